Source: an optimization exercise on an open RTL-to-GDS flow (aim: small area and a short achievable clock period). Production flows keep margins and buffers that such runs may drop.
RTL that was checked went through simulation tests only; none was proved equivalent to the original.
The runs stand in the order in which they began. Some may have run side by side, so a run need not build on the results above it, and the first need not be the original design.
The series may have gaps, and a smaller design here may also do less where the tests do not look.
For runs 2, 3, 5, 7, 8, 10, 17 to 19, 22, 23, 28, 31, 36 and 41 to 44, only the layout was checked, not whether the RTL still works.

## flow/design.v

```verilog
module DCT(clk,rst_n,ena,done,
			data_in0,data_in1,data_in2,data_in3,data_in4,data_in5,data_in6,data_in7,
			data_out0,data_out1,data_out2,data_out3,data_out4,data_out5,data_out6,data_out7);
parameter DATA_IN_WIDTH = 8;
parameter DATA_IN_SIGNED_WIDTH = DATA_IN_WIDTH + 1'b1;
parameter FACTOR_WIDTH = 4;
parameter FACTOR_SIGNED_WIDTH = FACTOR_WIDTH + 1'b1;
parameter TEMP_MULTIPLY_SIGNED_WIDTH = 17;  
parameter TEMP_ADDER_SIGNED_WIDTH = 18;
parameter DATA_OUT_SIGNED_WIDTH = 19;
input clk,rst_n,ena;
input signed [DATA_IN_SIGNED_WIDTH - 1:0] data_in0,data_in1,data_in2,data_in3,data_in4,data_in5,data_in6,data_in7;
output signed [DATA_OUT_SIGNED_WIDTH - 1:0] data_out0,data_out1,data_out2,data_out3,data_out4,data_out5,data_out6,data_out7;
output done;
reg signed [DATA_OUT_SIGNED_WIDTH - 1:0] data_out0,data_out1,data_out2,data_out3,data_out4,data_out5,data_out6,data_out7;
reg signed [DATA_OUT_SIGNED_WIDTH - 1:0] data_out_reg0,data_out_reg1,data_out_reg2,data_out_reg3,
			 data_out_reg4,data_out_reg5,data_out_reg6,data_out_reg7;
reg done;
reg done_pre;
reg signed [DATA_IN_SIGNED_WIDTH :0] M0,M1,M2,M3,P0,P1,P2,P3;
reg signed [DATA_IN_SIGNED_WIDTH :0] M0_reg1,M1_reg1,M2_reg1,M3_reg1,P0_reg1,P1_reg1,P2_reg1,P3_reg1;
reg signed [DATA_IN_SIGNED_WIDTH :0] M0_reg2,M1_reg2,M2_reg2,M3_reg2,P0_reg2,P1_reg2,P2_reg2,P3_reg2;
reg signed [DATA_IN_SIGNED_WIDTH + 1:0] M03,M12,P03,P12;
reg signed [DATA_IN_SIGNED_WIDTH + 1:0] M03_reg1,M12_reg1,P03_reg1,P12_reg1;
reg signed [DATA_IN_SIGNED_WIDTH + 2:0] M4,P4;
reg signed [TEMP_MULTIPLY_SIGNED_WIDTH - 1:0] tempMultiply[21:0];
reg signed [TEMP_ADDER_SIGNED_WIDTH - 1:0] tempAdder[11:0];
reg pipe0;
reg pipe1;
reg pipe2;
reg pipe3;
reg pipe4;
localparam signed [FACTOR_SIGNED_WIDTH - 1:0]	C1 = 4'd15,
				C2 = 4'd14,
				C3 = 4'd13,
				C4 = 4'd11,
				C5 = 4'd9,
				C6 = 4'd6,
				C7 = 4'd3;
  always@(posedge clk or negedge rst_n)
    begin
	   if(!rst_n)
		  begin
			 pipe0 <= 0;
		    M0 <= 10'b0;
			 M1 <= 10'b0;
			 M2 <= 10'b0;
			 M3 <= 10'b0;
			 P0 <= 10'b0;
			 P1 <= 10'b0;
			 P2 <= 10'b0;
			 P3 <= 10'b0;
			 M0_reg1 <= 10'b0;
			 M1_reg1 <= 10'b0;
			 M2_reg1 <= 10'b0;
			 M3_reg1 <= 10'b0;
			 P0_reg1 <= 10'b0;
			 P1_reg1 <= 10'b0;
			 P2_reg1 <= 10'b0;
			 P3_reg1 <= 10'b0;
			 M0_reg2 <= 10'b0;
			 M1_reg2 <= 10'b0;
			 M2_reg2 <= 10'b0;
			 M3_reg2 <= 10'b0;
			 P0_reg2 <= 10'b0;
			 P1_reg2 <= 10'b0;
			 P2_reg2 <= 10'b0;
			 P3_reg2 <= 10'b0;
		  end
		else
		  begin
		    pipe0 <= ena;
		    if(pipe1)
			   begin
				M0 <= M0_reg2;
				M1 <= M1_reg2;
				M2 <= M2_reg2;
				M3 <= M3_reg2;
				P0 <= P0_reg2;
				P1 <= P1_reg2;
				P2 <= P2_reg2;
				P3 <= P3_reg2;
				end
		    if(pipe0)
			   begin
				M0_reg2 <= M0_reg1;
				M1_reg2 <= M1_reg1;
				M2_reg2 <= M2_reg1;
				M3_reg2 <= M3_reg1;
				P0_reg2 <= P0_reg1;
				P1_reg2 <= P1_reg1;
				P2_reg2 <= P2_reg1;
				P3_reg2 <= P3_reg1;
				end
		    if(ena)
			   begin
				M0_reg1 <= data_in0 - data_in7;
				M1_reg1 <= data_in1 - data_in6;
				M2_reg1 <= data_in2 - data_in5;
				M3_reg1 <= data_in3 - data_in4;
				P0_reg1 <= data_in0 + data_in7;
				P1_reg1 <= data_in1 + data_in6;
				P2_reg1 <= data_in2 + data_in5;
				P3_reg1 <= data_in3 + data_in4;
				end
		  end
	 end
  always@(posedge clk or negedge rst_n)
    begin
	   if(!rst_n)
		  begin
		    M03 <= 11'b0;
			 M12 <= 11'b0;
			 P03 <= 11'b0;
			 P12 <= 11'b0;
			 pipe1 <= 0;
			 M03_reg1 <= 11'b0;
			 M12_reg1 <= 11'b0;
			 P03_reg1 <= 11'b0;
			 P12_reg1 <= 11'b0;
		  end
		else
		  begin
		    pipe1 <= pipe0;
		    if(pipe1)
			   begin
				M03 <= M03_reg1;
				M12 <= M12_reg1;
				P03 <= P03_reg1;
				P12 <= P12_reg1;
				end
		    if(pipe0)
			   begin
				M03_reg1 <= P0_reg1 - P3_reg1;
				M12_reg1 <= P1_reg1 - P2_reg1;
				P03_reg1 <= P0_reg1 + P3_reg1;
				P12_reg1 <= P1_reg1 + P2_reg1;
				end
		  end
	 end
  always@(posedge clk or negedge rst_n)
    begin
	   if(!rst_n)
		  begin
		    M4 <= 12'b0;
			 P4 <= 12'b0;
			 pipe2 <= 0;
		  end
		else
		  begin
		    pipe2 <= pipe1;
		    if(pipe1)
			   begin
				  M4 <= P03_reg1 - P12_reg1;
				  P4 <= P03_reg1 + P12_reg1;
				end
		  end
	 end
always@(posedge clk or negedge rst_n)
  begin
    if(!rst_n)
	   begin
		 tempMultiply[0]  <= 18'b0;
		 tempMultiply[1]  <= 18'b0;
		 tempMultiply[2]  <= 18'b0;
		 tempMultiply[3]  <= 18'b0;
		 tempMultiply[4]  <= 18'b0;
		 tempMultiply[5]  <= 18'b0;
		 tempMultiply[6]  <= 18'b0;
		 tempMultiply[7]  <= 18'b0;
		 tempMultiply[8]  <= 18'b0;
		 tempMultiply[9]  <= 18'b0;
		 tempMultiply[10]  <= 18'b0;
		 tempMultiply[11]  <= 18'b0;
		 tempMultiply[12]  <= 18'b0;
		 tempMultiply[13]  <= 18'b0;
		 tempMultiply[14]  <= 18'b0;
		 tempMultiply[15]  <= 18'b0;
		 tempMultiply[16]  <= 18'b0;
		 tempMultiply[17]  <= 18'b0;
		 tempMultiply[18]  <= 18'b0;
		 tempMultiply[19]  <= 18'b0;
		 tempMultiply[20]  <= 18'b0;
		 tempMultiply[21]  <= 18'b0;
		 pipe3 <= 0;
      end
    else
		begin
		 pipe3 <= pipe2;
		 if(pipe2)
		   begin
			 tempMultiply[0]  <= P4*C4;
			 tempMultiply[1]  <= M0*C1;
			 tempMultiply[2]  <= M1*C3;
			 tempMultiply[3]  <= M2*C5;
			 tempMultiply[4]  <= M3*C7;
			 tempMultiply[5]  <= M03*C2;
			 tempMultiply[6]  <= M12*C6;
			 tempMultiply[7]  <= M0*C3;
			 tempMultiply[8]  <= M1*C7;
			 tempMultiply[9]  <= M2*C1;
			 tempMultiply[10]  <= M3*C5;
			 tempMultiply[11]  <= M4*C4;
			 tempMultiply[12]  <= M0*C5;
			 tempMultiply[13]  <= M1*C1;
			 tempMultiply[14]  <= M2*C7;
			 tempMultiply[15]  <= M3*C3;
			 tempMultiply[16]  <= M03*C6;
			 tempMultiply[17]  <= M12*C2;
			 tempMultiply[18]  <= M0*C7;
			 tempMultiply[19]  <= M1*C5;
			 tempMultiply[20]  <= M2*C3;
			 tempMultiply[21]  <= M3*C1;
			end
	  end		  
  end
always@(posedge clk or negedge rst_n)
  begin
    if(!rst_n)
	   begin
			tempAdder[0]  <= 17'b0;
			tempAdder[1]  <= 17'b0;
			tempAdder[2]  <= 17'b0;
			tempAdder[3]  <= 17'b0;
			tempAdder[4]  <= 17'b0;
			tempAdder[5]  <= 17'b0;
			tempAdder[6]  <= 17'b0;
			tempAdder[7]  <= 17'b0;
			tempAdder[8]  <= 17'b0;
			tempAdder[9]  <= 17'b0;
			tempAdder[10]  <= 17'b0;
			tempAdder[11]  <= 17'b0;
			pipe4 <= 0;
      end
    else
		begin
		 pipe4 <= pipe3;
		 if(pipe3)
		   begin
				tempAdder[0]  <= tempMultiply[0];
				tempAdder[1]  <= tempMultiply[1] + tempMultiply[2];
				tempAdder[2]  <= tempMultiply[3] + tempMultiply[4];
				tempAdder[3]  <= tempMultiply[5] + tempMultiply[6];
				tempAdder[4]  <= tempMultiply[7] - tempMultiply[8];
				tempAdder[5]  <= tempMultiply[9] + tempMultiply[10];
				tempAdder[6]  <= tempMultiply[11];
				tempAdder[7]  <= tempMultiply[12] - tempMultiply[13];
				tempAdder[8]  <= tempMultiply[14] + tempMultiply[15];
				tempAdder[9]  <= tempMultiply[16] - tempMultiply[17];
				tempAdder[10]  <= tempMultiply[18] - tempMultiply[19];
				tempAdder[11]  <= tempMultiply[20] - tempMultiply[21];
			end
	  end		  
  end
always@(posedge clk or negedge rst_n)
  begin
    if(!rst_n)
	   begin
			 data_out_reg0 <= 18'b0;
			 data_out_reg1 <= 18'b0;
			 data_out_reg2 <= 18'b0;
			 data_out_reg3 <= 18'b0;
			 data_out_reg4 <= 18'b0;
			 data_out_reg5 <= 18'b0;
			 data_out_reg6 <= 18'b0;
			 data_out_reg7 <= 18'b0;
			 done_pre <= 0;
      end
    else
		begin
		 done_pre <= pipe4;
		 if(pipe4)
		   begin
			 data_out_reg0  <= tempAdder[0];
			 data_out_reg1  <= tempAdder[1] + tempAdder[2];
			 data_out_reg2  <= tempAdder[3];
			 data_out_reg3  <= tempAdder[4] - tempAdder[5];
			 data_out_reg4  <= tempAdder[6];
			 data_out_reg5  <= tempAdder[7] + tempAdder[8];
			 data_out_reg6  <= tempAdder[9];
			 data_out_reg7  <= tempAdder[10] + tempAdder[11];
			end
	  end		  
  end
always@(posedge clk or negedge rst_n)
  begin
    if(!rst_n)
	   begin
		  data_out0 <= 18'b0;
		  data_out1 <= 18'b0;
		  data_out2 <= 18'b0;
		  data_out3 <= 18'b0;
		  data_out4 <= 18'b0;
		  data_out5 <= 18'b0;
		  data_out6 <= 18'b0;
		  data_out7 <= 18'b0;
		  done <= 0;
      end
    else
	  begin
	    done <= done_pre;
	    if(done_pre)
		   begin
			 data_out0 <= data_out_reg0;
			 data_out1 <= data_out_reg1;
			 data_out2 <= data_out_reg2;
			 data_out3 <= data_out_reg3;
			 data_out4 <= data_out_reg4;
			 data_out5 <= data_out_reg5;
			 data_out6 <= data_out_reg6;
			 data_out7 <= data_out_reg7;
			end
	  end		  
  end
endmodule 
```

## flow/run.sh

```bash
#!/bin/bash
# synth_recipe.tcl (not shown) runs the flow's synth.tcl, then flattens the netlist and writes it again
# the make line also repeats each setting of config.mk as NAME=value (left out here)
make -C /OpenROAD-flow-scripts/flow DESIGN_CONFIG=/design/flow/config.mk WORK_HOME=/design/flow/orfs CLKGATE_MAP_FILE= SYNTH_SCRIPT=/design/flow/synth_recipe.tcl finish
```

## flow/config.mk

```make
export PLATFORM = sky130hd
export DESIGN_NAME = DCT
export DESIGN_NICKNAME = DCT
export VERILOG_FILES = /design/flow/design.v
export SDC_FILE = /design/flow/constraint.sdc
export NUM_CORES = 4
export LEC_CHECK = 0
export CAP_MARGIN = 20
export CORE_MARGIN = 2
export CORE_UTILIZATION = 40
export SLEW_MARGIN = 20
```

## flow/constraint.sdc

```tcl
create_clock -name core_clock -period 4.5 [get_ports {clk}]
set_input_delay 0.9000 -clock core_clock [delete_from_list [all_inputs] [get_ports {clk}]]
set_output_delay 0.9000 -clock core_clock [all_outputs]
set_load 0.01 [all_outputs]
```

==> impl.org, run 1 <==
** Logic synthesis
- Top_reg_cell synth :: sky130_fd_sc_hd__dfrtp_1
- For this run, the register share of the synthesized area comes to 0.3796.
- For this run, the number of Yosys warnings is 3.
- In this run, synthesis inferred 0 flip-flops with an integrated enable.
- Fraction of synthesis flops using an asynchronous set or reset pin :: 1.000
- After synthesis, the netlist uses 77 different library cells.
- Leading post-synthesis cells by cell area :: sky130_fd_sc_hd__dfrtp_1 (38%), sky130_fd_sc_hd__ha_1 (13%), sky130_fd_sc_hd__mux2_2 (9.6%)
- The share of synthesized area in the top cell type comes to 0.3796.
- Library cell occupying the most area in the post-synthesis netlist :: sky130_fd_sc_hd__dfrtp_1
- Syn Std Cell Area :: 67,840 µm²
- Number of instances in the synthesized netlist :: about 6,600
- In this run the mean area of a mapped cell was between 10 and 15 µm².
- In this run, synthesis produced a sequential element count of 1,029.

** Route
- The first routing iteration left between 3,000 and 4,000 violations.
- In the routed design, unresolved DRC markers number 0.
- After detailed routing, the total wire length is between 150 and 200 mm.
- Remaining number of nets flagged by the antenna check after routing :: 0
- The final route contains ~50,000 vias.
- DR WL/cell :: ~20 µm
- Avg Vias per Cell :: 5.308
- DRT Pass-1 Iters :: 5

** Clocking
- The H-tree was split into 3 levels.
- In this run the clock root is driven by a sky130_fd_sc_hd__clkbuf_16.
- Buffers inserted to repair hold after CTS numbered 0.
- TritonCTS created between 100 and 150 clock buffers.
- CTS tree :: done
- After clock tree synthesis, the setup repair step added 0 buffers.
- CTS Buffer Depth :: 3
- The clock drives just over 1,000 sinks.
- Clock transition at the register clock pins on the worst setup and hold paths after CTS :: around 0.060 ns
- Post-CTS repair changed the size of 0 cells.
- The later pin in the worst-skew pair is clocked with a latency of a little under 0.8 ns.

** Floorplan
- Height of the chip :: a little over 400 µm
- In this run the horizontal extent of the chip is between 400 and 500 µm.
- The initial utilization of the core area, before any placement, comes to 0.4016.
- The floorplan step defined a die boundary enclosing 172,900 µm².
- Placeable Area :: around 170,000 µm²
- In this run the core area contains roughly 150 standard-cell rows.
- ~230 I/O pins were placed.

** Global route
- Overall fraction of global-route tracks in use :: 0.2127
- Maximum number of pins on one net before global-route repair :: 154
- Overall overflow remaining after global route :: 0
- The via count of the first global-routing pass is ~48,000.
- Global-route wire length before repair :: between 200 and 300 mm
- The initial antenna violation count came to 18.

** Critical path
- Endpoint kind of the worst setup timing path :: flop
- Endpoint required time on the critical path :: approximately 5.1 ns
- Arrival time worst endpoint :: about 4.7 ns
- Crit path kind :: flop to flop
- In this run the worst path has a maximum fanout of 6.
- STA classifies the critical path startpoint as a flop.

** STA
- Fin Setup TNS :: 0 ns
- Fraction of the cycle the final worst path needs :: 0.9004
- Final Setup Violations :: 0
- Fin Hold WS :: roughly 0.26 ns
- The count of final hold-check violations is 0.
- Number of slew-limit violations in the final report :: 0
- Crit path time final :: between 4 and 5 ns
- Highest achievable clock rate :: ~250 MHz
- At the pin with the least slew margin, the transition time is around 1.1 ns.
- Final worst clock skew :: ~0.07 ns
- Slew HR :: 0.2490
- RSZ-0062 raised after global routing :: no

** Final layout
- After filler insertion, the fill cell instance count of the layout stands at 15,877.
- After the last flow step, the layout net total stands at 7,812.
- Once layout is complete, the cells apart from fillers number between 9,000 and 10,000.
- Ratio of cells with drive above 1 in the final layout :: 0.1324
- Signed area change from the synthesized netlist to the final layout :: 13.51%

** Placement
- The count of buffers added on input and output ports is 225.
- Once detailed placement completed, the half-perimeter wirelength came to about 150 mm.
- Placed insts :: 8,940
- RePlAce Congestion :: between 0.8 and 0.9

** Outcome
- Status :: complete, no violations

** Worst hold path
- The min-delay analysis places its worst path in the category input pin to async pin.

** Job
- Across the run, the number of max-cap violations was 0.
==> layout make-up <==
class	count	area, µm²	area share
antenna	7	17.52	0.0002275
sequential	1029	25770	0.3347
inverter	696	2614	0.03394
tap	2218	2775	0.03604
clock buffer	155	3279	0.04259
timing repair buffer	290	2918	0.03789
clock inverter	63	952.2	0.01236
multi-input combinational	4707	38680	0.5023
==> layer usage <==
metal,global-route usage,part of all wire,wire length [µm]
met5,0,0.000071,13
met4,0.04647,0.022,4011
met3,0.02223,0.041,7497
met2,0.3327,0.44,81490
met1,0.3164,0.49,90790
==> metrics by stage <==
stage,worst slack (ns),instance area (µm²),util
after detailed placement,0.4957,72760,0.4308
after global placement,0.5301,72750,0.4307
after global routing,0.1579,76990,0.4558
final,0.4484,77010,0.4559
after CTS,0.4194,76990,0.4558
after floorplan,0.7475,67840,-
==> logic make-up (layout without fill, tap and decap cells) <==
kind of cell / count (synthesis) / in the layout / share of synthesized area
buf+inv: 899 / 1204 / 0.05052
flops: 1029 / 1029 / 0.3796
xor+xnor: 439 / 439 / 0.05708
fa+ha+maj: 897 / 897 / 0.1859
mux: 624 / 624 / 0.1028
simple gates: 1340 / 1340 / 0.09358
other cells: 1 / 9 / 0.00005528
compound gates: 1405 / 1405 / 0.1305
==> Yosys cell counts (all sizes together), types with 46 or more instances <==
| cell | number |
|---|---|
| xor2 | 99 |
| ha | 712 |
| o31ai | 84 |
| or3 | 46 |
| a31oi | 78 |
| o21a | 104 |
| nor2 | 407 |
| o21ai | 374 |
| nand3 | 59 |
| xnor2 | 338 |
| mux2 | 578 |
| clkbuf | 163 |
| fa | 185 |
| a211oi | 57 |
| nand2b | 69 |
| nor2b | 109 |
| mux2i | 46 |
| dfrtp | 1029 |
| nand2 | 359 |
| a21oi | 370 |
| nor3 | 137 |
| a21o | 96 |
| inv | 692 |
==> layout by cell type, fill, tap and decap left out, drive strengths merged, types with 13 or more instances in the layout <==
cell type and n:
clkinv 37, a21o 96, a2111oi 18, nand3 59, a211oi 57, bufinv 18
xor2 99, nor3 137, clkbuf 155, o211ai 24, and3 27, a31o 29
nor2b 109, a21oi 370, or2 13, o21ai 374, nor3b 15, nand3b 25
nand4 18, a31oi 78, inv 696, xnor2 338, nand2 359, nor2 407
mux2 578, o31ai 84, dfrtp 1029, mux2i 46, fa 185, nand2b 69
buf 67, clkdlybuf4s50 223, ha 712, o21bai 35, o21a 104, or3 46
o2bb2ai 13
==> worst paths after layout <==
check,to,start,slack (ns),cells after the start
max reg2reg,tempMultiply[13][13],M1[1],0.45,14
max in group asynchronous,pipe0,rst_n,3.17,2
min in group core_clock,M3_reg1[1],M3_reg1[1],0.48,2
min,data_out0[1],rst_n,0.26,1
min reg2reg,M3_reg1[1],M3_reg1[1],0.48,2
max,tempMultiply[13][13],M1[1],0.45,14
==> flip-flops by register name, indices dropped and copies added (netlist names), 12 cells and up <==
name	count
data_out_reg7	18
data_out1	19
data_out_reg6	16
data_out0	17
data_out_reg0	17
data_out6	16
data_out7	18
data_out_reg3	18
data_out5	18
data_out_reg1	19
data_out4	16
M4	12
tempMultiply	299
tempAdder	202
data_out3	18
data_out_reg5	18
data_out_reg2	17
data_out_reg4	16
data_out2	17
==> critical path, cell delays in order, from the launching register on <==
cell	delay (ns)
sky130_fd_sc_hd__dfrtp_1	0.44
sky130_fd_sc_hd__ha_1	0.39
sky130_fd_sc_hd__xor2_1	0.22
sky130_fd_sc_hd__ha_1	0.29
sky130_fd_sc_hd__inv_1	0.05
sky130_fd_sc_hd__fa_1	0.51
sky130_fd_sc_hd__inv_1	0.05
sky130_fd_sc_hd__ha_1	0.34
sky130_fd_sc_hd__a21oi_1	0.19
sky130_fd_sc_hd__a21o_1	0.18
sky130_fd_sc_hd__a31oi_1	0.11
sky130_fd_sc_hd__or4_1	0.42
sky130_fd_sc_hd__a31oi_1	0.19
sky130_fd_sc_hd__xnor3_1	0.23
sky130_fd_sc_hd__mux2_2	0.26
Power of run 1 is not shown: the default activity estimate is doubtful for this run.
==> run 2: too many edits to list; what changed since run 1 <==
flow/design.v: 315 -> 1264 lines; modules unchanged: 0
  DCT: edited, 315 -> 1264 lines, shown in part
==> module DCT, changes in run 2, first 28 of 1577 lines <==
@@ -1,315 +1,1264 @@
 module DCT(clk,rst_n,ena,done,
-			data_in0,data_in1,data_in2,data_in3,data_in4,data_in5,data_in6,data_in7,
-			data_out0,data_out1,data_out2,data_out3,data_out4,data_out5,data_out6,data_out7);
-parameter DATA_IN_WIDTH = 8;
-parameter DATA_IN_SIGNED_WIDTH = DATA_IN_WIDTH + 1'b1;
-parameter FACTOR_WIDTH = 4;
-parameter FACTOR_SIGNED_WIDTH = FACTOR_WIDTH + 1'b1;
-parameter TEMP_MULTIPLY_SIGNED_WIDTH = 17;  
-parameter TEMP_ADDER_SIGNED_WIDTH = 18;
-parameter DATA_OUT_SIGNED_WIDTH = 19;
+  data_in0,data_in1,data_in2,data_in3,data_in4,data_in5,data_in6,data_in7,
+  data_out0,data_out1,data_out2,data_out3,data_out4,data_out5,data_out6,data_out7);
 input clk,rst_n,ena;
-input signed [DATA_IN_SIGNED_WIDTH - 1:0] data_in0,data_in1,data_in2,data_in3,data_in4,data_in5,data_in6,data_in7;
-output signed [DATA_OUT_SIGNED_WIDTH - 1:0] data_out0,data_out1,data_out2,data_out3,data_out4,data_out5,data_out6,data_out7;
+input signed [8:0] data_in0,data_in1,data_in2,data_in3,data_in4,data_in5,data_in6,data_in7;
+output signed [18:0] data_out0,data_out1,data_out2,data_out3,data_out4,data_out5,data_out6,data_out7;
 output done;
-reg signed [DATA_OUT_SIGNED_WIDTH - 1:0] data_out0,data_out1,data_out2,data_out3,data_out4,data_out5,data_out6,data_out7;
-reg signed [DATA_OUT_SIGNED_WIDTH - 1:0] data_out_reg0,data_out_reg1,data_out_reg2,data_out_reg3,
-			 data_out_reg4,data_out_reg5,data_out_reg6,data_out_reg7;
-reg done;
-reg done_pre;
-reg signed [DATA_IN_SIGNED_WIDTH :0] M0,M1,M2,M3,P0,P1,P2,P3;
-reg signed [DATA_IN_SIGNED_WIDTH :0] M0_reg1,M1_reg1,M2_reg1,M3_reg1,P0_reg1,P1_reg1,P2_reg1,P3_reg1;
-reg signed [DATA_IN_SIGNED_WIDTH :0] M0_reg2,M1_reg2,M2_reg2,M3_reg2,P0_reg2,P1_reg2,P2_reg2,P3_reg2;
-reg signed [DATA_IN_SIGNED_WIDTH + 1:0] M03,M12,P03,P12;
==> run 2 against run 1 <==
Still clean on timing, DRC and antenna; worst hold slack better by 0.044 ns; global-route usage is 3.7 points lower; count of clock-buffer cells in the layout is 67 lower; final area is 52% lower; final cell count is 54% lower; fmax is 11% higher; critical path type unchanged.
==> impl.org, run 2 <==
** Final layout
- Ratio of cells with drive above 1 in the final layout :: 0.03961
- Utilization of the core after routing :: 0.4768
- Most common cell after layout, fill and taps aside :: sky130_fd_sc_hd__inv_1
- The area growth from synthesis to layout is 18.09%.
- Area of all placed cells without fillers :: 36,880 µm²
- # diodes :: 0
- The top cell types in the final layout, fill and taps aside, are sky130_fd_sc_hd__inv_1 (580), sky130_fd_sc_hd__dfxtp_1 (577), sky130_fd_sc_hd__fa_1 (331), sky130_fd_sc_hd__ha_1 (312), sky130_fd_sc_hd__clkdlybuf4s50_1 (225).
- Registers take about 12,000 µm².
- The final layout contains slightly below 4,000 nets.
- Layout filler cell count :: about 7,200
- Final instance count without filler cells :: 4,221
- Summing all multi-input logic gate instances after layout gives ~17,000 µm².

** Clocking
- After clock tree synthesis, the clock-pin slew on the worst setup and hold paths is about 0.060 ns.
- Number of CTS-inserted buffers :: 68
- CTS tree :: done
- Worst skew pair latency :: 0.63 ns
- Post-CTS setup-driven buffer insertion count :: 0
- Clock Sinks :: 582
- Maximum level of the CTS H-tree :: 3
- After clock tree synthesis, the repair step resized 0 gates.
- Hold-fix buffers at CTS :: 0
- Root Driver :: sky130_fd_sc_hd__clkbuf_16
- No sink is reached through more buffers than the 3 on the longest clock path.

** Global route
- The via count of the first global-routing pass was between 20,000 and 25,000.
- Overall overflow remaining after global route :: 0
- Maximum number of pins on one net before global-route repair :: 15
- Initial antenna violation count :: 5
- The first global-routing pass estimated roughly 110 mm of wire.
- Overall fraction of global-route tracks in use :: 0.1755

** Route
- DRT Pass-1 Iters :: 5
- Starting DRC count in detailed routing :: 1,001
- For this block, the routed nets add up to roughly 69 mm of wire.
- The count of nets left with antenna violations once routing finished came out at 0.
- Final routed DRC violation total :: 0
- DR WL/cell :: 16.39 µm
- Via count :: 19,349
- Avg Vias per Cell :: 4.584

** Critical path
- Endpoint kind of the worst setup timing path :: flop
- Data on the critical path arrives at its endpoint at about 4.2 ns.
- STA classifies the critical path startpoint as a flop.
- Of all nets on the critical path, the largest fanout is 8.
- Crit path kind :: flop to flop
- Endpoint required time on the critical path :: roughly 5.0 ns

** Logic synthesis
- Fraction of the yosys area taken by sequential cells :: 0.3739
- Synthesis produced a netlist whose cell count is ~2,900.
- Dominant cell by count in the synthesized netlist :: sky130_fd_sc_hd__inv_1
- By area the synthesized netlist is led by sky130_fd_sc_hd__dfxtp_1 (37%), sky130_fd_sc_hd__fa_1 (21%), sky130_fd_sc_hd__ha_1 (13%).
- The synthesized design contains 0 enable-type register cells.
- For this run, asynchronously set or reset flops after synthesis account for 0.008591.
- The largest total area in the synthesized netlist belongs to sky130_fd_sc_hd__dfxtp_1.
- The cell area that synthesis handed to floorplanning was between 30,000 and 40,000 µm².
- By count the netlist is led by sky130_fd_sc_hd__inv_1 (580), sky130_fd_sc_hd__dfxtp_1 (577), sky130_fd_sc_hd__fa_1 (331).
- Number of library cell types mapped by synthesis :: 67
- Top_reg_cell synth :: sky130_fd_sc_hd__dfxtp_1
- Yosys synthesis warning count :: 1
- Of the post-synthesis cell area, the dominant cell type holds 0.3699.
- Average footprint of a synthesized cell :: 10.81 µm²
- After synthesis the netlist holds a flip-flop and latch count of between 500 and 600.

** STA
- Crit path time final :: ~3.7 ns
- On the final layout, the worst hold slack is around 0.3 ns.
- RSZ-0062 raised after global routing :: no
- Fin Setup TNS :: 0 ns
- Slew HR :: 0.4031
- The count of final hold-check violations came to 0.
- Once routing completed, OpenROAD measured the worst setup slack at between 0.8 and 0.9 ns.
- Highest achievable clock rate :: around 270 MHz
- Dividing the final minimum period by the clock period gives 0.8114.
- The number of slew-limit violations in the final report is 0.
- On the final layout, the worst clock skew is around 0.029 ns.
- Least-Margin Pin Slew :: roughly 0.87 ns
- Setup violations remaining at the end of the flow were counted as 0.

** Placement
- Count of input and output buffers :: 225
- Placed insts :: roughly 4,100
- After detailed placement, the total cell area comes to about 34,000 µm².
- Detailed placement finished with a half-perimeter wire length of ~56 mm.
- OpenSTA, run right after detailed placement, puts the worst setup slack at ~0.87 ns.
- RePlAce Congestion :: ~0.87

** Floorplan
- The die is 283.4 µm tall.
- The die is ~280 µm wide.
- Full die area :: approximately 80,000 µm²
- Number of placement rows :: a little over 100
- Starting density of the core :: 0.4038
- The core region is between 70,000 and 80,000 µm².
- For this design the top-level I/O count stands at about 230.

** Worst hold path
- The path class of the tightest hold or removal check is flop to flop.

** Job
- # Max-Cap Violations :: 0

** Outcome
- The flow ran to the end and the layout has no timing, DRC or antenna violations.
run 2: logic make-up (layout without fill, tap and decap cells):
group	Yosys count	in the layout	synth area share
simple gates	370	370	0.05806
flops	582	582	0.3739
mux	6	6	0.001923
fa+ha+maj	643	643	0.3372
buf+inv	639	930	0.08050
xor+xnor	191	191	0.05357
compound gates	457	457	0.09468
other cells	1	2	0.0001201
run 2: path summary, 6_finish.rpt:
kind                       endpoint  cells past startpoint  slack, ns  startpoint
max reg2reg                  rs[10]                     13       0.85      rp3[1]
max in group asynchronous    vld[4]                      1       3.80       rst_n
min reg2reg                rm2_c[3]                      0       0.30      rm2[3]
min                        rm2_c[3]                      0       0.30      rm2[3]
max                          rs[10]                     13       0.85      rp3[1]
min in group asynchronous    vld[0]                      1       0.51       rst_n
run 2: final cells by class:
| cell class | count | share of cell area |
|---|---|---|
| Clock inverter | 31 | 0.01242 |
| Inverter | 581 | 0.05914 |
| Multi-Input combinational cell | 1669 | 0.4621 |
| Sequential cell | 582 | 0.3166 |
| Timing Repair Buffer | 230 | 0.06209 |
| Clock buffer | 88 | 0.05232 |
| Tap cell | 1040 | 0.03529 |
run 2: critical path: stages (launching register included):
cell,delay (ns)
sky130_fd_sc_hd__dfxtp_1,0.43
sky130_fd_sc_hd__inv_1,0.07
sky130_fd_sc_hd__ha_1,0.28
sky130_fd_sc_hd__nor2b_1,0.04
sky130_fd_sc_hd__o21a_1,0.18
sky130_fd_sc_hd__o31ai_1,0.37
sky130_fd_sc_hd__a21oi_1,0.20
sky130_fd_sc_hd__xnor2_1,0.28
sky130_fd_sc_hd__ha_1,0.37
sky130_fd_sc_hd__nand2_1,0.10
sky130_fd_sc_hd__a211oi_1,0.05
sky130_fd_sc_hd__a2111oi_0,0.80
sky130_fd_sc_hd__a21oi_1,0.17
sky130_fd_sc_hd__xor2_1,0.18
run 2: per-layer routing:
layer | track usage | vias up | part of all wire
li1 | - | 9598 | -
met4 | 0.05939 | 0 | 0.026
met3 | 0.02942 | 100 | 0.047
met1 | 0.2474 | 9240 | 0.49
met2 | 0.2735 | 411 | 0.44
met5 | 0 | - | 0
Power of run 2 is not shown: the default activity estimate is doubtful for this run.
==> run 3: too many edits to list; what changed since run 2 <==
flow/design.v: 1264 -> 1248 lines; modules unchanged: 0
  DCT: edited, 1264 -> 1248 lines, shown in part
==> module DCT, changes in run 3, first 33 of 1276 lines <==
@@ -5,11 +5,11 @@
 input signed [8:0] data_in0,data_in1,data_in2,data_in3,data_in4,data_in5,data_in6,data_in7;
 output signed [18:0] data_out0,data_out1,data_out2,data_out3,data_out4,data_out5,data_out6,data_out7;
 output done;
-reg [4:0] vld;
+reg [3:0] vld;
 always @(posedge clk or negedge rst_n)
   if (!rst_n) vld <= 0;
-  else vld <= {vld[3:0], ena};
-assign done = vld[4];
+  else vld <= {vld[2:0], ena};
+assign done = vld[3];
 reg [8:0] x0, x1, x2, x3, x4, x5, x6, x7;
 wire signed [9:0] p0 = $signed({x0[8], x0[7], x0[6], x0[5], x0[4], x0[3], x0[2], x0[1], x0[0]}) + $signed({x7[8], x7[7], x7[6], x7[5], x7[4], x7[3], x7[2], x7[1], x7[0]});
 wire signed [9:0] p1 = $signed({x1[8], x1[7], x1[6], x1[5], x1[4], x1[3], x1[2], x1[1], x1[0]}) + $signed({x6[8], x6[7], x6[6], x6[5], x6[4], x6[3], x6[2], x6[1], x6[0]});
@@ -33,194 +33,186 @@
 wire signed [10:0] m12 = $signed({rp1[9], rp1[8], rp1[7], rp1[6], rp1[5], rp1[4], rp1[3], rp1[2], rp1[1], rp1[0]}) - $signed({rp2[9], rp2[8], rp2[7], rp2[6], rp2[5], rp2[4], rp2[3], rp2[2], rp2[1], rp2[0]});
 wire signed [11:0] s = $signed({p03[10], p03[9], p03[8], p03[7], p03[6], p03[5], p03[4], p03[3], p03[2], p03[1], p03[0]}) + $signed({p12[10], p12[9], p12[8], p12[7], p12[6], p12[5], p12[4], p12[3], p12[2], p12[1], p12[0]});
 wire signed [11:0] d = $signed({p03[10], p03[9], p03[8], p03[7], p03[6], p03[5], p03[4], p03[3], p03[2], p03[1], p03[0]}) - $signed({p12[10], p12[9], p12[8], p12[7], p12[6], p12[5], p12[4], p12[3], p12[2], p12[1], p12[0]});
-reg [11:0] rs;
-reg [11:0] rd;
-reg [10:0] rm03_c;
-reg [10:0] rm12_c;
-reg [9:0] rm0_c;
-reg [9:0] rm1_c;
-reg [9:0] rm2_c;
-reg [9:0] rm3_c;
 wire s1, c2;
-assign s1 = rs[0] ^ rs[2];
-assign c2 = rs[0] & rs[2];
+assign s1 = s[0] ^ s[2];
+assign c2 = s[0] & s[2];
 wire s3, c4;
==> run 3 against run 2 <==
Critical path depth is 2 higher; utilization is 0.28 points lower; count of clock-buffer cells in the layout is 17 lower; highest routed layer unchanged.
==> impl.org, run 3 <==
** Logic synthesis
- The fraction of the mapped netlist area in compound gates was 0.09306.
- In the synthesized netlist the dominant register cell turns out to be sky130_fd_sc_hd__dfxtp_1.
- Library cell occupying the most area in the post-synthesis netlist :: sky130_fd_sc_hd__dfxtp_1
- Yosys synthesis warning count :: 1
- Average footprint of a synthesized cell :: 10.53 µm²
- Ranked by instance count, the synthesized netlist is headed by sky130_fd_sc_hd__inv_1 (617), sky130_fd_sc_hd__dfxtp_1 (492), sky130_fd_sc_hd__fa_1 (327).
- Number of instances in the synthesized netlist :: about 2,800
- The share of the Yosys chip area taken by registers is 0.3404.
- Of the total synthesized cell area, the portion taken by full adders, half adders and majority gates is 0.3600.
- FF+latch count, synth :: 496
- Post-synth EDFFs :: 0
- Simple-gate portion of the synthesized area :: 0.05911
- Fraction of synthesis flops using an asynchronous set or reset pin :: 0.008065

** Worst hold path
- The worst hold path was traced through 0 stages.
- The path with the worst hold slack has its endpoint at vld[3].
- Path type of the worst min-delay path :: flop to flop

** Route
- Met3 WL post-DR :: approximately 2.7 mm
- Dividing the detail-routed via count by the number of cells gives between 4 and 5.
- Final routed DRC violation total :: 0
- Routed met2 length :: around 36 mm
- The routed layout has between 15,000 and 20,000 vias.
- Final wirelength :: slightly below 70 mm
- Highest metal layer with signal wires :: met4
- DR WL/cell :: 17.12 µm

** Job
- Max-cap violations in this run came to 0.

** STA
- Crit path time final :: approximately 4.2 ns
- Timing would allow up to 239.3 MHz.
- Number of slew-limit violations in the final report :: 0
- Fin Setup TNS :: 0 ns
- Least-Margin Pin Slew :: 0.8084 ns
- The count of final hold-check violations was 0.
- Fraction of the cycle the final worst path needs :: 0.9286
- Slew HR :: 0.4586
- Setup violations remaining at the end of the flow were counted as 0.

** Floorplan
- Tap cell count :: between 900 and 1,000
- The die is ~270 µm tall.
- Number of placement rows :: 99
- Width of the die :: 274.3 µm

** Critical path
- Arrival time worst endpoint :: 4.67 ns
- Length in cells of the worst reg-to-reg path :: 15
- Along the worst path, the maximum fanout reaches 7.
- Critical register-to-register path endpoint :: ryb4[11]
- By startpoint and endpoint, the worst setup path is classified as flop to flop.
- Kind of start point of the critical path :: flop
- STA puts the critical path data required time at about 5.0 ns.
- In this run the register-to-register setup slack is between 0.3 and 0.4 ns.
- Startpoint of the worst register-to-register path :: rp2[1]

** Global route
- The initial antenna violation count was 1.
- In the global route stage, overall resource usage came out at 0.1880.
- Global Route met3 Usage :: 0.02724
- Met1 GRT Util :: 0.2239

** Final layout
- Signed area change from the synthesized netlist to the final layout :: 17.90%
- Multi-input logic gates represent a cell area share of 0.4833.
- Total number of sequential cells :: 496
- Summing all multi-input logic gate instances after layout gives roughly 17,000 µm².
- CLK BUF :: just over 70
- Footprint of the flip-flops and latches :: between 9000 and 10,000 µm²
- Of the cells placed in the final design, the portion with a size suffix greater than 1 is 0.04241.
- Leaving out fill and tap cells, the most frequent cell in the layout is sky130_fd_sc_hd__inv_1.
- Registers represent a cell area share of 0.2887.
- The fraction of final cell area spent on clock buffers and inverters in this run is 0.05740.

** Clocking
- The later pin in the worst-skew pair is clocked with a latency of between 0.6 and 0.7 ns.
- Once the clock tree was built, the resizer swapped 0 gates to a different size.
- Clock transition at the register clock pins on the worst setup and hold paths after CTS :: roughly 0.06 ns
- Clock Sinks :: 496
- The cell sitting at the root of the clock tree is a sky130_fd_sc_hd__clkbuf_16.
- Maximum level of the CTS H-tree :: 2

** Placement
- Summed over all nets, the half-perimeter wirelength after detailed placement is about 57 mm.
- RePlAce Congestion :: slightly below 0.9
- Port buffering added ~230 buffers.

** Outcome
- Status :: complete, no violations
[run 3: changes by cell type in the layout (fill, tap and decap cells not counted), sizes merged, moves of 9 or more]
cell,before,now
dfxtp,577,492
inv,586,621
nor2,134,101
nand2,51,72
clkbuf,88,71
xor2,62,49
a211oi,19,9
buf,5,14
o21bai,22,31
[run 3: worst max-delay path by stage]
stage | start | endpoint | slack, ns | depth (start not counted)
after floorplan | rm0[0] | ryb4[11] | 0.73 | 11
after global placement | rp2[1] | ryb4[10] | 0.40 | 16
after CTS | rp3[1] | ryb4[11] | 0.31 | 15
after global routing | rp2[1] | ryb4[10] | 0.02 | 16
final | rp2[1] | ryb4[11] | 0.32 | 15
after detailed placement | rp3[1] | ryb4[11] | 0.34 | 15
[run 3: per-stage QoR]
| stage | setup slack [ns] | util | hold slack, ns | area [µm²] | instances |
|---|---|---|---|---|---|
| 2_1_floorplan | 0.7340 | - | 0.3312 | 29230 | 2777 |
| 3_3_place_gp | 0.4004 | 0.4467 | 0.3391 | 32480 | 3923 |
| 3_5_place_dp | 0.3440 | 0.4467 | 0.3411 | 32480 | 3923 |
| 4_1_cts | 0.3112 | 0.4739 | 0.3546 | 34460 | 4024 |
| 5_1_grt | 0.02027 | 0.4739 | 0.3638 | 34460 | 4024 |
| 6_report | 0.3211 | 0.4740 | 0.3489 | 34460 | 4025 |
[run 3: cells by family after synthesis]
logic type / Yosys count
AOI/OAI and AO/OA: 427
adders and majority gates: 645
buffers and inverters: 670
xor gates and xnor gates: 186
DFF: 496
other: 1
muxes: 4
and+or+nand+nor: 347
[run 3: worst max-delay path: stages (launching register included)]
cell and delay [ns]:
sky130_fd_sc_hd__dfxtp_1 0.38, sky130_fd_sc_hd__inv_1 0.10, sky130_fd_sc_hd__ha_1 0.29, sky130_fd_sc_hd__nand2b_1 0.14, sky130_fd_sc_hd__a21oi_1 0.20, sky130_fd_sc_hd__o21bai_1 0.09, sky130_fd_sc_hd__a21oi_1 0.21, sky130_fd_sc_hd__nor2_1 0.07
sky130_fd_sc_hd__xor2_1 0.16, sky130_fd_sc_hd__ha_1 0.42, sky130_fd_sc_hd__or4_1 0.60, sky130_fd_sc_hd__a311oi_2 0.31, sky130_fd_sc_hd__nor2_1 0.12, sky130_fd_sc_hd__xnor2_2 0.31, sky130_fd_sc_hd__inv_1 0.14, sky130_fd_sc_hd__fa_1 0.49
Power of run 3 is left out: the tool's default activity adds up to more than one toggle a clock period on the data nets, which glitch-free logic cannot reach.
--- run 4: outline of the changes from run 3 ---
flow/design.v: 1248 -> 1292 lines; modules unchanged: 0
  DCT: edited, 1248 -> 1292 lines, shown in part
==> module DCT as of run 4, first 29 of 1292 lines <==
module DCT(clk,rst_n,ena,done,
  data_in0,data_in1,data_in2,data_in3,data_in4,data_in5,data_in6,data_in7,
  data_out0,data_out1,data_out2,data_out3,data_out4,data_out5,data_out6,data_out7);
input clk,rst_n,ena;
input signed [8:0] data_in0,data_in1,data_in2,data_in3,data_in4,data_in5,data_in6,data_in7;
output signed [18:0] data_out0,data_out1,data_out2,data_out3,data_out4,data_out5,data_out6,data_out7;
output done;
reg [4:0] vld;
always @(posedge clk or negedge rst_n)
  if (!rst_n) vld <= 0;
  else vld <= {vld[3:0], ena};
assign done = vld[4];
reg [8:0] x0, x1, x2, x3, x4, x5, x6, x7;
wire signed [8:0] p0_a = {x0[8], x0[7], x0[6], x0[5], x0[4], x0[3], x0[2], x0[1], x0[0]};
wire signed [8:0] p0_b = {x7[8], x7[7], x7[6], x7[5], x7[4], x7[3], x7[2], x7[1], x7[0]};
wire signed [9:0] p0 = p0_a + p0_b;
wire signed [8:0] p1_a = {x1[8], x1[7], x1[6], x1[5], x1[4], x1[3], x1[2], x1[1], x1[0]};
wire signed [8:0] p1_b = {x6[8], x6[7], x6[6], x6[5], x6[4], x6[3], x6[2], x6[1], x6[0]};
wire signed [9:0] p1 = p1_a + p1_b;
wire signed [8:0] p2_a = {x2[8], x2[7], x2[6], x2[5], x2[4], x2[3], x2[2], x2[1], x2[0]};
wire signed [8:0] p2_b = {x5[8], x5[7], x5[6], x5[5], x5[4], x5[3], x5[2], x5[1], x5[0]};
wire signed [9:0] p2 = p2_a + p2_b;
wire signed [8:0] p3_a = {x3[8], x3[7], x3[6], x3[5], x3[4], x3[3], x3[2], x3[1], x3[0]};
wire signed [8:0] p3_b = {x4[8], x4[7], x4[6], x4[5], x4[4], x4[3], x4[2], x4[1], x4[0]};
wire signed [9:0] p3 = p3_a + p3_b;
wire signed [8:0] m0_a = {x0[8], x0[7], x0[6], x0[5], x0[4], x0[3], x0[2], x0[1], x0[0]};
wire signed [8:0] m0_b = {x7[8], x7[7], x7[6], x7[5], x7[4], x7[3], x7[2], x7[1], x7[0]};
wire signed [9:0] m0 = m0_a - m0_b;
wire signed [8:0] m1_a = {x1[8], x1[7], x1[6], x1[5], x1[4], x1[3], x1[2], x1[1], x1[0]};
==> run 4 against run 3 <==
Worst hold slack got worse by 0.024 ns; count of clock-buffer cells in the layout rose by 15; critical path depth decreased by 2; still clean on timing, DRC and antenna; synthesized area rose by 7.1%; die area rose by 7.0%; critical endpoint is now rc_d[10]; sequential cell count increased by 86; critical path type unchanged; via count rose by 3.1%; global-route usage down 1.1 points; sequential share of layout area increased by 2.9 points; setup slack better by 0.83 ns; final area increased by 6.8%; first-iteration DRC count rose by 47%.
==> impl.org, run 4 <==
** Floorplan
- Full die area :: approximately 81,000 µm²
- Number of placement rows :: between 100 and 150
- Placeable Area :: slightly below 80,000 µm²
- Starting density of the core :: 0.4043

** Route
- Via count :: between 15,000 and 20,000
- Starting DRC count in detailed routing :: ~1,200
- The highest layer touched by signal routing is met4.
- In the routed design, unresolved DRC markers number 0.
- DR WL/cell :: between 15 and 20 µm
- Routed met2 length :: 30.91 mm
- Remaining number of nets flagged by the antenna check after routing :: 0
- Avg Vias per Cell :: about 4.6

** STA
- For the pin with the worst max-slew slack, the measured transition is roughly 0.82 ns.
- Crit path time final :: roughly 3.4 ns
- RSZ-0062 raised after global routing :: no
- For this run, the top clock speed supported by timing is roughly 300 MHz.
- Between clock sinks in the finished design, the worst skew comes to between 0.015 and 0.02 ns.
- Slew HR :: 0.4548
- Number of slew-limit violations in the final report :: 0
- Setup violations remaining at the end of the flow were counted as 0.
- Fin Setup TNS :: 0 ns

** Clocking
- Post-CTS setup-driven buffer insertion count :: 0
- Hold-fix buffers at CTS :: 0
- Maximum level of the CTS H-tree :: 3
- Root Driver :: sky130_fd_sc_hd__clkbuf_16
- Clock transition at the register clock pins on the worst setup and hold paths after CTS :: around 0.06 ns
- Cells resized by post-CTS repair :: 0
- Number of CTS-inserted buffers :: just under 70
- At the later pin of the worst-skew pair, clock insertion delay measures 0.62 ns.

** Logic synthesis
- Commonest cells post-synth :: sky130_fd_sc_hd__inv_1 (591), sky130_fd_sc_hd__dfxtp_1 (577), sky130_fd_sc_hd__fa_1 (331)
- Number of library cell types mapped by synthesis :: 77
- Leading post-synthesis cells by cell area :: sky130_fd_sc_hd__dfxtp_1 (37%), sky130_fd_sc_hd__fa_1 (21%), sky130_fd_sc_hd__ha_1 (12%)
- Simple-gate portion of the synthesized area :: 0.05301
- For this run, asynchronously set or reset flops after synthesis account for 0.008591.
- sky130_fd_sc_hd__inv_1 is the most common cell in the netlist.
- Counting flops with a built-in enable in the synthesized netlist gives 0.
- Synthesis inferred a little under 600 register bits.
- Dividing the synthesized area by the synthesized cell count gives about 11 µm².
- The cell area that synthesis handed to floorplanning was between 30,000 and 40,000 µm².
- In the synthesized netlist, the number of instances is ~2,900.
- Fraction of synthesized cell area in xor and xnor cells :: 0.05062
- Area fraction of the dominant cell type after synthesis :: 0.3688
- For this run, the register share of the synthesized area comes to 0.3728.
- Top_reg_cell synth :: sky130_fd_sc_hd__dfxtp_1
- Multiplexer share of the synthesized area :: 0.002277
- Library cell occupying the most area in the post-synthesis netlist :: sky130_fd_sc_hd__dfxtp_1

** Global route
- met2 is the most crowded layer.
- Number of global-route vias before repair :: 20,080
- For this run, global-route usage on met3 was measured as 0.02645.
- Maximum number of pins on one net before global-route repair :: 15
- Met2 layer usage reported by global route :: 0.2729
- Initial antenna violation count :: 3
- In the global route stage, met1 resource usage came out at 0.2586.

** Worst hold path
- Origin of the worst min-delay path :: ra_m0[9]
- For hold timing, the worst endpoint is rc_m0[9].
- Path type of the worst min-delay path :: flop to flop
- Along the worst hold path, the cell count comes to 0.

** Final layout
- Total Nets Final :: 3,845
- Footprint of the multi-input gates :: 17,040 µm²
- Utilization of the core after routing :: 0.4749
- The sequential cells in the finished layout cover a total of between 10,000 and 15,000 µm².
- Most common cell after layout, fill and taps aside :: sky130_fd_sc_hd__inv_1
- The library cells used most frequently in the layout, excluding fill and tap cells, are sky130_fd_sc_hd__inv_1 (591), sky130_fd_sc_hd__dfxtp_1 (577), sky130_fd_sc_hd__fa_1 (331), sky130_fd_sc_hd__ha_1 (312), sky130_fd_sc_hd__clkdlybuf4s50_1 (225).

** Critical path
- The setup check on the worst reg-to-reg path leaves a slack of ~1.1 ns.
- The number of cells on the worst reg-to-reg path is 13.
- At the worst endpoint, the required time is a little over 5 ns.

** Job
- # Max-Cap Violations :: 0

** Outcome
- Status :: complete, no violations

** Placement
- Count of input and output buffers :: approximately 230
- DPL Wire Length :: between 50 and 60 mm
- RePlAce Congestion :: ~0.9
-- run 4: cell types whose count changed in the layout (fill, tap and decap cells not counted), moves of 12 or more --
cell	delta
sky130_fd_sc_hd__nand2_1	-34
sky130_fd_sc_hd__o21ai_1	-35
sky130_fd_sc_hd__nor2_1	+21
sky130_fd_sc_hd__o21ai_0	+26
sky130_fd_sc_hd__a21o_1	+22
sky130_fd_sc_hd__o21a_1	+12
sky130_fd_sc_hd__inv_1	-26
sky130_fd_sc_hd__a211oi_1	+15
sky130_fd_sc_hd__dfxtp_1	+85
-- run 4: how the worst max path moves through the flow --
stage	endpoint	slack [ns]	startpoint	cells after the start
floorplan	rya7[8]	1.26	rc_m0[7]	9
global placement	ryb7[10]	1.25	rc_m0[9]	9
detailed placement	rc_s[10]	1.19	ra_p3[1]	14
CTS	rc_s[10]	1.17	ra_p2[1]	13
global route	rc_s[10]	0.85	ra_p2[1]	13
finish	rc_d[10]	1.15	ra_m1[0]	13
-- run 4: area by class of cell --
type / instances / share of cell area
antenna: 1 / 0.00006802
clock buffer: 86 / 0.05026
clock inverter: 36 / 0.01064
inverter: 591 / 0.06030
multi-input combinational: 1651 / 0.4632
sequential: 582 / 0.3174
tap: 1040 / 0.03537
timing repair buffer: 233 / 0.06285
-- run 4: through the flow --
stage	setup slack (ns)	instances	hold slack [ns]	instance area (µm²)
final	1.148	4220	0.3253	36790
after global routing	0.8452	4219	0.3346	36790
after CTS	1.172	4219	0.3271	36790
after detailed placement	1.189	4097	0.3121	34550
after global placement	1.246	4097	0.3114	34550
after floorplan	1.259	2896	0.3096	31320
-- run 4: worst max-delay path, cell delays in order, from the launching register on --
cell                       delay, ns
sky130_fd_sc_hd__dfxtp_1        0.32
sky130_fd_sc_hd__ha_1           0.22
sky130_fd_sc_hd__fa_1           0.41
sky130_fd_sc_hd__nand2b_1       0.09
sky130_fd_sc_hd__a21oi_1        0.08
sky130_fd_sc_hd__o21ai_0        0.24
sky130_fd_sc_hd__nand3_1        0.13
sky130_fd_sc_hd__xnor2_1        0.32
sky130_fd_sc_hd__ha_1           0.39
sky130_fd_sc_hd__or2_2          0.33
sky130_fd_sc_hd__o31ai_1        0.33
sky130_fd_sc_hd__a21oi_1        0.12
sky130_fd_sc_hd__o21bai_1       0.16
sky130_fd_sc_hd__xnor2_1        0.14
Power of run 4 is not shown: the default activity estimate is doubtful for this run.
## Run 5: large edit since run 4, in outline
flow/design.v: 1292 -> 1189 lines; modules unchanged: 0
  DCT: edited, 1292 -> 1172 lines, not shown
  dct_fa: new, 6 lines
  dct_ha: new, 6 lines
  dct_not: new, 5 lines
==> module dct_fa as of run 5 <==
module dct_fa(a, b, c, s, co);
input a, b, c;
output s, co;
assign s = a ^ b ^ c;
assign co = (a & b) | (a & c) | (b & c);
endmodule
==> module dct_ha as of run 5 <==
module dct_ha(a, b, s, co);
input a, b;
output s, co;
assign s = a ^ b;
assign co = a & b;
endmodule
==> module dct_not as of run 5 <==
module dct_not(a, y);
input a;
output y;
assign y = ~a;
endmodule
--- a/flow/config.mk
+++ b/flow/config.mk
@@ -9,3 +9,5 @@
 export CORE_MARGIN = 2
 export CORE_UTILIZATION = 40
 export SLEW_MARGIN = 20
+export SYNTH_HIERARCHICAL = 1
+export SYNTH_MINIMUM_KEEP_SIZE = 0
==> run 5 against run 4 <==
Worst hold slack worse by 0.0032 ns; routed wire length is 0.37% higher; first-iteration DRC count is 24% lower; global-route usage is 0.53 points higher; via count is 2.1% lower; final area is 2.3% lower; clock skew is 0.0032 ns higher; die area is 2.6% lower; largest cell class unchanged.
==> impl.org, run 5 <==
** Clocking
- Worst skew pair latency :: between 0.6 and 0.7 ns
- In this run, post-CTS hold repair placed 0 buffers.
- Cells resized by post-CTS repair :: 0
- CTS Buffer Depth :: 3
- Once the clock tree was built, the setup fixing pass inserted 0 buffers.
- TritonCTS built the clock tree.
- Maximum level of the CTS H-tree :: 3
- The tree is rooted in a sky130_fd_sc_hd__clkbuf_16.
- The clock drives 590 sinks.
- Clock transition at the register clock pins on the worst setup and hold paths after CTS :: ~0.06 ns
- Number of CTS-inserted buffers :: 68

** Placement
- DPL Wire Length :: between 50 and 60 mm
- Port buffering added between 200 and 250 buffers.
- RePlAce Congestion :: between 0.8 and 0.9

** Route
- Dividing the detail-routed wire length by the instance count gives around 18 µm.
- Across all layers, the routed design uses about 19,000 vias.
- DRT Pass-1 Iters :: 7
- Starting DRC count in detailed routing :: just over 900
- Final wirelength :: between 60 and 70 mm
- For this run, design rule violations remaining after detail routing come to 0.
- Avg Vias per Cell :: ~4.9
- The count of nets left with antenna violations once routing finished came out at 0.

** Critical path
- Of all nets on the critical path, the largest fanout is 4.
- For this run, the slowest stage of the critical path takes ~0.45 ns.
- On the critical path, the stage with the largest delay is an instance of sky130_fd_sc_hd__a2111oi_0.
- Traced cell by cell, the critical path runs through ha_1 > fa_1 > a21oi_1 > o21a_1 > o31ai_1 > nor2_1 > xor2_1 > ha_1 > o21ai_0 > nand2b_1 > a21oi_1 > a21oi_1 > a2111oi_0 > a21o_1.
- The worst setup path is launched from a flop.
- Crit path kind :: flop to flop
- Endpoint kind of the worst setup timing path :: flop
- Arrival time worst endpoint :: approximately 4.0 ns
- Endpoint required time on the critical path :: 5.04 ns
- Most prevalent standard cell on the critical path :: sky130_fd_sc_hd__a21oi_1

** STA
- Static timing analysis puts the maximum clock frequency at 288.3 MHz.
- Final Setup Violations :: 0
- Least-Margin Pin Slew :: approximately 0.98 ns
- Final worst clock skew :: around 0.02 ns
- The number of slew-limit violations in the final report was 0.
- Headroom to the max-slew limit came out at 0.3464.
- Fin Setup TNS :: 0 ns
- Fraction of the cycle the final worst path needs :: 0.7709
- For the finished layout, the period the worst path requires is roughly 3.5 ns.
- Final Hold Vio Count :: 0
- Setup repair after global routing left no endpoint under its margin.
- Fin Hold WS :: ~0.32 ns

** Logic synthesis
- Yosys instantiated no cell more often than sky130_fd_sc_hd__dfxtp_1.
- Top_reg_cell synth :: sky130_fd_sc_hd__dfxtp_1
- Of the post-synthesis cell area, the dominant cell type holds 0.3840.
- Yosys mapped a number of flops with a built-in enable equal to 0.
- The synthesized design contains 590 register bits.
- Commonest cells post-synth :: sky130_fd_sc_hd__dfxtp_1 (585), sky130_fd_sc_hd__inv_1 (360), sky130_fd_sc_hd__fa_1 (332)
- Average footprint of a synthesized cell :: about 11 µm²
- Leading post-synthesis cells by cell area :: sky130_fd_sc_hd__dfxtp_1 (38%), sky130_fd_sc_hd__fa_1 (22%), sky130_fd_sc_hd__ha_1 (13%)
- Number of instances in the synthesized netlist :: between 2,000 and 3,000
- Fraction of synthesis flops using an asynchronous set or reset pin :: 0.008475
- Number of library cell types mapped by synthesis :: between 70 and 80
- Summing every instance area after synthesis gives 30,500 µm².
- Of the synthesized area, sequential elements account for 0.3881.
- The biggest area contributor in the post-synthesis netlist is sky130_fd_sc_hd__dfxtp_1.
- For this run, the number of Yosys warnings is 7.

** Floorplan
- Starting density of the core :: 0.4029
- After floorplanning, the core was sized to cover 75,700 µm².
- Height of the chip :: roughly 280 µm
- Number of placement rows :: 101
- The floorplan step defined a die boundary enclosing 78,460 µm².
- In this run the count of I/O pins placed on the die edge is 228.
- The die is 280.1 µm wide.

** Global route
- Global-route wire length before repair :: 110.9 mm
- Entering global routing, the biggest net connects 15 pins.
- Overall overflow remaining after global route :: 0
- Initial antenna violation count :: 0
- Number of global-route vias before repair :: between 20,000 and 25,000
- Overall fraction of global-route tracks in use :: 0.1825

** Final layout
- The top cell types in the final layout, fill and taps aside, are sky130_fd_sc_hd__dfxtp_1 (585), sky130_fd_sc_hd__inv_1 (360), sky130_fd_sc_hd__fa_1 (332), sky130_fd_sc_hd__ha_1 (315), sky130_fd_sc_hd__clkdlybuf4s50_1 (225).
- Most common cell after layout, fill and taps aside :: sky130_fd_sc_hd__dfxtp_1
- From synthesis to final layout, the design area changed by 17.89%.
- In the final layout, the share of cells above drive strength 1 is 0.04357.
- # diodes :: 0
- Total Nets Final :: about 3,600

** Job
- The tool flagged a number of max-cap violations equal to 0.

** Outcome
- The run finished with no timing, DRC or antenna violations.

** Worst hold path
- The tightest min-delay check is of the flop to flop type.
[run 5: kinds of logic after synthesis]
group / share of synthesized area
buffers and inverters: 0.05461
adder cells (fa/ha/maj): 0.3472
AND/OR/NAND/NOR: 0.05888
XOR/XNOR: 0.05198
multiplexers: 0.0009847
flip-flops: 0.3881
other: 0.0001230
AO/OA/AOI/OAI: 0.09810
[run 5: path summary, 6_finish.rpt]
path / from / end / slack [ns] / cells past startpoint
worst max-delay path: ra_m0[0] / rc_s[11] / 1.03 / 14
worst min-delay path: ra_m2[2] / rc_m2[2] / 0.32 / 0
worst max register to register: ra_m0[0] / rc_s[11] / 1.03 / 14
worst min register to register: ra_m2[2] / rc_m2[2] / 0.32 / 0
max in group asynchronous: rst_n / vld[2] / 3.80 / 1
min in group asynchronous: rst_n / vld[3] / 0.52 / 1
[run 5: critical path, delay by kind of cell (launching register included)]
kind,cells,cell delay [ns]
xor+xnor,1,0.40
flops,1,0.33
simple gates,2,0.24
fa+ha+maj,3,1.01
compound gates,8,1.42
[run 5: final cells by class]
class	count	area, µm²
clock buffer	88	1889
timing repair buffer	228	2275
sequential	590	11840
tap	978	1224
inverter	361	1355
multi-input combinational	1662	17000
clock inverter	32	370.4
fill	6757	39740
[run 5: per-stage QoR]
stage	utilization	setup WS, ns	instances	area (µm²)
after detailed placement	0.4450	1.110	3819	33690
after floorplan	-	1.494	2665	30500
after global placement	0.4450	1.190	3819	33690
final	0.4750	1.031	3939	35950
after CTS	0.4749	1.060	3939	35950
after global routing	0.4750	0.7654	3939	35950
[run 5: layer usage]
| layer | track usage | part of all wire | up-vias |
|---|---|---|---|
| li1 | - | - | 9227 |
| met1 | 0.2573 | 0.48 | 9403 |
| met2 | 0.2867 | 0.45 | 412 |
| met3 | 0.02889 | 0.045 | 97 |
| met4 | 0.05923 | 0.024 | 0 |
| met5 | 0 | 0 | - |
[run 5: per-module statistics from Yosys (local to each module, per instance)]
module | times used | cell area [µm²]
dct_not | 128 | 3.754
dct_ha | 66 | 12.51
DCT | 1 | 22980
dct_fa | 310 | 20.02
Power of run 5 is not shown: the default activity estimate is doubtful for this run.
==> run 6: too many edits to list; what changed since run 5 <==
flow/design.v: 1189 -> 3366 lines; modules unchanged: 3
  DCT: edited, 1172 -> 3349 lines, shown in part
==> module DCT as of run 6, first 51 of 3349 lines <==
module DCT(clk,rst_n,ena,done,
  data_in0,data_in1,data_in2,data_in3,data_in4,data_in5,data_in6,data_in7,
  data_out0,data_out1,data_out2,data_out3,data_out4,data_out5,data_out6,data_out7);
input clk,rst_n,ena;
input signed [8:0] data_in0,data_in1,data_in2,data_in3,data_in4,data_in5,data_in6,data_in7;
output signed [18:0] data_out0,data_out1,data_out2,data_out3,data_out4,data_out5,data_out6,data_out7;
output done;
reg [4:0] vld;
always @(posedge clk or negedge rst_n)
  if (!rst_n) vld <= 0;
  else vld <= {vld[3:0], ena};
assign done = vld[4];
reg [8:0] x0, x1, x2, x3, x4, x5, x6, x7;
wire s1, c2;
dct_ha us1 (.a(x0[0]), .b(x7[0]), .s(s1), .co(c2));
wire s3, c4;
dct_ha us3 (.a(x0[1]), .b(x7[1]), .s(s3), .co(c4));
wire s5, c6;
dct_ha us5 (.a(x0[2]), .b(x7[2]), .s(s5), .co(c6));
wire s7, c8;
dct_ha us7 (.a(x0[3]), .b(x7[3]), .s(s7), .co(c8));
wire s9, c10;
dct_ha us9 (.a(x0[4]), .b(x7[4]), .s(s9), .co(c10));
wire s11, c12;
dct_ha us11 (.a(x0[5]), .b(x7[5]), .s(s11), .co(c12));
wire s13, c14;
dct_ha us13 (.a(x0[6]), .b(x7[6]), .s(s13), .co(c14));
wire s15, c16;
dct_ha us15 (.a(x0[7]), .b(x7[7]), .s(s15), .co(c16));
wire s17, c18;
dct_ha us17 (.a(x0[8]), .b(x7[8]), .s(s17), .co(c18));
wire s19, c20;
dct_ha us19 (.a(x0[8]), .b(x7[8]), .s(s19), .co(c20));
wire p0_q21 = s3 & c2;
wire p0_q22 = c4 | (s3 & c2);
wire p0_q23 = s3 & s1;
wire p0_q24 = s7 & c6;
wire p0_q25 = c8 | (s7 & c6);
wire p0_q26 = s7 & s5;
wire p0_q27 = s11 & c10;
wire p0_q28 = c12 | (s11 & c10);
wire p0_q29 = s11 & s9;
wire p0_q30 = s15 & c14;
wire p0_q31 = c16 | (s15 & c14);
wire p0_q32 = s15 & s13;
wire p0_q33 = s19 & c18;
wire p0_q34 = c20 | (s19 & c18);
wire p0_q35 = s19 & s17;
wire p0_q36 = p0_q26 & p0_q22;
wire p0_q37 = p0_q25 | (p0_q26 & p0_q22);
wire p0_q38 = p0_q26 & p0_q23;
==> run 6 against run 5 <==
Sequential share of layout area is 1.8 points higher; register-to-register slack worse by 0.07 ns; worst hold slack lost 0.0018 ns; critical endpoint is now rc_d[11]; via count decreased by 15%; clock skew increased by 0.0043 ns; fmax is 2.0% lower.
==> impl.org, run 6 <==
** Route
- In the routed layout, each cell is associated on average with a via count of ~4.6.
- In the final routed layout, each cell accounts on average for approximately 17 µm.
- For this run, design rule violations remaining after detail routing come to 0.
- Final wirelength :: 59.74 mm
- In this run the remaining antenna-violating nets after routing total 0.
- Via count :: ~16,000
- Starting DRC count in detailed routing :: 653
- DRT Pass-1 Iters :: 4

** Critical path
- Kind of start point of the critical path :: flop
- For this design, the slowest cell found on the critical path is sky130_fd_sc_hd__ha_1.
- Most prevalent standard cell on the critical path :: sky130_fd_sc_hd__ha_1
- Arrival time worst endpoint :: 4.06 ns
- The critical path goes through ha_1 > ha_1 > or2_2 > ha_1 > nor2_1 > xnor2_1 > inv_1 > ha_1 > a21oi_1 > nand2_1 > a31oi_1 > o21ai_1 > a31o_1 > ha_1 > nor2_1 > xnor2_1.
- Endpoint required time on the critical path :: 5.02 ns
- Endpoint kind of the worst setup timing path :: flop
- Crit path kind :: flop to flop
- Cell family contributing the most delay on the critical path :: adder cells
- For this run, the slowest stage of the critical path takes between 0.3 and 0.4 ns.
- Max Fanout on Critical Path :: 3
- Total buffers and inverters traversed by the critical path :: 1

** STA
- Static timing analysis puts the maximum clock frequency at approximately 280 MHz.
- Of the available clock period, the critical path in the final layout requires 0.7863.
- Final Setup Violations :: 0
- RSZ-0062 raised after global routing :: no
- At the pin with the least slew margin, the transition time is between 0.8 and 0.9 ns.
- Slew HR :: 0.4264
- Number of slew-limit violations in the final report :: 0
- Final Hold Vio Count :: 0
- Between clock sinks in the finished design, the worst skew comes to about 0.024 ns.
- Fin Setup TNS :: 0 ns
- Counting I/O delays and the setup requirement, the final critical path takes approximately 3.5 ns.

** Logic synthesis
- In the post-synthesis netlist, the cell with the most instances is sky130_fd_sc_hd__dfxtp_1.
- Number of instances in the synthesized netlist :: between 2,000 and 2,500
- Commonest cells post-synth :: sky130_fd_sc_hd__dfxtp_1 (593), sky130_fd_sc_hd__ha_1 (462), sky130_fd_sc_hd__fa_1 (310)
- FF+latch count, synth :: approximately 600
- Number of library cell types mapped by synthesis :: 39
- Post-synth EDFFs :: 0
- The biggest area contributor in the post-synthesis netlist is sky130_fd_sc_hd__dfxtp_1.
- Yosys printed 7 warnings.
- Of the synthesized area, sequential elements account for 0.4102.
- By area the synthesized netlist is led by sky130_fd_sc_hd__dfxtp_1 (41%), sky130_fd_sc_hd__fa_1 (21%), sky130_fd_sc_hd__ha_1 (20%).
- Counting flops with an async set or reset pin after synthesis yields a share of 0.008361.
- Top_reg_cell synth :: sky130_fd_sc_hd__dfxtp_1
- Averaged over all synthesized cells, the footprint is about 12 µm².
- The synthesized netlist occupies a cell area of 29,250 µm².
- Of the post-synthesis cell area, the dominant cell type holds 0.4059.

** Clocking
- Maximum level of the CTS H-tree :: 3
- Post-CTS setup-driven buffer insertion count :: 0
- Counting every sink on the clock net gives approximately 600.
- CTS Buffer Depth :: 3
- Root Driver :: sky130_fd_sc_hd__clkbuf_16
- The number of gates resized after CTS was 0.
- Clock-pin slew was measured on the worst setup and hold paths at 0.06 ns.
- CTS tree :: done
- TritonCTS created 70 clock buffers.
- Hold-fix buffers at CTS :: 0
- Clock latency on the worst-skew pair, taken at its later pin, is approximately 0.6 ns.

** Final layout
- Footprint of the flip-flops and latches :: 12,000 µm²
- Footprint of the multi-input gates :: roughly 16,000 µm²
- Most common cell after layout, fill and taps aside :: sky130_fd_sc_hd__dfxtp_1
- Ratio of cells with drive above 1 in the final layout :: 0.06229
- Relative to the synthesized area, the layout overhead comes to 18.27%.
- The filler cells instantiated in the layout total 6,371.
- Total Nets Final :: ~3,400
- Commonest non-fill, non-tap cells in the layout :: sky130_fd_sc_hd__dfxtp_1 (593), sky130_fd_sc_hd__ha_1 (462), sky130_fd_sc_hd__fa_1 (310), sky130_fd_sc_hd__inv_1 (276), sky130_fd_sc_hd__clkdlybuf4s50_1 (225)

** Global route
- Global-route wire length before repair :: between 90 and 100 mm
- Maximum number of pins on one net before global-route repair :: 15
- Number of global-route vias before repair :: ~18,000
- The initial antenna violation count is 3.
- Overall fraction of global-route tracks in use :: 0.1677
- For this run the aggregate overflow at the end of global routing stands at 0.

** Placement
- The HPWL after detailed placement is about 48 mm.
- Routability-driven placement finished with a final weighted congestion of approximately 0.8.
- Count of input and output buffers :: about 230

** Worst hold path
- Path type of the worst min-delay path :: flop to flop

** Floorplan
- Placeable Area :: 72,710 µm²
- Starting density of the core :: 0.4023
- Number of placement rows :: between 90 and 100
- Width of the die :: around 270 µm
- Full die area :: roughly 75,000 µm²
- roughly 230 I/O pins were placed.
- Height of the chip :: between 200 and 300 µm

** Outcome
- Status :: complete, no violations

** Job
- # Max-Cap Violations :: 0
-- run 6: cell families (layout without fill, tap and decap cells) --
logic type                 count (synthesis)  count (layout)  synth area share
AOI/OAI and AO/OA                        204             204           0.04419
buffers and inverters                    360             629           0.05698
muxes                                      5               5          0.001882
other                                      1               3         0.0001282
adders and majority gates                772             772            0.4098
DFF                                      598             598            0.4102
xor gates and xnor gates                 109             109           0.03264
and+or+nand+nor                          298             298           0.04419
-- run 6: through the flow --
step                      utilization  hold WS (ns)  worst slack [ns]  cell area (µm²)  cells
final                          0.4757        0.3203            0.9617            34590   3577
after global routing           0.4757        0.3320            0.6564            34590   3576
after CTS                      0.4757        0.3242            0.9426            34590   3576
after floorplan                     -        0.3096             1.458            29250   2348
after global placement         0.4415        0.3143             1.035            32100   3452
after detailed placement       0.4415        0.3132            0.9947            32100   3452
-- run 6: per-module statistics from Yosys, one instance, submodules excluded --
module / flops+latches / cell area [µm²] / copies in the design / cells inside
DCT: 598 / 17950 / 1 / 1450
dct_fa: 0 / 20.02 / 310 / 1
dct_ha: 0 / 12.51 / 330 / 1
dct_not: 0 / 3.754 / 257 / 1
-- run 6: worst paths after layout --
check | start | to | slack [ns] | cells after the start
min in group asynchronous | rst_n | vld[4] | 0.51 | 1
max in group asynchronous | rst_n | vld[0] | 3.80 | 1
hold reg to reg | ra_m2[4] | rc_m2[4] | 0.32 | 0
hold / removal | ra_m2[4] | rc_m2[4] | 0.32 | 0
setup / recovery | ra_p1[1] | rc_d[11] | 0.96 | 16
setup reg to reg | ra_p1[1] | rc_d[11] | 0.96 | 16
-- run 6: layout make-up --
class	count	share of cell area
inverter	276	0.02995
clock buffer	96	0.05936
antenna	1	0.00007234
sequential	598	0.3468
timing repair buffer	229	0.06597
multi-input combinational	1390	0.4506
tap	959	0.03469
clock inverter	28	0.01251
-- run 6: layer usage --
layer | global-route usage | share of wire
met1 | 0.2290 | 0.48
met5 | 0 | 0
met4 | 0.04763 | 0.020
met2 | 0.2721 | 0.46
met3 | 0.03083 | 0.045
Power of run 6 is not shown: the default activity estimate is doubtful for this run.
## Run 7: large edit since run 6, in outline
flow/design.v: 3366 -> 3432 lines; modules unchanged: 3
  DCT: edited, 3349 -> 3415 lines, shown in part
==> module DCT, changes in run 7, first 45 of 4446 lines <==
@@ -5,12 +5,13 @@
 input signed [8:0] data_in0,data_in1,data_in2,data_in3,data_in4,data_in5,data_in6,data_in7;
 output signed [18:0] data_out0,data_out1,data_out2,data_out3,data_out4,data_out5,data_out6,data_out7;
 output done;
-reg [4:0] vld;
+reg [2:0] vld;
 always @(posedge clk or negedge rst_n)
   if (!rst_n) vld <= 0;
-  else vld <= {vld[3:0], ena};
-assign done = vld[4];
-reg [8:0] x0, x1, x2, x3, x4, x5, x6, x7;
+  else vld <= {vld[1:0], ena};
+assign done = vld[2];
+wire [8:0] x0 = data_in0, x1 = data_in1, x2 = data_in2, x3 = data_in3;
+wire [8:0] x4 = data_in4, x5 = data_in5, x6 = data_in6, x7 = data_in7;
 wire s1, c2;
 dct_ha us1 (.a(x0[0]), .b(x7[0]), .s(s1), .co(c2));
 wire s3, c4;
@@ -1013,2271 +1014,2346 @@
 wire m12_q936 = s876 ^ m12_q906;
 wire m12_q937 = s879 ^ m12_q924;
 wire m12_q938 = s881 ^ m12_q912;
-wire s939, c940;
-dct_ha us939 (.a(s609), .b(s686), .s(s939), .co(c940));
-wire s941, c942;
-dct_ha us941 (.a(p03_q676), .b(p12_q753), .s(s941), .co(c942));
-wire s943, c944;
-dct_ha us943 (.a(p03_q677), .b(p12_q754), .s(s943), .co(c944));
-wire s945, c946;
-dct_ha us945 (.a(p03_q678), .b(p12_q755), .s(s945), .co(c946));
+wire n939;
+dct_not un939 (.a(ra_m1[1]), .y(n939));
+wire s940, c941;
+dct_fa us940 (.a(ra_m0[3]), .b(ra_m1[0]), .c(n939), .s(s940), .co(c941));
+wire s942, c943;
+dct_fa us942 (.a(ra_m0[0]), .b(ra_m0[4]), .c(n939), .s(s942), .co(c943));
+wire s944, c945;
+dct_fa us944 (.a(ra_m1[2]), .b(ra_m1[4]), .c(ra_m2[1]), .s(s944), .co(c945));
+wire n946;
+dct_not un946 (.a(ra_m0[5]), .y(n946));
 wire s947, c948;
-dct_ha us947 (.a(p03_q679), .b(p12_q756), .s(s947), .co(c948));
+dct_fa us947 (.a(n946), .b(ra_m0[1]), .c(ra_m1[2]), .s(s947), .co(c948));
 wire s949, c950;
-dct_ha us949 (.a(p03_q680), .b(p12_q757), .s(s949), .co(c950));
==> run 7 against run 6 <==
Still clean; synthesized area fell by 7.9%; worst hold slack better by 0.026 ns; utilization shrank 0.20 points; via count shrank 3.3%; sequential cell count is 154 lower; first-iteration DRC count fell by 7.4%; final cell count fell by 6.2%; final area down 8.3%; critical path depth decreased by 4; critical path type unchanged; highest routed layer is now met5.
==> impl.org, run 7 <==
** Outcome
- The flow ran to the end and the layout has no timing, DRC or antenna violations.

** Logic synthesis
- Number of library cell types mapped by synthesis :: approximately 40
- Multiplexer share of the synthesized area :: 0.002044
- The share of the Yosys chip area taken by registers is 0.3306.
- Area fraction of the dominant cell type after synthesis :: 0.3278
- Fraction of synthesized cell area in xor and xnor cells :: 0.03252
- Yosys attributes the largest share of cell area to sky130_fd_sc_hd__dfxtp_1 (33%), sky130_fd_sc_hd__fa_1 (28%), sky130_fd_sc_hd__ha_1 (21%).
- Simple-gate portion of the synthesized area :: 0.04586
- Top_reg_cell synth :: sky130_fd_sc_hd__dfxtp_1
- Average footprint of a synthesized cell :: around 12 µm²
- Number of instances in the synthesized netlist :: 2,217
- By instance count, the leading cell after synthesis is sky130_fd_sc_hd__ha_1.
- The synthesized design contains 0 enable-type register cells.
- The fraction of the mapped netlist area in compound gates came to 0.04386.

** Placement
- DPL Wire Length :: 47.34 mm
- Count of input and output buffers :: approximately 230
- RePlAce Congestion :: between 0.8 and 0.9

** Route
- Avg Vias per Cell :: between 4 and 5
- For this run, design rule violations remaining after detail routing come to 0.
- DR WL/cell :: ~17 µm
- The count of nets left with antenna violations once routing finished came out at 0.
- Final wirelength :: 57.45 mm
- DRT Pass-1 Iters :: 4
- Across all layers, the routed design uses ~16,000 vias.
- The detailed router finished its first iteration with 605 violations.

** Clocking
- TritonCTS created 51 clock buffers.
- In this run, post-CTS hold repair placed 0 buffers.
- TritonCTS built the clock tree.
- Clock Sinks :: between 400 and 500
- Cells resized by post-CTS repair :: 0
- After clock tree synthesis, the clock-pin slew on the worst setup and hold paths is approximately 0.060 ns.
- Post-CTS timing repair inserted 0 buffers for setup.
- Maximum level of the CTS H-tree :: 2
- Root Driver :: sky130_fd_sc_hd__clkbuf_16
- Counting along the longest clock path gives a buffer depth of 3.

** Critical path
- Data arrives at the worst endpoint at 4.49 ns.
- Endpoint kind of the worst setup timing path :: flop
- Kind of start point of the critical path :: flop
- In this run the critical register-to-register path is captured at ryb4[10].
- Setup slack on the worst reg-to-reg path comes out at around 0.49 ns.
- Worst setup endpoint :: ryb4[10]
- The critical path is of the flop to flop type.
- Crit. path cell count :: 12
- For the worst setup path, the data required time is between 4 and 5 ns.

** Final layout
- The library cell used most frequently in the layout, excluding fill and tap cells, is sky130_fd_sc_hd__ha_1.
- Commonest non-fill, non-tap cells in the layout :: sky130_fd_sc_hd__ha_1 (446), sky130_fd_sc_hd__dfxtp_1 (441), sky130_fd_sc_hd__fa_1 (370), sky130_fd_sc_hd__inv_1 (310), sky130_fd_sc_hd__clkdlybuf4s50_1 (225)
- Relative to the synthesized area, the layout overhead comes to 17.73%.
- Area of all placed cells without fillers :: 31,710 µm²
- Total Nets Final :: roughly 3,300
- Once layout is complete, the utilization of the core stands at 0.4738.

** Global route
- Across every metal layer, demand over resource in global routing totals 0.1736.
- Entering global routing, the biggest net connects 15 pins.
- Number of global-route vias before repair :: 17,649
- The first global-routing pass estimated 93.80 mm of wire.
- Initial antenna violation count :: 13

** Floorplan
- 228 I/O pins were placed.
- Full die area :: between 60,000 and 70,000 µm²
- Placeable Area :: 66,920 µm²
- Starting density of the core :: 0.4024
- Height of the chip :: between 200 and 300 µm

** STA
- Number of slew-limit violations in the final report :: 0
- For this run, the top clock speed supported by timing is 249.2 MHz.
- For the pin with the worst max-slew slack, the measured transition is between 1 and 1.5 ns.
- The worst path needs about 4.0 ns of the cycle, external delays included.
- Clock skew on the completed layout was measured at between 0.015 and 0.02 ns.
- Of the available clock period, the critical path in the final layout requires 0.8916.
- Setup total negative slack on the finished layout was measured at 0 ns.
- Measured against its own limit, the worst slew margin works out to 0.2960.
- Final Setup Violations :: 0
- RSZ-0062 raised after global routing :: no

** Worst hold path
- The path class of the tightest hold or removal check is flop to flop.
[run 7: layout make-up]
cell class | count | area, µm²
Antenna cell | 6 | 15.01
Sequential cell | 444 | 8904
Inverter | 310 | 1164
Timing Repair Buffer | 235 | 2327
Tap cell | 873 | 1092
Clock inverter | 22 | 366.6
Multi-Input combinational cell | 1394 | 16350
Fill cell | 5916 | 35210
Clock buffer | 73 | 1489
[run 7: worst register-to-register path, cell delays in order, from the launching register on]
cell and delay, ns:
sky130_fd_sc_hd__dfxtp_1 0.32, sky130_fd_sc_hd__ha_1 0.29, sky130_fd_sc_hd__ha_1 0.19, sky130_fd_sc_hd__o211ai_1 0.17, sky130_fd_sc_hd__nand2_1 0.15, sky130_fd_sc_hd__a21oi_1 0.36, sky130_fd_sc_hd__inv_1 0.09, sky130_fd_sc_hd__ha_1 0.18
sky130_fd_sc_hd__nor2_1 0.13, sky130_fd_sc_hd__xnor2_1 0.47, sky130_fd_sc_hd__fa_1 0.59, sky130_fd_sc_hd__fa_1 0.55, sky130_fd_sc_hd__fa_1 0.42
[run 7: worst min-delay path by stage]
stage,startpoint,endpoint,cells past startpoint
2_1_floorplan,vld[0],vld[1],0
6_report,vld[1],vld[2],0
3_3_place_gp,vld[0],vld[1],0
3_5_place_dp,vld[1],vld[2],0
5_1_grt,vld[0],vld[1],0
4_1_cts,vld[1],vld[2],0
[run 7: cell families (layout without fill, tap and decap cells)]
group | Yosys count | after routing
flip-flops | 444 | 444
other | 1 | 8
adder cells (fa/ha/maj) | 816 | 816
multiplexers | 5 | 5
AO/OA/AOI/OAI | 188 | 188
XOR/XNOR | 100 | 100
buffers and inverters | 380 | 640
AND/OR/NAND/NOR | 283 | 283
[run 7: Yosys stat by module (local to each module, per instance)]
module	copies in the design	cell area [µm²]	cells
dct_ha	324	12.51	1
dct_fa	370	20.02	1
DCT	1	14360	1228
dct_not	295	3.754	1
[run 7: metrics by stage]
stage / hold WS, ns / instances / worst slack (ns)
global route: 0.3691 / 3352 / 0.2086
detailed placement: 0.3365 / 3256 / 0.4739
CTS: 0.3501 / 3351 / 0.4866
finish: 0.3467 / 3357 / 0.4879
global placement: 0.3380 / 3256 / 0.5506
floorplan: 0.3312 / 2218 / 0.9998
[run 7: routing by layer]
layer  up-vias  part of all wire  GRT usage
met3        93             0.059    0.04378
met2       290              0.47     0.2823
met4        16             0.022    0.04232
met5         -            0.0017          0
met1      7807              0.45     0.2319
li1       7531                 -          -
Power of run 7 is left out: the tool's default activity adds up to more than one toggle a clock period on the data nets, which glitch-free logic cannot reach.
==> inputs of run 8 (changes only) <==
--- a/flow/design.v
+++ b/flow/design.v
@@ -5,11 +5,11 @@
 input signed [8:0] data_in0,data_in1,data_in2,data_in3,data_in4,data_in5,data_in6,data_in7;
 output signed [18:0] data_out0,data_out1,data_out2,data_out3,data_out4,data_out5,data_out6,data_out7;
 output done;
-reg [2:0] vld;
+reg [1:0] vld;
 always @(posedge clk or negedge rst_n)
   if (!rst_n) vld <= 0;
-  else vld <= {vld[1:0], ena};
-assign done = vld[2];
+  else vld <= {vld[0:0], ena};
+assign done = vld[1];
 wire [8:0] x0 = data_in0, x1 = data_in1, x2 = data_in2, x3 = data_in3;
 wire [8:0] x4 = data_in4, x5 = data_in5, x6 = data_in6, x7 = data_in7;
 wire s1, c2;
@@ -3354,14 +3354,6 @@
 wire y6_q3021 = s2940 ^ y6_q2978;
 wire y6_q3022 = s2942 ^ y6_q3005;
 wire y6_q3023 = ~rya6[14] ^ y6_q2987;
-reg [15:0] ry0;
-reg [15:0] ry1;
-reg [14:0] ry2;
-reg [15:0] ry3;
-reg [15:0] ry4;
-reg [15:0] ry5;
-reg [14:0] ry6;
-reg [15:0] ry7;
 always @(posedge clk) begin
   ra_p0 <= {p0_q71, p0_q70, p0_q69, p0_q68, p0_q67, p0_q66, p0_q65, p0_q64, p0_q63, s1};
   ra_p1 <= {p1_q142, p1_q141, p1_q140, p1_q139, p1_q138, p1_q137, p1_q136, p1_q135, p1_q134, s72};
@@ -3387,30 +3379,22 @@
   ryb2 <= {m03_q849, c1945, s1944, s1942, s1939, s1937, s1935, s1933, s1931, s1929, s1926, s1923, s1921, s852};
   rya6 <= {c2015, s2014, s2011, c2007, c2004, c2002, c2000, c1998, c1996, c1994, c1992, c1990, c1988, m12_q929, s764};
   ryb6 <= {c2012, c2010, s2009, s2006, s2003, s2001, s1999, s1997, s1995, s1993, s1991, s1989, s1987, s852};
-  ry0 <= {y0_q2647, y0_q2662, y0_q2661, y0_q2660, y0_q2659, y0_q2658, y0_q2657, y0_q2656, y0_q2655, y0_q2654, y0_q2653, y0_q2652, y0_q2651, y0_q2650, y0_q2649, s2539};
-  ry1 <= {y1_q2124, y1_q2139, y1_q2138, y1_q2137, y1_q2136, y1_q2135, y1_q2134, y1_q2133, y1_q2132, y1_q2131, y1_q2130, y1_q2129, y1_q2128, y1_q2127, y1_q2126, s2016};
-  ry2 <= {y2_q2881, y2_q2913, y2_q2912, y2_q2911, y2_q2910, y2_q2909, y2_q2908, y2_q2907, y2_q2906, y2_q2905, y2_q2904, y2_q2903, y2_q2902, y2_q2901, s2808};
-  ry3 <= {y3_q2278, y3_q2277, y3_q2276, y3_q2275, y3_q2274, y3_q2273, y3_q2272, y3_q2271, y3_q2270, y3_q2269, y3_q2268, y3_q2267, y3_q2266, y3_q2265, y3_q2264, s2140};
-  ry4 <= {y4_q2805, y4_q2804, y4_q2803, y4_q2802, y4_q2801, y4_q2800, y4_q2799, y4_q2798, y4_q2797, y4_q2796, y4_q2795, y4_q2794, y4_q2793, y4_q2792, y4_q2791, s2665};
-  ry5 <= {y5_q2403, y5_q2402, y5_q2401, y5_q2400, y5_q2399, y5_q2398, y5_q2397, y5_q2396, y5_q2395, y5_q2394, y5_q2393, y5_q2392, y5_q2391, y5_q2390, y5_q2389, s2279};
-  ry6 <= {y6_q3023, y6_q3022, y6_q3021, y6_q3020, y6_q3019, y6_q3018, y6_q3017, y6_q3016, y6_q3015, y6_q3014, y6_q3013, y6_q3012, y6_q3011, y6_q3010, s2916};
-  ry7 <= {y7_q2538, y7_q2537, y7_q2536, y7_q2535, y7_q2534, y7_q2533, y7_q2532, y7_q2531, y7_q2530, y7_q2529, y7_q2528, y7_q2527, y7_q2526, y7_q2525, y7_q2524, s2404};
 end
-wire [15:0] yo0 = {~ry0[15], ry0[14], ry0[13], ry0[12], ry0[11], ry0[10], ry0[9], ry0[8], ry0[7], ry0[6], ry0[5], ry0[4], ry0[3], ry0[2], ry0[1], ry0[0]};
+wire [15:0] yo0 = {~y0_q2647, y0_q2662, y0_q2661, y0_q2660, y0_q2659, y0_q2658, y0_q2657, y0_q2656, y0_q2655, y0_q2654, y0_q2653, y0_q2652, y0_q2651, y0_q2650, y0_q2649, s2539};
 assign data_out0 = {{3{yo0[15]}}, yo0};
-wire [15:0] yo1 = {~ry1[15], ry1[14], ry1[13], ry1[12], ry1[11], ry1[10], ry1[9], ry1[8], ry1[7], ry1[6], ry1[5], ry1[4], ry1[3], ry1[2], ry1[1], ry1[0]};
+wire [15:0] yo1 = {~y1_q2124, y1_q2139, y1_q2138, y1_q2137, y1_q2136, y1_q2135, y1_q2134, y1_q2133, y1_q2132, y1_q2131, y1_q2130, y1_q2129, y1_q2128, y1_q2127, y1_q2126, s2016};
 assign data_out1 = {{3{yo1[15]}}, yo1};
-wire [15:0] yo2 = {~ry2[14], ry2[13], ry2[12], ry2[11], ry2[10], ry2[9], ry2[8], ry2[7], ry2[6], ry2[5], ry2[4], ry2[3], ry2[2], ry2[1], ry2[0], 1'b0};
+wire [15:0] yo2 = {~y2_q2881, y2_q2913, y2_q2912, y2_q2911, y2_q2910, y2_q2909, y2_q2908, y2_q2907, y2_q2906, y2_q2905, y2_q2904, y2_q2903, y2_q2902, y2_q2901, s2808, 1'b0};
 assign data_out2 = {{3{yo2[15]}}, yo2};
-wire [15:0] yo3 = {ry3[15], ry3[14], ry3[13], ry3[12], ry3[11], ry3[10], ry3[9], ry3[8], ry3[7], ry3[6], ry3[5], ry3[4], ry3[3], ry3[2], ry3[1], ry3[0]};
+wire [15:0] yo3 = {y3_q2278, y3_q2277, y3_q2276, y3_q2275, y3_q2274, y3_q2273, y3_q2272, y3_q2271, y3_q2270, y3_q2269, y3_q2268, y3_q2267, y3_q2266, y3_q2265, y3_q2264, s2140};
 assign data_out3 = {{3{yo3[15]}}, yo3};
-wire [15:0] yo4 = {ry4[15], ry4[14], ry4[13], ry4[12], ry4[11], ry4[10], ry4[9], ry4[8], ry4[7], ry4[6], ry4[5], ry4[4], ry4[3], ry4[2], ry4[1], ry4[0]};
+wire [15:0] yo4 = {y4_q2805, y4_q2804, y4_q2803, y4_q2802, y4_q2801, y4_q2800, y4_q2799, y4_q2798, y4_q2797, y4_q2796, y4_q2795, y4_q2794, y4_q2793, y4_q2792, y4_q2791, s2665};
 assign data_out4 = {{3{yo4[15]}}, yo4};
-wire [15:0] yo5 = {ry5[15], ry5[14], ry5[13], ry5[12], ry5[11], ry5[10], ry5[9], ry5[8], ry5[7], ry5[6], ry5[5], ry5[4], ry5[3], ry5[2], ry5[1], ry5[0]};
+wire [15:0] yo5 = {y5_q2403, y5_q2402, y5_q2401, y5_q2400, y5_q2399, y5_q2398, y5_q2397, y5_q2396, y5_q2395, y5_q2394, y5_q2393, y5_q2392, y5_q2391, y5_q2390, y5_q2389, s2279};
 assign data_out5 = {{3{yo5[15]}}, yo5};
-wire [15:0] yo6 = {ry6[14], ry6[13], ry6[12], ry6[11], ry6[10], ry6[9], ry6[8], ry6[7], ry6[6], ry6[5], ry6[4], ry6[3], ry6[2], ry6[1], ry6[0], 1'b0};
+wire [15:0] yo6 = {y6_q3023, y6_q3022, y6_q3021, y6_q3020, y6_q3019, y6_q3018, y6_q3017, y6_q3016, y6_q3015, y6_q3014, y6_q3013, y6_q3012, y6_q3011, y6_q3010, s2916, 1'b0};
 assign data_out6 = {{3{yo6[15]}}, yo6};
-wire [15:0] yo7 = {ry7[15], ry7[14], ry7[13], ry7[12], ry7[11], ry7[10], ry7[9], ry7[8], ry7[7], ry7[6], ry7[5], ry7[4], ry7[3], ry7[2], ry7[1], ry7[0]};
+wire [15:0] yo7 = {y7_q2538, y7_q2537, y7_q2536, y7_q2535, y7_q2534, y7_q2533, y7_q2532, y7_q2531, y7_q2530, y7_q2529, y7_q2528, y7_q2527, y7_q2526, y7_q2525, y7_q2524, s2404};
 assign data_out7 = {{3{yo7[15]}}, yo7};
 endmodule
 module dct_fa(a, b, c, s, co);
==> run 8 against run 7 <==
Final cell count down 5.5%; critical path depth down 1; worst hold slack better by 0.013 ns; setup slack worse by 0.30 ns; synthesized cell count down 2.3%; sequential cell count down 127; fmax down 7.0%; sequential share of layout area down 5.9 points; global-route usage up 0.92 points; final area down 9.4%; largest cell class unchanged.
==> impl.org, run 8 <==
** Outcome
- Status :: complete, no violations

** Logic synthesis
- The synthesized design contains 0 enable-type register cells.
- Leading post-synthesis cells by cell area :: sky130_fd_sc_hd__fa_1 (30%), sky130_fd_sc_hd__dfxtp_1 (25%), sky130_fd_sc_hd__ha_1 (22%)
- Yosys synthesis warning count :: 7
- Number of library cell types mapped by synthesis :: 38
- Of the post-synthesis cell area, the dominant cell type holds 0.2968.
- Number of instances in the synthesized netlist :: around 2,200
- Syn Std Cell Area :: roughly 25,000 µm²
- Top_reg_cell synth :: sky130_fd_sc_hd__dfxtp_1
- The most common cell in the synthesized netlist is sky130_fd_sc_hd__ha_1.
- By count the netlist is led by sky130_fd_sc_hd__ha_1 (446), sky130_fd_sc_hd__fa_1 (370), sky130_fd_sc_hd__dfxtp_1 (315).
- For this run, the register share of the synthesized area comes to 0.2547.
- In this run the mean area of a mapped cell was 11.52 µm².
- The largest total area in the synthesized netlist belongs to sky130_fd_sc_hd__fa_1.
- In this run, synthesis produced a sequential element count of between 300 and 400.
- In the synthesized netlist the async set-or-reset flop fraction comes to 0.006309.

** Placement
- RePlAce Congestion :: 0.8202
- OpenSTA, run right after detailed placement, puts the worst setup slack at around 0.27 ns.
- During placement, the flow inserted port buffers numbering 225.
- DPL Wire Length :: between 40 and 50 mm

** Route
- Dividing the detail-routed via count by the number of cells gives approximately 4.7.
- In the final routed layout, each cell accounts on average for ~18 µm.
- For this run, the detailed router's first-pass iteration total came to 5.
- For this block, the via count after detailed routing is 14,923.
- In the routed design, unresolved DRC markers number 0.
- After the first detailed-routing iteration, the DRC count stood at 561.
- For this block, the routed nets add up to around 56 mm of wire.
- Remaining number of nets flagged by the antenna check after routing :: 0

** Critical path
- The most numerous cell type found on the critical path is sky130_fd_sc_hd__ha_1.
- Kind of start point of the critical path :: flop
- STA puts the critical path data required time at approximately 3.6 ns.
- For the worst setup path, the data arrival time is between 3 and 4 ns.
- The signal on the critical path passes through ha_1 > ha_1 > o211ai_1 > a21oi_2 > o31ai_2 > o211ai_1 > buf_4 > ha_1 > nor2_1 > xnor2_1 > clkdlybuf4s50_1.
- The critical path contains buffers and inverters numbering 2 combined.
- Crit path kind :: flop to primary output
- STA classifies the critical path endpoint as a primary output.
- The cell family contributing the most delay on the critical path is compound AO/OA/AOI/OAI gates.
- The largest individual stage delay along the critical path comes from the cell sky130_fd_sc_hd__clkdlybuf4s50_1.
- In this run the worst path has a maximum fanout of 2.
- In this design, the stage delay of the slowest critical-path cell is around 0.57 ns.

** Final layout
- Ratio of cells with drive above 1 in the final layout :: 0.05913
- Signed area change from the synthesized netlist to the final layout :: 15.07%
- Leaving out fill and tap cells, the most frequent cell in the layout is sky130_fd_sc_hd__ha_1.
- The library cells used most frequently in the layout, excluding fill and tap cells, are sky130_fd_sc_hd__ha_1 (446), sky130_fd_sc_hd__fa_1 (370), sky130_fd_sc_hd__dfxtp_1 (315), sky130_fd_sc_hd__inv_1 (307), sky130_fd_sc_hd__clkdlybuf4s50_1 (204).
- The final layout contains 3,195 nets.
- Layout filler cell count :: between 5,000 and 6,000

** Clocking
- Clock tree synthesis selected as its root buffer the cell sky130_fd_sc_hd__clkbuf_16.
- For this design, the CTS-stage hold fixing added 0 buffers.
- TritonCTS built the clock tree.
- Maximum level of the CTS H-tree :: 2
- After clock tree synthesis, the clock-pin slew on the worst setup and hold paths is roughly 0.060 ns.
- The clock passes through at most 3 buffers.
- Number of CTS-inserted buffers :: 40
- Clock Sinks :: ~320
- Worst skew pair latency :: 0.57 ns

** Floorplan
- Height of the chip :: approximately 250 µm
- The core region is around 62,000 µm².
- # IOs :: ~230
- For this configuration, the core starts out at a cell density of 0.4043.
- Width of the die :: around 250 µm
- Full die area :: roughly 64,000 µm²
- Number of placement rows :: 91

** STA
- Final Hold Vio Count :: 0
- Final worst clock skew :: roughly 0.021 ns
- Crit path time final :: ~4.3 ns
- The number of slew-limit violations in the final report is 0.
- RSZ-0062 raised after global routing :: yes
- In the finished design, the share of the clock period the worst path needs comes to 0.9590.
- Highest achievable clock rate :: 231.7 MHz
- Final setup margin :: around 0.18 ns
- For the pin with the worst max-slew slack, the measured transition is 1.073 ns.
- Setup violations remaining at the end of the flow were counted as 0.
- Slew HR :: 0.2792

** Global route
- Entering global routing, the biggest net connects 13 pins.
- The via count of the first global-routing pass was 16,659.
- Global routing finished with a remaining overflow of 0.
- Initial antenna violation count :: 6
- Overall fraction of global-route tracks in use :: 0.1828
- Global-route wire length before repair :: between 80 and 90 mm

** Worst hold path
- Path type of the worst min-delay path :: flop to flop

** Job
- Across the run, the number of max-cap violations was 0.
run 8: changes by cell type after synthesis, sizes merged, moves of 2 or more:
cell	delta
dfxtp	-126
buf	+79
inv	-3
nand2	+2
nand2b	+2
nor2	+2
o21a	-2
or2	-2
run 8: repair_timing:
action	CTS	global route
endpoints found under the setup margin	24	19
resized for setup	28	12
pin swaps	8	8
buffers inserted	4	1
run 8: modules after synthesis, one instance, submodules excluded:
module | cells inside | flops+latches
DCT | 1177 | 317
dct_fa | 1 | 0
dct_ha | 1 | 0
dct_not | 1 | 0
run 8: logic make-up (layout without fill, tap and decap cells):
family	Yosys count	in the layout	share of synthesized area
AO/OA/AOI/OAI	186	186	0.04668
flip-flops	317	317	0.2547
multiplexers	5	5	0.002206
adder cells (fa/ha/maj)	816	816	0.5205
other	1	4	0.0001503
AND/OR/NAND/NOR	285	285	0.04964
XOR/XNOR	100	100	0.03510
buffers and inverters	456	623	0.09101
run 8: per-stage QoR:
stage | cells | instance area [µm²] | utilization | setup TNS (ns) | hold WS (ns)
global placement | 3094 | 27240 | 0.4414 | 0 | 0.3444
global route | 3173 | 28710 | 0.4653 | -0.1287 | 0.3621
CTS | 3170 | 28660 | 0.4643 | 0 | 0.3606
floorplan | 2167 | 24960 | - | 0 | 0.3312
finish | 3173 | 28710 | 0.4653 | 0 | 0.3593
detailed placement | 3094 | 27240 | 0.4414 | 0 | 0.3380
run 8: area by class of cell:
class	count	area (µm²)	share of cell area
Clock inverter	16	216.5	0.007539
Timing Repair Buffer	244	2387	0.08314
Sequential cell	317	6356	0.2214
Tap cell	837	1047	0.03647
Antenna cell	2	5.005	0.0001743
Clock buffer	56	1121	0.03905
Inverter	307	1152	0.04013
Multi-Input combinational cell	1394	16430	0.5721
run 8: path summary, 6_finish.rpt:
path | startpoint | endpoint | slack [ns] | depth (start not counted)
min reg2reg | vld[0] | vld[1] | 0.36 | 0
min in group asynchronous | rst_n | vld[1] | 0.49 | 1
max in group asynchronous | rst_n | vld[0] | 3.90 | 1
max reg2reg | ra_p0[1] | ryb0[10] | 0.50 | 14
min | vld[0] | vld[1] | 0.36 | 0
max | rya0[1] | data_out0[13] | 0.18 | 11
run 8: per-layer routing:
metal	track usage	share of wire	vias up
li1	-	-	7106
met4	0.04454	0.021	4
met2	0.2988	0.47	303
met1	0.2497	0.46	7427
met5	0	0.00043	-
met3	0.03564	0.054	83
Power of run 8 is left out for the same reason.
==> inputs of run 9 (changes only) <==
==> flow/design.v: back to that of run 6 <==
--- a/flow/config.mk
+++ b/flow/config.mk
@@ -8,6 +8,7 @@
 export CAP_MARGIN = 20
 export CORE_MARGIN = 2
 export CORE_UTILIZATION = 40
+export SETUP_SLACK_MARGIN = 1.0
 export SLEW_MARGIN = 20
 export SYNTH_HIERARCHICAL = 1
 export SYNTH_MINIMUM_KEEP_SIZE = 0
==> run 9 against run 8 <==
Sequential share of layout area up 12 points; routed wire length up 7.7%; fmax up 30%; clock skew up 0.0032 ns; final area up 21%; count of clock-buffer cells in the layout up 40; setup slack better by 1.0 ns; first-iteration DRC count up 16%; synthesized cell count up 8.4%; utilization up 1.2 points; largest cell class unchanged.
==> impl.org, run 9 <==
** Route
- Starting DRC count in detailed routing :: ~650
- DRT Pass-1 Iters :: 4
- DR WL/cell :: between 15 and 20 µm
- Via count :: between 15,000 and 20,000
- In this run the remaining antenna-violating nets after routing total 0.
- Wires add up to roughly 60 mm.
- Final routed DRC violation total :: 0
- Avg Vias per Cell :: 4.544

** Placement
- RePlAce Congestion :: ~0.8
- DPL Wire Length :: approximately 48 mm
- Count of input and output buffers :: roughly 230

** Critical path
- Measured in cells, the most critical reg-to-reg path has a length of 16.
- Together, buffers and inverters on the worst path number 1.
- Register-to-register path setup slack :: approximately 1.2 ns
- Endpoint required time on the critical path :: between 5 and 6 ns
- The critical path is of the flop to flop type.
- Along the worst path, the maximum fanout reaches 3.
- Cell family contributing the most delay on the critical path :: adder cells
- Cells along the critical path :: ha_1 > ha_1 > o211ai_1 > nand2_2 > ha_1 > nor2_2 > xnor2_2 > inv_1 > ha_4 > a21o_1 > a31oi_2 > o21ai_1 > a31o_1 > ha_1 > nor2_1 > xnor2_1
- STA classifies the critical path endpoint as a flop.
- The slowest stage of the critical path belongs to the cell sky130_fd_sc_hd__dfxtp_1.
- In this run the worst setup path begins at ra_p1[1].
- Arrival time worst endpoint :: ~3.8 ns
- Delay contributed by the slowest stage of the critical path :: 0.32 ns
- Counting stages on the worst path, the most repeated cell is sky130_fd_sc_hd__ha_1.
- The worst setup path is launched from a flop.
- The startpoint identified for the worst register-to-register timing path is ra_p1[1].
- The worst register-to-register path ends at rc_d[11].

** Worst hold path
- The worst hold path was traced through 0 stages.
- Worst hold path endpoint :: rc_m2[4]
- The path class of the tightest hold or removal check is flop to flop.
- The worst hold path begins at ra_m2[4].

** Global route
- Entering global routing, the biggest net connects 15 pins.
- Overall overflow remaining after global route :: 0
- The via count of the first global-routing pass is 18,151.
- Overall fraction of global-route tracks in use :: 0.1677
- Initial antenna violation count :: 3
- Global-route wire length before repair :: between 90 and 100 mm

** Floorplan
- Full die area :: between 70,000 and 80,000 µm²
- From left edge to right edge, the die measures 274.4 µm.
- For this design the top-level I/O count stands at roughly 230.
- In this run the standard cell core region covers 72,710 µm².
- Height of the chip :: between 200 and 300 µm
- The floorplan has 99 rows.
- Starting density of the core :: 0.4023

** Final layout
- In the layout the commonest cells are sky130_fd_sc_hd__dfxtp_1 (593), sky130_fd_sc_hd__ha_1 (459), sky130_fd_sc_hd__fa_1 (310), sky130_fd_sc_hd__inv_1 (275), sky130_fd_sc_hd__clkdlybuf4s50_1 (225).
- Leaving out fill and tap cells, the most frequent cell in the layout is sky130_fd_sc_hd__dfxtp_1.
- Ratio of cells with drive above 1 in the final layout :: 0.06914
- Signed area change from the synthesized netlist to the final layout :: 18.73%
- Total Nets Final :: 3,413

** STA
- Number of slew-limit violations in the final report :: 0
- The count of final hold-check violations came to 0.
- At the pin with the least slew margin, the transition time is a little under 0.9 ns.
- Fraction of the cycle the final worst path needs :: 0.7358
- Derived from the worst setup path, the maximum achievable clock frequency is 302.0 MHz.
- Between clock sinks in the finished design, the worst skew comes to 0.02426 ns.
- Slew HR :: 0.4148
- RSZ-0062 raised after global routing :: no
- Crit path time final :: 3.311 ns
- Setup violations remaining at the end of the flow were counted as 0.
- Setup total negative slack on the finished layout was measured at 0 ns.

** Logic synthesis
- Average footprint of a synthesized cell :: around 12 µm²
- Of the synthesized area, sequential elements account for 0.4102.
- During synthesis, Yosys emitted a total of 7 warnings.
- Counting flops with a built-in enable in the synthesized netlist gives 0.
- Number of instances in the synthesized netlist :: roughly 2,300
- The mapped netlist covers 29,250 µm².
- Ranked by total cell area, the synthesized netlist is headed by sky130_fd_sc_hd__dfxtp_1 (41%), sky130_fd_sc_hd__fa_1 (21%), sky130_fd_sc_hd__ha_1 (20%).
- For this run, asynchronously set or reset flops after synthesis account for 0.008361.
- sky130_fd_sc_hd__dfxtp_1 takes more of the synthesized area than any other cell.
- Dominant cell by count in the synthesized netlist :: sky130_fd_sc_hd__dfxtp_1
- Top_reg_cell synth :: sky130_fd_sc_hd__dfxtp_1
- Area fraction of the dominant cell type after synthesis :: 0.4059
- Number of library cell types mapped by synthesis :: 39
- The commonest cells after synthesis are sky130_fd_sc_hd__dfxtp_1 (593), sky130_fd_sc_hd__ha_1 (462), sky130_fd_sc_hd__fa_1 (310).
- FF+latch count, synth :: ~600

** Clocking
- CTS Buffer Depth :: 3
- CTS tree :: done
- Clock latency on the worst-skew pair, taken at its later pin, is approximately 0.60 ns.
- After clock tree synthesis, the clock-pin slew on the worst setup and hold paths is ~0.06 ns.
- Number of CTS-inserted buffers :: 70
- The cell sitting at the root of the clock tree is a sky130_fd_sc_hd__clkbuf_16.
- For this design, the sink count on the clock tree is 598.
- The clock tree synthesis step divided the H-tree into 3 levels.

** Job
- # Max-Cap Violations :: 0

** Outcome
- The run finished with no timing, DRC or antenna violations.
-- run 9: changes by cell type after synthesis, sizes merged, moves of 6 or more --
| cell | previous run | this run |
|---|---|---|
| buf | 149 | 84 |
| ha | 446 | 462 |
| fa | 370 | 310 |
| xnor2 | 96 | 106 |
| inv | 307 | 276 |
| nor2 | 119 | 125 |
| dfxtp | 315 | 593 |
-- run 9: how the worst max path moves through the flow --
stage	end	slack, ns	cells after the start
6_report	rc_d[11]	1.19	16
2_1_floorplan	rc_d[11]	1.46	16
3_3_place_gp	rc_d[11]	1.03	16
4_1_cts	rc_d[11]	1.01	16
3_5_place_dp	rc_d[11]	0.99	16
5_1_grt	rc_d[11]	0.99	16
-- run 9: layout make-up --
cell class / count / area [µm²]
fillers: 6367 / 37990
multi-input cells: 1390 / 15720
flip-flops and latches: 598 / 12000
repair buffers: 230 / 2290
clock buffers: 96 / 2053
well taps: 959 / 1200
inverters: 276 / 1036
clock inverters: 28 / 432.9
diodes: 1 / 2.502
-- run 9: cell families after synthesis --
| logic type | after synthesis | share of synthesized area |
|---|---|---|
| and+or+nand+nor | 298 | 0.04419 |
| buffers and inverters | 360 | 0.05698 |
| xor gates and xnor gates | 109 | 0.03264 |
| AOI/OAI and AO/OA | 204 | 0.04419 |
| muxes | 5 | 0.001882 |
| adders and majority gates | 772 | 0.4098 |
| DFF | 598 | 0.4102 |
| other | 1 | 0.0001282 |
-- run 9: modules after synthesis (local to each module, per instance) --
module | cells | flops+latches
dct_fa | 1 | 0
dct_not | 1 | 0
DCT | 1450 | 598
dct_ha | 1 | 0
-- run 9: repair_timing --
action,in CTS,in global routing
pin swaps,0,5
hold buffers,0,0
setup buffers,0,1
gates resized for setup,2,17
setup endpoints to repair,1,5
-- run 9: per-stage QoR --
stage	utilization	hold slack (ns)	area (µm²)	setup WS [ns]	instances
final	0.4776	0.3206	34730	1.189	3578
after global routing	0.4776	0.3320	34720	0.9859	3577
after CTS	0.4759	0.3242	34600	1.009	3576
after detailed placement	0.4415	0.3132	32100	0.9947	3452
after global placement	0.4415	0.3143	32100	1.035	3452
after floorplan	-	0.3096	29250	1.458	2348
-- run 9: routing by layer --
layer  GRT usage  vias up  routed length [µm]
met5           0        -                   0
met4     0.04763        0                1191
met3     0.03083       83                2841
met2      0.2721      274               27410
met1      0.2291     7917               28480
li1            -     7985                   -
Power of run 9 is not shown: the default activity estimate is doubtful for this run.
==> inputs of run 10 (changes only) <==
==> flow/design.v: back to that of run 8 <==
==> run 10 against run 9 <==
Setup slack lost 0.83 ns; utilization is 2.9 points higher; routed wire length down 3.1%; count of clock-buffer cells in the layout is 36 lower; sequential share of layout area down 14 points; critical endpoint is now data_out7[18]; still clean on timing, DRC and antenna; via count is 5.6% lower; sequential cell count fell by 281; clock skew rose by 0.0045 ns; synthesized cell count decreased by 7.7%; non-clock buffer count grew 101; final area shrank 9.9%.
==> impl.org, run 10 <==
** Logic synthesis
- Of the post-synthesis cell area, the part taken by muxes is 0.002206.
- FF+latch count, synth :: roughly 320
- Largest family of logic cells by synthesized area :: adder cells
- Of the synthesized area, sequential elements account for 0.2547.
- Area fraction of the dominant cell type after synthesis :: 0.2968
- Of the total synthesized cell area, the portion taken by XOR and XNOR cells is 0.03510.
- The cell area that synthesis handed to floorplanning was 24,950 µm².
- The synthesized design contains 0 enable-type register cells.
- Summed over all instances, the cell type with the most area after synthesis is sky130_fd_sc_hd__fa_1.
- The fraction of the mapped netlist area in compound gates was 0.04668.
- In this run the mean area of a mapped cell was ~12 µm².
- Leading post-synthesis cells by cell area :: sky130_fd_sc_hd__fa_1 (30%), sky130_fd_sc_hd__dfxtp_1 (25%), sky130_fd_sc_hd__ha_1 (22%)
- Number of instances in the synthesized netlist :: 2,166
- Of all flip-flops after synthesis, the portion carrying an async set or reset was 0.006309.
- Simple-gate portion of the synthesized area :: 0.04964

** STA
- In the final timing run, aggregate negative setup slack is 0 ns.
- Setup violations remaining at the end of the flow were counted as 0.
- Final Hold Vio Count :: 0
- Slew HR :: 0.4133
- Timing would allow up to between 200 and 250 MHz.
- The number of slew-limit violations in the final report came to 0.
- Crit path time final :: 4.137 ns
- Across all setup checks in the final design, the least slack found is ~0.36 ns.
- Dividing the final minimum period by the clock period gives 0.9194.

** Critical path
- STA puts the critical path data arrival time at between 3 and 4 ns.
- Cells along the critical path :: ha_4 > ha_4 > o211ai_1 > a21oi_2 > o31ai_2 > o211ai_1 > o31a_1 > ha_2 > nor2_2 > xor2_1 > buf_4 > buf_6
- The critical path crosses 12 cells after its start point.
- The most critical setup path has its endpoint at data_out7[18].
- Kind of start point of the critical path :: flop
- Across all register-to-register paths, the minimum setup slack is 1.07 ns.
- Critical path origin :: rya7[1]
- In this run the critical register-to-register path is captured at ryb0[10].
- STA puts the critical path data required time at around 3.6 ns.
- The number of buffers and inverters on the critical path is 2.
- Endpoint kind of the worst setup timing path :: primary output
- On the worst path, the slowest cell contributes a delay of 0.32 ns.
- On the critical path, the stage with the largest delay is an instance of sky130_fd_sc_hd__dfxtp_2.

** Floorplan
- The die is approximately 250 µm tall.
- Pin placement for this block handled around 230 I/O pins.
- Number of placement rows :: 91

** Route
- DRT Pass-1 Iters :: 5
- Avg Vias per Cell :: approximately 4.7
- The final layout contains routed wiring with a total length of a little under 60 mm.
- After detailed routing, the number of remaining DRC violations is 0.
- Via count :: ~15,000
- Remaining number of nets flagged by the antenna check after routing :: 0

** Outcome
- Status :: complete, no violations

** Placement
- Worst setup slack before clock tree synthesis :: between 0.2 and 0.25 ns
- Port buffering added about 230 buffers.
- In this run the cell area measured after placement is 27,230 µm².
- RePlAce Congestion :: 0.8440
- DPL Wire Length :: 45.70 mm

** Clocking
- Number of CTS-inserted buffers :: 39
- TritonCTS built the clock tree.
- The clock tree synthesis step divided the H-tree into 2 levels.
- Gates resized during post-CTS repair numbered slightly below 700.
- Clock transition at the register clock pins on the worst setup and hold paths after CTS :: about 0.06 ns
- In this run the deepest clock path goes through 3 buffers.
- The clock reaches the later pin of the worst-skew pair after approximately 0.57 ns.

** Final layout
- Final instance count without filler cells :: approximately 3,300
- Area of all placed cells without fillers :: 31,280 µm²
- In the final layout, the share of cells above drive strength 1 is 0.2365.
- Signed area change from the synthesized netlist to the final layout :: 25.34%
- Fill cells in the final layout number between 5,000 and 6,000.

** Worst hold path
- The path with the worst hold slack has its endpoint at vld[1].
- Path type of the worst min-delay path :: flop to flop
- The worst hold path passes through 0 cells.

** Global route
- The total overflow left after global routing is 0.
- The first global-routing pass estimated roughly 92 mm of wire.
- Maximum number of pins on one net before global-route repair :: 12
- Initial antenna violation count :: 4
-- run 10: changes by cell type in the layout (fill, tap and decap cells not counted), moves of 58 or more --
cell | previous run | this run
sky130_fd_sc_hd__ha_4 | 3 | 66
sky130_fd_sc_hd__buf_6 | 0 | 90
sky130_fd_sc_hd__ha_1 | 459 | 370
sky130_fd_sc_hd__fa_1 | 310 | 368
sky130_fd_sc_hd__dfxtp_1 | 593 | 294
sky130_fd_sc_hd__clkdlybuf4s50_1 | 225 | 100
sky130_fd_sc_hd__buf_4 | 5 | 71
-- run 10: kinds of logic after synthesis --
| group | count (synthesis) |
|---|---|
| AND/OR/NAND/NOR | 285 |
| other | 1 |
| buffers and inverters | 456 |
| adder cells (fa/ha/maj) | 816 |
| XOR/XNOR | 100 |
| flip-flops | 317 |
| multiplexers | 5 |
| AO/OA/AOI/OAI | 186 |
-- run 10: Yosys stat by module (local to each module, per instance) --
module   times used  cells  flip-flops and latches  area, µm²
DCT               1   1177                     317      12380
dct_fa          370      1                       0      20.02
dct_ha          324      1                       0      12.51
dct_not         295      1                       0      3.754
-- run 10: per-layer routing --
layer	vias to the layer above	wire, µm	part of all wire	global-route usage
met2	297	27230	0.47	0.3058
met5	-	23	0.00040	0
met1	7678	26910	0.46	0.2586
met3	79	2583	0.045	0.03257
li1	7289	-	-	-
met4	4	1288	0.022	0.04571
-- run 10: worst reg2reg max path, stage by stage, from the launching register on --
cell and delay, ns:
sky130_fd_sc_hd__dfxtp_2 0.34, sky130_fd_sc_hd__ha_4 0.24, sky130_fd_sc_hd__ha_4 0.15, sky130_fd_sc_hd__o211ai_1 0.19, sky130_fd_sc_hd__nand2_2 0.18, sky130_fd_sc_hd__a21oi_4 0.22, sky130_fd_sc_hd__inv_2 0.07, sky130_fd_sc_hd__ha_4 0.16
sky130_fd_sc_hd__nor2_4 0.14, sky130_fd_sc_hd__xnor2_4 0.13, sky130_fd_sc_hd__buf_6 0.15, sky130_fd_sc_hd__fa_2 0.38, sky130_fd_sc_hd__fa_1 0.57, sky130_fd_sc_hd__fa_1 0.41
-- run 10: cell type report --
type                    count  area [µm²]  share of cell area
diodes                      1       2.502          0.00008001
clock inverters            10       140.1            0.004481
inverters                 307        1155             0.03692
multi-input cells        1394       18350              0.5867
flip-flops and latches    317        6387              0.2042
clock buffers              60        1176             0.03760
well taps                 837        1047             0.03348
repair buffers            331        3018             0.09649
Power of run 10 is not shown: default switching activity piles up to over one toggle a cycle in this logic, so the estimate is an artifact.
==> inputs of run 11 (changes only) <==
==> flow/design.v: back to that of run 6 <==
--- a/flow/config.mk
+++ b/flow/config.mk
@@ -8,7 +8,8 @@
 export CAP_MARGIN = 20
 export CORE_MARGIN = 2
 export CORE_UTILIZATION = 40
-export SETUP_SLACK_MARGIN = 1.0
+export CTS_BUF_LIST = sky130_fd_sc_hd__clkbuf_8
+export SETUP_SLACK_MARGIN = 1.5
 export SLEW_MARGIN = 20
 export SYNTH_HIERARCHICAL = 1
 export SYNTH_MINIMUM_KEEP_SIZE = 0
==> run 11 against run 10 <==
Final area up 11%; routed wire length up 6.1%; utilization down 2.7 points; synthesized area up 17%; critical path type is now flop to flop; clock skew up 0.0076 ns; sequential cell count up 281.
==> impl.org, run 11 <==
** Route
- The detailed router finished its first iteration with 533 violations.
- The first detailed-routing pass ran for 5 iterations.
- Final routed DRC violation total :: 0
- Dividing the detail-routed via count by the number of cells gives ~4.6.
- The routed design has approximately 62 mm of wire.
- Via count :: about 17,000
- Dividing the detail-routed wire length by the instance count gives about 17 µm.
- Remaining number of nets flagged by the antenna check after routing :: 0

** Clocking
- Maximum level of the CTS H-tree :: 3
- Number of CTS-inserted buffers :: around 100
- Clock latency on the worst-skew pair, taken at its later pin, is around 0.72 ns.
- After clock tree synthesis, the clock-pin slew on the worst setup and hold paths is 0.07 ns.
- CTS tree :: done
- In this run the clock root is driven by a sky130_fd_sc_hd__clkbuf_8.
- Cells resized by post-CTS repair :: 99
- CTS saw roughly 600 sinks.

** Critical path
- For this design, the slowest cell found on the critical path is sky130_fd_sc_hd__dfxtp_2.
- The critical path goes through ha_4 > ha_4 > o211ai_1 > nand2_2 > buf_6 > ha_4 > nor2_4 > xnor2_4 > inv_2 > ha_4 > a21o_1 > a31oi_4 > o21ai_2 > a31o_1 > ha_2 > nor2_2 > xnor2_1.
- Along the worst path, the maximum fanout reaches 3.
- Delay contributed by the slowest stage of the critical path :: between 0.3 and 0.4 ns
- The critical path contains buffers and inverters numbering 2 combined.
- Crit path kind :: flop to flop
- STA classifies the critical path endpoint as a flop.
- Cell family contributing the most delay on the critical path :: adder cells
- Endpoint required time on the critical path :: about 5.2 ns
- Arrival time worst endpoint :: 3.76 ns

** STA
- Slew HR :: 0.5259
- Setup violations remaining at the end of the flow were counted as 0.
- For the finished layout, the period the worst path requires is 3.114 ns.
- Least-Margin Pin Slew :: approximately 0.71 ns
- For this run, the top clock speed supported by timing is 321.1 MHz.
- Of the available clock period, the critical path in the final layout requires 0.6921.
- Final worst clock skew :: 0.03637 ns
- Number of slew-limit violations in the final report :: 0
- Fin Setup TNS :: 0 ns
- Final setup margin :: 1.386 ns

** Global route
- Entering global routing, the biggest net connects 15 pins.
- Global-route wire length before repair :: 99.23 mm
- Overall overflow remaining after global route :: 0
- Overall fraction of global-route tracks in use :: 0.1720
- The via count of the first global-routing pass was approximately 19,000.

** Logic synthesis
- Dominant cell by count in the synthesized netlist :: sky130_fd_sc_hd__dfxtp_1
- Sorting the synthesized cells by area gives the leading types as sky130_fd_sc_hd__dfxtp_1 (41%), sky130_fd_sc_hd__fa_1 (21%), sky130_fd_sc_hd__ha_1 (20%).
- Library cell occupying the most area in the post-synthesis netlist :: sky130_fd_sc_hd__dfxtp_1
- FF+latch count, synth :: roughly 600
- The share of synthesized area in the top cell type comes to 0.4059.
- Of the total synthesized cell area, the portion taken by full adders, half adders and majority gates is 0.4098.
- Multiplexer share of the synthesized area :: 0.001882
- In the synthesized netlist the async set-or-reset flop fraction comes to 0.008361.
- Fraction of synthesized cell area in xor and xnor cells :: 0.03264
- Yosys mapped the design onto 39 distinct sky130hd cell types.
- Sorting the synthesized cells by how often they occur yields sky130_fd_sc_hd__dfxtp_1 (593), sky130_fd_sc_hd__ha_1 (462), sky130_fd_sc_hd__fa_1 (310).
- Compound-cell area share of the yosys netlist :: 0.04419
- The synthesized netlist occupies a cell area of a little under 30,000 µm².
- Post-synth EDFFs :: 0

** Floorplan
- Measured along the x axis, the die boundary spans between 200 and 300 µm.
- Placeable Area :: roughly 73,000 µm²
- The die is ~270 µm tall.
- Number of placement rows :: a little under 100
- 228 I/O pins were placed.
- Starting density of the core :: 0.4023

** Final layout
- Most common cell after layout, fill and taps aside :: sky130_fd_sc_hd__dfxtp_1
- Of the cells placed in the final design, the portion with a size suffix greater than 1 is 0.1186.
- Signed area change from the synthesized netlist to the final layout :: 19.20%
- Total Nets Final :: 3,463
- Commonest non-fill, non-tap cells in the layout :: sky130_fd_sc_hd__dfxtp_1 (553), sky130_fd_sc_hd__ha_1 (439), sky130_fd_sc_hd__fa_1 (310), sky130_fd_sc_hd__inv_1 (308), sky130_fd_sc_hd__clkdlybuf4s50_1 (225)

** Placement
- Placed insts :: roughly 3,400
- Count of input and output buffers :: about 230
- DPL Wire Length :: between 40 and 50 mm

** Outcome
- Status :: complete, no violations

** Worst hold path
- Path type of the worst min-delay path :: flop to flop
==> run 11: cell types whose count changed after synthesis, moves of 6 or more <==
cell,delta
sky130_fd_sc_hd__buf_4,-65
sky130_fd_sc_hd__fa_1,-60
sky130_fd_sc_hd__ha_1,+16
sky130_fd_sc_hd__nor2_1,+6
sky130_fd_sc_hd__inv_1,-31
sky130_fd_sc_hd__xnor2_1,+10
sky130_fd_sc_hd__dfxtp_1,+278
==> run 11: layer usage <==
metal / vias up / GRT usage / part of all wire
met5: - / 0 / 0
met4: 0 / 0.05149 / 0.024
met3: 100 / 0.03380 / 0.040
met2: 314 / 0.2764 / 0.46
met1: 8145 / 0.2346 / 0.48
li1: 8120 / - / -
==> run 11: area by class of cell <==
type | count | area [µm²]
Tap cell | 959 | 1200
Fill cell | 6422 | 37850
Multi-Input combinational cell | 1390 | 16040
Sequential cell | 598 | 12060
Clock buffer | 125 | 1720
Clock inverter | 60 | 339.1
Timing Repair Buffer | 249 | 2444
Inverter | 276 | 1047
Antenna cell | 4 | 10.01
==> run 11: worst paths after layout <==
path | from | end | slack (ns) | cells past startpoint
max | ra_p1[1] | rc_d[11] | 1.39 | 17
min reg2reg | ra_m0[4] | rc_m0[4] | 0.31 | 0
min in group asynchronous | rst_n | vld[4] | 0.40 | 1
min | ra_m0[4] | rc_m0[4] | 0.31 | 0
max in group asynchronous | rst_n | vld[1] | 3.91 | 1
max reg2reg | ra_p1[1] | rc_d[11] | 1.39 | 17
==> run 11: per-module statistics from Yosys, one instance, submodules excluded <==
module / cells inside / area (µm²) / flip-flops and latches
DCT: 1450 / 17950 / 598
dct_fa: 1 / 20.02 / 0
dct_ha: 1 / 12.51 / 0
dct_not: 1 / 3.754 / 0
==> run 11: logic make-up (layout without fill, tap and decap cells) <==
kind of cell / count (synthesis) / in the layout
muxes: 5 / 5
buffers and inverters: 360 / 710
AOI/OAI and AO/OA: 204 / 204
xor gates and xnor gates: 109 / 109
and+or+nand+nor: 298 / 298
DFF: 598 / 598
other: 1 / 6
adders and majority gates: 772 / 772
==> run 11: through the flow <==
| stage | hold WS (ns) | util |
|---|---|---|
| 6_report | 0.3127 | 0.4795 |
| 5_1_grt | 0.3266 | 0.4794 |
| 4_1_cts | 0.3184 | 0.4761 |
| 3_5_place_dp | 0.3128 | 0.4411 |
| 3_3_place_gp | 0.3154 | 0.4411 |
| 2_1_floorplan | 0.3095 | - |
Power of run 11 is not shown: the default activity estimate is doubtful for this run.
==> inputs of run 12 (changes only) <==
--- a/flow/config.mk
+++ b/flow/config.mk
@@ -8,8 +8,7 @@
 export CAP_MARGIN = 20
 export CORE_MARGIN = 2
 export CORE_UTILIZATION = 40
-export CTS_BUF_LIST = sky130_fd_sc_hd__clkbuf_8
-export SETUP_SLACK_MARGIN = 1.5
+export SETUP_SLACK_MARGIN = 2.0
 export SLEW_MARGIN = 20
 export SYNTH_HIERARCHICAL = 1
 export SYNTH_MINIMUM_KEEP_SIZE = 0
==> run 12 against run 11 <==
Final cell count is 0.76% higher; count of clock-buffer cells in the layout is 35 lower; routed wire length is 6.7% higher; worst hold slack worse by 0.0011 ns; synthesized cell count stayed put; critical path type unchanged; critical endpoint unchanged.
==> impl.org, run 12 <==
** Placement
- Summed over all nets, the half-perimeter wirelength after detailed placement is about 50 mm.
- Worst setup slack before clock tree synthesis :: 1.381 ns
- Routability-driven placement finished with a final weighted congestion of around 0.86.
- The count of buffers added on input and output ports is about 230.

** Worst hold path
- Path type of the worst min-delay path :: flop to flop
- Worst Hold Depth :: 0

** Logic synthesis
- sky130_fd_sc_hd__dfxtp_1 is the most common cell in the netlist.
- The share of synthesized area in the top cell type comes to 0.4059.
- The synthesized netlist occupies a cell area of just under 30,000 µm².
- Post-synth EDFFs :: 0
- Number of instances in the synthesized netlist :: ~2,300
- Sorting the synthesized cells by area gives the leading types as sky130_fd_sc_hd__dfxtp_1 (41%), sky130_fd_sc_hd__fa_1 (21%), sky130_fd_sc_hd__ha_1 (20%).
- Library cell occupying the most area in the post-synthesis netlist :: sky130_fd_sc_hd__dfxtp_1
- Number of library cell types mapped by synthesis :: 39
- Top_reg_cell synth :: sky130_fd_sc_hd__dfxtp_1
- For this run, asynchronously set or reset flops after synthesis account for 0.008361.
- Fraction of the yosys area taken by sequential cells :: 0.4102
- Commonest cells post-synth :: sky130_fd_sc_hd__dfxtp_1 (593), sky130_fd_sc_hd__ha_1 (462), sky130_fd_sc_hd__fa_1 (310)
- A synthesized cell averages 12.46 µm².
- Yosys synthesis warning count :: 7
- FF+latch count, synth :: roughly 600

** Clocking
- TritonCTS built the clock tree.
- Clock latency on the worst-skew pair, taken at its later pin, is ~0.62 ns.
- CTS Buffer Depth :: 3
- Root Driver :: sky130_fd_sc_hd__clkbuf_16
- The tree built by TritonCTS fans out to 598 sinks.
- Maximum level of the CTS H-tree :: 3
- Hold-fix buffers at CTS :: 0
- Clock transition at the register clock pins on the worst setup and hold paths after CTS :: roughly 0.060 ns
- Number of CTS-inserted buffers :: 68

** Critical path
- Data on the critical path arrives at its endpoint at 3.51 ns.
- Crit path kind :: flop to flop
- The worst setup path is captured at a flop.
- The slowest stage of the critical path belongs to the cell sky130_fd_sc_hd__dfxtp_2.
- Endpoint required time on the critical path :: approximately 5 ns
- For this run, the slowest stage of the critical path takes between 0.3 and 0.4 ns.
- Of all nets on the critical path, the largest fanout is 3.
- By instance count, the cell type seen most on the critical path is sky130_fd_sc_hd__ha_4.
- Length in cells of the worst reg-to-reg path :: 16
- Kind of start point of the critical path :: flop
- The critical path goes through ha_4 > ha_4 > o211ai_1 > nand2_2 > ha_4 > nor2_4 > xnor2_4 > inv_2 > ha_4 > a21o_1 > a31oi_4 > o21ai_2 > a31o_1 > ha_4 > nor2_2 > xnor2_1.
- Register-to-register path setup slack :: ~1.5 ns

** Final layout
- Once layout is complete, the utilization of the core stands at 0.5081.
- The top cell types in the final layout, fill and taps aside, are sky130_fd_sc_hd__dfxtp_1 (542), sky130_fd_sc_hd__ha_1 (410), sky130_fd_sc_hd__inv_1 (234), sky130_fd_sc_hd__clkdlybuf4s50_1 (211), sky130_fd_sc_hd__fa_1 (196).
- Total Nets Final :: between 3,000 and 4,000
- Of the cells placed in the final design, the portion with a size suffix greater than 1 is 0.2191.
- Most common cell after layout, fill and taps aside :: sky130_fd_sc_hd__dfxtp_1
- Relative to the synthesized area, the layout overhead comes to 26.31%.

** STA
- Final Hold Vio Count :: 0
- The worst path meets setup with ~1.5 ns of slack.
- Setup repair after global routing could not meet its margin everywhere.
- In the finished design, the share of the clock period the worst path needs comes to 0.6631.
- Final Setup Violations :: 0
- Number of slew-limit violations in the final report :: 0
- Slew HR :: 0.6579
- Least-Margin Pin Slew :: approximately 0.5 ns
- Fin Setup TNS :: 0 ns
- Final worst clock skew :: 0.04146 ns
- Static timing analysis puts the maximum clock frequency at approximately 340 MHz.
- Counting I/O delays and the setup requirement, the final critical path takes slightly below 3 ns.

** Global route
- Entering global routing, the biggest net connects 15 pins.
- The initial antenna violation count is 1.
- Overall overflow remaining after global route :: 0
- Global Route met3 Usage :: 0.03196
- The via count of the first global-routing pass was ~18,000.
- For met2 alone, demand over resource in global routing was 0.3157.
- Most Used Layer, Global Route :: met2
- The first global-routing pass estimated 102.1 mm of wire.
- In the global route stage, met1 resource usage came out at 0.2239.
- Across every metal layer, demand over resource in global routing totals 0.1810.

** Job
- Across the run, the number of max-cap violations was 0.

** Outcome
- Status :: complete, no violations

** Route
- Avg Vias per Cell :: 4.609
- After detailed routing, the total wire length is ~66 mm.
- DR WL/cell :: approximately 18 µm
- DRT Pass-1 Iters :: 4
- Via count :: around 17,000
- Final routed DRC violation total :: 0
- Starting DRC count in detailed routing :: about 510
- Remaining number of nets flagged by the antenna check after routing :: 0

** Floorplan
- In this run the core area contains a little under 100 standard-cell rows.
- For this configuration, the core starts out at a cell density of 0.4023.
- The die is approximately 270 µm tall.
- Full die area :: 75,300 µm²
- After floorplanning, the core was sized to cover approximately 73,000 µm².
- # IOs :: ~230
- Width of the die :: about 270 µm
==> run 12: through the flow <==
| stage | instance area [µm²] | std cells | hold slack, ns |
|---|---|---|---|
| 6_report | 36940 | 3689 | 0.3116 |
| 5_1_grt | 36940 | 3688 | 0.3198 |
| 4_1_cts | 36190 | 3655 | 0.3075 |
| 3_5_place_dp | 32560 | 3448 | 0.3118 |
| 3_3_place_gp | 32560 | 3448 | 0.3115 |
| 2_1_floorplan | 29730 | 2348 | 0.3089 |
==> run 12: repair_timing <==
action	in CTS	in global routing
setup buffers	85	33
pin swaps	102	111
gates resized for setup	183	120
endpoints found under the setup margin	102	110
cloned	0	0
==> run 12: routing by layer <==
metal | vias up | routed length (µm) | part of all wire
li1 | 8220 | - | -
met1 | 8336 | 27580 | 0.42
met2 | 324 | 32630 | 0.50
met3 | 124 | 3347 | 0.051
met4 | 0 | 2129 | 0.032
met5 | - | 0 | 0
==> run 12: final timing paths <==
path                          start  endpoint
min in group asynchronous     rst_n    vld[4]
hold reg to reg            ra_m2[0]  rc_m2[0]
setup / recovery           ra_p2[1]  rc_d[11]
hold / removal             ra_m2[0]  rc_m2[0]
setup reg to reg           ra_p2[1]  rc_d[11]
max in group asynchronous     rst_n    vld[0]
==> run 12: final cells by class <==
| class | instances | area, µm² |
|---|---|---|
| clock buffer | 90 | 1928 |
| clock inverter | 32 | 337.8 |
| inverter | 276 | 1075 |
| timing repair buffer | 343 | 3403 |
| fill | 6216 | 35770 |
| multi-input combinational | 1390 | 16840 |
| sequential | 598 | 12160 |
| antenna | 1 | 2.502 |
| tap | 959 | 1200 |
==> run 12: Yosys stat by module, one instance, submodules excluded <==
module,cells,flops+latches
dct_fa,1,0
dct_not,1,0
DCT,1450,598
dct_ha,1,0
==> run 12: logic make-up after synthesis <==
kind of cell,after synthesis,share of synthesized area
XOR/XNOR,109,0.03264
multiplexers,5,0.001882
AO/OA/AOI/OAI,204,0.04419
other,1,0.0001282
adder cells (fa/ha/maj),772,0.4098
flip-flops,598,0.4102
buffers and inverters,360,0.05698
AND/OR/NAND/NOR,298,0.04419
==> run 12: critical path: cells and delay by family, from the launching register on <==
| family | cells | cell delay (ns) |
|---|---|---|
| AO/OA/AOI/OAI | 5 | 0.88 |
| XOR/XNOR | 2 | 0.27 |
| adder cells (fa/ha/maj) | 5 | 0.97 |
| buffers and inverters | 1 | 0.06 |
| flip-flops | 1 | 0.33 |
| AND/OR/NAND/NOR | 3 | 0.36 |
Power of run 12 is not shown: the default activity estimate is doubtful for this run.
--- run 13: outline of the changes from run 12 ---
flow/design.v: 3366 -> 3354 lines; modules unchanged: 3
  DCT: edited, 3349 -> 3337 lines, shown in part
==> module DCT, changes in run 13, first 42 of 6421 lines <==
@@ -5,3279 +5,3277 @@
 input signed [8:0] data_in0,data_in1,data_in2,data_in3,data_in4,data_in5,data_in6,data_in7;
 output signed [18:0] data_out0,data_out1,data_out2,data_out3,data_out4,data_out5,data_out6,data_out7;
 output done;
-reg [4:0] vld;
+reg [2:0] vld;
 always @(posedge clk or negedge rst_n)
   if (!rst_n) vld <= 0;
-  else vld <= {vld[3:0], ena};
-assign done = vld[4];
-reg [8:0] x0, x1, x2, x3, x4, x5, x6, x7;
+  else vld <= {vld[1:0], ena};
+assign done = vld[2];
+wire [8:0] x0 = data_in0, x1 = data_in1, x2 = data_in2, x3 = data_in3;
+wire [8:0] x4 = data_in4, x5 = data_in5, x6 = data_in6, x7 = data_in7;
 wire s1, c2;
 dct_ha us1 (.a(x0[0]), .b(x7[0]), .s(s1), .co(c2));
 wire s3, c4;
-dct_ha us3 (.a(x0[1]), .b(x7[1]), .s(s3), .co(c4));
+dct_fa us3 (.a(x0[1]), .b(x7[1]), .c(x3[1]), .s(s3), .co(c4));
 wire s5, c6;
-dct_ha us5 (.a(x0[2]), .b(x7[2]), .s(s5), .co(c6));
+dct_fa us5 (.a(x0[2]), .b(x7[2]), .c(x3[2]), .s(s5), .co(c6));
 wire s7, c8;
-dct_ha us7 (.a(x0[3]), .b(x7[3]), .s(s7), .co(c8));
+dct_fa us7 (.a(x0[3]), .b(x7[3]), .c(x3[3]), .s(s7), .co(c8));
 wire s9, c10;
-dct_ha us9 (.a(x0[4]), .b(x7[4]), .s(s9), .co(c10));
+dct_fa us9 (.a(x0[4]), .b(x7[4]), .c(x3[4]), .s(s9), .co(c10));
 wire s11, c12;
-dct_ha us11 (.a(x0[5]), .b(x7[5]), .s(s11), .co(c12));
+dct_fa us11 (.a(x0[5]), .b(x7[5]), .c(x3[5]), .s(s11), .co(c12));
 wire s13, c14;
-dct_ha us13 (.a(x0[6]), .b(x7[6]), .s(s13), .co(c14));
+dct_fa us13 (.a(x0[6]), .b(x7[6]), .c(x3[6]), .s(s13), .co(c14));
 wire s15, c16;
-dct_ha us15 (.a(x0[7]), .b(x7[7]), .s(s15), .co(c16));
+dct_fa us15 (.a(x0[7]), .b(x7[7]), .c(x3[7]), .s(s15), .co(c16));
 wire s17, c18;
-dct_ha us17 (.a(x0[8]), .b(x7[8]), .s(s17), .co(c18));
+dct_fa us17 (.a(x0[8]), .b(x7[8]), .c(x3[8]), .s(s17), .co(c18));
 wire s19, c20;
--- a/flow/config.mk
+++ b/flow/config.mk
@@ -8,7 +8,7 @@
 export CAP_MARGIN = 20
 export CORE_MARGIN = 2
 export CORE_UTILIZATION = 40
-export SETUP_SLACK_MARGIN = 2.0
+export SETUP_SLACK_MARGIN = 1.0
 export SLEW_MARGIN = 20
 export SYNTH_HIERARCHICAL = 1
 export SYNTH_MINIMUM_KEEP_SIZE = 0
==> run 13 against run 12 <==
Non-clock buffer count shrank 107; fmax shrank 13%; setup slack lost 0.46 ns; largest cell class unchanged; register-to-register slack lost 0.34 ns; clock skew shrank 0.029 ns; highest routed layer is now met5; final cell count shrank 11%; critical path depth shrank 2; synthesized area shrank 6.5%; worst hold slack gained 0.035 ns.
==> impl.org, run 13 <==
** Logic synthesis
- Dominant cell by count in the synthesized netlist :: sky130_fd_sc_hd__dfxtp_1
- The synthesized design spends more area on one cell type than any other, namely sky130_fd_sc_hd__dfxtp_1.
- By count the netlist is led by sky130_fd_sc_hd__dfxtp_1 (446), sky130_fd_sc_hd__fa_1 (434), sky130_fd_sc_hd__ha_1 (406).
- The share of the Yosys chip area taken by registers is 0.3291.
- FF+latch count, synth :: approximately 450
- In this run, synthesis inferred 0 flip-flops with an integrated enable.
- During synthesis, Yosys emitted a total of 7 warnings.
- In this run the mean area of a mapped cell was approximately 13 µm².
- Of the post-synthesis cell area, the dominant cell type holds 0.3263.
- Number of instances in the synthesized netlist :: 2,173
- Leading post-synthesis cells by cell area :: sky130_fd_sc_hd__dfxtp_1 (33%), sky130_fd_sc_hd__fa_1 (32%), sky130_fd_sc_hd__ha_1 (19%)
- Syn Std Cell Area :: 27,360 µm²
- Of all flip-flops after synthesis, the portion carrying an async set or reset was 0.006682.
- In this run, distinct cell masters in the synthesized netlist total 39.
- Top_reg_cell synth :: sky130_fd_sc_hd__dfxtp_1

** Global route
- Overall overflow remaining after global route :: 0
- Overall fraction of global-route tracks in use :: 0.1764
- The initial antenna violation count is 9.
- Entering global routing, the biggest net connects 14 pins.
- The via count of the first global-routing pass came to 17,373.
- Global-route wire length before repair :: between 90 and 100 mm

** Route
- DRT Pass-1 Iters :: 5
- After detailed routing, the number of vias per cell comes to 4.627.
- Final routed DRC violation total :: 0
- Starting DRC count in detailed routing :: 590
- DR WL/cell :: between 15 and 20 µm
- Via count :: around 15,000
- The final layout contains routed wiring with a total length of between 50 and 60 mm.
- Once detail routing completed, the nets flagged for antenna violations numbered 0.

** STA
- The tightest hold path in the finished design has a slack of between 0.3 and 0.4 ns.
- Final Setup Violations :: 0
- Final setup margin :: about 1.1 ns
- The worst path in the final design needs a cycle of 3.440 ns, including I/O delays and setup.
- Measured against its own limit, the worst slew margin works out to 0.4298.
- Least-Margin Pin Slew :: ~0.85 ns
- Based on the critical path, the design can be clocked at up to around 290 MHz.
- Final Hold Vio Count :: 0
- The clock arrives with approximately 0.012 ns of skew.
- RSZ-0062 raised after global routing :: yes
- Number of slew-limit violations in the final report :: 0
- Dividing the final minimum period by the clock period gives 0.7645.
- In the final timing run, aggregate negative setup slack is 0 ns.

** Final layout
- Leaving out fill and tap cells, the most frequent cells in the layout are sky130_fd_sc_hd__dfxtp_1 (445), sky130_fd_sc_hd__fa_1 (433), sky130_fd_sc_hd__ha_1 (403), sky130_fd_sc_hd__inv_1 (335), sky130_fd_sc_hd__clkdlybuf4s50_1 (204).
- Final instance count without filler cells :: ~3,300
- Signed area change from the synthesized netlist to the final layout :: 16.80%
- Ratio of cells with drive above 1 in the final layout :: 0.05289
- Total Nets Final :: 3,306
- Most common cell after layout, fill and taps aside :: sky130_fd_sc_hd__dfxtp_1

** Worst hold path
- Path type of the worst min-delay path :: flop to flop
- Origin of the worst min-delay path :: vld[0]
- Worst Hold Depth :: 0

** Clocking
- CTS tree :: done
- Worst skew pair latency :: roughly 0.59 ns
- Clock Sinks :: 449
- TritonCTS created 49 clock buffers.
- Root Driver :: sky130_fd_sc_hd__clkbuf_16
- Clock transition at the register clock pins on the worst setup and hold paths after CTS :: roughly 0.06 ns
- CTS built an H-tree with a depth of 2.
- The number of hold buffers added after CTS was 0.
- CTS Buffer Depth :: 3

** Critical path
- Data on the critical path is required at its endpoint by about 5.0 ns.
- Slowest library cell on the worst path :: sky130_fd_sc_hd__clkdlybuf4s50_1
- Endpoint kind of the worst setup timing path :: flop
- In this run the worst path has a maximum fanout of 3.
- The critical path contains buffers and inverters numbering 4 combined.
- In this run the critical register-to-register path is launched from ra_m0[9].
- Most prevalent standard cell on the critical path :: sky130_fd_sc_hd__inv_1
- The critical path runs through a total of 14 cells.
- In this run the worst setup path terminates at ra_m12[9].
- Tracing the worst setup path back leads to its startpoint at data_in6[3].
- On the critical path the largest part of the delay comes from adder cells.
- Critical register-to-register path endpoint :: ryb7[10]
- Register-to-register path setup slack :: approximately 1.2 ns
- On the worst path, the slowest cell contributes a delay of around 0.58 ns.
- Counting cells, the worst reg-to-reg path comes to 7.
- Kind of start point of the critical path :: input pin
- The signal on the critical path passes through clkdlybuf4s50_1 > ha_4 > inv_1 > fa_1 > fa_1 > inv_1 > ha_2 > a21oi_2 > inv_1 > a31oi_4 > o21ai_1 > ha_1 > nor2_1 > xnor2_1.
- Crit path kind :: input pin to flop
- At the worst endpoint, the arrival time is 3.96 ns.

** Placement
- RePlAce Congestion :: 0.8399
- Input and output buffers added on the ports amount to 225.
- Placed insts :: 3,209
- The wire-length estimate of the detail-placed layout is ~48 mm.
- Prior to clock tree synthesis, the placed netlist has a worst setup slack of 0.1421 ns.

** Floorplan
- Starting density of the core :: 0.4060
- # IOs :: 228
- Height of the chip :: 265.5 µm
- Placeable Area :: approximately 67,000 µm²
- Width of the die :: 265.5 µm
- The floorplan step defined a die boundary enclosing about 70,000 µm².
- Number of placement rows :: 95

** Job
- Max-cap violations in this run came to 0.

** Outcome
- Status :: complete, no violations
[run 13: cells by family (layout without fill, tap and decap cells)]
kind of cell	Yosys count	count (layout)	share of synthesized area
adders and majority gates	840	840	0.5032
other	1	5	0.0001371
muxes	3	3	0.001280
buffers and inverters	406	652	0.06530
AOI/OAI and AO/OA	169	169	0.03892
DFF	449	449	0.3291
and+or+nand+nor	221	221	0.03521
xor gates and xnor gates	84	84	0.02689
[run 13: final cells by class]
type / instances / area [µm²]
fillers: 5951 / 35440
diodes: 3 / 7.507
multi-input cells: 1319 / 16650
repair buffers: 236 / 2342
clock inverters: 13 / 176.4
flip-flops and latches: 449 / 9005
inverters: 336 / 1261
clock buffers: 67 / 1424
well taps: 873 / 1092
[run 13: repair_timing]
action / CTS / global route
pin swaps: 6 / 8
setup buffers: 4 / 0
endpoints found under the setup margin: 17 / 14
resized for setup: 20 / 18
[run 13: Yosys stat by module (local to each module, per instance)]
| module | cell area [µm²] | cells | flops+latches |
|---|---|---|---|
| dct_not | 3.754 | 1 | 0 |
| dct_ha | 12.51 | 1 | 0 |
| dct_fa | 20.02 | 1 | 0 |
| DCT | 13670 | 1116 | 449 |
[run 13: worst min path at each step]
stage,endpoint,slack [ns]
after floorplan,vld[1],0.33
after global placement,vld[1],0.34
after detailed placement,vld[1],0.34
after CTS,vld[1],0.35
after global routing,vld[1],0.36
final,vld[1],0.35
[run 13: per-stage QoR]
step	utilization	area, µm²
after floorplan	-	27370
after global placement	0.4486	30240
after detailed placement	0.4486	30240
after CTS	0.4733	31900
after global routing	0.4741	31950
final	0.4742	31960
[run 13: per-layer routing]
metal	track usage	vias to the layer above	part of all wire
met3	0.04740	94	0.060
met5	0	-	0.0011
met4	0.04535	10	0.023
met2	0.2892	271	0.47
li1	-	7264	-
met1	0.2315	7613	0.45
Power of run 13 is not shown: the default activity estimate is doubtful for this run.
==> inputs of run 14 (changes only) <==
==> flow/design.v: back to that of run 6 <==
==> flow/flow/run.sh (new file) <==
#!/bin/bash
# The standard layout, with plain buf_1 cells as the input/output port buffers
# (the standard flow picks a larger delay-buffer cell for them).
set -euo pipefail
export BUFFER_PORTS_ARGS="-buffer_cell sky130_fd_sc_hd__buf_1"
bash standard.sh > standard.log 2>&1
==> flow/standard.sh (new file) <==
#!/bin/bash
# synth_recipe.tcl (not shown) runs the flow's synth.tcl, then flattens the netlist and writes it again
# the make line also repeats each setting of config.mk as NAME=value (left out here)
make -C /OpenROAD-flow-scripts/flow DESIGN_CONFIG=/design/flow/config.mk WORK_HOME=/design/flow/orfs CLKGATE_MAP_FILE= SYNTH_SCRIPT=/design/flow/synth_recipe.tcl "${@:-finish}"
--- a/flow/config.mk
+++ b/flow/config.mk
@@ -8,7 +8,7 @@
 export CAP_MARGIN = 20
 export CORE_MARGIN = 2
 export CORE_UTILIZATION = 40
-export SETUP_SLACK_MARGIN = 1.0
+export SETUP_SLACK_MARGIN = 1.5
 export SLEW_MARGIN = 20
 export SYNTH_HIERARCHICAL = 1
 export SYNTH_MINIMUM_KEEP_SIZE = 0
removed: flow/run.sh
==> run 14 against run 13 <==
First-iteration DRC count fell by 0.68%; sequential cell count rose by 149; final cell count up 9.2%; fmax rose by 13%; clock skew increased by 0.0044 ns; critical path depth rose by 2; critical endpoint is now rc_d[11].
==> impl.org, run 14 <==
** Critical path
- The worst setup path is launched from a flop.
- Cells along the critical path :: ha_4 > ha_2 > o211ai_1 > nand2_1 > ha_2 > nor2_4 > xnor2_4 > inv_2 > ha_4 > a21o_1 > a31oi_4 > o21ai_2 > a31o_1 > ha_1 > nor2_2 > xnor2_1
- Register-to-register path setup slack :: 1.45 ns
- The kind of cell with the highest combined delay along the critical path is adder cells.
- Slowest library cell on the worst path :: sky130_fd_sc_hd__dfxtp_2
- Arrival time worst endpoint :: between 3 and 4 ns
- Crit path kind :: flop to flop
- Delay contributed by the slowest stage of the critical path :: about 0.34 ns
- The worst setup path is captured at a flop.
- Max Fanout on Critical Path :: 3
- Total buffers and inverters traversed by the critical path :: 1
- Endpoint required time on the critical path :: 5.03 ns

** Route
- Via count :: between 15,000 and 20,000
- After detailed routing, the met2 layer carries 27.63 mm of wire.
- DR WL/cell :: about 17 µm
- The count of nets left with antenna violations once routing finished came out at 0.
- Highest metal layer with signal wires :: met4
- After detailed routing, the wire length on met1 is between 20 and 30 mm.
- Wire segments on met3 add up to ~2.6 mm in the final route.
- Dividing the detail-routed via count by the number of cells gives around 4.6.
- For this run, design rule violations remaining after detail routing come to 0.
- Summed over all layers, the routed wires come to around 60 mm.
- The first routing iteration left ~590 violations.
- The first TritonRoute pass finished after 6 iterations.

** Logic synthesis
- The cell area that synthesis handed to floorplanning was 29,250 µm².
- Fraction of synthesized cell area in xor and xnor cells :: 0.03264
- Average footprint of a synthesized cell :: 12.46 µm²
- Yosys mapped the design onto 39 distinct sky130hd cell types.
- Dominant cell by count in the synthesized netlist :: sky130_fd_sc_hd__dfxtp_1
- Compound-cell area share of the yosys netlist :: 0.04419
- Fraction of synthesis flops using an asynchronous set or reset pin :: 0.008361
- Counting flops with a built-in enable in the synthesized netlist gives 0.
- Of the post-synthesis cell area, the dominant cell type holds 0.4059.
- Counting instances in the post-synthesis netlist gives the leading cell types as sky130_fd_sc_hd__dfxtp_1 (593), sky130_fd_sc_hd__ha_1 (462), sky130_fd_sc_hd__fa_1 (310).
- Simple-gate portion of the synthesized area :: 0.04419
- Largest family of logic cells by synthesized area :: adder cells
- Synthesis handed over a netlist of roughly 2,300 instances.
- Sorting the synthesized cells by area gives the leading types as sky130_fd_sc_hd__dfxtp_1 (41%), sky130_fd_sc_hd__fa_1 (21%), sky130_fd_sc_hd__ha_1 (20%).
- Top_reg_cell synth :: sky130_fd_sc_hd__dfxtp_1
- Post-Synth Adder-Cell Area :: 0.4098
- Summed over all instances, the cell type with the most area after synthesis is sky130_fd_sc_hd__dfxtp_1.
- During synthesis, Yosys emitted a total of 7 warnings.
- FF+latch count, synth :: between 500 and 600
- Fraction of the yosys area taken by sequential cells :: 0.4102
- The portion of synthesized area spent on multiplexers is 0.001882.

** Global route
- The total overflow left after global routing is 0.
- Maximum number of pins on one net before global-route repair :: 15
- For this run, the total global-route usage over all layers was measured as 0.1696.
- Number of global-route vias before repair :: ~18,000
- The first global-routing pass estimated roughly 98 mm of wire.
- Initial antenna violation count :: 6

** STA
- Fin Setup TNS :: 0 ns
- The worst pin sits at a relative slew slack of 0.5925.
- At the pin with the least slew margin, the transition time is approximately 0.61 ns.
- Final Setup Violations :: 0
- The worst path in the final design needs a cycle of 3.053 ns, including I/O delays and setup.
- On the final layout, the worst clock skew is around 0.016 ns.
- Fraction of the cycle the final worst path needs :: 0.6784
- Fin Hold WS :: about 0.12 ns
- RSZ-0062 raised after global routing :: yes
- Final Hold Vio Count :: 0
- Based on the critical path, the design can be clocked at up to approximately 330 MHz.
- The number of slew-limit violations in the final report was 0.

** Floorplan
- In this run the horizontal extent of the chip is approximately 270 µm.
- Starting density of the core :: 0.4023
- Number of placement rows :: roughly 100
- The region available for standard cell placement spans just over 70,000 µm².
- Height of the chip :: ~270 µm
- Full die area :: 75,300 µm²
- roughly 230 I/O pins were placed.

** Job
- # Max-Cap Violations :: 0

** Final layout
- Leaving out fill and tap cells, the most frequent cell in the layout is sky130_fd_sc_hd__dfxtp_1.
- Commonest non-fill, non-tap cells in the layout :: sky130_fd_sc_hd__dfxtp_1 (553), sky130_fd_sc_hd__ha_1 (447), sky130_fd_sc_hd__fa_1 (310), sky130_fd_sc_hd__inv_1 (269), sky130_fd_sc_hd__buf_1 (225)
- The final layout contains 3,437 nets.
- Signed area change from the synthesized netlist to the final layout :: 15.79%
- # diodes :: 0
- Ratio of cells with drive above 1 in the final layout :: 0.1060

** Clocking
- Clock transition at the register clock pins on the worst setup and hold paths after CTS :: approximately 0.06 ns
- The clock passes through at most 3 buffers.
- CTS tree :: done
- Clock latency on the worst-skew pair, taken at its later pin, is between 0.6 and 0.7 ns.
- Maximum level of the CTS H-tree :: 3
- Root Driver :: sky130_fd_sc_hd__clkbuf_16
- Number of CTS-inserted buffers :: 70
- The clock net in this run drives a total of 598 sinks.

** Outcome
- Status :: complete, no violations

** Worst hold path
- The path class of the tightest hold or removal check is input pin to async pin.

** Placement
- Routability-driven placement finished with a final weighted congestion of about 0.84.
- Buffers placed on the I/O ports in this run total approximately 230.
- DPL Wire Length :: 47.40 mm
run 14: cell count changes after synthesis, sizes merged, moves of 26 or more:
| cell | before | now |
|---|---|---|
| fa | 434 | 310 |
| inv | 336 | 276 |
| dfxtp | 446 | 593 |
| nor2 | 94 | 125 |
| xnor2 | 80 | 106 |
| ha | 406 | 462 |
run 14: final timing paths:
kind | cells past startpoint | to | from
worst max-delay path | 16 | rc_d[11] | ra_p1[1]
worst min-delay path | 1 | vld[3] | rst_n
worst max register to register | 16 | rc_d[11] | ra_p1[1]
worst min register to register | 0 | rc_m3[9] | ra_m3[9]
max in group asynchronous | 1 | vld[1] | rst_n
min in group core_clock | 0 | rc_m3[9] | ra_m3[9]
run 14: final cells by class:
cell class / count / area [µm²]
sequential: 598 / 12060
fill: 6569 / 38840
inverter: 276 / 1055
multi-input combinational: 1390 / 15930
clock buffer: 92 / 1998
tap: 959 / 1200
timing repair buffer: 254 / 1066
clock inverter: 31 / 558.0
run 14: repair_timing:
item | in CTS | in global routing
hold buffers | 0 | 0
gates resized for setup | 87 | 25
setup endpoints to repair | 59 | 23
setup buffers | 14 | 13
pin swaps | 30 | 11
run 14: per-module statistics from Yosys (local to each module, per instance):
module | copies in the design | cell area (µm²) | cells | flip-flops and latches
DCT | 1 | 17950 | 1450 | 598
dct_fa | 310 | 20.02 | 1 | 0
dct_ha | 330 | 12.51 | 1 | 0
dct_not | 257 | 3.754 | 1 | 0
run 14: metrics by stage:
step,instance area [µm²],worst slack [ns],cells,utilization
after global placement,30680,1.043,3450,0.4220
after floorplan,29250,1.458,2348,-
final,33870,1.447,3600,0.4658
after global routing,33870,1.292,3600,0.4658
after detailed placement,30680,1.090,3450,0.4220
after CTS,33670,1.455,3587,0.4630
run 14: metal layers:
layer | vias up | track usage
li1 | 8037 | -
met1 | 8112 | 0.2353
met2 | 304 | 0.2680
met3 | 99 | 0.03380
met4 | 0 | 0.05020
met5 | - | 0
run 14: cells by family after synthesis:
| group | count (synthesis) |
|---|---|
| AND/OR/NAND/NOR | 298 |
| multiplexers | 5 |
| XOR/XNOR | 109 |
| flip-flops | 598 |
| buffers and inverters | 360 |
| AO/OA/AOI/OAI | 204 |
| other | 1 |
| adder cells (fa/ha/maj) | 772 |
Power of run 14 is not shown: the default activity estimate is doubtful for this run.
==> inputs of run 15 (changes only) <==
==> flow/design.v: back to that of run 13 <==
--- a/flow/config.mk
+++ b/flow/config.mk
@@ -8,7 +8,7 @@
 export CAP_MARGIN = 20
 export CORE_MARGIN = 2
 export CORE_UTILIZATION = 40
-export SETUP_SLACK_MARGIN = 1.5
+export SETUP_SLACK_MARGIN = 2.0
 export SLEW_MARGIN = 20
 export SYNTH_HIERARCHICAL = 1
 export SYNTH_MINIMUM_KEEP_SIZE = 0
==> run 15 against run 14 <==
Non-clock buffer count rose by 102; clock skew rose by 0.0033 ns; synthesized cell count fell by 7.4%; worst hold slack got worse by 0.020 ns; synthesized area fell by 6.5%; via count fell by 3.7%; final cell count fell by 4.6%; count of clock-buffer cells in the layout fell by 19; critical path depth fell by 3; first-iteration DRC count rose by 3.2%; fmax rose by 0.95%; critical endpoint is now ra_p12[5]; highest routed layer is now met5.
==> impl.org, run 15 <==
** Logic synthesis
- Of the total synthesized cell area, the portion taken by XOR and XNOR cells is 0.02689.
- FF+latch count, synth :: between 400 and 500
- Commonest cells post-synth :: sky130_fd_sc_hd__dfxtp_1 (446), sky130_fd_sc_hd__fa_1 (434), sky130_fd_sc_hd__ha_1 (406)
- Averaged over all synthesized cells, the footprint is 12.59 µm².
- Of the post-synthesis cell area, the part taken by muxes is 0.001280.
- For this run, the number of Yosys warnings is 7.
- Compound-cell area share of the yosys netlist :: 0.03892
- sky130_fd_sc_hd__dfxtp_1 is the most common cell in the netlist.
- Top_reg_cell synth :: sky130_fd_sc_hd__dfxtp_1
- The largest total area in the synthesized netlist belongs to sky130_fd_sc_hd__dfxtp_1.
- Simple-gate portion of the synthesized area :: 0.03521
- Area fraction of the dominant cell type after synthesis :: 0.3263
- Yosys mapped the design onto 39 distinct sky130hd cell types.
- Synthesis produced 2,173 cells.
- Fraction of the yosys area taken by sequential cells :: 0.3291

** Floorplan
- Width of the die :: between 200 and 300 µm
- From bottom edge to top edge, the die measures 265.5 µm.
- Full die area :: a little over 70,000 µm²
- The total area inside the core boundary comes to just under 70,000 µm².
- Number of placement rows :: 95

** Final layout
- Leaving out fill and tap cells, the most frequent cells in the layout are sky130_fd_sc_hd__dfxtp_1 (400), sky130_fd_sc_hd__ha_1 (336), sky130_fd_sc_hd__fa_1 (327), sky130_fd_sc_hd__inv_1 (286), sky130_fd_sc_hd__buf_1 (199).
- Leaving out fill and tap cells, the most frequent cell in the layout is sky130_fd_sc_hd__dfxtp_1.
- Of the cells placed in the final design, the portion with a size suffix greater than 1 is 0.2388.
- Signed area change from the synthesized netlist to the final layout :: 23.00%
- Layout filler cell count :: approximately 5,700

** STA
- Final setup margin :: ~1.5 ns
- Fin Setup TNS :: 0 ns
- Final Hold Vio Count :: 0
- Slew HR :: 0.5527
- The worst path needs around 3 ns of the cycle, external delays included.
- Final Setup Violations :: 0
- Final worst clock skew :: between 0.015 and 0.02 ns
- Least-Margin Pin Slew :: 0.6701 ns
- RSZ-0062 raised after global routing :: yes

** Route
- In this run the remaining antenna-violating nets after routing total 0.
- Final routed DRC violation total :: 0
- Wires add up to 62.46 mm.
- For this run, the detailed router's first-pass iteration total came to 7.
- DR WL/cell :: around 18 µm
- Wire length on met1 :: ~26 mm
- Met3 WL post-DR :: just under 4 mm
- For this block, the initial DRC count from the detailed router was around 610.
- Highest metal layer with signal wires :: met5

** Clocking
- Number of CTS-inserted buffers :: 51
- The number of hold buffers added after CTS was 0.
- The longest clock path from root to sink contains 3 buffers.
- The H-tree was split into 2 levels.
- Clock transition at the register clock pins on the worst setup and hold paths after CTS :: 0.06 ns
- Clock latency on the worst-skew pair, taken at its later pin, is 0.59 ns.

** Placement
- RePlAce Congestion :: approximately 0.84

** Global route
- Most Used Layer, Global Route :: met2
- Maximum number of pins on one net before global-route repair :: 14
- Met1 GRT Util :: 0.2326
- Initial antenna violation count :: 20
- The first global-routing pass estimated 98.19 mm of wire.

** Critical path
- On the critical path, the stage with the largest delay is an instance of sky130_fd_sc_hd__fa_1.
- Crit path kind :: input pin to flop
- Length in cells of the worst reg-to-reg path :: 7
- Of all nets on the critical path, the largest fanout is 3.
- The critical path crosses 13 cells after its start point.
- Together, buffers and inverters on the worst path number 4.
- Traced cell by cell, the critical path runs through buf_8 > fa_1 > fa_1 > ha_1 > ha_2 > o211ai_1 > nand2_2 > buf_4 > buf_6 > buf_6 > ha_4 > nor2_4 > xnor2_2.
- Arrival time worst endpoint :: between 3 and 4 ns
- Kind of start point of the critical path :: input pin
- Cell family contributing the most delay on the critical path :: adder cells
- Endpoint required time on the critical path :: about 5.0 ns
- Delay contributed by the slowest stage of the critical path :: between 0.5 and 0.6 ns
- STA classifies the critical path endpoint as a flop.

** Worst hold path
- The worst hold path belongs to the class input pin to async pin.

** Job
- # Max-Cap Violations :: 0

** Outcome
- The flow ran to the end and the layout has no timing, DRC or antenna violations.
==> run 15: cell count changes after synthesis, moves of 9 or more <==
| cell | delta |
|---|---|
| sky130_fd_sc_hd__dfxtp_1 | -147 |
| sky130_fd_sc_hd__fa_1 | +124 |
| sky130_fd_sc_hd__inv_1 | +60 |
| sky130_fd_sc_hd__ha_1 | -56 |
| sky130_fd_sc_hd__nor2_1 | -31 |
| sky130_fd_sc_hd__xnor2_1 | -26 |
| sky130_fd_sc_hd__nand2_1 | -25 |
| sky130_fd_sc_hd__a21oi_1 | -17 |
| sky130_fd_sc_hd__buf_4 | -14 |
| sky130_fd_sc_hd__o211ai_1 | -9 |
==> run 15: layout make-up <==
type | instances | area [µm²] | area share
Antenna cell | 7 | 17.52 | 0.0005205
Clock buffer | 73 | 1483 | 0.04406
Clock inverter | 21 | 297.8 | 0.008849
Inverter | 336 | 1368 | 0.04064
Multi-Input combinational cell | 1319 | 18050 | 0.5364
Sequential cell | 449 | 9151 | 0.2719
Tap cell | 873 | 1092 | 0.03246
Timing Repair Buffer | 356 | 2193 | 0.06517
==> run 15: worst paths after layout <==
kind,from,end,slack [ns]
max,data_in1[1],ra_p12[5],1.48
min,rst_n,vld[2],0.10
max reg2reg,ra_m0[6],rya7[8],1.64
min reg2reg,vld[0],vld[1],0.36
max in group asynchronous,rst_n,vld[0],4.24
min in group core_clock,vld[0],vld[1],0.36
==> run 15: through the flow <==
step | hold WS [ns] | instances | util
after floorplan | 0.3312 | 2174 | -
after global placement | 0.3432 | 3202 | 0.4377
after detailed placement | 0.3402 | 3202 | 0.4377
after CTS | 0.07097 | 3384 | 0.4871
after global routing | 0.08720 | 3431 | 0.4992
final | 0.1047 | 3434 | 0.4993
==> run 15: kinds of logic (layout without fill, tap and decap cells) <==
group                      count (synthesis)  in the layout
buffers and inverters                    406            786
muxes                                      3              3
DFF                                      449            449
and+or+nand+nor                          221            221
AOI/OAI and AO/OA                        169            169
adders and majority gates                840            840
xor gates and xnor gates                  84             84
other                                      1              9
==> run 15: Yosys stat by module (local to each module, per instance) <==
| module | area (µm²) | flops+latches | copies in the design |
|---|---|---|---|
| dct_ha | 12.51 | 0 | 304 |
| DCT | 13670 | 449 | 1 |
| dct_fa | 20.02 | 0 | 434 |
| dct_not | 3.754 | 0 | 319 |
==> run 15: what timing repair did <==
action,CTS,global route
setup endpoints to repair,115,112
buffers inserted,88,43
resized for setup,242,128
pin swaps,130,114
Power of run 15 is not shown: the default activity estimate is doubtful for this run.
==> inputs of run 16 (changes only) <==
--- a/flow/config.mk
+++ b/flow/config.mk
@@ -8,7 +8,7 @@
 export CAP_MARGIN = 20
 export CORE_MARGIN = 2
 export CORE_UTILIZATION = 40
-export SETUP_SLACK_MARGIN = 2.0
+export SETUP_SLACK_MARGIN = 1.5
 export SLEW_MARGIN = 20
 export SYNTH_HIERARCHICAL = 1
 export SYNTH_MINIMUM_KEEP_SIZE = 0
==> run 16 against run 15 <==
Still clean; routed wire length shrank 3.7%; clock skew is essentially flat; sequential cell count is the same; sequential share of layout area grew 1.9 points; critical path type unchanged; critical endpoint is now ra_p12[9].
==> impl.org, run 16 <==
** Worst hold path
- Path type of the worst min-delay path :: input pin to async pin

** Critical path
- Cells along the critical path :: buf_8 > fa_1 > fa_1 > ha_4 > ha_4 > o211ai_1 > nand2_2 > a31oi_4 > o21ai_2 > ha_2 > nor2_2 > xnor2_1
- The worst setup path is of the input pin to flop kind.
- Kind of start point of the critical path :: input pin
- Arrival time worst endpoint :: between 3 and 4 ns
- Endpoint required time on the critical path :: approximately 5.0 ns
- The largest single stage delay on the critical path is between 0.5 and 0.6 ns.
- Startpoint of the worst register-to-register path :: ra_m2[4]
- Max Fanout on Critical Path :: 4
- Among all stages on the critical path, the largest delay is contributed by sky130_fd_sc_hd__fa_1.
- Among cell families on the critical path, the largest total delay comes from adder cells.
- The worst setup path is captured at a flop.
- The most critical setup path has its startpoint at data_in1[1].
- The number of buffers and inverters on the critical path is 1.

** Logic synthesis
- Averaged over all synthesized cells, the footprint is approximately 13 µm².
- Of all flip-flops after synthesis, the portion carrying an async set or reset was 0.006682.
- Leading post-synthesis cells by cell area :: sky130_fd_sc_hd__dfxtp_1 (33%), sky130_fd_sc_hd__fa_1 (32%), sky130_fd_sc_hd__ha_1 (19%)
- Library cell occupying the most area in the post-synthesis netlist :: sky130_fd_sc_hd__dfxtp_1
- Commonest cells post-synth :: sky130_fd_sc_hd__dfxtp_1 (446), sky130_fd_sc_hd__fa_1 (434), sky130_fd_sc_hd__ha_1 (406)
- The synthesized design contains 0 enable-type register cells.
- Summing every instance area after synthesis gives about 27,000 µm².
- The synthesized netlist contains 39 unique library cells.
- Dominant cell by count in the synthesized netlist :: sky130_fd_sc_hd__dfxtp_1
- Fraction of the yosys area taken by sequential cells :: 0.3291
- During synthesis, Yosys emitted a total of 7 warnings.
- The cell count after synthesis came out at ~2,200.
- Area fraction of the dominant cell type after synthesis :: 0.3263
- Among all flip-flop cells after synthesis, the most frequent one is sky130_fd_sc_hd__dfxtp_1.
- FF+latch count, synth :: between 400 and 500

** Clocking
- Worst skew pair latency :: ~0.60 ns
- Clock transition at the register clock pins on the worst setup and hold paths after CTS :: approximately 0.06 ns
- Counting every sink on the clock net gives around 450.
- Hold-fix buffers at CTS :: 0
- Maximum level of the CTS H-tree :: 2
- CTS Buffer Depth :: 3
- Clock tree synthesis inserted a total of 50 buffers.
- TritonCTS built the clock tree.
- The root buffer cell chosen for the clock tree is sky130_fd_sc_hd__clkbuf_16.

** Route
- The first detailed-routing pass took 5 iterations.
- Starting DRC count in detailed routing :: between 500 and 600
- After detailed routing, the number of remaining DRC violations is 0.
- Routed met2 length :: 28.89 mm
- Met3 WL post-DR :: ~3.3 mm
- For this block, wires on met1 add up to between 20 and 30 mm.
- Final wirelength :: approximately 60 mm
- Highest metal layer with signal wires :: met5
- After detailed routing, the number of vias per cell comes to 4.663.
- In this run the remaining antenna-violating nets after routing total 0.
- Via count :: between 15,000 and 20,000
- After detailed routing, the average wire length per cell comes to 18.11 µm.

** STA
- Final worst clock skew :: about 0.02 ns
- Highest achievable clock rate :: 332.1 MHz
- At the pin with the least slew margin, the transition time is 0.7278 ns.
- The worst path needs approximately 3.0 ns of the cycle, external delays included.
- Setup repair after global routing could not meet its margin everywhere.
- The number of slew-limit violations in the final report is 0.
- Final Hold Vio Count :: 0
- Setup violations remaining at the end of the flow were counted as 0.
- In this run the tightest slew margin relative to its limit is 0.5142.
- Fin Setup TNS :: 0 ns
- Of the available clock period, the critical path in the final layout requires 0.6691.

** Placement
- RePlAce Congestion :: ~0.83
- Buffers placed on the I/O ports in this run total roughly 230.
- Once detailed placement completed, the half-perimeter wirelength came to between 40 and 50 mm.

** Global route
- Initial antenna violation count :: 21
- The via count of the first global-routing pass is approximately 17,000.
- Across every metal layer, demand over resource in global routing totals 0.1782.
- Maximum number of pins on one net before global-route repair :: 14
- Overall overflow remaining after global route :: 0
- The first global-routing pass estimated about 96 mm of wire.

** Job
- # Max-Cap Violations :: 0

** Final layout
- Registers take 9059 µm².
- Footprint of the multi-input gates :: 16,950 µm²
- Total Nets Final :: 3,320
- The filler cells instantiated in the layout total 6,015.
- Commonest non-fill, non-tap cells in the layout :: sky130_fd_sc_hd__fa_1 (434), sky130_fd_sc_hd__dfxtp_1 (414), sky130_fd_sc_hd__ha_1 (382), sky130_fd_sc_hd__inv_1 (326), sky130_fd_sc_hd__buf_1 (207)
- In the final layout, the share of cells above drive strength 1 is 0.09984.
- Relative to the synthesized area, the layout overhead comes to 13.85%.
- Most common cell after layout, fill and taps aside :: sky130_fd_sc_hd__fa_1

** Floorplan
- The initial utilization of the core area, before any placement, comes to 0.4060.
- Placeable Area :: 67,400 µm²
- Width of the die :: 265.5 µm
- Number of placement rows :: between 90 and 100
- Height of the chip :: between 200 and 300 µm
- Full die area :: 70,510 µm²
- # IOs :: 228

** Outcome
- Status :: complete, no violations
## run 16: logic make-up (layout without fill, tap and decap cells)
family                     after synthesis  after routing  share of synthesized area
adders and majority gates              840            840                     0.5032
DFF                                    449            449                     0.3291
buffers and inverters                  406            676                    0.06530
and+or+nand+nor                        221            221                    0.03521
AOI/OAI and AO/OA                      169            169                    0.03892
xor gates and xnor gates                84             84                    0.02689
muxes                                    3              3                   0.001280
other                                    1              8                  0.0001371
## run 16: final cells by class
| class | instances | share of cell area |
|---|---|---|
| clock buffers | 75 | 0.04703 |
| diodes | 6 | 0.0004820 |
| well taps | 873 | 0.03506 |
| inverters | 336 | 0.04093 |
| flip-flops and latches | 449 | 0.2908 |
| repair buffers | 249 | 0.03498 |
| multi-input cells | 1319 | 0.5442 |
| clock inverters | 16 | 0.006467 |
## run 16: final timing paths
path / to / cells past startpoint / slack (ns)
hold reg to reg: vld[1] / 0 / 0.36
max in group asynchronous: vld[1] / 1 / 4.24
setup reg to reg: rya3[8] / 4 / 1.53
min in group core_clock: vld[1] / 0 / 0.36
setup / recovery: ra_p12[9] / 12 / 1.49
hold / removal: vld[0] / 1 / 0.10
## run 16: routing by layer
layer,up-vias,global-route usage
li1,7318,-
met5,-,0
met1,7790,0.2278
met4,24,0.05466
met3,108,0.04703
met2,256,0.2955
## run 16: repair_timing
action / in CTS / in global routing
buffers inserted: 5 / 15
setup endpoints to repair: 71 / 29
resized for setup: 70 / 45
pin swaps: 30 / 35
## run 16: stage by stage
step / utilization / cells / area (µm²) / setup slack (ns) / hold WS [ns]
2_1_floorplan: - / 2174 / 27530 / 1.127 / 0.3312
3_3_place_gp: 0.4298 / 3206 / 28970 / 0.6214 / 0.3405
3_5_place_dp: 0.4298 / 3206 / 28970 / 0.5482 / 0.3490
4_1_cts: 0.4578 / 3302 / 30850 / 1.420 / 0.06155
5_1_grt: 0.4621 / 3320 / 31140 / 1.387 / 0.09571
6_report: 0.4622 / 3323 / 31150 / 1.489 / 0.1032
## run 16: Yosys stat by module (local to each module, per instance)
| module | times used | area (µm²) |
|---|---|---|
| DCT | 1 | 13670 |
| dct_fa | 434 | 20.02 |
| dct_ha | 304 | 12.51 |
| dct_not | 319 | 3.754 |
Power of run 16 is not shown: the default activity estimate is doubtful for this run.
--- run 17: outline of the changes from run 16 ---
flow/design.v: 3354 -> 3137 lines; modules unchanged: 3
  DCT: edited, 3337 -> 3120 lines, shown in part
==> module DCT, changes in run 17, first 43 of 6088 lines <==
@@ -13,7 +13,7 @@
 wire [8:0] x0 = data_in0, x1 = data_in1, x2 = data_in2, x3 = data_in3;
 wire [8:0] x4 = data_in4, x5 = data_in5, x6 = data_in6, x7 = data_in7;
 wire s1, c2;
-dct_ha us1 (.a(x0[0]), .b(x7[0]), .s(s1), .co(c2));
+dct_fa us1 (.a(x0[0]), .b(x7[0]), .c(x3[0]), .s(s1), .co(c2));
 wire s3, c4;
 dct_fa us3 (.a(x0[1]), .b(x7[1]), .c(x3[1]), .s(s3), .co(c4));
 wire s5, c6;
@@ -31,951 +31,841 @@
 wire s17, c18;
 dct_fa us17 (.a(x0[8]), .b(x7[8]), .c(x3[8]), .s(s17), .co(c18));
 wire s19, c20;
-dct_ha us19 (.a(x3[0]), .b(x4[0]), .s(s19), .co(c20));
+dct_fa us19 (.a(x4[1]), .b(c2), .c(s3), .s(s19), .co(c20));
 wire s21, c22;
-dct_fa us21 (.a(x4[1]), .b(c2), .c(s3), .s(s21), .co(c22));
+dct_fa us21 (.a(x4[2]), .b(c4), .c(s5), .s(s21), .co(c22));
 wire s23, c24;
-dct_fa us23 (.a(x4[2]), .b(c4), .c(s5), .s(s23), .co(c24));
+dct_fa us23 (.a(x4[3]), .b(c6), .c(s7), .s(s23), .co(c24));
 wire s25, c26;
-dct_fa us25 (.a(x4[3]), .b(c6), .c(s7), .s(s25), .co(c26));
+dct_fa us25 (.a(x4[4]), .b(c8), .c(s9), .s(s25), .co(c26));
 wire s27, c28;
-dct_fa us27 (.a(x4[4]), .b(c8), .c(s9), .s(s27), .co(c28));
+dct_fa us27 (.a(x4[5]), .b(c10), .c(s11), .s(s27), .co(c28));
 wire s29, c30;
-dct_fa us29 (.a(x4[5]), .b(c10), .c(s11), .s(s29), .co(c30));
+dct_fa us29 (.a(x4[6]), .b(c12), .c(s13), .s(s29), .co(c30));
 wire s31, c32;
-dct_fa us31 (.a(x4[6]), .b(c12), .c(s13), .s(s31), .co(c32));
-wire s33, c34;
-dct_fa us33 (.a(x4[7]), .b(c14), .c(s15), .s(s33), .co(c34));
-wire n35;
-dct_not un35 (.a(c16), .y(n35));
+dct_fa us31 (.a(x4[7]), .b(c14), .c(s15), .s(s31), .co(c32));
+wire n33;
+dct_not un33 (.a(c16), .y(n33));
+wire s34, c35;
+dct_fa us34 (.a(x4[8]), .b(s17), .c(n33), .s(s34), .co(c35));
 wire s36, c37;
-dct_fa us36 (.a(x4[8]), .b(s17), .c(n35), .s(s36), .co(c37));
==> run 17 against run 16 <==
Still clean on timing, DRC and antenna; synthesized area fell by 3.2%; sequential cell count fell by 11; routed wire length fell by 7.0%; critical path depth fell by 1; fmax fell by 2.5%; non-clock buffer count fell by 13; global-route usage fell by 0.50 points; register-to-register slack improved by 0.09 ns; final area fell by 5.6%; via count fell by 7.1%; highest routed layer unchanged.
==> impl.org, run 17 <==
** Logic synthesis
- Library cell occupying the most area in the post-synthesis netlist :: sky130_fd_sc_hd__dfxtp_1
- Top_reg_cell synth :: sky130_fd_sc_hd__dfxtp_1
- The cell area that synthesis handed to floorplanning was ~26,000 µm².
- The most common cell in the synthesized netlist is sky130_fd_sc_hd__dfxtp_1.
- Commonest cells post-synth :: sky130_fd_sc_hd__dfxtp_1 (435), sky130_fd_sc_hd__fa_1 (420), sky130_fd_sc_hd__ha_1 (345)
- Leading post-synthesis cells by cell area :: sky130_fd_sc_hd__dfxtp_1 (33%), sky130_fd_sc_hd__fa_1 (32%), sky130_fd_sc_hd__ha_1 (16%)
- Area fraction of the dominant cell type after synthesis :: 0.3290
- Number of library cell types mapped by synthesis :: 42
- Synthesis produced a netlist whose cell count is between 2,000 and 2,500.
- Average footprint of a synthesized cell :: approximately 13 µm²
- Fraction of synthesis flops using an asynchronous set or reset pin :: 0.006849
- Post-synth EDFFs :: 0
- Of the synthesized area, sequential elements account for 0.3318.
- FF+latch count, synth :: 438
- Yosys synthesis warning count :: 7

** Placement
- Placed insts :: 3,065
- Count of input and output buffers :: ~230
- At the placement stage, the worst setup path has a slack of a little under 0.7 ns.
- DPL Wire Length :: around 46 mm
- RePlAce Congestion :: between 0.8 and 0.9

** Critical path
- Max Fanout on Critical Path :: 3
- The cell family contributing the most delay on the critical path is adder cells.
- Slowest library cell on the worst path :: sky130_fd_sc_hd__fa_1
- STA classifies the critical path startpoint as an input pin.
- Most prevalent standard cell on the critical path :: sky130_fd_sc_hd__a21o_1
- Arrival time worst endpoint :: 3.61 ns
- Delay contributed by the slowest stage of the critical path :: around 0.56 ns
- Total buffers and inverters traversed by the critical path :: 1
- STA puts the critical path data required time at 5.02 ns.
- The critical path goes through buf_8 > fa_1 > fa_1 > ha_1 > a21o_1 > a21o_1 > a21o_1 > o41a_1 > ha_2 > nor2_2 > xnor2_1.
- STA classifies the critical path endpoint as a flop.
- Crit path kind :: input pin to flop

** Global route
- In the global route stage, overall resource usage came out at 0.1732.
- Initial antenna violation count :: 8
- Overall overflow remaining after global route :: 0
- Number of global-route vias before repair :: 16,228
- Entering global routing, the biggest net connects 15 pins.
- The first global-routing pass estimated a little under 90 mm of wire.

** Floorplan
- The floorplan step set the die width to ~260 µm.
- After floorplanning, the core was divided into 94 placement rows.
- For this design the top-level I/O count stands at 228.
- Full die area :: around 68,000 µm²
- Height of the chip :: ~260 µm
- For this configuration, the core starts out at a cell density of 0.4034.
- Placeable Area :: approximately 66,000 µm²

** Final layout
- Signed area change from the synthesized netlist to the final layout :: 11.03%
- Final instance count without filler cells :: 3,173
- The library cell used most frequently in the layout, excluding fill and tap cells, is sky130_fd_sc_hd__fa_1.
- Total Nets Final :: 3,103
- Layout filler cell count :: roughly 6,100
- Ratio of cells with drive above 1 in the final layout :: 0.08507
- Measured on the finished design, the core utilization comes to 0.4479.
- Commonest non-fill, non-tap cells in the layout :: sky130_fd_sc_hd__fa_1 (420), sky130_fd_sc_hd__dfxtp_1 (401), sky130_fd_sc_hd__inv_1 (342), sky130_fd_sc_hd__ha_1 (336), sky130_fd_sc_hd__buf_1 (213)

** Clocking
- Number of CTS-inserted buffers :: slightly above 50
- The later pin in the worst-skew pair is clocked with a latency of approximately 0.61 ns.
- Hold-fix buffers at CTS :: 0
- Clock transition at the register clock pins on the worst setup and hold paths after CTS :: 0.06 ns
- CTS Buffer Depth :: 3
- CTS built an H-tree with a depth of 2.
- CTS saw between 400 and 500 sinks.
- Root Driver :: sky130_fd_sc_hd__clkbuf_16
- TritonCTS built the clock tree.

** Job
- The tool flagged a number of max-cap violations equal to 0.

** STA
- RSZ-0062 raised after global routing :: yes
- The number of slew-limit violations in the final report was 0.
- Final Hold Vio Count :: 0
- The worst path meets setup with between 1 and 1.5 ns of slack.
- The clock arrives with around 0.032 ns of skew.
- Slew HR :: 0.4975
- Fin Setup TNS :: 0 ns
- Fraction of the cycle the final worst path needs :: 0.6864
- Highest achievable clock rate :: between 300 and 400 MHz
- Setup violations remaining at the end of the flow were counted as 0.
- Least-Margin Pin Slew :: about 0.75 ns
- After layout, the minimum clock period comes to 3.089 ns.

** Route
- Final routed DRC violation total :: 0
- DR WL/cell :: 17.64 µm
- Before antenna repair, the detailed router went through 5 iterations.
- Via count :: between 10,000 and 15,000
- Starting DRC count in detailed routing :: 638
- Wires add up to between 50 and 60 mm.
- Remaining number of nets flagged by the antenna check after routing :: 0
- Using the TritonRoute via totals, the vias-per-cell ratio works out to 4.539.

** Outcome
- The flow ran to the end and the layout has no timing, DRC or antenna violations.

** Worst hold path
- Path type of the worst min-delay path :: input pin to async pin
## run 17: cell types whose count changed after synthesis, moves of 14 or more
cell                      before  now
sky130_fd_sc_hd__fa_1        434  420
sky130_fd_sc_hd__a21o_1       13   36
sky130_fd_sc_hd__nand2_1      72   40
sky130_fd_sc_hd__buf_4        70  140
sky130_fd_sc_hd__ha_1        406  345
sky130_fd_sc_hd__o21ai_0      22    8
sky130_fd_sc_hd__a21oi_1      62   37
## run 17: path summary, 6_finish.rpt
kind | start | endpoint | slack, ns | cells after the start
worst max-delay path | data_in2[2] | ra_p12[9] | 1.41 | 11
worst min-delay path | rst_n | vld[2] | 0.11 | 1
worst max register to register | ra_m1[1] | ryb1[3] | 1.62 | 6
worst min register to register | rya4[0] | ry4[0] | 0.32 | 0
max in group asynchronous | rst_n | vld[0] | 4.24 | 1
min in group core_clock | rya4[0] | ry4[0] | 0.32 | 0
## run 17: per-stage QoR
stage	instance area, µm²	hold WS [ns]
after floorplan	26490	0.3096
after global placement	27380	0.3152
after detailed placement	27380	0.3143
after CTS	29230	0.08020
after global routing	29390	0.08998
final	29390	0.1077
## run 17: per-module statistics from Yosys (local to each module, per instance)
module	flip-flops and latches	cells	copies in the design	cell area [µm²]
DCT	438	1124	1	13770
dct_fa	0	1	420	20.02
dct_ha	0	1	246	12.51
dct_not	0	1	323	3.754
## run 17: cell families (layout without fill, tap and decap cells)
logic type | after synthesis | after routing | share of synthesized area
buffers and inverters | 483 | 673 | 0.08834
and+or+nand+nor | 199 | 199 | 0.03408
other | 1 | 7 | 0.0001417
DFF | 438 | 438 | 0.3318
xor gates and xnor gates | 79 | 79 | 0.02614
adders and majority gates | 765 | 765 | 0.4807
AOI/OAI and AO/OA | 148 | 148 | 0.03885
## run 17: area by class of cell
cell class                 count  area (µm²)  share of cell area
timing repair buffer         236       958.4             0.03261
tap                          864        1081             0.03678
clock inverter                24       320.3             0.01090
multi-input combinational   1193       15470              0.5262
sequential                   438        8826              0.3003
antenna                        5       12.51           0.0004257
clock buffer                  70        1438             0.04891
inverter                     343        1291             0.04393
## run 17: what timing repair did
item                       4_1_cts  5_1_grt
setup endpoints to repair       45       27
hold endpoints to repair         0        0
pin swaps                        6       11
resized for setup               41       32
buffers inserted                 3        6
## run 17: per-layer routing
layer,part of all wire,vias up,track usage
met5,0.00079,-,0
li1,-,6834,-
met3,0.055,81,0.03852
met1,0.46,7204,0.2359
met4,0.020,8,0.04167
met2,0.47,276,0.2816
Power of run 17 is not shown: the default activity estimate is doubtful for this run.
==> inputs of run 18 (changes only) <==
--- a/flow/config.mk
+++ b/flow/config.mk
@@ -5,6 +5,7 @@
 export SDC_FILE = /design/flow/constraint.sdc
 export NUM_CORES = 4
 export LEC_CHECK = 0
+export ABC_CLOCK_PERIOD_IN_PS = 2500
 export CAP_MARGIN = 20
 export CORE_MARGIN = 2
 export CORE_UTILIZATION = 40
==> run 18 against run 17 <==
Clock skew stayed put; critical endpoint unchanged; synthesized area stayed put; largest cell class unchanged; critical path type unchanged; worst hold slack stayed put; fmax stayed put; via count stayed put; global-route usage stayed put; still clean on timing, DRC and antenna.
==> impl.org, run 18 <==
** Clocking
- Worst skew pair latency :: between 0.6 and 0.7 ns
- The cell sitting at the root of the clock tree is a sky130_fd_sc_hd__clkbuf_16.
- For this design, the CTS-stage hold fixing added 0 buffers.
- The H-tree was split into 2 levels.
- TritonCTS built the clock tree.
- In this run, CTS created clock tree buffers numbering 51.
- Clock transition at the register clock pins on the worst setup and hold paths after CTS :: 0.06 ns
- Clock Sinks :: approximately 440
- CTS Buffer Depth :: 3

** Placement
- Including well taps, the total number of placed cells is 3,065.
- Worst setup slack before clock tree synthesis :: around 0.7 ns
- After detailed placement, the total cell area comes to ~27,000 µm².
- Input and output buffers added on the ports amount to ~230.
- At the end of routability-driven placement, the weighted congestion stood at between 0.8 and 0.9.
- DPL Wire Length :: about 46 mm

** Final layout
- Layout filler cell count :: 6,050
- Total Nets Final :: 3,103
- Leaving out fill and tap cells, the most frequent cells in the layout are sky130_fd_sc_hd__fa_1 (420), sky130_fd_sc_hd__dfxtp_1 (401), sky130_fd_sc_hd__inv_1 (342), sky130_fd_sc_hd__ha_1 (336), sky130_fd_sc_hd__buf_1 (213).
- Most common cell after layout, fill and taps aside :: sky130_fd_sc_hd__fa_1
- Summing all multi-input logic gate instances after layout gives about 15,000 µm².
- Summing all flip-flop and latch instances after layout gives around 8800 µm².
- In the final layout, the share of cells above drive strength 1 is 0.08507.
- Signed area change from the synthesized netlist to the final layout :: 11.03%
- Excluding fillers, the count of instances in the completed layout stands at 3,173.
- With fillers left out, the area of the finished cells amounts to between 20,000 and 30,000 µm².

** Logic synthesis
- FF+latch count, synth :: around 440
- Counting instances in the post-synthesis netlist gives the leading cell types as sky130_fd_sc_hd__dfxtp_1 (435), sky130_fd_sc_hd__fa_1 (420), sky130_fd_sc_hd__ha_1 (345).
- The synthesized design contains 0 enable-type register cells.
- Yosys attributes the largest share of cell area to sky130_fd_sc_hd__dfxtp_1 (33%), sky130_fd_sc_hd__fa_1 (32%), sky130_fd_sc_hd__ha_1 (16%).
- The cell count after synthesis came out at between 2,000 and 2,500.
- Fraction of the yosys area taken by sequential cells :: 0.3318
- After synthesis, the mean cell area works out to about 13 µm².
- Area fraction of the dominant cell type after synthesis :: 0.3290
- sky130_fd_sc_hd__dfxtp_1 is the most common cell in the netlist.
- In the synthesized netlist the async set-or-reset flop fraction comes to 0.006849.
- The cell area that synthesis handed to floorplanning was approximately 26,000 µm².
- The Yosys step of the flow raised 7 warnings.
- Top_reg_cell synth :: sky130_fd_sc_hd__dfxtp_1
- Summed over all instances, the cell type with the most area after synthesis is sky130_fd_sc_hd__dfxtp_1.
- Number of library cell types mapped by synthesis :: 42

** STA
- For the final routed database, the setup TNS stands at 0 ns.
- The worst pin sits at a relative slew slack of 0.4975.
- Final Hold Vio Count :: 0
- Crit path time final :: about 3.1 ns
- Fraction of the cycle the final worst path needs :: 0.6864
- The clock arrives with approximately 0.032 ns of skew.
- Least-Margin Pin Slew :: 0.7527 ns
- Final Setup Violations :: 0
- Number of slew-limit violations in the final report :: 0
- Derived from the worst setup path, the maximum achievable clock frequency is about 320 MHz.
- Once routing completed, OpenROAD measured the worst setup slack at approximately 1.4 ns.
- Setup repair after global routing could not meet its margin everywhere.

** Floorplan
- The floorplan step defined a die boundary enclosing slightly below 70,000 µm².
- During I/O placement, the number of pins put on the boundary was 228.
- Starting density of the core :: 0.4034
- In this run the standard cell core region covers between 60,000 and 70,000 µm².
- Number of placement rows :: 94
- Height of the chip :: about 260 µm
- The die is roughly 260 µm wide.

** Outcome
- Status :: complete, no violations

** Global route
- Initial antenna violation count :: 8
- Entering global routing, the biggest net connects 15 pins.
- The first global-routing pass estimated slightly below 90 mm of wire.
- Across every metal layer, demand over resource in global routing totals 0.1732.
- Number of global-route vias before repair :: 16,228
- Overall overflow remaining after global route :: 0

** Route
- Before antenna repair, the detailed router went through 5 iterations.
- Final routed DRC violation total :: 0
- Avg Vias per Cell :: roughly 4.5
- Final wirelength :: 55.96 mm
- In the final routed layout, each cell accounts on average for between 15 and 20 µm.
- In this run the remaining antenna-violating nets after routing total 0.
- Detailed routing inserted a total of 14,403 vias.
- Starting DRC count in detailed routing :: around 640

** Critical path
- Max Fanout on Critical Path :: 3
- Cell family contributing the most delay on the critical path :: adder cells
- STA puts the critical path data arrival time at 3.61 ns.
- The number of buffers and inverters on the critical path is 1.
- Kind of start point of the critical path :: input pin
- Traced cell by cell, the critical path runs through buf_8 > fa_1 > fa_1 > ha_1 > a21o_1 > a21o_1 > a21o_1 > o41a_1 > ha_2 > nor2_2 > xnor2_1.
- The worst setup path is captured at a flop.
- The critical path runs through a total of 11 cells.
- The number of cells on the worst reg-to-reg path is 6.
- By startpoint and endpoint, the worst setup path is classified as input pin to flop.
- Delay contributed by the slowest stage of the critical path :: about 0.56 ns
- The slowest stage of the critical path belongs to the cell sky130_fd_sc_hd__fa_1.
- Counting stages on the worst path, the most repeated cell is sky130_fd_sc_hd__a21o_1.
- At the worst endpoint, the required time is about 5.0 ns.

** Worst hold path
- In this run the worst hold path is classified as input pin to async pin.

** Job
- # Max-Cap Violations :: 0
## run 18: cell counts in the layout (fill, tap and decap cells not counted)
Identical to the previous run, type by type.
## run 18: final cells by class
class / instances / share of cell area
multi-input combinational: 1193 / 0.5262
timing repair buffer: 236 / 0.03261
clock buffer: 70 / 0.04891
tap: 864 / 0.03678
antenna: 5 / 0.0004257
sequential: 438 / 0.3003
inverter: 343 / 0.04393
clock inverter: 24 / 0.01090
## run 18: metrics by stage
stage          hold WS (ns)  utilization
2_1_floorplan        0.3096            -
3_3_place_gp         0.3152       0.4173
3_5_place_dp         0.3143       0.4173
4_1_cts             0.08020       0.4454
5_1_grt             0.08998       0.4478
6_report             0.1077       0.4479
## run 18: worst paths after layout
| kind | to | from | slack, ns |
|---|---|---|---|
| worst min register to register | ry4[0] | rya4[0] | 0.32 |
| worst max-delay path | ra_p12[9] | data_in2[2] | 1.41 |
| worst min-delay path | vld[2] | rst_n | 0.11 |
| max in group asynchronous | vld[0] | rst_n | 4.24 |
| min in group core_clock | ry4[0] | rya4[0] | 0.32 |
| worst max register to register | ryb1[3] | ra_m1[1] | 1.62 |
## run 18: logic make-up (layout without fill, tap and decap cells)
kind of cell	Yosys count	after routing	share of synthesized area
compound gates	148	148	0.03885
fa+ha+maj	765	765	0.4807
other cells	1	7	0.0001417
buf+inv	483	673	0.08834
simple gates	199	199	0.03408
flops	438	438	0.3318
xor+xnor	79	79	0.02614
## run 18: timing repair
| action | CTS | global route |
|---|---|---|
| buffers inserted | 3 | 6 |
| gates resized for setup | 41 | 32 |
| pin swaps | 6 | 11 |
| setup endpoints to repair | 45 | 27 |
| cloned | 0 | 0 |
## run 18: per-module statistics from Yosys (local to each module, per instance)
module | times used | flip-flops and latches | cells
dct_not | 323 | 0 | 1
dct_ha | 246 | 0 | 1
dct_fa | 420 | 0 | 1
DCT | 1 | 438 | 1124
## run 18: metal layers
layer  track usage  part of all wire
met1        0.2359              0.46
met2        0.2816              0.47
met5             0           0.00079
met3       0.03852             0.055
met4       0.04167             0.020
Power of run 18 is not shown: the default activity estimate is doubtful for this run.
## Run 19: large edit since run 18, in outline
flow/design.v: 3137 -> 3678 lines; modules unchanged: 3
  DCT: edited, 3120 -> 3651 lines, shown in part
  dct_ao: new, 5 lines
  dct_and: new, 5 lines
==> module DCT as of run 19, first 43 of 3651 lines <==
module DCT(clk,rst_n,ena,done,
  data_in0,data_in1,data_in2,data_in3,data_in4,data_in5,data_in6,data_in7,
  data_out0,data_out1,data_out2,data_out3,data_out4,data_out5,data_out6,data_out7);
input clk,rst_n,ena;
input signed [8:0] data_in0,data_in1,data_in2,data_in3,data_in4,data_in5,data_in6,data_in7;
output signed [18:0] data_out0,data_out1,data_out2,data_out3,data_out4,data_out5,data_out6,data_out7;
output done;
reg [2:0] vld;
always @(posedge clk or negedge rst_n)
  if (!rst_n) vld <= 0;
  else vld <= {vld[1:0], ena};
assign done = vld[2];
wire [8:0] x0 = data_in0, x1 = data_in1, x2 = data_in2, x3 = data_in3;
wire [8:0] x4 = data_in4, x5 = data_in5, x6 = data_in6, x7 = data_in7;
wire s1, c2;
dct_fa us1 (.a(x0[0]), .b(x7[0]), .c(x3[0]), .s(s1), .co(c2));
wire s3, c4;
dct_fa us3 (.a(x0[1]), .b(x7[1]), .c(x3[1]), .s(s3), .co(c4));
wire s5, c6;
dct_fa us5 (.a(x0[2]), .b(x7[2]), .c(x3[2]), .s(s5), .co(c6));
wire s7, c8;
dct_fa us7 (.a(x0[3]), .b(x7[3]), .c(x3[3]), .s(s7), .co(c8));
wire s9, c10;
dct_fa us9 (.a(x0[4]), .b(x7[4]), .c(x3[4]), .s(s9), .co(c10));
wire s11, c12;
dct_fa us11 (.a(x0[5]), .b(x7[5]), .c(x3[5]), .s(s11), .co(c12));
wire s13, c14;
dct_fa us13 (.a(x0[6]), .b(x7[6]), .c(x3[6]), .s(s13), .co(c14));
wire s15, c16;
dct_fa us15 (.a(x0[7]), .b(x7[7]), .c(x3[7]), .s(s15), .co(c16));
wire s17, c18;
dct_fa us17 (.a(x0[8]), .b(x7[8]), .c(x3[8]), .s(s17), .co(c18));
wire s19, c20;
dct_fa us19 (.a(x4[1]), .b(c2), .c(s3), .s(s19), .co(c20));
wire s21, c22;
dct_fa us21 (.a(x4[2]), .b(c4), .c(s5), .s(s21), .co(c22));
wire s23, c24;
dct_fa us23 (.a(x4[3]), .b(c6), .c(s7), .s(s23), .co(c24));
wire s25, c26;
dct_fa us25 (.a(x4[4]), .b(c8), .c(s9), .s(s25), .co(c26));
wire s27, c28;
dct_fa us27 (.a(x4[5]), .b(c10), .c(s11), .s(s27), .co(c28));
wire s29, c30;
==> module dct_ao as of run 19 <==
module dct_ao(a, b, c, y);
input a, b, c;
output y;
assign y = a | (b & c);
endmodule
==> module dct_and as of run 19 <==
module dct_and(a, b, y);
input a, b;
output y;
assign y = a & b;
endmodule
--- a/flow/config.mk
+++ b/flow/config.mk
@@ -5,7 +5,6 @@
 export SDC_FILE = /design/flow/constraint.sdc
 export NUM_CORES = 4
 export LEC_CHECK = 0
-export ABC_CLOCK_PERIOD_IN_PS = 2500
 export CAP_MARGIN = 20
 export CORE_MARGIN = 2
 export CORE_UTILIZATION = 40
==> run 19 against run 18 <==
Still clean; critical path depth decreased by 2; clock skew is 0.022 ns lower; worst hold slack got worse by 0.0049 ns; synthesized cell count grew 5.2%; sequential cell count unchanged; first-iteration DRC count is 9.1% lower; critical path type unchanged.
==> impl.org, run 19 <==
** Critical path
- The critical path is of the input pin to flop type.
- For the worst setup path, the data arrival time is roughly 3.4 ns.
- The worst register-to-register path has a depth of 4.
- The worst setup path is captured at a flop.
- Critical path origin :: data_in6[3]
- Max Fanout on Critical Path :: 5
- At the worst endpoint, the required time is between 4 and 5 ns.
- The worst setup path is launched from an input pin.
- In this run the critical register-to-register path is captured at ryb1[6].
- Register-to-register path setup slack :: about 1.6 ns
- The worst register-to-register path begins at ra_m0[2].

** Worst hold path
- Path type of the worst min-delay path :: input pin to async pin

** STA
- The clock arrives with just over 0.01 ns of skew.
- RSZ-0062 raised after global routing :: no
- Of the available clock period, the critical path in the final layout requires 0.6485.
- Number of slew-limit violations in the final report :: 0
- Fin Setup TNS :: 0 ns
- Setup violations remaining at the end of the flow were counted as 0.
- At the pin with the least slew margin, the transition time is about 0.74 ns.
- The worst pin sits at a relative slew slack of 0.5035.
- Highest achievable clock rate :: around 340 MHz
- The count of final hold-check violations was 0.
- Crit path time final :: 2.918 ns

** Global route
- Overall overflow remaining after global route :: 0
- Global-route wire length before repair :: 91.07 mm
- Across every metal layer, demand over resource in global routing totals 0.1675.
- Initial antenna violation count :: 14
- The via count of the first global-routing pass was about 17,000.
- Entering global routing, the biggest net connects 14 pins.

** Route
- In the routed design, unresolved DRC markers number 0.
- Starting DRC count in detailed routing :: 580
- In the routed layout, each cell is associated on average with a via count of 4.580.
- The pre-antenna-repair detailed-routing pass consisted of 4 iterations.
- DR WL/cell :: roughly 17 µm
- Via count :: around 15,000
- Final wirelength :: roughly 56 mm
- Remaining number of nets flagged by the antenna check after routing :: 0

** Logic synthesis
- Of the total synthesized cell area, the portion taken by XOR and XNOR cells is 0.05680.
- Average footprint of a synthesized cell :: 12.35 µm²
- The most used flip-flop cell after synthesis is sky130_fd_sc_hd__dfxtp_1.
- Commonest cells post-synth :: sky130_fd_sc_hd__dfxtp_1 (435), sky130_fd_sc_hd__fa_1 (420), sky130_fd_sc_hd__inv_1 (336)
- Dominant cell by count in the synthesized netlist :: sky130_fd_sc_hd__dfxtp_1
- Multiplexer share of the synthesized area :: 0
- For this run, the number of Yosys warnings is 7.
- In the synthesized netlist the async set-or-reset flop fraction comes to 0.006849.
- Area fraction of the dominant cell type after synthesis :: 0.3173
- After synthesis the cells add up to between 20,000 and 30,000 µm².
- Largest family of logic cells by synthesized area :: adder cells
- After synthesis, the netlist uses 12 different library cells.
- For this run, the register share of the synthesized area comes to 0.3200.
- FF+latch count, synth :: around 440
- Of the total synthesized cell area, the portion taken by full adders, half adders and majority gates is 0.4185.
- Leading post-synthesis cells by cell area :: sky130_fd_sc_hd__dfxtp_1 (32%), sky130_fd_sc_hd__fa_1 (31%), sky130_fd_sc_hd__ha_1 (11%)
- Of the total synthesized cell area, the portion taken by AND, OR, NAND and NOR gates is 0.03547.
- The fraction of the mapped netlist area in compound gates is 0.08480.
- Synthesis produced a netlist whose cell count is roughly 2,200.
- Post-synth EDFFs :: 0
- Library cell occupying the most area in the post-synthesis netlist :: sky130_fd_sc_hd__dfxtp_1

** Clocking
- Clock-pin slew was measured on the worst setup and hold paths at roughly 0.060 ns.
- Clock Sinks :: 438
- Number of CTS-inserted buffers :: between 50 and 60
- The clock passes through at most 3 buffers.
- CTS tree :: done
- The H-tree was split into 2 levels.
- The clock reaches the later pin of the worst-skew pair after around 0.6 ns.
- Root Driver :: sky130_fd_sc_hd__clkbuf_16

** Final layout
- In the final design database the tool counted between 3,000 and 4,000 nets.
- Commonest non-fill, non-tap cells in the layout :: sky130_fd_sc_hd__fa_1 (420), sky130_fd_sc_hd__dfxtp_1 (405), sky130_fd_sc_hd__inv_1 (331), sky130_fd_sc_hd__a21o_1 (309), sky130_fd_sc_hd__ha_1 (236)
- Ratio of cells with drive above 1 in the final layout :: 0.05983
- Signed area change from the synthesized netlist to the final layout :: 10.26%
- Leaving out fill and tap cells, the most frequent cell in the layout is sky130_fd_sc_hd__fa_1.

** Floorplan
- Height of the chip :: roughly 270 µm
- The initialized floorplan defines 96 standard-cell rows.
- The floorplan step defined a core boundary enclosing 68,230 µm².
- The floorplan step defined a die boundary enclosing 70,720 µm².
- Measured along the x axis, the die boundary spans approximately 270 µm.
- For this design the top-level I/O count stands at between 200 and 250.
- For this configuration, the core starts out at a cell density of 0.4023.

** Placement
- DPL Wire Length :: roughly 47 mm
- Routability-driven placement finished with a final weighted congestion of 0.8167.
- Buffers placed on the I/O ports in this run total around 230.

** Outcome
- The run finished with no timing, DRC or antenna violations.

** Job
- Across the run, the number of max-cap violations was 0.
## run 19: final cells by class
cell class	count	area [µm²]
fill	6297	37970
multi-input combinational	1310	16480
sequential	438	8823
clock buffer	69	1445
inverter	336	1265
tap	882	1104
timing repair buffer	233	914.6
clock inverter	21	219.0
antenna	4	10.01
## run 19: timing repair
| item | in CTS | in global routing |
|---|---|---|
| hold buffers | 0 | 0 |
| pin swaps | 0 | 0 |
| setup endpoints to repair | 30 | 21 |
| buffers inserted | 0 | 2 |
| resized for setup | 20 | 19 |
| cloned | 0 | 0 |
## run 19: cells by family (layout without fill, tap and decap cells)
kind of cell,Yosys count,after routing
compound gates,310,310
flops,438,438
xor+xnor,178,178
other cells,1,6
fa+ha+maj,666,666
simple gates,154,154
buf+inv,476,659
## run 19: layer usage
metal | vias to the layer above | part of all wire | GRT usage
li1 | 7122 | - | -
met1 | 7610 | 0.45 | 0.2260
met2 | 245 | 0.48 | 0.2722
met3 | 85 | 0.054 | 0.03965
met4 | 20 | 0.021 | 0.04115
met5 | - | 0.0023 | 0
## run 19: critical path, cell delays in order
cell,delay [ns]
sky130_fd_sc_hd__buf_1,0.24
sky130_fd_sc_hd__fa_1,0.49
sky130_fd_sc_hd__fa_1,0.55
sky130_fd_sc_hd__ha_4,0.22
sky130_fd_sc_hd__and2_1,0.15
sky130_fd_sc_hd__a21o_1,0.26
sky130_fd_sc_hd__a21o_1,0.24
sky130_fd_sc_hd__a21o_1,0.18
sky130_fd_sc_hd__xor2_1,0.16
## run 19: how the worst max path moves through the flow
| stage | slack [ns] | to | depth (start not counted) |
|---|---|---|---|
| 2_1_floorplan | 1.33 | ra_m03[9] | 11 |
| 3_3_place_gp | 0.96 | ra_m03[9] | 12 |
| 3_5_place_dp | 0.91 | ra_m03[9] | 10 |
| 4_1_cts | 1.51 | ryb3[8] | 7 |
| 5_1_grt | 1.51 | ryb1[6] | 4 |
| 6_report | 1.58 | ra_p12[9] | 9 |
## run 19: through the flow
step	std cells	utilization	instance area, µm²	hold WS, ns	setup WS (ns)
2_1_floorplan	2224	-	27570	0.3096	1.328
3_3_place_gp	3197	0.4180	28520	0.3154	0.9603
3_5_place_dp	3197	0.4180	28520	0.3143	0.9050
4_1_cts	3287	0.4427	30210	0.06467	1.508
5_1_grt	3292	0.4435	30260	0.08853	1.508
6_report	3293	0.4435	30260	0.1028	1.582
Power of run 19 is not shown: the default activity estimate is doubtful for this run.
## Run 20: large edit since run 19, in outline
flow/design.v: 3678 -> 3446 lines; modules unchanged: 5
  DCT: edited, 3651 -> 3419 lines, shown in part
==> module DCT, changes in run 20, first 40 of 6399 lines <==
@@ -93,96 +93,92 @@
 wire p03_p66;
 dct_and up03_p66 (.a(s55), .b(s51), .y(p03_p66));
 wire p03_g67;
-dct_ao up03_g67 (.a(c39), .b(s38), .c(p03_p57), .y(p03_g67));
+dct_ao up03_g67 (.a(p03_g59), .b(p03_p60), .c(p03_p57), .y(p03_g67));
 wire p03_p68;
-dct_and up03_p68 (.a(s38), .b(p03_p58), .y(p03_p68));
+dct_and up03_p68 (.a(p03_p60), .b(p03_p58), .y(p03_p68));
 wire p03_g69;
-dct_ao up03_g69 (.a(p03_g59), .b(p03_p60), .c(p03_p57), .y(p03_g69));
+dct_ao up03_g69 (.a(p03_g63), .b(p03_p64), .c(p03_g61), .y(p03_g69));
 wire p03_p70;
-dct_and up03_p70 (.a(p03_p60), .b(p03_p58), .y(p03_p70));
+dct_and up03_p70 (.a(p03_p64), .b(p03_p62), .y(p03_p70));
 wire p03_g71;
-dct_ao up03_g71 (.a(c47), .b(s46), .c(p03_g61), .y(p03_g71));
+dct_ao up03_g71 (.a(p03_g69), .b(p03_p70), .c(p03_g67), .y(p03_g71));
 wire p03_p72;
-dct_and up03_p72 (.a(s46), .b(p03_p62), .y(p03_p72));
+dct_and up03_p72 (.a(p03_p70), .b(p03_p68), .y(p03_p72));
 wire p03_g73;
-dct_ao up03_g73 (.a(p03_g63), .b(p03_p64), .c(p03_g61), .y(p03_g73));
+dct_ao up03_g73 (.a(p03_g61), .b(p03_p62), .c(p03_g67), .y(p03_g73));
 wire p03_p74;
-dct_and up03_p74 (.a(p03_p64), .b(p03_p62), .y(p03_p74));
+dct_and up03_p74 (.a(p03_p62), .b(p03_p68), .y(p03_p74));
 wire p03_g75;
-dct_ao up03_g75 (.a(c43), .b(s42), .c(p03_g69), .y(p03_g75));
+dct_ao up03_g75 (.a(p03_g65), .b(p03_p66), .c(p03_g71), .y(p03_g75));
 wire p03_p76;
-dct_and up03_p76 (.a(s42), .b(p03_p70), .y(p03_p76));
+dct_and up03_p76 (.a(p03_p66), .b(p03_p72), .y(p03_p76));
 wire p03_g77;
-dct_ao up03_g77 (.a(p03_g61), .b(p03_p62), .c(p03_g69), .y(p03_g77));
+dct_ao up03_g77 (.a(c39), .b(s38), .c(p03_p57), .y(p03_g77));
 wire p03_p78;
-dct_and up03_p78 (.a(p03_p62), .b(p03_p70), .y(p03_p78));
+dct_and up03_p78 (.a(s38), .b(p03_p58), .y(p03_p78));
 wire p03_g79;
--- a/flow/config.mk
+++ b/flow/config.mk
@@ -8,7 +8,7 @@
 export CAP_MARGIN = 20
 export CORE_MARGIN = 2
 export CORE_UTILIZATION = 40
-export SETUP_SLACK_MARGIN = 1.5
+export SETUP_SLACK_MARGIN = 2.0
 export SLEW_MARGIN = 20
 export SYNTH_HIERARCHICAL = 1
 export SYNTH_MINIMUM_KEEP_SIZE = 0
==> run 20 against run 19 <==
Critical path depth grew 3; synthesized cell count shrank 4.0%; critical path type unchanged; count of clock-buffer cells in the layout grew 1; highest routed layer unchanged; largest cell class unchanged; first-iteration DRC count shrank 29%; final cell count is essentially flat; register-to-register slack gained 0.21 ns; synthesized area shrank 2.3%; setup slack gained 0.096 ns; fmax grew 3.4%; utilization grew 3.2 points.
==> impl.org, run 20 <==
** Logic synthesis
- Dominant cell by count in the synthesized netlist :: sky130_fd_sc_hd__dfxtp_1
- The Yosys step of the flow raised 7 warnings.
- In this run, synthesis produced a sequential element count of between 400 and 500.
- Number of library cell types mapped by synthesis :: 12
- Fraction of synthesis flops using an asynchronous set or reset pin :: 0.006849
- Of the post-synthesis cell area, the dominant cell type holds 0.3246.
- Leading post-synthesis cells by cell area :: sky130_fd_sc_hd__dfxtp_1 (32%), sky130_fd_sc_hd__fa_1 (31%), sky130_fd_sc_hd__ha_1 (11%)
- The synthesized design spends more area on one cell type than any other, namely sky130_fd_sc_hd__dfxtp_1.
- Of the total synthesized cell area, the portion taken by AND, OR, NAND and NOR gates is 0.02579.
- Measured against the total synthesized area, the mux share comes to 0.
- Commonest cells post-synth :: sky130_fd_sc_hd__dfxtp_1 (435), sky130_fd_sc_hd__fa_1 (420), sky130_fd_sc_hd__inv_1 (336)
- The cell area that synthesis handed to floorplanning was 26,830 µm².
- Of the total synthesized cell area, the portion taken by full adders, half adders and majority gates is 0.4282.
- For this run, the leading register cell type out of synthesis is sky130_fd_sc_hd__dfxtp_1.
- Compound-cell area share of the yosys netlist :: 0.07416
- Post-synth EDFFs :: 0
- Number of instances in the synthesized netlist :: roughly 2,100
- Average footprint of a synthesized cell :: around 13 µm²

** Route
- After detailed routing, the wire length on met1 is 25.09 mm.
- In the detailed route, the total length drawn on met2 is between 20 and 30 mm.
- After detailed routing, the number of remaining DRC violations is 0.
- Via count :: around 15,000
- DRT Pass-1 Iters :: 4
- Remaining number of nets flagged by the antenna check after routing :: 0
- The final layout contains routed wiring with a total length of about 57 mm.
- In the final routed layout, each cell accounts on average for around 17 µm.
- Highest metal layer with signal wires :: met5

** Placement
- Count of input and output buffers :: around 230
- Placed insts :: between 3,000 and 4,000
- Routability-driven placement finished with a final weighted congestion of 0.8564.
- After legalization and detailed placement, the total HPWL measured roughly 45 mm.

** STA
- In this run the tightest slew margin relative to its limit is 0.5759.
- Final Hold Vio Count :: 0
- Fraction of the cycle the final worst path needs :: 0.6272
- Crit path time final :: 2.822 ns
- For this run, the top clock speed supported by timing is 354.3 MHz.
- Setup repair after global routing could not meet its margin everywhere.

** Global route
- The via count of the first global-routing pass is about 17,000.
- Global routing finished with a remaining overflow of 0.
- The first global-routing pass estimated approximately 91 mm of wire.
- Maximum number of pins on one net before global-route repair :: 14

** Outcome
- The run finished with no timing, DRC or antenna violations.

** Clocking
- In this run the number of H-tree levels came out at 2.
- Hold repair after CTS inserted 0 buffers.
- Root Driver :: sky130_fd_sc_hd__clkbuf_16
- Clock transition at the register clock pins on the worst setup and hold paths after CTS :: 0.06 ns
- The clock passes through at most 3 buffers.
- Worst skew pair latency :: between 0.5 and 0.6 ns
- The clock net in this run drives a total of approximately 440 sinks.
- TritonCTS built the clock tree.

** Final layout
- Total Nets Final :: between 3,000 and 4,000
- Most common cell after layout, fill and taps aside :: sky130_fd_sc_hd__dfxtp_1
- Signed area change from the synthesized netlist to the final layout :: 17.17%
- In the final layout, the share of cells above drive strength 1 is 0.1720.

** Floorplan
- Starting density of the core :: 0.4058
- The floorplan step set the die width to between 200 and 300 µm.
- Placeable Area :: 66,100 µm²
- 228 I/O pins were placed.
- The floorplan step defined a die boundary enclosing ~70,000 µm².
- The floorplan has 94 rows.

** Critical path
- For this run, the slowest stage of the critical path takes approximately 0.55 ns.
- Endpoint required time on the critical path :: 4.97 ns
- The worst setup path is launched from an input pin.
- Slowest library cell on the worst path :: sky130_fd_sc_hd__fa_1
- The signal on the critical path passes through buf_8 > inv_8 > fa_1 > inv_2 > fa_1 > inv_2 > ha_4 > and2_4 > a21o_4 > a21o_1 > a21o_1 > xor2_1.
- Max Fanout on Critical Path :: 3
- The critical path contains buffers and inverters numbering 4 combined.
- The cell family contributing the most delay on the critical path is adder cells.
- The critical path is of the input pin to flop type.

** Job
- # Max-Cap Violations :: 0

** Worst hold path
- Path type of the worst min-delay path :: input pin to async pin
## run 20: cell types whose count changed after synthesis
cell                     change
sky130_fd_sc_hd__and2_1     -45
sky130_fd_sc_hd__a21o_1     -45
## run 20: cell type report
cell class / count / area [µm²]
flip-flops and latches: 438 / 8934
well taps: 864 / 1081
repair buffers: 345 / 2115
multi-input cells: 1220 / 16280
inverters: 336 / 1306
diodes: 2 / 5.005
clock buffers: 70 / 1459
clock inverters: 21 / 254.0
fillers: 5905 / 34670
## run 20: logic make-up (layout without fill, tap and decap cells)
group                      count (synthesis)  in the layout
other                                      1              4
xor gates and xnor gates                 178            178
AOI/OAI and AO/OA                        265            265
adders and majority gates                666            666
buffers and inverters                    476            772
and+or+nand+nor                          109            109
DFF                                      438            438
## run 20: worst reg2reg max path: cells and delay by family (launching register included)
| kind | cells | cell delay [ns] |
|---|---|---|
| adder cells (fa/ha/maj) | 4 | 1.76 |
| flip-flops | 1 | 0.43 |
| buffers and inverters | 2 | 0.38 |
## run 20: Yosys stat by module, one instance, submodules excluded
module | times used | flops+latches | cell area, µm²
dct_not | 324 | 0 | 3.754
DCT | 1 | 438 | 11480
dct_ao | 265 | 0 | 7.507
dct_and | 105 | 0 | 6.256
dct_fa | 420 | 0 | 20.02
dct_ha | 246 | 0 | 12.51
## run 20: routing by layer
layer	GRT usage	vias up
met2	0.2849	262
met1	0.2213	7442
met4	0.04402	24
met5	0	-
met3	0.04404	99
li1	-	7029
## run 20: what timing repair did
item | in CTS | in global routing
setup buffers | 90 | 30
pin swaps | 93 | 69
setup endpoints to repair | 92 | 76
cloned | 0 | 0
resized for setup | 153 | 72
## run 20: worst paths after layout
path / endpoint / from / slack [ns] / depth (start not counted)
min in group core_clock: ry1[0] / rya1[0] / 0.33 / 0
min: vld[2] / rst_n / 0.10 / 1
min reg2reg: ry1[0] / rya1[0] / 0.33 / 0
max reg2reg: ryb5[6] / ra_m0[3] / 1.81 / 6
max: ra_m12[9] / data_in2[2] / 1.68 / 12
max in group asynchronous: vld[1] / rst_n / 4.23 / 1
## run 20: through the flow
| stage | setup slack (ns) | area [µm²] |
|---|---|---|
| 3_3_place_gp | 0.9486 | 27980 |
| 3_5_place_dp | 0.8691 | 27980 |
| 4_1_cts | 1.738 | 30980 |
| 2_1_floorplan | 1.349 | 27100 |
| 5_1_grt | 1.681 | 31430 |
| 6_report | 1.678 | 31430 |
Power of run 20 is not shown: the default activity estimate is doubtful for this run.
==> inputs of run 21 (changes only) <==
--- a/flow/config.mk
+++ b/flow/config.mk
@@ -8,7 +8,7 @@
 export CAP_MARGIN = 20
 export CORE_MARGIN = 2
 export CORE_UTILIZATION = 40
-export SETUP_SLACK_MARGIN = 2.0
+export SETUP_SLACK_MARGIN = 1.5
 export SLEW_MARGIN = 20
 export SYNTH_HIERARCHICAL = 1
 export SYNTH_MINIMUM_KEEP_SIZE = 0
==> run 21 against run 20 <==
Largest cell class unchanged; sequential cell count did not move; still clean on timing, DRC and antenna; final area fell by 5.3%; fmax fell by 3.6%; first-iteration DRC count rose by 28%; global-route usage fell by 0.47 points; critical path type is now flop to flop; via count fell by 3.0%; worst hold slack improved by 0.012 ns; clock skew fell by 0.0013 ns; sequential share of layout area rose by 1.2 points; critical path depth fell by 7.
==> impl.org, run 21 <==
** Logic synthesis
- The share of synthesized area in the top cell type comes to 0.3246.
- Top_reg_cell synth :: sky130_fd_sc_hd__dfxtp_1
- The largest total area in the synthesized netlist belongs to sky130_fd_sc_hd__dfxtp_1.
- Synthesis instantiated 12 different standard cells from the library.
- After synthesis, the cell types taking the most area are sky130_fd_sc_hd__dfxtp_1 (32%), sky130_fd_sc_hd__fa_1 (31%), sky130_fd_sc_hd__ha_1 (11%).
- Post-synth EDFFs :: 0
- Syn Std Cell Area :: around 27,000 µm²
- The commonest cells after synthesis are sky130_fd_sc_hd__dfxtp_1 (435), sky130_fd_sc_hd__fa_1 (420), sky130_fd_sc_hd__inv_1 (336).
- For this run, asynchronously set or reset flops after synthesis account for 0.006849.
- FF+latch count, synth :: 438
- The cell count after synthesis came out at roughly 2,100.
- Of the synthesized area, sequential elements account for 0.3274.
- In this run the mean area of a mapped cell was 12.58 µm².
- The Yosys step of the flow raised 7 warnings.
- The most common cell in the synthesized netlist is sky130_fd_sc_hd__dfxtp_1.

** Clocking
- After clock tree synthesis, the clock-pin slew on the worst setup and hold paths is about 0.060 ns.
- TritonCTS built the clock tree.
- The tree built by TritonCTS fans out to 438 sinks.
- Hold-fix buffers at CTS :: 0
- The clock passes through at most 3 buffers.
- Counting the buffers created by CTS gives 51.
- Root Driver :: sky130_fd_sc_hd__clkbuf_16
- For the worst-skew pair, the clock arrives at the later sink with an insertion delay of between 0.5 and 0.6 ns.
- The H-tree generated during clock tree synthesis spans 2 levels.

** STA
- Final worst clock skew :: ~0.016 ns
- Derived from the worst setup path, the maximum achievable clock frequency is approximately 340 MHz.
- Fin Setup TNS :: 0 ns
- The smallest clock period supported by the final layout is computed as 2.928 ns.
- Fraction of the cycle the final worst path needs :: 0.6507
- The number of slew-limit violations in the final report was 0.
- Setup violations remaining at the end of the flow were counted as 0.
- The count of final hold-check violations was 0.
- At the pin with the least slew margin, the transition time is approximately 0.75 ns.
- Setup repair after global routing could not meet its margin everywhere.
- Slew HR :: 0.4972

** Global route
- After global routing, the most crowded layer is met2.
- Entering global routing, the biggest net connects 14 pins.
- Overall overflow remaining after global route :: 0
- The first global-routing pass estimated a little under 90 mm of wire.
- Met1 GRT Util :: 0.2129
- Across every metal layer, demand over resource in global routing totals 0.1662.
- Met2 layer usage reported by global route :: 0.2684
- Number of global-route vias before repair :: about 17,000
- For this run, global-route usage on met3 was measured as 0.05360.
- Initial antenna violation count :: 21

** Route
- Starting DRC count in detailed routing :: 526
- Dividing the detail-routed wire length by the instance count gives about 17 µm.
- After detailed routing, the number of remaining DRC violations is 0.
- Met3 WL post-DR :: 3.711 mm
- Routed met2 length :: approximately 26 mm
- Using the TritonRoute via totals, the vias-per-cell ratio works out to approximately 4.5.
- In this run the remaining antenna-violating nets after routing total 0.
- Final wirelength :: around 55 mm
- Wire length on met1 :: around 24 mm
- The first detailed-routing pass took 4 iterations.
- Via count :: 14,416
- Routed signal wires occupy layers up through met5.

** Final layout
- Signed area change from the synthesized netlist to the final layout :: 10.95%
- Total Nets Final :: just over 3,000
- Most common cell after layout, fill and taps aside :: sky130_fd_sc_hd__fa_1
- Commonest non-fill, non-tap cells in the layout :: sky130_fd_sc_hd__fa_1 (420), sky130_fd_sc_hd__dfxtp_1 (407), sky130_fd_sc_hd__inv_1 (331), sky130_fd_sc_hd__a21o_1 (265), sky130_fd_sc_hd__ha_1 (234)
- Ratio of cells with drive above 1 in the final layout :: 0.06218

** Job
- # Max-Cap Violations :: 0

** Worst hold path
- Path type of the worst min-delay path :: input pin to async pin

** Placement
- RePlAce Congestion :: 0.8176
- Detailed placement finished with a half-perimeter wire length of around 45 mm.
- Port buffering added ~230 buffers.

** Floorplan
- The region available for standard cell placement spans approximately 66,000 µm².
- Row generation in the floorplan step produced 94 rows.
- During I/O placement, the number of pins put on the boundary was 228.
- The die covers roughly 69,000 µm².
- The initial utilization of the core area, before any placement, comes to 0.4058.
- Width of the die :: approximately 260 µm
- Height of the chip :: 263.0 µm

** Critical path
- Traced cell by cell, the critical path runs through fa_1 > fa_1 > inv_1 > fa_1 > fa_1.
- The setup path with the least slack is of type flop to flop.
- Max Fanout on Critical Path :: 9
- On the critical path, the stage with the largest delay is an instance of sky130_fd_sc_hd__dfxtp_1.
- Endpoint kind of the worst setup timing path :: flop
- Most prevalent standard cell on the critical path :: sky130_fd_sc_hd__fa_1
- The cell family contributing the most delay on the critical path is adder cells.
- Arrival time worst endpoint :: 3.38 ns
- For the worst setup path, the data required time is 4.95 ns.
- Kind of start point of the critical path :: flop
- The largest single stage delay on the critical path is about 0.80 ns.
- The number of buffers and inverters on the critical path is 1.

** Outcome
- Status :: complete, no violations
==> run 21: cell count changes in the layout (fill, tap and decap cells not counted), moves of 30 or more <==
cell,delta
sky130_fd_sc_hd__fa_1,+71
sky130_fd_sc_hd__fa_2,-71
sky130_fd_sc_hd__buf_4,-75
sky130_fd_sc_hd__buf_1,+30
sky130_fd_sc_hd__dfxtp_4,-39
==> run 21: modules after synthesis (local to each module, per instance) <==
module   area [µm²]  cells  times used
DCT           11480    773           1
dct_and       6.256      1         105
dct_ao        7.507      1         265
dct_fa        20.02      1         420
dct_ha        12.51      1         246
dct_not       3.754      1         324
==> run 21: cell families after synthesis <==
| group | after synthesis | synth area share |
|---|---|---|
| xor gates and xnor gates | 178 | 0.05812 |
| adders and majority gates | 666 | 0.4282 |
| buffers and inverters | 476 | 0.08619 |
| and+or+nand+nor | 109 | 0.02579 |
| AOI/OAI and AO/OA | 265 | 0.07416 |
| DFF | 438 | 0.3274 |
| other | 1 | 0.0001398 |
==> run 21: what timing repair did <==
action / CTS / global route
buffers inserted: 0 / 2
gates resized for setup: 21 / 12
cloned: 0 / 0
setup endpoints to repair: 35 / 30
==> run 21: final cells by class <==
| class | count | area (µm²) |
|---|---|---|
| clock inverters | 22 | 332.8 |
| clock buffers | 68 | 1450 |
| flip-flops and latches | 438 | 8818 |
| well taps | 864 | 1081 |
| inverters | 336 | 1280 |
| diodes | 6 | 15.01 |
| multi-input cells | 1220 | 15880 |
| fillers | 6114 | 36330 |
| repair buffers | 232 | 902.1 |
==> run 21: path summary, 6_finish.rpt <==
kind | slack (ns) | cells after the start | start | end
setup / recovery | 1.57 | 5 | ra_m3[7] | ryb7[7]
min in group core_clock | 0.33 | 0 | rya1[0] | ry1[0]
max in group asynchronous | 4.24 | 1 | rst_n | vld[0]
setup reg to reg | 1.57 | 5 | ra_m3[7] | ryb7[7]
hold reg to reg | 0.33 | 0 | rya1[0] | ry1[0]
hold / removal | 0.11 | 1 | rst_n | vld[2]
==> run 21: metrics by stage <==
step           worst slack [ns]  utilization  instance area, µm²  instances  hold WS, ns
3_3_place_gp             0.9620       0.4222               27910       3088       0.3143
5_1_grt                   1.474       0.4501               29750       3182      0.09422
6_report                  1.572       0.4503               29760       3186       0.1145
4_1_cts                   1.426       0.4496               29720       3178      0.07065
2_1_floorplan             1.349            -               26990       2134       0.3096
3_5_place_dp             0.8978       0.4222               27910       3088       0.3143
Power of run 21 is not shown: the default activity estimate is doubtful for this run.
==> run 22: too many edits to list; what changed since run 21 <==
flow/design.v: 3446 -> 3614 lines; modules unchanged: 5
  DCT: edited, 3419 -> 3587 lines, shown in part
==> module DCT, changes in run 22, first 40 of 2379 lines <==
@@ -5,11 +5,11 @@
 input signed [8:0] data_in0,data_in1,data_in2,data_in3,data_in4,data_in5,data_in6,data_in7;
 output signed [18:0] data_out0,data_out1,data_out2,data_out3,data_out4,data_out5,data_out6,data_out7;
 output done;
-reg [2:0] vld;
+reg [1:0] vld;
 always @(posedge clk or negedge rst_n)
   if (!rst_n) vld <= 0;
-  else vld <= {vld[1:0], ena};
-assign done = vld[2];
+  else vld <= {vld[0:0], ena};
+assign done = vld[1];
 wire [8:0] x0 = data_in0, x1 = data_in1, x2 = data_in2, x3 = data_in3;
 wire [8:0] x4 = data_in4, x5 = data_in5, x6 = data_in6, x7 = data_in7;
 wire s1, c2;
@@ -2231,1141 +2231,1317 @@
 wire y1_p1712;
 dct_and uy1_p1712 (.a(s1697), .b(s1694), .y(y1_p1712));
 wire y1_g1713;
-dct_ao uy1_g1713 (.a(y1_g1701), .b(y1_p1702), .c(y1_g1699), .y(y1_g1713));
+dct_ao uy1_g1713 (.a(c1673), .b(s1672), .c(y1_g1699), .y(y1_g1713));
 wire y1_p1714;
-dct_and uy1_p1714 (.a(y1_p1702), .b(y1_p1700), .y(y1_p1714));
+dct_and uy1_p1714 (.a(s1672), .b(y1_p1700), .y(y1_p1714));
 wire y1_g1715;
-dct_ao uy1_g1715 (.a(y1_g1705), .b(y1_p1706), .c(y1_g1703), .y(y1_g1715));
+dct_ao uy1_g1715 (.a(y1_g1701), .b(y1_p1702), .c(y1_g1699), .y(y1_g1715));
 wire y1_p1716;
-dct_and uy1_p1716 (.a(y1_p1706), .b(y1_p1704), .y(y1_p1716));
+dct_and uy1_p1716 (.a(y1_p1702), .b(y1_p1700), .y(y1_p1716));
 wire y1_g1717;
-dct_ao uy1_g1717 (.a(y1_g1709), .b(y1_p1710), .c(y1_g1707), .y(y1_g1717));
+dct_ao uy1_g1717 (.a(c1681), .b(s1680), .c(y1_g1703), .y(y1_g1717));
 wire y1_p1718;
-dct_and uy1_p1718 (.a(y1_p1710), .b(y1_p1708), .y(y1_p1718));
+dct_and uy1_p1718 (.a(s1680), .b(y1_p1704), .y(y1_p1718));
 wire y1_g1719;
-dct_ao uy1_g1719 (.a(y1_g1715), .b(y1_p1716), .c(y1_g1713), .y(y1_g1719));
+dct_ao uy1_g1719 (.a(y1_g1705), .b(y1_p1706), .c(y1_g1703), .y(y1_g1719));
 wire y1_p1720;
==> run 22 against run 21 <==
Final cell count down 3.0%; setup slack worse by 0.40 ns; worst hold slack better by 0.0063 ns; register-to-register slack better by 0.04 ns; still clean.
==> impl.org, run 22 <==
** Outcome
- The flow ran to the end and the layout has no timing, DRC or antenna violations.

** Route
- Final routed DRC violation total :: 0
- The count of nets left with antenna violations once routing finished came out at 0.
- Via count :: 14,295
- Dividing the detail-routed via count by the number of cells gives approximately 4.6.
- Final wirelength :: between 50 and 60 mm
- DRT Pass-1 Iters :: 4
- Starting DRC count in detailed routing :: approximately 420
- Dividing the detail-routed wire length by the instance count gives roughly 18 µm.

** Logic synthesis
- Among all cell types in the netlist, the one instantiated most often is sky130_fd_sc_hd__fa_1.
- Yosys printed 7 warnings.
- By area, the combinational part of the netlist is dominated by adder cells.
- Summing every instance area after synthesis gives 24,790 µm².
- Area fraction of the dominant cell type after synthesis :: 0.3392
- After synthesis, the cell types taking the most area are sky130_fd_sc_hd__fa_1 (34%), sky130_fd_sc_hd__dfxtp_1 (25%), sky130_fd_sc_hd__ha_1 (12%).
- Number of instances in the synthesized netlist :: ~2,100
- The share of the Yosys chip area taken by registers is 0.2516.
- The biggest area contributor in the post-synthesis netlist is sky130_fd_sc_hd__fa_1.
- Multiplexer share of the synthesized area :: 0
- The synthesized design contains between 300 and 400 register bits.
- Averaged over all synthesized cells, the footprint is 11.92 µm².
- The fraction of the mapped netlist area in compound gates came to 0.09146.
- Post-Synth Adder-Cell Area :: 0.4634
- Yosys mapped the design onto 12 distinct sky130hd cell types.
- In this run, synthesis inferred 0 flip-flops with an integrated enable.
- Simple-gate portion of the synthesized area :: 0.03725
- Commonest cells post-synth :: sky130_fd_sc_hd__fa_1 (420), sky130_fd_sc_hd__inv_1 (336), sky130_fd_sc_hd__dfxtp_1 (309)
- Of the total synthesized cell area, the portion taken by XOR and XNOR cells is 0.06289.
- Among all flip-flop cells after synthesis, the most frequent one is sky130_fd_sc_hd__dfxtp_1.
- Fraction of synthesis flops using an asynchronous set or reset pin :: 0.006431

** Critical path
- STA puts the critical path data arrival time at 2.43 ns.
- STA puts the critical path data required time at around 3.6 ns.
- Walking the worst path, the cells encountered are inv_2 > ha_4 > a21o_1 > a21o_1 > a21o_4 > a21o_1 > xor2_2 > buf_2.
- The worst setup path is launched from a flop.
- Max Fanout on Critical Path :: 8
- The slowest stage of the critical path is the sky130_fd_sc_hd__dfxtp_2 cell.
- The worst setup path is of the flop to primary output kind.
- The most numerous cell type found on the critical path is sky130_fd_sc_hd__a21o_1.
- Cell family contributing the most delay on the critical path :: compound AO/OA/AOI/OAI gates
- Total buffers and inverters traversed by the critical path :: 2
- On the worst path, the slowest cell contributes a delay of about 0.32 ns.
- The worst setup path is captured at a primary output.

** Final layout
- Measured on the finished design, the core utilization comes to 0.4715.
- Leaving out fill and tap cells, the most frequent cell in the layout is sky130_fd_sc_hd__fa_1.
- Commonest non-fill, non-tap cells in the layout :: sky130_fd_sc_hd__fa_1 (420), sky130_fd_sc_hd__inv_1 (311), sky130_fd_sc_hd__a21o_1 (289), sky130_fd_sc_hd__dfxtp_1 (248), sky130_fd_sc_hd__ha_1 (166)
- At the end of the flow, the number of nets in the layout was about 3,000.
- Footprint of the multi-input gates :: about 17,000 µm²
- After the flow finishes, the layout carries non-filler instances totaling ~3,000.
- Footprint of the flip-flops and latches :: roughly 6300 µm²
- Ratio of cells with drive above 1 in the final layout :: 0.1983
- Layout filler cell count :: approximately 5,600
- The area growth from synthesis to layout is 16.96%.

** STA
- Final worst clock skew :: 0.01770 ns
- Setup violations remaining at the end of the flow were counted as 0.
- Hold is met by approximately 0.12 ns.
- Measured against its own limit, the worst slew margin works out to 0.5220.
- Fin Setup TNS :: 0 ns
- RSZ-0062 raised after global routing :: yes
- Final Hold Vio Count :: 0
- Least-Margin Pin Slew :: between 0.7 and 0.8 ns
- For this run, the top clock speed supported by timing is between 300 and 400 MHz.
- Fraction of the cycle the final worst path needs :: 0.7406
- Number of slew-limit violations in the final report :: 0
- Crit path time final :: 3.333 ns

** Worst hold path
- The min-delay analysis places its worst path in the category input pin to async pin.

** Job
- The tool flagged a number of max-cap violations equal to 0.

** Clocking
- Hold repair after CTS inserted 0 buffers.
- The H-tree generated during clock tree synthesis spans 2 levels.
- The clock reaches the later pin of the worst-skew pair after roughly 0.56 ns.
- TritonCTS built the clock tree.
- Clock-pin slew was measured on the worst setup and hold paths at around 0.06 ns.
- The tree is rooted in a sky130_fd_sc_hd__clkbuf_16.
- Counting the buffers created by CTS gives 38.
- CTS Buffer Depth :: 3
- The clock net in this run drives a total of 311 sinks.

** Global route
- Number of global-route vias before repair :: about 16,000
- Entering global routing, the biggest net connects 16 pins.
- The first global-routing pass estimated 86.22 mm of wire.
- Across every metal layer, demand over resource in global routing totals 0.1768.
- The initial antenna violation count is 6.
- For this run the aggregate overflow at the end of global routing stands at 0.

** Placement
- During placement, the flow inserted port buffers numbering approximately 230.
- RePlAce Congestion :: 0.8148
- Summed over all nets, the half-perimeter wirelength after detailed placement is about 44 mm.
- Placed insts :: just under 3,000

** Floorplan
- Full die area :: about 64,000 µm²
- The initial utilization of the core area, before any placement, comes to 0.4032.
- Width of the die :: between 200 and 300 µm
- # IOs :: ~230
- Height of the chip :: 252.9 µm
- The floorplan step defined a core boundary enclosing 61,480 µm².
- In this run the core area contains a little over 90 standard-cell rows.
## run 22: repair_timing
item	CTS	global route
pin swaps	79	72
buffers inserted	36	19
gates resized for setup	269	103
endpoints found under the setup margin	140	134
hold endpoints to repair	0	0
## run 22: final timing paths
check,from,endpoint,slack [ns],cells after the start
max,rya3[5],data_out3[11],1.17,8
min,rst_n,vld[0],0.12,1
max reg2reg,ra_m1[1],ryb1[3],1.61,6
min reg2reg,vld[0],vld[1],0.36,0
max in group asynchronous,rst_n,vld[0],4.26,1
min in group core_clock,vld[0],vld[1],0.36,0
## run 22: cells by family (layout without fill, tap and decap cells)
logic type,count (synthesis),in the layout
buffers and inverters,476,690
adders and majority gates,666,666
xor gates and xnor gates,178,178
DFF,311,311
AOI/OAI and AO/OA,302,302
other,1,6
and+or+nand+nor,146,146
## run 22: metal layers
metal | up-vias | global-route usage | part of all wire
met5 | - | 0 | 0.0012
met4 | 10 | 0.03872 | 0.017
met3 | 64 | 0.03690 | 0.044
met2 | 238 | 0.3020 | 0.50
met1 | 7266 | 0.2309 | 0.44
li1 | 6717 | - | -
## run 22: per-stage QoR
stage / cell area [µm²] / setup WS, ns
6_report: 28990 / 1.167
5_1_grt: 28980 / 1.099
4_1_cts: 28320 / 1.163
3_5_place_dp: 25770 / 0.8580
3_3_place_gp: 25770 / 0.9246
2_1_floorplan: 24960 / 1.349
## run 22: worst reg2reg max path, delay by kind of cell (launching register included)
family / cells / cell delay, ns
adders and majority gates: 4 / 2.02
buffers and inverters: 2 / 0.29
DFF: 1 / 0.47
## run 22: Yosys stat by module (local to each module, per instance)
module / copies in the design / flops+latches / cells
DCT: 1 / 311 / 646
dct_fa: 420 / 0 / 1
dct_ha: 246 / 0 / 1
dct_ao: 302 / 0 / 1
dct_and: 142 / 0 / 1
dct_not: 324 / 0 / 1
## run 22: area by class of cell
type	instances	area share
repair buffers	284	0.05874
clock buffers	47	0.03755
multi-input cells	1294	0.6014
clock inverters	23	0.006129
inverters	336	0.04402
well taps	790	0.03410
diodes	4	0.0003453
flip-flops and latches	311	0.2177
Power of run 22 is not shown: default switching activity piles up to over one toggle a cycle in this logic, so the estimate is an artifact.
--- run 23: outline of the changes from run 22 ---
flow/design.v: 3614 -> 3494 lines; modules unchanged: 5
  DCT: edited, 3587 -> 3467 lines, shown in part
==> module DCT, changes in run 23, first 41 of 6137 lines <==
@@ -5,11 +5,11 @@
 input signed [8:0] data_in0,data_in1,data_in2,data_in3,data_in4,data_in5,data_in6,data_in7;
 output signed [18:0] data_out0,data_out1,data_out2,data_out3,data_out4,data_out5,data_out6,data_out7;
 output done;
-reg [1:0] vld;
+reg [2:0] vld;
 always @(posedge clk or negedge rst_n)
   if (!rst_n) vld <= 0;
-  else vld <= {vld[0:0], ena};
-assign done = vld[1];
+  else vld <= {vld[1:0], ena};
+assign done = vld[2];
 wire [8:0] x0 = data_in0, x1 = data_in1, x2 = data_in2, x3 = data_in3;
 wire [8:0] x4 = data_in4, x5 = data_in5, x6 = data_in6, x7 = data_in7;
 wire s1, c2;
@@ -93,92 +93,96 @@
 wire p03_p66;
 dct_and up03_p66 (.a(s55), .b(s51), .y(p03_p66));
 wire p03_g67;
-dct_ao up03_g67 (.a(p03_g59), .b(p03_p60), .c(p03_p57), .y(p03_g67));
+dct_ao up03_g67 (.a(c39), .b(s38), .c(p03_p57), .y(p03_g67));
 wire p03_p68;
-dct_and up03_p68 (.a(p03_p60), .b(p03_p58), .y(p03_p68));
+dct_and up03_p68 (.a(s38), .b(p03_p58), .y(p03_p68));
 wire p03_g69;
-dct_ao up03_g69 (.a(p03_g63), .b(p03_p64), .c(p03_g61), .y(p03_g69));
+dct_ao up03_g69 (.a(p03_g59), .b(p03_p60), .c(p03_p57), .y(p03_g69));
 wire p03_p70;
-dct_and up03_p70 (.a(p03_p64), .b(p03_p62), .y(p03_p70));
+dct_and up03_p70 (.a(p03_p60), .b(p03_p58), .y(p03_p70));
 wire p03_g71;
-dct_ao up03_g71 (.a(p03_g69), .b(p03_p70), .c(p03_g67), .y(p03_g71));
+dct_ao up03_g71 (.a(c47), .b(s46), .c(p03_g61), .y(p03_g71));
 wire p03_p72;
-dct_and up03_p72 (.a(p03_p70), .b(p03_p68), .y(p03_p72));
+dct_and up03_p72 (.a(s46), .b(p03_p62), .y(p03_p72));
 wire p03_g73;
-dct_ao up03_g73 (.a(p03_g61), .b(p03_p62), .c(p03_g67), .y(p03_g73));
+dct_ao up03_g73 (.a(p03_g63), .b(p03_p64), .c(p03_g61), .y(p03_g73));
 wire p03_p74;
-dct_and up03_p74 (.a(p03_p62), .b(p03_p68), .y(p03_p74));
==> run 23 against run 22 <==
Final area up 2.4%; die area up 8.5%; clock skew down 0.0029 ns; count of clock-buffer cells in the layout up 29; critical endpoint is now ra_p12[9]; largest cell class unchanged.
==> impl.org, run 23 <==
** Outcome
- Status :: complete, no violations

** Critical path
- In this design, the critical path's most frequently occurring cell is sky130_fd_sc_hd__a21o_1.
- The critical path is of the input pin to flop type.
- The worst register-to-register path begins at ra_m1[1].
- Along the worst path, the maximum fanout reaches 5.
- The worst setup path is captured at a flop.
- At the worst endpoint, the arrival time is 3.41 ns.
- The endpoint identified for the worst register-to-register timing path is ryb1[3].
- Cells along the critical path :: buf_1 > fa_1 > fa_1 > ha_4 > a21o_1 > a21o_1 > a21o_1 > a21o_1 > xor2_1
- The worst setup path is launched from an input pin.
- Delay contributed by the slowest stage of the critical path :: approximately 0.54 ns

** Logic synthesis
- Fraction of the yosys area taken by sequential cells :: 0.3261
- Fraction of synthesis flops using an asynchronous set or reset pin :: 0.006849
- Number of instances in the synthesized netlist :: around 2,100
- Largest family of logic cells by synthesized area :: adder cells
- Of the total synthesized cell area, the portion taken by AND, OR, NAND and NOR gates is 0.02755.
- Top_reg_cell synth :: sky130_fd_sc_hd__dfxtp_1
- Fraction of synthesized cell area in xor and xnor cells :: 0.05788
- Of the total synthesized cell area, the portion taken by full adders, half adders and majority gates is 0.4264.
- By area the synthesized netlist is led by sky130_fd_sc_hd__dfxtp_1 (32%), sky130_fd_sc_hd__fa_1 (31%), sky130_fd_sc_hd__ha_1 (11%).
- The number of different library cells used by synthesis comes to 12.
- Compound-cell area share of the yosys netlist :: 0.07609
- The portion of synthesized area spent on multiplexers is 0.
- Averaged over all synthesized cells, the footprint is approximately 13 µm².
- During synthesis, Yosys emitted a total of 7 warnings.
- Yosys instantiated no cell more often than sky130_fd_sc_hd__dfxtp_1.
- Counting flops and latches in the post-synthesis netlist gives ~440.
- Of the post-synthesis cell area, the dominant cell type holds 0.3233.
- In this run, synthesis inferred 0 flip-flops with an integrated enable.

** Route
- Remaining number of nets flagged by the antenna check after routing :: 0
- Final routed DRC violation total :: 0
- Starting DRC count in detailed routing :: slightly below 400
- Avg Vias per Cell :: roughly 4.5
- For this block, the via count after detailed routing is about 14,000.
- DR WL/cell :: 16.85 µm

** STA
- Fraction of the cycle the final worst path needs :: 0.6529
- Final worst clock skew :: approximately 0.015 ns
- Least-Margin Pin Slew :: ~0.74 ns
- Slew HR :: 0.5035
- The number of slew-limit violations in the final report came to 0.
- Fin Setup TNS :: 0 ns
- Final Hold Vio Count :: 0
- Setup violations remaining at the end of the flow were counted as 0.

** Final layout
- Leaving out fill and tap cells, the most frequent cell in the layout is sky130_fd_sc_hd__fa_1.
- Utilization of the core after routing :: 0.4438
- Signed area change from the synthesized netlist to the final layout :: 10.26%
- Layout filler cell count :: slightly above 6,000
- Ratio of cells with drive above 1 in the final layout :: 0.05701
- Total Nets Final :: roughly 3,000
- Commonest non-fill, non-tap cells in the layout :: sky130_fd_sc_hd__fa_1 (420), sky130_fd_sc_hd__dfxtp_1 (406), sky130_fd_sc_hd__inv_1 (330), sky130_fd_sc_hd__a21o_1 (273), sky130_fd_sc_hd__ha_1 (236)

** Floorplan
- Measured along the x axis, the die boundary spans approximately 260 µm.
- Number of placement rows :: 95
- After floorplanning, the core was sized to cover 66,920 µm².
- For this configuration, the core starts out at a cell density of 0.4025.
- Full die area :: a little under 70,000 µm²

** Clocking
- Root Driver :: sky130_fd_sc_hd__clkbuf_16
- Clock Sinks :: ~440
- Number of CTS-inserted buffers :: 51
- Clock-pin slew was measured on the worst setup and hold paths at ~0.06 ns.
- TritonCTS built the clock tree.
- The H-tree was split into 2 levels.
- CTS Buffer Depth :: 3
- Worst skew pair latency :: ~0.6 ns

** Global route
- Entering global routing, the biggest net connects 14 pins.
- Number of global-route vias before repair :: approximately 16,000
- The first global-routing pass estimated 88.03 mm of wire.
- Initial antenna violation count :: 18

** Placement
- DPL Wire Length :: 45.10 mm
- The count of buffers added on input and output ports is about 230.

** Worst hold path
- In this run the worst hold path is classified as input pin to async pin.

** Job
- Across the run, the number of max-cap violations was 0.
## run 23: cell count changes after synthesis
cell                      before  now
sky130_fd_sc_hd__dfxtp_1     309  435
sky130_fd_sc_hd__a21o_1      302  273
sky130_fd_sc_hd__and2_1      142  113
sky130_fd_sc_hd__dfrtp_1       2    3
## run 23: per-stage QoR
stage          std cells  worst slack, ns  cell area [µm²]  hold slack [ns]
6_report            3214            1.562            29700           0.1013
3_3_place_gp        3112            1.010            27980           0.3133
5_1_grt             3209            1.500            29690          0.08957
3_5_place_dp        3112           0.9835            27980           0.3135
4_1_cts             3204            1.465            29650          0.06687
2_1_floorplan       2150            1.328            27060           0.3096
## run 23: timing repair
item	in CTS	in global routing
gates cloned	0	0
buffers inserted	0	2
resized for setup	23	8
setup endpoints to repair	33	20
## run 23: per-layer routing
| metal | part of all wire | up-vias | GRT usage |
|---|---|---|---|
| met3 | 0.064 | 73 | 0.04686 |
| met1 | 0.44 | 7252 | 0.2128 |
| met5 | 0.0020 | - | 0 |
| li1 | - | 6860 | - |
| met4 | 0.017 | 18 | 0.03737 |
| met2 | 0.48 | 240 | 0.2712 |
## run 23: logic make-up after synthesis
group                      after synthesis
adders and majority gates              666
buffers and inverters                  476
DFF                                    438
AOI/OAI and AO/OA                      273
xor gates and xnor gates               178
and+or+nand+nor                        117
other                                    1
## run 23: how the worst max path moves through the flow
stage,start,end,slack (ns),depth (start not counted)
CTS,ra_m1[8],ryb7[7],1.47,4
global route,ra_m0[2],ryb1[6],1.50,4
global placement,data_in2[2],ra_m12[9],1.01,12
finish,data_in6[3],ra_p12[9],1.56,9
detailed placement,data_in6[3],ra_p12[9],0.98,9
floorplan,data_in3[2],ra_m03[9],1.33,11
## run 23: area by class of cell
cell class	instances	area [µm²]	share of cell area
well taps	873	1092	0.03678
diodes	8	20.02	0.0006741
inverters	336	1265	0.04259
multi-input cells	1236	15970	0.5377
clock inverters	16	163.9	0.005519
clock buffers	76	1480	0.04984
repair buffers	231	889.6	0.02995
flip-flops and latches	438	8820	0.2970
## run 23: per-module statistics from Yosys (local to each module, per instance)
module   cells  flip-flops and latches  cell area [µm²]
DCT        773                     438            11480
dct_fa       1                       0            20.02
dct_ha       1                       0            12.51
dct_ao       1                       0            7.507
dct_and      1                       0            6.256
dct_not      1                       0            3.754
## run 23: critical path, delay by kind of cell
kind | cells | cell delay [ns]
buffers and inverters | 1 | 0.26
adder cells (fa/ha/maj) | 3 | 1.26
XOR/XNOR | 1 | 0.15
AO/OA/AOI/OAI | 4 | 0.84
Power of run 23 is not shown: the default activity estimate is doubtful for this run.
==> inputs of run 24 (changes only) <==
==> flow/design.v: back to that of run 20 <==
--- a/flow/config.mk
+++ b/flow/config.mk
@@ -7,7 +7,8 @@
 export LEC_CHECK = 0
 export CAP_MARGIN = 20
 export CORE_MARGIN = 2
-export CORE_UTILIZATION = 40
+export CORE_UTILIZATION = 60
+export PLACE_DENSITY = 0.75
 export SETUP_SLACK_MARGIN = 1.5
 export SLEW_MARGIN = 20
 export SYNTH_HIERARCHICAL = 1
==> run 24 against run 23 <==
Final area shrank 1.7%; clock skew shrank 0.0029 ns; setup slack gained 0.025 ns; fmax grew 0.87%; final cell count shrank 9.6%; first-iteration DRC count grew 45%; via count grew 0.20%; non-clock buffer count shrank 1; count of clock-buffer cells in the layout shrank 10; die area shrank 33%; critical path type unchanged; critical endpoint is now ra_m03[9].
==> impl.org, run 24 <==
** Final layout
- Leaving out fill and tap cells, the most frequent cell in the layout is sky130_fd_sc_hd__fa_1.
- Of the cells placed in the final design, the portion with a size suffix greater than 1 is 0.06023.
- Signed area change from the synthesized netlist to the final layout :: 8.825%
- At the end of the flow, the number of nets in the layout was roughly 3,000.
- Layout filler cell count :: 3,285
- The top cell types in the final layout, fill and taps aside, are sky130_fd_sc_hd__fa_1 (420), sky130_fd_sc_hd__dfxtp_1 (406), sky130_fd_sc_hd__inv_1 (332), sky130_fd_sc_hd__a21o_1 (265), sky130_fd_sc_hd__ha_1 (234).

** Logic synthesis
- In this run the cell area of the synthesized design comes to roughly 27,000 µm².
- Leading post-synthesis cells by cell area :: sky130_fd_sc_hd__dfxtp_1 (32%), sky130_fd_sc_hd__fa_1 (31%), sky130_fd_sc_hd__ha_1 (11%)
- A synthesized cell averages between 10 and 15 µm².
- Dominant cell by count in the synthesized netlist :: sky130_fd_sc_hd__dfxtp_1
- For this run, the register share of the synthesized area comes to 0.3274.
- Commonest cells post-synth :: sky130_fd_sc_hd__dfxtp_1 (435), sky130_fd_sc_hd__fa_1 (420), sky130_fd_sc_hd__inv_1 (336)
- The cell count after synthesis came out at between 2,000 and 2,500.
- Number of library cell types mapped by synthesis :: 12
- After synthesis, the share of flip-flops with an asynchronous set or reset is 0.006849.
- Yosys synthesis warning count :: 7
- Area fraction of the dominant cell type after synthesis :: 0.3246
- Post-synth EDFFs :: 0
- sky130_fd_sc_hd__dfxtp_1 takes more of the synthesized area than any other cell.
- The synthesized design contains roughly 440 register bits.
- Top_reg_cell synth :: sky130_fd_sc_hd__dfxtp_1

** Critical path
- Startpoint of the worst register-to-register path :: ra_m3[7]
- Max Fanout on Critical Path :: 4
- STA puts the critical path data arrival time at about 3.4 ns.
- Kind of start point of the critical path :: input pin
- Endpoint kind of the worst setup timing path :: flop
- Most prevalent standard cell on the critical path :: sky130_fd_sc_hd__a21o_1
- For this run, the slowest stage of the critical path takes about 0.52 ns.
- Critical path origin :: data_in7[1]
- Traced cell by cell, the critical path runs through buf_1 > inv_1 > ha_1 > fa_1 > inv_1 > ha_1 > a21o_1 > a21o_1 > a21o_1 > a21o_1 > xor2_1.
- Data on the critical path is required at its endpoint by just under 5 ns.
- The worst setup path is of the input pin to flop kind.
- Among all stages on the critical path, the largest delay is contributed by sky130_fd_sc_hd__fa_1.

** STA
- Fraction of the cycle the final worst path needs :: 0.6473
- Adding up every negative setup slack in the final design gives 0 ns.
- Final Setup Violations :: 0
- Highest achievable clock rate :: 343.3 MHz
- Crit path time final :: between 2 and 3 ns
- The count of final hold-check violations came to 0.
- Measured against its own limit, the worst slew margin works out to 0.5101.
- Number of slew-limit violations in the final report :: 0
- Across the routed clock network, the largest skew measured is between 0.01 and 0.015 ns.
- RSZ-0062 raised after global routing :: no
- Least-Margin Pin Slew :: 0.7339 ns

** Clocking
- CTS tree :: done
- The longest clock path from root to sink contains 3 buffers.
- Clock transition at the register clock pins on the worst setup and hold paths after CTS :: 0.06 ns
- The H-tree was split into 2 levels.
- The clock net in this run drives a total of 438 sinks.
- Buffers inserted to repair hold after CTS numbered 0.
- Post-CTS timing repair inserted 0 buffers for setup.
- TritonCTS created between 40 and 50 clock buffers.
- Root Driver :: sky130_fd_sc_hd__clkbuf_16
- Clock latency on the worst-skew pair, taken at its later pin, is just under 0.6 ns.

** Floorplan
- In this run the core area contains 77 standard-cell rows.
- After floorplanning, the core was sized to cover roughly 44,000 µm².
- # IOs :: roughly 230
- Starting density of the core :: 0.6066
- The die covers 46,420 µm².
- Width of the die :: 215.4 µm
- In this run the vertical extent of the chip is 215.4 µm.

** Worst hold path
- The path class of the tightest hold or removal check is input pin to async pin.

** Global route
- The initial antenna violation count was 10.
- The first global-routing pass estimated 83.86 mm of wire.
- Maximum number of pins on one net before global-route repair :: 15
- Overall fraction of global-route tracks in use :: 0.2346
- Overall overflow remaining after global route :: 0
- The via count of the first global-routing pass came to 16,120.

** Route
- Starting DRC count in detailed routing :: ~570
- Once detail routing completed, the nets flagged for antenna violations numbered 0.
- In the routed design, unresolved DRC markers number 0.
- Final wirelength :: 50.95 mm
- Via count :: 14,472
- Avg Vias per Cell :: between 4 and 5
- DR WL/cell :: ~18 µm
- DRT Pass-1 Iters :: 4

** Placement
- DPL Wire Length :: ~41 mm
- RePlAce Congestion :: 0.8570
- Count of input and output buffers :: 225

** Job
- # Max-Cap Violations :: 0

** Outcome
- The run finished with no timing, DRC or antenna violations.
[run 24: cell types whose count changed in the layout (fill, tap and decap cells not counted), sizes merged]
cell      before  now
and2         113  105
a21o         273  265
diode          8    4
inv          339  337
clkbuf        76   73
buf          231  223
clkinvlp       4    8
[run 24: final timing paths]
path | to | slack, ns | cells past startpoint
worst max-delay path | ra_m03[9] | 1.59 | 11
worst min register to register | ry7[0] | 0.33 | 0
min in group core_clock | ry7[0] | 0.33 | 0
max in group asynchronous | vld[1] | 4.22 | 1
worst min-delay path | vld[0] | 0.13 | 1
worst max register to register | ryb5[7] | 1.59 | 4
[run 24: layer usage]
layer,routed length [µm],GRT usage
met2,24640,0.3858
met1,22210,0.3136
met5,108,0
met3,2644,0.04933
met4,1341,0.07517
[run 24: metrics by stage]
stage | setup WS, ns | hold WS (ns) | cell area [µm²] | utilization | instances
final | 1.587 | 0.1272 | 29190 | 0.6602 | 2904
after global routing | 1.504 | 0.1104 | 29180 | 0.6599 | 2900
after CTS | 1.504 | 0.09581 | 29160 | 0.6594 | 2900
after detailed placement | 0.8816 | 0.3128 | 27570 | 0.6234 | 2816
after global placement | 0.9329 | 0.3135 | 27570 | 0.6234 | 2816
after floorplan | 1.349 | 0.3096 | 26990 | - | 2134
[run 24: what timing repair did]
action                     4_1_cts  5_1_grt
resized for setup               16       20
setup endpoints to repair       30       27
hold endpoints to repair         0        0
[run 24: cells by family (layout without fill, tap and decap cells)]
| kind of cell | after synthesis | count (layout) | share of synthesized area |
|---|---|---|---|
| compound gates | 265 | 265 | 0.07416 |
| xor+xnor | 178 | 178 | 0.05812 |
| fa+ha+maj | 666 | 666 | 0.4282 |
| buf+inv | 476 | 650 | 0.08619 |
| flops | 438 | 438 | 0.3274 |
| other cells | 1 | 6 | 0.0001398 |
| simple gates | 109 | 109 | 0.02579 |
[run 24: critical path: cells and delay by family]
kind | cells | cell delay (ns)
buffers and inverters | 3 | 0.33
AO/OA/AOI/OAI | 4 | 0.86
adder cells (fa/ha/maj) | 3 | 1.13
XOR/XNOR | 1 | 0.16
[run 24: final cells by class]
cell class,instances,area [µm²],share of cell area
antenna,4,10.01,0.0003429
clock buffer,66,1400,0.04796
clock inverter,18,171.4,0.005872
inverter,336,1276,0.04372
multi-input combinational,1220,15880,0.5441
sequential,438,8820,0.3021
tap,592,740.7,0.02537
timing repair buffer,230,890.9,0.03052
Power of run 24 is not shown: the default activity estimate is doubtful for this run.
==> inputs of run 25 (changes only) <==
--- a/flow/config.mk
+++ b/flow/config.mk
@@ -7,9 +7,8 @@
 export LEC_CHECK = 0
 export CAP_MARGIN = 20
 export CORE_MARGIN = 2
-export CORE_UTILIZATION = 60
-export PLACE_DENSITY = 0.75
-export SETUP_SLACK_MARGIN = 1.5
+export CORE_UTILIZATION = 40
+export SETUP_SLACK_MARGIN = 1.25
 export SLEW_MARGIN = 20
 export SYNTH_HIERARCHICAL = 1
 export SYNTH_MINIMUM_KEEP_SIZE = 0
==> run 25 against run 24 <==
Sequential share of layout area is 0.52 points lower; setup slack worse by 0.19 ns; non-clock buffer count is 1 lower; via count is 1.1% lower; critical path depth is 6 lower; final area is 1.4% higher; global-route usage is 6.8 points lower; synthesized cell count stayed put; die area is 49% higher; routed wire length is 7.4% higher; count of clock-buffer cells in the layout stayed put; sequential cell count stayed put; critical endpoint is now ryb7[4].
==> impl.org, run 25 <==
** Outcome
- Status :: complete, no violations

** Logic synthesis
- Dividing the synthesized area by the synthesized cell count gives approximately 13 µm².
- By area, the combinational part of the netlist is dominated by adder cells.
- Of the total synthesized cell area, the portion taken by AND, OR, NAND and NOR gates is 0.02579.
- Number of library cell types mapped by synthesis :: 12
- In the synthesized netlist the dominant register cell turns out to be sky130_fd_sc_hd__dfxtp_1.
- Syn Std Cell Area :: about 27,000 µm²
- Of all flip-flops after synthesis, the portion carrying an async set or reset was 0.006849.
- Post-Synth Adder-Cell Area :: 0.4282
- Fraction of synthesized cell area in xor and xnor cells :: 0.05812
- Library cell occupying the most area in the post-synthesis netlist :: sky130_fd_sc_hd__dfxtp_1
- Yosys synthesis warning count :: 7
- Synthesis produced a netlist whose cell count is approximately 2,100.
- Yosys mapped a number of flops with a built-in enable equal to 0.
- The fraction of the mapped netlist area in compound gates is 0.07416.
- Multiplexer share of the synthesized area :: 0
- Leading post-synthesis cells by cell area :: sky130_fd_sc_hd__dfxtp_1 (32%), sky130_fd_sc_hd__fa_1 (31%), sky130_fd_sc_hd__ha_1 (11%)
- Of the post-synthesis cell area, the dominant cell type holds 0.3246.
- Fraction of the yosys area taken by sequential cells :: 0.3274
- Commonest cells post-synth :: sky130_fd_sc_hd__dfxtp_1 (435), sky130_fd_sc_hd__fa_1 (420), sky130_fd_sc_hd__inv_1 (336)
- Dominant cell by count in the synthesized netlist :: sky130_fd_sc_hd__dfxtp_1
- The synthesized design contains approximately 440 register bits.

** Placement
- RePlAce Congestion :: ~0.85
- Worst setup slack before clock tree synthesis :: 0.9457 ns
- Count of input and output buffers :: ~230
- The HPWL after detailed placement is about 45 mm.

** Worst hold path
- The min-delay analysis places its worst path in the category input pin to async pin.

** STA
- Final Hold Vio Count :: 0
- Fin Setup TNS :: 0 ns
- Highest achievable clock rate :: around 320 MHz
- Number of slew-limit violations in the final report :: 0
- Crit path time final :: roughly 3.1 ns
- Hold is met by just over 0.08 ns.
- Fraction of the cycle the final worst path needs :: 0.6885
- Setup slack closes at about 1.4 ns.
- For the pin with the worst max-slew slack, the measured transition is between 0.7 and 0.8 ns.
- Final worst clock skew :: between 0.03 and 0.04 ns
- Slew HR :: 0.4731
- Setup violations remaining at the end of the flow were counted as 0.
- RSZ-0062 raised after global routing :: no

** Critical path
- The worst setup path is launched from a flop.
- Critical path origin :: ra_m1[5]
- Data on the critical path arrives at its endpoint at ~3.5 ns.
- Endpoint required time on the critical path :: around 4.9 ns
- Startpoint of the worst register-to-register path :: ra_m1[5]
- STA classifies the critical path endpoint as a flop.
- Max Fanout on Critical Path :: 9
- The critical path is of the flop to flop type.

** Route
- Avg Vias per Cell :: approximately 4.5
- Dividing the detail-routed wire length by the instance count gives 17.19 µm.
- The first detailed-routing pass ran for 4 iterations.
- Remaining number of nets flagged by the antenna check after routing :: 0
- Final wirelength :: 54.71 mm
- Final routed DRC violation total :: 0
- Starting DRC count in detailed routing :: roughly 460
- Via count :: 14,317

** Floorplan
- The die is 263.0 µm wide.
- The die covers between 60,000 and 70,000 µm².
- Height of the chip :: 263.0 µm
- During I/O placement, the number of pins put on the boundary was 228.
- In this run the standard cell core region covers approximately 66,000 µm².
- Starting density of the core :: 0.4058
- Row generation in the floorplan step produced 94 rows.

** Global route
- Initial antenna violation count :: 16
- Number of global-route vias before repair :: roughly 16,000
- Entering global routing, the biggest net connects 15 pins.
- Overall fraction of global-route tracks in use :: 0.1662
- The first global-routing pass estimated 89.13 mm of wire.
- Global routing finished with a remaining overflow of 0.

** Clocking
- Root Driver :: sky130_fd_sc_hd__clkbuf_16
- Maximum level of the CTS H-tree :: 2
- TritonCTS built the clock tree.
- Clock-pin slew was measured on the worst setup and hold paths at roughly 0.060 ns.
- Hold-fix buffers at CTS :: 0
- Worst skew pair latency :: around 0.61 ns
- CTS Buffer Depth :: 3
- Cells resized by post-CTS repair :: 0
- Post-CTS setup-driven buffer insertion count :: 0
- Number of CTS-inserted buffers :: 49
- Clock Sinks :: 438

** Final layout
- In the final design database the tool counted approximately 3,000 nets.
- Layout filler cell count :: about 6,000
- Signed area change from the synthesized netlist to the final layout :: 10.34%
- Ratio of cells with drive above 1 in the final layout :: 0.04194
- Most common cell after layout, fill and taps aside :: sky130_fd_sc_hd__dfxtp_1
- The top cell types in the final layout, fill and taps aside, are sky130_fd_sc_hd__dfxtp_1 (432), sky130_fd_sc_hd__fa_1 (420), sky130_fd_sc_hd__inv_1 (336), sky130_fd_sc_hd__a21o_1 (265), sky130_fd_sc_hd__ha_1 (244).

** Job
- Max-cap violations in this run came to 0.
-- run 25: cell types whose count changed in the layout (fill, tap and decap cells not counted), sizes merged, moves of 2 or more --
cell      previous run  this run
clkinvlp             8         1
clkinv               7        12
diode                4         6
clkbuf              73        66
bufinv               2         9
buf                223       229
-- run 25: kinds of logic after synthesis --
logic type	Yosys count
DFF	438
AOI/OAI and AO/OA	265
and+or+nand+nor	109
other	1
adders and majority gates	666
xor gates and xnor gates	178
buffers and inverters	476
-- run 25: per-module statistics from Yosys, one instance, submodules excluded --
module | cells | times used | cell area (µm²) | flip-flops and latches
dct_ha | 1 | 246 | 12.51 | 0
dct_ao | 1 | 265 | 7.507 | 0
dct_not | 1 | 324 | 3.754 | 0
dct_and | 1 | 105 | 6.256 | 0
DCT | 773 | 1 | 11480 | 438
dct_fa | 1 | 420 | 20.02 | 0
-- run 25: metal layers --
metal  vias up  global-route usage  wire (µm)
met1      7174              0.2111      23860
met3        90             0.04132       2924
met4        16             0.04757       1397
met2       239              0.2809      26420
met5         -                   0        111
li1       6798                   -          -
-- run 25: stage by stage --
stage          cell area, µm²  cells    util
6_report                29600   3183  0.4478
5_1_grt                 29590   3179  0.4477
4_1_cts                 29580   3177  0.4475
3_5_place_dp            27760   3087  0.4200
3_3_place_gp            27760   3087  0.4200
2_1_floorplan           26850   2134       -
-- run 25: worst max-delay path, cell delays in order (launching register included) --
cell and delay, ns:
sky130_fd_sc_hd__dfxtp_1 0.82, sky130_fd_sc_hd__fa_1 0.54, sky130_fd_sc_hd__fa_1 0.47, sky130_fd_sc_hd__fa_1 0.53
sky130_fd_sc_hd__inv_1 0.06, sky130_fd_sc_hd__fa_1 0.52
-- run 25: path summary, 6_finish.rpt --
check / to / slack, ns / cells after the start
max in group asynchronous: vld[1] / 4.27 / 1
worst max register to register: ryb7[4] / 1.40 / 5
worst max-delay path: ryb7[4] / 1.40 / 5
worst min register to register: ry4[0] / 0.33 / 0
worst min-delay path: vld[2] / 0.08 / 1
min in group core_clock: ry4[0] / 0.33 / 0
-- run 25: final cells by class --
| cell class | count | area [µm²] | share of cell area |
|---|---|---|---|
| Antenna cell | 6 | 15.01 | 0.0005073 |
| Inverter | 336 | 1261 | 0.04261 |
| Multi-Input combinational cell | 1220 | 15760 | 0.5324 |
| Tap cell | 864 | 1081 | 0.03652 |
| Clock buffer | 66 | 1411 | 0.04768 |
| Sequential cell | 438 | 8787 | 0.2969 |
| Timing Repair Buffer | 229 | 874.6 | 0.02955 |
| Clock inverter | 24 | 410.4 | 0.01386 |
Power of run 25 is not shown: the default activity estimate is doubtful for this run.
==> inputs of run 26 (changes only) <==
--- a/flow/config.mk
+++ b/flow/config.mk
@@ -8,7 +8,7 @@
 export CAP_MARGIN = 20
 export CORE_MARGIN = 2
 export CORE_UTILIZATION = 40
-export SETUP_SLACK_MARGIN = 1.25
+export SETUP_SLACK_MARGIN = 1.75
 export SLEW_MARGIN = 20
 export SYNTH_HIERARCHICAL = 1
 export SYNTH_MINIMUM_KEEP_SIZE = 0
==> run 26 against run 25 <==
Via count increased by 1.2%; synthesized cell count unchanged; register-to-register slack improved by 0.36 ns; non-clock buffer count increased by 42; final area increased by 2.7%; setup slack improved by 0.33 ns; sequential share of layout area decreased by 0.42 points; fmax increased by 12%; critical path type is now input pin to flop.
==> impl.org, run 26 <==
** Critical path
- Register-to-register path setup slack :: approximately 1.8 ns
- Following the worst setup path forward leads to its endpoint at ra_p12[9].
- Endpoint kind of the worst setup timing path :: flop
- Arrival time worst endpoint :: around 3.2 ns
- The worst register-to-register path has a depth of 5.
- Critical register-to-register path endpoint :: ryb7[7]
- Along the worst path, the maximum fanout reaches 4.
- Startpoint of the worst register-to-register path :: ra_m2[5]
- The worst setup path is of the input pin to flop kind.
- In this run the worst setup path begins at data_in2[3].

** Final layout
- From synthesis to final layout, the design area changed by 13.33%.
- Ratio of cells with drive above 1 in the final layout :: 0.1057
- Layout filler cell count :: between 6,000 and 7,000
- Total Nets Final :: slightly above 3,000

** Route
- Starting DRC count in detailed routing :: 441
- Wire length on met1 :: approximately 24 mm
- Summed over all nets, wire length on met2 after detailed routing comes to around 26 mm.
- DR WL/cell :: 16.83 µm
- The detailed router used layers up to and including met5.
- Final routed DRC violation total :: 0
- Final wirelength :: between 50 and 60 mm
- Across all layers, the routed design uses 14,487 vias.
- In the detailed route, the total length drawn on met3 is ~3.8 mm.

** STA
- The worst pin sits at a relative slew slack of 0.6341.
- The number of slew-limit violations in the final report was 0.
- RSZ-0062 raised after global routing :: yes
- Crit path time final :: around 2.8 ns
- Final worst clock skew :: 0.02758 ns
- Highest achievable clock rate :: 361.4 MHz
- Final Setup Violations :: 0
- Final Hold Vio Count :: 0

** Outcome
- Status :: complete, no violations

** Logic synthesis
- Leading post-synthesis cells by cell area :: sky130_fd_sc_hd__dfxtp_1 (32%), sky130_fd_sc_hd__fa_1 (31%), sky130_fd_sc_hd__ha_1 (11%)
- Fraction of synthesized cell area in xor and xnor cells :: 0.05812
- The commonest cells after synthesis are sky130_fd_sc_hd__dfxtp_1 (435), sky130_fd_sc_hd__fa_1 (420), sky130_fd_sc_hd__inv_1 (336).
- Fraction of synthesis flops using an asynchronous set or reset pin :: 0.006849
- Area fraction of the dominant cell type after synthesis :: 0.3246
- Of the total synthesized cell area, the portion taken by AND, OR, NAND and NOR gates is 0.02579.
- The mapped netlist covers 26,830 µm².
- Among all flip-flop cells after synthesis, the most frequent one is sky130_fd_sc_hd__dfxtp_1.
- Each instance of the synthesized netlist takes up on average 12.58 µm².
- Compound-cell area share of the yosys netlist :: 0.07416
- sky130_fd_sc_hd__dfxtp_1 is the most common cell in the netlist.
- In the synthesized netlist, the number of instances is between 2,000 and 2,500.
- Yosys synthesis warning count :: 7
- Fraction of the yosys area taken by sequential cells :: 0.3274
- By area, the combinational part of the netlist is dominated by adder cells.
- Of the total synthesized cell area, the portion taken by full adders, half adders and majority gates is 0.4282.
- FF+latch count, synth :: around 440

** Global route
- Overall overflow remaining after global route :: 0
- Overall fraction of global-route tracks in use :: 0.1638
- The first global-routing pass estimated 87.84 mm of wire.
- Maximum number of pins on one net before global-route repair :: 15
- The via count of the first global-routing pass came to approximately 16,000.
- The initial antenna violation count is 23.

** Worst hold path
- The worst hold path belongs to the class input pin to async pin.

** Clocking
- Maximum level of the CTS H-tree :: 2
- No sink is reached through more buffers than the 3 on the longest clock path.
- Root Driver :: sky130_fd_sc_hd__clkbuf_16
- At the later pin of the worst-skew pair, clock insertion delay measures 0.59 ns.
- Clock-pin slew was measured on the worst setup and hold paths at 0.06 ns.
- Number of CTS-inserted buffers :: 50

** Floorplan
- Measured along the y axis, the die boundary spans 263.0 µm.
- Starting density of the core :: 0.4058
- Width of the die :: roughly 260 µm
- Number of placement rows :: between 90 and 100
- # IOs :: approximately 230
- Full die area :: roughly 69,000 µm²

** Placement
- Count of input and output buffers :: between 200 and 250
- DPL Wire Length :: 44.44 mm

** Job
- The tool flagged a number of max-cap violations equal to 0.
-- run 26: Yosys stat by module (local to each module, per instance) --
module	cell area, µm²	times used
DCT	11480	1
dct_and	6.256	105
dct_ao	7.507	265
dct_fa	20.02	420
dct_ha	12.51	246
dct_not	3.754	324
-- run 26: layout make-up --
cell class / instances / area (µm²) / area share
Timing Repair Buffer: 271 / 1308 / 0.04301
Multi-Input combinational cell: 1220 / 16040 / 0.5276
Antenna cell: 12 / 30.03 / 0.0009878
Clock buffer: 65 / 1418 / 0.04663
Tap cell: 864 / 1081 / 0.03556
Clock inverter: 26 / 332.8 / 0.01095
Sequential cell: 438 / 8897 / 0.2927
Inverter: 336 / 1295 / 0.04260
-- run 26: how the worst min path moves through the flow --
stage | startpoint | to | slack (ns) | cells after the start
3_5_place_dp | rya2[0] | ry2[0] | 0.31 | 0
3_3_place_gp | rya4[0] | ry4[0] | 0.31 | 0
4_1_cts | rst_n | vld[2] | 0.08 | 1
6_report | rst_n | vld[2] | 0.11 | 1
2_1_floorplan | rya1[0] | ry1[0] | 0.31 | 0
5_1_grt | rst_n | vld[2] | 0.09 | 1
-- run 26: cell families after synthesis --
group	after synthesis
xor gates and xnor gates	178
AOI/OAI and AO/OA	265
and+or+nand+nor	109
other	1
buffers and inverters	476
adders and majority gates	666
DFF	438
-- run 26: what timing repair did --
item | 4_1_cts | 5_1_grt
setup endpoints to repair | 81 | 39
gates resized for setup | 87 | 53
hold buffers | 0 | 0
pin swaps | 14 | 32
setup buffers | 16 | 26
-- run 26: metal layers --
layer	vias up	track usage
met5	-	0
met4	28	0.04510
met3	105	0.04976
met2	255	0.2681
met1	7207	0.2102
li1	6892	-
-- run 26: metrics by stage --
| stage | instance area (µm²) | cells | hold slack (ns) | worst slack (ns) | util |
|---|---|---|---|---|---|
| after CTS | 29960 | 3194 | 0.07856 | 1.668 | 0.4533 |
| after global routing | 30390 | 3226 | 0.09400 | 1.691 | 0.4597 |
| after global placement | 27900 | 3087 | 0.3150 | 0.9641 | 0.4222 |
| after detailed placement | 27900 | 3087 | 0.3121 | 0.8964 | 0.4222 |
| final | 30400 | 3232 | 0.1118 | 1.733 | 0.4599 |
| after floorplan | 27000 | 2134 | 0.3096 | 1.349 | - |
-- run 26: critical path, delay by kind of cell --
kind | cells | cell delay (ns)
adder cells (fa/ha/maj) | 3 | 1.29
buffers and inverters | 1 | 0.10
XOR/XNOR | 1 | 0.15
AND/OR/NAND/NOR | 1 | 0.15
AO/OA/AOI/OAI | 3 | 0.62
Power of run 26 is not shown: the default activity estimate is doubtful for this run.
==> inputs of run 27 (changes only) <==
--- a/flow/config.mk
+++ b/flow/config.mk
@@ -8,7 +8,9 @@
 export CAP_MARGIN = 20
 export CORE_MARGIN = 2
 export CORE_UTILIZATION = 40
-export SETUP_SLACK_MARGIN = 1.75
+export CTS_CLUSTER_DIAMETER = 70
+export CTS_CLUSTER_SIZE = 30
+export SETUP_SLACK_MARGIN = 1.5
 export SLEW_MARGIN = 20
 export SYNTH_HIERARCHICAL = 1
 export SYNTH_MINIMUM_KEEP_SIZE = 0
==> run 27 against run 26 <==
Sequential share of layout area grew 0.87 points; critical endpoint is now ryb7[7]; die area is the same; global-route usage is essentially flat; worst hold slack gained 0.015 ns; setup slack lost 0.15 ns; via count shrank 1.5%.
==> impl.org, run 27 <==
** Placement
- During placement, the flow inserted port buffers numbering 225.
- The wire-length estimate of the detail-placed layout is about 45 mm.
- The congestion estimate from routability-driven global placement came to slightly above 0.8.
- Placed insts :: slightly above 3,000

** Logic synthesis
- Of all flip-flops after synthesis, the portion carrying an async set or reset was 0.006849.
- Of the synthesized area, sequential elements account for 0.3274.
- Area fraction of the dominant cell type after synthesis :: 0.3246
- Counting distinct cell types in the post-synthesis netlist gives 12.
- Average footprint of a synthesized cell :: around 13 µm²
- Syn Std Cell Area :: 26,830 µm²
- Among all cell types in the netlist, the one instantiated most often is sky130_fd_sc_hd__dfxtp_1.
- The cell count after synthesis came out at between 2,000 and 2,500.
- Leading post-synthesis cells by cell area :: sky130_fd_sc_hd__dfxtp_1 (32%), sky130_fd_sc_hd__fa_1 (31%), sky130_fd_sc_hd__ha_1 (11%)
- The largest total area in the synthesized netlist belongs to sky130_fd_sc_hd__dfxtp_1.
- Among all flip-flop cells after synthesis, the most frequent one is sky130_fd_sc_hd__dfxtp_1.
- FF+latch count, synth :: around 440
- Post-synth EDFFs :: 0
- Sorting the synthesized cells by how often they occur yields sky130_fd_sc_hd__dfxtp_1 (435), sky130_fd_sc_hd__fa_1 (420), sky130_fd_sc_hd__inv_1 (336).
- During synthesis, Yosys emitted a total of 7 warnings.

** STA
- Highest achievable clock rate :: around 340 MHz
- The count of final hold-check violations came to 0.
- Fin Setup TNS :: 0 ns
- Across the routed clock network, the largest skew measured is 0.03914 ns.
- Setup violations remaining at the end of the flow were counted as 0.
- Slew HR :: 0.5108
- Counting I/O delays and the setup requirement, the final critical path takes 2.919 ns.
- Fraction of the cycle the final worst path needs :: 0.6486
- The number of slew-limit violations in the final report is 0.
- Least-Margin Pin Slew :: 0.7328 ns
- Setup repair after global routing left no endpoint under its margin.

** Clocking
- CTS tree :: done
- Post-CTS setup-driven buffer insertion count :: 0
- Root Driver :: sky130_fd_sc_hd__clkbuf_16
- CTS built an H-tree with a depth of 2.
- In this run, CTS created clock tree buffers numbering 34.
- Clock-pin slew was measured on the worst setup and hold paths at around 0.080 ns.
- Worst skew pair latency :: 0.57 ns
- After clock tree synthesis, the flow added hold-fix buffers numbering 0.
- Clock Sinks :: between 400 and 500
- CTS Buffer Depth :: 3

** Critical path
- Slowest library cell on the worst path :: sky130_fd_sc_hd__dfxtp_2
- Endpoint kind of the worst setup timing path :: flop
- Endpoint required time on the critical path :: between 4 and 5 ns
- In this design, the stage delay of the slowest critical-path cell is 0.58 ns.
- The critical path goes through inv_1 > fa_1 > fa_1 > fa_1 > fa_1.
- Kind of start point of the critical path :: flop
- Arrival time worst endpoint :: roughly 3.4 ns
- Total buffers and inverters traversed by the critical path :: 1
- In this design, the largest share of critical-path delay is due to adder cells.
- In this run the worst path has a maximum fanout of 8.
- Crit path kind :: flop to flop
- Register-to-register path setup slack :: about 1.6 ns
- Most prevalent standard cell on the critical path :: sky130_fd_sc_hd__fa_1

** Floorplan
- In this run the horizontal extent of the chip is about 260 µm.
- Placeable Area :: 66,100 µm²
- Height of the chip :: between 200 and 300 µm
- For this configuration, the core starts out at a cell density of 0.4058.
- Pin placement for this block handled ~230 I/O pins.
- The die covers between 60,000 and 70,000 µm².
- After floorplanning, the core was divided into 94 placement rows.

** Route
- In this run the remaining antenna-violating nets after routing total 0.
- DRT Pass-1 Iters :: 4
- Wires add up to ~54 mm.
- After detailed routing, the number of vias per cell comes to 4.523.
- Via count :: about 14,000
- Final routed DRC violation total :: 0
- DR WL/cell :: 17.10 µm
- For this block, the initial DRC count from the detailed router was around 520.

** Global route
- Met1 GRT Util :: 0.2138
- The layer flagged by global routing as most heavily used is met2.
- In the global route stage, met2 resource usage came out at 0.2672.
- Global Route met3 Usage :: 0.04779
- The via count of the first global-routing pass came to ~16,000.
- The initial antenna violation count was 20.
- In the global route stage, overall resource usage came out at 0.1642.
- Maximum number of pins on one net before global-route repair :: 26
- The first global-routing pass estimated between 80 and 90 mm of wire.
- The total overflow left after global routing is 0.

** Final layout
- Commonest non-fill, non-tap cells in the layout :: sky130_fd_sc_hd__fa_1 (420), sky130_fd_sc_hd__dfxtp_1 (408), sky130_fd_sc_hd__inv_1 (332), sky130_fd_sc_hd__a21o_1 (265), sky130_fd_sc_hd__ha_1 (233)
- Ratio of cells with drive above 1 in the final layout :: 0.05077
- Once layout is complete, the cells apart from fillers number about 3,200.
- The library cell used most frequently in the layout, excluding fill and tap cells, is sky130_fd_sc_hd__fa_1.
- The net count of the finished layout is ~3,000.
- Compared with the post-synthesis result, the final layout area differs by 9.049%.

** Worst hold path
- In this run the worst hold path is classified as input pin to async pin.

** Outcome
- Status :: complete, no violations

** Job
- # Max-Cap Violations :: 0
## run 27: modules after synthesis, one instance, submodules excluded
| module | flops+latches | copies in the design |
|---|---|---|
| dct_ao | 0 | 265 |
| dct_and | 0 | 105 |
| dct_fa | 0 | 420 |
| dct_ha | 0 | 246 |
| dct_not | 0 | 324 |
| DCT | 438 | 1 |
## run 27: area by class of cell
| type | count | area [µm²] |
|---|---|---|
| fillers | 6141 | 36850 |
| multi-input cells | 1220 | 15900 |
| flip-flops and latches | 438 | 8817 |
| inverters | 336 | 1276 |
| well taps | 864 | 1081 |
| repair buffers | 230 | 888.4 |
| clock buffers | 38 | 887.1 |
| clock inverters | 23 | 389.1 |
| diodes | 7 | 17.52 |
## run 27: kinds of logic (layout without fill, tap and decap cells)
| family | after synthesis | in the layout | synth area share |
|---|---|---|---|
| AOI/OAI and AO/OA | 265 | 265 | 0.07416 |
| xor gates and xnor gates | 178 | 178 | 0.05812 |
| adders and majority gates | 666 | 666 | 0.4282 |
| buffers and inverters | 476 | 627 | 0.08619 |
| DFF | 438 | 438 | 0.3274 |
| other | 1 | 9 | 0.0001398 |
| and+or+nand+nor | 109 | 109 | 0.02579 |
## run 27: timing repair
action,4_1_cts,5_1_grt
endpoints found under the hold margin,0,0
endpoints found under the setup margin,31,27
gates resized for setup,18,15
## run 27: metal layers
metal	vias up	part of all wire
li1	6765	-
met5	-	0.0037
met4	32	0.023
met3	96	0.065
met1	7159	0.44
met2	224	0.47
## run 27: metrics by stage
step | hold slack, ns | util | setup WS [ns] | cell area [µm²]
3_5_place_dp | 0.3143 | 0.4222 | 0.8978 | 27910
3_3_place_gp | 0.3143 | 0.4222 | 0.9620 | 27910
5_1_grt | 0.1008 | 0.4424 | 1.502 | 29240
2_1_floorplan | 0.3096 | - | 1.349 | 26990
6_report | 0.1267 | 0.4426 | 1.581 | 29250
4_1_cts | 0.08236 | 0.4418 | 1.470 | 29210
## run 27: worst paths after layout
path,startpoint,end,cells past startpoint
setup / recovery,ra_m2[5],ryb7[7],5
hold / removal,rst_n,vld[0],1
setup reg to reg,ra_m2[5],ryb7[7],5
hold reg to reg,rya2[0],ry2[0],0
max in group asynchronous,rst_n,vld[1],1
min in group core_clock,rya2[0],ry2[0],0
Power of run 27 is not shown: the default activity estimate is doubtful for this run.
==> inputs of run 28 (changes only) <==
--- a/flow/design.v
+++ b/flow/design.v
@@ -5,13 +5,12 @@
 input signed [8:0] data_in0,data_in1,data_in2,data_in3,data_in4,data_in5,data_in6,data_in7;
 output signed [18:0] data_out0,data_out1,data_out2,data_out3,data_out4,data_out5,data_out6,data_out7;
 output done;
-reg [2:0] vld;
+reg [3:0] vld;
 always @(posedge clk or negedge rst_n)
   if (!rst_n) vld <= 0;
-  else vld <= {vld[1:0], ena};
-assign done = vld[2];
-wire [8:0] x0 = data_in0, x1 = data_in1, x2 = data_in2, x3 = data_in3;
-wire [8:0] x4 = data_in4, x5 = data_in5, x6 = data_in6, x7 = data_in7;
+  else vld <= {vld[2:0], ena};
+assign done = vld[3];
+reg [8:0] x0, x1, x2, x3, x4, x5, x6, x7;
 wire s1, c2;
 dct_fa us1 (.a(x0[0]), .b(x7[0]), .c(x3[0]), .s(s1), .co(c2));
 wire s3, c4;
@@ -3367,6 +3366,8 @@
 reg [14:0] ry6;
 reg [15:0] ry7;
 always @(posedge clk) begin
+  x0 <= data_in0; x1 <= data_in1; x2 <= data_in2; x3 <= data_in3;
+  x4 <= data_in4; x5 <= data_in5; x6 <= data_in6; x7 <= data_in7;
   ra_p03 <= {p03_g75, p03_q93, p03_q92, p03_q91, p03_q90, p03_q89, p03_q88, p03_q87, p03_q86, p03_q85, s36};
   ra_p12 <= {p12_g168, p12_q186, p12_q185, p12_q184, p12_q183, p12_q182, p12_q181, p12_q180, p12_q179, p12_q178, s129};
   ra_m03 <= {m03_g282, m03_q300, m03_q299, m03_q298, m03_q297, m03_q296, m03_q295, m03_q294, m03_q293, m03_q292, s239};
--- a/flow/config.mk
+++ b/flow/config.mk
@@ -10,7 +10,7 @@
 export CORE_UTILIZATION = 40
 export CTS_CLUSTER_DIAMETER = 70
 export CTS_CLUSTER_SIZE = 30
-export SETUP_SLACK_MARGIN = 1.5
+export SETUP_SLACK_MARGIN = 1.75
 export SLEW_MARGIN = 20
 export SYNTH_HIERARCHICAL = 1
 export SYNTH_MINIMUM_KEEP_SIZE = 0
==> run 28 against run 27 <==
Clock skew is 0.0013 ns higher; sequential cell count is 73 higher; critical path depth is 4 higher.
==> impl.org, run 28 <==
** Floorplan
- # IOs :: about 230
- Height of the chip :: approximately 270 µm
- In this run the core area contains 97 standard-cell rows.
- For this configuration, the core starts out at a cell density of 0.4040.
- Width of the die :: 270.0 µm
- The floorplan step defined a die boundary enclosing ~73,000 µm².
- Placeable Area :: about 70,000 µm²

** Critical path
- The largest single stage delay on the critical path is approximately 0.58 ns.
- Max Fanout on Critical Path :: 4
- The critical path goes through buf_4 > fa_1 > fa_1 > ha_4 > and2_4 > a21o_4 > a21o_4 > a21o_1 > xor2_1.
- At the worst endpoint, the arrival time is 3.21 ns.
- Kind of start point of the critical path :: flop
- STA classifies the critical path endpoint as a flop.
- Register-to-register path setup slack :: around 1.7 ns
- Slowest library cell on the worst path :: sky130_fd_sc_hd__fa_1
- Together, buffers and inverters on the worst path number 1.
- Crit path kind :: flop to flop
- Startpoint of the worst register-to-register path :: x3[2]
- At the worst endpoint, the required time is 4.95 ns.
- The number of cells on the worst reg-to-reg path is 9.
- Critical register-to-register path endpoint :: ra_p03[9]
- The kind of cell with the highest combined delay along the critical path is adder cells.

** Logic synthesis
- The biggest area contributor in the post-synthesis netlist is sky130_fd_sc_hd__dfxtp_1.
- Yosys attributes the largest share of cell area to sky130_fd_sc_hd__dfxtp_1 (36%), sky130_fd_sc_hd__fa_1 (30%), sky130_fd_sc_hd__ha_1 (11%).
- Summing every instance area after synthesis gives 28,290 µm².
- Top_reg_cell synth :: sky130_fd_sc_hd__dfxtp_1
- The share of synthesized area in the top cell type comes to 0.3587.
- Fraction of the yosys area taken by sequential cells :: 0.3623
- Average footprint of a synthesized cell :: 12.83 µm²
- Number of library cell types mapped by synthesis :: 12
- In the synthesized netlist the async set-or-reset flop fraction comes to 0.007828.
- Yosys synthesis warning count :: 7
- Commonest cells post-synth :: sky130_fd_sc_hd__dfxtp_1 (507), sky130_fd_sc_hd__fa_1 (420), sky130_fd_sc_hd__inv_1 (336)
- FF+latch count, synth :: slightly above 500
- Post-synth EDFFs :: 0
- In the post-synthesis netlist, the cell with the most instances is sky130_fd_sc_hd__dfxtp_1.
- Synthesis produced a netlist whose cell count is 2,206.

** Final layout
- Signed area change from the synthesized netlist to the final layout :: 10.77%
- Of the cells placed in the final design, the portion with a size suffix greater than 1 is 0.08860.
- The library cells used most frequently in the layout, excluding fill and tap cells, are sky130_fd_sc_hd__dfxtp_1 (437), sky130_fd_sc_hd__fa_1 (419), sky130_fd_sc_hd__inv_1 (328), sky130_fd_sc_hd__a21o_1 (263), sky130_fd_sc_hd__ha_1 (232).
- The library cell used most frequently in the layout, excluding fill and tap cells, is sky130_fd_sc_hd__dfxtp_1.
- Measured on the finished design, the core utilization comes to 0.4475.
- After filler insertion, the fill cell instance count of the layout stands at ~6,400.
- Total Nets Final :: 3,116
- Area of all placed cells without fillers :: ~31,000 µm²

** Worst hold path
- Path type of the worst min-delay path :: input pin to async pin

** Job
- The tool flagged a number of max-cap violations equal to 0.

** Placement
- Post-detailed-placement cell area :: between 20,000 and 30,000 µm²
- During placement, the flow inserted port buffers numbering 225.
- The congestion estimate from routability-driven global placement came to 0.8172.
- Worst setup slack before clock tree synthesis :: around 1.4 ns
- DPL Wire Length :: between 40 and 50 mm

** Route
- Starting DRC count in detailed routing :: 469
- Across all layers, the routed design uses 14,730 vias.
- Final routed DRC violation total :: 0
- DRT Pass-1 Iters :: 4
- The detail route stage leaves a number of antenna-violating nets equal to 0.
- DR WL/cell :: 16.86 µm
- In the routed layout, each cell is associated on average with a via count of around 4.4.
- The final layout contains routed wiring with a total length of 56.39 mm.

** STA
- Setup violations remaining at the end of the flow were counted as 0.
- The clock arrives with a little over 0.04 ns of skew.
- The number of slew-limit violations in the final report was 0.
- Slew HR :: 0.5971
- In the finished design, the share of the clock period the worst path needs comes to 0.6123.
- Final Hold Vio Count :: 0
- Setup repair after global routing could not meet its margin everywhere.
- Highest achievable clock rate :: around 360 MHz
- Least-Margin Pin Slew :: 0.6036 ns
- Fin Setup TNS :: 0 ns
- Setup slack closes at between 1.5 and 2 ns.
- Crit path time final :: around 2.8 ns

** Clocking
- Root Driver :: sky130_fd_sc_hd__clkbuf_16
- TritonCTS created 37 clock buffers.
- Clock transition at the register clock pins on the worst setup and hold paths after CTS :: roughly 0.08 ns
- Worst skew pair latency :: approximately 0.59 ns
- TritonCTS built the clock tree.
- Clock Sinks :: 511
- Hold-fix buffers at CTS :: 0
- Maximum level of the CTS H-tree :: 2
- CTS Buffer Depth :: 3

** Global route
- Global-route wire length before repair :: around 92 mm
- Overall overflow remaining after global route :: 0
- Maximum number of pins on one net before global-route repair :: 25
- Number of global-route vias before repair :: between 15,000 and 20,000
- The initial antenna violation count came to 4.
- In the global route stage, overall resource usage came out at 0.1622.

** Outcome
- The run finished with no timing, DRC or antenna violations.
-- run 28: repair_timing --
action	in CTS	in global routing
cloned	0	0
pin swaps	11	13
gates resized for setup	82	54
setup endpoints to repair	79	46
buffers inserted	9	35
-- run 28: cells by family (layout without fill, tap and decap cells) --
family,count (synthesis),after routing,share of synthesized area
flip-flops,511,511,0.3623
XOR/XNOR,178,178,0.05510
AO/OA/AOI/OAI,265,265,0.07032
adder cells (fa/ha/maj),666,666,0.4060
buffers and inverters,476,673,0.08173
AND/OR/NAND/NOR,109,109,0.02446
other,1,3,0.0001325
-- run 28: modules after synthesis (local to each module, per instance) --
module | cells inside | area, µm²
dct_ao | 1 | 7.507
dct_fa | 1 | 20.02
DCT | 846 | 12940
dct_ha | 1 | 12.51
dct_and | 1 | 6.256
dct_not | 1 | 3.754
-- run 28: area by class of cell --
class / instances / area (µm²) / share of cell area
multi-input combinational: 1220 / 15950 / 0.5091
inverter: 336 / 1272 / 0.04060
tap: 940 / 1176 / 0.03753
antenna: 1 / 2.502 / 0.00007985
clock buffer: 41 / 950.9 / 0.03034
timing repair buffer: 269 / 1190 / 0.03797
sequential: 511 / 10430 / 0.3327
clock inverter: 27 / 365.4 / 0.01166
-- run 28: metal layers --
layer,vias up,GRT usage,wire (µm)
met2,217,0.2778,27630
met4,2,0.04459,1423
met3,66,0.02649,2422
li1,7053,-,-
met1,7392,0.2124,24900
met5,-,0,13
-- run 28: how the worst max path moves through the flow --
stage / cells after the start / startpoint / to / slack (ns)
2_1_floorplan: 6 / ra_m0[6] / ryb5[8] / 1.76
3_3_place_gp: 5 / ra_m0[4] / ryb1[3] / 1.39
3_5_place_dp: 5 / ra_m0[4] / ryb1[3] / 1.37
4_1_cts: 5 / ra_m0[0] / ryb1[3] / 1.69
5_1_grt: 9 / x3[2] / ra_p03[9] / 1.67
6_report: 9 / x3[2] / ra_p03[9] / 1.74
-- run 28: per-stage QoR --
step	hold WS, ns	cells
3_3_place_gp	0.3176	3232
4_1_cts	0.08589	3309
6_report	0.1164	3345
3_5_place_dp	0.3168	3232
2_1_floorplan	0.3096	2207
5_1_grt	0.09984	3344
Power of run 28 is not shown: the default activity estimate is doubtful for this run.
==> inputs of run 29 (changes only) <==
--- a/flow/design.v
+++ b/flow/design.v
@@ -5,12 +5,13 @@
 input signed [8:0] data_in0,data_in1,data_in2,data_in3,data_in4,data_in5,data_in6,data_in7;
 output signed [18:0] data_out0,data_out1,data_out2,data_out3,data_out4,data_out5,data_out6,data_out7;
 output done;
-reg [3:0] vld;
+reg [2:0] vld;
 always @(posedge clk or negedge rst_n)
   if (!rst_n) vld <= 0;
-  else vld <= {vld[2:0], ena};
-assign done = vld[3];
-reg [8:0] x0, x1, x2, x3, x4, x5, x6, x7;
+  else vld <= {vld[1:0], ena};
+assign done = vld[2];
+wire [8:0] x0 = data_in0, x1 = data_in1, x2 = data_in2, x3 = data_in3;
+wire [8:0] x4 = data_in4, x5 = data_in5, x6 = data_in6, x7 = data_in7;
 wire s1, c2;
 dct_fa us1 (.a(x0[0]), .b(x7[0]), .c(x3[0]), .s(s1), .co(c2));
 wire s3, c4;
@@ -3366,8 +3367,6 @@
 reg [14:0] ry6;
 reg [15:0] ry7;
 always @(posedge clk) begin
-  x0 <= data_in0; x1 <= data_in1; x2 <= data_in2; x3 <= data_in3;
-  x4 <= data_in4; x5 <= data_in5; x6 <= data_in6; x7 <= data_in7;
   ra_p03 <= {p03_g75, p03_q93, p03_q92, p03_q91, p03_q90, p03_q89, p03_q88, p03_q87, p03_q86, p03_q85, s36};
   ra_p12 <= {p12_g168, p12_q186, p12_q185, p12_q184, p12_q183, p12_q182, p12_q181, p12_q180, p12_q179, p12_q178, s129};
   ra_m03 <= {m03_g282, m03_q300, m03_q299, m03_q298, m03_q297, m03_q296, m03_q295, m03_q294, m03_q293, m03_q292, s239};
--- a/flow/config.mk
+++ b/flow/config.mk
@@ -5,12 +5,12 @@
 export SDC_FILE = /design/flow/constraint.sdc
 export NUM_CORES = 4
 export LEC_CHECK = 0
-export CAP_MARGIN = 20
+export CAP_MARGIN = 10
 export CORE_MARGIN = 2
 export CORE_UTILIZATION = 40
 export CTS_CLUSTER_DIAMETER = 70
 export CTS_CLUSTER_SIZE = 30
 export SETUP_SLACK_MARGIN = 1.75
-export SLEW_MARGIN = 20
+export SLEW_MARGIN = 10
 export SYNTH_HIERARCHICAL = 1
 export SYNTH_MINIMUM_KEEP_SIZE = 0
==> run 29 against run 28 <==
Highest routed layer unchanged; global-route usage increased by 0.087 points; critical path type is now input pin to flop; routed wire length shrank 4.2%; die area is 5.1% lower; via count shrank 2.5%.
==> impl.org, run 29 <==
** Logic synthesis
- Of the total synthesized cell area, the portion taken by full adders, half adders and majority gates is 0.4282.
- Syn Std Cell Area :: ~27,000 µm²
- Area fraction of the dominant cell type after synthesis :: 0.3246
- Leading post-synthesis cells by cell area :: sky130_fd_sc_hd__dfxtp_1 (32%), sky130_fd_sc_hd__fa_1 (31%), sky130_fd_sc_hd__ha_1 (11%)
- Of the total synthesized cell area, the portion taken by XOR and XNOR cells is 0.05812.
- Commonest cells post-synth :: sky130_fd_sc_hd__dfxtp_1 (435), sky130_fd_sc_hd__fa_1 (420), sky130_fd_sc_hd__inv_1 (336)
- Compound-cell area share of the yosys netlist :: 0.07416
- Of the total synthesized cell area, the portion taken by AND, OR, NAND and NOR gates is 0.02579.
- Synthesis produced a netlist whose cell count is about 2,100.
- Yosys mapped the design onto 12 distinct sky130hd cell types.
- Fraction of synthesis flops using an asynchronous set or reset pin :: 0.006849
- Dominant cell by count in the synthesized netlist :: sky130_fd_sc_hd__dfxtp_1
- Multiplexer share of the synthesized area :: 0
- Counting flops with a built-in enable in the synthesized netlist gives 0.
- Synthesis inferred around 440 register bits.

** Route
- For this run, the detailed router's first-pass iteration total came to 4.
- DR WL/cell :: 16.86 µm
- The final layout contains routed wiring with a total length of around 54 mm.
- Avg Vias per Cell :: between 4 and 5
- Remaining number of nets flagged by the antenna check after routing :: 0
- Via count :: 14,367
- Final routed DRC violation total :: 0

** Critical path
- Following the worst setup path forward leads to its endpoint at ra_p12[9].
- Most prevalent standard cell on the critical path :: sky130_fd_sc_hd__a21o_1
- STA classifies the critical path endpoint as a flop.
- In this run the critical register-to-register path is launched from ra_m2[4].
- Critical path origin :: data_in1[2]
- Max Fanout on Critical Path :: 3
- Register-to-register path setup slack :: 1.80 ns
- Traced cell by cell, the critical path runs through buf_2 > fa_2 > fa_1 > ha_4 > and2_1 > a21o_1 > a21o_1 > a21o_1 > xor2_1.
- Total buffers and inverters traversed by the critical path :: 1
- Endpoint required time on the critical path :: 4.95 ns
- Crit path kind :: input pin to flop
- Measured in cells, the most critical reg-to-reg path has a length of 6.
- The critical path crosses 9 cells after its start point.
- Among cell families on the critical path, the largest total delay comes from adder cells.
- Delay contributed by the slowest stage of the critical path :: between 0.5 and 0.6 ns
- Arrival time worst endpoint :: ~3.2 ns

** Global route
- Global routing finished with a remaining overflow of 0.
- Overall fraction of global-route tracks in use :: 0.1631
- Maximum number of pins on one net before global-route repair :: 31

** Final layout
- Utilization of the core after routing :: 0.4543
- Footprint of the multi-input gates :: roughly 16,000 µm²
- At the end of the flow, the number of nets in the layout was ~3,000.
- In the final layout, the share of cells above drive strength 1 is 0.09605.
- Fill cells in the final layout number a little over 6,000.
- Commonest non-fill, non-tap cells in the layout :: sky130_fd_sc_hd__fa_1 (418), sky130_fd_sc_hd__dfxtp_1 (398), sky130_fd_sc_hd__inv_1 (327), sky130_fd_sc_hd__a21o_1 (265), sky130_fd_sc_hd__ha_1 (224)
- Most common cell after layout, fill and taps aside :: sky130_fd_sc_hd__fa_1

** Clocking
- Clock latency on the worst-skew pair, taken at its later pin, is 0.59 ns.
- For this design, the sink count on the clock tree is around 440.
- Number of CTS-inserted buffers :: 36
- Root Driver :: sky130_fd_sc_hd__clkbuf_16
- TritonCTS built the clock tree.
- Clock transition at the register clock pins on the worst setup and hold paths after CTS :: approximately 0.09 ns
- CTS Buffer Depth :: 3

** Floorplan
- Height of the chip :: 263.0 µm
- For this configuration, the core starts out at a cell density of 0.4058.
- between 200 and 250 I/O pins were placed.

** Placement
- At the end of routability-driven placement, the weighted congestion stood at between 0.8 and 0.9.
- Input and output buffers added on the ports amount to between 200 and 250.

** STA
- Counting I/O delays and the setup requirement, the final critical path takes roughly 2.8 ns.
- The count of final hold-check violations was 0.
- Least-Margin Pin Slew :: 0.5621 ns
- Timing would allow up to roughly 360 MHz.
- Setup violations remaining at the end of the flow were counted as 0.
- Fraction of the cycle the final worst path needs :: 0.6119
- In this run the tightest slew margin relative to its limit is 0.6247.
- The number of slew-limit violations in the final report was 0.

** Job
- # Max-Cap Violations :: 0

** Outcome
- Status :: complete, no violations

** Worst hold path
- Path type of the worst min-delay path :: input pin to async pin
## run 29: how the worst min path moves through the flow
stage	start	to	slack, ns	cells past startpoint
after CTS	rst_n	vld[0]	0.07	1
after floorplan	rya1[0]	ry1[0]	0.31	0
after global routing	rst_n	vld[0]	0.08	1
after detailed placement	rya2[0]	ry2[0]	0.31	0
final	rst_n	vld[0]	0.10	1
after global placement	rya4[0]	ry4[0]	0.31	0
## run 29: area by class of cell
type	instances	share of cell area
Antenna cell	8	0.0006667
Clock buffer	42	0.03284
Clock inverter	24	0.01413
Inverter	336	0.04313
Multi-Input combinational cell	1220	0.5335
Sequential cell	438	0.2964
Tap cell	864	0.03600
Timing Repair Buffer	272	0.04334
## run 29: Yosys stat by module, one instance, submodules excluded
module | cells inside | area, µm²
dct_and | 1 | 6.256
dct_ha | 1 | 12.51
dct_not | 1 | 3.754
dct_ao | 1 | 7.507
dct_fa | 1 | 20.02
DCT | 773 | 11480
## run 29: cells by family (layout without fill, tap and decap cells)
logic type | after synthesis | after routing
flip-flops | 438 | 438
XOR/XNOR | 178 | 178
other | 1 | 10
AO/OA/AOI/OAI | 265 | 265
AND/OR/NAND/NOR | 109 | 109
buffers and inverters | 476 | 674
adder cells (fa/ha/maj) | 666 | 666
## run 29: layer usage
metal  GRT usage  wire length, µm
met1      0.2103            23870
met2      0.2687            25540
met3     0.04835             3310
met4     0.04031             1101
met5           0              198
## run 29: through the flow
| step | cells | hold slack (ns) | setup slack (ns) | instance area [µm²] |
|---|---|---|---|---|
| floorplan | 2134 | 0.3096 | 1.349 | 27000 |
| detailed placement | 3087 | 0.3121 | 0.8964 | 27900 |
| CTS | 3170 | 0.07210 | 1.664 | 29640 |
| finish | 3204 | 0.1020 | 1.746 | 30030 |
| global placement | 3087 | 0.3150 | 0.9641 | 27900 |
| global route | 3202 | 0.08224 | 1.689 | 30020 |
## run 29: what timing repair did
action,in CTS,in global routing
endpoints found under the hold margin,0,0
hold buffers,0,0
buffers inserted,17,26
gates resized for setup,87,48
endpoints found under the setup margin,82,45
pin swaps,19,28
## run 29: worst register-to-register path, stage by stage (launching register included)
cell                      delay (ns)
sky130_fd_sc_hd__dfxtp_1        0.37
sky130_fd_sc_hd__buf_8          0.13
sky130_fd_sc_hd__inv_1          0.10
sky130_fd_sc_hd__fa_1           0.41
sky130_fd_sc_hd__fa_1           0.58
sky130_fd_sc_hd__fa_1           0.45
sky130_fd_sc_hd__fa_1           0.52
Power of run 29 is not shown: the default activity estimate is doubtful for this run.
==> inputs of run 30 (changes only) <==
--- a/flow/config.mk
+++ b/flow/config.mk
@@ -5,12 +5,12 @@
 export SDC_FILE = /design/flow/constraint.sdc
 export NUM_CORES = 4
 export LEC_CHECK = 0
-export CAP_MARGIN = 10
+export CAP_MARGIN = 20
 export CORE_MARGIN = 2
 export CORE_UTILIZATION = 40
 export CTS_CLUSTER_DIAMETER = 70
 export CTS_CLUSTER_SIZE = 30
 export SETUP_SLACK_MARGIN = 1.75
-export SLEW_MARGIN = 10
+export SLEW_MARGIN = 20
 export SYNTH_HIERARCHICAL = 1
 export SYNTH_MINIMUM_KEEP_SIZE = 0
==> run 30 against run 29 <==
Sequential share of layout area is the same; via count is the same; utilization is the same; global-route usage is the same; final area is the same; sequential cell count is the same; clock skew is the same; final cell count is the same; highest routed layer unchanged.
==> impl.org, run 30 <==
** Floorplan
- Number of placement rows :: 94
- The floorplan step defined a die boundary enclosing roughly 69,000 µm².
- Starting density of the core :: 0.4058
- After floorplanning, the core was sized to cover about 66,000 µm².
- # IOs :: about 230
- The die is about 260 µm tall.
- Width of the die :: approximately 260 µm

** Route
- The count of nets left with antenna violations once routing finished came out at 0.
- The first TritonRoute pass finished after 4 iterations.
- Summed over all layers, the routed wires come to between 50 and 60 mm.
- For this block, the via count after detailed routing is 14,367.
- DR WL/cell :: between 15 and 20 µm
- Final routed DRC violation total :: 0
- Starting DRC count in detailed routing :: 470
- After detailed routing, the number of vias per cell comes to 4.484.

** Global route
- Number of global-route vias before repair :: between 15,000 and 20,000
- Initial antenna violation count :: 24
- The first global-routing pass estimated 87.26 mm of wire.
- Maximum number of pins on one net before global-route repair :: 31
- Global routing finished with a remaining overflow of 0.
- In the global route stage, overall resource usage came out at 0.1631.

** Job
- Across the run, the number of max-cap violations was 0.

** Logic synthesis
- In the synthesized netlist the dominant register cell turns out to be sky130_fd_sc_hd__dfxtp_1.
- Commonest cells post-synth :: sky130_fd_sc_hd__dfxtp_1 (435), sky130_fd_sc_hd__fa_1 (420), sky130_fd_sc_hd__inv_1 (336)
- Summed over all instances, the cell type with the most area after synthesis is sky130_fd_sc_hd__dfxtp_1.
- Number of instances in the synthesized netlist :: roughly 2,100
- Post-synth EDFFs :: 0
- Ranked by total cell area, the synthesized netlist is headed by sky130_fd_sc_hd__dfxtp_1 (32%), sky130_fd_sc_hd__fa_1 (31%), sky130_fd_sc_hd__ha_1 (11%).
- The synthesized netlist occupies a cell area of approximately 27,000 µm².
- FF+latch count, synth :: ~440
- The share of synthesized area in the top cell type comes to 0.3246.
- The share of the Yosys chip area taken by registers is 0.3274.
- Average footprint of a synthesized cell :: 12.58 µm²
- The Yosys step of the flow raised 7 warnings.
- Fraction of synthesis flops using an asynchronous set or reset pin :: 0.006849
- Dominant cell by count in the synthesized netlist :: sky130_fd_sc_hd__dfxtp_1
- Number of library cell types mapped by synthesis :: 12

** STA
- Fin Setup TNS :: 0 ns
- The number of slew-limit violations in the final report came to 0.
- Slew HR :: 0.6247
- Least-Margin Pin Slew :: approximately 0.56 ns
- Fraction of the cycle the final worst path needs :: 0.6119
- Crit path time final :: between 2 and 3 ns
- Highest achievable clock rate :: between 300 and 400 MHz
- Across the routed clock network, the largest skew measured is about 0.042 ns.
- RSZ-0062 raised after global routing :: yes
- Setup violations remaining at the end of the flow were counted as 0.
- Final Hold Vio Count :: 0

** Final layout
- Ratio of cells with drive above 1 in the final layout :: 0.09605
- Most common cell after layout, fill and taps aside :: sky130_fd_sc_hd__fa_1
- Total Nets Final :: between 3,000 and 4,000
- Signed area change from the synthesized netlist to the final layout :: 11.93%
- Commonest non-fill, non-tap cells in the layout :: sky130_fd_sc_hd__fa_1 (418), sky130_fd_sc_hd__dfxtp_1 (398), sky130_fd_sc_hd__inv_1 (327), sky130_fd_sc_hd__a21o_1 (265), sky130_fd_sc_hd__ha_1 (224)
- Area of all placed cells without fillers :: roughly 30,000 µm²
- Fill cells in the final layout number approximately 6,100.

** Clocking
- In this run the number of H-tree levels came out at 2.
- Worst skew pair latency :: slightly below 0.6 ns
- TritonCTS built the clock tree.
- The clock passes through at most 3 buffers.
- In this run, CTS created clock tree buffers numbering 36.
- Root Driver :: sky130_fd_sc_hd__clkbuf_16
- After clock tree synthesis, the clock-pin slew on the worst setup and hold paths is 0.09 ns.
- For this design, the sink count on the clock tree is roughly 440.

** Critical path
- Endpoint kind of the worst setup timing path :: flop
- The worst setup path is launched from an input pin.
- Crit path kind :: input pin to flop
- Of all nets on the critical path, the largest fanout is 3.
- The critical path goes through buf_2 > fa_2 > fa_1 > ha_4 > and2_1 > a21o_1 > a21o_1 > a21o_1 > xor2_1.
- Most prevalent standard cell on the critical path :: sky130_fd_sc_hd__a21o_1
- Slowest library cell on the worst path :: sky130_fd_sc_hd__fa_2
- Register-to-register path setup slack :: roughly 1.8 ns
- On the worst path, the slowest cell contributes a delay of slightly below 0.6 ns.
- STA puts the critical path data arrival time at around 3.2 ns.
- Endpoint required time on the critical path :: around 5.0 ns

** Placement
- DPL Wire Length :: 44.44 mm
- RePlAce Congestion :: approximately 0.81
- Input and output buffers added on the ports amount to about 230.
- Post-detailed-placement cell area :: between 20,000 and 30,000 µm²

** Worst hold path
- The worst hold path belongs to the class input pin to async pin.

** Outcome
- The flow ran to the end and the layout has no timing, DRC or antenna violations.
## run 30: cell counts after synthesis
Identical to the previous run, type by type.
## run 30: final timing paths
path / start / to / cells past startpoint
setup / recovery: data_in1[2] / ra_p12[9] / 9
hold / removal: rst_n / vld[0] / 1
setup reg to reg: ra_m2[4] / ryb7[7] / 6
hold reg to reg: rya1[0] / ry1[0] / 0
max in group asynchronous: rst_n / vld[1] / 1
min in group core_clock: rya1[0] / ry1[0] / 0
## run 30: per-layer routing
layer  global-route usage  vias up  part of all wire
li1                     -     6855                 -
met1               0.2103     7166              0.44
met2               0.2687      228              0.47
met3              0.04835       86             0.061
met4              0.04031       32             0.020
met5                    0        -            0.0037
## run 30: metrics by stage
stage,hold WS [ns],cells,util,setup slack (ns)
floorplan,0.3096,2134,-,1.349
global placement,0.3150,3087,0.4222,0.9641
detailed placement,0.3121,3087,0.4222,0.8964
CTS,0.07210,3170,0.4484,1.664
global route,0.08224,3202,0.4542,1.689
finish,0.1020,3204,0.4543,1.746
## run 30: worst max-delay path, delay by kind of cell
family,cells,cell delay [ns]
fa+ha+maj,3,1.27
compound gates,3,0.60
xor+xnor,1,0.15
buf+inv,1,0.14
simple gates,1,0.13
## run 30: repair_timing
| action | in CTS | in global routing |
|---|---|---|
| hold buffers | 0 | 0 |
| setup buffers | 17 | 26 |
| gates resized for setup | 87 | 48 |
| gates cloned | 0 | 0 |
| pin swaps | 19 | 28 |
| endpoints found under the setup margin | 82 | 45 |
## run 30: logic make-up after synthesis
| group | count (synthesis) | share of synthesized area |
|---|---|---|
| simple gates | 109 | 0.02579 |
| flops | 438 | 0.3274 |
| compound gates | 265 | 0.07416 |
| xor+xnor | 178 | 0.05812 |
| other cells | 1 | 0.0001398 |
| fa+ha+maj | 666 | 0.4282 |
| buf+inv | 476 | 0.08619 |
## run 30: per-module statistics from Yosys (local to each module, per instance)
module,flops+latches,copies in the design,area [µm²],cells
dct_and,0,105,6.256,1
dct_not,0,324,3.754,1
DCT,438,1,11480,773
dct_ao,0,265,7.507,1
dct_fa,0,420,20.02,1
dct_ha,0,246,12.51,1
## run 30: area by class of cell
class / count / area (µm²) / share of cell area
diodes: 8 / 20.02 / 0.0006667
repair buffers: 272 / 1301 / 0.04334
flip-flops and latches: 438 / 8900 / 0.2964
multi-input cells: 1220 / 16020 / 0.5335
inverters: 336 / 1295 / 0.04313
well taps: 864 / 1081 / 0.03600
clock buffers: 42 / 985.9 / 0.03284
clock inverters: 24 / 424.2 / 0.01413
Power of run 30 is not shown: the default activity estimate is doubtful for this run.
==> inputs of run 31 (changes only) <==
==> flow/design.v: back to that of run 23 <==
==> run 31 against run 30 <==
Sequential cell count is the same; non-clock buffer count increased by 2; register-to-register slack worse by 0.02 ns; global-route usage increased by 0.23 points; setup slack got worse by 0.020 ns; die area increased by 0.41%; final cell count increased by 0.69%; synthesized area grew 0.41%; fmax down 0.73%; clock skew decreased by 0.017 ns; via count up 0.97%; final area about the same; largest cell class unchanged.
==> impl.org, run 31 <==
** Outcome
- The run finished with no timing, DRC or antenna violations.

** Route
- The first detailed-routing pass took 4 iterations.
- Avg Vias per Cell :: between 4 and 5
- Final wirelength :: roughly 55 mm
- Detailed routing inserted a total of between 10,000 and 15,000 vias.
- Starting DRC count in detailed routing :: approximately 540

** Final layout
- Ratio of cells with drive above 1 in the final layout :: 0.1006
- Total Nets Final :: 3,061
- Commonest non-fill, non-tap cells in the layout :: sky130_fd_sc_hd__fa_1 (415), sky130_fd_sc_hd__dfxtp_1 (397), sky130_fd_sc_hd__inv_1 (324), sky130_fd_sc_hd__a21o_1 (273), sky130_fd_sc_hd__ha_1 (222)
- Most common cell after layout, fill and taps aside :: sky130_fd_sc_hd__fa_1
- Compared with the post-synthesis result, the final layout area differs by 11.46%.

** Critical path
- STA classifies the critical path endpoint as a flop.
- STA classifies the critical path startpoint as an input pin.
- Cells along the critical path :: buf_8 > fa_1 > fa_1 > ha_4 > a21o_1 > a21o_1 > a21o_1 > a21o_1 > xor2_1
- Measured in cells, the most critical reg-to-reg path has a length of 7.
- Slowest library cell on the worst path :: sky130_fd_sc_hd__fa_1
- Crit path kind :: input pin to flop
- In this run the register-to-register setup slack is 1.78 ns.
- Arrival time worst endpoint :: 3.22 ns
- Crit. path cell count :: 9
- The worst register-to-register path ends at ryb5[8].
- The largest single stage delay on the critical path is around 0.57 ns.
- Startpoint of the worst register-to-register path :: ra_m0[6]
- The number of buffers and inverters on the critical path is 1.
- At the worst endpoint, the required time is 4.94 ns.
- In this design, the critical path's most frequently occurring cell is sky130_fd_sc_hd__a21o_1.
- Of all nets on the critical path, the largest fanout is 3.

** Logic synthesis
- Dominant cell by count in the synthesized netlist :: sky130_fd_sc_hd__dfxtp_1
- The synthesized design contains 0 enable-type register cells.
- Number of instances in the synthesized netlist :: 2,149
- Compound-cell area share of the yosys netlist :: 0.07609
- The synthesized netlist occupies a cell area of approximately 27,000 µm².
- The netlist uses 12 different library cells.
- Fraction of synthesis flops using an asynchronous set or reset pin :: 0.006849
- By count the netlist is led by sky130_fd_sc_hd__dfxtp_1 (435), sky130_fd_sc_hd__fa_1 (420), sky130_fd_sc_hd__inv_1 (336).
- Post-Synth Adder-Cell Area :: 0.4264
- Library cell occupying the most area in the post-synthesis netlist :: sky130_fd_sc_hd__dfxtp_1
- Of the total synthesized cell area, the portion taken by AND, OR, NAND and NOR gates is 0.02755.
- Yosys printed 7 warnings.
- By area, the combinational part of the netlist is dominated by adder cells.
- Of the total synthesized cell area, the portion taken by XOR and XNOR cells is 0.05788.
- Average footprint of a synthesized cell :: 12.53 µm²
- Leading post-synthesis cells by cell area :: sky130_fd_sc_hd__dfxtp_1 (32%), sky130_fd_sc_hd__fa_1 (31%), sky130_fd_sc_hd__ha_1 (11%)

** Worst hold path
- Path type of the worst min-delay path :: input pin to async pin

** STA
- Final Setup Violations :: 0
- Setup repair after global routing could not meet its margin everywhere.
- Crit path time final :: between 2 and 3 ns
- For the pin with the worst max-slew slack, the measured transition is about 0.55 ns.
- Dividing the final minimum period by the clock period gives 0.6164.
- The count of final hold-check violations is 0.
- Between clock sinks in the finished design, the worst skew comes to around 0.026 ns.

** Placement
- The HPWL after detailed placement is around 45 mm.
- Routability-driven placement finished with a final weighted congestion of 0.8211.
- Count of input and output buffers :: approximately 230

** Floorplan
- Full die area :: between 60,000 and 70,000 µm²
- Placeable Area :: around 67,000 µm²
- Width of the die :: 263.5 µm
- # IOs :: approximately 230
- For this configuration, the core starts out at a cell density of 0.4025.
- Row generation in the floorplan step produced 95 rows.

** Clocking
- Buffers inserted during clock tree synthesis total 34.
- Maximum level of the CTS H-tree :: 2
- Clock transition at the register clock pins on the worst setup and hold paths after CTS :: about 0.08 ns
- The tree is rooted in a sky130_fd_sc_hd__clkbuf_16.
- CTS Buffer Depth :: 3
- Counting every sink on the clock net gives between 400 and 500.

** Global route
- Maximum number of pins on one net before global-route repair :: 29
- Number of global-route vias before repair :: ~16,000
- For this run, the total global-route usage over all layers was measured as 0.1653.
- Overall overflow remaining after global route :: 0
- The first global-routing pass estimated approximately 90 mm of wire.
==> run 31: cell types whose count changed after synthesis <==
cell                     change
sky130_fd_sc_hd__and2_1      +8
sky130_fd_sc_hd__a21o_1      +8
==> run 31: cell families after synthesis <==
group | count (synthesis)
AO/OA/AOI/OAI | 273
adder cells (fa/ha/maj) | 666
XOR/XNOR | 178
flip-flops | 438
buffers and inverters | 476
AND/OR/NAND/NOR | 117
other | 1
==> run 31: timing repair <==
action	in CTS	in global routing
cloned	0	0
hold buffers	0	0
setup endpoints to repair	76	42
setup buffers	11	34
pin swaps	15	34
resized for setup	96	61
==> run 31: worst min path at each step <==
stage	from	to	slack (ns)	cells past startpoint
6_report	rst_n	vld[0]	0.12	1
5_1_grt	rst_n	vld[1]	0.11	1
4_1_cts	rst_n	vld[0]	0.1	1
3_5_place_dp	rya4[0]	ry4[0]	0.31	0
3_3_place_gp	rya7[0]	ry7[0]	0.31	0
2_1_floorplan	rya1[0]	ry1[0]	0.31	0
==> run 31: per-module statistics from Yosys (local to each module, per instance) <==
module / cells inside / copies in the design / flip-flops and latches / cell area (µm²)
DCT: 773 / 1 / 438 / 11480
dct_and: 1 / 113 / 0 / 6.256
dct_ao: 1 / 273 / 0 / 7.507
dct_fa: 1 / 420 / 0 / 20.02
dct_ha: 1 / 246 / 0 / 12.51
dct_not: 1 / 324 / 0 / 3.754
==> run 31: cell type report <==
type,count,area [µm²]
clock inverter,24,332.8
clock buffer,37,893.4
timing repair buffer,274,1334
multi-input combinational,1236,16160
fill,6056,36900
antenna,8,20.02
sequential,438,8896
tap,873,1092
inverter,336,1291
==> run 31: routing by layer <==
layer | global-route usage | part of all wire
met1 | 0.2148 | 0.44
met5 | 0 | 0.0037
met2 | 0.2736 | 0.48
met4 | 0.03722 | 0.019
met3 | 0.04714 | 0.060
==> run 31: stage by stage <==
step | setup WS [ns] | hold slack [ns] | util | area (µm²) | std cells
2_1_floorplan | 1.337 | 0.3096 | - | 27080 | 2150
3_3_place_gp | 0.9451 | 0.3143 | 0.4184 | 28000 | 3112
3_5_place_dp | 0.9420 | 0.3121 | 0.4184 | 28000 | 3112
4_1_cts | 1.699 | 0.09732 | 0.4420 | 29580 | 3184
5_1_grt | 1.683 | 0.1091 | 0.4485 | 30020 | 3223
6_report | 1.726 | 0.1229 | 0.4486 | 30020 | 3226
Power of run 31 is not shown: the default activity estimate is doubtful for this run.
==> inputs of run 32 (changes only) <==
==> flow/design.v: back to that of run 20 <==
--- a/flow/config.mk
+++ b/flow/config.mk
@@ -10,7 +10,7 @@
 export CORE_UTILIZATION = 40
 export CTS_CLUSTER_DIAMETER = 70
 export CTS_CLUSTER_SIZE = 30
-export SETUP_SLACK_MARGIN = 1.75
+export SETUP_SLACK_MARGIN = 1.9
 export SLEW_MARGIN = 20
 export SYNTH_HIERARCHICAL = 1
 export SYNTH_MINIMUM_KEEP_SIZE = 0
==> run 32 against run 31 <==
Routed wire length fell by 0.24%; die area fell by 0.41%; still clean on timing, DRC and antenna; critical endpoint unchanged; sequential cell count did not move; critical path depth did not move; non-clock buffer count rose by 55; setup slack improved by 0.012 ns; fmax rose by 0.42%.
==> impl.org, run 32 <==
** Clocking
- Worst skew pair latency :: roughly 0.58 ns
- Maximum level of the CTS H-tree :: 2
- After clock tree synthesis, the clock-pin slew on the worst setup and hold paths is about 0.07 ns.
- Number of CTS-inserted buffers :: 36
- Root Driver :: sky130_fd_sc_hd__clkbuf_16
- CTS Buffer Depth :: 3
- Hold repair after CTS inserted 0 buffers.
- Clock Sinks :: 438
- CTS tree :: done

** Logic synthesis
- The largest total area in the synthesized netlist belongs to sky130_fd_sc_hd__dfxtp_1.
- Number of library cell types mapped by synthesis :: 12
- Fraction of the yosys area taken by sequential cells :: 0.3274
- FF+latch count, synth :: between 400 and 500
- Post-synth EDFFs :: 0
- Fraction of synthesis flops using an asynchronous set or reset pin :: 0.006849
- Average footprint of a synthesized cell :: ~13 µm²
- Of the post-synthesis cell area, the dominant cell type holds 0.3246.
- Number of instances in the synthesized netlist :: about 2,100
- Syn Std Cell Area :: about 27,000 µm²
- Commonest cells post-synth :: sky130_fd_sc_hd__dfxtp_1 (435), sky130_fd_sc_hd__fa_1 (420), sky130_fd_sc_hd__inv_1 (336)
- In the synthesized netlist the dominant register cell turns out to be sky130_fd_sc_hd__dfxtp_1.
- Yosys synthesis warning count :: 7
- Leading post-synthesis cells by cell area :: sky130_fd_sc_hd__dfxtp_1 (32%), sky130_fd_sc_hd__fa_1 (31%), sky130_fd_sc_hd__ha_1 (11%)
- By instance count, the leading cell after synthesis is sky130_fd_sc_hd__dfxtp_1.

** Critical path
- By instance count, the cell type seen most on the critical path is sky130_fd_sc_hd__a21o_1.
- Endpoint required time on the critical path :: slightly below 5 ns
- The worst setup path is launched from an input pin.
- The number of cells on the worst reg-to-reg path is 6.
- Walking the worst path, the cells encountered are buf_2 > fa_2 > fa_1 > ha_4 > and2_4 > a21o_1 > a21o_1 > a21o_1 > xor2_1.
- Total buffers and inverters traversed by the critical path :: 1
- Arrival time worst endpoint :: roughly 3.2 ns
- Along the worst path, the maximum fanout reaches 3.
- The worst setup path is captured at a flop.
- The worst register-to-register path has a setup slack of between 1.5 and 2 ns.
- Cell family contributing the most delay on the critical path :: adder cells
- The critical path in this run is classified as input pin to flop.
- The endpoint identified for the worst register-to-register timing path is ryb5[8].
- The startpoint identified for the worst register-to-register timing path is ra_m1[5].
- The slowest stage of the critical path is the sky130_fd_sc_hd__fa_2 cell.
- Delay contributed by the slowest stage of the critical path :: roughly 0.55 ns

** Global route
- Overall overflow remaining after global route :: 0
- The via count of the first global-routing pass was roughly 16,000.
- Initial antenna violation count :: 18
- For this run, the total global-route usage over all layers was measured as 0.1662.
- The first global-routing pass estimated a little under 90 mm of wire.
- Entering global routing, the biggest net connects 26 pins.

** Floorplan
- During I/O placement, the number of pins put on the boundary was about 230.
- Number of placement rows :: 94
- Starting density of the core :: 0.4058
- The die covers approximately 69,000 µm².
- From bottom edge to top edge, the die measures ~260 µm.
- Measured along the x axis, the die boundary spans between 200 and 300 µm.
- The core region is between 60,000 and 70,000 µm².

** Final layout
- After the last flow step, the layout net total stands at approximately 3,100.
- In the layout the commonest cells are sky130_fd_sc_hd__dfxtp_1 (395), sky130_fd_sc_hd__fa_1 (381), sky130_fd_sc_hd__inv_1 (317), sky130_fd_sc_hd__a21o_1 (263), sky130_fd_sc_hd__ha_1 (221).
- Leaving out fill and tap cells, the most frequent cell in the layout is sky130_fd_sc_hd__dfxtp_1.
- Ratio of cells with drive above 1 in the final layout :: 0.1441
- The layout has 5,980 filler cells.
- The area growth from synthesis to layout is 14.70%.

** STA
- Fin Setup TNS :: 0 ns
- Headroom to the max-slew limit came out at 0.6581.
- Setup repair after global routing could not meet its margin everywhere.
- Setup violations remaining at the end of the flow were counted as 0.
- Crit path time final :: 2.762 ns
- The clock arrives with 0.03985 ns of skew.
- Based on the critical path, the design can be clocked at up to around 360 MHz.
- Fraction of the cycle the final worst path needs :: 0.6138
- At the pin with the least slew margin, the transition time is between 0.5 and 0.6 ns.
- The count of final hold-check violations is 0.
- The number of slew-limit violations in the final report came to 0.

** Placement
- Once detailed placement completed, the half-perimeter wirelength came to roughly 44 mm.
- RePlAce Congestion :: between 0.8 and 0.9
- The count of buffers added on input and output ports is 225.

** Route
- For this block, the routed nets add up to 54.76 mm of wire.
- Final routed DRC violation total :: 0
- Avg Vias per Cell :: around 4.5
- Remaining number of nets flagged by the antenna check after routing :: 0
- DRT Pass-1 Iters :: 6
- In this run, the number of DRC markers left after iteration 0 of detailed routing was between 400 and 500.
- DR WL/cell :: 16.82 µm
- Via count :: about 15,000

** Outcome
- Status :: complete, no violations

** Worst hold path
- The worst hold path belongs to the class input pin to async pin.

** Job
- # Max-Cap Violations :: 0
run 32: cell count changes after synthesis:
cell,previous run,this run
sky130_fd_sc_hd__a21o_1,273,265
sky130_fd_sc_hd__and2_1,113,105
run 32: cell families (layout without fill, tap and decap cells):
family,Yosys count,in the layout,share of synthesized area
adder cells (fa/ha/maj),666,666,0.4282
buffers and inverters,476,730,0.08619
flip-flops,438,438,0.3274
AO/OA/AOI/OAI,265,265,0.07416
XOR/XNOR,178,178,0.05812
AND/OR/NAND/NOR,109,109,0.02579
other,1,6,0.0001398
run 32: per-stage QoR:
stage / hold slack (ns) / utilization / area (µm²) / instances / setup slack (ns)
after CTS: 0.1003 / 0.4587 / 30320 / 3223 / 1.767
final: 0.1361 / 0.4655 / 30770 / 3256 / 1.738
after detailed placement: 0.3143 / 0.4223 / 27920 / 3083 / 0.9261
after global routing: 0.1069 / 0.4654 / 30760 / 3253 / 1.691
after floorplan: 0.3096 / - / 27040 / 2134 / 1.349
after global placement: 0.3147 / 0.4223 / 27920 / 3083 / 0.9409
run 32: worst register-to-register path: stages, from the launching register on:
cell and delay (ns):
sky130_fd_sc_hd__dfxtp_4 0.38, sky130_fd_sc_hd__buf_4 0.16, sky130_fd_sc_hd__fa_1 0.47, sky130_fd_sc_hd__fa_1 0.50
sky130_fd_sc_hd__inv_1 0.06, sky130_fd_sc_hd__fa_2 0.54, sky130_fd_sc_hd__fa_1 0.42
run 32: how the worst max path moves through the flow:
stage                            from  depth (start not counted)  slack, ns   endpoint
final                     data_in6[2]                          9       1.74  ra_p12[9]
after global routing      data_in3[2]                         13       1.69  ra_m03[5]
after CTS                 data_in3[3]                          9       1.77  ra_p03[9]
after detailed placement  data_in2[2]                         12       0.93  ra_m12[9]
after global placement    data_in2[2]                         12       0.94  ra_m12[9]
after floorplan           data_in3[2]                         11       1.35  ra_m03[9]
run 32: layer usage:
metal | global-route usage | part of all wire
met1 | 0.2198 | 0.44
met2 | 0.2697 | 0.47
met3 | 0.04966 | 0.062
met4 | 0.03537 | 0.019
met5 | 0 | 0.0030
run 32: final cells by class:
type	instances	area, µm²	area share
Antenna cell	4	10.01	0.0003253
Clock buffer	42	984.7	0.03200
Clock inverter	23	334.1	0.01086
Inverter	336	1303	0.04233
Multi-Input combinational cell	1220	16170	0.5257
Sequential cell	438	8931	0.2903
Tap cell	864	1081	0.03513
Timing Repair Buffer	329	1952	0.06344
run 32: repair_timing:
item	4_1_cts	5_1_grt
resized for setup	150	68
buffers inserted	75	29
pin swaps	60	70
endpoints found under the setup margin	88	61
Power of run 32 is not shown: the default activity estimate is doubtful for this run.
--- run 33: outline of the changes from run 32 ---
flow/design.v: 3446 -> 3625 lines; modules unchanged: 5
  DCT: edited, 3419 -> 3598 lines, shown in part
==> module DCT, changes in run 33, first 42 of 4768 lines <==
@@ -988,2376 +988,2559 @@
 reg [9:0] ra_m1;
 reg [9:0] ra_m2;
 reg [9:0] ra_m3;
-wire n669;
-dct_not un669 (.a(ra_m1[1]), .y(n669));
-wire s670, c671;
-dct_fa us670 (.a(ra_m0[3]), .b(ra_m1[0]), .c(n669), .s(s670), .co(c671));
-wire s672, c673;
-dct_fa us672 (.a(ra_m0[0]), .b(ra_m0[4]), .c(n669), .s(s672), .co(c673));
-wire s674, c675;
-dct_fa us674 (.a(ra_m1[2]), .b(ra_m1[4]), .c(ra_m2[1]), .s(s674), .co(c675));
-wire n676;
-dct_not un676 (.a(ra_m0[5]), .y(n676));
+wire s669, c670;
+dct_ha us669 (.a(ra_p03[0]), .b(ra_p12[0]), .s(s669), .co(c670));
+wire s671, c672;
+dct_ha us671 (.a(ra_p03[1]), .b(ra_p12[1]), .s(s671), .co(c672));
+wire s673, c674;
+dct_ha us673 (.a(ra_p03[2]), .b(ra_p12[2]), .s(s673), .co(c674));
+wire s675, c676;
+dct_ha us675 (.a(ra_p03[3]), .b(ra_p12[3]), .s(s675), .co(c676));
 wire s677, c678;
-dct_fa us677 (.a(n676), .b(ra_m0[1]), .c(ra_m1[2]), .s(s677), .co(c678));
+dct_ha us677 (.a(ra_p03[4]), .b(ra_p12[4]), .s(s677), .co(c678));
 wire s679, c680;
-dct_fa us679 (.a(ra_m1[3]), .b(ra_m1[5]), .c(ra_m2[2]), .s(s679), .co(c680));
+dct_ha us679 (.a(ra_p03[5]), .b(ra_p12[5]), .s(s679), .co(c680));
 wire s681, c682;
-dct_fa us681 (.a(ra_m2[5]), .b(ra_m3[4]), .c(ra_m3[5]), .s(s681), .co(c682));
-wire n683;
-dct_not un683 (.a(ra_m0[6]), .y(n683));
-wire s684, c685;
-dct_fa us684 (.a(n683), .b(ra_m0[2]), .c(ra_m1[3]), .s(s684), .co(c685));
-wire s686, c687;
-dct_fa us686 (.a(ra_m1[4]), .b(ra_m1[6]), .c(ra_m2[3]), .s(s686), .co(c687));
-wire s688, c689;
-dct_fa us688 (.a(ra_m2[6]), .b(ra_m3[5]), .c(ra_m3[6]), .s(s688), .co(c689));
+dct_ha us681 (.a(ra_p03[6]), .b(ra_p12[6]), .s(s681), .co(c682));
+wire s683, c684;
+dct_ha us683 (.a(ra_p03[7]), .b(ra_p12[7]), .s(s683), .co(c684));
+wire s685, c686;
--- a/flow/config.mk
+++ b/flow/config.mk
@@ -10,7 +10,7 @@
 export CORE_UTILIZATION = 40
 export CTS_CLUSTER_DIAMETER = 70
 export CTS_CLUSTER_SIZE = 30
-export SETUP_SLACK_MARGIN = 1.9
+export SETUP_SLACK_MARGIN = 1.75
 export SLEW_MARGIN = 20
 export SYNTH_HIERARCHICAL = 1
 export SYNTH_MINIMUM_KEEP_SIZE = 0
==> run 33 against run 32 <==
Synthesized cell count hardly changed; non-clock buffer count is 37 lower; fmax is 0.77% lower; sequential share of layout area is 2.3 points lower; largest cell class unchanged; via count is 1.6% lower; utilization is 0.98 points lower; clock skew is 0.014 ns lower; synthesized area is 5.2% lower.
==> impl.org, run 33 <==
** Outcome
- Status :: complete, no violations

** Logic synthesis
- Of all flip-flops after synthesis, the portion carrying an async set or reset was 0.007979.
- Fraction of synthesized cell area in xor and xnor cells :: 0.07544
- The Yosys step of the flow raised 7 warnings.
- Number of library cell types mapped by synthesis :: 12
- Post-Synth Adder-Cell Area :: 0.4132
- Of the total synthesized cell area, the portion taken by AND, OR, NAND and NOR gates is 0.03282.
- Leading post-synthesis cells by cell area :: sky130_fd_sc_hd__dfxtp_1 (29%), sky130_fd_sc_hd__fa_1 (27%), sky130_fd_sc_hd__ha_1 (14%)
- After synthesis, the mean cell area works out to about 12 µm².
- Synthesis produced about 2,100 cells.
- Syn Std Cell Area :: around 25,000 µm²
- Post-synth EDFFs :: 0
- Fraction of the yosys area taken by sequential cells :: 0.2966
- sky130_fd_sc_hd__dfxtp_1 takes more of the synthesized area than any other cell.
- Commonest cells post-synth :: sky130_fd_sc_hd__dfxtp_1 (373), sky130_fd_sc_hd__fa_1 (348), sky130_fd_sc_hd__a21o_1 (319)
- The most used flip-flop cell after synthesis is sky130_fd_sc_hd__dfxtp_1.
- After synthesis, the largest family of logic cells by area is adder cells.
- After synthesis, the share of cell area in mux cells is 0.
- Compound-cell area share of the yosys netlist :: 0.09418
- Among all cell types in the netlist, the one instantiated most often is sky130_fd_sc_hd__dfxtp_1.
- Area fraction of the dominant cell type after synthesis :: 0.2937
- FF+latch count, synth :: ~380

** Route
- Met3 WL post-DR :: around 2.8 mm
- Highest metal layer with signal wires :: met5
- Final routed DRC violation total :: 0
- In the final routing, the length of wire on met1 measures 23.96 mm.
- Remaining number of nets flagged by the antenna check after routing :: 0
- Before antenna repair, the detailed router went through 4 iterations.
- For this block, the via count after detailed routing is around 14,000.
- Routed met2 length :: roughly 25 mm
- In the final routed layout, each cell accounts on average for 16.53 µm.
- The detailed router finished its first iteration with about 400 violations.
- Final wirelength :: roughly 53 mm
- Avg Vias per Cell :: 4.500

** Floorplan
- Height of the chip :: 256.1 µm
- The floorplan step defined a die boundary enclosing around 66,000 µm².
- Starting density of the core :: 0.4038
- Placeable Area :: between 60,000 and 70,000 µm²
- # IOs :: roughly 230
- The floorplan has 92 rows.
- Width of the die :: between 200 and 300 µm

** Final layout
- Total Nets Final :: 3,027
- Leaving out fill and tap cells, the most frequent cells in the layout are sky130_fd_sc_hd__fa_1 (338), sky130_fd_sc_hd__dfxtp_1 (333), sky130_fd_sc_hd__a21o_1 (315), sky130_fd_sc_hd__inv_1 (305), sky130_fd_sc_hd__ha_1 (261).
- Compared with the post-synthesis result, the final layout area differs by 12.85%.
- Most common cell after layout, fill and taps aside :: sky130_fd_sc_hd__fa_1
- Ratio of cells with drive above 1 in the final layout :: 0.1109

** Critical path
- Among cell families on the critical path, the largest total delay comes from adder cells.
- Endpoint kind of the worst setup timing path :: flop
- Register-to-register path setup slack :: 1.79 ns
- The critical path contains buffers and inverters numbering 4 combined.
- The worst register-to-register path begins at ra_m0[6].
- Max Fanout on Critical Path :: 3
- Slowest library cell on the worst path :: sky130_fd_sc_hd__fa_1
- Length in cells of the worst reg-to-reg path :: 7
- In this design, the stage delay of the slowest critical-path cell is 0.53 ns.
- Arrival time worst endpoint :: between 3 and 4 ns
- In this run the critical register-to-register path is captured at ryb1[6].
- The cell that appears most often on the critical path is sky130_fd_sc_hd__a21o_1.
- Crit path kind :: input pin to flop
- Endpoint required time on the critical path :: roughly 5 ns
- Cells along the critical path :: buf_12 > inv_8 > fa_1 > inv_1 > fa_1 > inv_2 > ha_4 > and2_4 > a21o_1 > a21o_1 > a21o_1 > xor2_1
- Kind of start point of the critical path :: input pin

** STA
- Static timing analysis puts the maximum clock frequency at between 300 and 400 MHz.
- Fraction of the cycle the final worst path needs :: 0.6186
- The worst path needs between 2 and 3 ns of the cycle, external delays included.
- Clock skew on the completed layout was measured at 0.02546 ns.
- RSZ-0062 raised after global routing :: yes
- Final Hold Vio Count :: 0
- The number of slew-limit violations in the final report came to 0.
- Final Setup Violations :: 0
- Fin Setup TNS :: 0 ns

** Clocking
- CTS Buffer Depth :: 3
- Number of CTS-inserted buffers :: 34
- Root Driver :: sky130_fd_sc_hd__clkbuf_16
- CTS tree :: done
- Clock-pin slew was measured on the worst setup and hold paths at approximately 0.080 ns.
- The clock net in this run drives a total of between 300 and 400 sinks.
- Maximum level of the CTS H-tree :: 2
- The later pin in the worst-skew pair is clocked with a latency of 0.57 ns.

** Global route
- Initial antenna violation count :: 9
- The first global-routing pass estimated 86.24 mm of wire.
- After global routing the overflow that remains totals 0.
- In the global route stage, overall resource usage came out at 0.1677.
- The via count of the first global-routing pass came to 15,982.
- Entering global routing, the biggest net connects 21 pins.

** Job
- Max-cap violations in this run came to 0.

** Placement
- Routability-driven placement finished with a final weighted congestion of 0.8338.
- Count of input and output buffers :: 225
- Detailed placement ended at an HPWL of around 43 mm.

** Worst hold path
- Path type of the worst min-delay path :: input pin to async pin
[run 33: cell types whose count changed after synthesis, sizes merged]
cell,change
fa,-72
dfxtp,-62
a21o,+54
xor2,+41
ha,+37
inv,-21
and2,+20
or2,+2
buf,-1
[run 33: cell type report]
class	count	area [µm²]
clock buffer	38	907.1
inverter	315	1216
sequential	376	7670
antenna	1	2.502
clock inverter	22	319.1
tap	846	1059
multi-input combinational	1302	16010
timing repair buffer	292	1510
fill	5791	34270
[run 33: repair_timing]
action / CTS / global route
resized for setup: 92 / 84
endpoints found under the setup margin: 83 / 40
pin swaps: 18 / 40
buffers inserted: 18 / 47
hold buffers: 0 / 0
[run 33: worst max-delay path by stage]
stage,start,to,cells past startpoint
after CTS,data_in2[3],ra_p12[9],9
after global placement,data_in2[2],ra_m12[9],12
after global routing,data_in0[6],ra_m03[9],9
after floorplan,data_in3[2],ra_m03[9],11
after detailed placement,data_in2[2],ra_m12[9],12
final,data_in2[2],ra_m12[9],12
[run 33: logic make-up after synthesis]
family	count (synthesis)
buf+inv	454
compound gates	319
simple gates	131
xor+xnor	219
fa+ha+maj	631
other cells	1
flops	376
[run 33: worst reg2reg max path: stages (launching register included)]
cell and delay, ns:
sky130_fd_sc_hd__dfxtp_2 0.33, sky130_fd_sc_hd__buf_6 0.10, sky130_fd_sc_hd__clkinvlp_4 0.12, sky130_fd_sc_hd__buf_4 0.16, sky130_fd_sc_hd__fa_1 0.45, sky130_fd_sc_hd__fa_2 0.58
sky130_fd_sc_hd__fa_1 0.42, sky130_fd_sc_hd__fa_1 0.44
[run 33: stage by stage]
step / cell area (µm²) / setup WS [ns] / instances / hold WS (ns) / utilization
2_1_floorplan: 25600 / 1.349 / 2132 / 0.3096 / -
3_3_place_gp: 26480 / 0.9386 / 3066 / 0.3206 / 0.4205
3_5_place_dp: 26480 / 0.9074 / 3066 / 0.3144 / 0.4205
4_1_cts: 28020 / 1.710 / 3144 / 0.1145 / 0.4450
5_1_grt: 28690 / 1.670 / 3191 / 0.1305 / 0.4557
6_report: 28690 / 1.716 / 3192 / 0.1477 / 0.4557
[run 33: per-layer routing]
layer / up-vias / global-route usage
met4: 16 / 0.03574
met3: 66 / 0.03912
met5: - / 0
li1: 6993 / -
met1: 7093 / 0.2247
met2: 197 / 0.2763
Power of run 33 is not shown: the default activity estimate is doubtful for this run.
==> inputs of run 34 (changes only) <==
--- a/flow/config.mk
+++ b/flow/config.mk
@@ -10,7 +10,7 @@
 export CORE_UTILIZATION = 40
 export CTS_CLUSTER_DIAMETER = 70
 export CTS_CLUSTER_SIZE = 30
-export SETUP_SLACK_MARGIN = 1.75
+export SETUP_SLACK_MARGIN = 1.5
 export SLEW_MARGIN = 20
 export SYNTH_HIERARCHICAL = 1
 export SYNTH_MINIMUM_KEEP_SIZE = 0
==> run 34 against run 33 <==
Via count shrank 1.5%; non-clock buffer count decreased by 61; count of clock-buffer cells in the layout shrank 1; register-to-register slack lost 0.16 ns; routed wire length fell by 1.8%; utilization is 1.5 points lower; critical path type unchanged; synthesized area is the same; still clean on timing, DRC and antenna; fmax shrank 4.6%; final area fell by 3.2%; critical path depth is 2 lower; first-iteration DRC count shrank 3.3%.
==> impl.org, run 34 <==
** Outcome
- Status :: complete, no violations

** Route
- Before antenna repair, the detailed router went through 4 iterations.
- After detailed routing, the number of vias per cell comes to about 4.5.
- Remaining number of nets flagged by the antenna check after routing :: 0
- Dividing the detail-routed wire length by the instance count gives around 17 µm.
- Final wirelength :: just over 50 mm
- Final routed DRC violation total :: 0
- Via count :: between 10,000 and 15,000
- The first routing iteration left roughly 380 violations.

** Logic synthesis
- Fraction of the yosys area taken by sequential cells :: 0.2966
- Library cell occupying the most area in the post-synthesis netlist :: sky130_fd_sc_hd__dfxtp_1
- Post-synth EDFFs :: 0
- Dominant cell by count in the synthesized netlist :: sky130_fd_sc_hd__dfxtp_1
- Area fraction of the dominant cell type after synthesis :: 0.2937
- Average footprint of a synthesized cell :: 11.93 µm²
- Leading post-synthesis cells by cell area :: sky130_fd_sc_hd__dfxtp_1 (29%), sky130_fd_sc_hd__fa_1 (27%), sky130_fd_sc_hd__ha_1 (14%)
- Fraction of synthesis flops using an asynchronous set or reset pin :: 0.007979
- Counting instances in the post-synthesis netlist gives the leading cell types as sky130_fd_sc_hd__dfxtp_1 (373), sky130_fd_sc_hd__fa_1 (348), sky130_fd_sc_hd__a21o_1 (319).
- Top_reg_cell synth :: sky130_fd_sc_hd__dfxtp_1
- After synthesis, the netlist uses 12 different library cells.
- FF+latch count, synth :: 376
- Summing every instance area after synthesis gives 25,430 µm².
- Yosys synthesis warning count :: 7
- Number of instances in the synthesized netlist :: between 2,000 and 2,500

** STA
- RSZ-0062 raised after global routing :: no
- Highest achievable clock rate :: approximately 340 MHz
- Fin Setup TNS :: 0 ns
- Number of slew-limit violations in the final report :: 0
- The count of final hold-check violations came to 0.
- Slew HR :: 0.5166
- Fraction of the cycle the final worst path needs :: 0.6485
- Setup violations remaining at the end of the flow were counted as 0.
- Crit path time final :: approximately 2.9 ns
- Least-Margin Pin Slew :: between 0.7 and 0.8 ns
- Final worst clock skew :: 0.04072 ns

** Final layout
- Fill cells in the final layout number around 5,900.
- The library cell used most frequently in the layout, excluding fill and tap cells, is sky130_fd_sc_hd__fa_1.
- Footprint of the flip-flops and latches :: 7584 µm²
- In the final layout, the share of cells above drive strength 1 is 0.05385.
- Commonest non-fill, non-tap cells in the layout :: sky130_fd_sc_hd__fa_1 (348), sky130_fd_sc_hd__dfxtp_1 (342), sky130_fd_sc_hd__a21o_1 (318), sky130_fd_sc_hd__inv_1 (310), sky130_fd_sc_hd__ha_1 (271)
- The area growth from synthesis to layout is 9.202%.
- Summing all multi-input logic gate instances after layout gives ~16,000 µm².
- Total Nets Final :: approximately 3,000

** Job
- # Max-Cap Violations :: 0

** Clocking
- CTS tree :: done
- Root Driver :: sky130_fd_sc_hd__clkbuf_16
- Clock Sinks :: 376
- The clock reaches the later pin of the worst-skew pair after between 0.5 and 0.6 ns.
- Clock tree synthesis inserted a total of 34 buffers.
- The clock passes through at most 3 buffers.
- Hold-fix buffers at CTS :: 0
- Clock transition at the register clock pins on the worst setup and hold paths after CTS :: ~0.070 ns
- Maximum level of the CTS H-tree :: 2

** Critical path
- Crit path kind :: input pin to flop
- In this design, the stage delay of the slowest critical-path cell is approximately 0.57 ns.
- The cell that appears most often on the critical path is sky130_fd_sc_hd__a21o_1.
- For the worst setup path, the data required time is between 4 and 5 ns.
- Slowest library cell on the worst path :: sky130_fd_sc_hd__fa_1
- Arrival time worst endpoint :: roughly 3.4 ns
- Endpoint kind of the worst setup timing path :: flop
- The signal on the critical path passes through buf_1 > inv_1 > fa_1 > fa_1 > ha_4 > a21o_1 > a21o_1 > a21o_1 > a21o_1 > xor2_1.
- Along the worst path, the maximum fanout reaches 4.
- STA classifies the critical path startpoint as an input pin.

** Floorplan
- During I/O placement, the number of pins put on the boundary was ~230.
- In this run the vertical extent of the chip is ~260 µm.
- Full die area :: around 66,000 µm²
- The die is ~260 µm wide.
- In this run the core area contains between 90 and 100 standard-cell rows.
- The region available for standard cell placement spans 62,970 µm².
- The initial utilization of the core area, before any placement, comes to 0.4038.

** Global route
- Global routing finished with a remaining overflow of 0.
- The initial antenna violation count was 16.
- The first global-routing pass estimated ~85 mm of wire.
- The via count of the first global-routing pass was between 15,000 and 20,000.
- Overall fraction of global-route tracks in use :: 0.1660
- Entering global routing, the biggest net connects 26 pins.

** Placement
- Detailed placement finished with a half-perimeter wire length of approximately 43 mm.
- Routability-driven placement finished with a final weighted congestion of 0.8392.
- Count of input and output buffers :: 225

** Worst hold path
- Path type of the worst min-delay path :: input pin to async pin
-- run 34: modules after synthesis, one instance, submodules excluded --
module   times used  cells inside  flops+latches
DCT               1           754            376
dct_and         125             1              0
dct_ha          283             1              0
dct_ao          319             1              0
dct_not         302             1              0
dct_fa          348             1              0
-- run 34: per-layer routing --
| metal | vias up | share of wire | track usage |
|---|---|---|---|
| met4 | 22 | 0.017 | 0.03444 |
| met2 | 228 | 0.47 | 0.2719 |
| met5 | - | 0.0022 | 0 |
| met3 | 76 | 0.059 | 0.04595 |
| met1 | 6956 | 0.45 | 0.2196 |
| li1 | 6868 | - | - |
-- run 34: cell type report --
type                            instances  share of cell area
Antenna cell                            8           0.0007210
Clock buffer                           37             0.03181
Clock inverter                         23             0.01099
Inverter                              315             0.04326
Multi-Input combinational cell       1302              0.5698
Sequential cell                       376              0.2731
Tap cell                              846             0.03812
Timing Repair Buffer                  231             0.03222
-- run 34: cells by family (layout without fill, tap and decap cells) --
kind of cell             after synthesis  after routing  share of synthesized area
adder cells (fa/ha/maj)              631            631                     0.4132
buffers and inverters                454            606                    0.08754
flip-flops                           376            376                     0.2966
AO/OA/AOI/OAI                        319            319                    0.09418
XOR/XNOR                             219            219                    0.07544
AND/OR/NAND/NOR                      131            131                    0.03282
other                                  1             10                  0.0001475
-- run 34: final timing paths --
path / startpoint / slack, ns / cells past startpoint / endpoint
min in group core_clock: rya1[0] / 0.33 / 0 / ry1[0]
worst min register to register: rya1[0] / 0.33 / 0 / ry1[0]
worst max register to register: ra_m2[5] / 1.63 / 7 / ryb3[5]
worst max-delay path: data_in3[3] / 1.58 / 10 / ra_m03[9]
worst min-delay path: rst_n / 0.15 / 1 / vld[1]
max in group asynchronous: rst_n / 4.20 / 1 / vld[0]
-- run 34: worst max-delay path: cells and delay by family --
family / cells / cell delay [ns]
AO/OA/AOI/OAI: 4 / 0.80
XOR/XNOR: 1 / 0.15
adder cells (fa/ha/maj): 3 / 1.26
buffers and inverters: 2 / 0.23
-- run 34: through the flow --
step                      hold slack (ns)  cells  utilization  area [µm²]  worst slack [ns]
after detailed placement           0.3175   3068       0.4206       26490            0.9099
after floorplan                    0.3096   2132            -       25600             1.349
final                              0.1516   3138       0.4410       27770             1.582
after global placement             0.3182   3068       0.4206       26490            0.9465
after CTS                          0.1185   3128       0.4400       27700             1.515
after global routing               0.1288   3131       0.4407       27750             1.513
-- run 34: timing repair --
action | 4_1_cts | 5_1_grt
buffers inserted | 0 | 2
gates resized for setup | 24 | 14
endpoints found under the setup margin | 41 | 17
Power of run 34 is not shown: the default activity estimate is doubtful for this run.
==> inputs of run 35 (changes only) <==
--- a/flow/config.mk
+++ b/flow/config.mk
@@ -10,7 +10,7 @@
 export CORE_UTILIZATION = 40
 export CTS_CLUSTER_DIAMETER = 70
 export CTS_CLUSTER_SIZE = 30
-export SETUP_SLACK_MARGIN = 1.5
+export SETUP_SLACK_MARGIN = 2.0
 export SLEW_MARGIN = 20
 export SYNTH_HIERARCHICAL = 1
 export SYNTH_MINIMUM_KEEP_SIZE = 0
==> run 35 against run 34 <==
Die area stayed put; via count is 3.4% higher; register-to-register slack better by 0.21 ns; final area is 7.0% higher; routed wire length is 4.8% higher; sequential share of layout area is 1.3 points lower; critical path depth is 2 higher; clock skew is 0.0080 ns higher; synthesized area stayed put; first-iteration DRC count is 14% higher; setup slack better by 0.19 ns; sequential cell count stayed put; highest routed layer unchanged.
==> impl.org, run 35 <==
** Global route
- In the global route stage, met2 resource usage came out at 0.2907.
- For met1 alone, demand over resource in global routing was 0.2158.
- Most Used Layer, Global Route :: met2
- Number of global-route vias before repair :: around 16,000
- Overall overflow remaining after global route :: 0
- For this run, global-route usage on met3 was measured as 0.03941.
- The initial antenna violation count was 16.
- In the global route stage, overall resource usage came out at 0.1691.
- Global-route wire length before repair :: 87.60 mm
- Maximum number of pins on one net before global-route repair :: 31

** Route
- After detailed routing, the average wire length per cell comes to about 17 µm.
- Via count :: ~15,000
- Final wirelength :: 54.26 mm
- Starting DRC count in detailed routing :: 430
- Remaining number of nets flagged by the antenna check after routing :: 0
- Before antenna repair, the detailed router went through 4 iterations.
- Final routed DRC violation total :: 0
- In the routed layout, each cell is associated on average with a via count of 4.510.

** Logic synthesis
- Number of instances in the synthesized netlist :: 2,131
- Area fraction of the dominant cell type after synthesis :: 0.2937
- Number of library cell types mapped by synthesis :: 12
- The share of the Yosys chip area taken by registers is 0.2966.
- Syn Std Cell Area :: roughly 25,000 µm²
- Sorting the synthesized cells by area gives the leading types as sky130_fd_sc_hd__dfxtp_1 (29%), sky130_fd_sc_hd__fa_1 (27%), sky130_fd_sc_hd__ha_1 (14%).
- Average footprint of a synthesized cell :: ~12 µm²
- Library cell occupying the most area in the post-synthesis netlist :: sky130_fd_sc_hd__dfxtp_1
- For this run, asynchronously set or reset flops after synthesis account for 0.007979.
- Commonest cells post-synth :: sky130_fd_sc_hd__dfxtp_1 (373), sky130_fd_sc_hd__fa_1 (348), sky130_fd_sc_hd__a21o_1 (319)
- By instance count, the leading cell after synthesis is sky130_fd_sc_hd__dfxtp_1.
- Yosys synthesis warning count :: 7
- FF+latch count, synth :: between 300 and 400
- The most used flip-flop cell after synthesis is sky130_fd_sc_hd__dfxtp_1.
- Post-synth EDFFs :: 0

** Floorplan
- From left edge to right edge, the die measures 256.1 µm.
- Height of the chip :: 256.1 µm
- Starting density of the core :: 0.4038
- Placeable Area :: approximately 63,000 µm²
- The floorplan has 92 rows.
- The die covers between 60,000 and 70,000 µm².
- For this design the top-level I/O count stands at roughly 230.

** Clocking
- After clock tree synthesis, the clock-pin slew on the worst setup and hold paths is 0.08 ns.
- CTS Buffer Depth :: 3
- CTS saw roughly 380 sinks.
- In this run the number of H-tree levels came out at 1.
- Hold repair after CTS inserted 0 buffers.
- Worst skew pair latency :: roughly 0.63 ns
- Clock tree synthesis selected as its root buffer the cell sky130_fd_sc_hd__clkbuf_16.
- TritonCTS built the clock tree.
- Clock tree synthesis inserted a total of 30 buffers.

** STA
- The count of final hold-check violations is 0.
- The number of slew-limit violations in the final report is 0.
- Fraction of the cycle the final worst path needs :: 0.6071
- For the final routed database, the setup TNS stands at 0 ns.
- Crit path time final :: 2.732 ns
- Between clock sinks in the finished design, the worst skew comes to just under 0.05 ns.
- Timing would allow up to roughly 370 MHz.
- Setup violations remaining at the end of the flow were counted as 0.
- RSZ-0062 raised after global routing :: yes

** Placement
- At the end of routability-driven placement, the weighted congestion stood at 0.8232.
- Count of input and output buffers :: roughly 230
- Once detailed placement completed, the half-perimeter wirelength came to ~44 mm.

** Critical path
- Together, buffers and inverters on the worst path number 4.
- For this run, the slowest stage of the critical path takes 0.52 ns.
- Data arrives at the worst endpoint at approximately 3.2 ns.
- Cells along the critical path :: buf_12 > inv_8 > fa_1 > inv_1 > fa_1 > inv_2 > ha_4 > and2_4 > a21o_4 > a21o_1 > a21o_1 > xor2_1
- Kind of start point of the critical path :: input pin
- Max Fanout on Critical Path :: 3
- Broken down by cell family, the worst path's largest delay share belongs to adder cells.
- At the worst endpoint, the required time is around 5 ns.
- The worst register-to-register path has a setup slack of roughly 1.8 ns.
- The worst setup path is captured at a flop.
- The slowest stage of the critical path belongs to the cell sky130_fd_sc_hd__fa_1.
- By startpoint and endpoint, the worst setup path is classified as input pin to flop.

** Final layout
- The net count of the finished layout is slightly above 3,000.
- Commonest non-fill, non-tap cells in the layout :: sky130_fd_sc_hd__a21o_1 (317), sky130_fd_sc_hd__dfxtp_1 (311), sky130_fd_sc_hd__inv_1 (283), sky130_fd_sc_hd__fa_1 (253), sky130_fd_sc_hd__ha_1 (251)
- The library cell used most frequently in the layout, excluding fill and tap cells, is sky130_fd_sc_hd__a21o_1.
- In the final layout, the share of cells above drive strength 1 is 0.1896.
- Signed area change from the synthesized netlist to the final layout :: 16.86%
- The filler cells instantiated in the layout total around 5,700.

** Worst hold path
- Path type of the worst min-delay path :: input pin to async pin

** Job
- # Max-Cap Violations :: 0

** Outcome
- The flow ran to the end and the layout has no timing, DRC or antenna violations.
[run 35: cell counts after synthesis]
No cell type changed its count.
[run 35: modules after synthesis, one instance, submodules excluded]
module / flip-flops and latches / cells / copies in the design / area [µm²]
dct_not: 0 / 1 / 302 / 3.754
dct_and: 0 / 1 / 125 / 6.256
dct_fa: 0 / 1 / 348 / 20.02
DCT: 376 / 754 / 1 / 10610
dct_ha: 0 / 1 / 283 / 12.51
dct_ao: 0 / 1 / 319 / 7.507
[run 35: kinds of logic after synthesis]
| logic type | synth area share |
|---|---|
| AO/OA/AOI/OAI | 0.09418 |
| XOR/XNOR | 0.07544 |
| adder cells (fa/ha/maj) | 0.4132 |
| buffers and inverters | 0.08754 |
| flip-flops | 0.2966 |
| other | 0.0001475 |
| AND/OR/NAND/NOR | 0.03282 |
[run 35: cell type report]
type / instances / area [µm²] / area share
multi-input cells: 1302 / 16360 / 0.5505
flip-flops and latches: 376 / 7725 / 0.2600
repair buffers: 346 / 2110 / 0.07099
inverters: 315 / 1236 / 0.04160
well taps: 846 / 1059 / 0.03562
clock buffers: 32 / 778.2 / 0.02619
clock inverters: 24 / 435.4 / 0.01465
diodes: 5 / 12.51 / 0.0004211
[run 35: worst paths after layout]
path | start | end | cells after the start
min in group core_clock | vld[1] | vld[2] | 0
worst max-delay path | data_in3[2] | ra_m03[9] | 12
max in group asynchronous | rst_n | vld[1] | 1
worst min register to register | vld[1] | vld[2] | 0
worst min-delay path | rst_n | vld[2] | 1
worst max register to register | ra_m1[5] | ryb7[4] | 6
[run 35: repair_timing]
action,in CTS,in global routing
hold endpoints to repair,0,0
pin swaps,75,70
buffers inserted,88,33
resized for setup,185,111
endpoints found under the setup margin,97,84
[run 35: metrics by stage]
stage                     area [µm²]  cells    util  worst slack, ns  hold WS [ns]
final                          29710   3246  0.4719            1.768       0.07111
after global routing           29700   3242  0.4718            1.722       0.04528
after CTS                      29120   3208  0.4625            1.814       0.02928
after detailed placement       26570   3064  0.4219           0.8789        0.3121
after global placement         26570   3064  0.4219           0.9267        0.3151
after floorplan                25710   2132       -            1.349        0.3096
[run 35: routing by layer]
metal,vias up,wire [µm]
met2,216,26590
met5,-,123
met1,7226,23490
li1,7101,-
met4,20,1040
met3,75,3018
Power of run 35 is not shown: the default activity estimate is doubtful for this run.
## Run 36: large edit since run 35, in outline
flow/design.v: 3625 -> 3784 lines; modules unchanged: 5
  DCT: edited, 3598 -> 3757 lines, shown in part
==> module DCT, changes in run 36, first 36 of 2449 lines <==
@@ -2347,1200 +2347,1359 @@
 wire y1_p1715;
 dct_and uy1_p1715 (.a(s1700), .b(s1697), .y(y1_p1715));
 wire y1_g1716;
-dct_ao uy1_g1716 (.a(y1_g1704), .b(y1_p1705), .c(y1_g1702), .y(y1_g1716));
+dct_ao uy1_g1716 (.a(c1676), .b(s1675), .c(y1_g1702), .y(y1_g1716));
 wire y1_p1717;
-dct_and uy1_p1717 (.a(y1_p1705), .b(y1_p1703), .y(y1_p1717));
+dct_and uy1_p1717 (.a(s1675), .b(y1_p1703), .y(y1_p1717));
 wire y1_g1718;
-dct_ao uy1_g1718 (.a(y1_g1708), .b(y1_p1709), .c(y1_g1706), .y(y1_g1718));
+dct_ao uy1_g1718 (.a(y1_g1704), .b(y1_p1705), .c(y1_g1702), .y(y1_g1718));
 wire y1_p1719;
-dct_and uy1_p1719 (.a(y1_p1709), .b(y1_p1707), .y(y1_p1719));
+dct_and uy1_p1719 (.a(y1_p1705), .b(y1_p1703), .y(y1_p1719));
 wire y1_g1720;
-dct_ao uy1_g1720 (.a(y1_g1712), .b(y1_p1713), .c(y1_g1710), .y(y1_g1720));
+dct_ao uy1_g1720 (.a(c1684), .b(s1683), .c(y1_g1706), .y(y1_g1720));
 wire y1_p1721;
-dct_and uy1_p1721 (.a(y1_p1713), .b(y1_p1711), .y(y1_p1721));
+dct_and uy1_p1721 (.a(s1683), .b(y1_p1707), .y(y1_p1721));
 wire y1_g1722;
-dct_ao uy1_g1722 (.a(y1_g1718), .b(y1_p1719), .c(y1_g1716), .y(y1_g1722));
+dct_ao uy1_g1722 (.a(y1_g1708), .b(y1_p1709), .c(y1_g1706), .y(y1_g1722));
 wire y1_p1723;
-dct_and uy1_p1723 (.a(y1_p1719), .b(y1_p1717), .y(y1_p1723));
+dct_and uy1_p1723 (.a(y1_p1709), .b(y1_p1707), .y(y1_p1723));
 wire y1_g1724;
-dct_ao uy1_g1724 (.a(y1_g1720), .b(y1_p1721), .c(y1_g1722), .y(y1_g1724));
+dct_ao uy1_g1724 (.a(c1692), .b(s1691), .c(y1_g1710), .y(y1_g1724));
 wire y1_p1725;
-dct_and uy1_p1725 (.a(y1_p1721), .b(y1_p1723), .y(y1_p1725));
+dct_and uy1_p1725 (.a(s1691), .b(y1_p1711), .y(y1_p1725));
 wire y1_g1726;
-dct_ao uy1_g1726 (.a(y1_g1706), .b(y1_p1707), .c(y1_g1716), .y(y1_g1726));
+dct_ao uy1_g1726 (.a(y1_g1712), .b(y1_p1713), .c(y1_g1710), .y(y1_g1726));
--- a/flow/config.mk
+++ b/flow/config.mk
@@ -10,7 +10,7 @@
 export CORE_UTILIZATION = 40
 export CTS_CLUSTER_DIAMETER = 70
 export CTS_CLUSTER_SIZE = 30
-export SETUP_SLACK_MARGIN = 2.0
+export SETUP_SLACK_MARGIN = 1.75
 export SLEW_MARGIN = 20
 export SYNTH_HIERARCHICAL = 1
 export SYNTH_MINIMUM_KEEP_SIZE = 0
==> run 36 against run 35 <==
Register-to-register slack got worse by 0.06 ns; worst hold slack improved by 0.056 ns; sequential cell count stayed put; critical path type unchanged; critical endpoint unchanged; highest routed layer unchanged.
==> impl.org, run 36 <==
** Clocking
- CTS Buffer Depth :: 3
- Maximum level of the CTS H-tree :: 2
- TritonCTS created 35 clock buffers.
- Hold-fix buffers at CTS :: 0
- Root Driver :: sky130_fd_sc_hd__clkbuf_16
- At the later pin of the worst-skew pair, clock insertion delay measures approximately 0.57 ns.
- TritonCTS built the clock tree.
- Clock-pin slew was measured on the worst setup and hold paths at about 0.07 ns.
- Clock Sinks :: approximately 380

** Route
- For this block, wires on met1 add up to about 24 mm.
- The first detailed-routing pass ran for 4 iterations.
- Via count :: 14,911
- After detailed routing, the number of remaining DRC violations is 0.
- Starting DRC count in detailed routing :: ~490
- Remaining number of nets flagged by the antenna check after routing :: 0
- Avg Vias per Cell :: between 4 and 5
- Final wirelength :: 53.29 mm
- In the detailed route, the total length drawn on met3 is approximately 3.4 mm.
- Routed met2 length :: 24.69 mm
- The highest metal layer carrying signal wires in the routed design is met5.
- Dividing the detail-routed wire length by the instance count gives between 15 and 20 µm.

** Placement
- During placement, the flow inserted port buffers numbering roughly 230.
- Routability-driven placement finished with a final weighted congestion of 0.8404.
- Detailed placement finished with a half-perimeter wire length of between 40 and 50 mm.

** Global route
- Global-route wire length before repair :: around 87 mm
- For this run, the total global-route usage over all layers was measured as 0.1671.
- Overall overflow remaining after global route :: 0
- The via count of the first global-routing pass was roughly 16,000.
- Entering global routing, the biggest net connects 26 pins.
- Initial antenna violation count :: 22

** Critical path
- Endpoint required time on the critical path :: about 4.9 ns
- Kind of start point of the critical path :: input pin
- STA classifies the critical path endpoint as a flop.
- The number of cells on the worst reg-to-reg path is 7.
- The signal on the critical path passes through buf_12 > inv_8 > fa_1 > inv_1 > fa_1 > inv_2 > ha_4 > and2_4 > a21o_1 > a21o_1 > a21o_1 > xor2_1.
- By instance count, the cell type seen most on the critical path is sky130_fd_sc_hd__a21o_1.
- Slowest library cell on the worst path :: sky130_fd_sc_hd__fa_1
- Arrival time worst endpoint :: about 3.3 ns
- Delay contributed by the slowest stage of the critical path :: between 0.5 and 0.6 ns
- Of all nets on the critical path, the largest fanout is 3.
- Crit path kind :: input pin to flop

** STA
- In the finished design, the share of the clock period the worst path needs comes to 0.6295.
- The number of slew-limit violations in the final report was 0.
- Crit path time final :: 2.833 ns
- Setup repair after global routing could not meet its margin everywhere.
- Final Setup Violations :: 0
- Final worst clock skew :: about 0.027 ns
- The count of final hold-check violations was 0.
- Highest achievable clock rate :: roughly 350 MHz
- Fin Setup TNS :: 0 ns

** Floorplan
- Starting density of the core :: 0.4027
- Full die area :: between 60,000 and 70,000 µm²
- In this run the horizontal extent of the chip is between 200 and 300 µm.
- # IOs :: 228
- After floorplanning, the core was divided into 93 placement rows.
- Height of the chip :: approximately 260 µm
- Placeable Area :: approximately 64,000 µm²

** Worst hold path
- The worst hold path belongs to the class input pin to async pin.

** Logic synthesis
- Library cell occupying the most area in the post-synthesis netlist :: sky130_fd_sc_hd__dfxtp_1
- Area fraction of the dominant cell type after synthesis :: 0.2892
- Fraction of synthesis flops using an asynchronous set or reset pin :: 0.007979
- After synthesis, the mean cell area works out to around 12 µm².
- Top_reg_cell synth :: sky130_fd_sc_hd__dfxtp_1
- FF+latch count, synth :: approximately 380
- Commonest cells post-synth :: sky130_fd_sc_hd__dfxtp_1 (373), sky130_fd_sc_hd__a21o_1 (354), sky130_fd_sc_hd__fa_1 (348)
- Dominant cell by count in the synthesized netlist :: sky130_fd_sc_hd__dfxtp_1
- Leading post-synthesis cells by cell area :: sky130_fd_sc_hd__dfxtp_1 (29%), sky130_fd_sc_hd__fa_1 (27%), sky130_fd_sc_hd__ha_1 (14%)
- In this run, synthesis inferred 0 flip-flops with an integrated enable.
- Yosys synthesis warning count :: 7
- Number of instances in the synthesized netlist :: 2,191
- The share of the Yosys chip area taken by registers is 0.2921.
- After synthesis the cells add up to between 20,000 and 30,000 µm².
- After synthesis, the netlist uses 12 different library cells.

** Final layout
- Commonest non-fill, non-tap cells in the layout :: sky130_fd_sc_hd__a21o_1 (353), sky130_fd_sc_hd__fa_1 (341), sky130_fd_sc_hd__dfxtp_1 (336), sky130_fd_sc_hd__inv_1 (311), sky130_fd_sc_hd__ha_1 (260)
- Across the whole layout, storage elements account for 7661 µm².
- In the final layout, the multi-input gates occupy 16,450 µm².
- Total Nets Final :: between 3,000 and 4,000
- Most common cell after layout, fill and taps aside :: sky130_fd_sc_hd__a21o_1
- Ratio of cells with drive above 1 in the final layout :: 0.09734
- Layout filler cell count :: 5,891
- Compared with the post-synthesis result, the final layout area differs by 12.58%.

** Job
- # Max-Cap Violations :: 0

** Outcome
- The run finished with no timing, DRC or antenna violations.
## run 36: cell count changes after synthesis
cell                     delta
sky130_fd_sc_hd__inv_1      +5
sky130_fd_sc_hd__or2_4      +1
sky130_fd_sc_hd__a21o_1    +35
sky130_fd_sc_hd__and2_1    +32
sky130_fd_sc_hd__buf_4     -13
## run 36: repair_timing
item | CTS | global route
setup buffers | 20 | 26
resized for setup | 88 | 59
pin swaps | 20 | 18
setup endpoints to repair | 82 | 43
## run 36: kinds of logic (layout without fill, tap and decap cells)
logic type                 after synthesis  in the layout  synth area share
adders and majority gates              631            631            0.4070
buffers and inverters                  446            658           0.08316
DFF                                    376            376            0.2921
AOI/OAI and AO/OA                      354            354            0.1029
xor gates and xnor gates               219            219           0.07429
and+or+nand+nor                        164            164           0.04041
other                                    1              7         0.0001452
## run 36: metrics by stage
step           cell area, µm²  setup WS, ns  hold WS (ns)  std cells  utilization
2_1_floorplan           25990         1.349        0.3096       2192            -
3_3_place_gp            26990        0.9087        0.3162       3150       0.4210
3_5_place_dp            26990        0.8845        0.3147       3150       0.4210
4_1_cts                 28650         1.725       0.09705       3233       0.4468
5_1_grt                 29060         1.625        0.1126       3261       0.4532
6_report                29070         1.667        0.1266       3264       0.4534
## run 36: routing by layer
layer,GRT usage,vias to the layer above
li1,-,7213
met1,0.2180,7333
met3,0.04819,100
met2,0.2708,229
met5,0,-
met4,0.04640,36
## run 36: worst paths after layout
path / start / endpoint / slack (ns)
setup / recovery: data_in3[2] / ra_m03[9] / 1.67
hold / removal: rst_n / vld[2] / 0.13
setup reg to reg: ra_m1[1] / ryb1[3] / 1.78
hold reg to reg: rya1[0] / ry1[0] / 0.33
max in group asynchronous: rst_n / vld[0] / 4.23
min in group core_clock: rya1[0] / ry1[0] / 0.33
## run 36: modules after synthesis, one instance, submodules excluded
module | times used | cells
dct_not | 294 | 1
dct_ao | 354 | 1
dct_ha | 283 | 1
dct_fa | 348 | 1
dct_and | 157 | 1
DCT | 1 | 755
## run 36: layout make-up
class	instances	share of cell area
Timing Repair Buffer	275	0.04662
Multi-Input combinational cell	1370	0.5660
Inverter	320	0.04236
Clock inverter	24	0.01175
Clock buffer	39	0.03246
Antenna cell	5	0.0004305
Tap cell	855	0.03680
Sequential cell	376	0.2636
## run 36: critical path: cells and delay by family
family                     cells  cell delay, ns
and+or+nand+nor                1            0.13
buffers and inverters          4            0.22
adders and majority gates      3            1.24
AOI/OAI and AO/OA              3            0.63
xor gates and xnor gates       1            0.16
Power of run 36 is not shown: the default activity estimate is doubtful for this run.
--- run 37: outline of the changes from run 36 ---
flow/design.v: 3784 -> 3582 lines; modules unchanged: 5
  DCT: edited, 3757 -> 3555 lines, shown in part
==> module DCT, changes in run 37, first 41 of 6957 lines <==
@@ -13,3693 +13,3491 @@
 wire [8:0] x0 = data_in0, x1 = data_in1, x2 = data_in2, x3 = data_in3;
 wire [8:0] x4 = data_in4, x5 = data_in5, x6 = data_in6, x7 = data_in7;
 wire s1, c2;
-dct_fa us1 (.a(x0[0]), .b(x7[0]), .c(x3[0]), .s(s1), .co(c2));
+dct_ha us1 (.a(x0[0]), .b(x7[0]), .s(s1), .co(c2));
 wire s3, c4;
-dct_fa us3 (.a(x0[1]), .b(x7[1]), .c(x3[1]), .s(s3), .co(c4));
+dct_ha us3 (.a(x0[1]), .b(x7[1]), .s(s3), .co(c4));
 wire s5, c6;
-dct_fa us5 (.a(x0[2]), .b(x7[2]), .c(x3[2]), .s(s5), .co(c6));
+dct_ha us5 (.a(x0[2]), .b(x7[2]), .s(s5), .co(c6));
 wire s7, c8;
-dct_fa us7 (.a(x0[3]), .b(x7[3]), .c(x3[3]), .s(s7), .co(c8));
+dct_ha us7 (.a(x0[3]), .b(x7[3]), .s(s7), .co(c8));
 wire s9, c10;
-dct_fa us9 (.a(x0[4]), .b(x7[4]), .c(x3[4]), .s(s9), .co(c10));
+dct_ha us9 (.a(x0[4]), .b(x7[4]), .s(s9), .co(c10));
 wire s11, c12;
-dct_fa us11 (.a(x0[5]), .b(x7[5]), .c(x3[5]), .s(s11), .co(c12));
+dct_ha us11 (.a(x0[5]), .b(x7[5]), .s(s11), .co(c12));
 wire s13, c14;
-dct_fa us13 (.a(x0[6]), .b(x7[6]), .c(x3[6]), .s(s13), .co(c14));
+dct_ha us13 (.a(x0[6]), .b(x7[6]), .s(s13), .co(c14));
 wire s15, c16;
-dct_fa us15 (.a(x0[7]), .b(x7[7]), .c(x3[7]), .s(s15), .co(c16));
+dct_ha us15 (.a(x0[7]), .b(x7[7]), .s(s15), .co(c16));
 wire s17, c18;
-dct_fa us17 (.a(x0[8]), .b(x7[8]), .c(x3[8]), .s(s17), .co(c18));
+dct_ha us17 (.a(x0[8]), .b(x7[8]), .s(s17), .co(c18));
 wire s19, c20;
-dct_fa us19 (.a(x4[1]), .b(c2), .c(s3), .s(s19), .co(c20));
-wire s21, c22;
-dct_fa us21 (.a(x4[2]), .b(c4), .c(s5), .s(s21), .co(c22));
-wire s23, c24;
-dct_fa us23 (.a(x4[3]), .b(c6), .c(s7), .s(s23), .co(c24));
-wire s25, c26;
-dct_fa us25 (.a(x4[4]), .b(c8), .c(s9), .s(s25), .co(c26));
-wire s27, c28;
-dct_fa us27 (.a(x4[5]), .b(c10), .c(s11), .s(s27), .co(c28));
-wire s29, c30;
--- a/flow/config.mk
+++ b/flow/config.mk
@@ -10,7 +10,7 @@
 export CORE_UTILIZATION = 40
 export CTS_CLUSTER_DIAMETER = 70
 export CTS_CLUSTER_SIZE = 30
-export SETUP_SLACK_MARGIN = 1.75
+export SETUP_SLACK_MARGIN = 1.5
 export SLEW_MARGIN = 20
 export SYNTH_HIERARCHICAL = 1
 export SYNTH_MINIMUM_KEEP_SIZE = 0
==> run 37 against run 36 <==
Critical path depth decreased by 1; sequential cell count decreased by 4; sequential share of layout area increased by 0.97 points; synthesized area decreased by 2.4%; setup slack got worse by 0.062 ns; utilization decreased by 1.5 points; non-clock buffer count decreased by 45; largest cell class unchanged; highest routed layer unchanged.
==> impl.org, run 37 <==
** Final layout
- At the end of the flow, the number of nets in the layout was between 2,000 and 3,000.
- After filler insertion, the fill cell instance count of the layout stands at 5,917.
- Most common cell after layout, fill and taps aside :: sky130_fd_sc_hd__fa_1
- In the layout the commonest cells are sky130_fd_sc_hd__fa_1 (355), sky130_fd_sc_hd__dfxtp_1 (327), sky130_fd_sc_hd__inv_1 (319), sky130_fd_sc_hd__a21o_1 (316), sky130_fd_sc_hd__ha_1 (281).
- In the final layout, the share of cells above drive strength 1 is 0.04927.
- The area growth from synthesis to layout is 9.126%.
- The sequential cells in the finished layout cover a total of ~7500 µm².
- Summing all multi-input logic gate instances after layout gives 15,690 µm².

** Logic synthesis
- Yosys synthesis warning count :: 7
- Commonest cells post-synth :: sky130_fd_sc_hd__dfxtp_1 (369), sky130_fd_sc_hd__fa_1 (355), sky130_fd_sc_hd__inv_1 (319)
- Dominant cell by count in the synthesized netlist :: sky130_fd_sc_hd__dfxtp_1
- Number of library cell types mapped by synthesis :: 12
- Number of instances in the synthesized netlist :: around 2,100
- Of the post-synthesis cell area, the dominant cell type holds 0.2930.
- Counting flops and latches in the post-synthesis netlist gives about 370.
- Leading post-synthesis cells by cell area :: sky130_fd_sc_hd__dfxtp_1 (29%), sky130_fd_sc_hd__fa_1 (28%), sky130_fd_sc_hd__ha_1 (14%)
- Syn Std Cell Area :: 25,210 µm²
- Counting flops with a built-in enable in the synthesized netlist gives 0.
- Each instance of the synthesized netlist takes up on average about 12 µm².
- For this run, asynchronously set or reset flops after synthesis account for 0.008065.
- Of all cell types, the one taking the most synthesized area is sky130_fd_sc_hd__dfxtp_1.
- The share of the Yosys chip area taken by registers is 0.2960.
- Top_reg_cell synth :: sky130_fd_sc_hd__dfxtp_1

** Clocking
- Worst skew pair latency :: roughly 0.63 ns
- Root Driver :: sky130_fd_sc_hd__clkbuf_16
- Counting along the longest clock path gives a buffer depth of 3.
- Hold-fix buffers at CTS :: 0
- After clock tree synthesis, the clock-pin slew on the worst setup and hold paths is about 0.09 ns.
- Maximum level of the CTS H-tree :: 1
- Clock tree synthesis found a total of ~370 sinks.
- TritonCTS built the clock tree.
- Clock tree synthesis inserted a total of 31 buffers.

** STA
- RSZ-0062 raised after global routing :: no
- The number of slew-limit violations in the final report is 0.
- The count of final hold-check violations came to 0.
- Highest achievable clock rate :: roughly 350 MHz
- Setup violations remaining at the end of the flow were counted as 0.
- Fin Setup TNS :: 0 ns
- For the final database, setup skew stands at roughly 0.051 ns.
- Crit path time final :: between 2 and 3 ns
- Fraction of the cycle the final worst path needs :: 0.6433
- At the pin with the least slew margin, the transition time is approximately 0.74 ns.
- Slew HR :: 0.5062

** Critical path
- At the worst endpoint, the arrival time is ~3.4 ns.
- On the worst path, the slowest cell contributes a delay of 0.54 ns.
- The critical path goes through inv_1 > fa_1 > inv_1 > fa_1 > inv_1 > ha_1 > and2_1 > a21o_1 > a21o_1 > a21o_1 > xor2_1.
- Kind of start point of the critical path :: flop
- The worst setup path is of the flop to flop kind.
- Grouping stages by cell kind, the critical path spends the most delay in adder cells.
- STA classifies the critical path endpoint as a flop.
- The largest individual stage delay along the critical path comes from the cell sky130_fd_sc_hd__fa_1.
- Along the worst path, the maximum fanout reaches 4.
- Counting both buffers and inverters, the worst setup path holds a total of 3.
- Endpoint required time on the critical path :: around 5 ns

** Route
- The first routing iteration left ~450 violations.
- Dividing the detail-routed wire length by the instance count gives between 15 and 20 µm.
- In the routed layout, each cell is associated on average with a via count of approximately 4.5.
- Remaining number of nets flagged by the antenna check after routing :: 0
- Summing over every cut layer, the via total after detailed routing is between 10,000 and 15,000.
- The first detailed-routing pass took 5 iterations.
- The final layout contains routed wiring with a total length of 51.29 mm.
- In the routed design, unresolved DRC markers number 0.

** Floorplan
- Placeable Area :: approximately 63,000 µm²
- Number of placement rows :: between 90 and 100
- During I/O placement, the number of pins put on the boundary was between 200 and 250.
- The die covers about 65,000 µm².
- Width of the die :: around 260 µm
- The die is ~260 µm tall.
- For this configuration, the core starts out at a cell density of 0.4019.

** Global route
- The initial antenna violation count came to 8.
- Overall fraction of global-route tracks in use :: 0.1655
- Overall overflow remaining after global route :: 0
- Global-route wire length before repair :: between 80 and 90 mm
- The via count of the first global-routing pass is between 15,000 and 20,000.
- Entering global routing, the biggest net connects 27 pins.

** Placement
- Summed over all nets, the half-perimeter wirelength after detailed placement is between 40 and 50 mm.
- At the end of routability-driven placement, the weighted congestion stood at between 0.8 and 0.9.
- Count of input and output buffers :: ~230

** Worst hold path
- Path type of the worst min-delay path :: input pin to async pin

** Job
- Max-cap violations in this run came to 0.

** Outcome
- The flow ran to the end and the layout has no timing, DRC or antenna violations.
run 37: timing repair:
item / 4_1_cts / 5_1_grt
buffers inserted: 0 / 4
setup endpoints to repair: 29 / 32
gates resized for setup: 21 / 23
pin swaps: 0 / 4
run 37: cell type report:
cell class / instances / area share
Multi-Input combinational cell: 1294 / 0.5701
Sequential cell: 372 / 0.2733
Inverter: 319 / 0.04352
Tap cell: 846 / 0.03847
Timing Repair Buffer: 230 / 0.03206
Clock buffer: 32 / 0.02870
Clock inverter: 26 / 0.01355
Antenna cell: 3 / 0.0002729
run 37: per-module statistics from Yosys (local to each module, per instance):
module / cell area [µm²] / cells / times used
dct_ha: 12.51 / 1 / 281
dct_and: 6.256 / 1 / 118
dct_fa: 20.02 / 1 / 355
dct_not: 3.754 / 1 / 283
DCT: 10420 / 747 / 1
dct_ao: 7.507 / 1 / 316
run 37: through the flow:
step                area [µm²]  std cells  utilization  worst slack, ns  hold slack [ns]
floorplan                25220       2101            -            1.676           0.3096
global placement         26260       3057       0.4185            1.433           0.3161
detailed placement       26260       3057       0.4185            1.380           0.3147
CTS                      27440       3115       0.4375            1.496          0.02431
global route             27510       3121       0.4385            1.501          0.03031
finish                   27510       3122       0.4386            1.605          0.05806
run 37: kinds of logic after synthesis:
| family | share of synthesized area |
|---|---|
| flops | 0.2960 |
| other cells | 0.0001487 |
| xor+xnor | 0.07469 |
| buf+inv | 0.08203 |
| compound gates | 0.09409 |
| fa+ha+maj | 0.4213 |
| simple gates | 0.03171 |
run 37: final timing paths:
| path | startpoint | endpoint | slack, ns | cells past startpoint |
|---|---|---|---|---|
| worst max register to register | ra_p2[2] | ru[10] | 1.61 | 11 |
| max in group asynchronous | rst_n | vld[0] | 4.29 | 1 |
| worst min-delay path | rst_n | vld[2] | 0.06 | 1 |
| min in group core_clock | rya7[0] | ry7[0] | 0.33 | 0 |
| worst max-delay path | ra_p2[2] | ru[10] | 1.61 | 11 |
| worst min register to register | rya7[0] | ry7[0] | 0.33 | 0 |
run 37: metal layers:
layer / GRT usage / vias up / share of wire
met5: 0 / - / 0.0010
met4: 0.03492 / 10 / 0.018
met3: 0.02339 / 58 / 0.047
met2: 0.2655 / 217 / 0.46
met1: 0.2382 / 6956 / 0.47
li1: - / 6827 / -
Power of run 37 is left out: the tool's default activity adds up to more than one toggle a clock period on the data nets, which glitch-free logic cannot reach.
==> inputs of run 38 (changes only) <==
--- a/flow/config.mk
+++ b/flow/config.mk
@@ -10,7 +10,7 @@
 export CORE_UTILIZATION = 40
 export CTS_CLUSTER_DIAMETER = 70
 export CTS_CLUSTER_SIZE = 30
-export SETUP_SLACK_MARGIN = 1.5
+export SETUP_SLACK_MARGIN = 1.75
 export SLEW_MARGIN = 20
 export SYNTH_HIERARCHICAL = 1
 export SYNTH_MINIMUM_KEEP_SIZE = 0
==> run 38 against run 37 <==
First-iteration DRC count increased by 4.0%; final area increased by 2.6%; non-clock buffer count increased by 41; clock skew fell by 0.0089 ns; setup slack gained 0.10 ns; worst hold slack got worse by 0.0089 ns; final cell count is 1.3% higher; synthesized cell count did not move; global-route usage about the same; via count increased by 0.90%; fmax grew 3.6%; critical path depth stayed put; critical endpoint is now rv[10]; largest cell class unchanged.
==> impl.org, run 38 <==
** Route
- Final wirelength :: about 52 mm
- DRT Pass-1 Iters :: 4
- Using the TritonRoute via totals, the vias-per-cell ratio works out to 4.489.
- After detailed routing, the average wire length per cell comes to around 16 µm.
- Once detail routing completed, the nets flagged for antenna violations numbered 0.
- Starting DRC count in detailed routing :: roughly 470
- The final route contains 14,194 vias.

** Clocking
- In this run the deepest clock path goes through 3 buffers.
- CTS tree :: done
- Clock transition at the register clock pins on the worst setup and hold paths after CTS :: 0.09 ns
- CTS built an H-tree with a depth of 1.
- Root Driver :: sky130_fd_sc_hd__clkbuf_16
- Hold-fix buffers at CTS :: 0
- Counting the buffers created by CTS gives 31.
- Counting every sink on the clock net gives 372.

** STA
- The number of slew-limit violations in the final report came to 0.
- Final worst clock skew :: 0.04239 ns
- Fin Setup TNS :: 0 ns
- Setup slack closes at between 1.5 and 2 ns.
- Final Setup Violations :: 0
- Highest achievable clock rate :: roughly 360 MHz
- Final Hold Vio Count :: 0
- Setup repair after global routing could not meet its margin everywhere.

** Logic synthesis
- Multiplexer share of the synthesized area :: 0
- Largest family of logic cells by synthesized area :: adder cells
- Average footprint of a synthesized cell :: around 12 µm²
- Dominant cell by count in the synthesized netlist :: sky130_fd_sc_hd__dfxtp_1
- Synthesis instantiated 12 different standard cells from the library.
- In the synthesized netlist the async set-or-reset flop fraction comes to 0.008065.
- Of the total synthesized cell area, the portion taken by XOR and XNOR cells is 0.07469.
- Post-synth EDFFs :: 0
- Yosys synthesis warning count :: 7
- Synthesis produced a netlist whose cell count is between 2,000 and 2,500.
- The most used flip-flop cell after synthesis is sky130_fd_sc_hd__dfxtp_1.
- The biggest area contributor in the post-synthesis netlist is sky130_fd_sc_hd__dfxtp_1.
- Of the total synthesized cell area, the portion taken by AND, OR, NAND and NOR gates is 0.03171.
- FF+latch count, synth :: 372
- Syn Std Cell Area :: 25,210 µm²
- The fraction of the mapped netlist area in compound gates was 0.09409.
- The share of synthesized area in the top cell type comes to 0.2930.

** Final layout
- Ratio of cells with drive above 1 in the final layout :: 0.08729
- Leaving out fill and tap cells, the most frequent cells in the layout are sky130_fd_sc_hd__fa_1 (352), sky130_fd_sc_hd__a21o_1 (315), sky130_fd_sc_hd__inv_1 (310), sky130_fd_sc_hd__dfxtp_1 (308), sky130_fd_sc_hd__ha_1 (268).
- Compared with the post-synthesis result, the final layout area differs by 11.95%.

** Floorplan
- # IOs :: between 200 and 250
- The initial utilization of the core area, before any placement, comes to 0.4019.
- After floorplanning, the core was sized to cover around 63,000 µm².

** Global route
- Entering global routing, the biggest net connects 26 pins.
- Number of global-route vias before repair :: about 15,000
- The initial antenna violation count was 4.
- Global-route wire length before repair :: ~83 mm
- Overall overflow remaining after global route :: 0

** Critical path
- Most prevalent standard cell on the critical path :: sky130_fd_sc_hd__a21o_1
- The endpoint identified for the worst register-to-register timing path is rv[10].
- STA classifies the critical path endpoint as a flop.
- Walking the worst path, the cells encountered are inv_2 > fa_1 > inv_1 > fa_1 > inv_2 > ha_4 > and2_4 > a21o_1 > a21o_1 > a21o_1 > xor2_1.
- Data arrives at the worst endpoint at between 3 and 4 ns.
- The setup path with the least slack is of type flop to flop.
- Length in cells of the worst reg-to-reg path :: 11
- In this run the critical register-to-register path is launched from ra_p1[2].
- On the critical path, the stage with the largest delay is an instance of sky130_fd_sc_hd__fa_1.
- STA puts the critical path data required time at roughly 5 ns.
- Max Fanout on Critical Path :: 4
- Kind of start point of the critical path :: flop
- Worst setup endpoint :: rv[10]

** Placement
- Timing analysis after detailed placement gives a worst setup slack of ~1.4 ns.
- RePlAce Congestion :: between 0.8 and 0.9
- DPL Wire Length :: 43.01 mm
- Buffers placed on the I/O ports in this run total 225.

** Job
- # Max-Cap Violations :: 0

** Outcome
- Status :: complete, no violations

** Worst hold path
- Path type of the worst min-delay path :: input pin to async pin
==> run 38: cell counts after synthesis <==
Identical to the previous run, type by type.
==> run 38: Yosys stat by module, one instance, submodules excluded <==
module   area [µm²]  copies in the design  cells inside  flops+latches
DCT           10420                     1           747            372
dct_and       6.256                   118             1              0
dct_ao        7.507                   316             1              0
dct_fa        20.02                   355             1              0
dct_ha        12.51                   281             1              0
dct_not       3.754                   283             1              0
==> run 38: worst min-delay path by stage <==
| stage | slack [ns] | end | cells after the start |
|---|---|---|---|
| after CTS | 0.02 | vld[2] | 1 |
| final | 0.05 | vld[2] | 1 |
| after global routing | 0.02 | vld[2] | 1 |
| after floorplan | 0.31 | ry1[0] | 0 |
| after global placement | 0.32 | ry7[0] | 0 |
| after detailed placement | 0.33 | ry7[0] | 0 |
==> run 38: kinds of logic (layout without fill, tap and decap cells) <==
kind of cell    Yosys count  count (layout)
buf+inv                 435             648
simple gates            125             125
fa+ha+maj               636             636
other cells               1               4
compound gates          316             316
flops                   372             372
xor+xnor                215             215
==> run 38: cell type report <==
class                      count  area, µm²  area share
timing repair buffer         271       1201     0.04256
clock buffer                  32      779.5     0.02762
clock inverter                26      415.4     0.01472
inverter                     319       1212     0.04296
sequential                   372       7661      0.2714
tap                          846       1059     0.03751
multi-input combinational   1294      15890      0.5630
antenna                        2      5.005   0.0001773
==> run 38: through the flow <==
| step | hold WS (ns) | instance area, µm² | std cells |
|---|---|---|---|
| after floorplan | 0.3096 | 25220 | 2101 |
| after global placement | 0.3160 | 26260 | 3057 |
| after detailed placement | 0.3257 | 26260 | 3057 |
| after CTS | 0.01674 | 27860 | 3135 |
| after global routing | 0.01922 | 28220 | 3160 |
| final | 0.04921 | 28220 | 3162 |
==> run 38: repair_timing <==
item                       in CTS  in global routing
pin swaps                      18                 20
setup endpoints to repair      88                 56
gates resized for setup        90                 48
buffers inserted               20                 25
==> run 38: critical path: cells and delay by family (launching register included) <==
kind                     cells  cell delay (ns)
adder cells (fa/ha/maj)      3             1.23
AO/OA/AOI/OAI                3             0.64
flip-flops                   1             0.39
XOR/XNOR                     1             0.15
buffers and inverters        3             0.14
AND/OR/NAND/NOR              1             0.13
==> run 38: layer usage <==
layer / vias to the layer above / global-route usage / routed length [µm]
met5: - / 0 / 34
met4: 6 / 0.03592 / 918
met3: 55 / 0.02217 / 1941
met2: 200 / 0.2674 / 24010
met1: 7032 / 0.2367 / 25060
li1: 6901 / - / -
Power of run 38 is left out for the same reason.
==> inputs of run 39 (changes only) <==
--- a/flow/config.mk
+++ b/flow/config.mk
@@ -8,8 +8,8 @@
 export CAP_MARGIN = 20
 export CORE_MARGIN = 2
 export CORE_UTILIZATION = 40
-export CTS_CLUSTER_DIAMETER = 70
-export CTS_CLUSTER_SIZE = 30
+export CTS_CLUSTER_DIAMETER = 60
+export CTS_CLUSTER_SIZE = 25
 export SETUP_SLACK_MARGIN = 1.75
 export SLEW_MARGIN = 20
 export SYNTH_HIERARCHICAL = 1
==> run 39 against run 38 <==
Critical endpoint unchanged; sequential cell count did not move; global-route usage rose by 0.21 points; still clean; fmax fell by 0.72%; clock skew fell by 0.024 ns.
==> impl.org, run 39 <==
** Logic synthesis
- In this run, synthesis produced a sequential element count of 372.
- Ranked by total cell area, the synthesized netlist is headed by sky130_fd_sc_hd__dfxtp_1 (29%), sky130_fd_sc_hd__fa_1 (28%), sky130_fd_sc_hd__ha_1 (14%).
- Commonest cells post-synth :: sky130_fd_sc_hd__dfxtp_1 (369), sky130_fd_sc_hd__fa_1 (355), sky130_fd_sc_hd__inv_1 (319)
- The synthesized design contains 0 enable-type register cells.
- For this run, the number of Yosys warnings is 7.
- Syn Std Cell Area :: 25,210 µm²
- Fraction of the yosys area taken by sequential cells :: 0.2960
- Yosys mapped the design onto 12 distinct sky130hd cell types.
- Area fraction of the dominant cell type after synthesis :: 0.2930
- Of the total synthesized cell area, the portion taken by full adders, half adders and majority gates is 0.4213.
- Each instance of the synthesized netlist takes up on average 12.01 µm².
- Dominant cell by count in the synthesized netlist :: sky130_fd_sc_hd__dfxtp_1
- Synthesis produced a netlist whose cell count is about 2,100.
- Fraction of synthesized cell area in xor and xnor cells :: 0.07469
- Multiplexer share of the synthesized area :: 0
- Top_reg_cell synth :: sky130_fd_sc_hd__dfxtp_1
- Fraction of synthesis flops using an asynchronous set or reset pin :: 0.008065
- The largest total area in the synthesized netlist belongs to sky130_fd_sc_hd__dfxtp_1.
- Largest family of logic cells by synthesized area :: adder cells
- Simple-gate portion of the synthesized area :: 0.03171
- The fraction of the mapped netlist area in compound gates came to 0.09409.

** Floorplan
- After floorplanning, the core was sized to cover about 63,000 µm².
- Starting density of the core :: 0.4019
- Full die area :: 65,050 µm²
- For this design the top-level I/O count stands at between 200 and 250.
- In this run the horizontal extent of the chip is about 260 µm.
- In this run the vertical extent of the chip is roughly 260 µm.
- Number of placement rows :: between 90 and 100

** Outcome
- Status :: complete, no violations

** Critical path
- Crit path kind :: flop to flop
- At the worst endpoint, the required time is 4.95 ns.
- Kind of start point of the critical path :: flop
- Endpoint kind of the worst setup timing path :: flop
- Length in cells of the worst reg-to-reg path :: 10
- Max Fanout on Critical Path :: 4
- At the worst endpoint, the arrival time is around 3.3 ns.

** STA
- Final worst clock skew :: approximately 0.018 ns
- Highest achievable clock rate :: 355.4 MHz
- Fraction of the cycle the final worst path needs :: 0.6253
- Number of slew-limit violations in the final report :: 0
- RSZ-0062 raised after global routing :: yes
- Setup slack closes at around 1.7 ns.
- For the final routed database, the setup TNS stands at 0 ns.
- Crit path time final :: around 2.8 ns
- Final Hold Vio Count :: 0
- Final Setup Violations :: 0
- The tightest hold path in the finished design has a slack of 0.1307 ns.

** Final layout
- Of the cells placed in the final design, the portion with a size suffix greater than 1 is 0.09514.
- Final instance count without filler cells :: roughly 3,200
- Relative to the synthesized area, the layout overhead comes to 12.64%.
- Area of all placed cells without fillers :: about 28,000 µm²
- The library cell used most frequently in the layout, excluding fill and tap cells, is sky130_fd_sc_hd__fa_1.
- Leaving out fill and tap cells, the most frequent cells in the layout are sky130_fd_sc_hd__fa_1 (351), sky130_fd_sc_hd__a21o_1 (315), sky130_fd_sc_hd__dfxtp_1 (309), sky130_fd_sc_hd__inv_1 (307), sky130_fd_sc_hd__ha_1 (263).
- The filler cells instantiated in the layout total about 5,800.
- Total Nets Final :: approximately 3,000
- Measured on the finished design, the core utilization comes to 0.4527.

** Clocking
- Number of CTS-inserted buffers :: 37
- Clock tree synthesis found a total of around 370 sinks.
- Buffers inserted to repair hold after CTS numbered 0.
- Clock latency on the worst-skew pair, taken at its later pin, is about 0.56 ns.
- CTS Buffer Depth :: 3
- Clock-pin slew was measured on the worst setup and hold paths at roughly 0.08 ns.
- CTS tree :: done
- Root Driver :: sky130_fd_sc_hd__clkbuf_16
- The H-tree was split into 2 levels.

** Global route
- The initial antenna violation count is 7.
- Maximum number of pins on one net before global-route repair :: 24
- Met1 GRT Util :: 0.2370
- The via count of the first global-routing pass is approximately 15,000.
- The first global-routing pass estimated 83.42 mm of wire.
- Overall fraction of global-route tracks in use :: 0.1674
- Global Route met3 Usage :: 0.03020
- The total overflow left after global routing is 0.
- In the global route stage, met2 resource usage came out at 0.2657.
- Most Used Layer, Global Route :: met2

** Placement
- The wire-length estimate of the detail-placed layout is 43.01 mm.
- After detailed placement, the design holds a cell count of 3,057.
- The placed instances occupy a cell area of ~26,000 µm².
- The congestion estimate from routability-driven global placement came to 0.8148.
- Input and output buffers added on the ports amount to between 200 and 250.
- Timing analysis after detailed placement gives a worst setup slack of 1.361 ns.

** Route
- Once detail routing completed, the nets flagged for antenna violations numbered 0.
- In this run, the number of DRC markers left after iteration 0 of detailed routing was 445.
- DRT Pass-1 Iters :: 4
- Summing over every cut layer, the via total after detailed routing is ~14,000.
- In the routed design, unresolved DRC markers number 0.
- Final wirelength :: ~52 mm
- After detailed routing, the number of vias per cell comes to 4.491.
- DR WL/cell :: 16.46 µm

** Job
- # Max-Cap Violations :: 0

** Worst hold path
- Path type of the worst min-delay path :: input pin to async pin
[run 39: cell counts after synthesis]
No cell type changed its count.
[run 39: final timing paths]
path | from | endpoint | slack, ns
hold / removal | rst_n | vld[2] | 0.13
max in group asynchronous | rst_n | vld[1] | 4.21
setup / recovery | ra_p2[2] | rv[10] | 1.69
min in group core_clock | rya7[0] | ry7[0] | 0.34
hold reg to reg | rya7[0] | ry7[0] | 0.34
setup reg to reg | ra_p2[2] | rv[10] | 1.69
[run 39: per-layer routing]
layer | routed length (µm) | share of wire
met2 | 23840 | 0.46
met5 | 34 | 0.00065
met1 | 24680 | 0.47
met3 | 2619 | 0.050
met4 | 1015 | 0.019
[run 39: logic make-up (layout without fill, tap and decap cells)]
kind of cell,count (synthesis),after routing
adder cells (fa/ha/maj),636,636
buffers and inverters,435,657
flip-flops,372,372
AO/OA/AOI/OAI,316,316
XOR/XNOR,215,215
AND/OR/NAND/NOR,125,125
other,1,5
[run 39: modules after synthesis (local to each module, per instance)]
| module | area (µm²) | cells | flip-flops and latches | times used |
|---|---|---|---|---|
| dct_ha | 12.51 | 1 | 0 | 281 |
| dct_not | 3.754 | 1 | 0 | 283 |
| dct_and | 6.256 | 1 | 0 | 118 |
| DCT | 10420 | 747 | 372 | 1 |
| dct_ao | 7.507 | 1 | 0 | 316 |
| dct_fa | 20.02 | 1 | 0 | 355 |
[run 39: layout make-up]
type	instances	area [µm²]	share of cell area
Antenna cell	3	7.507	0.0002644
Timing Repair Buffer	271	1221	0.04300
Inverter	319	1212	0.04269
Clock inverter	26	295.3	0.01040
Sequential cell	372	7650	0.2694
Clock buffer	41	993.5	0.03498
Multi-Input combinational cell	1294	15960	0.5620
Tap cell	846	1059	0.03727
[run 39: critical path, stage by stage (launching register included)]
cell and delay [ns]:
sky130_fd_sc_hd__dfxtp_4 0.37, sky130_fd_sc_hd__fa_1 0.55, sky130_fd_sc_hd__inv_2 0.04, sky130_fd_sc_hd__fa_1 0.51
sky130_fd_sc_hd__inv_2 0.05, sky130_fd_sc_hd__ha_4 0.23, sky130_fd_sc_hd__and2_4 0.13, sky130_fd_sc_hd__a21o_1 0.23
sky130_fd_sc_hd__a21o_1 0.23, sky130_fd_sc_hd__a21o_1 0.21, sky130_fd_sc_hd__xor2_1 0.15
[run 39: what timing repair did]
action                                  4_1_cts  5_1_grt
setup buffers                                20       25
pin swaps                                    18       26
gates resized for setup                      98       48
endpoints found under the setup margin       89       55
Power of run 39 is left out for the same reason.
==> inputs of run 40 (changes only) <==
--- a/flow/config.mk
+++ b/flow/config.mk
@@ -8,9 +8,9 @@
 export CAP_MARGIN = 20
 export CORE_MARGIN = 2
 export CORE_UTILIZATION = 40
-export CTS_CLUSTER_DIAMETER = 60
-export CTS_CLUSTER_SIZE = 25
-export SETUP_SLACK_MARGIN = 1.75
+export CTS_CLUSTER_DIAMETER = 70
+export CTS_CLUSTER_SIZE = 30
+export SETUP_SLACK_MARGIN = 1.9
 export SLEW_MARGIN = 20
 export SYNTH_HIERARCHICAL = 1
 export SYNTH_MINIMUM_KEEP_SIZE = 0
==> run 40 against run 39 <==
Still clean; routed wire length rose by 2.4%; synthesized cell count is the same; final area up 2.7%; sequential share of layout area is 0.55 points lower; count of clock-buffer cells in the layout shrank 6; first-iteration DRC count fell by 11%; clock skew up 0.013 ns; setup slack got worse by 0.0045 ns; final cell count rose by 2.0%; critical endpoint is now rv[11]; largest cell class unchanged.
==> impl.org, run 40 <==
** Floorplan
- ~230 I/O pins were placed.
- Measured along the x axis, the die boundary spans 255.1 µm.
- Placeable Area :: between 60,000 and 70,000 µm²
- Full die area :: approximately 65,000 µm²
- From bottom edge to top edge, the die measures around 260 µm.
- Number of placement rows :: about 90
- Starting density of the core :: 0.4019

** Final layout
- Ratio of cells with drive above 1 in the final layout :: 0.1531
- The filler cells instantiated in the layout total 5,684.
- For this run, the share of the core covered by cells in the final layout is 0.4651.
- Compared with the post-synthesis result, the final layout area differs by 15.72%.
- The finished layout holds 3,236 standard cells, fillers aside.
- The net count of the finished layout is ~3,000.
- Most common cell after layout, fill and taps aside :: sky130_fd_sc_hd__fa_1
- Leaving out fill and tap cells, the most frequent cells in the layout are sky130_fd_sc_hd__fa_1 (314), sky130_fd_sc_hd__a21o_1 (313), sky130_fd_sc_hd__dfxtp_1 (293), sky130_fd_sc_hd__inv_1 (288), sky130_fd_sc_hd__ha_1 (257).

** Route
- DR WL/cell :: 16.52 µm
- Starting DRC count in detailed routing :: 394
- The routed design uses slightly above 3 mm of met3 wire.
- Across all layers, the routed design uses 14,575 vias.
- The first detailed-routing pass ran for 4 iterations.
- Final routed DRC violation total :: 0
- Remaining number of nets flagged by the antenna check after routing :: 0
- Routed signal wires occupy layers up through met5.
- In the routed layout, each cell is associated on average with a via count of 4.504.
- After detailed routing, the wire length on met1 is between 20 and 25 mm.
- Final wirelength :: 53.47 mm
- In the detailed route, the total length drawn on met2 is between 20 and 25 mm.

** STA
- Setup violations remaining at the end of the flow were counted as 0.
- Final setup margin :: roughly 1.7 ns
- RSZ-0062 raised after global routing :: yes
- Counting I/O delays and the setup requirement, the final critical path takes between 2 and 3 ns.
- Static timing analysis puts the maximum clock frequency at approximately 350 MHz.
- Fin Setup TNS :: 0 ns
- Final worst clock skew :: slightly above 0.03 ns
- Number of slew-limit violations in the final report :: 0
- Of the available clock period, the critical path in the final layout requires 0.6263.
- The count of final hold-check violations is 0.

** Clocking
- In this run the number of H-tree levels came out at 1.
- Clock tree synthesis selected as its root buffer the cell sky130_fd_sc_hd__clkbuf_16.
- The clock passes through at most 3 buffers.
- Clock Sinks :: ~370
- Worst skew pair latency :: 0.63 ns
- CTS tree :: done
- Hold-fix buffers at CTS :: 0
- Clock transition at the register clock pins on the worst setup and hold paths after CTS :: around 0.090 ns
- Number of CTS-inserted buffers :: 31

** Logic synthesis
- Top_reg_cell synth :: sky130_fd_sc_hd__dfxtp_1
- In the post-synthesis netlist, the biggest area contributors are sky130_fd_sc_hd__dfxtp_1 (29%), sky130_fd_sc_hd__fa_1 (28%), sky130_fd_sc_hd__ha_1 (14%).
- Post-synth EDFFs :: 0
- Syn Std Cell Area :: roughly 25,000 µm²
- Of the synthesized area, sequential elements account for 0.2960.
- Library cell occupying the most area in the post-synthesis netlist :: sky130_fd_sc_hd__dfxtp_1
- After synthesis, the netlist uses 12 different library cells.
- Fraction of synthesis flops using an asynchronous set or reset pin :: 0.008065
- Number of instances in the synthesized netlist :: between 2,000 and 2,500
- The commonest cells after synthesis are sky130_fd_sc_hd__dfxtp_1 (369), sky130_fd_sc_hd__fa_1 (355), sky130_fd_sc_hd__inv_1 (319).
- Dividing the synthesized area by the synthesized cell count gives between 10 and 15 µm².
- Yosys synthesis warning count :: 7
- Dominant cell by count in the synthesized netlist :: sky130_fd_sc_hd__dfxtp_1
- Area fraction of the dominant cell type after synthesis :: 0.2930
- FF+latch count, synth :: about 370

** Critical path
- Startpoint of the worst register-to-register path :: ra_p2[2]
- The critical path in this run is classified as flop to flop.
- The worst setup path is launched from a flop.
- Most prevalent standard cell on the critical path :: sky130_fd_sc_hd__a21o_1
- Total buffers and inverters traversed by the critical path :: 2
- The worst register-to-register path has a setup slack of about 1.7 ns.
- Endpoint required time on the critical path :: around 5 ns
- Cell family contributing the most delay on the critical path :: adder cells
- Along the worst path, the maximum fanout reaches 4.
- The largest individual stage delay along the critical path comes from the cell sky130_fd_sc_hd__fa_1.
- In this run the critical register-to-register path is captured at rv[11].
- The critical path goes through fa_1 > inv_2 > fa_1 > inv_2 > ha_4 > and2_4 > a21o_4 > a21o_1 > a21o_1 > a21o_1.
- STA puts the critical path data arrival time at approximately 3.3 ns.
- The worst setup path is captured at a flop.
- The worst register-to-register path has a depth of 10.
- Crit. path cell count :: 10
- For this run, the slowest stage of the critical path takes between 0.5 and 0.6 ns.

** Placement
- Counting tap cells, the placed design contains a total of a little over 3,000 instances.
- Once detailed placement completed, the half-perimeter wirelength came to 43.15 mm.
- Count of input and output buffers :: roughly 230
- RePlAce Congestion :: about 0.82
- Worst setup slack before clock tree synthesis :: roughly 1.5 ns

** Global route
- Initial antenna violation count :: 19
- The total overflow left after global routing is 0.
- Number of global-route vias before repair :: approximately 16,000
- Overall fraction of global-route tracks in use :: 0.1690
- The first global-routing pass estimated about 85 mm of wire.
- Maximum number of pins on one net before global-route repair :: 24

** Worst hold path
- The worst hold path belongs to the class input pin to async pin.

** Outcome
- The flow ran to the end and the layout has no timing, DRC or antenna violations.

** Job
- Max-cap violations in this run came to 0.
==> run 40: worst max path at each step <==
stage	slack, ns	from	endpoint
2_1_floorplan	1.83	ra_p2[2]	ru[10]
3_3_place_gp	1.51	data_in5[0]	ra_m2[9]
3_5_place_dp	1.53	data_in5[0]	ra_m2[9]
4_1_cts	1.71	ra_p1[3]	rv[11]
5_1_grt	1.59	ra_p2[2]	rv[11]
6_report	1.68	ra_p2[2]	rv[11]
==> run 40: what timing repair did <==
item,4_1_cts,5_1_grt
setup endpoints to repair,89,68
buffers inserted,71,46
gates resized for setup,109,90
pin swaps,47,83
==> run 40: cell families after synthesis <==
logic type / share of synthesized area
fa+ha+maj: 0.4213
flops: 0.2960
other cells: 0.0001487
buf+inv: 0.08203
simple gates: 0.03171
compound gates: 0.09409
xor+xnor: 0.07469
==> run 40: final cells by class <==
class / instances / area [µm²] / area share
Clock inverter: 22 / 302.8 / 0.01038
Sequential cell: 372 / 7700 / 0.2639
Inverter: 319 / 1219 / 0.04177
Tap cell: 846 / 1059 / 0.03628
Multi-Input combinational cell: 1294 / 16200 / 0.5551
Timing Repair Buffer: 342 / 1874 / 0.06424
Antenna cell: 6 / 15.01 / 0.0005146
Clock buffer: 35 / 810.8 / 0.02779
==> run 40: per-module statistics from Yosys, one instance, submodules excluded <==
| module | cell area (µm²) | cells inside | flops+latches |
|---|---|---|---|
| dct_and | 6.256 | 1 | 0 |
| dct_not | 3.754 | 1 | 0 |
| DCT | 10420 | 747 | 372 |
| dct_ao | 7.507 | 1 | 0 |
| dct_fa | 20.02 | 1 | 0 |
| dct_ha | 12.51 | 1 | 0 |
==> run 40: layer usage <==
layer / vias up / track usage
met5: - / 0
met4: 24 / 0.03876
met3: 82 / 0.03834
met2: 222 / 0.2748
met1: 7187 / 0.2297
li1: 7060 / -
==> run 40: per-stage QoR <==
stage               hold WS [ns]  cell area, µm²
floorplan                 0.3096           25360
global placement          0.3179           26400
global route             0.03302           29170
finish                   0.05833           29180
CTS                      0.01635           28500
detailed placement        0.3136           26400
Power of run 40 is left out for the same reason.
==> inputs of run 41 (changes only) <==
--- a/flow/design.v
+++ b/flow/design.v
@@ -3530,8 +3530,8 @@
   ry0 <= {y0_g2125, y0_q2151, y0_q2150, y0_q2149, y0_q2148, y0_q2147, y0_q2146, y0_q2145, y0_q2144, y0_q2143, y0_q2142, y0_q2141, y0_q2140, y0_q2139, s2072, rs[0]};
   ry1 <= {y1_g1722, y1_q1748, y1_q1747, y1_q1746, y1_q1745, y1_q1744, y1_q1743, y1_q1742, y1_q1741, y1_q1740, y1_q1739, y1_q1738, y1_q1737, y1_q1736, s1663, rya1[0]};
   ry2 <= {y2_g2353, y2_q2366, y2_q2365, y2_q2364, y2_q2363, y2_q2362, y2_q2361, y2_q2360, y2_q2359, y2_q2358, y2_q2357, y2_q2356, y2_q2355, s2291, ru[0]};
-  ry3 <= {y3_g1837, y3_q1852, y3_q1851, y3_q1850, y3_q1849, y3_q1848, y3_q1847, y3_q1846, y3_q1845, y3_q1844, y3_q1843, y3_q1842, y3_q1841, y3_q1840, y3_q1839, s1750};
-  ry4 <= {y4_g2236, y4_q2262, y4_q2261, y4_q2260, y4_q2259, y4_q2258, y4_q2257, y4_q2256, y4_q2255, y4_q2254, y4_q2253, y4_q2252, y4_q2251, y4_q2250, s2177, rd[0]};
+  ry3 <= {y3_g1837, ~y3_q1852, ~y3_q1851, ~y3_q1850, ~y3_q1849, ~y3_q1848, ~y3_q1847, ~y3_q1846, ~y3_q1845, ~y3_q1844, ~y3_q1843, ~y3_q1842, ~y3_q1841, ~y3_q1840, ~y3_q1839, s1750};
+  ry4 <= {y4_g2236, ~y4_q2262, ~y4_q2261, ~y4_q2260, ~y4_q2259, ~y4_q2258, ~y4_q2257, ~y4_q2256, ~y4_q2255, ~y4_q2254, ~y4_q2253, ~y4_q2252, ~y4_q2251, ~y4_q2250, s2177, rd[0]};
   ry5 <= {y5_g1935, y5_q1950, y5_q1949, y5_q1948, y5_q1947, y5_q1946, y5_q1945, y5_q1944, y5_q1943, y5_q1942, y5_q1941, y5_q1940, y5_q1939, y5_q1938, y5_q1937, s1855};
   ry6 <= {y6_g2454, y6_q2480, y6_q2479, y6_q2478, y6_q2477, y6_q2476, y6_q2475, y6_q2474, y6_q2473, y6_q2472, y6_q2471, y6_q2470, s2408, s2372, rv[0]};
   ry7 <= {y7_g2019, y7_q2045, y7_q2044, y7_q2043, y7_q2042, y7_q2041, y7_q2040, y7_q2039, y7_q2038, y7_q2037, y7_q2036, y7_q2035, y7_q2034, y7_q2033, s1952, rya7[0]};
@@ -3542,9 +3542,9 @@
 assign data_out1 = {{3{yo1[15]}}, yo1};
 wire [15:0] yo2 = {~ry2[14], ry2[13], ry2[12], ry2[11], ry2[10], ry2[9], ry2[8], ry2[7], ry2[6], ry2[5], ry2[4], ry2[3], ry2[2], ry2[1], ry2[0], 1'b0};
 assign data_out2 = {{3{yo2[15]}}, yo2};
-wire [15:0] yo3 = {ry3[15], ~ry3[14], ~ry3[13], ~ry3[12], ~ry3[11], ~ry3[10], ~ry3[9], ~ry3[8], ~ry3[7], ~ry3[6], ~ry3[5], ~ry3[4], ~ry3[3], ~ry3[2], ~ry3[1], ry3[0]};
+wire [15:0] yo3 = {ry3[15], ry3[14], ry3[13], ry3[12], ry3[11], ry3[10], ry3[9], ry3[8], ry3[7], ry3[6], ry3[5], ry3[4], ry3[3], ry3[2], ry3[1], ry3[0]};
 assign data_out3 = {{3{yo3[15]}}, yo3};
-wire [15:0] yo4 = {ry4[15], ~ry4[14], ~ry4[13], ~ry4[12], ~ry4[11], ~ry4[10], ~ry4[9], ~ry4[8], ~ry4[7], ~ry4[6], ~ry4[5], ~ry4[4], ~ry4[3], ~ry4[2], ry4[1], ry4[0]};
+wire [15:0] yo4 = {ry4[15], ry4[14], ry4[13], ry4[12], ry4[11], ry4[10], ry4[9], ry4[8], ry4[7], ry4[6], ry4[5], ry4[4], ry4[3], ry4[2], ry4[1], ry4[0]};
 assign data_out4 = {{3{yo4[15]}}, yo4};
 wire [15:0] yo5 = {~ry5[15], ry5[14], ry5[13], ry5[12], ry5[11], ry5[10], ry5[9], ry5[8], ry5[7], ry5[6], ry5[5], ry5[4], ry5[3], ry5[2], ry5[1], ry5[0]};
 assign data_out5 = {{3{yo5[15]}}, yo5};
--- a/flow/config.mk
+++ b/flow/config.mk
@@ -10,7 +10,7 @@
 export CORE_UTILIZATION = 40
 export CTS_CLUSTER_DIAMETER = 70
 export CTS_CLUSTER_SIZE = 30
-export SETUP_SLACK_MARGIN = 1.9
+export SETUP_SLACK_MARGIN = 1.75
 export SLEW_MARGIN = 20
 export SYNTH_HIERARCHICAL = 1
 export SYNTH_MINIMUM_KEEP_SIZE = 0
==> run 41 against run 40 <==
Still clean; clock skew increased by 0.0032 ns; register-to-register slack got worse by 0.05 ns; worst hold slack improved by 0.078 ns; non-clock buffer count decreased by 54; setup slack got worse by 0.046 ns; utilization decreased by 0.76 points; final cell count decreased by 2.8%; synthesized cell count decreased by 1.5%; synthesized area decreased by 0.49%; critical path type unchanged; highest routed layer unchanged.
==> impl.org, run 41 <==
** Logic synthesis
- Of the post-synthesis cell area, the dominant cell type holds 0.2944.
- Leading post-synthesis cells by cell area :: sky130_fd_sc_hd__dfxtp_1 (29%), sky130_fd_sc_hd__fa_1 (28%), sky130_fd_sc_hd__ha_1 (14%)
- The mapped netlist covers between 20,000 and 30,000 µm².
- Fraction of the yosys area taken by sequential cells :: 0.2974
- Yosys synthesis warning count :: 7
- Counting distinct cell types in the post-synthesis netlist gives 13.
- A synthesized cell averages about 12 µm².
- Library cell occupying the most area in the post-synthesis netlist :: sky130_fd_sc_hd__dfxtp_1
- Of all flip-flops after synthesis, the portion carrying an async set or reset was 0.008065.
- Number of instances in the synthesized netlist :: 2,068
- By count the netlist is led by sky130_fd_sc_hd__dfxtp_1 (369), sky130_fd_sc_hd__fa_1 (355), sky130_fd_sc_hd__a21o_1 (316).
- In this run, synthesis inferred 0 flip-flops with an integrated enable.
- The synthesized design contains roughly 370 register bits.
- The most common cell in the synthesized netlist is sky130_fd_sc_hd__dfxtp_1.
- In the synthesized netlist the dominant register cell turns out to be sky130_fd_sc_hd__dfxtp_1.

** Worst hold path
- Path type of the worst min-delay path :: input pin to async pin

** Route
- Routed signal wires occupy layers up through met5.
- After detailed routing, the number of vias per cell comes to 4.533.
- DRT Pass-1 Iters :: 4
- In the detailed route, the total length drawn on met3 is about 2.7 mm.
- In this run, the number of DRC markers left after iteration 0 of detailed routing was roughly 460.
- The detailed router placed approximately 14,000 vias in this run.
- Remaining number of nets flagged by the antenna check after routing :: 0
- Routed met2 length :: between 20 and 25 mm
- Final routed DRC violation total :: 0
- Wires add up to approximately 52 mm.
- DR WL/cell :: roughly 17 µm
- In the final routing, the length of wire on met1 measures ~24 mm.

** Global route
- Across every metal layer, demand over resource in global routing totals 0.1691.
- The initial antenna violation count is 11.
- Entering global routing, the biggest net connects 23 pins.
- Number of global-route vias before repair :: around 16,000
- The first global-routing pass estimated roughly 85 mm of wire.
- Overall overflow remaining after global route :: 0

** Critical path
- STA classifies the critical path startpoint as a flop.
- The worst setup path is captured at a flop.
- The critical path starts at ra_p0[3].
- Along the worst path, the maximum fanout reaches 4.
- Startpoint of the worst register-to-register path :: ra_p0[3]
- Arrival time worst endpoint :: 3.32 ns
- At the worst endpoint, the required time is 4.96 ns.
- Crit path kind :: flop to flop

** Placement
- DPL Wire Length :: approximately 43 mm
- RePlAce Congestion :: around 0.83
- Counting tap cells, the placed design contains a total of approximately 3,000 instances.
- Count of input and output buffers :: 225
- The placed instances occupy a cell area of between 20,000 and 30,000 µm².

** Final layout
- The library cell used most frequently in the layout, excluding fill and tap cells, is sky130_fd_sc_hd__fa_1.
- Signed area change from the synthesized netlist to the final layout :: 12.74%
- The library cells used most frequently in the layout, excluding fill and tap cells, are sky130_fd_sc_hd__fa_1 (352), sky130_fd_sc_hd__a21o_1 (316), sky130_fd_sc_hd__dfxtp_1 (309), sky130_fd_sc_hd__inv_1 (285), sky130_fd_sc_hd__ha_1 (269).
- The layout has around 5,700 filler cells.
- Measured on the finished design, the core utilization comes to 0.4575.
- Total Nets Final :: roughly 3,000
- Area of all placed cells without fillers :: 28,280 µm²
- The repair_antennas step left the layout with diodes totalling 0.
- In the final layout, the share of cells above drive strength 1 is 0.09753.
- The finished layout holds around 3,100 standard cells, fillers aside.

** Floorplan
- # IOs :: ~230
- Full die area :: around 65,000 µm²
- The die is roughly 250 µm wide.
- The core region is 61,830 µm².
- Height of the chip :: 254.4 µm
- Number of placement rows :: 91
- For this configuration, the core starts out at a cell density of 0.4058.

** Clocking
- Clock latency on the worst-skew pair, taken at its later pin, is ~0.56 ns.
- The number of hold buffers added after CTS was 0.
- Clock Sinks :: around 370
- Root Driver :: sky130_fd_sc_hd__clkbuf_16
- TritonCTS built the clock tree.
- No sink is reached through more buffers than the 3 on the longest clock path.
- Clock transition at the register clock pins on the worst setup and hold paths after CTS :: roughly 0.080 ns
- The H-tree generated during clock tree synthesis spans 2 levels.
- Counting the buffers created by CTS gives 34.

** Job
- Max-cap violations in this run came to 0.

** STA
- Highest achievable clock rate :: ~350 MHz
- RSZ-0062 raised after global routing :: yes
- The count of final hold-check violations was 0.
- Setup violations remaining at the end of the flow were counted as 0.
- The worst path needs 2.864 ns of the cycle, external delays included.
- Of the available clock period, the critical path in the final layout requires 0.6365.
- Number of slew-limit violations in the final report :: 0
- Fin Setup TNS :: 0 ns
- Final worst clock skew :: about 0.034 ns

** Outcome
- Status :: complete, no violations
## run 41: Yosys stat by module, one instance, submodules excluded
module / cells inside / flip-flops and latches
dct_ha: 1 / 0
DCT: 715 / 372
dct_and: 1 / 0
dct_not: 1 / 0
dct_fa: 1 / 0
dct_ao: 1 / 0
## run 41: area by class of cell
| cell class | count | area (µm²) | area share |
|---|---|---|---|
| Multi-Input combinational cell | 1294 | 15930 | 0.5632 |
| Sequential cell | 372 | 7650 | 0.2705 |
| Timing Repair Buffer | 288 | 1344 | 0.04751 |
| Inverter | 292 | 1111 | 0.03928 |
| Tap cell | 837 | 1047 | 0.03703 |
| Clock buffer | 37 | 893.4 | 0.03159 |
| Clock inverter | 24 | 307.8 | 0.01088 |
## run 41: what timing repair did
action,CTS,global route
pin swaps,23,30
endpoints found under the setup margin,90,64
resized for setup,96,43
setup buffers,22,41
## run 41: final timing paths
path | end | slack, ns | cells past startpoint
max | rd[9] | 1.64 | 9
min | vld[2] | 0.14 | 1
max reg2reg | rd[9] | 1.64 | 9
min reg2reg | ry7[0] | 0.33 | 0
max in group asynchronous | vld[1] | 4.21 | 1
min in group core_clock | ry7[0] | 0.33 | 0
## run 41: layer usage
| metal | up-vias | track usage |
|---|---|---|
| li1 | 6888 | - |
| met1 | 7052 | 0.2329 |
| met2 | 227 | 0.2723 |
| met3 | 68 | 0.03786 |
| met4 | 18 | 0.03697 |
| met5 | - | 0 |
## run 41: kinds of logic (layout without fill, tap and decap cells)
logic type,count (synthesis),after routing,share of synthesized area
xor+xnor,215,215,0.07566
fa+ha+maj,636,636,0.4234
flops,372,372,0.2974
other cells,1,2,0.0001495
compound gates,316,316,0.09456
simple gates,125,125,0.03187
buf+inv,403,641,0.07690
## run 41: through the flow
stage / hold slack, ns / worst slack [ns]
after floorplan: 0.3096 / 1.742
after global placement: 0.3168 / 1.370
after detailed placement: 0.3147 / 1.304
after CTS: 0.1105 / 1.608
after global routing: 0.1223 / 1.555
final: 0.1361 / 1.636
## run 41: worst max-delay path, stage by stage, from the launching register on
cell	delay, ns
sky130_fd_sc_hd__dfxtp_4	0.37
sky130_fd_sc_hd__inv_2	0.04
sky130_fd_sc_hd__fa_1	0.50
sky130_fd_sc_hd__fa_1	0.59
sky130_fd_sc_hd__ha_4	0.23
sky130_fd_sc_hd__a21o_1	0.15
sky130_fd_sc_hd__a21o_1	0.20
sky130_fd_sc_hd__a21o_1	0.24
sky130_fd_sc_hd__a21o_1	0.20
sky130_fd_sc_hd__xor2_2	0.23
Power of run 41 is left out for the same reason.
==> run 42: too many edits to list; what changed since run 41 <==
flow/design.v: 3582 -> 3614 lines; modules unchanged: 5
  DCT: edited, 3555 -> 3587 lines, shown in part
==> module DCT, changes in run 42, first 41 of 4812 lines <==
@@ -863,2641 +863,2673 @@
 wire s_p568;
 dct_and us_p568 (.a(s553), .b(s550), .y(s_p568));
 wire s_g569;
-dct_ao us_g569 (.a(s_g561), .b(s_p562), .c(s_p559), .y(s_g569));
+dct_ao us_g569 (.a(c539), .b(s538), .c(s_p559), .y(s_g569));
 wire s_p570;
-dct_and us_p570 (.a(s_p562), .b(s_p560), .y(s_p570));
+dct_and us_p570 (.a(s538), .b(s_p560), .y(s_p570));
 wire s_g571;
-dct_ao us_g571 (.a(s_g565), .b(s_p566), .c(s_g563), .y(s_g571));
+dct_ao us_g571 (.a(s_g561), .b(s_p562), .c(s_p559), .y(s_g571));
 wire s_p572;
-dct_and us_p572 (.a(s_p566), .b(s_p564), .y(s_p572));
+dct_and us_p572 (.a(s_p562), .b(s_p560), .y(s_p572));
 wire s_g573;
-dct_ao us_g573 (.a(c558), .b(s557), .c(s_g567), .y(s_g573));
+dct_ao us_g573 (.a(c547), .b(s546), .c(s_g563), .y(s_g573));
 wire s_p574;
-dct_and us_p574 (.a(s557), .b(s_p568), .y(s_p574));
+dct_and us_p574 (.a(s546), .b(s_p564), .y(s_p574));
 wire s_g575;
-dct_ao us_g575 (.a(s_g571), .b(s_p572), .c(s_g569), .y(s_g575));
+dct_ao us_g575 (.a(s_g565), .b(s_p566), .c(s_g563), .y(s_g575));
 wire s_p576;
-dct_and us_p576 (.a(s_p572), .b(s_p570), .y(s_p576));
+dct_and us_p576 (.a(s_p566), .b(s_p564), .y(s_p576));
 wire s_g577;
-dct_ao us_g577 (.a(s_g573), .b(s_p574), .c(s_g575), .y(s_g577));
+dct_ao us_g577 (.a(c558), .b(s557), .c(s_g567), .y(s_g577));
 wire s_p578;
-dct_and us_p578 (.a(s_p574), .b(s_p576), .y(s_p578));
+dct_and us_p578 (.a(s557), .b(s_p568), .y(s_p578));
 wire s_g579;
-dct_ao us_g579 (.a(s_g563), .b(s_p564), .c(s_g569), .y(s_g579));
+dct_ao us_g579 (.a(c558), .b(s557), .c(s_g567), .y(s_g579));
 wire s_p580;
-dct_and us_p580 (.a(s_p564), .b(s_p570), .y(s_p580));
+dct_and us_p580 (.a(s557), .b(s_p568), .y(s_p580));
 wire s_g581;
-dct_ao us_g581 (.a(s_g567), .b(s_p568), .c(s_g575), .y(s_g581));
==> run 42 against run 41 <==
Die area increased by 0.43%; critical path depth unchanged; global-route usage decreased by 0.055 points; clock skew rose by 0.014 ns; sequential cell count unchanged; register-to-register slack improved by 0.07 ns; critical endpoint is now rs[9]; still clean; highest routed layer unchanged; synthesized cell count rose by 0.77%; synthesized area up 0.44%; first-iteration DRC count decreased by 1.1%.
==> impl.org, run 42 <==
** STA
- Highest achievable clock rate :: 358.2 MHz
- Setup violations remaining at the end of the flow were counted as 0.
- Subtracting the final worst setup slack from the clock period gives 2.792 ns.
- Fin Setup TNS :: 0 ns
- Fraction of the cycle the final worst path needs :: 0.6204
- RSZ-0062 raised after global routing :: yes
- Final setup margin :: about 1.7 ns
- Final worst clock skew :: slightly below 0.05 ns
- Number of slew-limit violations in the final report :: 0
- Final Hold Vio Count :: 0

** Critical path
- Following the worst setup path forward leads to its endpoint at rs[9].
- The worst register-to-register path begins at ra_p0[3].
- Kind of start point of the critical path :: flop
- Critical path origin :: ra_p0[3]
- STA puts the critical path data arrival time at between 3 and 4 ns.
- Slowest library cell on the worst path :: sky130_fd_sc_hd__fa_1
- Delay contributed by the slowest stage of the critical path :: between 0.5 and 0.6 ns
- The endpoint identified for the worst register-to-register timing path is rs[9].
- On the critical path the largest part of the delay comes from adder cells.
- Crit. path cell count :: 9
- Endpoint kind of the worst setup timing path :: flop
- Counting cells, the worst reg-to-reg path comes to 9.
- The signal on the critical path passes through buf_6 > fa_1 > fa_1 > ha_4 > a21o_1 > a21o_1 > a21o_1 > a21o_1 > xor2_2.
- Along the worst path, the maximum fanout reaches 4.
- In this design, the critical path's most frequently occurring cell is sky130_fd_sc_hd__a21o_1.
- Register-to-register path setup slack :: between 1.5 and 2 ns
- Total buffers and inverters traversed by the critical path :: 1
- The critical path is of the flop to flop type.
- STA puts the critical path data required time at between 4 and 5 ns.

** Job
- Max-cap violations in this run came to 0.

** Logic synthesis
- Yosys attributes the largest share of cell area to sky130_fd_sc_hd__dfxtp_1 (29%), sky130_fd_sc_hd__fa_1 (28%), sky130_fd_sc_hd__ha_1 (14%).
- The average instance in the mapped netlist occupies 12.09 µm².
- Yosys synthesis warning count :: 7
- Fraction of the yosys area taken by sequential cells :: 0.2961
- Number of instances in the synthesized netlist :: about 2,100
- Yosys mapped a number of flops with a built-in enable equal to 0.
- In this run, synthesis produced a sequential element count of 372.
- By instance count, the leading cell after synthesis is sky130_fd_sc_hd__dfxtp_1.
- The number of different library cells used by synthesis comes to 13.
- Summed over all instances, the cell type with the most area after synthesis is sky130_fd_sc_hd__dfxtp_1.
- Area fraction of the dominant cell type after synthesis :: 0.2932
- Fraction of synthesis flops using an asynchronous set or reset pin :: 0.008065
- The cell area that synthesis handed to floorplanning was 25,200 µm².
- By count the netlist is led by sky130_fd_sc_hd__dfxtp_1 (369), sky130_fd_sc_hd__fa_1 (355), sky130_fd_sc_hd__a21o_1 (324).
- Top_reg_cell synth :: sky130_fd_sc_hd__dfxtp_1

** Clocking
- Clock transition at the register clock pins on the worst setup and hold paths after CTS :: about 0.09 ns
- Root Driver :: sky130_fd_sc_hd__clkbuf_16
- Worst skew pair latency :: roughly 0.63 ns
- Number of CTS-inserted buffers :: 30
- Hold-fix buffers at CTS :: 0
- Clock Sinks :: roughly 370
- CTS Buffer Depth :: 3
- CTS built an H-tree with a depth of 1.
- CTS tree :: done

** Route
- Across all layers, the routed design uses 14,329 vias.
- Final routed DRC violation total :: 0
- After detailed routing, the number of vias per cell comes to 4.562.
- After detailed routing, the total wire length is approximately 53 mm.
- In the final routed layout, each cell accounts on average for approximately 17 µm.
- DRT Pass-1 Iters :: 4
- Starting DRC count in detailed routing :: about 450
- Remaining number of nets flagged by the antenna check after routing :: 0

** Placement
- RePlAce Congestion :: 0.8244
- Once detailed placement completed, the half-perimeter wirelength came to ~44 mm.
- Buffers placed on the I/O ports in this run total between 200 and 250.
- Before CTS, the worst setup slack after placement is 1.291 ns.

** Global route
- Overall overflow remaining after global route :: 0
- Entering global routing, the biggest net connects 27 pins.
- The initial antenna violation count was 7.
- Across every metal layer, demand over resource in global routing totals 0.1685.
- Global-route wire length before repair :: roughly 84 mm
- The via count of the first global-routing pass was around 16,000.

** Floorplan
- From bottom edge to top edge, the die measures ~250 µm.
- Width of the die :: roughly 250 µm
- The die covers 65,020 µm².
- For this configuration, the core starts out at a cell density of 0.4024.
- between 200 and 250 I/O pins were placed.
- Row generation in the floorplan step produced 92 rows.
- Placeable Area :: 62,620 µm²

** Final layout
- Leaving out fill and tap cells, the most frequent cells in the layout are sky130_fd_sc_hd__fa_1 (354), sky130_fd_sc_hd__a21o_1 (321), sky130_fd_sc_hd__dfxtp_1 (306), sky130_fd_sc_hd__inv_1 (282), sky130_fd_sc_hd__ha_1 (260).
- Most common cell after layout, fill and taps aside :: sky130_fd_sc_hd__fa_1
- Total Nets Final :: 2,981
- Ratio of cells with drive above 1 in the final layout :: 0.09115
- Relative to the synthesized area, the layout overhead comes to 12.20%.

** Outcome
- Status :: complete, no violations

** Worst hold path
- Path type of the worst min-delay path :: input pin to async pin
-- run 42: cell count changes in the layout (fill, tap and decap cells not counted), sizes merged --
cell / change
diode: +2
buf: -24
bufinv: -1
a21o: +8
inv: +2
clkinv: +2
clkinvlp: -4
clkbuf: -5
and2: +8
-- run 42: cells by family (layout without fill, tap and decap cells) --
logic type,count (synthesis),in the layout,synth area share
other,1,4,0.0001488
xor gates and xnor gates,215,215,0.07533
buffers and inverters,403,611,0.07657
and+or+nand+nor,133,133,0.03372
DFF,372,372,0.2961
AOI/OAI and AO/OA,324,324,0.09653
adders and majority gates,636,636,0.4216
-- run 42: how the worst min path moves through the flow --
stage / startpoint / end / slack [ns] / depth (start not counted)
floorplan: rya1[0] / ry1[0] / 0.31 / 0
global placement: rya1[0] / ry1[0] / 0.32 / 0
detailed placement: rya7[0] / ry7[0] / 0.31 / 0
CTS: rst_n / vld[1] / 0.02 / 1
global route: rst_n / vld[1] / 0.04 / 1
finish: rst_n / vld[1] / 0.06 / 1
-- run 42: what timing repair did --
action	in CTS	in global routing
resized for setup	105	46
endpoints found under the setup margin	80	47
pin swaps	18	21
buffers inserted	21	18
-- run 42: layout make-up --
class	count	area (µm²)
multi-input combinational	1310	16150
inverter	292	1111
tap	846	1059
clock inverter	23	352.8
antenna	2	5.005
clock buffer	32	768.2
sequential	372	7666
timing repair buffer	264	1165
fill	5873	34350
-- run 42: per-layer routing --
metal	track usage	up-vias	share of wire
met3	0.02431	62	0.047
met1	0.2375	7148	0.46
met4	0.03709	8	0.017
met2	0.2753	221	0.47
met5	0	-	0.0010
li1	-	6890	-
-- run 42: per-module statistics from Yosys (local to each module, per instance) --
| module | flops+latches | cells inside | area, µm² |
|---|---|---|---|
| DCT | 372 | 715 | 10290 |
| dct_and | 0 | 1 | 6.256 |
| dct_ao | 0 | 1 | 7.507 |
| dct_fa | 0 | 1 | 20.02 |
| dct_ha | 0 | 1 | 12.51 |
| dct_not | 0 | 1 | 3.754 |
-- run 42: per-stage QoR --
stage	util	area [µm²]	hold slack (ns)	instances
floorplan	-	25240	0.3096	2085
global placement	0.4201	26310	0.3156	3045
detailed placement	0.4201	26310	0.3136	3045
CTS	0.4458	27920	0.02014	3121
global route	0.4514	28270	0.04428	3139
finish	0.4515	28270	0.06211	3141
Power of run 42 is left out for the same reason.
==> run 43: too many edits to list; what changed since run 42 <==
flow/design.v: 3614 -> 4543 lines; modules unchanged: 5
  DCT: edited, 3587 -> 4506 lines, shown in part
  dct_xor: new, 5 lines
  dct_maj: new, 5 lines
==> module DCT, changes in run 43, first 41 of 6309 lines <==
@@ -777,2759 +777,3678 @@
 reg [9:0] ra_m2;
 reg [9:0] ra_m3;
 wire s497, c498;
-dct_fa us497 (.a(ra_p0[0]), .b(ra_p1[0]), .c(ra_p2[0]), .s(s497), .co(c498));
-wire s499, c500;
-dct_fa us499 (.a(ra_p0[1]), .b(ra_p1[1]), .c(ra_p2[1]), .s(s499), .co(c500));
-wire s501, c502;
-dct_fa us501 (.a(ra_p0[2]), .b(ra_p1[2]), .c(ra_p2[2]), .s(s501), .co(c502));
+wire x499;
+dct_xor ux499 (.a(ra_p0[0]), .b(ra_p1[0]), .y(x499));
+dct_xor us497 (.a(x499), .b(ra_p2[0]), .y(s497));
+dct_maj uc498 (.a(ra_p0[0]), .b(ra_p1[0]), .c(ra_p2[0]), .y(c498));
+wire s500, c501;
+wire x502;
+dct_xor ux502 (.a(ra_p0[1]), .b(ra_p1[1]), .y(x502));
+dct_xor us500 (.a(x502), .b(ra_p2[1]), .y(s500));
+dct_maj uc501 (.a(ra_p0[1]), .b(ra_p1[1]), .c(ra_p2[1]), .y(c501));
 wire s503, c504;
-dct_fa us503 (.a(ra_p0[3]), .b(ra_p1[3]), .c(ra_p2[3]), .s(s503), .co(c504));
-wire s505, c506;
-dct_fa us505 (.a(ra_p0[4]), .b(ra_p1[4]), .c(ra_p2[4]), .s(s505), .co(c506));
-wire s507, c508;
-dct_fa us507 (.a(ra_p0[5]), .b(ra_p1[5]), .c(ra_p2[5]), .s(s507), .co(c508));
+wire x505;
+dct_xor ux505 (.a(ra_p0[2]), .b(ra_p1[2]), .y(x505));
+dct_xor us503 (.a(x505), .b(ra_p2[2]), .y(s503));
+dct_maj uc504 (.a(ra_p0[2]), .b(ra_p1[2]), .c(ra_p2[2]), .y(c504));
+wire s506, c507;
+wire x508;
+dct_xor ux508 (.a(ra_p0[3]), .b(ra_p1[3]), .y(x508));
+dct_xor us506 (.a(x508), .b(ra_p2[3]), .y(s506));
+dct_maj uc507 (.a(ra_p0[3]), .b(ra_p1[3]), .c(ra_p2[3]), .y(c507));
 wire s509, c510;
-dct_fa us509 (.a(ra_p0[6]), .b(ra_p1[6]), .c(ra_p2[6]), .s(s509), .co(c510));
-wire s511, c512;
-dct_fa us511 (.a(ra_p0[7]), .b(ra_p1[7]), .c(ra_p2[7]), .s(s511), .co(c512));
-wire s513, c514;
-dct_fa us513 (.a(ra_p0[8]), .b(ra_p1[8]), .c(ra_p2[8]), .s(s513), .co(c514));
+wire x511;
+dct_xor ux511 (.a(ra_p0[4]), .b(ra_p1[4]), .y(x511));
==> module dct_xor as of run 43 <==
module dct_xor(a, b, y);
input a, b;
output y;
assign y = a ^ b;
endmodule
==> module dct_maj as of run 43 <==
module dct_maj(a, b, c, y);
input a, b, c;
output y;
assign y = (a & b) | (a & c) | (b & c);
endmodule
==> run 43 against run 42 <==
Still clean on timing, DRC and antenna; largest cell class unchanged; routed wire length increased by 15%; first-iteration DRC count grew 20%; die area is 10% higher; setup slack better by 0.13 ns; critical path depth is 1 higher; utilization is 0.85 points lower; critical endpoint is now rd[10]; non-clock buffer count fell by 8; synthesized area is 11% higher.
==> impl.org, run 43 <==
** Outcome
- Status :: complete, no violations

** Logic synthesis
- Of the total synthesized cell area, the portion taken by AND, OR, NAND and NOR gates is 0.02869.
- FF+latch count, synth :: about 370
- In this run the mean area of a mapped cell was a little over 10 µm².
- By area the synthesized netlist is led by sky130_fd_sc_hd__dfxtp_1 (27%), sky130_fd_sc_hd__xor2_1 (26%), sky130_fd_sc_hd__maj3_2 (13%).
- Commonest cells post-synth :: sky130_fd_sc_hd__xor2_1 (824), sky130_fd_sc_hd__dfxtp_1 (369), sky130_fd_sc_hd__maj3_2 (317)
- Compound-cell area share of the yosys netlist :: 0.08514
- Summed over all instances, the cell type with the most area after synthesis is sky130_fd_sc_hd__dfxtp_1.
- Synthesis produced ~2,700 cells.
- Top_reg_cell synth :: sky130_fd_sc_hd__dfxtp_1
- Fraction of synthesis flops using an asynchronous set or reset pin :: 0.008065
- In the post-synthesis netlist, the cell with the most instances is sky130_fd_sc_hd__xor2_1.
- Largest family of logic cells by synthesized area :: adder cells
- Multiplexer share of the synthesized area :: 0
- The share of synthesized area in the top cell type comes to 0.2651.
- Fraction of the yosys area taken by sequential cells :: 0.2678

** Critical path
- Along the worst path, the maximum fanout reaches 7.
- For this run, the slowest stage of the critical path takes 0.44 ns.
- Total buffers and inverters traversed by the critical path :: 0
- Critical register-to-register path endpoint :: rd[10]
- The critical path runs through a total of 10 cells.
- Kind of start point of the critical path :: flop
- Arrival time worst endpoint :: around 3.2 ns
- Length in cells of the worst reg-to-reg path :: 10
- For flop-to-flop paths, the worst setup slack is around 1.8 ns.
- STA puts the critical path data required time at roughly 5.0 ns.
- On the critical path the largest part of the delay comes from XOR/XNOR gates.
- Tracing the worst setup path back leads to its startpoint at ra_p1[7].
- The slowest stage of the critical path is the sky130_fd_sc_hd__dfxtp_2 cell.
- Following the worst setup path forward leads to its endpoint at rd[10].
- Cells along the critical path :: xor2_1 > xor2_1 > xor2_1 > xor2_1 > ha_1 > and2_1 > a21o_1 > a21o_1 > a21o_1 > xor2_1
- Endpoint kind of the worst setup timing path :: flop

** Route
- In the final routed layout, each cell accounts on average for roughly 16 µm.
- Remaining number of nets flagged by the antenna check after routing :: 0
- For this run, design rule violations remaining after detail routing come to 0.
- Final wirelength :: 61.20 mm
- After detailed routing, the number of vias per cell comes to 4.629.
- The first detailed-routing pass took 5 iterations.
- The final route contains ~18,000 vias.
- Starting DRC count in detailed routing :: 542

** Placement
- Port buffering added 225 buffers.
- Routability-driven placement finished with a final weighted congestion of 0.8395.

** Floorplan
- For this configuration, the core starts out at a cell density of 0.4049.
- In this run the count of I/O pins placed on the die edge is about 230.
- Width of the die :: 267.9 µm
- The floorplan step set the die height to 267.9 µm.
- The floorplan step defined a die boundary enclosing 71,790 µm².

** Global route
- Overall overflow remaining after global route :: 0
- Maximum number of pins on one net before global-route repair :: 24
- Global-route wire length before repair :: 96.93 mm
- Number of global-route vias before repair :: roughly 18,000
- For this run, the total global-route usage over all layers was measured as 0.1708.

** Final layout
- The layout has approximately 6,600 filler cells.
- Ratio of cells with drive above 1 in the final layout :: 0.1574
- Total Nets Final :: between 3,000 and 4,000
- With fillers left out, the area of the finished cells amounts to 30,490 µm².
- In the layout the commonest cells are sky130_fd_sc_hd__xor2_1 (820), sky130_fd_sc_hd__dfxtp_1 (330), sky130_fd_sc_hd__maj3_2 (317), sky130_fd_sc_hd__a21o_1 (316), sky130_fd_sc_hd__inv_1 (291).

** Worst hold path
- The worst hold path belongs to the class input pin to async pin.

** Clocking
- Number of CTS-inserted buffers :: 31
- Hold-fix buffers at CTS :: 0
- The root buffer cell chosen for the clock tree is sky130_fd_sc_hd__clkbuf_16.
- CTS Buffer Depth :: 3
- Clock transition at the register clock pins on the worst setup and hold paths after CTS :: ~0.090 ns

** STA
- Across the routed clock network, the largest skew measured is about 0.018 ns.
- RSZ-0062 raised after global routing :: yes
- Of the available clock period, the critical path in the final layout requires 0.5925.
- For the pin with the worst max-slew slack, the measured transition is 0.8528 ns.
- Slew HR :: 0.4307
- Setup violations remaining at the end of the flow were counted as 0.
- The number of slew-limit violations in the final report came to 0.
- The clock period could shrink to ~2.7 ns.
## run 43: repair_timing
action / in CTS / in global routing
gates resized for setup: 5 / 42
setup buffers: 0 / 6
setup endpoints to repair: 8 / 53
pin swaps: 0 / 6
## run 43: worst min-delay path by stage
stage	slack [ns]	endpoint	startpoint
after global placement	0.32	ry1[0]	rya1[0]
after floorplan	0.31	ry1[0]	rya1[0]
after detailed placement	0.31	ry1[0]	rya1[0]
after CTS	0.02	vld[2]	rst_n
final	0.07	vld[0]	rst_n
after global routing	0.03	vld[1]	rst_n
## run 43: metal layers
metal	global-route usage	wire length [µm]	vias up
li1	-	-	9112
met1	0.2027	25900	8350
met3	0.02886	2912	89
met4	0.04409	1330	18
met2	0.3165	30950	207
met5	0	102	-
## run 43: layout make-up
class | count | area, µm² | share of cell area
inverters | 292 | 1096 | 0.03595
well taps | 931 | 1165 | 0.03821
multi-input cells | 1928 | 18520 | 0.6074
diodes | 5 | 12.51 | 0.0004104
flip-flops and latches | 372 | 7516 | 0.2465
clock inverters | 22 | 294.0 | 0.009645
clock buffers | 34 | 807.0 | 0.02647
repair buffers | 256 | 1077 | 0.03534
## run 43: worst reg2reg max path, stage by stage, from the launching register on
cell	delay (ns)
sky130_fd_sc_hd__dfxtp_2	0.44
sky130_fd_sc_hd__xor2_1	0.19
sky130_fd_sc_hd__xor2_1	0.24
sky130_fd_sc_hd__xor2_1	0.21
sky130_fd_sc_hd__xor2_1	0.26
sky130_fd_sc_hd__ha_1	0.31
sky130_fd_sc_hd__and2_1	0.18
sky130_fd_sc_hd__a21o_1	0.17
sky130_fd_sc_hd__a21o_1	0.21
sky130_fd_sc_hd__a21o_1	0.19
sky130_fd_sc_hd__xor2_1	0.15
## run 43: kinds of logic (layout without fill, tap and decap cells)
kind of cell / after synthesis / after routing
AOI/OAI and AO/OA: 316 / 316
other: 1 / 7
buffers and inverters: 403 / 604
DFF: 372 / 372
adders and majority gates: 636 / 636
xor gates and xnor gates: 849 / 849
and+or+nand+nor: 125 / 125
## run 43: per-stage QoR
step | instances | hold slack, ns | util | setup WS [ns]
final | 3840 | 0.06658 | 0.4430 | 1.834
after detailed placement | 3773 | 0.3121 | 0.4247 | 1.705
after CTS | 3829 | 0.02063 | 0.4408 | 1.760
after global routing | 3837 | 0.03004 | 0.4428 | 1.718
after floorplan | 2703 | 0.3096 | - | 1.992
after global placement | 3773 | 0.3159 | 0.4247 | 1.739
Power of run 43 is left out for the same reason.
==> inputs of run 44 (changes only) <==
--- a/flow/config.mk
+++ b/flow/config.mk
@@ -10,7 +10,7 @@
 export CORE_UTILIZATION = 40
 export CTS_CLUSTER_DIAMETER = 70
 export CTS_CLUSTER_SIZE = 30
-export SETUP_SLACK_MARGIN = 1.75
+export SETUP_SLACK_MARGIN = 2.0
 export SLEW_MARGIN = 20
 export SYNTH_HIERARCHICAL = 1
 export SYNTH_MINIMUM_KEEP_SIZE = 0
==> run 44 against run 43 <==
Routed wire length up 2.3%; count of clock-buffer cells in the layout down 2; register-to-register slack better by 0.09 ns; worst hold slack worse by 0.0012 ns; critical endpoint is now rs[11].
==> impl.org, run 44 <==
** Logic synthesis
- Counting every instance in the synthesized netlist gives about 2,700.
- Post-synth EDFFs :: 0
- Synthesis inferred about 370 register bits.
- Leading post-synthesis cells by cell area :: sky130_fd_sc_hd__dfxtp_1 (27%), sky130_fd_sc_hd__xor2_1 (26%), sky130_fd_sc_hd__maj3_2 (13%)
- By count the netlist is led by sky130_fd_sc_hd__xor2_1 (824), sky130_fd_sc_hd__dfxtp_1 (369), sky130_fd_sc_hd__maj3_2 (317).
- The number of different library cells used by synthesis comes to 14.
- In the synthesized netlist the dominant register cell turns out to be sky130_fd_sc_hd__dfxtp_1.
- By instance count, the leading cell after synthesis is sky130_fd_sc_hd__xor2_1.
- Syn Std Cell Area :: about 28,000 µm²
- Fraction of synthesis flops using an asynchronous set or reset pin :: 0.008065
- For this run, the register share of the synthesized area comes to 0.2678.
- Average footprint of a synthesized cell :: 10.31 µm²
- The share of synthesized area in the top cell type comes to 0.2651.
- The Yosys step of the flow raised 7 warnings.
- The biggest area contributor in the post-synthesis netlist is sky130_fd_sc_hd__dfxtp_1.

** STA
- Dividing the final minimum period by the clock period gives 0.5721.
- Highest achievable clock rate :: 388.5 MHz
- Across all setup checks in the final design, the least slack found is roughly 1.9 ns.
- The count of final hold-check violations is 0.
- Setup violations remaining at the end of the flow were counted as 0.
- Summed over all failing endpoints, the final setup total negative slack is 0 ns.
- Subtracting the final worst setup slack from the clock period gives roughly 2.6 ns.
- On the final layout, the worst clock skew is between 0.03 and 0.04 ns.
- RSZ-0062 raised after global routing :: yes
- Slew HR :: 0.5195
- Number of slew-limit violations in the final report :: 0
- At the pin with the least slew margin, the transition time is roughly 0.7 ns.

** Global route
- Most Used Layer, Global Route :: met2
- Global Route met3 Usage :: 0.03061
- Global-route wire length before repair :: ~99 mm
- Entering global routing, the biggest net connects 27 pins.
- The via count of the first global-routing pass came to approximately 19,000.
- Overall overflow remaining after global route :: 0
- Initial antenna violation count :: 15
- For met1 alone, demand over resource in global routing was 0.2039.
- Met2 layer usage reported by global route :: 0.3180
- Overall fraction of global-route tracks in use :: 0.1735

** Route
- In the final routed layout, each cell accounts on average for 15.96 µm.
- For this run, the detailed router's first-pass iteration total came to 5.
- Summing over every cut layer, the via total after detailed routing is 18,241.
- Final routed DRC violation total :: 0
- Starting DRC count in detailed routing :: a little under 600
- Final wirelength :: 62.58 mm
- Avg Vias per Cell :: roughly 4.7
- Remaining number of nets flagged by the antenna check after routing :: 0

** Clocking
- CTS built an H-tree with a depth of 1.
- The tree built by TritonCTS fans out to about 370 sinks.
- Clock transition at the register clock pins on the worst setup and hold paths after CTS :: approximately 0.1 ns
- Root Driver :: sky130_fd_sc_hd__clkbuf_16
- The clock passes through at most 3 buffers.
- TritonCTS built the clock tree.
- At the later pin of the worst-skew pair, clock insertion delay measures ~0.62 ns.
- Number of CTS-inserted buffers :: 31

** Job
- Across the run, the number of max-cap violations was 0.

** Critical path
- Slowest library cell on the worst path :: sky130_fd_sc_hd__dfxtp_4
- The startpoint identified for the worst register-to-register timing path is ra_p1[5].
- Critical path origin :: ra_p1[5]
- Kind of start point of the critical path :: flop
- Endpoint kind of the worst setup timing path :: flop
- Max Fanout on Critical Path :: 5
- For this run, the slowest stage of the critical path takes 0.38 ns.
- Most prevalent standard cell on the critical path :: sky130_fd_sc_hd__a21o_1
- At the worst endpoint, the required time is roughly 5.0 ns.
- By startpoint and endpoint, the worst setup path is classified as flop to flop.
- At the worst endpoint, the arrival time is 3.09 ns.
- Cells along the critical path :: buf_4 > xor2_2 > xor2_1 > maj3_2 > ha_1 > and2_1 > and2_1 > a21o_1 > a21o_1 > a21o_1

** Placement
- Worst setup slack before clock tree synthesis :: about 1.7 ns
- Count of input and output buffers :: between 200 and 250
- DPL Wire Length :: 48.92 mm
- Routability-driven placement finished with a final weighted congestion of 0.8537.

** Floorplan
- # IOs :: 228
- Placeable Area :: between 60,000 and 70,000 µm²
- Starting density of the core :: 0.4049
- From left edge to right edge, the die measures 267.9 µm.
- From bottom edge to top edge, the die measures around 270 µm.
- The initialized floorplan defines 96 standard-cell rows.
- The die covers 71,790 µm².

** Outcome
- The flow ran to the end and the layout has no timing, DRC or antenna violations.

** Final layout
- In the final layout, the share of cells above drive strength 1 is 0.2122.
- Utilization of the core after routing :: 0.4608
- Signed area change from the synthesized netlist to the final layout :: 13.81%
- Leaving out fill and tap cells, the most frequent cell in the layout is sky130_fd_sc_hd__xor2_1.
- Commonest non-fill, non-tap cells in the layout :: sky130_fd_sc_hd__xor2_1 (806), sky130_fd_sc_hd__maj3_2 (317), sky130_fd_sc_hd__a21o_1 (315), sky130_fd_sc_hd__dfxtp_1 (290), sky130_fd_sc_hd__inv_1 (276)
- The filler cells instantiated in the layout total ~6,500.
- Total Nets Final :: about 3,400

** Worst hold path
- The min-delay analysis places its worst path in the category input pin to async pin.
-- run 44: worst paths after layout --
path	end	slack [ns]	cells past startpoint
max in group asynchronous	vld[0]	4.28	1
max	rs[11]	1.93	10
min in group core_clock	ry7[0]	0.33	0
min reg2reg	ry7[0]	0.33	0
min	vld[1]	0.07	1
max reg2reg	rs[11]	1.93	10
-- run 44: area by class of cell --
cell class | count | area [µm²] | share of cell area
well taps | 931 | 1165 | 0.03673
clock inverters | 25 | 345.3 | 0.01089
inverters | 292 | 1115 | 0.03515
multi-input cells | 1928 | 18840 | 0.5940
repair buffers | 339 | 1792 | 0.05650
diodes | 3 | 7.507 | 0.0002367
clock buffers | 32 | 789.5 | 0.02490
flip-flops and latches | 372 | 7661 | 0.2416
-- run 44: routing by layer --
layer  vias to the layer above  wire length, µm
li1                       9276                -
met5                         -              126
met3                        97             2684
met1                      8616            26470
met2                       232            31680
met4                        20             1617
-- run 44: modules after synthesis, one instance, submodules excluded --
| module | cells inside | flip-flops and latches |
|---|---|---|
| dct_xor | 1 | 0 |
| dct_ha | 1 | 0 |
| dct_not | 1 | 0 |
| dct_ao | 1 | 0 |
| dct_fa | 1 | 0 |
| DCT | 715 | 372 |
| dct_maj | 1 | 0 |
| dct_and | 1 | 0 |
-- run 44: cells by family (layout without fill, tap and decap cells) --
logic type,count (synthesis),count (layout),synth area share
xor gates and xnor gates,849,849,0.2674
and+or+nand+nor,125,125,0.02869
other,1,5,0.0001346
buffers and inverters,403,688,0.06924
AOI/OAI and AO/OA,316,316,0.08514
adders and majority gates,636,636,0.2816
DFF,372,372,0.2678
-- run 44: through the flow --
step	hold slack, ns	instances	cell area [µm²]
4_1_cts	0.03236	3872	31010
5_1_grt	0.05394	3921	31710
6_report	0.06534	3922	31710
2_1_floorplan	0.3096	2703	27870
3_5_place_dp	0.3121	3767	29190
3_3_place_gp	0.3164	3767	29190
-- run 44: worst max-delay path: cells and delay by family, from the launching register on --
| kind | cells | cell delay (ns) |
|---|---|---|
| AND/OR/NAND/NOR | 2 | 0.32 |
| AO/OA/AOI/OAI | 3 | 0.57 |
| buffers and inverters | 1 | 0.16 |
| XOR/XNOR | 2 | 0.38 |
| adder cells (fa/ha/maj) | 2 | 0.66 |
| flip-flops | 1 | 0.38 |
-- run 44: repair_timing --
action | 4_1_cts | 5_1_grt
cloned | 0 | 0
resized for setup | 111 | 85
hold buffers | 0 | 0
setup endpoints to repair | 93 | 72
buffers inserted | 48 | 47
pin swaps | 67 | 57
hold endpoints to repair | 0 | 0
Power of run 44 is left out for the same reason.
==> inputs of run 45 (changes only) <==
==> flow/design.v: back to that of run 37 <==
--- a/flow/config.mk
+++ b/flow/config.mk
@@ -10,7 +10,8 @@
 export CORE_UTILIZATION = 40
 export CTS_CLUSTER_DIAMETER = 70
 export CTS_CLUSTER_SIZE = 30
-export SETUP_SLACK_MARGIN = 2.0
+export PLACE_DENSITY = 0.7
+export SETUP_SLACK_MARGIN = 1.75
 export SLEW_MARGIN = 20
 export SYNTH_HIERARCHICAL = 1
 export SYNTH_MINIMUM_KEEP_SIZE = 0
==> run 45 against run 44 <==
Still clean on timing, DRC and antenna; utilization is 1.3 points lower; global-route usage is 0.94 points lower; count of clock-buffer cells in the layout is 3 lower.
==> impl.org, run 45 <==
** Outcome
- The flow ran to the end and the layout has no timing, DRC or antenna violations.

** Critical path
- Max Fanout on Critical Path :: 4
- Arrival time worst endpoint :: about 3.3 ns
- STA classifies the critical path startpoint as a flop.
- Data on the critical path is required at its endpoint by 4.98 ns.
- Crit path kind :: flop to flop
- STA classifies the critical path endpoint as a flop.

** Logic synthesis
- Post-synth EDFFs :: 0
- Dominant cell by count in the synthesized netlist :: sky130_fd_sc_hd__dfxtp_1
- By area the synthesized netlist is led by sky130_fd_sc_hd__dfxtp_1 (29%), sky130_fd_sc_hd__fa_1 (28%), sky130_fd_sc_hd__ha_1 (14%).
- Compound-cell area share of the yosys netlist :: 0.09409
- Averaged over all synthesized cells, the footprint is 12.01 µm².
- Fraction of the yosys area taken by sequential cells :: 0.2960
- The Yosys step of the flow raised 7 warnings.
- For this run, the leading register cell type out of synthesis is sky130_fd_sc_hd__dfxtp_1.
- By count the netlist is led by sky130_fd_sc_hd__dfxtp_1 (369), sky130_fd_sc_hd__fa_1 (355), sky130_fd_sc_hd__inv_1 (319).
- The biggest area contributor in the post-synthesis netlist is sky130_fd_sc_hd__dfxtp_1.
- FF+latch count, synth :: 372
- Fraction of synthesized cell area in xor and xnor cells :: 0.07469
- Of the post-synthesis cell area, the dominant cell type holds 0.2930.
- Number of library cell types mapped by synthesis :: 12
- Largest family of logic cells by synthesized area :: adder cells
- Of the total synthesized cell area, the portion taken by full adders, half adders and majority gates is 0.4213.
- Simple-gate portion of the synthesized area :: 0.03171
- After synthesis the cells add up to roughly 25,000 µm².
- Fraction of synthesis flops using an asynchronous set or reset pin :: 0.008065
- Number of instances in the synthesized netlist :: around 2,100
- Multiplexer share of the synthesized area :: 0

** Route
- Final wirelength :: around 52 mm
- After the first detailed-routing iteration, the DRC count stood at between 400 and 500.
- DR WL/cell :: 16.44 µm
- In this run the remaining antenna-violating nets after routing total 0.
- For this block, the via count after detailed routing is ~14,000.
- Wire length on met1 :: between 20 and 25 mm
- Final routed DRC violation total :: 0
- The routed design uses 2.868 mm of met3 wire.
- Avg Vias per Cell :: between 4 and 5
- Signal routing reaches up to met5.
- DRT Pass-1 Iters :: 4
- Routed met2 length :: ~25 mm

** Floorplan
- After floorplanning, the core was divided into 92 placement rows.
- 228 I/O pins were placed.
- The die covers 65,050 µm².
- Starting density of the core :: 0.4019
- Placeable Area :: between 60,000 and 70,000 µm²
- Measured along the x axis, the die boundary spans roughly 260 µm.
- Height of the chip :: 255.1 µm

** Global route
- The first global-routing pass estimated around 83 mm of wire.
- Initial antenna violation count :: 14
- The via count of the first global-routing pass was 15,778.
- Overall overflow remaining after global route :: 0
- Overall fraction of global-route tracks in use :: 0.1641
- Maximum number of pins on one net before global-route repair :: 31

** STA
- Final worst clock skew :: 0.03290 ns
- The worst path in the final design needs a cycle of about 2.8 ns, including I/O delays and setup.
- Fin Setup TNS :: 0 ns
- Fin Hold WS :: 0.09804 ns
- Highest achievable clock rate :: 352.1 MHz
- At the pin with the least slew margin, the transition time is 0.5403 ns.
- Final Hold Vio Count :: 0
- Setup violations remaining at the end of the flow were counted as 0.
- Number of slew-limit violations in the final report :: 0
- RSZ-0062 raised after global routing :: yes
- Slew HR :: 0.6393
- Dividing the final minimum period by the clock period gives 0.6311.

** Clocking
- Number of CTS-inserted buffers :: 26
- Maximum level of the CTS H-tree :: 1
- Clock-pin slew was measured on the worst setup and hold paths at ~0.09 ns.
- CTS saw about 370 sinks.
- CTS tree :: done
- At the later pin of the worst-skew pair, clock insertion delay measures about 0.6 ns.
- Root Driver :: sky130_fd_sc_hd__clkbuf_16
- In this run the deepest clock path goes through 3 buffers.
- Hold-fix buffers at CTS :: 0

** Final layout
- The top cell types in the final layout, fill and taps aside, are sky130_fd_sc_hd__fa_1 (354), sky130_fd_sc_hd__a21o_1 (316), sky130_fd_sc_hd__dfxtp_1 (309), sky130_fd_sc_hd__inv_1 (308), sky130_fd_sc_hd__ha_1 (265).
- From synthesis to final layout, the design area changed by 11.39%.
- Ratio of cells with drive above 1 in the final layout :: 0.08453
- At the end of the flow, the number of nets in the layout was 2,998.
- Final instance count without filler cells :: ~3,200
- Leaving out fill and tap cells, the most frequent cell in the layout is sky130_fd_sc_hd__fa_1.
- Measured on the finished design, the core utilization comes to 0.4476.

** Placement
- Placed insts :: slightly above 3,000
- Once detailed placement completed, the half-perimeter wirelength came to about 43 mm.
- Input and output buffers added on the ports amount to 225.
- RePlAce Congestion :: ~0.86

** Job
- # Max-Cap Violations :: 0

** Worst hold path
- Path type of the worst min-delay path :: input pin to async pin
[run 45: layout make-up]
cell class | instances | area (µm²)
clock inverters | 19 | 305.3
clock buffers | 29 | 703.2
diodes | 6 | 15.01
flip-flops and latches | 372 | 7657
fillers | 5716 | 34650
well taps | 846 | 1059
repair buffers | 274 | 1224
inverters | 319 | 1215
multi-input cells | 1294 | 15910
[run 45: cells by family (layout without fill, tap and decap cells)]
logic type	Yosys count	count (layout)
and+or+nand+nor	125	125
buffers and inverters	435	641
adders and majority gates	636	636
xor gates and xnor gates	215	215
AOI/OAI and AO/OA	316	316
DFF	372	372
other	1	8
[run 45: repair_timing]
item | CTS | global route
setup buffers | 15 | 34
pin swaps | 15 | 35
gates resized for setup | 97 | 40
setup endpoints to repair | 85 | 49
[run 45: Yosys stat by module, one instance, submodules excluded]
module / area [µm²] / flip-flops and latches
dct_ha: 12.51 / 0
dct_and: 6.256 / 0
DCT: 10420 / 372
dct_ao: 7.507 / 0
dct_fa: 20.02 / 0
dct_not: 3.754 / 0
[run 45: critical path, cell delays in order (launching register included)]
cell and delay (ns):
sky130_fd_sc_hd__dfxtp_4 0.38, sky130_fd_sc_hd__inv_4 0.04, sky130_fd_sc_hd__fa_1 0.51, sky130_fd_sc_hd__fa_2 0.61, sky130_fd_sc_hd__ha_4 0.22, sky130_fd_sc_hd__a21o_1 0.16
sky130_fd_sc_hd__a21o_1 0.21, sky130_fd_sc_hd__a21o_1 0.24, sky130_fd_sc_hd__a21o_1 0.20, sky130_fd_sc_hd__a21o_1 0.17
[run 45: metal layers]
| layer | track usage | vias to the layer above |
|---|---|---|
| met5 | 0 | - |
| met4 | 0.04160 | 16 |
| met3 | 0.03559 | 77 |
| met2 | 0.2761 | 209 |
| met1 | 0.2147 | 7089 |
| li1 | - | 6893 |
[run 45: path summary, 6_finish.rpt]
check	from	to	slack, ns	cells past startpoint
setup / recovery	ra_p0[3]	rd[11]	1.66	9
hold reg to reg	rya7[0]	ry7[0]	0.34	0
max in group asynchronous	rst_n	vld[0]	4.25	1
hold / removal	rst_n	vld[1]	0.1	1
setup reg to reg	ra_p0[3]	rd[11]	1.66	9
min in group core_clock	rya7[0]	ry7[0]	0.34	0
[run 45: stage by stage]
step | setup slack, ns | instance area [µm²]
2_1_floorplan | 1.742 | 25220
3_3_place_gp | 1.399 | 26260
3_5_place_dp | 1.362 | 26260
4_1_cts | 1.599 | 27680
5_1_grt | 1.598 | 28070
6_report | 1.660 | 28080
Power of run 45 is left out for the same reason.
==> inputs of run 46 (changes only) <==
--- a/flow/config.mk
+++ b/flow/config.mk
@@ -10,7 +10,7 @@
 export CORE_UTILIZATION = 40
 export CTS_CLUSTER_DIAMETER = 70
 export CTS_CLUSTER_SIZE = 30
-export PLACE_DENSITY = 0.7
+export GPL_ROUTABILITY_DRIVEN = 0
 export SETUP_SLACK_MARGIN = 1.75
 export SLEW_MARGIN = 20
 export SYNTH_HIERARCHICAL = 1
==> run 46 against run 45 <==
Still clean; fmax increased by 1.5%; worst hold slack worse by 0.014 ns; setup slack better by 0.041 ns; critical path depth unchanged; synthesized area did not move; register-to-register slack better by 0.04 ns; count of clock-buffer cells in the layout grew 3; non-clock buffer count shrank 11; die area is the same; sequential share of layout area fell by 0.073 points; sequential cell count stayed put; critical path type unchanged.
==> impl.org, run 46 <==
** Critical path
- The slowest stage of the critical path is the sky130_fd_sc_hd__fa_1 cell.
- Arrival time worst endpoint :: ~3.3 ns
- Most prevalent standard cell on the critical path :: sky130_fd_sc_hd__a21o_1
- Endpoint kind of the worst setup timing path :: flop
- Crit path kind :: flop to flop
- STA puts the critical path data required time at approximately 5 ns.
- STA classifies the critical path startpoint as a flop.
- Delay contributed by the slowest stage of the critical path :: just under 0.6 ns
- Max Fanout on Critical Path :: 3
- Cells along the critical path :: buf_6 > fa_1 > fa_1 > ha_4 > a21o_1 > a21o_1 > a21o_1 > a21o_1 > a21o_1

** Logic synthesis
- Dominant cell by count in the synthesized netlist :: sky130_fd_sc_hd__dfxtp_1
- Leading post-synthesis cells by cell area :: sky130_fd_sc_hd__dfxtp_1 (29%), sky130_fd_sc_hd__fa_1 (28%), sky130_fd_sc_hd__ha_1 (14%)
- Number of library cell types mapped by synthesis :: 12
- FF+latch count, synth :: 372
- Top_reg_cell synth :: sky130_fd_sc_hd__dfxtp_1
- Yosys printed 7 warnings.
- Commonest cells post-synth :: sky130_fd_sc_hd__dfxtp_1 (369), sky130_fd_sc_hd__fa_1 (355), sky130_fd_sc_hd__inv_1 (319)
- Summing every instance area after synthesis gives ~25,000 µm².
- Of the synthesized area, sequential elements account for 0.2960.
- Post-synth EDFFs :: 0
- A synthesized cell averages between 10 and 15 µm².
- Library cell occupying the most area in the post-synthesis netlist :: sky130_fd_sc_hd__dfxtp_1
- Area fraction of the dominant cell type after synthesis :: 0.2930
- Number of instances in the synthesized netlist :: about 2,100
- For this run, asynchronously set or reset flops after synthesis account for 0.008065.

** Route
- DR WL/cell :: 16.46 µm
- For this run, design rule violations remaining after detail routing come to 0.
- In this run the remaining antenna-violating nets after routing total 0.
- In the routed layout, each cell is associated on average with a via count of roughly 4.5.
- Via count :: ~14,000
- Final wirelength :: approximately 52 mm
- Starting DRC count in detailed routing :: about 370
- Before antenna repair, the detailed router went through 4 iterations.

** Clocking
- Maximum level of the CTS H-tree :: 1
- CTS Buffer Depth :: 3
- Number of CTS-inserted buffers :: 30
- After clock tree synthesis, the clock-pin slew on the worst setup and hold paths is approximately 0.09 ns.
- TritonCTS built the clock tree.
- Hold repair after CTS inserted 0 buffers.
- Root Driver :: sky130_fd_sc_hd__clkbuf_16
- Clock Sinks :: about 370
- Worst skew pair latency :: roughly 0.62 ns

** Floorplan
- The floorplan step defined a core boundary enclosing between 60,000 and 70,000 µm².
- In this run the horizontal extent of the chip is between 200 and 300 µm.
- The initial utilization of the core area, before any placement, comes to 0.4019.
- # IOs :: 228
- Number of placement rows :: between 90 and 100
- In this run the vertical extent of the chip is about 260 µm.
- Full die area :: 65,050 µm²

** STA
- In the finished design, the share of the clock period the worst path needs comes to 0.6221.
- The number of slew-limit violations in the final report came to 0.
- Counting I/O delays and the setup requirement, the final critical path takes around 2.8 ns.
- Fin Setup TNS :: 0 ns
- Setup repair after global routing could not meet its margin everywhere.
- Highest achievable clock rate :: between 300 and 400 MHz
- Final setup margin :: roughly 1.7 ns
- The count of final hold-check violations was 0.
- Setup violations remaining at the end of the flow were counted as 0.
- Final worst clock skew :: between 0.03 and 0.04 ns

** Placement
- DPL Wire Length :: around 43 mm
- Worst setup slack before clock tree synthesis :: ~1.4 ns
- Port buffering added 225 buffers.
- Placed insts :: a little over 3,000

** Final layout
- Commonest non-fill, non-tap cells in the layout :: sky130_fd_sc_hd__fa_1 (354), sky130_fd_sc_hd__a21o_1 (315), sky130_fd_sc_hd__inv_1 (308), sky130_fd_sc_hd__dfxtp_1 (306), sky130_fd_sc_hd__ha_1 (263)
- After the flow finishes, the layout carries non-filler instances totaling between 3,000 and 4,000.
- Signed area change from the synthesized netlist to the final layout :: 11.74%
- In the final layout, the share of cells above drive strength 1 is 0.08767.
- The filler cells instantiated in the layout total approximately 5,900.
- Leaving out fill and tap cells, the most frequent cell in the layout is sky130_fd_sc_hd__fa_1.
- Total Nets Final :: roughly 3,000
- The multi-input combinational cells in the finished layout cover a total of about 16,000 µm².
- Footprint of the flip-flops and latches :: around 7700 µm²

** Job
- # Max-Cap Violations :: 0

** Outcome
- The run finished with no timing, DRC or antenna violations.

** Global route
- After global routing the overflow that remains totals 0.
- Global-route wire length before repair :: ~84 mm
- The via count of the first global-routing pass came to 15,711.
- For this run, the total global-route usage over all layers was measured as 0.1663.
- Maximum number of pins on one net before global-route repair :: 29
- Initial antenna violation count :: 12

** Worst hold path
- Path type of the worst min-delay path :: input pin to async pin
==> run 46: cell counts after synthesis <==
No cell type changed its count.
==> run 46: cells by family after synthesis <==
| group | count (synthesis) | synth area share |
|---|---|---|
| AO/OA/AOI/OAI | 316 | 0.09409 |
| other | 1 | 0.0001487 |
| adder cells (fa/ha/maj) | 636 | 0.4213 |
| AND/OR/NAND/NOR | 125 | 0.03171 |
| XOR/XNOR | 215 | 0.07469 |
| flip-flops | 372 | 0.2960 |
| buffers and inverters | 435 | 0.08203 |
==> run 46: repair_timing <==
| item | CTS | global route |
|---|---|---|
| buffers inserted | 13 | 25 |
| setup endpoints to repair | 84 | 48 |
| gates resized for setup | 99 | 47 |
| pin swaps | 23 | 26 |
| gates cloned | 0 | 0 |
==> run 46: worst max-delay path, delay by kind of cell, from the launching register on <==
kind	cells	cell delay, ns
fa+ha+maj	3	1.27
compound gates	5	0.95
flops	1	0.36
buf+inv	1	0.12
==> run 46: worst paths after layout <==
path | to | cells after the start | slack (ns) | from
setup / recovery | ru[11] | 9 | 1.70 | ra_p0[3]
min in group core_clock | ry1[0] | 0 | 0.34 | rya1[0]
hold / removal | vld[2] | 1 | 0.08 | rst_n
hold reg to reg | ry1[0] | 0 | 0.34 | rya1[0]
max in group asynchronous | vld[1] | 1 | 4.26 | rst_n
setup reg to reg | ru[11] | 9 | 1.70 | ra_p0[3]
==> run 46: per-module statistics from Yosys (local to each module, per instance) <==
module | cell area, µm² | times used | flops+latches | cells inside
dct_fa | 20.02 | 355 | 0 | 1
dct_not | 3.754 | 283 | 0 | 1
dct_and | 6.256 | 118 | 0 | 1
dct_ao | 7.507 | 316 | 0 | 1
dct_ha | 12.51 | 281 | 0 | 1
DCT | 10420 | 1 | 372 | 747
==> run 46: stage by stage <==
step           hold WS, ns  area (µm²)    util
2_1_floorplan       0.3096       25220       -
3_3_place_gp        0.3206       26260  0.4185
3_5_place_dp        0.3189       26260  0.4185
4_1_cts            0.04461       27740  0.4422
5_1_grt            0.05356       28160  0.4489
6_report           0.08377       28170  0.4491
==> run 46: routing by layer <==
metal,global-route usage,share of wire
met1,0.2272,0.46
met2,0.2715,0.46
met3,0.03051,0.050
met4,0.04478,0.023
met5,0,0.0022
==> run 46: layout make-up <==
class	count	share of cell area
tap	846	0.03757
inverter	319	0.04304
antenna	5	0.0004441
timing repair buffer	263	0.04050
clock buffer	32	0.02802
sequential	372	0.2719
multi-input combinational	1294	0.5664
clock inverter	24	0.01204
Power of run 46 is left out for the same reason.
==> inputs of run 47 (changes only) <==
--- a/flow/config.mk
+++ b/flow/config.mk
@@ -10,8 +10,8 @@
 export CORE_UTILIZATION = 40
 export CTS_CLUSTER_DIAMETER = 70
 export CTS_CLUSTER_SIZE = 30
-export GPL_ROUTABILITY_DRIVEN = 0
 export SETUP_SLACK_MARGIN = 1.75
 export SLEW_MARGIN = 20
 export SYNTH_HIERARCHICAL = 1
 export SYNTH_MINIMUM_KEEP_SIZE = 0
+export TNS_END_PERCENT = 10
==> run 47 against run 46 <==
Sequential share of layout area rose by 0.25 points; highest routed layer unchanged; via count down 1.0%; setup slack lost 0.090 ns; first-iteration DRC count increased by 10%; routed wire length increased by 0.21%; fmax fell by 3.1%; global-route usage about the same; synthesized area unchanged; utilization is 0.77 points lower; clock skew grew 0.0030 ns; final area decreased by 1.7%; synthesized cell count stayed put.
==> impl.org, run 47 <==
** Outcome
- Status :: complete, no violations

** Route
- Avg Vias per Cell :: 4.517
- After detailed routing, the total wire length is 52.04 mm.
- Final routed DRC violation total :: 0
- The pre-antenna-repair detailed-routing pass consisted of 4 iterations.
- The first routing iteration left ~400 violations.
- The routed layout has roughly 14,000 vias.

** STA
- Crit path time final :: between 2 and 3 ns
- Number of slew-limit violations in the final report :: 0
- Static timing analysis puts the maximum clock frequency at around 350 MHz.
- Fraction of the cycle the final worst path needs :: 0.6421
- Final setup margin :: roughly 1.6 ns
- Fin Setup TNS :: 0 ns
- For the pin with the worst max-slew slack, the measured transition is approximately 0.72 ns.
- RSZ-0062 raised after global routing :: yes

** Final layout
- Commonest non-fill, non-tap cells in the layout :: sky130_fd_sc_hd__fa_1 (354), sky130_fd_sc_hd__a21o_1 (316), sky130_fd_sc_hd__dfxtp_1 (312), sky130_fd_sc_hd__inv_1 (311), sky130_fd_sc_hd__ha_1 (273)
- The finished layout holds between 3,000 and 4,000 standard cells, fillers aside.
- Proportion of final cell area spent on non-clock buffers :: 0.03376
- Clock network contribution to total cell area :: 0.03949
- CLK BUF :: 33
- Total number of sequential cells :: about 370
- For this run, the post-layout net count is approximately 3,000.
- Count of multi-input gates :: roughly 1,300
- Ratio of cells with drive above 1 in the final layout :: 0.06541
- Counting the fill cells in the layout gives 5,850.
- Non-clock inverters in the final layout number 319.
- The repair_antennas step left the layout with diodes totalling 5.
- Non-clock buffer count in the final layout :: 237
- Across the whole layout, storage elements account for 7599 µm².
- Most common cell after layout, fill and taps aside :: sky130_fd_sc_hd__fa_1
- Ranked by total area, the top cell class in this layout is multi-input combinational cells.

** Clocking
- Counting every sink on the clock net gives between 300 and 400.
- CTS tree :: done
- At the later pin of the worst-skew pair, clock insertion delay measures 0.62 ns.
- The longest clock path from root to sink contains 3 buffers.
- Root Driver :: sky130_fd_sc_hd__clkbuf_16
- Buffers inserted during clock tree synthesis total 31.
- Clock transition at the register clock pins on the worst setup and hold paths after CTS :: around 0.09 ns
- In this run the number of H-tree levels came out at 1.

** Logic synthesis
- In this run the cell area of the synthesized design comes to approximately 25,000 µm².
- Top_reg_cell synth :: sky130_fd_sc_hd__dfxtp_1
- Library cell occupying the most area in the post-synthesis netlist :: sky130_fd_sc_hd__dfxtp_1
- Yosys mapped the design onto 12 distinct sky130hd cell types.
- Counting flops and latches in the post-synthesis netlist gives between 300 and 400.
- sky130_fd_sc_hd__dfxtp_1 is the most common cell in the netlist.
- Fraction of synthesis flops using an asynchronous set or reset pin :: 0.008065
- Yosys attributes the largest share of cell area to sky130_fd_sc_hd__dfxtp_1 (29%), sky130_fd_sc_hd__fa_1 (28%), sky130_fd_sc_hd__ha_1 (14%).
- The cell count after synthesis came out at roughly 2,100.
- Fraction of the yosys area taken by sequential cells :: 0.2960
- Of the post-synthesis cell area, the dominant cell type holds 0.2930.
- Yosys synthesis warning count :: 7

** Job
- The tool flagged a number of max-cap violations equal to 0.

** Floorplan
- Tap cell count :: 846
- For this configuration, the core starts out at a cell density of 0.4019.
- Placeable Area :: roughly 63,000 µm²
- Number of placement rows :: slightly above 90
- The floorplan step set the die width to about 260 µm.
- Full die area :: ~65,000 µm²

** Critical path
- Max Fanout on Critical Path :: 4
- Arrival time worst endpoint :: 3.35 ns
- Kind of start point of the critical path :: flop
- Endpoint required time on the critical path :: ~5.0 ns
- The worst setup path is of the flop to flop kind.

** Placement
- At the end of routability-driven placement, the weighted congestion stood at roughly 0.82.
- DPL Wire Length :: about 43 mm
- During placement, the flow inserted port buffers numbering ~230.
- Placed insts :: ~3,000

** Global route
- Number of global-route vias before repair :: approximately 16,000
- In the global route stage, overall resource usage came out at 0.1661.
- Entering global routing, the biggest net connects 27 pins.
- Initial antenna violation count :: 12
run 47: cell count changes in the layout (fill, tap and decap cells not counted), sizes merged:
| cell | delta |
|---|---|
| clkbuf | +1 |
| clkinv | +3 |
| buf | -26 |
| clkinvlp | -2 |
| inv | -2 |
run 47: worst paths after layout:
| check | slack, ns | to | cells past startpoint | from |
|---|---|---|---|---|
| worst max register to register | 1.61 | rs[7] | 8 | ra_p0[3] |
| worst min register to register | 0.34 | ry1[0] | 0 | rya1[0] |
| max in group asynchronous | 4.28 | vld[0] | 1 | rst_n |
| min in group core_clock | 0.34 | ry1[0] | 0 | rya1[0] |
| worst max-delay path | 1.61 | rs[7] | 8 | ra_p0[3] |
| worst min-delay path | 0.07 | vld[1] | 1 | rst_n |
run 47: per-layer routing:
metal	wire (µm)	GRT usage	vias up
met5	110	0	-
met1	24060	0.2307	6978
met4	1020	0.03893	18
met2	24170	0.2718	230
met3	2688	0.02715	70
li1	-	-	6839
run 47: Yosys stat by module (local to each module, per instance):
| module | cells inside | flops+latches | cell area [µm²] | times used |
|---|---|---|---|---|
| DCT | 747 | 372 | 10420 | 1 |
| dct_fa | 1 | 0 | 20.02 | 355 |
| dct_ha | 1 | 0 | 12.51 | 281 |
| dct_ao | 1 | 0 | 7.507 | 316 |
| dct_and | 1 | 0 | 6.256 | 118 |
| dct_not | 1 | 0 | 3.754 | 283 |
run 47: critical path, stage by stage, from the launching register on:
cell	delay (ns)
sky130_fd_sc_hd__dfxtp_4	0.37
sky130_fd_sc_hd__fa_1	0.58
sky130_fd_sc_hd__fa_1	0.42
sky130_fd_sc_hd__ha_1	0.33
sky130_fd_sc_hd__and2_1	0.17
sky130_fd_sc_hd__a21o_1	0.23
sky130_fd_sc_hd__a21o_1	0.20
sky130_fd_sc_hd__a21o_1	0.16
sky130_fd_sc_hd__xor2_1	0.32
run 47: kinds of logic (layout without fill, tap and decap cells):
family	Yosys count	count (layout)	share of synthesized area
other	1	7	0.0001487
buffers and inverters	435	612	0.08203
flip-flops	372	372	0.2960
AND/OR/NAND/NOR	125	125	0.03171
adder cells (fa/ha/maj)	636	636	0.4213
XOR/XNOR	215	215	0.07469
AO/OA/AOI/OAI	316	316	0.09409
run 47: what timing repair did:
item | in CTS | in global routing
setup endpoints to repair | 90 | 75
hold buffers | 0 | 0
pin swaps | 2 | 14
cloned | 0 | 0
resized for setup | 56 | 43
setup buffers | 6 | 5
Power of run 47 is left out for the same reason.
==> inputs of run 48 (changes only) <==
--- a/flow/config.mk
+++ b/flow/config.mk
@@ -14,4 +14,4 @@
 export SLEW_MARGIN = 20
 export SYNTH_HIERARCHICAL = 1
 export SYNTH_MINIMUM_KEEP_SIZE = 0
-export TNS_END_PERCENT = 10
+export TNS_END_PERCENT = 50
==> run 48 against run 47 <==
Still clean; final area increased by 1.3%; critical path depth increased by 1; non-clock buffer count increased by 23; fmax increased by 3.2%.
==> impl.org, run 48 <==
** Critical path
- The worst setup path is captured at a flop.
- Data on the critical path arrives at its endpoint at about 3.3 ns.
- Register-to-register path setup slack :: about 1.7 ns
- Critical path origin :: ra_p0[3]
- In this run the worst path has a maximum fanout of 4.
- The endpoint identified for the worst register-to-register timing path is rd[11].
- Length in cells of the worst reg-to-reg path :: 9
- For the worst setup path, the data required time is 4.98 ns.
- Kind of start point of the critical path :: flop
- Startpoint of the worst register-to-register path :: ra_p0[3]
- The worst setup path is of the flop to flop kind.

** Route
- The pre-antenna-repair detailed-routing pass consisted of 4 iterations.
- Final wirelength :: 52.52 mm
- Final routed DRC violation total :: 0
- Avg Vias per Cell :: roughly 4.5
- The routed layout has 14,305 vias.
- The count of nets left with antenna violations once routing finished came out at 0.
- Starting DRC count in detailed routing :: about 370
- In the final routed layout, each cell accounts on average for 16.68 µm.

** Global route
- For met2 alone, demand over resource in global routing was 0.2722.
- Global Route met3 Usage :: 0.02644
- For met1 alone, demand over resource in global routing was 0.2316.
- Maximum number of pins on one net before global-route repair :: 27
- Global-route wire length before repair :: around 83 mm
- Overall overflow remaining after global route :: 0
- Number of global-route vias before repair :: between 15,000 and 20,000
- Initial antenna violation count :: 12
- Most Used Layer, Global Route :: met2
- In the global route stage, overall resource usage came out at 0.1667.

** Logic synthesis
- Ranked by instance count, the synthesized netlist is headed by sky130_fd_sc_hd__dfxtp_1 (369), sky130_fd_sc_hd__fa_1 (355), sky130_fd_sc_hd__inv_1 (319).
- Syn Std Cell Area :: roughly 25,000 µm²
- Counting flops with an async set or reset pin after synthesis yields a share of 0.008065.
- Yosys synthesis warning count :: 7
- Area fraction of the dominant cell type after synthesis :: 0.2930
- For this run, the register share of the synthesized area comes to 0.2960.
- Counting flops with a built-in enable in the synthesized netlist gives 0.
- After synthesis the netlist holds a flip-flop and latch count of about 370.
- Leading post-synthesis cells by cell area :: sky130_fd_sc_hd__dfxtp_1 (29%), sky130_fd_sc_hd__fa_1 (28%), sky130_fd_sc_hd__ha_1 (14%)
- In the synthesized netlist the dominant register cell turns out to be sky130_fd_sc_hd__dfxtp_1.
- In the post-synthesis netlist, the cell with the most instances is sky130_fd_sc_hd__dfxtp_1.
- Average footprint of a synthesized cell :: 12.01 µm²
- Library cell occupying the most area in the post-synthesis netlist :: sky130_fd_sc_hd__dfxtp_1
- Number of library cell types mapped by synthesis :: 12
- Number of instances in the synthesized netlist :: around 2,100

** Final layout
- Layout filler cell count :: ~5,800
- The library cells used most frequently in the layout, excluding fill and tap cells, are sky130_fd_sc_hd__fa_1 (352), sky130_fd_sc_hd__a21o_1 (316), sky130_fd_sc_hd__dfxtp_1 (309), sky130_fd_sc_hd__inv_1 (308), sky130_fd_sc_hd__ha_1 (266).
- At the end of the flow the core is filled with cells to 0.4469.
- Most common cell after layout, fill and taps aside :: sky130_fd_sc_hd__fa_1
- Signed area change from the synthesized netlist to the final layout :: 11.21%
- Final instance count without filler cells :: between 3,000 and 4,000
- Ratio of cells with drive above 1 in the final layout :: 0.08344
- After routing the design area is approximately 28,000 µm².
- Total Nets Final :: around 3,000

** Outcome
- The run finished with no timing, DRC or antenna violations.

** Clocking
- CTS built an H-tree with a depth of 1.
- No sink is reached through more buffers than the 3 on the longest clock path.
- Clock transition at the register clock pins on the worst setup and hold paths after CTS :: ~0.090 ns
- TritonCTS built the clock tree.
- The clock net in this run drives a total of 372 sinks.
- Hold-fix buffers at CTS :: 0
- In this run the clock root is driven by a sky130_fd_sc_hd__clkbuf_16.
- Number of CTS-inserted buffers :: 31
- For the worst-skew pair, the clock arrives at the later sink with an insertion delay of between 0.6 and 0.7 ns.

** STA
- Fin Setup TNS :: 0 ns
- RSZ-0062 raised after global routing :: yes
- Final Setup Violations :: 0
- Of the available clock period, the critical path in the final layout requires 0.6220.
- Highest achievable clock rate :: about 360 MHz
- Final setup margin :: 1.701 ns
- Final Hold Vio Count :: 0
- Number of slew-limit violations in the final report :: 0
- Final worst clock skew :: roughly 0.035 ns
- Fin Hold WS :: between 0.07 and 0.08 ns
- Crit path time final :: between 2 and 3 ns

** Floorplan
- Number of placement rows :: 92
- # IOs :: 228
- For this configuration, the core starts out at a cell density of 0.4019.
- The region available for standard cell placement spans 62,740 µm².
- Width of the die :: between 200 and 300 µm
- The die covers 65,050 µm².
- The die is 255.1 µm tall.

** Placement
- The HPWL after detailed placement is ~43 mm.
- Worst setup slack before clock tree synthesis :: approximately 1.3 ns
- During placement, the flow inserted port buffers numbering between 200 and 250.
- The number of placed instances, taps included, is between 3,000 and 4,000.
- Post-detailed-placement cell area :: 26,260 µm²
- RePlAce Congestion :: 0.8186

** Worst hold path
- Path type of the worst min-delay path :: input pin to async pin

** Job
- # Max-Cap Violations :: 0
-- run 48: cell counts after synthesis --
No cell type changed its count.
-- run 48: worst max path at each step --
stage          endpoint  slack (ns)
2_1_floorplan   ryb1[3]        1.72
3_3_place_gp    ryb7[6]        1.40
3_5_place_dp    ryb7[6]        1.32
4_1_cts           rs[7]        1.66
5_1_grt          rd[11]        1.60
6_report         rd[11]        1.70
-- run 48: cells by family (layout without fill, tap and decap cells) --
group | after synthesis | count (layout) | synth area share
AO/OA/AOI/OAI | 316 | 316 | 0.09409
XOR/XNOR | 215 | 215 | 0.07469
adder cells (fa/ha/maj) | 636 | 636 | 0.4213
buffers and inverters | 435 | 635 | 0.08203
flip-flops | 372 | 372 | 0.2960
other | 1 | 4 | 0.0001487
AND/OR/NAND/NOR | 125 | 125 | 0.03171
-- run 48: timing repair --
item / in CTS / in global routing
setup buffers: 20 / 14
resized for setup: 106 / 34
pin swaps: 17 / 27
setup endpoints to repair: 90 / 48
-- run 48: per-module statistics from Yosys, one instance, submodules excluded --
| module | times used | cells inside | cell area, µm² | flip-flops and latches |
|---|---|---|---|---|
| DCT | 1 | 747 | 10420 | 372 |
| dct_fa | 355 | 1 | 20.02 | 0 |
| dct_ha | 281 | 1 | 12.51 | 0 |
| dct_ao | 316 | 1 | 7.507 | 0 |
| dct_and | 118 | 1 | 6.256 | 0 |
| dct_not | 283 | 1 | 3.754 | 0 |
-- run 48: layout make-up --
| type | instances | area, µm² | share of cell area |
|---|---|---|---|
| multi-input cells | 1294 | 15910 | 0.5673 |
| clock buffers | 33 | 793.3 | 0.02829 |
| repair buffers | 260 | 1111 | 0.03963 |
| clock inverters | 23 | 300.3 | 0.01071 |
| inverters | 319 | 1215 | 0.04333 |
| well taps | 846 | 1059 | 0.03775 |
| diodes | 2 | 5.005 | 0.0001785 |
| flip-flops and latches | 372 | 7650 | 0.2728 |
-- run 48: routing by layer --
layer  vias up  routed length [µm]
met4        18                1102
met5         -                 112
met2       221               24360
li1       6893                   -
met1      7101               24690
met3        72                2254
-- run 48: critical path, cell delays in order (launching register included) --
cell and delay [ns]:
sky130_fd_sc_hd__dfxtp_4 0.37, sky130_fd_sc_hd__inv_1 0.05, sky130_fd_sc_hd__fa_1 0.46, sky130_fd_sc_hd__fa_1 0.60, sky130_fd_sc_hd__ha_4 0.23, sky130_fd_sc_hd__a21o_1 0.17, sky130_fd_sc_hd__a21o_1 0.19, sky130_fd_sc_hd__a21o_1 0.25
sky130_fd_sc_hd__a21o_1 0.20, sky130_fd_sc_hd__a21o_1 0.18
Power of run 48 is left out for the same reason.
==> inputs of run 49 (changes only) <==
--- a/flow/config.mk
+++ b/flow/config.mk
@@ -10,8 +10,8 @@
 export CORE_UTILIZATION = 40
 export CTS_CLUSTER_DIAMETER = 70
 export CTS_CLUSTER_SIZE = 30
-export SETUP_SLACK_MARGIN = 1.75
+export SETUP_SLACK_MARGIN = 2.0
 export SLEW_MARGIN = 20
 export SYNTH_HIERARCHICAL = 1
 export SYNTH_MINIMUM_KEEP_SIZE = 0
-export TNS_END_PERCENT = 50
+export TNS_END_PERCENT = 30
==> run 49 against run 48 <==
Still clean; final cell count grew 2.3%; via count grew 1.1%; first-iteration DRC count decreased by 2.1%; fmax about the same; clock skew decreased by 0.010 ns; critical path type unchanged.
==> impl.org, run 49 <==
** Critical path
- For this design, the slowest cell found on the critical path is sky130_fd_sc_hd__fa_1.
- Critical path origin :: ra_p0[3]
- Cells along the critical path :: buf_4 > fa_1 > fa_1 > ha_4 > a21o_1 > a21o_1 > a21o_1 > a21o_1 > a21o_1
- In this run the worst path has a maximum fanout of 4.
- Endpoint required time on the critical path :: 4.96 ns
- Delay contributed by the slowest stage of the critical path :: around 0.55 ns
- Startpoint of the worst register-to-register path :: ra_p0[3]
- Worst setup endpoint :: ru[11]
- In this run the number of cells on the critical path is 9.
- Counting cells, the worst reg-to-reg path comes to 9.
- Most prevalent standard cell on the critical path :: sky130_fd_sc_hd__a21o_1
- The critical path is of the flop to flop type.
- Critical register-to-register path endpoint :: ru[11]
- Register-to-register path setup slack :: 1.70 ns
- At the worst endpoint, the arrival time is 3.26 ns.
- On the critical path the largest part of the delay comes from adder cells.
- Total buffers and inverters traversed by the critical path :: 1
- STA classifies the critical path startpoint as a flop.
- The worst setup path is captured at a flop.

** Logic synthesis
- Top_reg_cell synth :: sky130_fd_sc_hd__dfxtp_1
- The commonest cells after synthesis are sky130_fd_sc_hd__dfxtp_1 (369), sky130_fd_sc_hd__fa_1 (355), sky130_fd_sc_hd__inv_1 (319).
- FF+latch count, synth :: ~370
- Counting flops with a built-in enable in the synthesized netlist gives 0.
- Fraction of synthesis flops using an asynchronous set or reset pin :: 0.008065
- Fraction of the yosys area taken by sequential cells :: 0.2960
- For this run, the number of Yosys warnings is 7.
- Average footprint of a synthesized cell :: 12.01 µm²
- Of the post-synthesis cell area, the dominant cell type holds 0.2930.
- Syn Std Cell Area :: 25,210 µm²
- Leading post-synthesis cells by cell area :: sky130_fd_sc_hd__dfxtp_1 (29%), sky130_fd_sc_hd__fa_1 (28%), sky130_fd_sc_hd__ha_1 (14%)
- Library cell occupying the most area in the post-synthesis netlist :: sky130_fd_sc_hd__dfxtp_1
- The netlist uses 12 different library cells.
- Dominant cell by count in the synthesized netlist :: sky130_fd_sc_hd__dfxtp_1
- Synthesis produced a netlist whose cell count is ~2,100.

** Clocking
- CTS tree :: done
- In this run, post-CTS hold repair placed 0 buffers.
- In this run the deepest clock path goes through 3 buffers.
- Clock transition at the register clock pins on the worst setup and hold paths after CTS :: 0.08 ns
- Root Driver :: sky130_fd_sc_hd__clkbuf_16
- CTS built an H-tree with a depth of 2.
- TritonCTS created 34 clock buffers.
- The clock drives around 370 sinks.
- At the later pin of the worst-skew pair, clock insertion delay measures roughly 0.57 ns.

** Route
- Wires add up to 52.60 mm.
- Before antenna repair, the detailed router went through 4 iterations.
- Via count :: approximately 14,000
- In the routed design, unresolved DRC markers number 0.
- Remaining number of nets flagged by the antenna check after routing :: 0
- After detailed routing, the average wire length per cell comes to between 15 and 20 µm.
- Avg Vias per Cell :: 4.493
- The detailed router finished its first iteration with roughly 370 violations.

** Outcome
- Status :: complete, no violations

** Job
- # Max-Cap Violations :: 0

** Global route
- Overall fraction of global-route tracks in use :: 0.1672
- The initial antenna violation count came to 16.
- Global-route wire length before repair :: roughly 84 mm
- Entering global routing, the biggest net connects 24 pins.
- Number of global-route vias before repair :: ~16,000
- Overall overflow remaining after global route :: 0

** Floorplan
- Full die area :: between 60,000 and 70,000 µm²
- The region available for standard cell placement spans roughly 63,000 µm².
- Measured along the x axis, the die boundary spans between 200 and 300 µm.
- Height of the chip :: 255.1 µm
- Number of placement rows :: 92
- Starting density of the core :: 0.4019
- # IOs :: between 200 and 250

** Placement
- Count of input and output buffers :: 225
- The wire-length estimate of the detail-placed layout is about 43 mm.
- Placed insts :: roughly 3,100
- Worst setup slack before clock tree synthesis :: 1.513 ns
- The congestion estimate from routability-driven global placement came to 0.8130.

** Final layout
- Most common cell after layout, fill and taps aside :: sky130_fd_sc_hd__fa_1
- Leaving out fill and tap cells, the most frequent cells in the layout are sky130_fd_sc_hd__fa_1 (319), sky130_fd_sc_hd__a21o_1 (315), sky130_fd_sc_hd__dfxtp_1 (299), sky130_fd_sc_hd__inv_1 (296), sky130_fd_sc_hd__ha_1 (265).
- Layout filler cell count :: between 5,000 and 6,000
- Ratio of cells with drive above 1 in the final layout :: 0.1362
- After the flow finishes, the layout carries non-filler instances totaling between 3,000 and 4,000.
- Total Nets Final :: 3,057
- Signed area change from the synthesized netlist to the final layout :: 14.73%

** STA
- Fraction of the cycle the final worst path needs :: 0.6215
- The number of slew-limit violations in the final report was 0.
- Final worst clock skew :: approximately 0.025 ns
- The smallest clock period supported by the final layout is computed as between 2 and 3 ns.
- Static timing analysis puts the maximum clock frequency at approximately 360 MHz.
- Across all hold checks on the routed design, the worst slack comes to 0.1266 ns.
- Setup violations remaining at the end of the flow were counted as 0.
- The count of final hold-check violations was 0.
- Setup total negative slack on the finished layout was measured at 0 ns.
- RSZ-0062 raised after global routing :: yes
- After layout, the worst setup slack is roughly 1.7 ns.

** Worst hold path
- Path type of the worst min-delay path :: input pin to async pin
[run 49: modules after synthesis (local to each module, per instance)]
module / times used / cells inside
DCT: 1 / 747
dct_ha: 281 / 1
dct_not: 283 / 1
dct_ao: 316 / 1
dct_fa: 355 / 1
dct_and: 118 / 1
[run 49: repair_timing]
action	4_1_cts	5_1_grt
endpoints found under the hold margin	0	0
setup endpoints to repair	100	106
pin swaps	53	22
resized for setup	78	56
buffers inserted	55	45
[run 49: metal layers]
| layer | vias up | share of wire | GRT usage |
|---|---|---|---|
| met2 | 219 | 0.46 | 0.2701 |
| li1 | 7025 | - | - |
| met1 | 7129 | 0.46 | 0.2227 |
| met3 | 75 | 0.057 | 0.04434 |
| met4 | 20 | 0.023 | 0.04311 |
| met5 | - | 0.0022 | 0 |
[run 49: kinds of logic (layout without fill, tap and decap cells)]
kind of cell	after synthesis	count (layout)	share of synthesized area
and+or+nand+nor	125	125	0.03171
xor gates and xnor gates	215	215	0.07469
AOI/OAI and AO/OA	316	316	0.09409
buffers and inverters	435	705	0.08203
adders and majority gates	636	636	0.4213
other	1	5	0.0001487
DFF	372	372	0.2960
[run 49: metrics by stage]
stage	utilization	instance area, µm²
floorplan	-	25440
global placement	0.4220	26470
detailed placement	0.4220	26470
CTS	0.4518	28340
global route	0.4610	28920
finish	0.4611	28930
[run 49: worst reg2reg max path: stages (launching register included)]
cell                      delay, ns
sky130_fd_sc_hd__dfxtp_4       0.37
sky130_fd_sc_hd__buf_4         0.14
sky130_fd_sc_hd__fa_1          0.46
sky130_fd_sc_hd__fa_1          0.55
sky130_fd_sc_hd__ha_4          0.22
sky130_fd_sc_hd__a21o_1        0.18
sky130_fd_sc_hd__a21o_1        0.21
sky130_fd_sc_hd__a21o_1        0.22
sky130_fd_sc_hd__a21o_1        0.19
sky130_fd_sc_hd__a21o_1        0.15
[run 49: final cells by class]
type | count | area (µm²) | share of cell area
Antenna cell | 3 | 7.507 | 0.0002595
Clock buffer | 38 | 929.6 | 0.03214
Clock inverter | 23 | 279.0 | 0.009646
Inverter | 319 | 1222 | 0.04226
Multi-Input combinational cell | 1294 | 16060 | 0.5552
Sequential cell | 372 | 7677 | 0.2654
Tap cell | 846 | 1059 | 0.03660
Timing Repair Buffer | 325 | 1692 | 0.05848
Power of run 49 is left out for the same reason.
==> inputs of run 50 (changes only) <==
--- a/flow/config.mk
+++ b/flow/config.mk
@@ -10,7 +10,7 @@
 export CORE_UTILIZATION = 40
 export CTS_CLUSTER_DIAMETER = 70
 export CTS_CLUSTER_SIZE = 30
-export SETUP_SLACK_MARGIN = 2.0
+export SETUP_SLACK_MARGIN = 1.75
 export SLEW_MARGIN = 20
 export SYNTH_HIERARCHICAL = 1
 export SYNTH_MINIMUM_KEEP_SIZE = 0
==> run 50 against run 49 <==
Synthesized area unchanged; setup slack improved by 0.0031 ns; worst hold slack got worse by 0.058 ns; fmax is 0.11% higher; sequential share of layout area up 0.82 points.
==> impl.org, run 50 <==
** Route
- Using the TritonRoute via totals, the vias-per-cell ratio works out to about 4.5.
- Starting DRC count in detailed routing :: approximately 420
- DR WL/cell :: between 15 and 20 µm
- The pre-antenna-repair detailed-routing pass consisted of 4 iterations.
- Via count :: roughly 14,000
- Remaining number of nets flagged by the antenna check after routing :: 0
- Final wirelength :: about 52 mm
- Final routed DRC violation total :: 0

** Logic synthesis
- Dominant cell by count in the synthesized netlist :: sky130_fd_sc_hd__dfxtp_1
- Counting flops and latches in the post-synthesis netlist gives about 370.
- Library cell occupying the most area in the post-synthesis netlist :: sky130_fd_sc_hd__dfxtp_1
- Of the post-synthesis cell area, the dominant cell type holds 0.2930.
- Of the synthesized area, sequential elements account for 0.2960.
- During synthesis, Yosys emitted a total of 7 warnings.
- Top_reg_cell synth :: sky130_fd_sc_hd__dfxtp_1
- After synthesis, the netlist uses 12 different library cells.
- Number of instances in the synthesized netlist :: around 2,100
- Syn Std Cell Area :: between 20,000 and 30,000 µm²
- Commonest cells post-synth :: sky130_fd_sc_hd__dfxtp_1 (369), sky130_fd_sc_hd__fa_1 (355), sky130_fd_sc_hd__inv_1 (319)
- Fraction of synthesis flops using an asynchronous set or reset pin :: 0.008065
- Post-synth EDFFs :: 0
- Average footprint of a synthesized cell :: approximately 12 µm²
- By area the synthesized netlist is led by sky130_fd_sc_hd__dfxtp_1 (29%), sky130_fd_sc_hd__fa_1 (28%), sky130_fd_sc_hd__ha_1 (14%).

** Placement
- Count of input and output buffers :: 225
- RePlAce Congestion :: 0.8186
- DPL Wire Length :: 43.46 mm
- The number of placed instances, taps included, is about 3,000.

** Floorplan
- The die is roughly 260 µm tall.
- Width of the die :: approximately 260 µm
- For this design the top-level I/O count stands at ~230.
- Placeable Area :: around 63,000 µm²
- Row generation in the floorplan step produced between 90 and 100 rows.
- The die covers 65,050 µm².
- For this configuration, the core starts out at a cell density of 0.4019.

** Critical path
- Max Fanout on Critical Path :: 4
- STA puts the critical path data required time at 4.97 ns.
- The largest single stage delay on the critical path is about 0.59 ns.
- Slowest library cell on the worst path :: sky130_fd_sc_hd__fa_1
- Arrival time worst endpoint :: 3.26 ns
- The cell that appears most often on the critical path is sky130_fd_sc_hd__a21o_1.
- Length in cells of the worst reg-to-reg path :: 9
- Walking the worst path, the cells encountered are inv_2 > fa_1 > fa_1 > ha_4 > and2_4 > a21o_1 > a21o_1 > a21o_1 > xor2_1.
- The worst setup path is captured at a flop.
- The setup path with the least slack is of type flop to flop.
- STA classifies the critical path startpoint as a flop.

** Final layout
- After the last flow step, the layout net total stands at just under 3,000.
- Ratio of cells with drive above 1 in the final layout :: 0.07649
- The area growth from synthesis to layout is 10.59%.
- Footprint of the multi-input gates :: about 16,000 µm²
- Final instance count without filler cells :: 3,137
- Footprint of the flip-flops and latches :: 7629 µm²
- Layout filler cell count :: between 5,000 and 6,000
- The library cells used most frequently in the layout, excluding fill and tap cells, are sky130_fd_sc_hd__fa_1 (354), sky130_fd_sc_hd__a21o_1 (316), sky130_fd_sc_hd__dfxtp_1 (310), sky130_fd_sc_hd__inv_1 (307), sky130_fd_sc_hd__ha_1 (268).
- Leaving out fill and tap cells, the most frequent cell in the layout is sky130_fd_sc_hd__fa_1.

** Clocking
- Maximum level of the CTS H-tree :: 1
- Root Driver :: sky130_fd_sc_hd__clkbuf_16
- Worst skew pair latency :: 0.62 ns
- The number of clock buffers added by TritonCTS is 31.
- CTS tree :: done
- Clock transition at the register clock pins on the worst setup and hold paths after CTS :: 0.09 ns
- Clock Sinks :: ~370
- Counting along the longest clock path gives a buffer depth of 3.

** STA
- Fin Hold WS :: ~0.069 ns
- Fraction of the cycle the final worst path needs :: 0.6208
- The number of slew-limit violations in the final report came to 0.
- Crit path time final :: ~2.8 ns
- Setup total negative slack on the finished layout was measured at 0 ns.
- Final worst clock skew :: 0.04081 ns
- Setup violations remaining at the end of the flow were counted as 0.
- RSZ-0062 raised after global routing :: yes
- Final Hold Vio Count :: 0
- For this run, the top clock speed supported by timing is roughly 360 MHz.

** Outcome
- The flow ran to the end and the layout has no timing, DRC or antenna violations.

** Global route
- Global-route wire length before repair :: 83.28 mm
- For this run, the total global-route usage over all layers was measured as 0.1663.
- The initial antenna violation count came to 12.
- After global routing the overflow that remains totals 0.
- Number of global-route vias before repair :: between 15,000 and 20,000
- Entering global routing, the biggest net connects 27 pins.

** Worst hold path
- In this run the worst hold path is classified as input pin to async pin.

** Job
- Max-cap violations in this run came to 0.
-- run 50: layout make-up --
| cell class | instances | share of cell area |
|---|---|---|
| diodes | 3 | 0.0002693 |
| clock inverters | 23 | 0.01077 |
| multi-input cells | 1294 | 0.5694 |
| clock buffers | 33 | 0.02845 |
| inverters | 319 | 0.04335 |
| flip-flops and latches | 372 | 0.2736 |
| repair buffers | 247 | 0.03621 |
| well taps | 846 | 0.03796 |
-- run 50: stage by stage --
| step | area [µm²] | worst slack (ns) | util |
|---|---|---|---|
| 3_3_place_gp | 26260 | 1.398 | 0.4185 |
| 2_1_floorplan | 25220 | 1.717 | - |
| 5_1_grt | 27880 | 1.614 | 0.4444 |
| 4_1_cts | 27550 | 1.579 | 0.4392 |
| 3_5_place_dp | 26260 | 1.324 | 0.4185 |
| 6_report | 27880 | 1.706 | 0.4444 |
-- run 50: worst max-delay path, delay by kind of cell, from the launching register on --
family,cells,cell delay (ns)
and+or+nand+nor,1,0.15
AOI/OAI and AO/OA,3,0.65
buffers and inverters,1,0.04
DFF,1,0.38
xor gates and xnor gates,1,0.16
adders and majority gates,3,1.28
-- run 50: kinds of logic after synthesis --
group	synth area share
simple gates	0.03171
flops	0.2960
xor+xnor	0.07469
other cells	0.0001487
compound gates	0.09409
buf+inv	0.08203
fa+ha+maj	0.4213
-- run 50: path summary, 6_finish.rpt --
check | start | to | slack (ns)
max | ra_p0[3] | rd[9] | 1.71
min | rst_n | vld[1] | 0.07
min in group core_clock | rya1[0] | ry1[0] | 0.34
max reg2reg | ra_p0[3] | rd[9] | 1.71
min reg2reg | rya1[0] | ry1[0] | 0.34
max in group asynchronous | rst_n | vld[0] | 4.28
-- run 50: routing by layer --
| layer | GRT usage | up-vias | share of wire | wire [µm] |
|---|---|---|---|---|
| li1 | - | 6860 | - | - |
| met1 | 0.2315 | 7027 | 0.47 | 24370 |
| met2 | 0.2721 | 224 | 0.47 | 24360 |
| met3 | 0.02644 | 71 | 0.046 | 2412 |
| met4 | 0.03893 | 18 | 0.019 | 1007 |
| met5 | 0 | - | 0.0021 | 110 |
-- run 50: per-module statistics from Yosys (local to each module, per instance) --
module | cells | flip-flops and latches
dct_ao | 1 | 0
dct_fa | 1 | 0
DCT | 747 | 372
dct_ha | 1 | 0
dct_not | 1 | 0
dct_and | 1 | 0
-- run 50: repair_timing --
item | CTS | global route
hold buffers | 0 | 0
pin swaps | 2 | 21
resized for setup | 67 | 59
buffers inserted | 11 | 10
endpoints found under the setup margin | 90 | 59
Power of run 50 is left out for the same reason.
==> inputs of run 51 (changes only) <==
--- a/flow/config.mk
+++ b/flow/config.mk
@@ -14,4 +14,4 @@
 export SLEW_MARGIN = 20
 export SYNTH_HIERARCHICAL = 1
 export SYNTH_MINIMUM_KEEP_SIZE = 0
-export TNS_END_PERCENT = 30
+export TNS_END_PERCENT = 20
==> run 51 against run 50 <==
Worst hold slack hardly changed; sequential cell count stayed put; largest cell class unchanged; setup slack worse by 0.0044 ns; synthesized area stayed put; fmax is 0.16% lower; global-route usage hardly changed; routed wire length is 0.21% lower; synthesized cell count stayed put; via count hardly changed; register-to-register slack hardly changed; final area is 0.17% lower; highest routed layer unchanged.
==> impl.org, run 51 <==
** Global route
- Entering global routing, the biggest net connects 27 pins.
- For this run, the total global-route usage over all layers was measured as 0.1663.
- Summed over all layers, the global routing overflow is 0.
- Global-route wire length before repair :: between 80 and 90 mm
- The initial antenna violation count was 12.
- The via count of the first global-routing pass is approximately 16,000.

** Critical path
- Critical register-to-register path endpoint :: rd[9]
- Register-to-register path setup slack :: between 1.5 and 2 ns
- Startpoint of the worst register-to-register path :: ra_p0[3]
- Length in cells of the worst reg-to-reg path :: 9
- In this design, the critical path's most frequently occurring cell is sky130_fd_sc_hd__a21o_1.
- STA puts the critical path data required time at a little under 5 ns.
- Arrival time worst endpoint :: around 3.3 ns
- Max Fanout on Critical Path :: 4
- STA classifies the critical path endpoint as a flop.
- Slowest library cell on the worst path :: sky130_fd_sc_hd__fa_1
- Kind of start point of the critical path :: flop
- Cells along the critical path :: inv_2 > fa_1 > fa_1 > ha_4 > and2_4 > a21o_1 > a21o_1 > a21o_1 > xor2_1
- The worst setup path is of the flop to flop kind.
- The largest single stage delay on the critical path is approximately 0.60 ns.

** Route
- Dividing the detail-routed via count by the number of cells gives ~4.5.
- Via count :: around 14,000
- Starting DRC count in detailed routing :: 369
- Remaining number of nets flagged by the antenna check after routing :: 0
- DRT Pass-1 Iters :: 4
- Final wirelength :: about 52 mm
- In the routed design, unresolved DRC markers number 0.
- DR WL/cell :: ~17 µm

** Clocking
- Root Driver :: sky130_fd_sc_hd__clkbuf_16
- Maximum level of the CTS H-tree :: 1
- Clock Sinks :: roughly 370
- Clock-pin slew was measured on the worst setup and hold paths at roughly 0.09 ns.
- TritonCTS built the clock tree.
- Worst skew pair latency :: slightly above 0.6 ns
- Number of CTS-inserted buffers :: 31
- The longest clock path from root to sink contains 3 buffers.

** Worst hold path
- The worst hold path belongs to the class input pin to async pin.

** Floorplan
- Height of the chip :: around 260 µm
- After floorplanning, the core was divided into roughly 90 placement rows.
- 228 I/O pins were placed.
- Starting density of the core :: 0.4019
- Full die area :: roughly 65,000 µm²
- The die is approximately 260 µm wide.
- Placeable Area :: 62,740 µm²

** Placement
- During placement, the flow inserted port buffers numbering 225.
- The wire-length estimate of the detail-placed layout is approximately 43 mm.
- Routability-driven placement finished with a final weighted congestion of about 0.82.
- Prior to clock tree synthesis, the placed netlist has a worst setup slack of about 1.3 ns.
- Once placement finished, the instance area stood at 26,260 µm².

** STA
- Final Hold Vio Count :: 0
- Of the available clock period, the critical path in the final layout requires 0.6218.
- Least-Margin Pin Slew :: around 0.71 ns
- The worst path meets setup with around 1.7 ns of slack.
- RSZ-0062 raised after global routing :: yes
- Highest achievable clock rate :: 357.4 MHz
- Fin Setup TNS :: 0 ns
- Measured against its own limit, the worst slew margin works out to 0.5293.
- Between clock sinks in the finished design, the worst skew comes to ~0.041 ns.
- Number of slew-limit violations in the final report :: 0
- Final Setup Violations :: 0
- Crit path time final :: 2.798 ns

** Logic synthesis
- Leading post-synthesis cells by cell area :: sky130_fd_sc_hd__dfxtp_1 (29%), sky130_fd_sc_hd__fa_1 (28%), sky130_fd_sc_hd__ha_1 (14%)
- Among all flip-flop cells after synthesis, the most frequent one is sky130_fd_sc_hd__dfxtp_1.
- After technology mapping, the gate count stands at about 2,100.
- Number of library cell types mapped by synthesis :: 12
- The commonest cells after synthesis are sky130_fd_sc_hd__dfxtp_1 (369), sky130_fd_sc_hd__fa_1 (355), sky130_fd_sc_hd__inv_1 (319).
- Yosys printed 7 warnings.
- The synthesized design contains 372 register bits.
- Area fraction of the dominant cell type after synthesis :: 0.2930
- Averaged over all synthesized cells, the footprint is approximately 12 µm².
- Fraction of the yosys area taken by sequential cells :: 0.2960
- Fraction of synthesis flops using an asynchronous set or reset pin :: 0.008065
- Syn Std Cell Area :: between 20,000 and 30,000 µm²
- Post-synth EDFFs :: 0
- Dominant cell by count in the synthesized netlist :: sky130_fd_sc_hd__dfxtp_1
- Library cell occupying the most area in the post-synthesis netlist :: sky130_fd_sc_hd__dfxtp_1

** Job
- # Max-Cap Violations :: 0

** Final layout
- Most common cell after layout, fill and taps aside :: sky130_fd_sc_hd__fa_1
- Of the cells placed in the final design, the portion with a size suffix greater than 1 is 0.07393.
- Footprint of the multi-input gates :: between 15,000 and 20,000 µm²
- The sequential cells in the finished layout cover a total of ~7600 µm².
- Measured on the finished design, the core utilization comes to 0.4437.
- Signed area change from the synthesized netlist to the final layout :: 10.40%
- Counting the fill cells in the layout gives between 5,000 and 6,000.
- With fillers left out, the area of the finished cells amounts to 27,830 µm².
- Total Nets Final :: slightly below 3,000
- The top cell types in the final layout, fill and taps aside, are sky130_fd_sc_hd__fa_1 (354), sky130_fd_sc_hd__a21o_1 (316), sky130_fd_sc_hd__dfxtp_1 (311), sky130_fd_sc_hd__inv_1 (308), sky130_fd_sc_hd__ha_1 (269).

** Outcome
- Status :: complete, no violations
## run 51: cell counts after synthesis
Identical to the previous run, type by type.
## run 51: final cells by class
class	instances	share of cell area
multi-input combinational	1294	0.5696
sequential	372	0.2738
inverter	319	0.04329
tap	846	0.03803
timing repair buffer	245	0.03574
clock buffer	33	0.02850
clock inverter	23	0.01079
antenna	3	0.0002697
## run 51: per-module statistics from Yosys (local to each module, per instance)
| module | area (µm²) | cells | flip-flops and latches |
|---|---|---|---|
| dct_ha | 12.51 | 1 | 0 |
| dct_not | 3.754 | 1 | 0 |
| dct_and | 6.256 | 1 | 0 |
| DCT | 10420 | 747 | 372 |
| dct_fa | 20.02 | 1 | 0 |
| dct_ao | 7.507 | 1 | 0 |
## run 51: how the worst max path moves through the flow
| stage | from | to |
|---|---|---|
| CTS | ra_p1[2] | rv[10] |
| global route | ra_p0[2] | rd[10] |
| floorplan | ra_m1[1] | ryb1[3] |
| finish | ra_p0[3] | rd[9] |
| global placement | ra_m2[4] | ryb7[6] |
| detailed placement | ra_m2[4] | ryb7[6] |
## run 51: cells by family after synthesis
kind of cell / after synthesis / share of synthesized area
fa+ha+maj: 636 / 0.4213
buf+inv: 435 / 0.08203
flops: 372 / 0.2960
compound gates: 316 / 0.09409
xor+xnor: 215 / 0.07469
simple gates: 125 / 0.03171
other cells: 1 / 0.0001487
## run 51: stage by stage
step | std cells | hold slack (ns)
floorplan | 2101 | 0.3096
global placement | 3057 | 0.3201
detailed placement | 3057 | 0.3135
CTS | 3124 | 0.03227
global route | 3134 | 0.04238
finish | 3135 | 0.06896
## run 51: timing repair
| item | 4_1_cts | 5_1_grt |
|---|---|---|
| pin swaps | 2 | 18 |
| hold buffers | 0 | 0 |
| resized for setup | 65 | 54 |
| buffers inserted | 11 | 8 |
| setup endpoints to repair | 90 | 64 |
## run 51: per-layer routing
layer | global-route usage | vias up | wire, µm
met3 | 0.02715 | 72 | 2524
met4 | 0.03893 | 18 | 1019
met5 | 0 | - | 104
met1 | 0.2311 | 7021 | 24270
li1 | - | 6856 | -
met2 | 0.2720 | 225 | 24230
## run 51: critical path, delay by kind of cell (launching register included)
family,cells,cell delay (ns)
AOI/OAI and AO/OA,3,0.66
xor gates and xnor gates,1,0.16
adders and majority gates,3,1.29
buffers and inverters,1,0.04
DFF,1,0.38
and+or+nand+nor,1,0.15
Power of run 51 is left out for the same reason.

## static timing again, ports no longer ideal
How much do the figures lean on ideal ports? The routed layouts below were timed once more, with nothing changed but the port constraints. Step 1 (the two cells are an assumption about what drives the block):
set clk [get_ports {clk}]
set_driving_cell -lib_cell sky130_fd_sc_hd__clkbuf_16 $clk
set_driving_cell -lib_cell sky130_fd_sc_hd__buf_2 [delete_from_list [all_inputs] $clk]
Step 2, shift: input delay + t, output delay - t, t = (earliest + latest rising clock arrival at the registers) / 2. This alone moves slack from input paths to output paths. Three values: ideal, step 1, step 2; two values: the first two.
run	shift t [ns]	setup WS [ns]	worst hold slack (ns)	latest minus earliest clock arrival (ns)	cell pins on the clock port's net
run 1	0.823	0.448 / 0.448 / 0.448	0.257 / 0.224 / 0.481	0.073 / 0.072	1
run 2	0.673	0.849 / 0.849 / 0.849	0.301 / 0.301 / 0.301	0.029 / 0.029	1
run 3	0.667	0.321 / 0.321 / 0.321	0.349 / 0.349 / 0.349	0.035 / 0.035	1
run 4	0.669	1.148 / 1.148 / 1.148	0.325 / 0.325 / 0.325	0.019 / 0.020	1
run 5	0.659	1.031 / 1.031 / 1.031	0.322 / 0.322 / 0.322	0.022 / 0.022	1
run 6	0.657	0.962 / 0.962 / 0.962	0.320 / 0.320 / 0.320	0.027 / 0.027	1
run 7	0.659	0.488 / 0.488 / 0.488	0.347 / 0.347 / 0.347	0.019 / 0.019	1
run 8	0.619	0.184 / 0.128 / 0.500	0.359 / 0.359 / 0.359	0.021 / 0.022	1
run 9	0.655	1.189 / 1.189 / 1.189	0.321 / 0.321 / 0.321	0.027 / 0.027	1
run 10	0.609	0.363 / 0.306 / 0.763	0.362 / 0.362 / 0.362	0.031 / 0.031	1
run 11	0.765	1.386 / 1.386 / 1.386	0.313 / 0.313 / 0.313	0.036 / 0.036	1
run 12	0.661	1.516 / 1.516 / 1.516	0.312 / 0.312 / 0.312	0.043 / 0.043	1
run 13	0.639	1.060 / 1.085 / 0.446	0.347 / 0.347 / 0.347	0.015 / 0.015	1
run 14	0.666	1.447 / 1.447 / 1.447	0.124 / 0.088 / 0.318	0.017 / 0.016	1
run 15	0.641	1.476 / 1.495 / 0.853	0.105 / 0.079 / 0.363	0.023 / 0.023	1
run 16	0.644	1.489 / 1.488 / 0.844	0.103 / 0.079 / 0.357	0.022 / 0.022	1
run 17	0.660	1.411 / 1.430 / 0.770	0.108 / 0.073 / 0.320	0.035 / 0.034	1
run 18	0.660	1.411 / 1.430 / 0.770	0.108 / 0.073 / 0.320	0.035 / 0.034	1
run 19	0.647	1.582 / 1.562 / 0.915	0.103 / 0.065 / 0.326	0.012 / 0.012	1
run 20	0.642	1.678 / 1.648 / 1.006	0.102 / 0.070 / 0.328	0.020 / 0.020	1
run 21	0.640	1.572 / 1.570 / 0.930	0.114 / 0.082 / 0.326	0.020 / 0.020	1
run 22	0.613	1.167 / 1.110 / 0.900	0.121 / 0.088 / 0.357	0.018 / 0.018	1
run 23	0.643	1.562 / 1.550 / 0.908	0.101 / 0.067 / 0.325	0.016 / 0.015	1
run 24	0.624	1.587 / 1.552 / 0.928	0.127 / 0.099 / 0.328	0.016 / 0.016	1
run 25	0.653	1.402 / 1.402 / 0.869	0.082 / 0.045 / 0.326	0.030 / 0.031	1
run 26	0.640	1.733 / 1.702 / 1.062	0.112 / 0.079 / 0.326	0.030 / 0.030	1
run 27	0.613	1.581 / 1.553 / 0.940	0.127 / 0.090 / 0.334	0.040 / 0.040	1
run 28	0.627	1.745 / 1.745 / 1.745	0.116 / 0.080 / 0.333	0.041 / 0.040	1
run 29	0.625	1.746 / 1.692 / 1.067	0.102 / 0.073 / 0.334	0.043 / 0.043	1
run 30	0.625	1.746 / 1.692 / 1.067	0.102 / 0.073 / 0.334	0.043 / 0.043	1
run 31	0.618	1.726 / 1.705 / 1.087	0.123 / 0.088 / 0.332	0.026 / 0.026	1
run 32	0.619	1.738 / 1.705 / 1.086	0.136 / 0.105 / 0.335	0.042 / 0.041	1
run 33	0.607	1.716 / 1.612 / 1.004	0.148 / 0.114 / 0.327	0.026 / 0.027	1
run 34	0.605	1.582 / 1.538 / 0.933	0.152 / 0.118 / 0.332	0.051 / 0.051	1
run 35	0.665	1.768 / 1.696 / 1.031	0.071 / 0.034 / 0.326	0.052 / 0.052	1
run 36	0.617	1.667 / 1.656 / 1.039	0.127 / 0.088 / 0.331	0.028 / 0.028	1
run 37	0.659	1.605 / 1.605 / 1.534	0.058 / 0.025 / 0.333	0.053 / 0.053	1
run 38	0.679	1.707 / 1.707 / 1.596	0.049 / 0.013 / 0.347	0.047 / 0.048	1
run 39	0.611	1.686 / 1.686 / 1.572	0.131 / 0.098 / 0.343	0.024 / 0.025	1
run 40	0.669	1.682 / 1.682 / 1.576	0.058 / 0.027 / 0.333	0.039 / 0.039	1
run 41	0.605	1.636 / 1.636 / 1.599	0.136 / 0.099 / 0.331	0.034 / 0.035	1
run 42	0.657	1.708 / 1.708 / 1.654	0.062 / 0.033 / 0.336	0.051 / 0.052	1
run 43	0.667	1.834 / 1.834 / 1.728	0.067 / 0.042 / 0.328	0.025 / 0.025	1
run 44	0.661	1.926 / 1.926 / 1.714	0.065 / 0.034 / 0.335	0.033 / 0.033	1
run 45	0.639	1.660 / 1.660 / 1.555	0.098 / 0.068 / 0.344	0.038 / 0.038	1
run 46	0.656	1.701 / 1.701 / 1.564	0.084 / 0.046 / 0.344	0.039 / 0.040	1
run 47	0.652	1.611 / 1.611 / 1.611	0.069 / 0.039 / 0.335	0.050 / 0.050	1
run 48	0.649	1.701 / 1.701 / 1.601	0.070 / 0.042 / 0.335	0.047 / 0.047	1
run 49	0.616	1.703 / 1.703 / 1.550	0.127 / 0.093 / 0.335	0.034 / 0.034	1
run 50	0.653	1.706 / 1.706 / 1.604	0.069 / 0.040 / 0.335	0.051 / 0.051	1
run 51	0.651	1.702 / 1.702 / 1.607	0.069 / 0.040 / 0.335	0.050 / 0.050	1
After both steps every run listed still meets setup and hold. The setup slack of run 35, which loses most, moves by -0.072 ns with the drivers and by -0.737 ns with both steps.
